This is an optimization exercise on Yosys and OpenROAD, whose aim is small area and a short achievable clock period, not a production implementation.
RTL that was checked went through simulation tests only; none was proved equivalent to the original.
The runs stand in the order in which they began. Some may have run side by side, so a run need not build on the results above it, and the first need not be the original design.
Some runs may be left out. An edit can pass the tests and still lose a function that they never use.
For runs 2, 21 and 23, only the layout was checked, not whether the RTL still works.
In runs 9 to 14 and 17 to 38 the design's own scripts or RTL, not TritonCTS, make the clock network.
The flow treats the clock pin as an ideal source. Dropping or thinning the clock tree relies on that and would not hold on a real chip.

[design/flow/config.mk]
export PLATFORM = sky130hd
export DESIGN_NAME = mul32
export DESIGN_NICKNAME = mul32
export VERILOG_FILES = /design/flow/design.v
export SDC_FILE = /design/flow/constraint.sdc
export NUM_CORES = 4
export LEC_CHECK = 0
export CAP_MARGIN = 20
export CORE_MARGIN = 2
export CORE_UTILIZATION = 40
export SLEW_MARGIN = 20
[design/flow/design.v]
module BarCell(bn, am, si, ci, co, so);
    input bn, am, si, ci;
    output co, so;
    wire t;
    nand (t, am, bn);
    FACell fa(.bn(t), .am(si), .ci(ci), .co(co), .so(so));
endmodule
module Cell(bn, am, si, ci, co, so);
    input bn, am, si, ci;
    output co, so;
    wire t;
    and (t, bn, am);
    FACell fa(.bn(t), .am(si), .ci(ci), .co(co), .so(so));
endmodule
module FACell(bn, am, ci, co, so);
    input bn, am, ci;
    output co, so;
    wire t1, t2, t3;
    xor (t1, am, bn);
    and (t2, am, bn);
    xor (so, t1, ci);
    and (t3, t1, ci);
    or (co, t2, t3);
endmodule
module baughWooleyArrayMultiplier(product, a, b);
    parameter M = 32;
    parameter N = 32;
    output [M+N-1:0] product;
    input [M-1:0] a;
    input [N-1:0] b;
    wire [M-1:0] c_partial[N-1:0] ;
    wire [M-1:0] s_partial[N-1:0] ;
    genvar i, j;
    generate
        for(i=0; i<N; i=i+1)begin
            for(j=0; j<M; j=j+1)begin
                if(i == 0) begin
                    if(j<M-1)
                        Cell cell_first(.bn(b[i]), .am(a[j]), .si(1'b0), .ci(1'b0),
                                        .co(c_partial[i][j]), .so(s_partial[i][j]));
                    else
                        BarCell bcell_first(.bn(b[i]), .am(a[j]), .si(1'b0), .ci(1'b0),
                                            .co(c_partial[i][j]), .so(s_partial[i][j]));
                end
                else if(i<N-1) begin
                    if(j<M-1)
                        Cell cell_middle(b[i], a[j], s_partial[i-1][j+1], c_partial[i-1][j],
                                         c_partial[i][j], s_partial[i][j]);
                    else
                        BarCell bcell_middle(.bn(b[i]), .am(a[j]), .si(1'b0), .ci(c_partial[i-1][j]),
                                             .co(c_partial[i][j]), .so(s_partial[i][j]));
                end
                else begin
                    if(j<M-1)
                        BarCell bcell_last(.bn(b[i]), .am(a[j]), .si(s_partial[i-1][j+1]), .ci(c_partial[i-1][j]),
                                           .co(c_partial[i][j]), .so(s_partial[i][j]));
                    else
                        Cell cell_last(.bn(b[i]), .am(a[j]), .si(1'b0), .ci(c_partial[i-1][j]),
                                       .co(c_partial[i][j]), .so(s_partial[i][j]));
                end
            end
        end
    endgenerate
    wire [M:0] c_last;
    assign c_last[0] = 1'b1;
    generate
        for(i=0; i<N; i=i+1)begin
            assign product[i] = s_partial[i][0];
        end
    endgenerate
    generate
        for(j=0; j<M; j=j+1)begin
            if(j<M-1)
                FACell fa(s_partial[N-1][j+1], c_partial[N-1][j], c_last[j],
                          c_last[j+1], product[N+j]);
            else
                FACell fa(1'b1, c_partial[N-1][j], c_last[j],
                          c_last[j+1], product[N+j]);
        end
    endgenerate
endmodule
module mul32 (
    input             clk,
    input      [31:0] a,
    input      [31:0] b,
    output reg [63:0] product
);
    reg  [31:0] a_q, b_q;
    wire [63:0] p;
    baughWooleyArrayMultiplier #(.M(32), .N(32)) u_mul (
        .product(p), .a(a_q), .b(b_q)
    );
    always @(posedge clk) begin
        a_q     <= a;
        b_q     <= b;
        product <= p;
    end
endmodule
[design/flow/constraint.sdc]
create_clock -name core_clock -period 30.0 [get_ports {clk}]
set_input_delay 6.0000 -clock core_clock [delete_from_list [all_inputs] [get_ports {clk}]]
set_output_delay 6.0000 -clock core_clock [all_outputs]
set_load 0.01 [all_outputs]
[design/flow/run.sh]
#!/bin/bash
# synth_recipe.tcl (not shown) runs the flow's synth.tcl, then flattens the netlist and writes it again
# the make line also repeats each setting of config.mk as NAME=value (left out here)
make -C /OpenROAD-flow-scripts/flow DESIGN_CONFIG=/design/flow/config.mk WORK_HOME=/design/flow/orfs CLKGATE_MAP_FILE= SYNTH_SCRIPT=/design/flow/synth_recipe.tcl finish
==> results of run 1 <==
==> sequential cells by signal (all words and copies together), names as in the netlist <==
signal / cells
b_q: 32
a_q: 32
product: 64
==> per-layer routing <==
| metal | GRT usage | up-vias | wire, um |
|---|---|---|---|
| li1 | - | 7387 | - |
| met1 | 0.156 | 9479 | 19300 |
| met2 | 0.284 | 103 | 27600 |
| met3 | 0.0225 | 34 | 931 |
| met4 | 0.0267 | 0 | 442 |
| met5 | 0 | - | 0 |
==> layout make-up <==
class | instances | area share
sequential | 128 | 0.0787
tap | 978 | 0.0375
inverter | 296 | 0.0340
clock inverter | 14 | 0.00548
timing repair buffer | 132 | 0.0402
multi-input combinational | 2016 | 0.791
clock buffer | 18 | 0.0135
==> through the flow <==
step	std cells	worst slack, ns	area [um2]	util	hold slack, ns
after floorplan	2632	1.87	30400	-	0.624
after global placement	3550	0.766	32000	0.423	0.851
after detailed placement	3550	0.615	32000	0.423	0.842
after CTS	3582	0.601	32600	0.431	0.864
after global routing	3582	0.104	32600	0.431	0.894
final	3582	1.08	32600	0.431	0.851
==> worst paths after layout <==
path                            slack (ns)             endpoint
worst max-delay path                  1.08  product[62]$_DFF_P_
worst min-delay path                  0.85   product[0]$_DFF_P_
worst max register to register        1.08  product[62]$_DFF_P_
worst min register to register        0.85   product[0]$_DFF_P_
==> cell families (layout without fill, tap and decap cells) <==
kind of cell	Yosys count	in the layout	share of synthesized area
and+or+nand+nor	1024	1024	0.203
buffers and inverters	488	460	0.0681
DFF	128	128	0.0842
adders and majority gates	992	992	0.644
==> cells in the final DEF (no fill, tap or decap), drive strengths merged <==
master	n
buf	4
clkbuf	18
dfxtp	128
inv	300
bufinv	3
clkinvlp	5
ha	32
clkinv	2
and2	933
nand2	91
clkdlybuf4s50	128
fa	960
==> critical path, delay by kind of cell, from the launching register on <==
family	cells	cell delay (ns)
simple gates	1	0.23
fa+ha+maj	62	27.28
flops	1	0.85
buf+inv	8	0.47
==> results.ini, run 1 <==
[status]
outcome=finished clean

[clock_tree]
cts_tree=done
h-tree-depth=4
cts_setup_buffers=0
ctsResizeCount=0
clock-sinks=128
clockBufferDepth=2
insertion_delay_ns=0.49
clk_pin_slew_ns=0.07
root_buffer=clkbuf_16
ctsHoldBuffers=0
cts-buffers-inserted=17

[floorplan]
row_count=101
initial_utilization=0.402
dieArea_um2=78300
ioPinCount=129
die_w_um=280
core_um2=75700
die_height_um=280

[worst_setup_path]
critPathLaunch=a_q[28]$_DFF_P_
rr_startpoint=a_q[28]$_DFF_P_
cpMostUsedCell=fa_1
cp-start-kind=flip-flop
crit_type=reg2reg
crit_arrival_ns=29.36
worst_ep_required_time_ns=30.44
r2r_cells=71
cp_max_fo=32
max_stage_delay_ns=0.85
crit_path_end_kind=flip-flop
critPathSlowestCell=dfxtp_1

[synth]
synth_commonest_cells=fa_1, and2_1, inv_1
ys_types=9
yosys_warnings=2
synth_nets=3689
synth_seq_cells=128
synth-edff-count=0
ys.flop_type=dfxtp_1
ys_async_sr_fraction=0
synth_area_leaders=fa_1, and2_1, dfxtp_1
syn_area_um2=30400
synth_area_leader_cell=fa_1
syn_inst=2632
syn-mean-instance-area_um2=11.6
yosysSeqAreaShare=0.0842
post-synth-top-count-cell=fa_1
yosysTopAreaCellShare=0.631

[timing]
worst_slew_pin_slew_ns=1.03
max_freq_ghz=0.0346
fin_skew_ns=0.0176
hold_viol=0
fin_crit_sh=0.964
timing.final.crit_period_ns=28.92
slew_viol_final=0
rsz0062_at_grt=false
setup_viol=0
relSlewSlack=0.313
fin_setup_tns_ns=0

[global_routing]
antenna_found_initial=0
grt_pass1_vias=20853
grt_max_degree=33
grt_pass1_wl_um=92800
grt.overflow.total=0
track_usage=0.142

[hold_path]
hp-class=reg2reg
worstHoldStart=b_q[0]$_DFF_P_
min_delay_path_depth=2

[finish]
multi_input_area_um2=25800
antenna_cells=0
syn2layout_area_growth_pct=7.22
ff_latch_area_um2=2570
num-nets-final=3648
final_layout_size_suffix_gt1_frac=0.0188
nFillCells=7220

[placed_design]
port_buffers=128
place.gp.congestion=0.756
hpwl_um=43100

[flow_run]
maxCapViolCount=0

[drt]
wirelength_um=48200
routedWlPerCell_um=13.5
drc=0
drtAntennaViolNets=0
drt_iter0_drc=293
via_count=17003
viasPerCell=4.75
drt_first_pass_iters=4

Power of run 1 is not shown: default switching activity piles up to over one toggle a cycle in this logic, so the estimate is an artifact.
## Run 2: large edit since run 1, in outline
design/flow/design.v: 98 -> 2431 lines; modules unchanged: 1
  bw_fa: new, 4 lines
  bw_ha: new, 4 lines
  baughWooleyArrayMultiplier: edited, 57 -> 2406 lines, shown in part
  removed: BarCell, Cell, FACell
==> module bw_fa as of run 2 <==
module bw_fa(input a, input b, input ci, output s, output co);
    assign s = a ^ b ^ ci;
    assign co = (a & b) | (a & ci) | (b & ci);
endmodule
==> module bw_ha as of run 2 <==
module bw_ha(input a, input b, output s, output co);
    assign s = a ^ b;
    assign co = a & b;
endmodule
==> module baughWooleyArrayMultiplier as of run 2, first 122 of 2406 lines <==
module baughWooleyArrayMultiplier(product, a, b);
    parameter M = 32;
    parameter N = 32;
    output [63:0] product;
    input [31:0] a;
    input [31:0] b;
    wire s1;
    wire c2;
    wire s3;
    wire c4;
    wire s5;
    wire c6;
    wire s7;
    wire c8;
    wire s9;
    wire c10;
    wire s11;
    wire c12;
    wire s13;
    wire c14;
    wire s15;
    wire c16;
    wire s17;
    wire c18;
    wire s19;
    wire c20;
    wire s21;
    wire c22;
    wire s23;
    wire c24;
    wire s25;
    wire c26;
    wire s27;
    wire c28;
    wire s29;
    wire c30;
    wire s31;
    wire c32;
    wire s33;
    wire c34;
    wire s35;
    wire c36;
    wire s37;
    wire c38;
    wire s39;
    wire c40;
    wire s41;
    wire c42;
    wire s43;
    wire c44;
    wire s45;
    wire c46;
    wire s47;
    wire c48;
    wire s49;
    wire c50;
    wire s51;
    wire c52;
    wire s53;
    wire c54;
    wire s55;
    wire c56;
    wire s57;
    wire c58;
    wire s59;
    wire c60;
    wire s61;
    wire c62;
    wire s63;
    wire c64;
    wire s65;
    wire c66;
    wire s67;
    wire c68;
    wire s69;
    wire c70;
    wire s71;
    wire c72;
    wire s73;
    wire c74;
    wire s75;
    wire c76;
    wire s77;
    wire c78;
    wire s79;
    wire c80;
    wire s81;
    wire c82;
    wire s83;
    wire c84;
    wire s85;
    wire c86;
    wire s87;
    wire c88;
    wire s89;
    wire c90;
    wire s91;
    wire c92;
    wire s93;
    wire c94;
    wire s95;
    wire c96;
    wire s97;
    wire c98;
    wire s99;
    wire c100;
    wire s101;
    wire c102;
    wire s103;
    wire c104;
    wire s105;
    wire c106;
    wire s107;
    wire c108;
    wire s109;
    wire c110;
    wire s111;
    wire c112;
    wire s113;
    wire c114;
    wire s115;
    wire c116;
--- a/design/flow/config.mk
+++ b/design/flow/config.mk
@@ -5,7 +5,10 @@
 export SDC_FILE = /design/flow/constraint.sdc
 export NUM_CORES = 4
 export LEC_CHECK = 0
+export ABC_AREA = 1
 export CAP_MARGIN = 20
 export CORE_MARGIN = 2
 export CORE_UTILIZATION = 40
 export SLEW_MARGIN = 20
+export SYNTH_HIERARCHICAL = 1
+export SYNTH_MINIMUM_KEEP_SIZE = 0
==> run 2 against run 1 <==
Net effect:
- highest routed layer unchanged
- worst hold slack lost 0.24 ns
- via count grew 13%
- count of clock-buffer cells in the layout is the same
- final cell count shrank 11%
- worst setup slack gained 21 ns
- core utilization grew 1.3 points
==> results.ini, run 2 <==
[timing]
timing.final.crit_period_ns=7.63
fin_skew_ns=0.0213
rsz0062_at_grt=false
setup_viol=0
slew_viol_final=0
fin_crit_sh=0.254
worst_slew_pin_slew_ns=0.995
relSlewSlack=0.334
fin_setup_tns_ns=0
hold_viol=0
timing.final.ws_setup_ns=22.37
max_freq_ghz=0.131

[global_routing]
track_usage=0.260
antenna_found_initial=1
grt.overflow.total=0
grt_max_degree=47
grt_pass1_vias=20815
grt_pass1_wl_um=124000

[worst_setup_path]
crit_type=reg2reg
worst_ep_required_time_ns=30.39
cp-start-kind=flip-flop
max_stage_delay_ns=0.77
critPathSlowestCell=o21ai_2
crit_arrival_ns=8.02
crit_path_end_kind=flip-flop
cp_max_fo=37

[finish]
nFillCells=5740
multi_input_area_um2=20200
final_layout_size_suffix_gt1_frac=0.0722
syn2layout_area_growth_pct=10.2
ff_latch_area_um2=2580
final_cell_mix=xor2_1, o22ai_1, fa_1
num-nets-final=3037
largest_reg_flops=64
final_core_util=0.444
reg_top3=product x64, a_q x32, b_q x32
top_register=product
mostFrequentLayoutCell=xor2_1

[drt]
drtAntennaViolNets=0
routedWlPerCell_um=25.2
drt_first_pass_iters=6
drt_iter0_drc=2207
via_count=19283
viasPerCell=6.06
drc=0
wirelength_um=80100

[floorplan]
die_w_um=250
dieArea_um2=62500
initial_utilization=0.403
ioPinCount=129
row_count=90
core_um2=60100
die_height_um=250

[synth]
ys_types=34
synth_area_leaders=fa_1, xor2_1, o22ai_1
ys_async_sr_fraction=0
syn_area_um2=24200
ys.flop_type=dfxtp_1
synth_seq_cells=128
syn-mean-instance-area_um2=10.0
synth_nets=3071
synth_commonest_cells=xor2_1, o22ai_1, fa_1
post-synth-top-count-cell=xor2_1
yosysSeqAreaShare=0.106
synth-edff-count=0
yosys_warnings=7
synth_area_leader_cell=fa_1
syn_inst=2418
yosysTopAreaCellShare=0.384

[clock_tree]
ctsHoldBuffers=0
insertion_delay_ns=0.51
root_buffer=clkbuf_16
h-tree-depth=4
cts-buffers-inserted=17
ctsResizeCount=0
cts_setup_buffers=0
cts_tree=done
clk_pin_slew_ns=0.06
clock-sinks=128
clockBufferDepth=2

[flow_run]
maxCapViolCount=0

[placed_design]
place.gp.congestion=0.909
hpwl_um=54900
post-place-ws_ns=22.45
port_buffers=128

[hold_path]
hp-class=reg2reg

[status]
outcome=finished clean

[run 2: cell count changes after synthesis, moves of 34 or more]
cell	change
a21oi_1	+34
and2_1	-924
buf_1	+52
clkbuf_1	+112
clkbuf_2	-118
fa_1	-495
ha_1	+91
inv_1	-173
nor2_1	+45
o22ai_1	+495
xor2_1	+533
[run 2: cells by family after synthesis]
family	Yosys count	share of synthesized area
compound gates	590	0.153
fa+ha+maj	588	0.448
xor+xnor	542	0.196
buf+inv	382	0.0640
simple gates	188	0.0331
flops	128	0.106
[run 2: per-module statistics from Yosys (local to each module, per instance), excerpt]
module	cells inside	times used	cell area (um2)	flip-flops and latches
bw_fa	1	434	20.0	0
mul32	128	1	2560	128
bw_ha	1	61	12.5	0
[run 2: final cells by class]
cell class	count	share of cell area
Sequential cell	128	0.0968
Inverter	125	0.0176
Multi-Input combinational cell	1908	0.758
Timing Repair Buffer	204	0.0694
Tap cell	782	0.0367
Clock buffer	18	0.0165
Clock inverter	14	0.00492
Antenna cell	1	0.0000938
[run 2: stage by stage]
step                instances  hold WS, ns  instance area [um2]
CTS                      3179        0.613                26700
detailed placement       3147        0.609                26100
global placement         3147        0.597                26100
global route             3180        0.651                26700
floorplan                2418        0.544                24200
finish                   3180        0.609                26700
[run 2: critical path: cells and delay by family (launching register included)]
kind,cells,cell delay [ns]
buf+inv,4,1.30
compound gates,4,1.35
simple gates,11,0.82
fa+ha+maj,7,3.18
flops,1,0.31
xor+xnor,2,0.50
[run 2: path summary, 6_finish.rpt]
path	start	to	slack, ns	cells after the start
worst max-delay path	b_q[9]$_DFF_P_	product[63]$_DFF_P_	22.37	28
worst min-delay path	a_q[0]$_DFF_P_	product[0]$_DFF_P_	0.61	3
worst max register to register	b_q[9]$_DFF_P_	product[63]$_DFF_P_	22.37	28
worst min register to register	a_q[0]$_DFF_P_	product[0]$_DFF_P_	0.61	3
[run 2: metal layers]
metal / vias to the layer above / GRT usage / part of all wire
li1: 8126 / - / -
met1: 9780 / 0.320 / 0.39
met2: 1137 / 0.421 / 0.47
met3: 240 / 0.0615 / 0.086
met4: 0 / 0.139 / 0.053
met5: - / 0 / 0
Power of run 2 is left out for the same reason.
==> run 3: too many edits to list; what changed since run 2 <==
design/flow/design.v: 2431 -> 2399 lines; modules unchanged: 2
  bw_booth_enc: new, 11 lines
  baughWooleyArrayMultiplier: edited, 2406 -> 2358 lines, shown in part
  mul32: edited, 17 -> 22 lines
==> module bw_booth_enc as of run 3 <==
module bw_booth_enc(input [31:0] b, output [15:0] none, output [15:0] ntwo, output [15:0] neg);
    wire [32:0] bx = {b, 1'b0};
    genvar i;
    generate
        for (i = 0; i < 16; i = i + 1) begin : g
            assign none[i] = ~(bx[2*i+1] ^ bx[2*i]);
            assign ntwo[i] = ~((bx[2*i+2] & ~bx[2*i+1] & ~bx[2*i]) | (~bx[2*i+2] & bx[2*i+1] & bx[2*i]));
            assign neg[i] = bx[2*i+2];
        end
    endgenerate
endmodule
==> module baughWooleyArrayMultiplier, changes in run 3, first 43 of 1245 lines <==
@@ -1,9 +1,9 @@
-module baughWooleyArrayMultiplier(product, a, b);
-    parameter M = 32;
-    parameter N = 32;
+module baughWooleyArrayMultiplier(product, na, none, ntwo, neg);
     output [63:0] product;
-    input [31:0] a;
-    input [31:0] b;
+    input [31:0] na;
+    input [15:0] none;
+    input [15:0] ntwo;
+    input [15:0] neg;
     wire s1;
     wire c2;
     wire s3;
@@ -994,597 +994,549 @@
     wire c988;
     wire s989;
     wire c990;
-    wire neg0 = b[1];
-    wire one0 = b[0] ^ 1'b0;
-    wire two0 = (b[1] & ~b[0] & ~1'b0) | (~b[1] & b[0] & 1'b0);
-    wire p0_0 = (a[0] & one0) ^ neg0;
-    wire p0_1 = ((a[1] & one0) | (a[0] & two0)) ^ neg0;
-    wire p0_2 = ((a[2] & one0) | (a[1] & two0)) ^ neg0;
-    wire p0_3 = ((a[3] & one0) | (a[2] & two0)) ^ neg0;
-    wire p0_4 = ((a[4] & one0) | (a[3] & two0)) ^ neg0;
-    wire p0_5 = ((a[5] & one0) | (a[4] & two0)) ^ neg0;
-    wire p0_6 = ((a[6] & one0) | (a[5] & two0)) ^ neg0;
-    wire p0_7 = ((a[7] & one0) | (a[6] & two0)) ^ neg0;
-    wire p0_8 = ((a[8] & one0) | (a[7] & two0)) ^ neg0;
-    wire p0_9 = ((a[9] & one0) | (a[8] & two0)) ^ neg0;
-    wire p0_10 = ((a[10] & one0) | (a[9] & two0)) ^ neg0;
-    wire p0_11 = ((a[11] & one0) | (a[10] & two0)) ^ neg0;
-    wire p0_12 = ((a[12] & one0) | (a[11] & two0)) ^ neg0;
-    wire p0_13 = ((a[13] & one0) | (a[12] & two0)) ^ neg0;
-    wire p0_14 = ((a[14] & one0) | (a[13] & two0)) ^ neg0;
-    wire p0_15 = ((a[15] & one0) | (a[14] & two0)) ^ neg0;
-    wire p0_16 = ((a[16] & one0) | (a[15] & two0)) ^ neg0;
-    wire p0_17 = ((a[17] & one0) | (a[16] & two0)) ^ neg0;
-    wire p0_18 = ((a[18] & one0) | (a[17] & two0)) ^ neg0;
-    wire p0_19 = ((a[19] & one0) | (a[18] & two0)) ^ neg0;
-    wire p0_20 = ((a[20] & one0) | (a[19] & two0)) ^ neg0;
==> module mul32 as of run 3 <==
module mul32 (
    input             clk,
    input      [31:0] a,
    input      [31:0] b,
    output reg [63:0] product
);
    reg  [31:0] na_q;
    reg  [15:0] none_q, ntwo_q, neg_q;
    wire [15:0] none_d, ntwo_d, neg_d;
    wire [63:0] p;
    bw_booth_enc u_enc (.b(b), .none(none_d), .ntwo(ntwo_d), .neg(neg_d));
    baughWooleyArrayMultiplier u_mul (
        .product(p), .na(na_q), .none(none_q), .ntwo(ntwo_q), .neg(neg_q)
    );
    always @(posedge clk) begin
        na_q    <= ~a;
        none_q  <= none_d;
        ntwo_q  <= ntwo_d;
        neg_q   <= neg_d;
        product <= p;
    end
endmodule
==> run 3 against run 2 <==
Net effect:
- sequential cell count rose by 16
- first-iteration DRC count increased by 8.2%
- area after synthesis grew 2.1%
- register-to-register slack better by 0.79 ns
- still clean on timing, DRC and antenna
- non-clock buffer count fell by 11
- wire length increased by 7.8%
- clock skew down 0.0021 ns
- synthesized cell count is 1.9% higher
- count of clock-buffer cells in the layout stayed put
- core utilization decreased by 0.48 points
- critical path depth is 27 lower
- worst hold slack better by 0.30 ns
==> results.ini, run 3 <==
[clock_tree]
clockBufferDepth=2
cts_setup_buffers=0
clk_pin_slew_ns=0.07
root_buffer=clkbuf_16
insertion_delay_ns=0.49
clock-sinks=144
ctsHoldBuffers=0
cts-buffers-inserted=17
h-tree-depth=4
ctsResizeCount=0
cts_tree=done

[worst_setup_path]
path_cells=clkdlybuf4s50_1
crit_arrival_ns=1.36
crit_buf_inv=1
cp_top_family=buffers and inverters
critPathSlowestCell=clkdlybuf4s50_1
cp-start-kind=flip-flop
crit_path_end_kind=output port
worst_ep_required_time_ns=24.00
max_stage_delay_ns=0.55
path_depth=1
r2r_cells=24
cp_max_fo=1
crit_type=reg2out

[global_routing]
grt_pass1_vias=21854
antenna_found_initial=0
grtUsageMet1=0.325
track_usage=0.273
met3_usage=0.0807
grt.overflow.total=0
grt_max_degree=35
met2_usage=0.437
grt_busiest_layer=met2
grt_pass1_wl_um=131000

[timing]
setup_viol=0
slew_viol_final=0
worst_slew_pin_slew_ns=1.15
relSlewSlack=0.231
fin_skew_ns=0.0192
timing.final.crit_period_ns=7.36
fin_crit_sh=0.245
max_freq_ghz=0.136
rsz0062_at_grt=false
fin_setup_tns_ns=0
hold_viol=0

[finish]
num-nets-final=3042
largest_reg_flops=64
final_cell_mix=xor2_1, o22ai_1, fa_1
antenna_cells=0
final_layout_size_suffix_gt1_frac=0.0758
mostFrequentLayoutCell=xor2_1
top_register=product
reg_top3=product x64, na_q x32
nFillCells=5729
syn2layout_area_growth_pct=9.01

[hold_path]
min_delay_path_depth=2
hp-class=reg2reg

[synth]
ys_async_sr_fraction=0
yosysTopAreaCellShare=0.377
synth_area_leaders=fa_1, xor2_1, o22ai_1
yosysSeqAreaShare=0.117
yosys_warnings=7
synth_area_leader_cell=fa_1
synth-edff-count=0
synth_commonest_cells=xor2_1, o22ai_1, fa_1
ys_types=33
ys.flop_type=dfxtp_1
syn-mean-instance-area_um2=10.0
post-synth-top-count-cell=xor2_1
syn_inst=2465
syn_area_um2=24700
synth_nets=3118
synth_seq_cells=144

[drt]
drt_iter0_drc=2389
routedWlPerCell_um=27.0
viasPerCell=6.35
via_count=20283
drt_first_pass_iters=5
wirelength_um=86300
drtAntennaViolNets=0
drc=0

[floorplan]
row_count=91
dieArea_um2=63800
initial_utilization=0.403
die_height_um=253
die_w_um=253
ioPinCount=129
core_um2=61400

[placed_design]
port_buffers=128
hpwl_um=52900
place.gp.congestion=0.868

[status]
outcome=finished clean

[flow_run]
maxCapViolCount=0

## run 3: cell count changes in the layout (fill, tap and decap cells not counted), moves of 14 or more
cell	change
xnor2_1	+15
nor2_1	-14
dfxtp_2	+44
a211oi_1	-15
xor2_1	+17
dfxtp_1	-28
o21ai_0	+14
## run 3: kinds of logic after synthesis
group	synth area share
AOI/OAI and AO/OA	0.144
and+or+nand+nor	0.0300
adders and majority gates	0.439
DFF	0.117
buffers and inverters	0.0667
xor gates and xnor gates	0.203
## run 3: worst min-delay path: cells and delay by family (launching register included)
family	cells	cell delay, ns
flops	1	0.31
buf+inv	1	0.30
xor+xnor	1	0.24
## run 3: cell type report
type                            count  area (um2)  area share
Clock buffer                       18         439      0.0163
Clock inverter                     14         138     0.00511
Inverter                          124         465      0.0173
Multi-Input combinational cell   1909       20200       0.749
Sequential cell                   144        2960       0.110
Tap cell                          790         988      0.0367
Timing Repair Buffer              193        1770      0.0657
## run 3: metal layers
| layer | up-vias | routed length, um | part of all wire |
|---|---|---|---|
| met1 | 10175 | 31100 | 0.36 |
| met4 | 0 | 5030 | 0.058 |
| met3 | 394 | 10100 | 0.12 |
| met5 | - | 0 | 0 |
| met2 | 1597 | 40000 | 0.46 |
| li1 | 8117 | - | - |
## run 3: Yosys stat by module, one instance, submodules excluded
module                      area (um2)  times used  cells  flops+latches
baughWooleyArrayMultiplier       11700           1   1686              0
mul32                             3000           1    176            144
bw_booth_enc                       559           1    108              0
bw_fa                             20.0         434      1              0
bw_ha                             12.5          61      1              0
## run 3: metrics by stage
step / std cells / instance area [um2] / utilization / hold slack, ns / setup WS (ns)
after detailed placement: 3160 / 26400 / 0.430 / 0.909 / 23.01
after global routing: 3192 / 26900 / 0.439 / 0.933 / 22.59
after floorplan: 2465 / 24700 / - / 0.548 / 23.67
after global placement: 3160 / 26400 / 0.430 / 0.909 / 22.98
final: 3192 / 26900 / 0.439 / 0.909 / 22.64
after CTS: 3192 / 26900 / 0.439 / 0.920 / 22.60
## run 3: path summary, 6_finish.rpt
path                         endpoint  slack (ns)           startpoint
hold reg to reg    product[0]$_DFF_P_        0.91     neg_q[0]$_DFF_P_
hold / removal     product[0]$_DFF_P_        0.91     neg_q[0]$_DFF_P_
setup reg to reg  product[63]$_DFF_P_       23.16    ntwo_q[4]$_DFF_P_
setup / recovery          product[60]       22.64  product[60]$_DFF_P_
Power of run 3 is left out for the same reason.
==> run 4: changes to the inputs <==
==> design/flow/flow/run.sh (new file) <==
#!/bin/bash
export BUFFER_PORTS_ARGS="-buffer_cell sky130_fd_sc_hd__buf_2"
cp standard.sh standard_copy.sh.txt 2>/dev/null
bash standard.sh > standard.log 2>&1
==> design/flow/standard.sh (new file) <==
#!/bin/bash
# synth_recipe.tcl (not shown) runs the flow's synth.tcl, then flattens the netlist and writes it again
# the make line also repeats each setting of config.mk as NAME=value (left out here)
make -C /OpenROAD-flow-scripts/flow DESIGN_CONFIG=/design/flow/config.mk WORK_HOME=/design/flow/orfs CLKGATE_MAP_FILE= SYNTH_SCRIPT=/design/flow/synth_recipe.tcl "${@:-finish}"
removed: design/flow/run.sh
==> run 4 against run 3 <==
Net effect:
- still clean
- sequential share of layout area up 0.22 points
- global-route usage down 1.3 points
- area after synthesis unchanged
- count of clock-buffer cells in the layout down 1
- die area unchanged
- clock skew up 0.012 ns
- critical path type unchanged
- largest cell class unchanged
- highest routed layer is now met5
==> results.ini, run 4 <==
[flow_run]
maxCapViolCount=0

[global_routing]
grtUsageMet1=0.326
grt_pass1_wl_um=126000
met2_usage=0.418
grt.overflow.total=0
antenna_found_initial=1
grt_pass1_vias=21183
grt_max_degree=35
track_usage=0.260
met3_usage=0.0604
grt_busiest_layer=met2

[finish]
syn2layout_area_growth_pct=6.16
ff_latch_area_um2=2940
nFillCells=5806
multi_input_area_um2=20200
num-nets-final=3031
top_register=product
antenna_cells=0
final_cell_mix=xor2_1, o22ai_1, fa_1
largest_reg_flops=64
reg_top3=product x64, na_q x32
mostFrequentLayoutCell=xor2_1
final_layout_size_suffix_gt1_frac=0.119

[timing]
timing.final.crit_period_ns=7.02
slew_viol_final=0
fin_crit_sh=0.234
hold_viol=0
fin_skew_ns=0.0311
worst_slew_pin_slew_ns=1.07
setup_viol=0
fin_setup_tns_ns=0
max_freq_ghz=0.142
relSlewSlack=0.284
rsz0062_at_grt=false

[drt]
drtAntennaViolNets=0
viasPerCell=6.22
via_count=19772
drt_iter0_drc=2381
routedWlPerCell_um=25.7
drt_first_pass_iters=6
drc=0
wirelength_um=81600

[synth]
syn-mean-instance-area_um2=10.0
syn_area_um2=24700
synth_area_leader_cell=fa_1
synth_area_leaders=fa_1, xor2_1, o22ai_1
synth_nets=3118
synth_seq_cells=144
ys.flop_type=dfxtp_1
post-synth-top-count-cell=xor2_1
yosys_warnings=7
synth_compound_area_frac=0.144
yosysTopAreaCellShare=0.377
synth_commonest_cells=xor2_1, o22ai_1, fa_1
yosysSeqAreaShare=0.117
synthAdderAreaFrac=0.439
synth-edff-count=0
syn_inst=2465
synth_xor_area_frac=0.203
synthMuxAreaShare=0
synth_top_family_by_area=adder cells
ys_types=33
synth-simple-area-share=0.0300
ys_async_sr_fraction=0

[clock_tree]
clockBufferDepth=2
insertion_delay_ns=0.52
cts_tree=done
clock-sinks=144
clk_pin_slew_ns=0.10
ctsResizeCount=0
h-tree-depth=4
root_buffer=clkbuf_16
cts-buffers-inserted=17
cts_setup_buffers=0
ctsHoldBuffers=0

[worst_setup_path]
cp_max_fo=1
crit_arrival_ns=1.02
worst_ep_required_time_ns=24.00
critPathSlowestCell=dfxtp_1
crit_type=reg2out
cp_top_family=flip-flops
path_cells=buf_2
crit_path_end_kind=output port
max_stage_delay_ns=0.36
crit_buf_inv=1
cp-start-kind=flip-flop

[floorplan]
row_count=91
core_um2=61400
initial_utilization=0.403
die_w_um=253
dieArea_um2=63800
ioPinCount=129
die_height_um=253

[placed_design]
place.gp.congestion=0.857
port_buffers=128
hpwl_um=53100

[status]
outcome=finished clean

[hold_path]
hp-class=reg2reg

run 4: cell type report:
| cell class | instances | area share |
|---|---|---|
| flip-flops and latches | 144 | 0.112 |
| multi-input cells | 1909 | 0.769 |
| inverters | 124 | 0.0177 |
| repair buffers | 182 | 0.0399 |
| well taps | 790 | 0.0377 |
| clock buffers | 17 | 0.0162 |
| clock inverters | 15 | 0.00725 |
run 4: logic make-up (layout without fill, tap and decap cells):
group | Yosys count | after routing
AO/OA/AOI/OAI | 571 | 571
XOR/XNOR | 574 | 574
adder cells (fa/ha/maj) | 588 | 588
buffers and inverters | 412 | 338
flip-flops | 144 | 144
AND/OR/NAND/NOR | 176 | 176
run 4: modules after synthesis (local to each module, per instance):
module / cells inside / cell area, um2 / flip-flops and latches / copies in the design
baughWooleyArrayMultiplier: 1686 / 11700 / 0 / 1
mul32: 176 / 3000 / 144 / 1
bw_booth_enc: 108 / 559 / 0 / 1
bw_fa: 1 / 20.0 / 0 / 434
bw_ha: 1 / 12.5 / 0 / 61
run 4: metrics by stage:
| stage | area [um2] | util | std cells | hold slack (ns) | setup slack (ns) |
|---|---|---|---|---|---|
| floorplan | 24700 | - | 2465 | 0.548 | 23.67 |
| detailed placement | 25600 | 0.418 | 3149 | 0.867 | 23.44 |
| global route | 26200 | 0.428 | 3181 | 0.891 | 22.95 |
| global placement | 25600 | 0.418 | 3149 | 0.853 | 23.45 |
| finish | 26200 | 0.428 | 3181 | 0.881 | 22.98 |
| CTS | 26200 | 0.428 | 3181 | 0.878 | 22.93 |
run 4: final timing paths:
| check | start | endpoint | slack, ns | depth (start not counted) |
|---|---|---|---|---|
| setup / recovery | product[7]$_DFF_P_ | product[7] | 22.98 | 1 |
| setup reg to reg | none_q[5]$_DFF_P_ | product[55]$_DFF_P_ | 23.37 | 20 |
| hold reg to reg | neg_q[0]$_DFF_P_ | product[0]$_DFF_P_ | 0.88 | 2 |
| hold / removal | neg_q[0]$_DFF_P_ | product[0]$_DFF_P_ | 0.88 | 2 |
run 4: metal layers:
layer,wire (um),part of all wire
met5,16,0.00020
met3,8140,0.10
met2,38400,0.47
met1,31000,0.38
met4,4100,0.050
Power of run 4 is left out for the same reason.
==> run 5: changes to the inputs <==
==> design/flow/flow/run.sh (replaced) <==
#!/bin/bash
export BUFFER_PORTS_ARGS="-buffer_cell sky130_fd_sc_hd__buf_2"
bash standard.sh > standard.log 2>&1
==> run 5 against run 4 <==
Net effect:
- still clean
- clock skew is the same
- non-clock buffer count stayed put
- core utilization unchanged
- count of clock-buffer cells in the layout did not move
- area after synthesis unchanged
==> results.ini, run 5 <==
[finish]
antenna_cells=0
reg_top3=product x64, na_q x32
top_register=product
final_cell_mix=xor2_1, o22ai_1, fa_1
num-nets-final=3031
largest_reg_flops=64
final_layout_size_suffix_gt1_frac=0.119
nFillCells=5806
syn2layout_area_growth_pct=6.16
mostFrequentLayoutCell=xor2_1

[synth]
post-synth-top-count-cell=xor2_1
synth-edff-count=0
syn_area_um2=24700
synth_seq_cells=144
synth_area_leaders=fa_1, xor2_1, o22ai_1
yosysTopAreaCellShare=0.377
synth_top_family_by_area=adder cells
synth_nets=3118
yosys_warnings=7
ys.flop_type=dfxtp_1
syn_inst=2465
synth_commonest_cells=xor2_1, o22ai_1, fa_1
ys_async_sr_fraction=0
synth_xor_area_frac=0.203
synth_area_leader_cell=fa_1
syn-mean-instance-area_um2=10.0
synthAdderAreaFrac=0.439
synth_compound_area_frac=0.144
synth-simple-area-share=0.0300
synthMuxAreaShare=0
yosysSeqAreaShare=0.117
ys_types=33

[worst_setup_path]
critPathSlowestCell=dfxtp_1
cp-start-kind=flip-flop
cp_top_family=flip-flops
cp_max_fo=1
crit_arrival_ns=1.02
worst_ep_required_time_ns=24.00
crit_path_end_kind=output port
crit_buf_inv=1
crit_type=reg2out
max_stage_delay_ns=0.36
path_cells=buf_2

[clock_tree]
ctsHoldBuffers=0
clockBufferDepth=2
clk_pin_slew_ns=0.10
cts_setup_buffers=0
cts_tree=done
ctsResizeCount=0
root_buffer=clkbuf_16
insertion_delay_ns=0.52
clock-sinks=144
cts-buffers-inserted=17
h-tree-depth=4

[timing]
rsz0062_at_grt=false
fin_skew_ns=0.0311
slew_viol_final=0
timing.final.crit_period_ns=7.02
fin_crit_sh=0.234
setup_viol=0
timing.final.ws_setup_ns=22.98
relSlewSlack=0.284
hold_viol=0
worst_slew_pin_slew_ns=1.07
fin_setup_tns_ns=0
timing.hold.ws_ns=0.881
max_freq_ghz=0.142

[drt]
drt_first_pass_iters=6
drtAntennaViolNets=0
via_count=19772
viasPerCell=6.22
drc=0
routedWlPerCell_um=25.7
drt_iter0_drc=2381
wirelength_um=81600

[global_routing]
track_usage=0.260
antenna_found_initial=1
grt.overflow.total=0
grt_pass1_wl_um=126000
grt_max_degree=35
grt_pass1_vias=21183

[floorplan]
die_height_um=253
initial_utilization=0.403
row_count=91
die_w_um=253
ioPinCount=129
core_um2=61400
dieArea_um2=63800

[placed_design]
port_buffers=128
post-place-ws_ns=23.44
place.gp.congestion=0.857
hpwl_um=53100

[flow_run]
maxCapViolCount=0

[status]
outcome=finished clean

[hold_path]
hp-class=reg2reg

## run 5: cell counts in the layout (fill, tap and decap cells not counted)
Identical to the previous run, type by type.
## run 5: cell type report
class	instances	area (um2)	area share
clock inverters	15	190	0.00725
inverters	124	465	0.0177
clock buffers	17	425	0.0162
well taps	790	988	0.0377
flip-flops and latches	144	2940	0.112
repair buffers	182	1050	0.0399
multi-input cells	1909	20200	0.769
## run 5: final timing paths
check | start | endpoint | slack (ns) | cells past startpoint
max | product[7]$_DFF_P_ | product[7] | 22.98 | 1
max reg2reg | none_q[5]$_DFF_P_ | product[55]$_DFF_P_ | 23.37 | 20
min | neg_q[0]$_DFF_P_ | product[0]$_DFF_P_ | 0.88 | 2
min reg2reg | neg_q[0]$_DFF_P_ | product[0]$_DFF_P_ | 0.88 | 2
## run 5: per-layer routing
| metal | vias up | track usage | routed length [um] |
|---|---|---|---|
| met3 | 291 | 0.0604 | 8140 |
| li1 | 8099 | - | - |
| met2 | 1379 | 0.418 | 38400 |
| met4 | 2 | 0.135 | 4100 |
| met5 | - | 0 | 16 |
| met1 | 10001 | 0.326 | 31000 |
## run 5: through the flow
stage | utilization | cell area [um2] | std cells
finish | 0.428 | 26200 | 3181
detailed placement | 0.418 | 25600 | 3149
CTS | 0.428 | 26200 | 3181
global route | 0.428 | 26200 | 3181
floorplan | - | 24700 | 2465
global placement | 0.418 | 25600 | 3149
## run 5: per-module statistics from Yosys (local to each module, per instance)
module,area (um2),copies in the design
baughWooleyArrayMultiplier,11700,1
mul32,3000,1
bw_booth_enc,559,1
bw_fa,20.0,434
bw_ha,12.5,61
## run 5: cells by family after synthesis
| group | count (synthesis) |
|---|---|
| fa+ha+maj | 588 |
| xor+xnor | 574 |
| compound gates | 571 |
| buf+inv | 412 |
| simple gates | 176 |
| flops | 144 |
Power of run 5 is left out for the same reason.
==> run 6: changes to the inputs <==
==> design/flow/flow/run.sh (replaced) <==
#!/bin/bash
export BUFFER_PORTS_ARGS="-buffer_cell sky130_fd_sc_hd__buf_2"
export CTS_ARGS="-sink_clustering_enable -repair_clock_nets -dont_use_dummy_load -sink_clustering_size 24 -sink_clustering_max_diameter 100 -buf_list sky130_fd_sc_hd__clkbuf_16"
bash standard.sh > standard.log 2>&1
==> run 6 against run 5 <==
Net effect:
- final cell count fell by 0.47%
- synthesized cell count did not move
- critical endpoint unchanged
- sequential cell count did not move
- core utilization fell by 0.31 points
- first-iteration DRC count rose by 4.0%
- still clean on timing, DRC and antenna
- fmax rose by 0.21%
- worst setup slack improved by 0.015 ns
==> results.ini, run 6 <==
[drt]
drc=0
routedWlPerCell_um=25.8
drt_iter0_drc=2476
drtAntennaViolNets=0
drt_first_pass_iters=7
via_count=19691
wirelength_um=81600
viasPerCell=6.22

[placed_design]
place.gp.congestion=0.857
port_buffers=128
hpwl_um=53100

[clock_tree]
h-tree-depth=4
clock-sinks=144
clockBufferDepth=2
cts_setup_buffers=0
root_buffer=clkbuf_16
ctsResizeCount=0
insertion_delay_ns=0.50
clk_pin_slew_ns=0.07
cts-buffers-inserted=17
cts_tree=done
ctsHoldBuffers=0

[floorplan]
die_height_um=253
ioPinCount=129
row_count=91
die_w_um=253
dieArea_um2=63800
initial_utilization=0.403
core_um2=61400

[timing]
setup_viol=0
max_freq_ghz=0.143
timing.hold.ws_ns=0.879
relSlewSlack=0.301
fin_crit_sh=0.234
rsz0062_at_grt=false
worst_slew_pin_slew_ns=1.05
timing.final.crit_period_ns=7.01
slew_viol_final=0
hold_viol=0
fin_setup_tns_ns=0
fin_skew_ns=0.0401

[worst_setup_path]
cp-start-kind=flip-flop
crit_arrival_ns=1.01
crit_path_end_kind=output port
path_cells=buf_2
cp_top_family=flip-flops
crit_type=reg2out
worst_ep_required_time_ns=24.00
path_depth=1
critPathSlowestCell=dfxtp_1
max_stage_delay_ns=0.36
cp_max_fo=1
r2r_cells=22
crit_buf_inv=1

[synth]
synth_area_leader_cell=fa_1
syn-mean-instance-area_um2=10.0
synth_nets=3118
syn_inst=2465
ys_types=33
syn_area_um2=24700
post-synth-top-count-cell=xor2_1
synth_seq_cells=144
ys.flop_type=dfxtp_1
yosys_warnings=7
yosysSeqAreaShare=0.117
ys_async_sr_fraction=0
synth_area_leaders=fa_1, xor2_1, o22ai_1
synth-edff-count=0
synth_commonest_cells=xor2_1, o22ai_1, fa_1
yosysTopAreaCellShare=0.377

[finish]
nFillCells=5828
antenna_cells=0
largest_reg_flops=64
final_layout_size_suffix_gt1_frac=0.113
num-nets-final=3031
final_cell_mix=xor2_1, o22ai_1, fa_1
reg_top3=product x64, na_q x32
mostFrequentLayoutCell=xor2_1
top_register=product
syn2layout_area_growth_pct=5.39

[global_routing]
grt_pass1_vias=21112
antenna_found_initial=1
track_usage=0.260
grt_pass1_wl_um=126000
grt.overflow.total=0
grt_max_degree=35

[status]
outcome=finished clean

[flow_run]
maxCapViolCount=0

[hold_path]
hp-class=reg2reg
min_delay_path_depth=2

==> run 6: cell count changes in the layout (fill, tap and decap cells not counted), sizes merged <==
cell and delta:
inv -5, clkinv -9, clkinvlp -1
==> run 6: per-module statistics from Yosys (local to each module, per instance) <==
module                      cell area [um2]  cells
baughWooleyArrayMultiplier            11700   1686
bw_booth_enc                            559    108
bw_ha                                  12.5      1
mul32                                  3000    176
bw_fa                                  20.0      1
==> run 6: cells by family after synthesis <==
logic type / count (synthesis) / synth area share
adder cells (fa/ha/maj): 588 / 0.439
AND/OR/NAND/NOR: 176 / 0.0300
buffers and inverters: 412 / 0.0667
AO/OA/AOI/OAI: 571 / 0.144
XOR/XNOR: 574 / 0.203
flip-flops: 144 / 0.117
==> run 6: path summary, 6_finish.rpt <==
kind / start / endpoint / slack, ns
max: product[7]$_DFF_P_ / product[7] / 22.99
min: neg_q[0]$_DFF_P_ / product[0]$_DFF_P_ / 0.88
max reg2reg: none_q[5]$_DFF_P_ / product[55]$_DFF_P_ / 23.36
min reg2reg: neg_q[0]$_DFF_P_ / product[0]$_DFF_P_ / 0.88
==> run 6: final cells by class <==
type | instances | area, um2 | share of cell area
Clock buffer | 17 | 425 | 0.0163
Tap cell | 790 | 988 | 0.0379
Sequential cell | 144 | 2940 | 0.113
Inverter | 124 | 465 | 0.0179
Timing Repair Buffer | 182 | 1050 | 0.0402
Multi-Input combinational cell | 1909 | 20200 | 0.775
==> run 6: per-layer routing <==
| metal | vias to the layer above | routed length, um | share of wire | track usage |
|---|---|---|---|---|
| met5 | - | 16 | 0.00020 | 0 |
| met4 | 2 | 3850 | 0.047 | 0.135 |
| met3 | 259 | 8160 | 0.10 | 0.0577 |
| met2 | 1359 | 38500 | 0.47 | 0.417 |
| met1 | 9995 | 31000 | 0.38 | 0.328 |
| li1 | 8076 | - | - | - |
==> run 6: per-stage QoR <==
step	setup WS, ns	util	cells	instance area [um2]
floorplan	23.67	-	2465	24700
global placement	23.45	0.418	3149	25600
detailed placement	23.44	0.418	3149	25600
CTS	22.95	0.424	3166	26000
global route	22.97	0.424	3166	26000
finish	22.99	0.424	3166	26000
Power of run 6 is left out for the same reason.
==> run 7: changes to the inputs <==
--- a/design/flow/config.mk
+++ b/design/flow/config.mk
@@ -8,7 +8,7 @@
 export ABC_AREA = 1
 export CAP_MARGIN = 20
 export CORE_MARGIN = 2
-export CORE_UTILIZATION = 40
+export CORE_UTILIZATION = 65
 export SLEW_MARGIN = 20
 export SYNTH_HIERARCHICAL = 1
 export SYNTH_MINIMUM_KEEP_SIZE = 0
==> run 7 against run 6 <==
Net effect:
- worst hold slack improved by 0.048 ns
- worst setup slack better by 0.058 ns
- count of clock-buffer cells in the layout stayed put
- wire length grew 1.0%
- via count is 2.9% higher
- first-iteration DRC count grew 0.16%
- area after synthesis is the same
- critical path type unchanged
==> results.ini, run 7 <==
[worst_setup_path]
crit_path_end_kind=output port
worst_ep_required_time_ns=24.00
max_stage_delay_ns=0.33
path_cells=buf_2
crit_arrival_ns=0.95
cp_top_family=flip-flops
critPathSlowestCell=dfxtp_1
cp_max_fo=1
crit_type=reg2out
cp-start-kind=flip-flop
crit_buf_inv=1

[synth]
ys_types=33
post-synth-top-count-cell=xor2_1
synth_nets=3118
ys_async_sr_fraction=0
synth_area_leader_cell=fa_1
synth-edff-count=0
syn_area_um2=24700
synth_commonest_cells=xor2_1, o22ai_1, fa_1
yosysSeqAreaShare=0.117
syn_inst=2465
syn-mean-instance-area_um2=10.0
yosys_warnings=7
synth_area_leaders=fa_1, xor2_1, o22ai_1
ys.flop_type=dfxtp_1
synth_seq_cells=144
yosysTopAreaCellShare=0.377

[finish]
syn2layout_area_growth_pct=3.98
top_register=product
final_area_um2=25700
largest_reg_flops=64
multi_input_area_um2=20200
final_core_util=0.684
reg_top3=product x64, na_q x32
mostFrequentLayoutCell=xor2_1
ff_latch_area_um2=2950
final_layout_size_suffix_gt1_frac=0.117
nFillCells=2975
final_cell_mix=xor2_1, o22ai_1, fa_1
num-nets-final=3029

[floorplan]
row_count=71
ioPinCount=129
initial_utilization=0.658
die_w_um=199
die_height_um=199
core_um2=37600
dieArea_um2=39600

[timing]
timing.final.crit_period_ns=6.95
fin_setup_tns_ns=0
worst_slew_pin_slew_ns=1.10
fin_crit_sh=0.232
fin_skew_ns=0.0162
relSlewSlack=0.267
timing.hold.ws_ns=0.927
slew_viol_final=0
rsz0062_at_grt=false
hold_viol=0
setup_viol=0
max_freq_ghz=0.144

[global_routing]
track_usage=0.431
grt_max_degree=35
grt_pass1_wl_um=126000
antenna_found_initial=1
grt_pass1_vias=21634
grt.overflow.total=0

[drt]
drt_first_pass_iters=6
drt_iter0_drc=2480
wirelength_um=82400
drc=0
drtAntennaViolNets=0
via_count=20257
routedWlPerCell_um=28.5
viasPerCell=7.02

[clock_tree]
clockBufferDepth=2
root_buffer=clkbuf_16
ctsHoldBuffers=0
clock-sinks=144
cts-buffers-inserted=17
cts_tree=done
cts_setup_buffers=0
h-tree-depth=4
insertion_delay_ns=0.48
clk_pin_slew_ns=0.07
ctsResizeCount=0

[placed_design]
port_buffers=128
place.gp.congestion=0.871
hpwl_um=50700
place_area_um2=25300

[flow_run]
maxCapViolCount=0

[status]
outcome=finished clean

[hold_path]
hp-class=reg2reg

-- run 7: cell counts after synthesis --
No cell type changed its count.
-- run 7: kinds of logic after synthesis --
kind of cell	share of synthesized area
AO/OA/AOI/OAI	0.144
buffers and inverters	0.0667
AND/OR/NAND/NOR	0.0300
XOR/XNOR	0.203
adder cells (fa/ha/maj)	0.439
flip-flops	0.117
-- run 7: area by class of cell --
cell class,count,area share
repair buffers,180,0.0401
clock buffers,17,0.0166
multi-input cells,1909,0.785
flip-flops and latches,144,0.115
diodes,1,0.0000974
well taps,511,0.0249
inverters,124,0.0181
-- run 7: modules after synthesis (local to each module, per instance) --
module | times used | area, um2
mul32 | 1 | 3000
baughWooleyArrayMultiplier | 1 | 11700
bw_booth_enc | 1 | 559
bw_ha | 61 | 12.5
bw_fa | 434 | 20.0
-- run 7: worst paths after layout --
check / to / startpoint / slack, ns / cells past startpoint
worst min-delay path: product[0]$_DFF_P_ / neg_q[0]$_DFF_P_ / 0.93 / 2
worst max-delay path: product[58] / product[58]$_DFF_P_ / 23.05 / 1
worst max register to register: product[63]$_DFF_P_ / none_q[8]$_DFF_P_ / 23.11 / 24
worst min register to register: product[0]$_DFF_P_ / neg_q[0]$_DFF_P_ / 0.93 / 2
-- run 7: metrics by stage --
step           setup WS [ns]  instances
3_3_place_gp           23.42       2868
4_1_cts                23.03       2885
2_1_floorplan          23.67       2465
3_5_place_dp           23.34       2868
5_1_grt                22.98       2885
6_report               23.05       2886
-- run 7: metal layers --
layer / routed length (um) / vias to the layer above / global-route usage
met1: 30600 / 10081 / 0.561
met2: 36100 / 1725 / 0.638
met5: 13 / - / 0
met4: 3980 / 2 / 0.210
met3: 11700 / 368 / 0.157
li1: - / 8081 / -
Power of run 7 is left out for the same reason.
==> run 8: changes to the inputs <==
==> design/flow/flow/run.sh (replaced) <==
#!/bin/bash
export BUFFER_PORTS_ARGS="-buffer_cell sky130_fd_sc_hd__buf_2"
export CTS_ARGS="-sink_clustering_enable -repair_clock_nets -dont_use_dummy_load"
export POST_CTS_TCL="$PWD/flow/clock_roots.tcl"
bash standard.sh > standard.log 2>&1
==> design/flow/flow/clock_roots.tcl (new file) <==
set block [ord::get_db_block]
set port_net [[$block findBTerm clk] getNet]
set roots {}
foreach it [$port_net getITerms] { lappend roots [$it getInst] }
if {[llength $roots] != 1} { error "clock_roots: expected one root buffer, found [llength $roots]" }
set root [lindex $roots 0]
set root_master [[$root getMaster] getName]
set root_out ""
foreach it [$root getITerms] {
  if {[$it isOutputSignal]} { set root_out [$it getNet] }
}
set leaves {}
foreach it [$root_out getITerms] {
  if {[$it isInputSignal]} { lappend leaves $it }
}
puts "clock_roots: root [$root getName] ($root_master) drives [llength $leaves] pins"
# split the leaves at the median x, then each half at its median y
proc loc {it} {
  set b [[$it getInst] getBBox]
  return [list [expr {([$b xMin] + [$b xMax]) / 2}] [expr {([$b yMin] + [$b yMax]) / 2}]]
}
set pts {}
foreach it $leaves { lappend pts [concat [loc $it] [list $it]] }
set pts [lsort -integer -index 0 $pts]
set h [expr {[llength $pts] / 2}]
set groups {}
foreach half [list [lrange $pts 0 [expr {$h - 1}]] [lrange $pts $h end]] {
  set half [lsort -integer -index 1 $half]
  set q [expr {[llength $half] / 2}]
  lappend groups [lrange $half 0 [expr {$q - 1}]] [lrange $half $q end]
}
set n 0
foreach g $groups {
  if {[llength $g] == 0} continue
  set sx 0; set sy 0
  foreach p $g { incr sx [lindex $p 0]; incr sy [lindex $p 1] }
  set cx [expr {$sx / [llength $g]}]
  set cy [expr {$sy / [llength $g]}]
  set bname "clkroot_$n"
  set nname "clkroot_net_$n"
  set inst [odb::dbInst_create $block [[ord::get_db] findMaster $root_master] $bname]
  set net [odb::dbNet_create $block $nname]
  $inst setLocation $cx $cy
  $inst setPlacementStatus PLACED
  $net setSigType CLOCK
  foreach p $g {
    set it [lindex $p 2]
    $it disconnect
    $it connect $net
  }
  foreach it [$inst getITerms] {
    if {[$it isOutputSignal]} { $it connect $net }
    if {[$it isInputSignal]} { $it connect $port_net }
  }
  puts "clock_roots: $bname at $cx $cy drives [llength $g] pins"
  incr n
}
odb::dbInst_destroy $root
odb::dbNet_destroy $root_out
detailed_placement
check_placement
estimate_parasitics -placement
--- a/design/flow/config.mk
+++ b/design/flow/config.mk
@@ -8,7 +8,7 @@
 export ABC_AREA = 1
 export CAP_MARGIN = 20
 export CORE_MARGIN = 2
-export CORE_UTILIZATION = 65
+export CORE_UTILIZATION = 40
 export SLEW_MARGIN = 20
 export SYNTH_HIERARCHICAL = 1
 export SYNTH_MINIMUM_KEEP_SIZE = 0
==> run 8 against run 7 <==
Net effect:
- final cell count is 9.8% higher
- global-route usage is 17 points lower
- sequential share of layout area is 0.23 points lower
- wire length down 0.74%
- critical path depth stayed put
- first-iteration DRC count is 4.9% lower
- core utilization fell by 26 points
- worst setup slack improved by 0.14 ns
- critical endpoint is now product[7]
==> results.ini, run 8 <==
[status]
outcome=finished clean

[finish]
final_layout_size_suffix_gt1_frac=0.114
final_core_util=0.426
largest_reg_flops=64
antenna_cells=0
top_register=product
syn2layout_area_growth_pct=5.70
mostFrequentLayoutCell=xor2_1
num-nets-final=3034
final_cell_mix=xor2_1, o22ai_1, fa_1
nFillCells=5818
ff_latch_area_um2=2940
multi_input_area_um2=20200
reg_top3=product x64, na_q x32

[hold_path]
hp-class=reg2reg
min_delay_path_depth=2
worstHoldStart=neg_q[0]$_DFF_P_
hold_end=product[0]$_DFF_P_

[synth]
synth_area_leader_cell=fa_1
ys_types=33
synth_commonest_cells=xor2_1, o22ai_1, fa_1
synth_seq_cells=144
syn_inst=2465
synth_nets=3118
synth_area_leaders=fa_1, xor2_1, o22ai_1
syn-mean-instance-area_um2=10.0
yosys_warnings=7
ys.flop_type=dfxtp_1
synth-edff-count=0
yosysTopAreaCellShare=0.377
ys_async_sr_fraction=0
syn_area_um2=24700
post-synth-top-count-cell=xor2_1
yosysSeqAreaShare=0.117

[worst_setup_path]
cp_max_fo=1
crit_type=reg2out
cp_top_family=flip-flops
cp-start-kind=flip-flop
regToRegEndpoint=product[55]$_DFF_P_
worst_ep_required_time_ns=24.00
path_cells=buf_2
rr_startpoint=none_q[5]$_DFF_P_
critPathSlowestCell=dfxtp_1
max_stage_delay_ns=0.35
crit_arrival_ns=0.81
crit_buf_inv=1
crit_path_end_kind=output port
r2r_cells=22
reg2reg_slack_ns=23.37

[drt]
viasPerCell=6.26
via_count=19832
drc=0
drtAntennaViolNets=0
routedWlPerCell_um=25.8
drt_first_pass_iters=5
drt_iter0_drc=2358
wirelength_um=81800

[global_routing]
met2_usage=0.419
grt_pass1_vias=21145
met3_usage=0.0505
grt_max_degree=35
antenna_found_initial=0
grt_pass1_wl_um=126000
grt_busiest_layer=met2
grtUsageMet1=0.327
track_usage=0.257
grt.overflow.total=0

[floorplan]
ioPinCount=129
initial_utilization=0.403
die_w_um=253
dieArea_um2=63800
core_um2=61400
die_height_um=253
row_count=91

[placed_design]
port_buffers=128
hpwl_um=53100
place.gp.congestion=0.857

[timing]
slew_viol_final=0
setup_viol=0
fin_skew_ns=0.0443
hold_viol=0
timing.final.crit_period_ns=6.81
timing.hold.ws_ns=0.879
max_freq_ghz=0.147
fin_setup_tns_ns=0
fin_crit_sh=0.227
worst_slew_pin_slew_ns=1.10
relSlewSlack=0.270
rsz0062_at_grt=false

[clock_tree]
clk_pin_slew_ns=0.07
clock-sinks=144
insertion_delay_ns=0.33

[flow_run]
maxCapViolCount=0

-- run 8: worst max path at each step --
stage	from	endpoint	cells past startpoint
6_report	product[7]$_DFF_P_	product[7]	1
5_1_grt	none_q[5]$_DFF_P_	product[55]$_DFF_P_	22
3_5_place_dp	none_q[5]$_DFF_P_	product[55]$_DFF_P_	22
3_3_place_gp	b[13]	ntwo_q[7]$_DFF_P_	3
2_1_floorplan	product[0]$_DFF_P_	product[0]	0
-- run 8: per-module statistics from Yosys (local to each module, per instance) --
module                      cell area (um2)  copies in the design  cells inside
bw_ha                                  12.5                    61             1
bw_booth_enc                            559                     1           108
baughWooleyArrayMultiplier            11700                     1          1686
mul32                                  3000                     1           176
bw_fa                                  20.0                   434             1
-- run 8: cell families after synthesis --
logic type,Yosys count,share of synthesized area
AOI/OAI and AO/OA,571,0.144
xor gates and xnor gates,574,0.203
adders and majority gates,588,0.439
buffers and inverters,412,0.0667
DFF,144,0.117
and+or+nand+nor,176,0.0300
-- run 8: layout make-up, clock buffers not listed --
type / count / area share
multi-input cells: 1909 / 0.773
flip-flops and latches: 144 / 0.113
repair buffers: 182 / 0.0400
well taps: 790 / 0.0378
inverters: 124 / 0.0178
plain buffers: 4 / 0.00383
-- run 8: per-stage QoR --
step / cell area [um2] / setup WS, ns / cells
after floorplan: 24700 / 23.67 / 2465
after global placement: 25600 / 23.45 / 3149
after detailed placement: 25600 / 23.44 / 3149
after global routing: 26100 / 23.12 / 3169
final: 26100 / 23.19 / 3169
-- run 8: worst register-to-register path, cell delays in order (launching register included) --
cell	delay, ns
dfxtp_2	0.98
o22ai_1	0.24
xor2_1	0.21
fa_1	0.42
fa_1	0.59
fa_1	0.44
fa_1	0.40
fa_1	0.51
fa_1	0.47
ha_1	0.35
a21o_1	0.19
nor2_1	0.12
nand2_1	0.06
a21oi_1	0.22
nand2_4	0.15
nand2_4	0.11
nand2_4	0.08
inv_2	0.12
o21bai_4	0.07
nand3_1	0.07
nand2_1	0.06
fa_1	0.38
xor2_1	0.25
-- run 8: layer usage --
layer  wire (um)  share of wire  vias to the layer above
li1            -              -                     8089
met1       30600           0.37                    10016
met2       38400           0.47                     1432
met3        8470           0.10                      295
met4        4280          0.052                        0
met5           0              0                        -
Power of run 8 is left out for the same reason.
==> run 9: changes to the inputs <==
==> design/flow/flow/run.sh (replaced) <==
#!/bin/bash
export BUFFER_PORTS_ARGS="-buffer_cell sky130_fd_sc_hd__buf_2"
export CTS_ARGS="-sink_clustering_enable -repair_clock_nets -dont_use_dummy_load"
export POST_CTS_TCL="$PWD/flow/clock_inv.tcl"
bash standard.sh > standard.log 2>&1
==> design/flow/flow/clock_inv.tcl (new file) <==
# Clock tree rework, run after CTS. CTS builds one root buffer that drives
# every leaf buffer across the die. Here the clock port instead drives up to
# four root inverters, one per quadrant of the leaves, and each leaf buffer
# becomes an inverter: every register's clock still passes through the same
# two stages (now inverting twice), keeping the tree balanced, with about
# half the insertion delay. Leaf clusters and flip-flops are left as CTS
# made them.
set root_cell sky130_fd_sc_hd__clkinv_16
set leaf_cell sky130_fd_sc_hd__clkinv_8
set block [ord::get_db_block]
set port_net [[$block findBTerm clk] getNet]
set roots {}
foreach it [$port_net getITerms] { lappend roots [$it getInst] }
if {[llength $roots] != 1} { error "clock_roots: expected one root buffer, found [llength $roots]" }
set root [lindex $roots 0]
set root_master [[$root getMaster] getName]
set root_out ""
foreach it [$root getITerms] {
  if {[$it isOutputSignal]} { set root_out [$it getNet] }
}
set leaves {}
foreach it [$root_out getITerms] {
  if {[$it isInputSignal]} { lappend leaves $it }
}
# every leaf must be a buffer whose output drives only flip-flop clock pins
foreach it $leaves {
  set li [$it getInst]
  if {![string match "*clkbuf*" [[$li getMaster] getName]]} { error "clock_roots: unexpected leaf [$li getName]" }
  foreach o [$li getITerms] {
    if {[$o isOutputSignal]} {
      foreach s [[$o getNet] getITerms] {
        if {[$s isInputSignal] && ![string match "*dfxtp*" [[[$s getInst] getMaster] getName]]} {
          error "clock_roots: leaf [$li getName] drives [[$s getInst] getName]"
        }
      }
    }
  }
}
puts "clock_roots: root [$root getName] ($root_master) drives [llength $leaves] pins"
# split the leaves at the median x, then each half at its median y
proc loc {it} {
  set b [[$it getInst] getBBox]
  return [list [expr {([$b xMin] + [$b xMax]) / 2}] [expr {([$b yMin] + [$b yMax]) / 2}]]
}
set pts {}
foreach it $leaves { lappend pts [concat [loc $it] [list $it]] }
set pts [lsort -integer -index 0 $pts]
set h [expr {[llength $pts] / 2}]
set groups {}
foreach half [list [lrange $pts 0 [expr {$h - 1}]] [lrange $pts $h end]] {
  set half [lsort -integer -index 1 $half]
  set q [expr {[llength $half] / 2}]
  lappend groups [lrange $half 0 [expr {$q - 1}]] [lrange $half $q end]
}
set n 0
foreach g $groups {
  if {[llength $g] == 0} continue
  set sx 0; set sy 0
  foreach p $g { incr sx [lindex $p 0]; incr sy [lindex $p 1] }
  set cx [expr {$sx / [llength $g]}]
  set cy [expr {$sy / [llength $g]}]
  set bname "clkroot_$n"
  set nname "clkroot_net_$n"
  set inst [odb::dbInst_create $block [[ord::get_db] findMaster $root_cell] $bname]
  set net [odb::dbNet_create $block $nname]
  $inst setLocation $cx $cy
  $inst setPlacementStatus PLACED
  $net setSigType CLOCK
  foreach p $g {
    set it [lindex $p 2]
    $it disconnect
    $it connect $net
  }
  foreach it [$inst getITerms] {
    if {[$it isOutputSignal]} { $it connect $net }
    if {[$it isInputSignal]} { $it connect $port_net }
  }
  puts "clock_roots: $bname at $cx $cy drives [llength $g] pins"
  incr n
}
# replace each leaf buffer by an inverter at the same place
set k 0
foreach it $leaves {
  set li [$it getInst]
  set in_net ""
  set out_net ""
  foreach t [$li getITerms] {
    if {[$t isInputSignal]} { set in_net [$t getNet] }
    if {[$t isOutputSignal]} { set out_net [$t getNet] }
  }
  set loc [$li getLocation]
  set ni [odb::dbInst_create $block [[ord::get_db] findMaster $leaf_cell] "clkleaf_$k"]
  $ni setLocation [lindex $loc 0] [lindex $loc 1]
  $ni setPlacementStatus PLACED
  odb::dbInst_destroy $li
  foreach t [$ni getITerms] {
    if {[$t isInputSignal]} { $t connect $in_net }
    if {[$t isOutputSignal]} { $t connect $out_net }
  }
  incr k
}
odb::dbInst_destroy $root
odb::dbNet_destroy $root_out
detailed_placement
check_placement
estimate_parasitics -placement
removed: design/flow/flow/clock_roots.tcl
==> run 9 against run 8 <==
Net effect:
- clock skew fell by 0.0055 ns
- die area did not move
- wire length is 0.31% lower
- still clean
- area after synthesis did not move
- synthesized cell count is the same
- final area down 0.46%
- first-iteration DRC count is 1.5% higher
- critical path depth unchanged
- sequential share of layout area grew 0.052 points
- register-to-register slack got worse by 0.02 ns
- sequential cell count unchanged
- via count shrank 0.93%
==> results.ini, run 9 <==
[synth]
synth_nets=3118
yosysTopAreaCellShare=0.377
ys.flop_type=dfxtp_1
synth-edff-count=0
synth_area_leader_cell=fa_1
synth_area_leaders=fa_1, xor2_1, o22ai_1
yosysSeqAreaShare=0.117
syn_area_um2=24700
synth_seq_cells=144
synth_commonest_cells=xor2_1, o22ai_1, fa_1
post-synth-top-count-cell=xor2_1
ys_types=33
syn-mean-instance-area_um2=10.0
syn_inst=2465
ys_async_sr_fraction=0
yosys_warnings=7

[clock_tree]
clock-sinks=144
insertion_delay_ns=0.18
clk_pin_slew_ns=0.07

[floorplan]
row_count=91
ioPinCount=129
die_w_um=253
core_um2=61400
dieArea_um2=63800
initial_utilization=0.403
die_height_um=253

[worst_setup_path]
crit_type=reg2out
crit_buf_inv=1
r2r_cells=22
worst_ep_required_time_ns=24.00
critPathSlowestCell=dfxtp_1
max_stage_delay_ns=0.35
crit_path_end_kind=output port
rr_startpoint=none_q[5]$_DFF_P_
reg2reg_slack_ns=23.35
cp-start-kind=flip-flop
path_cells=buf_2
cp_max_fo=1
crit_arrival_ns=0.66
regToRegEndpoint=product[55]$_DFF_P_
cp_top_family=flip-flops

[timing]
slew_viol_final=0
rsz0062_at_grt=false
setup_viol=0
fin_crit_sh=0.222
max_freq_ghz=0.150
fin_setup_tns_ns=0
timing.final.crit_period_ns=6.66
relSlewSlack=0.270
hold_viol=0
worst_slew_pin_slew_ns=1.10
fin_skew_ns=0.0388

[finish]
final_cell_mix=xor2_1, o22ai_1, fa_1
syn2layout_area_growth_pct=5.21
num-nets-final=3034
top_register=product
antenna_cells=0
nFillCells=5837
reg_top3=product x64, na_q x32
largest_reg_flops=64
final_layout_size_suffix_gt1_frac=0.114
mostFrequentLayoutCell=xor2_1

[hold_path]
hp-class=reg2reg
min_delay_path_depth=2
worstHoldStart=neg_q[0]$_DFF_P_
hold_end=product[0]$_DFF_P_

[drt]
routedWlPerCell_um=25.7
drt_iter0_drc=2394
drtAntennaViolNets=0
drt_first_pass_iters=7
drc=0
viasPerCell=6.20
via_count=19647
wirelength_um=81500

[flow_run]
maxCapViolCount=0

[global_routing]
track_usage=0.257
grt_pass1_wl_um=126000
grt_max_degree=35
antenna_found_initial=1
grt.overflow.total=0
grt_pass1_vias=21161

[placed_design]
hpwl_um=53100
place.gp.congestion=0.857
port_buffers=128

[status]
outcome=finished clean

## run 9: worst max-delay path by stage
stage	depth (start not counted)	startpoint	slack, ns	end
after floorplan	0	product[0]$_DFF_P_	23.67	product[0]
after global placement	3	b[13]	23.45	ntwo_q[7]$_DFF_P_
after detailed placement	22	none_q[5]$_DFF_P_	23.44	product[55]$_DFF_P_
after global routing	22	none_q[5]$_DFF_P_	23.11	product[55]$_DFF_P_
final	1	product[7]$_DFF_P_	23.34	product[7]
## run 9: per-layer routing
layer  routed length (um)  vias up  GRT usage
li1                     -     8074          -
met1                30700     9946      0.325
met2                38300     1337      0.419
met3                 8300      290     0.0505
met4                 4190        0      0.130
met5                    0        -          0
## run 9: through the flow
step	instances	area [um2]	util	worst slack [ns]	hold WS, ns
2_1_floorplan	2465	24700	-	23.67	0.548
3_3_place_gp	3149	25600	0.418	23.45	0.853
3_5_place_dp	3149	25600	0.418	23.44	0.867
5_1_grt	3169	26000	0.424	23.11	0.888
6_report	3169	26000	0.424	23.34	0.875
## run 9: per-module statistics from Yosys, one instance, submodules excluded
module                      cell area (um2)  cells inside  times used
baughWooleyArrayMultiplier            11700          1686           1
bw_booth_enc                            559           108           1
bw_fa                                  20.0             1         434
bw_ha                                  12.5             1          61
mul32                                  3000           176           1
## run 9: cell type report
cell class / count / area, um2 / area share
multi-input combinational: 1909 / 20200 / 0.776
sequential: 144 / 2940 / 0.113
timing repair buffer: 182 / 1050 / 0.0402
tap: 790 / 988 / 0.0380
inverter: 144 / 846 / 0.0325
## run 9: cell families (layout without fill, tap and decap cells)
group,count (synthesis),in the layout,share of synthesized area
fa+ha+maj,588,588,0.439
xor+xnor,574,574,0.203
compound gates,571,571,0.144
buf+inv,412,326,0.0667
simple gates,176,176,0.0300
flops,144,144,0.117
Power of run 9 is left out for the same reason.
==> run 10: changes to the inputs <==
--- a/design/flow/config.mk
+++ b/design/flow/config.mk
@@ -8,7 +8,7 @@
 export ABC_AREA = 1
 export CAP_MARGIN = 20
 export CORE_MARGIN = 2
-export CORE_UTILIZATION = 40
+export CORE_UTILIZATION = 65
 export SLEW_MARGIN = 20
 export SYNTH_HIERARCHICAL = 1
 export SYNTH_MINIMUM_KEEP_SIZE = 0
==> run 10 against run 9 <==
Net effect:
- still clean on timing, DRC and antenna
- global-route usage up 17 points
- worst setup slack worse by 0.23 ns
- synthesized cell count unchanged
- die area down 38%
- worst hold slack better by 0.063 ns
- critical path type is now reg2reg
==> results.ini, run 10 <==
[synth]
synth_nets=3118
synthAdderAreaFrac=0.439
synth_commonest_cells=xor2_1, o22ai_1, fa_1
syn-mean-instance-area_um2=10.0
syn_inst=2465
yosysSeqAreaShare=0.117
synth_seq_cells=144
post-synth-top-count-cell=xor2_1
yosysTopAreaCellShare=0.377
yosys_warnings=7
synth_compound_area_frac=0.144
synth-edff-count=0
ys.flop_type=dfxtp_1
synth_area_leader_cell=fa_1
ys_async_sr_fraction=0
synth_xor_area_frac=0.203
synth-simple-area-share=0.0300
syn_area_um2=24700
synth_area_leaders=fa_1, xor2_1, o22ai_1
ys_types=33
synth_top_family_by_area=adder cells
synthMuxAreaShare=0

[worst_setup_path]
r2r_cells=24
path_cells=o22ai_1, xor2_1, ha_1, fa_1, fa_1, fa_1, fa_1, fa_1, ha_1, a21o_1, nor2_1, nand2_1, a21oi_1, nand2_4, nand2_4, nand2_4, nand2_2, nand2_2, nand2_2, nand2_2, nand2_1, nand2_1, fa_1, xnor2_1
reg2reg_slack_ns=23.11
crit_buf_inv=0
crit_arrival_ns=6.95
crit_path_end=product[63]$_DFF_P_
critPathSlowestCell=dfxtp_2
cp_top_family=adder cells
crit_path_end_kind=flip-flop
max_stage_delay_ns=1.03
rr_startpoint=none_q[8]$_DFF_P_
worst_ep_required_time_ns=30.06
cp-start-kind=flip-flop
regToRegEndpoint=product[63]$_DFF_P_
critPathLaunch=none_q[8]$_DFF_P_
crit_type=reg2reg
cp_max_fo=33
cpMostUsedCell=fa_1
path_depth=24

[global_routing]
antenna_found_initial=2
grt_pass1_wl_um=126000
grt_max_degree=35
track_usage=0.427
grt.overflow.total=0
grt_pass1_vias=21632

[placed_design]
hpwl_um=50700
post-place-ws_ns=23.34
place.gp.congestion=0.871
port_buffers=128

[drt]
drc=0
wirelength_um=82300
drt_first_pass_iters=8
routedWlPerCell_um=28.5
drtAntennaViolNets=0
drt_iter0_drc=2577
viasPerCell=7.01
via_count=20263

[finish]
reg_top3=product x64, na_q x32
ff_latch_area_um2=2950
final_layout_size_suffix_gt1_frac=0.118
final_cell_mix=xor2_1, o22ai_1, fa_1
top_register=product
mostFrequentLayoutCell=xor2_1
num-nets-final=3032
syn2layout_area_growth_pct=3.80
multi_input_area_um2=20200
nFillCells=2997
largest_reg_flops=64

[timing]
hold_viol=0
worst_slew_pin_slew_ns=1.09
rsz0062_at_grt=false
relSlewSlack=0.273
fin_setup_tns_ns=0
timing.final.crit_period_ns=6.89
setup_viol=0
timing.final.ws_setup_ns=23.11
max_freq_ghz=0.145
fin_skew_ns=0.0214
slew_viol_final=0
fin_crit_sh=0.230

[status]
outcome=finished clean

[clock_tree]
clock-sinks=144
clk_pin_slew_ns=0.06
insertion_delay_ns=0.16

[floorplan]
die_height_um=199
ioPinCount=129
initial_utilization=0.658
core_um2=37600
die_w_um=199
dieArea_um2=39600
row_count=71

[flow_run]
maxCapViolCount=0

[hold_path]
hp-class=reg2reg

[run 10: worst min-delay path by stage]
| stage | start | endpoint | slack [ns] | cells past startpoint |
|---|---|---|---|---|
| 3_5_place_dp | neg_q[0]$_DFF_P_ | product[0]$_DFF_P_ | 0.90 | 2 |
| 3_3_place_gp | neg_q[0]$_DFF_P_ | product[0]$_DFF_P_ | 0.90 | 2 |
| 2_1_floorplan | neg_q[0]$_DFF_P_ | product[0]$_DFF_P_ | 0.55 | 2 |
| 6_report | neg_q[0]$_DFF_P_ | product[0]$_DFF_P_ | 0.94 | 2 |
| 5_1_grt | neg_q[0]$_DFF_P_ | product[0]$_DFF_P_ | 0.95 | 2 |
[run 10: area by class of cell]
| cell class | count | area share |
|---|---|---|
| Sequential cell | 144 | 0.115 |
| Tap cell | 511 | 0.0249 |
| Inverter | 144 | 0.0330 |
| Antenna cell | 1 | 0.0000975 |
| Multi-Input combinational cell | 1909 | 0.787 |
| Timing Repair Buffer | 180 | 0.0402 |
[run 10: worst reg2reg max path, delay by kind of cell, from the launching register on]
kind,cells,cell delay (ns)
fa+ha+maj,8,3.46
simple gates,11,1.13
compound gates,3,0.68
xor+xnor,2,0.47
flops,1,1.03
[run 10: cell families (layout without fill, tap and decap cells)]
| kind of cell | count (synthesis) | count (layout) |
|---|---|---|
| AO/OA/AOI/OAI | 571 | 571 |
| XOR/XNOR | 574 | 574 |
| adder cells (fa/ha/maj) | 588 | 588 |
| buffers and inverters | 412 | 324 |
| flip-flops | 144 | 144 |
| other | 0 | 1 |
| AND/OR/NAND/NOR | 176 | 176 |
[run 10: stage by stage]
stage	instance area [um2]	hold WS, ns	util	cells
floorplan	24700	0.548	-	2465
global placement	25300	0.899	0.672	2868
detailed placement	25300	0.902	0.672	2868
global route	25700	0.955	0.683	2888
finish	25700	0.937	0.683	2889
[run 10: per-module statistics from Yosys (local to each module, per instance)]
module / flip-flops and latches / times used / area, um2
bw_booth_enc: 0 / 1 / 559
bw_ha: 0 / 61 / 12.5
mul32: 144 / 1 / 3000
bw_fa: 0 / 434 / 20.0
baughWooleyArrayMultiplier: 0 / 1 / 11700
[run 10: per-layer routing]
layer  vias up  track usage  routed length, um
met5         -            0                 27
met4         4        0.206               4190
met3       365        0.136              11500
met2      1702        0.639              35700
met1     10093        0.565              30900
li1       8099            -                  -
Power of run 10 is left out for the same reason.
==> run 11: too many edits to list; what changed since run 10 <==
design/flow/design.v: 2399 -> 2341 lines; modules unchanged: 3
  bw_booth_enc: edited, 11 -> 12 lines
  bw_xnor: new, 3 lines
  bw_or: new, 3 lines
  bw_fa1: new, 4 lines
  baughWooleyArrayMultiplier: edited, 2358 -> 2289 lines, shown in part
==> module bw_booth_enc as of run 11 <==
module bw_booth_enc(input [31:0] b, output [15:0] none, output [15:0] ntwo, output [15:0] neg);
    wire [32:0] bx = {b, 1'b0};
    genvar i;
    generate
        for (i = 0; i < 16; i = i + 1) begin : g
            wire x1 = bx[2*i+2] ^ bx[2*i+1];
            assign none[i] = ~(bx[2*i+1] ^ bx[2*i]);
            assign ntwo[i] = ~(x1 & none[i]);
            assign neg[i] = bx[2*i+2];
        end
    endgenerate
endmodule
==> module bw_xnor as of run 11 <==
module bw_xnor(input a, input b, output y);
    assign y = ~(a ^ b);
endmodule
==> module bw_or as of run 11 <==
module bw_or(input a, input b, output y);
    assign y = a | b;
endmodule
==> module bw_fa1 as of run 11 <==
module bw_fa1(input a, input b, output s, output co);
    bw_xnor u_s (.a(a), .b(b), .y(s));
    bw_or u_co (.a(a), .b(b), .y(co));
endmodule
==> module baughWooleyArrayMultiplier, changes in run 11, first 111 of 1686 lines <==
@@ -81,9 +81,9 @@
     wire s75;
     wire c76;
     wire s77;
-    wire c78;
-    wire s79;
-    wire c80;
+    wire s78;
+    wire c79;
+    wire s80;
     wire s81;
     wire c82;
     wire s83;
@@ -267,17 +267,17 @@
     wire s261;
     wire c262;
     wire s263;
-    wire c264;
-    wire s265;
-    wire c266;
-    wire s267;
-    wire c268;
-    wire s269;
-    wire c270;
-    wire s271;
-    wire c272;
-    wire s273;
-    wire c274;
+    wire s264;
+    wire c265;
+    wire s266;
+    wire c267;
+    wire s268;
+    wire c269;
+    wire s270;
+    wire c271;
+    wire s272;
+    wire c273;
+    wire s274;
     wire s275;
     wire c276;
     wire s277;
@@ -285,9 +285,9 @@
     wire s279;
     wire c280;
     wire s281;
-    wire c282;
-    wire s283;
-    wire c284;
+    wire s282;
+    wire c283;
+    wire s284;
     wire s285;
     wire c286;
     wire s287;
@@ -515,325 +515,325 @@
     wire s509;
     wire c510;
     wire s511;
-    wire c512;
-    wire s513;
-    wire c514;
-    wire s515;
-    wire c516;
-    wire s517;
-    wire c518;
+    wire s512;
+    wire c513;
+    wire s514;
+    wire c515;
+    wire s516;
+    wire c517;
+    wire s518;
     wire s519;
     wire c520;
     wire s521;
-    wire c522;
-    wire s523;
-    wire c524;
-    wire s525;
-    wire c526;
-    wire s527;
-    wire c528;
-    wire s529;
-    wire c530;
-    wire s531;
-    wire c532;
-    wire s533;
-    wire c534;
-    wire s535;
-    wire c536;
-    wire s537;
-    wire c538;
-    wire s539;
-    wire c540;
-    wire s541;
-    wire c542;
-    wire s543;
-    wire c544;
-    wire s545;
-    wire c546;
-    wire s547;
-    wire c548;
-    wire s549;
-    wire c550;
-    wire s551;
-    wire c552;
-    wire s553;
-    wire c554;
-    wire s555;
-    wire c556;
--- a/design/flow/config.mk
+++ b/design/flow/config.mk
@@ -8,7 +8,7 @@
 export ABC_AREA = 1
 export CAP_MARGIN = 20
 export CORE_MARGIN = 2
-export CORE_UTILIZATION = 65
+export CORE_UTILIZATION = 40
 export SLEW_MARGIN = 20
 export SYNTH_HIERARCHICAL = 1
 export SYNTH_MINIMUM_KEEP_SIZE = 0
==> run 11 against run 10 <==
Net effect:
- clock skew rose by 0.0039 ns
- final cell count rose by 9.2%
- synthesized cell count fell by 0.85%
==> results.ini, run 11 <==
[worst_setup_path]
crit_type=reg2reg
crit_arrival_ns=6.76
crit_path_end_kind=flip-flop
regToRegEndpoint=product[57]$_DFF_P_
rr_startpoint=ntwo_q[8]$_DFF_P_
r2r_cells=18
cpMostUsedCell=fa_1
cp-start-kind=flip-flop
max_stage_delay_ns=1.02
path_cells=o22ai_1, xor2_1, fa_1, fa_1, fa_1, fa_1, fa_1, fa_1, ha_1, nand4_1, nor4_1, nand2_2, nand2_2, nand2_1, nand2_1, inv_1, fa_1, xnor2_1
cp_max_fo=32
critPathSlowestCell=dfxtp_2
reg2reg_slack_ns=23.28
worst_ep_required_time_ns=30.04

[finish]
num-nets-final=2999
final_core_util=0.428
top_register=product
syn2layout_area_growth_pct=5.67
final_cell_mix=xor2_1, o22ai_1, fa_1
antenna_cells=0
final_layout_size_suffix_gt1_frac=0.127
mostFrequentLayoutCell=xor2_1
reg_top3=product x64, na_q x32
fin_cells=3154
largest_reg_flops=64

[synth]
syn-mean-instance-area_um2=9.99
synth-edff-count=0
synth_seq_cells=144
yosys_warnings=7
synth_area_leader_cell=fa_1
ys.flop_type=dfxtp_1
ys_types=36
post-synth-top-count-cell=xor2_1
synth_nets=3069
ys_async_sr_fraction=0
yosysTopAreaCellShare=0.381
syn_area_um2=24400
synth_commonest_cells=xor2_1, o22ai_1, fa_1
synth_area_leaders=fa_1, xor2_1, o22ai_1
syn_inst=2444
yosysSeqAreaShare=0.118

[hold_path]
hold_end=product[1]$_DFF_P_
min_delay_path_depth=3
hp-class=reg2reg
worstHoldStart=ntwo_q[0]$_DFF_P_

[timing]
timing.hold.ws_ns=0.759
setup_viol=0
fin_setup_tns_ns=0
fin_crit_sh=0.224
relSlewSlack=0.295
max_freq_ghz=0.149
slew_viol_final=0
worst_slew_pin_slew_ns=1.06
timing.final.crit_period_ns=6.72
rsz0062_at_grt=false
hold_viol=0
fin_skew_ns=0.0253

[drt]
drtAntennaViolNets=0
drt_iter0_drc=2082
via_count=19770
drt_first_pass_iters=6
wirelength_um=82200
drc=0
routedWlPerCell_um=26.1
viasPerCell=6.27

[floorplan]
die_height_um=251
die_w_um=251
row_count=90
core_um2=60400
initial_utilization=0.405
dieArea_um2=63000
ioPinCount=129

[global_routing]
antenna_found_initial=2
grt_max_degree=35
grt_pass1_wl_um=127000
track_usage=0.261
grt.overflow.total=0
grt_pass1_vias=21729

[placed_design]
hpwl_um=51800
dp.cells=3134
place.gp.congestion=0.870
port_buffers=128

[clock_tree]
clock-sinks=144
insertion_delay_ns=0.17
clk_pin_slew_ns=0.05

[status]
outcome=finished clean

[flow_run]
maxCapViolCount=0

==> run 11: changes by cell type in the layout (fill, tap and decap cells not counted), moves of 2 or more <==
cell,change
nand2_1,+6
a21oi_1,-3
inv_1,-2
nor2_1,-2
ha_1,-28
xnor2_1,+4
nand4_1,-2
buf_4,+16
a21oi_2,+3
xor2_1,-5
==> run 11: worst max path at each step <==
| stage | startpoint | slack [ns] | end |
|---|---|---|---|
| 2_1_floorplan | product[0]$_DFF_P_ | 23.67 | product[0] |
| 3_3_place_gp | b[17] | 23.43 | ntwo_q[9]$_DFF_P_ |
| 3_5_place_dp | none_q[8]$_DFF_P_ | 23.42 | product[62]$_DFF_P_ |
| 5_1_grt | ntwo_q[8]$_DFF_P_ | 23.11 | product[57]$_DFF_P_ |
| 6_report | ntwo_q[8]$_DFF_P_ | 23.28 | product[57]$_DFF_P_ |
==> run 11: cell type report <==
| cell class | count | area, um2 |
|---|---|---|
| multi-input cells | 1889 | 19900 |
| well taps | 782 | 978 |
| flip-flops and latches | 144 | 2950 |
| fillers | 5814 | 34600 |
| repair buffers | 196 | 1150 |
| inverters | 143 | 842 |
==> run 11: through the flow <==
step / worst slack [ns] / instance area [um2]
2_1_floorplan: 23.67 / 24400
3_3_place_gp: 23.43 / 25400
3_5_place_dp: 23.42 / 25400
5_1_grt: 23.11 / 25800
6_report: 23.28 / 25800
==> run 11: layer usage <==
| layer | global-route usage | vias to the layer above | share of wire |
|---|---|---|---|
| met2 | 0.426 | 1428 | 0.47 |
| met4 | 0.157 | 2 | 0.065 |
| li1 | - | 8026 | - |
| met3 | 0.0589 | 410 | 0.098 |
| met5 | 0 | - | 0.00016 |
| met1 | 0.317 | 9904 | 0.37 |
==> run 11: kinds of logic (layout without fill, tap and decap cells) <==
family,Yosys count,after routing,synth area share
xor+xnor,573,573,0.206
simple gates,184,184,0.0320
fa+ha+maj,560,560,0.430
flops,144,144,0.118
compound gates,572,572,0.147
buf+inv,411,339,0.0678
==> run 11: critical path: cells and delay by family, from the launching register on <==
kind / cells / cell delay [ns]
compound gates: 1 / 0.23
xor+xnor: 2 / 0.48
fa+ha+maj: 8 / 3.58
buf+inv: 1 / 0.11
flops: 1 / 1.02
simple gates: 6 / 1.17
==> run 11: per-module statistics from Yosys (local to each module, per instance), excerpt <==
module	copies in the design	cell area (um2)
bw_or	1	11.3
bw_ha	33	12.5
bw_fa	434	20.0
bw_booth_enc	1	559
bw_xnor	1	18.8
mul32	1	3000
baughWooleyArrayMultiplier	1	11700
Power of run 11 is left out for the same reason.
==> run 12: changes to the inputs <==
==> design/flow/flow/run.sh (replaced) <==
#!/bin/bash
export BUFFER_PORTS_ARGS="-buffer_cell sky130_fd_sc_hd__buf_2"
export CTS_ARGS="-sink_clustering_enable -repair_clock_nets -dont_use_dummy_load"
export POST_CTS_TCL="$PWD/flow/clock_inv.tcl"
export SETUP_SLACK_MARGIN=23.35
bash standard.sh > standard.log 2>&1
==> run 12 against run 11 <==
Net effect:
- sequential cell count did not move
- clock skew rose by 0.0024 ns
- via count rose by 0.17%
- synthesized cell count did not move
- global-route usage barely moved
- worst hold slack improved by 0.034 ns
- critical path depth fell by 17
- core utilization rose by 0.32 points
- die area did not move
- fmax rose by 1.9%
- first-iteration DRC count rose by 3.6%
- critical path type is now reg2out
==> results.ini, run 12 <==
[drt]
drtAntennaViolNets=0
drc=0
drt_iter0_drc=2157
viasPerCell=6.28
drt_first_pass_iters=5
via_count=19803
routedWlPerCell_um=26.2
wirelength_um=82600

[synth]
synth_nets=3069
syn_inst=2444
syn-mean-instance-area_um2=9.99
yosysSeqAreaShare=0.118
synth_area_leaders=fa_1, xor2_1, o22ai_1
synth-edff-count=0
ys_async_sr_fraction=0
syn_area_um2=24400
synth_area_leader_cell=fa_1
ys_types=36
ys.flop_type=dfxtp_1
yosys_warnings=7
yosysTopAreaCellShare=0.381
post-synth-top-count-cell=xor2_1
synth_seq_cells=144
synth_commonest_cells=xor2_1, o22ai_1, fa_1

[worst_setup_path]
crit_arrival_ns=0.60
worst_ep_required_time_ns=24.00
crit_path_end_kind=output port
critPathSlowestCell=dfxtp_1
r2r_cells=20
max_stage_delay_ns=0.31
reg2reg_slack_ns=23.53
rr_startpoint=na_q[9]$_DFF_P_
regToRegEndpoint=product[62]$_DFF_P_
crit_buf_inv=1
cp_max_fo=1
crit_type=reg2out
path_depth=1
cp-start-kind=flip-flop
path_cells=buf_2
cp_top_family=flip-flops

[flow_run]
maxCapViolCount=0

[finish]
num-nets-final=3000
multi_input_area_um2=19900
antenna_cells=0
final_cell_mix=xor2_1, o22ai_1, fa_1
top_register=product
ff_latch_area_um2=2990
final_layout_size_suffix_gt1_frac=0.134
nFillCells=5796
reg_top3=product x64, na_q x32
largest_reg_flops=64
syn2layout_area_growth_pct=6.47
mostFrequentLayoutCell=xor2_1

[clock_tree]
clock-sinks=144
insertion_delay_ns=0.17
clk_pin_slew_ns=0.06

[hold_path]
hp-class=reg2reg
hold_end=product[0]$_DFF_P_
min_delay_path_depth=2
worstHoldStart=neg_q[0]$_DFF_P_

[timing]
fin_skew_ns=0.0277
fin_setup_tns_ns=0
relSlewSlack=0.325
rsz0062_at_grt=false
hold_viol=0
worst_slew_pin_slew_ns=1.01
timing.final.crit_period_ns=6.60
max_freq_ghz=0.152
slew_viol_final=0
fin_crit_sh=0.220
setup_viol=0

[placed_design]
port_buffers=128
place.gp.congestion=0.870
hpwl_um=51800

[floorplan]
die_w_um=251
die_height_um=251
core_um2=60400
initial_utilization=0.405
ioPinCount=129
row_count=90
dieArea_um2=63000

[global_routing]
antenna_found_initial=2
grt_pass1_wl_um=127000
grt.overflow.total=0
track_usage=0.261
met3_usage=0.0592
grt_pass1_vias=21746
met2_usage=0.426
grt_busiest_layer=met2
grt_max_degree=35
grtUsageMet1=0.317

[status]
outcome=finished clean

==> run 12: cell types whose count changed in the layout (fill, tap and decap cells not counted), sizes merged <==
cell,before,now
buf,196,197
==> run 12: metal layers <==
layer,vias to the layer above,wire length (um)
li1,8029,-
met1,9981,30400
met2,1393,38600
met3,398,8210
met4,2,5380
met5,-,13
==> run 12: worst max-delay path by stage <==
stage	startpoint	end	slack (ns)
final	product[7]$_DFF_P_	product[7]	23.40
after global routing	ntwo_q[0]$_DFF_P_	product[59]$_DFF_P_	23.36
after detailed placement	none_q[8]$_DFF_P_	product[62]$_DFF_P_	23.42
after global placement	b[17]	ntwo_q[9]$_DFF_P_	23.43
after floorplan	product[0]$_DFF_P_	product[0]	23.67
==> run 12: cells by family after synthesis <==
logic type | Yosys count | synth area share
xor gates and xnor gates | 573 | 0.206
AOI/OAI and AO/OA | 572 | 0.147
adders and majority gates | 560 | 0.430
buffers and inverters | 411 | 0.0678
and+or+nand+nor | 184 | 0.0320
DFF | 144 | 0.118
==> run 12: per-stage QoR <==
stage	utilization	setup slack [ns]	area (um2)	hold slack [ns]	std cells
3_5_place_dp	0.421	23.42	25400	0.744	3134
6_report	0.431	23.40	26000	0.793	3155
5_1_grt	0.431	23.36	26000	0.817	3155
2_1_floorplan	-	23.67	24400	0.548	2444
3_3_place_gp	0.421	23.43	25400	0.743	3134
==> run 12: layout make-up <==
cell class | instances | share of cell area
timing repair buffer | 197 | 0.0500
tap | 782 | 0.0376
sequential | 144 | 0.115
multi-input combinational | 1889 | 0.765
inverter | 143 | 0.0324
==> run 12: per-module statistics from Yosys (local to each module, per instance), excerpt <==
module	flip-flops and latches	cell area, um2	cells inside	copies in the design
bw_xnor	0	18.8	5	1
bw_fa	0	20.0	1	434
mul32	144	3000	176	1
bw_booth_enc	0	559	108	1
bw_ha	0	12.5	1	33
bw_or	0	11.3	3	1
baughWooleyArrayMultiplier	0	11700	1685	1
Power of run 12 is left out for the same reason.
==> run 13: changes to the inputs <==
==> design/flow/flow/run.sh (replaced) <==
#!/bin/bash
export BUFFER_PORTS_ARGS="-buffer_cell sky130_fd_sc_hd__buf_2"
export CTS_ARGS="-sink_clustering_enable -repair_clock_nets -dont_use_dummy_load"
export POST_CTS_TCL="$PWD/flow/clock_inv.tcl"
export SETUP_SLACK_MARGIN=23.25
bash standard.sh > standard.log 2>&1
==> run 13 against run 12 <==
Net effect:
- still clean
- area after synthesis stayed put
- core utilization down 0.060 points
- via count did not move
- sequential cell count unchanged
- synthesized cell count stayed put
- global-route usage unchanged
- critical path depth unchanged
- worst setup slack got worse by 0.0018 ns
- die area is the same
==> results.ini, run 13 <==
[worst_setup_path]
path_cells=buf_2
worst_ep_required_time_ns=24.00
rr_startpoint=na_q[12]$_DFF_P_
crit_arrival_ns=0.60
crit_type=reg2out
cp-start-kind=flip-flop
r2r_cells=20
crit_path_end_kind=output port
crit_buf_inv=1
cp_max_fo=1
cp_top_family=flip-flops
regToRegEndpoint=product[62]$_DFF_P_
reg2reg_slack_ns=23.49
max_stage_delay_ns=0.31
critPathSlowestCell=dfxtp_1

[timing]
rsz0062_at_grt=false
slew_viol_final=0
fin_setup_tns_ns=0
timing.hold.ws_ns=0.787
fin_crit_sh=0.220
relSlewSlack=0.323
hold_viol=0
setup_viol=0
worst_slew_pin_slew_ns=1.02
max_freq_ghz=0.151
timing.final.crit_period_ns=6.60
fin_skew_ns=0.0270

[hold_path]
worstHoldStart=neg_q[0]$_DFF_P_
hp-class=reg2reg
hold_end=product[0]$_DFF_P_
min_delay_path_depth=2

[status]
outcome=finished clean

[floorplan]
die_height_um=251
ioPinCount=129
row_count=90
core_um2=60400
die_w_um=251
dieArea_um2=63000
initial_utilization=0.405

[finish]
final_layout_size_suffix_gt1_frac=0.134
nFillCells=5798
top_register=product
final_area_um2=26000
multi_input_area_um2=19900
syn2layout_area_growth_pct=6.32
reg_top3=product x64, na_q x32
num-nets-final=3000
final_cell_mix=xor2_1, o22ai_1, fa_1
largest_reg_flops=64
antenna_cells=0
mostFrequentLayoutCell=xor2_1
ff_latch_area_um2=2980

[placed_design]
place.gp.congestion=0.870
place_area_um2=25400
hpwl_um=51800
port_buffers=128

[drt]
drc=0
viasPerCell=6.28
via_count=19803
drt_first_pass_iters=6
drt_iter0_drc=2221
drtAntennaViolNets=0
wirelength_um=82400
routedWlPerCell_um=26.1

[synth]
synth_area_leaders=fa_1, xor2_1, o22ai_1
synth-edff-count=0
post-synth-top-count-cell=xor2_1
syn_inst=2444
syn-mean-instance-area_um2=9.99
ys_async_sr_fraction=0
synth_nets=3069
yosysSeqAreaShare=0.118
synth_commonest_cells=xor2_1, o22ai_1, fa_1
syn_area_um2=24400
ys_types=36
synth_seq_cells=144
synth_area_leader_cell=fa_1
yosysTopAreaCellShare=0.381
ys.flop_type=dfxtp_1
yosys_warnings=7

[global_routing]
grt_max_degree=35
grt_pass1_vias=21746
antenna_found_initial=2
grt.overflow.total=0
track_usage=0.261
grt_pass1_wl_um=127000

[flow_run]
maxCapViolCount=0

[clock_tree]
clock-sinks=144
clk_pin_slew_ns=0.06
insertion_delay_ns=0.17

-- run 13: cell counts after synthesis --
Identical to the previous run, type by type.
-- run 13: worst max path at each step --
stage	cells after the start	startpoint	endpoint	slack (ns)
2_1_floorplan	0	product[0]$_DFF_P_	product[0]	23.67
3_3_place_gp	3	b[17]	ntwo_q[9]$_DFF_P_	23.43
3_5_place_dp	20	none_q[8]$_DFF_P_	product[62]$_DFF_P_	23.42
5_1_grt	20	na_q[14]$_DFF_P_	product[59]$_DFF_P_	23.27
6_report	1	product[7]$_DFF_P_	product[7]	23.40
-- run 13: kinds of logic (layout without fill, tap and decap cells) --
kind of cell / Yosys count / in the layout / share of synthesized area
simple gates: 184 / 184 / 0.0320
compound gates: 572 / 572 / 0.147
flops: 144 / 144 / 0.118
fa+ha+maj: 560 / 560 / 0.430
buf+inv: 411 / 340 / 0.0678
xor+xnor: 573 / 573 / 0.206
-- run 13: cell type report --
cell class,instances,area share
timing repair buffer,197,0.0490
tap,782,0.0377
multi-input combinational,1889,0.766
sequential,144,0.115
inverter,143,0.0324
-- run 13: metrics by stage --
step                      cells  setup WS [ns]  utilization
final                      3155          23.40        0.430
after global routing       3155          23.27        0.430
after detailed placement   3134          23.42        0.421
after global placement     3134          23.43        0.421
after floorplan            2444          23.67            -
-- run 13: per-layer routing --
metal / global-route usage / part of all wire / up-vias
met4: 0.156 / 0.065 / 2
met2: 0.426 / 0.47 / 1455
met5: 0 / 0.00016 / -
li1: - / - / 8030
met1: 0.317 / 0.37 / 9908
met3: 0.0592 / 0.10 / 408
-- run 13: worst reg2reg max path: stages (launching register included) --
cell and delay (ns):
dfxtp_2 0.98, o22ai_1 0.23, xor2_1 0.20, ha_1 0.37, fa_1 0.53, fa_1 0.54
fa_1 0.44, fa_1 0.52, fa_1 0.43, ha_1 0.36, nand4_1 0.24, nor4_1 0.35
nand2_2 0.09, nand2_2 0.12, nand2_1 0.07, nand2_1 0.17, nand2_1 0.09, nand2_2 0.09
a21oi_2 0.06, fa_1 0.49, inv_1 0.04
-- run 13: modules after synthesis, one instance, submodules excluded, excerpt --
| module | times used | cell area (um2) | cells inside |
|---|---|---|---|
| bw_fa | 434 | 20.0 | 1 |
| bw_xnor | 1 | 18.8 | 5 |
| bw_booth_enc | 1 | 559 | 108 |
| bw_or | 1 | 11.3 | 3 |
| bw_ha | 33 | 12.5 | 1 |
| mul32 | 1 | 3000 | 176 |
| baughWooleyArrayMultiplier | 1 | 11700 | 1685 |
Power of run 13 is left out for the same reason.
==> run 14: changes to the inputs <==
==> design/flow/flow/run.sh (replaced) <==
#!/bin/bash
export BUFFER_PORTS_ARGS="-buffer_cell sky130_fd_sc_hd__buf_2"
export CTS_ARGS="-sink_clustering_enable -repair_clock_nets -dont_use_dummy_load"
export POST_CTS_TCL="$PWD/flow/clock_inv.tcl"
export SETUP_SLACK_MARGIN=23.30
bash standard.sh > standard.log 2>&1
==> run 14 against run 13 <==
Net effect:
- die area did not move
- highest routed layer unchanged
- synthesized cell count did not move
- sequential share of layout area barely moved
- via count barely moved
- still clean
- register-to-register slack improved by 0.07 ns
- clock skew barely moved
==> results.ini, run 14 <==
[status]
outcome=finished clean

[floorplan]
core_um2=60400
die_w_um=251
row_count=90
initial_utilization=0.405
die_height_um=251
ioPinCount=129
dieArea_um2=63000

[synth]
ys_types=36
ys.flop_type=dfxtp_1
post-synth-top-count-cell=xor2_1
syn_inst=2444
syn_area_um2=24400
yosysSeqAreaShare=0.118
syn-mean-instance-area_um2=9.99
ys_async_sr_fraction=0
yosysTopAreaCellShare=0.381
synth_nets=3069
synth_area_leader_cell=fa_1
yosys_warnings=7
synth-edff-count=0
synth_area_leaders=fa_1, xor2_1, o22ai_1
synth_seq_cells=144
synth_commonest_cells=xor2_1, o22ai_1, fa_1

[timing]
relSlewSlack=0.354
worst_slew_pin_slew_ns=0.969
timing.final.crit_period_ns=6.60
timing.final.ws_setup_ns=23.40
slew_viol_final=0
max_freq_ghz=0.152
fin_skew_ns=0.0265
fin_setup_tns_ns=0
hold_viol=0
rsz0062_at_grt=false
fin_crit_sh=0.220
setup_viol=0

[worst_setup_path]
cp_top_family=flip-flops
crit_buf_inv=1
crit_path_end_kind=output port
critPathSlowestCell=dfxtp_1
worst_ep_required_time_ns=24.00
cp-start-kind=flip-flop
path_cells=buf_2
cp_max_fo=1
max_stage_delay_ns=0.31
crit_arrival_ns=0.60
crit_type=reg2out

[finish]
final_cell_mix=xor2_1, o22ai_1, fa_1
syn2layout_area_growth_pct=6.35
fin_cells=3155
final_layout_size_suffix_gt1_frac=0.134
antenna_cells=0
top_register=product
num-nets-final=3000
mostFrequentLayoutCell=xor2_1
reg_top3=product x64, na_q x32
largest_reg_flops=64

[drt]
wirelength_um=82300
drt_first_pass_iters=6
viasPerCell=6.28
drt_iter0_drc=2188
via_count=19821
routedWlPerCell_um=26.1
drc=0
drtAntennaViolNets=0

[global_routing]
grt_pass1_vias=21746
track_usage=0.261
grt_pass1_wl_um=127000
grt_max_degree=35
grt.overflow.total=0
antenna_found_initial=2

[clock_tree]
clock-sinks=144
insertion_delay_ns=0.17
clk_pin_slew_ns=0.05

[placed_design]
port_buffers=128
place.gp.congestion=0.870
dp.cells=3134
post-place-ws_ns=23.42
hpwl_um=51800

[flow_run]
maxCapViolCount=0

[hold_path]
hp-class=reg2reg

-- run 14: modules after synthesis (local to each module, per instance), a selection --
| module | copies in the design | flip-flops and latches | area [um2] | cells |
|---|---|---|---|---|
| baughWooleyArrayMultiplier | 1 | 0 | 11700 | 1685 |
| bw_booth_enc | 1 | 0 | 559 | 108 |
| bw_fa | 434 | 0 | 20.0 | 1 |
| bw_ha | 33 | 0 | 12.5 | 1 |
| bw_or | 1 | 0 | 11.3 | 3 |
| bw_xnor | 1 | 0 | 18.8 | 5 |
| mul32 | 1 | 144 | 3000 | 176 |
-- run 14: logic make-up after synthesis --
family                     count (synthesis)  synth area share
buffers and inverters                    411            0.0678
adders and majority gates                560             0.430
xor gates and xnor gates                 573             0.206
AOI/OAI and AO/OA                        572             0.147
DFF                                      144             0.118
and+or+nand+nor                          184            0.0320
-- run 14: layer usage --
layer | up-vias | global-route usage | routed length [um]
met5 | - | 0 | 13
met4 | 2 | 0.156 | 5370
met3 | 399 | 0.0592 | 8270
met2 | 1491 | 0.426 | 38500
met1 | 9899 | 0.317 | 30100
li1 | 8030 | - | -
-- run 14: worst register-to-register path: stages, from the launching register on --
cell,delay (ns)
dfxtp_2,0.96
o22ai_1,0.17
xor2_1,0.20
ha_1,0.35
fa_1,0.53
fa_1,0.54
fa_1,0.44
fa_1,0.52
fa_1,0.43
ha_1,0.36
nand4_1,0.24
nor4_1,0.35
nand2_2,0.09
nand2_2,0.12
nand2_1,0.07
nand2_1,0.18
inv_1,0.11
fa_1,0.38
xnor2_1,0.27
-- run 14: through the flow --
stage                     hold slack (ns)  utilization  instance area, um2
after floorplan                     0.548            -               24400
after global placement              0.743        0.421               25400
after detailed placement            0.744        0.421               25400
after global routing                0.822        0.430               26000
final                               0.792        0.430               26000
-- run 14: area by class of cell --
class	count	area, um2
Fill cell	5797	34400
Inverter	143	842
Tap cell	782	978
Multi-Input combinational cell	1889	19900
Sequential cell	144	2990
Timing Repair Buffer	197	1270
-- run 14: path summary, 6_finish.rpt --
kind / start / endpoint / slack, ns / cells past startpoint
worst max register to register: na_q[9]$_DFF_P_ / product[57]$_DFF_P_ / 23.56 / 18
worst min register to register: neg_q[0]$_DFF_P_ / product[0]$_DFF_P_ / 0.79 / 2
worst min-delay path: neg_q[0]$_DFF_P_ / product[0]$_DFF_P_ / 0.79 / 2
worst max-delay path: product[62]$_DFF_P_ / product[62] / 23.40 / 1
Power of run 14 is left out for the same reason.
==> run 15: changes to the inputs <==
==> design/flow/flow/run.sh (replaced) <==
#!/bin/bash
export BUFFER_PORTS_ARGS="-buffer_cell sky130_fd_sc_hd__buf_2"
export CTS_ARGS="-sink_clustering_enable -repair_clock_nets -dont_use_dummy_load"
export POST_CTS_TCL="$PWD/flow/clock_inv.tcl"
export SETUP_SLACK_MARGIN=23.30
export POST_GLOBAL_PLACE_TCL="$PWD/flow/keep_outputs.tcl"
bash standard.sh > standard.log 2>&1
==> design/flow/flow/keep_outputs.tcl (new file) <==
set block [ord::get_db_block]
set n 0
foreach bt [$block getBTerms] {
  if {[$bt getIoType] != "OUTPUT"} continue
  set net [$bt getNet]
  foreach it [$net getITerms] {
    if {![$it isOutputSignal]} continue
    set buf [$it getInst]
    $buf setDoNotTouch 1
    incr n
    foreach bi [$buf getITerms] {
      if {![$bi isInputSignal]} continue
      foreach d [[$bi getNet] getITerms] {
        if {[$d isOutputSignal] && [[[$d getInst] getMaster] isSequential]} {
          [$d getInst] setDoNotTouch 1
          incr n
        }
      }
    }
  }
}
puts "keep_outputs: $n cells marked dont_touch"
==> run 15 against run 14 <==
Net effect:
- synthesized cell count unchanged
- the flow now stops in 4_1_cts
- area after synthesis unchanged
==> results.ini, run 15 <==
[status]
outcome=stopped before the end
lastStage=4_1_cts
firstError=[ERROR ODB-0370] Attempt to disconnect term CLK of dont_touch instance product\[9\]$_DFF_P_

[synth]
yosysTopAreaCellShare=0.381
synth-edff-count=0
synth_nets=3069
post-synth-top-count-cell=xor2_1
yosysSeqAreaShare=0.118
ys_types=36
yosys_warnings=7
ys_async_sr_fraction=0
syn_inst=2444
synth_area_leader_cell=fa_1
synth_area_leaders=fa_1, xor2_1, o22ai_1
syn-mean-instance-area_um2=9.99
synth_seq_cells=144
ys.flop_type=dfxtp_1
synth_commonest_cells=xor2_1, o22ai_1, fa_1
syn_area_um2=24400

[floorplan]
die_height_um=251
die_w_um=251
ioPinCount=129
initial_utilization=0.405
row_count=90

[placed_design]
hpwl_um=51800
port_buffers=128

[clock_tree]
clock-sinks=144

==> run 15: per-module statistics from Yosys (local to each module, per instance), excerpt <==
module,flops+latches,cells
baughWooleyArrayMultiplier,0,1685
bw_booth_enc,0,108
bw_fa,0,1
bw_ha,0,1
bw_or,0,3
bw_xnor,0,5
mul32,144,176
==> run 15: how the worst max path moves through the flow <==
stage | startpoint | to | slack [ns] | depth (start not counted)
floorplan | product[0]$_DFF_P_ | product[0] | 23.67 | 0
global placement | b[17] | ntwo_q[9]$_DFF_P_ | 23.43 | 3
detailed placement | none_q[8]$_DFF_P_ | product[62]$_DFF_P_ | 23.42 | 20
==> run 15: stage by stage <==
step / worst slack (ns) / hold WS [ns] / area (um2) / std cells
global placement: 23.43 / 0.743 / 25400 / 3134
detailed placement: 23.42 / 0.744 / 25400 / 3134
floorplan: 23.67 / 0.548 / 24400 / 2444
==> run 15: logic make-up after synthesis <==
group	Yosys count	share of synthesized area
AOI/OAI and AO/OA	572	0.147
adders and majority gates	560	0.430
and+or+nand+nor	184	0.0320
DFF	144	0.118
xor gates and xnor gates	573	0.206
buffers and inverters	411	0.0678
==> run 16: changes to the inputs <==
--- a/design/flow/flow/clock_inv.tcl
+++ b/design/flow/flow/clock_inv.tcl
@@ -6,7 +6,7 @@
 # half the insertion delay. Leaf clusters and flip-flops are left as CTS
 # made them.
 set root_cell sky130_fd_sc_hd__clkinv_16
-set leaf_cell sky130_fd_sc_hd__clkinv_8
+set leaf_cell sky130_fd_sc_hd__clkinv_4
 set block [ord::get_db_block]
 set port_net [[$block findBTerm clk] getNet]
 set roots {}
--- a/design/flow/config.mk
+++ b/design/flow/config.mk
@@ -5,7 +5,7 @@
 export SDC_FILE = /design/flow/constraint.sdc
 export NUM_CORES = 4
 export LEC_CHECK = 0
-export ABC_AREA = 1
+export ABC_AREA = 0
 export CAP_MARGIN = 20
 export CORE_MARGIN = 2
 export CORE_UTILIZATION = 40
==> run 16 against run 15 <==
Net effect:
- the run again fails in 4_1_cts
- synthesized cell count shrank 4.2%
- area after synthesis shrank 1.2%
==> results.ini, run 16 <==
[status]
outcome=stopped before the end
lastStage=4_1_cts
firstError=[ERROR ODB-0370] Attempt to disconnect term CLK of dont_touch instance product\[9\]$_DFF_P_

[synth]
synth_area_leaders=fa_1, xor2_1, o22ai_1
syn-mean-instance-area_um2=10.3
yosysTopAreaCellShare=0.386
ys_async_sr_fraction=0
synth_commonest_cells=xor2_1, o22ai_1, fa_1
syn_area_um2=24100
synth_nets=2966
yosysSeqAreaShare=0.119
synth-edff-count=0
post-synth-top-count-cell=xor2_1
synth_area_leader_cell=fa_1
yosys_warnings=7
ys_types=45
synth_seq_cells=144
ys.flop_type=dfxtp_1
syn_inst=2341

[floorplan]
die_height_um=250
initial_utilization=0.402
row_count=90
die_w_um=250
ioPinCount=129

[placed_design]
port_buffers=128
hpwl_um=52100

[clock_tree]
clock-sinks=144

## run 16: how the worst max path moves through the flow
| stage | start | endpoint | slack, ns |
|---|---|---|---|
| 2_1_floorplan | neg_q[4]$_DFF_P_ | product[55]$_DFF_P_ | 23.60 |
| 3_3_place_gp | ntwo_q[3]$_DFF_P_ | product[62]$_DFF_P_ | 22.69 |
| 3_5_place_dp | na_q[25]$_DFF_P_ | product[55]$_DFF_P_ | 22.87 |
## run 16: logic make-up after synthesis
kind of cell    count (synthesis)  share of synthesized area
flops                         144                      0.119
simple gates                   95                     0.0206
compound gates                611                      0.158
buf+inv                       357                     0.0580
fa+ha+maj                     560                      0.435
xor+xnor                      574                      0.208
## run 16: Yosys stat by module (local to each module, per instance), a selection
module                      flops+latches  cells inside
baughWooleyArrayMultiplier              0          1618
bw_booth_enc                            0            78
mul32                                 144           176
bw_xnor                                 0             1
bw_fa                                   0             1
bw_or                                   0             1
## run 16: stage by stage
stage / util / setup slack [ns] / instance area, um2 / hold WS [ns] / std cells
3_5_place_dp: 0.419 / 22.87 / 25100 / 0.857 / 3027
3_3_place_gp: 0.419 / 22.69 / 25100 / 0.868 / 3027
2_1_floorplan: - / 23.60 / 24100 / 0.548 / 2341
==> run 17: changes to the inputs <==
--- a/design/flow/flow/clock_inv.tcl
+++ b/design/flow/flow/clock_inv.tcl
@@ -6,7 +6,7 @@
 # half the insertion delay. Leaf clusters and flip-flops are left as CTS
 # made them.
 set root_cell sky130_fd_sc_hd__clkinv_16
-set leaf_cell sky130_fd_sc_hd__clkinv_4
+set leaf_cell sky130_fd_sc_hd__clkinv_8
 set block [ord::get_db_block]
 set port_net [[$block findBTerm clk] getNet]
 set roots {}
==> design/flow/flow/keep_outputs.tcl (replaced) <==
set block [ord::get_db_block]
set n 0
foreach bt [$block getBTerms] {
  if {[$bt getIoType] != "OUTPUT"} continue
  foreach it [[$bt getNet] getITerms] {
    if {[$it isOutputSignal]} {
      [$it getInst] setDoNotTouch 1
      incr n
    }
  }
}
puts "keep_outputs: $n output buffers marked dont_touch"
--- a/design/flow/config.mk
+++ b/design/flow/config.mk
@@ -5,7 +5,7 @@
 export SDC_FILE = /design/flow/constraint.sdc
 export NUM_CORES = 4
 export LEC_CHECK = 0
-export ABC_AREA = 0
+export ABC_AREA = 1
 export CAP_MARGIN = 20
 export CORE_MARGIN = 2
 export CORE_UTILIZATION = 40
==> run 17 against run 16 <==
Net effect:
- now clean on timing, DRC and antenna
- synthesized cell count increased by 4.4%
- area after synthesis increased by 1.2%
==> results.ini, run 17 <==
[status]
outcome=finished clean

[timing]
slew_viol_final=0
fin_setup_tns_ns=0
fin_skew_ns=0.0268
rsz0062_at_grt=false
timing.final.crit_period_ns=6.61
worst_slew_pin_slew_ns=0.982
fin_crit_sh=0.220
max_freq_ghz=0.151
timing.final.ws_setup_ns=23.39
relSlewSlack=0.345
hold_viol=0
setup_viol=0

[placed_design]
hpwl_um=51800
post-place-ws_ns=23.42
dp.cells=3134
port_buffers=128

[synth]
synth_area_leader_cell=fa_1
synth_seq_cells=144
synth_area_leaders=fa_1, xor2_1, o22ai_1
synth-edff-count=0
yosysSeqAreaShare=0.118
syn_area_um2=24400
ys_types=36
post-synth-top-count-cell=xor2_1
syn_inst=2444
yosys_warnings=7
ys.flop_type=dfxtp_1
syn-mean-instance-area_um2=9.99
ys_async_sr_fraction=0
synth_nets=3069
synth_commonest_cells=xor2_1, o22ai_1, fa_1
yosysTopAreaCellShare=0.381

[finish]
mostFrequentLayoutCell=xor2_1
antenna_cells=0
largest_reg_flops=64
final_cell_mix=xor2_1, o22ai_1, fa_1
num-nets-final=3000
final_layout_size_suffix_gt1_frac=0.132
top_register=product
syn2layout_area_growth_pct=5.97
multi_input_area_um2=19900
nFillCells=5803
reg_top3=product x64, na_q x32
ff_latch_area_um2=2980
fin_cells=3155

[worst_setup_path]
max_stage_delay_ns=0.31
crit_arrival_ns=0.61
cp-start-kind=flip-flop
crit_type=reg2out
crit_buf_inv=1
crit_path_end_kind=output port
cp_top_family=flip-flops
cp_max_fo=1
critPathSlowestCell=dfxtp_2
critPathLaunch=product[43]$_DFF_P_
rr_startpoint=na_q[10]$_DFF_P_
path_cells=buf_2
worst_ep_required_time_ns=24.00

[floorplan]
initial_utilization=0.405
core_um2=60400
row_count=90
dieArea_um2=63000
die_w_um=251
ioPinCount=129
die_height_um=251

[global_routing]
track_usage=0.261
grt_pass1_wl_um=127000
grt.overflow.total=0
antenna_found_initial=2
grt_max_degree=35
grt_pass1_vias=21729

[clock_tree]
clk_pin_slew_ns=0.06
clock-sinks=144
insertion_delay_ns=0.17

[drt]
drc=0
drtAntennaViolNets=0
viasPerCell=6.28
drt_first_pass_iters=6
routedWlPerCell_um=26.1
via_count=19820
wirelength_um=82400
drt_iter0_drc=2305

[hold_path]
hp-class=reg2reg
worstHoldStart=neg_q[0]$_DFF_P_

[flow_run]
maxCapViolCount=0

-- run 17: changes by cell type after synthesis, moves of 10 or more --
cell / previous run / this run
and3b_1: 14 / 0
a21oi_1: 55 / 30
a21o_1: 22 / 8
buf_1: 35 / 0
nor2_1: 39 / 29
inv_1: 69 / 121
nand2_1: 18 / 122
buf_2: 0 / 42
xnor2_1: 38 / 28
-- run 17: Yosys stat by module (local to each module, per instance), a selection --
module,flops+latches,cells
baughWooleyArrayMultiplier,0,1685
bw_booth_enc,0,108
bw_fa,0,1
bw_ha,0,1
bw_or,0,3
bw_xnor,0,5
mul32,144,176
-- run 17: stage by stage --
stage	hold WS [ns]	cell area, um2	util
after floorplan	0.548	24400	-
after global placement	0.743	25400	0.421
after detailed placement	0.744	25400	0.421
after global routing	0.822	25900	0.429
final	0.787	25900	0.429
-- run 17: cells by family after synthesis --
group / count (synthesis) / share of synthesized area
adders and majority gates: 560 / 0.430
AOI/OAI and AO/OA: 572 / 0.147
and+or+nand+nor: 184 / 0.0320
buffers and inverters: 411 / 0.0678
xor gates and xnor gates: 573 / 0.206
DFF: 144 / 0.118
-- run 17: routing by layer --
layer | wire (um) | GRT usage | share of wire | vias to the layer above
met5 | 13 | 0 | 0.00016 | -
met4 | 5380 | 0.157 | 0.065 | 2
met3 | 8580 | 0.0589 | 0.10 | 404
met2 | 38600 | 0.426 | 0.47 | 1437
met1 | 29900 | 0.317 | 0.36 | 9941
li1 | - | - | - | 8036
-- run 17: tightest hold or removal path, stage by stage (launching register included) --
cell     delay (ns)
dfxtp_2        0.31
buf_6          0.22
xnor2_1        0.19
-- run 17: area by class of cell --
class | instances | area share
inverter | 143 | 0.0325
multi-input combinational | 1889 | 0.769
sequential | 144 | 0.115
tap | 782 | 0.0378
timing repair buffer | 197 | 0.0458
-- run 17: path summary, 6_finish.rpt --
check	end	slack, ns	cells after the start
hold / removal	product[0]$_DFF_P_	0.79	2
setup reg to reg	product[62]$_DFF_P_	23.57	20
setup / recovery	product[43]	23.39	1
hold reg to reg	product[0]$_DFF_P_	0.79	2
Power of run 17 is left out for the same reason.
==> run 18: changes to the inputs <==
--- a/design/flow/flow/clock_inv.tcl
+++ b/design/flow/flow/clock_inv.tcl
@@ -6,7 +6,7 @@
 # half the insertion delay. Leaf clusters and flip-flops are left as CTS
 # made them.
 set root_cell sky130_fd_sc_hd__clkinv_16
-set leaf_cell sky130_fd_sc_hd__clkinv_8
+set leaf_cell sky130_fd_sc_hd__clkinv_4
 set block [ord::get_db_block]
 set port_net [[$block findBTerm clk] getNet]
 set roots {}
--- a/design/flow/config.mk
+++ b/design/flow/config.mk
@@ -5,7 +5,7 @@
 export SDC_FILE = /design/flow/constraint.sdc
 export NUM_CORES = 4
 export LEC_CHECK = 0
-export ABC_AREA = 1
+export ABC_AREA = 0
 export CAP_MARGIN = 20
 export CORE_MARGIN = 2
 export CORE_UTILIZATION = 40
==> run 18 against run 17 <==
Net effect:
- area after synthesis fell by 1.2%
- sequential cell count did not move
- critical path depth did not move
- global-route usage is 0.96 points higher
- fmax hardly changed
- core utilization is 1.2 points higher
- final cell count decreased by 2.4%
- die area is 1.2% lower
- clock skew rose by 0.018 ns
- wire length up 5.5%
- still clean
- critical path type unchanged
- register-to-register slack worse by 0.13 ns
- first-iteration DRC count grew 3.2%
==> results.ini, run 18 <==
[timing]
setup_viol=0
worst_slew_pin_slew_ns=0.801
fin_skew_ns=0.0451
timing.hold.ws_ns=0.826
relSlewSlack=0.466
fin_setup_tns_ns=0
hold_viol=0
max_freq_ghz=0.151
rsz0062_at_grt=false
fin_crit_sh=0.220
slew_viol_final=0
timing.final.crit_period_ns=6.61

[clock_tree]
clk_pin_slew_ns=0.09
clock-sinks=144
insertion_delay_ns=0.15

[drt]
drt_first_pass_iters=8
routedWlPerCell_um=28.3
viasPerCell=6.41
drc=0
drt_iter0_drc=2379
via_count=19730
wirelength_um=87000
drtAntennaViolNets=0

[worst_setup_path]
crit_buf_inv=1
cp_max_fo=1
crit_path_end_kind=output port
max_stage_delay_ns=0.33
crit_arrival_ns=0.61
worst_ep_required_time_ns=24.00
critPathSlowestCell=dfxtp_2
path_cells=buf_2
crit_type=reg2out
cp-start-kind=flip-flop
cp_top_family=flip-flops

[floorplan]
initial_utilization=0.402
row_count=90
dieArea_um2=62300
ioPinCount=129
core_um2=60000
die_w_um=250
die_height_um=250

[synth]
synth_nets=2966
synth_seq_cells=144
synth-edff-count=0
post-synth-top-count-cell=xor2_1
yosys_warnings=7
syn_inst=2341
synth_area_leader_cell=fa_1
synth_area_leaders=fa_1, xor2_1, o22ai_1
ys_async_sr_fraction=0
yosysSeqAreaShare=0.119
synth_commonest_cells=xor2_1, o22ai_1, fa_1
yosysTopAreaCellShare=0.386
ys.flop_type=dfxtp_1
syn-mean-instance-area_um2=10.3
syn_area_um2=24100
ys_types=45

[finish]
largest_reg_flops=64
nFillCells=5620
final_layout_size_suffix_gt1_frac=0.143
antenna_cells=0
syn2layout_area_growth_pct=9.56
final_cell_mix=xor2_1, o22ai_1, fa_1
reg_top3=product x64, na_q x32
multi_input_area_um2=19900
mostFrequentLayoutCell=xor2_1
num-nets-final=2924
top_register=product
ff_latch_area_um2=3000

[placed_design]
hpwl_um=52100
port_buffers=128

[global_routing]
track_usage=0.271
grt.overflow.total=0
grt_pass1_wl_um=129000
grt_max_degree=35
grt_pass1_vias=21120
antenna_found_initial=1

[hold_path]
hp-class=reg2reg

[flow_run]
maxCapViolCount=0

[status]
outcome=finished clean

==> run 18: changes by cell type after synthesis, sizes merged, moves of 9 or more <==
cell,change
nand2,-114
inv,-54
a21oi,+21
and3b,+15
a21o,+14
xnor2,+10
nand3,-9
xor2,-9
==> run 18: area by class of cell <==
| type | count | area share |
|---|---|---|
| multi-input cells | 1840 | 0.754 |
| well taps | 782 | 0.0370 |
| inverters | 89 | 0.0196 |
| repair buffers | 224 | 0.0754 |
| flip-flops and latches | 144 | 0.114 |
==> run 18: cell families after synthesis <==
family,share of synthesized area
compound gates,0.158
xor+xnor,0.208
fa+ha+maj,0.435
buf+inv,0.0580
flops,0.119
simple gates,0.0206
==> run 18: layer usage <==
layer	global-route usage	vias up	part of all wire
li1	-	7895	-
met1	0.341	9932	0.37
met2	0.432	1512	0.45
met3	0.0664	389	0.12
met4	0.143	2	0.063
met5	0	-	0.00023
==> run 18: final timing paths <==
check                           start                   to  slack [ns]  depth (start not counted)
setup reg to reg    ntwo_q[0]$_DFF_P_  product[62]$_DFF_P_       23.44                         21
setup / recovery  product[62]$_DFF_P_          product[62]       23.39                          1
hold / removal       neg_q[0]$_DFF_P_   product[0]$_DFF_P_        0.83                          2
hold reg to reg      neg_q[0]$_DFF_P_   product[0]$_DFF_P_        0.83                          2
==> run 18: metrics by stage <==
stage	std cells	cell area [um2]	setup slack (ns)	util
floorplan	2341	24100	23.60	-
global placement	3027	25100	22.69	0.419
detailed placement	3027	25100	22.87	0.419
global route	3079	26400	23.27	0.440
finish	3079	26400	23.39	0.440
==> run 18: worst register-to-register path, delay by kind of cell (launching register included) <==
kind            cells  cell delay (ns)
fa+ha+maj           8             3.71
compound gates      8             1.68
flops               1             0.33
xor+xnor            1             0.33
buf+inv             2             0.22
simple gates        2             0.21
==> run 18: modules after synthesis (local to each module, per instance), excerpt <==
module                      cells inside  flops+latches  area (um2)  copies in the design
bw_xnor                                1              0        8.76                     1
bw_or                                  1              0        6.26                     1
bw_fa                                  1              0        20.0                   434
bw_ha                                  1              0        12.5                    33
mul32                                176            144        3000                     1
bw_booth_enc                          78              0         523                     1
baughWooleyArrayMultiplier          1618              0       11500                     1
Power of run 18 is left out for the same reason.
==> run 19: changes to the inputs <==
--- a/design/flow/config.mk
+++ b/design/flow/config.mk
@@ -5,7 +5,7 @@
 export SDC_FILE = /design/flow/constraint.sdc
 export NUM_CORES = 4
 export LEC_CHECK = 0
-export ABC_AREA = 0
+export ABC_AREA = 1
 export CAP_MARGIN = 20
 export CORE_MARGIN = 2
 export CORE_UTILIZATION = 40
==> run 19 against run 18 <==
Net effect:
- still clean on timing, DRC and antenna
- worst hold slack worse by 0.026 ns
- sequential share of layout area is 0.22 points higher
- first-iteration DRC count is 6.7% lower
- die area is 1.2% higher
- wire length is 5.3% lower
- largest cell class unchanged
==> results.ini, run 19 <==
[worst_setup_path]
crit_buf_inv=1
cp-start-kind=flip-flop
path_cells=buf_2
cp_max_fo=1
crit_type=reg2out
worst_ep_required_time_ns=24.00
max_stage_delay_ns=0.32
rr_startpoint=na_q[10]$_DFF_P_
critPathSlowestCell=dfxtp_2
critPathLaunch=product[43]$_DFF_P_
crit_path_end_kind=output port
crit_arrival_ns=0.62
cp_top_family=flip-flops

[timing]
rsz0062_at_grt=false
hold_viol=0
relSlewSlack=0.352
worst_slew_pin_slew_ns=0.972
fin_setup_tns_ns=0
max_freq_ghz=0.151
fin_crit_sh=0.221
fin_skew_ns=0.0364
slew_viol_final=0
setup_viol=0
timing.final.crit_period_ns=6.62

[drt]
routedWlPerCell_um=26.1
drt_first_pass_iters=8
wirelength_um=82400
viasPerCell=6.26
drc=0
via_count=19753
drt_iter0_drc=2219
drtAntennaViolNets=0

[floorplan]
initial_utilization=0.405
ioPinCount=129
dieArea_um2=63000
die_height_um=251
row_count=90
core_um2=60400
die_w_um=251

[synth]
synth-edff-count=0
synthAdderAreaFrac=0.430
synth_top_family_by_area=adder cells
post-synth-top-count-cell=xor2_1
synth_area_leader_cell=fa_1
synth_commonest_cells=xor2_1, o22ai_1, fa_1
synthMuxAreaShare=0
yosysSeqAreaShare=0.118
syn_inst=2444
synth_area_leaders=fa_1, xor2_1, o22ai_1
synth-simple-area-share=0.0320
yosys_warnings=7
synth_seq_cells=144
synth_compound_area_frac=0.147
ys_types=36
syn-mean-instance-area_um2=9.99
synth_xor_area_frac=0.206
ys_async_sr_fraction=0
synth_nets=3069
ys.flop_type=dfxtp_1
yosysTopAreaCellShare=0.381
syn_area_um2=24400

[finish]
final_cell_mix=xor2_1, o22ai_1, fa_1
num-nets-final=3000
largest_reg_flops=64
reg_top3=product x64, na_q x32
top_register=product
nFillCells=5808
syn2layout_area_growth_pct=5.48
final_area_um2=25800
final_layout_size_suffix_gt1_frac=0.132
antenna_cells=0
mostFrequentLayoutCell=xor2_1

[global_routing]
grt_pass1_vias=21729
antenna_found_initial=2
grt_pass1_wl_um=127000
grt.overflow.total=0
grt_max_degree=35
track_usage=0.261

[flow_run]
maxCapViolCount=0

[clock_tree]
clock-sinks=144
insertion_delay_ns=0.16
clk_pin_slew_ns=0.09

[hold_path]
worstHoldStart=neg_q[0]$_DFF_P_
hp-class=reg2reg

[placed_design]
place_area_um2=25400
port_buffers=128
hpwl_um=51800

[status]
outcome=finished clean

==> run 19: cell count changes in the layout (fill, tap and decap cells not counted), sizes merged, moves of 14 or more <==
| cell | previous run | this run |
|---|---|---|
| a21oi | 56 | 35 |
| inv | 69 | 123 |
| a21o | 22 | 8 |
| and3b | 15 | 0 |
| nand2 | 18 | 132 |
| buf | 214 | 197 |
==> run 19: tightest hold or removal path, delay by kind of cell (launching register included) <==
family,cells,cell delay (ns)
XOR/XNOR,1,0.19
flip-flops,1,0.32
buffers and inverters,1,0.22
==> run 19: through the flow <==
stage                     hold WS [ns]   util  worst slack (ns)  std cells
after floorplan                  0.548      -             23.67       2444
after global placement           0.743  0.421             23.43       3134
after detailed placement         0.744  0.421             23.42       3134
after global routing             0.831  0.427             23.31       3155
final                            0.800  0.427             23.38       3155
==> run 19: modules after synthesis, one instance, submodules excluded, excerpt <==
module	cells inside	times used	flops+latches	cell area, um2
bw_booth_enc	108	1	0	559
bw_or	3	1	0	11.3
bw_ha	1	33	0	12.5
bw_xnor	5	1	0	18.8
baughWooleyArrayMultiplier	1685	1	0	11700
bw_fa	1	434	0	20.0
mul32	176	1	144	3000
==> run 19: layout make-up <==
| cell class | instances | area, um2 | area share |
|---|---|---|---|
| Multi-Input combinational cell | 1889 | 19900 | 0.772 |
| Sequential cell | 144 | 2980 | 0.116 |
| Inverter | 143 | 722 | 0.0280 |
| Tap cell | 782 | 978 | 0.0380 |
| Timing Repair Buffer | 197 | 1180 | 0.0460 |
==> run 19: kinds of logic (layout without fill, tap and decap cells) <==
logic type / count (synthesis) / in the layout
buf+inv: 411 / 340
flops: 144 / 144
xor+xnor: 573 / 573
simple gates: 184 / 184
compound gates: 572 / 572
fa+ha+maj: 560 / 560
==> run 19: path summary, 6_finish.rpt <==
path	endpoint	slack [ns]	cells past startpoint
hold / removal	product[0]$_DFF_P_	0.80	2
setup / recovery	product[43]	23.38	1
hold reg to reg	product[0]$_DFF_P_	0.80	2
setup reg to reg	product[57]$_DFF_P_	23.54	18
==> run 19: metal layers <==
metal  vias to the layer above  track usage  routed length (um)
met4                         2        0.157                5340
met2                      1454        0.426               38500
met5                         -            0                  13
li1                       8026            -                   -
met1                      9873        0.317               30100
met3                       398       0.0589                8440
Power of run 19 is left out for the same reason.
==> run 20: changes to the inputs <==
--- a/design/flow/flow/clock_inv.tcl
+++ b/design/flow/flow/clock_inv.tcl
@@ -6,7 +6,7 @@
 # half the insertion delay. Leaf clusters and flip-flops are left as CTS
 # made them.
 set root_cell sky130_fd_sc_hd__clkinv_16
-set leaf_cell sky130_fd_sc_hd__clkinv_4
+set leaf_cell sky130_fd_sc_hd__clkinv_8
 set block [ord::get_db_block]
 set port_net [[$block findBTerm clk] getNet]
 set roots {}
--- a/design/flow/config.mk
+++ b/design/flow/config.mk
@@ -6,9 +6,9 @@
 export NUM_CORES = 4
 export LEC_CHECK = 0
 export ABC_AREA = 1
-export CAP_MARGIN = 20
+export CAP_MARGIN = 5
 export CORE_MARGIN = 2
 export CORE_UTILIZATION = 40
-export SLEW_MARGIN = 20
+export SLEW_MARGIN = 5
 export SYNTH_HIERARCHICAL = 1
 export SYNTH_MINIMUM_KEEP_SIZE = 0
==> run 20 against run 19 <==
Net effect:
- via count up 0.34%
- final area up 0.47%
- global-route usage about the same
- worst setup slack better by 0.0085 ns
- critical path depth unchanged
==> results.ini, run 20 <==
[timing]
rsz0062_at_grt=false
fin_setup_tns_ns=0
timing.final.crit_period_ns=6.61
max_freq_ghz=0.151
setup_viol=0
hold_viol=0
timing.final.ws_setup_ns=23.39
slew_viol_final=0
fin_crit_sh=0.220
fin_skew_ns=0.0268
worst_slew_pin_slew_ns=0.982
relSlewSlack=0.345

[synth]
synth_seq_cells=144
syn_area_um2=24400
synth_area_leader_cell=fa_1
synth-edff-count=0
yosysTopAreaCellShare=0.381
synth_area_leaders=fa_1, xor2_1, o22ai_1
ys_async_sr_fraction=0
synth_nets=3069
post-synth-top-count-cell=xor2_1
yosysSeqAreaShare=0.118
syn-mean-instance-area_um2=9.99
yosys_warnings=7
ys.flop_type=dfxtp_1
syn_inst=2444
ys_types=36
synth_commonest_cells=xor2_1, o22ai_1, fa_1

[placed_design]
port_buffers=128
place_area_um2=25400
hpwl_um=51800
post-place-ws_ns=23.42

[worst_setup_path]
cp_top_family=flip-flops
critPathSlowestCell=dfxtp_2
crit_path_end_kind=output port
path_cells=buf_2
worst_ep_required_time_ns=24.00
crit_arrival_ns=0.61
crit_type=reg2out
cp_max_fo=1
max_stage_delay_ns=0.31
crit_buf_inv=1
cp-start-kind=flip-flop

[global_routing]
antenna_found_initial=2
grt_pass1_wl_um=127000
track_usage=0.261
grt.overflow.total=0
grt_pass1_vias=21729
grt_max_degree=35

[floorplan]
core_um2=60400
row_count=90
die_height_um=251
ioPinCount=129
die_w_um=251
initial_utilization=0.405
dieArea_um2=63000

[finish]
final_layout_size_suffix_gt1_frac=0.132
mostFrequentLayoutCell=xor2_1
num-nets-final=3000
final_cell_mix=xor2_1, o22ai_1, fa_1
antenna_cells=0
nFillCells=5803
top_register=product
syn2layout_area_growth_pct=5.97
final_area_um2=25900
largest_reg_flops=64
reg_top3=product x64, na_q x32

[drt]
via_count=19820
wirelength_um=82400
drt_first_pass_iters=6
drt_iter0_drc=2305
routedWlPerCell_um=26.1
drc=0
viasPerCell=6.28
drtAntennaViolNets=0

[flow_run]
maxCapViolCount=0

[hold_path]
hp-class=reg2reg

[clock_tree]
insertion_delay_ns=0.17
clk_pin_slew_ns=0.06
clock-sinks=144

[status]
outcome=finished clean

-- run 20: changes by cell type in the layout (fill, tap and decap cells not counted) --
cell / previous run / this run
clkinv_4: 16 / 0
clkinv_8: 0 / 16
-- run 20: stage by stage --
step,std cells,hold WS (ns),util
floorplan,2444,0.548,-
global placement,3134,0.743,0.421
detailed placement,3134,0.744,0.421
global route,3155,0.822,0.429
finish,3155,0.787,0.429
-- run 20: logic make-up (layout without fill, tap and decap cells) --
group                    count (synthesis)  count (layout)  share of synthesized area
AO/OA/AOI/OAI                          572             572                      0.147
XOR/XNOR                               573             573                      0.206
adder cells (fa/ha/maj)                560             560                      0.430
buffers and inverters                  411             340                     0.0678
flip-flops                             144             144                      0.118
AND/OR/NAND/NOR                        184             184                     0.0320
-- run 20: metal layers --
layer / track usage / wire length [um] / part of all wire / up-vias
met5: 0 / 13 / 0.00016 / -
met2: 0.426 / 38600 / 0.47 / 1437
met1: 0.317 / 29900 / 0.36 / 9941
li1: - / - / - / 8036
met4: 0.157 / 5380 / 0.065 / 2
met3: 0.0589 / 8580 / 0.10 / 404
-- run 20: worst register-to-register path, cell delays in order, from the launching register on --
cell and delay [ns]:
dfxtp_2 0.94, o22ai_1 0.21, xor2_1 0.20, ha_1 0.35, fa_1 0.53, fa_1 0.54
fa_1 0.44, fa_1 0.51, fa_1 0.43, ha_1 0.36, nand4_1 0.24, nor4_1 0.35
nand2_2 0.09, nand2_2 0.12, nand2_1 0.07, nand2_1 0.18, nand2_1 0.09, nand2_2 0.09
a21oi_2 0.06, fa_1 0.49, inv_1 0.04
-- run 20: worst paths after layout --
path | from | endpoint | slack, ns | cells past startpoint
hold reg to reg | neg_q[0]$_DFF_P_ | product[0]$_DFF_P_ | 0.79 | 2
setup reg to reg | na_q[10]$_DFF_P_ | product[62]$_DFF_P_ | 23.57 | 20
hold / removal | neg_q[0]$_DFF_P_ | product[0]$_DFF_P_ | 0.79 | 2
setup / recovery | product[43]$_DFF_P_ | product[43] | 23.39 | 1
-- run 20: final cells by class --
type                    instances  area [um2]  area share
inverters                     143         842      0.0325
multi-input cells            1889       19900       0.769
flip-flops and latches        144        2980       0.115
well taps                     782         978      0.0378
repair buffers                197        1180      0.0458
-- run 20: modules after synthesis, one instance, submodules excluded, excerpt --
module | times used | flip-flops and latches | cell area (um2) | cells inside
baughWooleyArrayMultiplier | 1 | 0 | 11700 | 1685
bw_booth_enc | 1 | 0 | 559 | 108
bw_fa | 434 | 0 | 20.0 | 1
bw_xnor | 1 | 0 | 18.8 | 5
bw_or | 1 | 0 | 11.3 | 3
bw_ha | 33 | 0 | 12.5 | 1
mul32 | 1 | 144 | 3000 | 176
Power of run 20 is left out for the same reason.
==> run 21: changes to the inputs <==
--- a/design/flow/design.v
+++ b/design/flow/design.v
@@ -2013,309 +2013,224 @@
     wire [63:0] g0 = opx & opy;
     wire [63:0] p0 = opx ^ opy;
     wire gg1 = g0[1] | (p0[1] & g0[0]);
-    wire pp1 = p0[1] & p0[0];
-    wire gg2 = g0[3] | (p0[3] & g0[2]);
-    wire pp2 = p0[3] & p0[2];
-    wire gg3 = g0[5] | (p0[5] & g0[4]);
-    wire pp3 = p0[5] & p0[4];
-    wire gg4 = g0[7] | (p0[7] & g0[6]);
-    wire pp4 = p0[7] & p0[6];
-    wire gg5 = g0[9] | (p0[9] & g0[8]);
-    wire pp5 = p0[9] & p0[8];
-    wire gg6 = g0[11] | (p0[11] & g0[10]);
-    wire pp6 = p0[11] & p0[10];
-    wire gg7 = g0[13] | (p0[13] & g0[12]);
-    wire pp7 = p0[13] & p0[12];
-    wire gg8 = g0[15] | (p0[15] & g0[14]);
-    wire pp8 = p0[15] & p0[14];
-    wire gg9 = g0[17] | (p0[17] & g0[16]);
-    wire pp9 = p0[17] & p0[16];
-    wire gg10 = g0[19] | (p0[19] & g0[18]);
-    wire pp10 = p0[19] & p0[18];
-    wire gg11 = g0[21] | (p0[21] & g0[20]);
-    wire pp11 = p0[21] & p0[20];
-    wire gg12 = g0[23] | (p0[23] & g0[22]);
-    wire pp12 = p0[23] & p0[22];
-    wire gg13 = g0[25] | (p0[25] & g0[24]);
-    wire pp13 = p0[25] & p0[24];
-    wire gg14 = g0[27] | (p0[27] & g0[26]);
-    wire pp14 = p0[27] & p0[26];
-    wire gg15 = g0[29] | (p0[29] & g0[28]);
-    wire pp15 = p0[29] & p0[28];
-    wire gg16 = g0[31] | (p0[31] & g0[30]);
-    wire pp16 = p0[31] & p0[30];
-    wire gg17 = g0[33] | (p0[33] & g0[32]);
-    wire pp17 = p0[33] & p0[32];
-    wire gg18 = g0[35] | (p0[35] & g0[34]);
-    wire pp18 = p0[35] & p0[34];
-    wire gg19 = g0[37] | (p0[37] & g0[36]);
-    wire pp19 = p0[37] & p0[36];
-    wire gg20 = g0[39] | (p0[39] & g0[38]);
-    wire pp20 = p0[39] & p0[38];
-    wire gg21 = g0[41] | (p0[41] & g0[40]);
-    wire pp21 = p0[41] & p0[40];
-    wire gg22 = g0[43] | (p0[43] & g0[42]);
-    wire pp22 = p0[43] & p0[42];
-    wire gg23 = g0[45] | (p0[45] & g0[44]);
-    wire pp23 = p0[45] & p0[44];
-    wire gg24 = g0[47] | (p0[47] & g0[46]);
-    wire pp24 = p0[47] & p0[46];
-    wire gg25 = g0[49] | (p0[49] & g0[48]);
-    wire pp25 = p0[49] & p0[48];
-    wire gg26 = g0[51] | (p0[51] & g0[50]);
-    wire pp26 = p0[51] & p0[50];
-    wire gg27 = g0[53] | (p0[53] & g0[52]);
-    wire pp27 = p0[53] & p0[52];
-    wire gg28 = g0[55] | (p0[55] & g0[54]);
-    wire pp28 = p0[55] & p0[54];
-    wire gg29 = g0[57] | (p0[57] & g0[56]);
-    wire pp29 = p0[57] & p0[56];
-    wire gg30 = g0[59] | (p0[59] & g0[58]);
-    wire pp30 = p0[59] & p0[58];
-    wire gg31 = g0[61] | (p0[61] & g0[60]);
-    wire pp31 = p0[61] & p0[60];
-    wire gg32 = g0[63] | (p0[63] & g0[62]);
-    wire pp32 = p0[63] & p0[62];
-    wire gg33 = gg2 | (pp2 & gg1);
-    wire pp33 = pp2 & pp1;
-    wire gg34 = gg4 | (pp4 & gg3);
-    wire pp34 = pp4 & pp3;
-    wire gg35 = gg6 | (pp6 & gg5);
-    wire pp35 = pp6 & pp5;
-    wire gg36 = gg8 | (pp8 & gg7);
-    wire pp36 = pp8 & pp7;
-    wire gg37 = gg10 | (pp10 & gg9);
-    wire pp37 = pp10 & pp9;
-    wire gg38 = gg12 | (pp12 & gg11);
-    wire pp38 = pp12 & pp11;
-    wire gg39 = gg14 | (pp14 & gg13);
-    wire pp39 = pp14 & pp13;
-    wire gg40 = gg16 | (pp16 & gg15);
-    wire pp40 = pp16 & pp15;
-    wire gg41 = gg18 | (pp18 & gg17);
-    wire pp41 = pp18 & pp17;
-    wire gg42 = gg20 | (pp20 & gg19);
-    wire pp42 = pp20 & pp19;
-    wire gg43 = gg22 | (pp22 & gg21);
-    wire pp43 = pp22 & pp21;
-    wire gg44 = gg24 | (pp24 & gg23);
-    wire pp44 = pp24 & pp23;
-    wire gg45 = gg26 | (pp26 & gg25);
-    wire pp45 = pp26 & pp25;
-    wire gg46 = gg28 | (pp28 & gg27);
-    wire pp46 = pp28 & pp27;
-    wire gg47 = gg30 | (pp30 & gg29);
-    wire pp47 = pp30 & pp29;
-    wire gg48 = gg32 | (pp32 & gg31);
-    wire pp48 = pp32 & pp31;
-    wire gg49 = gg34 | (pp34 & gg33);
-    wire pp49 = pp34 & pp33;
-    wire gg50 = gg36 | (pp36 & gg35);
-    wire pp50 = pp36 & pp35;
-    wire gg51 = gg38 | (pp38 & gg37);
-    wire pp51 = pp38 & pp37;
-    wire gg52 = gg40 | (pp40 & gg39);
-    wire pp52 = pp40 & pp39;
-    wire gg53 = gg42 | (pp42 & gg41);
-    wire pp53 = pp42 & pp41;
-    wire gg54 = gg44 | (pp44 & gg43);
-    wire pp54 = pp44 & pp43;
-    wire gg55 = gg46 | (pp46 & gg45);
-    wire pp55 = pp46 & pp45;
-    wire gg56 = gg48 | (pp48 & gg47);
-    wire pp56 = pp48 & pp47;
-    wire gg57 = gg50 | (pp50 & gg49);
-    wire pp57 = pp50 & pp49;
-    wire gg58 = gg52 | (pp52 & gg51);
-    wire pp58 = pp52 & pp51;
-    wire gg59 = gg54 | (pp54 & gg53);
-    wire pp59 = pp54 & pp53;
-    wire gg60 = gg56 | (pp56 & gg55);
-    wire pp60 = pp56 & pp55;
-    wire gg61 = gg58 | (pp58 & gg57);
-    wire pp61 = pp58 & pp57;
+    wire gg2 = g0[2] | (p0[2] & gg1);
+    wire gg3 = g0[3] | (p0[3] & gg2);
+    wire gg4 = g0[4] | (p0[4] & gg3);
+    wire gg5 = g0[5] | (p0[5] & gg4);
+    wire gg6 = g0[6] | (p0[6] & gg5);
+    wire gg7 = g0[7] | (p0[7] & gg6);
+    wire gg8 = g0[8] | (p0[8] & gg7);
+    wire gg9 = g0[9] | (p0[9] & gg8);
+    wire gg10 = g0[10] | (p0[10] & gg9);
+    wire gg11 = g0[11] | (p0[11] & gg10);
+    wire gg12 = g0[12] | (p0[12] & gg11);
+    wire gg13 = g0[13] | (p0[13] & gg12);
+    wire gg14 = g0[14] | (p0[14] & gg13);
+    wire gg15 = g0[15] | (p0[15] & gg14);
+    wire gg16 = g0[17] | (p0[17] & g0[16]);
+    wire pp16 = p0[17] & p0[16];
+    wire gg17 = g0[19] | (p0[19] & g0[18]);
+    wire pp17 = p0[19] & p0[18];
+    wire gg18 = g0[21] | (p0[21] & g0[20]);
+    wire pp18 = p0[21] & p0[20];
+    wire gg19 = g0[23] | (p0[23] & g0[22]);
+    wire pp19 = p0[23] & p0[22];
+    wire gg20 = g0[25] | (p0[25] & g0[24]);
+    wire pp20 = p0[25] & p0[24];
+    wire gg21 = g0[27] | (p0[27] & g0[26]);
+    wire pp21 = p0[27] & p0[26];
+    wire gg22 = g0[29] | (p0[29] & g0[28]);
+    wire pp22 = p0[29] & p0[28];
+    wire gg23 = g0[31] | (p0[31] & g0[30]);
+    wire pp23 = p0[31] & p0[30];
+    wire gg24 = g0[33] | (p0[33] & g0[32]);
+    wire pp24 = p0[33] & p0[32];
+    wire gg25 = g0[35] | (p0[35] & g0[34]);
+    wire pp25 = p0[35] & p0[34];
+    wire gg26 = g0[37] | (p0[37] & g0[36]);
+    wire pp26 = p0[37] & p0[36];
+    wire gg27 = g0[39] | (p0[39] & g0[38]);
+    wire pp27 = p0[39] & p0[38];
+    wire gg28 = g0[41] | (p0[41] & g0[40]);
+    wire pp28 = p0[41] & p0[40];
+    wire gg29 = g0[43] | (p0[43] & g0[42]);
+    wire pp29 = p0[43] & p0[42];
+    wire gg30 = g0[45] | (p0[45] & g0[44]);
+    wire pp30 = p0[45] & p0[44];
+    wire gg31 = g0[47] | (p0[47] & g0[46]);
+    wire pp31 = p0[47] & p0[46];
+    wire gg32 = g0[49] | (p0[49] & g0[48]);
+    wire pp32 = p0[49] & p0[48];
+    wire gg33 = g0[51] | (p0[51] & g0[50]);
+    wire pp33 = p0[51] & p0[50];
+    wire gg34 = g0[53] | (p0[53] & g0[52]);
+    wire pp34 = p0[53] & p0[52];
+    wire gg35 = g0[55] | (p0[55] & g0[54]);
+    wire pp35 = p0[55] & p0[54];
+    wire gg36 = g0[57] | (p0[57] & g0[56]);
+    wire pp36 = p0[57] & p0[56];
+    wire gg37 = g0[59] | (p0[59] & g0[58]);
+    wire pp37 = p0[59] & p0[58];
+    wire gg38 = g0[61] | (p0[61] & g0[60]);
+    wire pp38 = p0[61] & p0[60];
+    wire gg39 = g0[63] | (p0[63] & g0[62]);
+    wire pp39 = p0[63] & p0[62];
+    wire gg40 = gg17 | (pp17 & gg16);
+    wire pp40 = pp17 & pp16;
+    wire gg41 = gg19 | (pp19 & gg18);
+    wire pp41 = pp19 & pp18;
+    wire gg42 = gg21 | (pp21 & gg20);
+    wire pp42 = pp21 & pp20;
+    wire gg43 = gg23 | (pp23 & gg22);
+    wire pp43 = pp23 & pp22;
+    wire gg44 = gg25 | (pp25 & gg24);
+    wire pp44 = pp25 & pp24;
+    wire gg45 = gg27 | (pp27 & gg26);
+    wire pp45 = pp27 & pp26;
+    wire gg46 = gg29 | (pp29 & gg28);
+    wire pp46 = pp29 & pp28;
+    wire gg47 = gg31 | (pp31 & gg30);
+    wire pp47 = pp31 & pp30;
+    wire gg48 = gg33 | (pp33 & gg32);
+    wire pp48 = pp33 & pp32;
+    wire gg49 = gg35 | (pp35 & gg34);
+    wire pp49 = pp35 & pp34;
+    wire gg50 = gg37 | (pp37 & gg36);
+    wire pp50 = pp37 & pp36;
+    wire gg51 = gg39 | (pp39 & gg38);
+    wire pp51 = pp39 & pp38;
+    wire gg52 = gg41 | (pp41 & gg40);
+    wire pp52 = pp41 & pp40;
+    wire gg53 = gg43 | (pp43 & gg42);
+    wire pp53 = pp43 & pp42;
+    wire gg54 = gg45 | (pp45 & gg44);
+    wire pp54 = pp45 & pp44;
+    wire gg55 = gg47 | (pp47 & gg46);
+    wire pp55 = pp47 & pp46;
+    wire gg56 = gg49 | (pp49 & gg48);
+    wire pp56 = pp49 & pp48;
+    wire gg57 = gg51 | (pp51 & gg50);
+    wire pp57 = pp51 & pp50;
+    wire gg58 = gg53 | (pp53 & gg52);
+    wire pp58 = pp53 & pp52;
+    wire gg59 = gg55 | (pp55 & gg54);
+    wire pp59 = pp55 & pp54;
+    wire gg60 = gg57 | (pp57 & gg56);
+    wire pp60 = pp57 & pp56;
+    wire gg61 = gg58 | (pp58 & gg15);
     wire gg62 = gg60 | (pp60 & gg59);
     wire pp62 = pp60 & pp59;
     wire gg63 = gg62 | (pp62 & gg61);
-    wire pp63 = pp62 & pp61;
     wire gg64 = gg59 | (pp59 & gg61);
-    wire pp64 = pp59 & pp61;
-    wire gg65 = gg51 | (pp51 & gg57);
-    wire pp65 = pp51 & pp57;
-    wire gg66 = gg53 | (pp53 & gg61);
-    wire pp66 = pp53 & pp61;
-    wire gg67 = gg55 | (pp55 & gg64);
-    wire pp67 = pp55 & pp64;
-    wire gg68 = gg35 | (pp35 & gg49);
-    wire pp68 = pp35 & pp49;
-    wire gg69 = gg37 | (pp37 & gg57);
-    wire pp69 = pp37 & pp57;
-    wire gg70 = gg39 | (pp39 & gg65);
-    wire pp70 = pp39 & pp65;
-    wire gg71 = gg41 | (pp41 & gg61);
-    wire pp71 = pp41 & pp61;
-    wire gg72 = gg43 | (pp43 & gg66);
-    wire pp72 = pp43 & pp66;
-    wire gg73 = gg45 | (pp45 & gg64);
-    wire pp73 = pp45 & pp64;
-    wire gg74 = gg47 | (pp47 & gg67);
-    wire pp74 = pp47 & pp67;
-    wire gg75 = gg3 | (pp3 & gg33);
-    wire pp75 = pp3 & pp33;
-    wire gg76 = gg5 | (pp5 & gg49);
-    wire pp76 = pp5 & pp49;
-    wire gg77 = gg7 | (pp7 & gg68);
-    wire pp77 = pp7 & pp68;
-    wire gg78 = gg9 | (pp9 & gg57);
-    wire pp78 = pp9 & pp57;
-    wire gg79 = gg11 | (pp11 & gg69);
-    wire pp79 = pp11 & pp69;
-    wire gg80 = gg13 | (pp13 & gg65);
-    wire pp80 = pp13 & pp65;
-    wire gg81 = gg15 | (pp15 & gg70);
-    wire pp81 = pp15 & pp70;
-    wire gg82 = gg17 | (pp17 & gg61);
-    wire pp82 = pp17 & pp61;
-    wire gg83 = gg19 | (pp19 & gg71);
-    wire pp83 = pp19 & pp71;
-    wire gg84 = gg21 | (pp21 & gg66);
-    wire pp84 = pp21 & pp66;
-    wire gg85 = gg23 | (pp23 & gg72);
-    wire pp85 = pp23 & pp72;
-    wire gg86 = gg25 | (pp25 & gg64);
-    wire pp86 = pp25 & pp64;
-    wire gg87 = gg27 | (pp27 & gg73);
-    wire pp87 = pp27 & pp73;
-    wire gg88 = gg29 | (pp29 & gg67);
-    wire pp88 = pp29 & pp67;
-    wire gg89 = gg31 | (pp31 & gg74);
-    wire pp89 = pp31 & pp74;
-    wire gg90 = g0[2] | (p0[2] & gg1);
-    wire pp90 = p0[2] & pp1;
-    wire gg91 = g0[4] | (p0[4] & gg33);
-    wire pp91 = p0[4] & pp33;
-    wire gg92 = g0[6] | (p0[6] & gg75);
-    wire pp92 = p0[6] & pp75;
-    wire gg93 = g0[8] | (p0[8] & gg49);
-    wire pp93 = p0[8] & pp49;
-    wire gg94 = g0[10] | (p0[10] & gg76);
-    wire pp94 = p0[10] & pp76;
-    wire gg95 = g0[12] | (p0[12] & gg68);
-    wire pp95 = p0[12] & pp68;
-    wire gg96 = g0[14] | (p0[14] & gg77);
-    wire pp96 = p0[14] & pp77;
-    wire gg97 = g0[16] | (p0[16] & gg57);
-    wire pp97 = p0[16] & pp57;
-    wire gg98 = g0[18] | (p0[18] & gg78);
-    wire pp98 = p0[18] & pp78;
-    wire gg99 = g0[20] | (p0[20] & gg69);
-    wire pp99 = p0[20] & pp69;
-    wire gg100 = g0[22] | (p0[22] & gg79);
-    wire pp100 = p0[22] & pp79;
-    wire gg101 = g0[24] | (p0[24] & gg65);
-    wire pp101 = p0[24] & pp65;
-    wire gg102 = g0[26] | (p0[26] & gg80);
-    wire pp102 = p0[26] & pp80;
-    wire gg103 = g0[28] | (p0[28] & gg70);
-    wire pp103 = p0[28] & pp70;
-    wire gg104 = g0[30] | (p0[30] & gg81);
-    wire pp104 = p0[30] & pp81;
-    wire gg105 = g0[32] | (p0[32] & gg61);
-    wire pp105 = p0[32] & pp61;
-    wire gg106 = g0[34] | (p0[34] & gg82);
-    wire pp106 = p0[34] & pp82;
-    wire gg107 = g0[36] | (p0[36] & gg71);
-    wire pp107 = p0[36] & pp71;
-    wire gg108 = g0[38] | (p0[38] & gg83);
-    wire pp108 = p0[38] & pp83;
-    wire gg109 = g0[40] | (p0[40] & gg66);
-    wire pp109 = p0[40] & pp66;
-    wire gg110 = g0[42] | (p0[42] & gg84);
-    wire pp110 = p0[42] & pp84;
-    wire gg111 = g0[44] | (p0[44] & gg72);
-    wire pp111 = p0[44] & pp72;
-    wire gg112 = g0[46] | (p0[46] & gg85);
-    wire pp112 = p0[46] & pp85;
-    wire gg113 = g0[48] | (p0[48] & gg64);
-    wire pp113 = p0[48] & pp64;
-    wire gg114 = g0[50] | (p0[50] & gg86);
-    wire pp114 = p0[50] & pp86;
-    wire gg115 = g0[52] | (p0[52] & gg73);
-    wire pp115 = p0[52] & pp73;
-    wire gg116 = g0[54] | (p0[54] & gg87);
-    wire pp116 = p0[54] & pp87;
-    wire gg117 = g0[56] | (p0[56] & gg67);
-    wire pp117 = p0[56] & pp67;
-    wire gg118 = g0[58] | (p0[58] & gg88);
-    wire pp118 = p0[58] & pp88;
-    wire gg119 = g0[60] | (p0[60] & gg74);
-    wire pp119 = p0[60] & pp74;
-    wire gg120 = g0[62] | (p0[62] & gg89);
-    wire pp120 = p0[62] & pp89;
+    wire gg65 = gg52 | (pp52 & gg15);
+    wire gg66 = gg54 | (pp54 & gg61);
+    wire gg67 = gg56 | (pp56 & gg64);
+    wire gg68 = gg40 | (pp40 & gg15);
+    wire gg69 = gg42 | (pp42 & gg65);
+    wire gg70 = gg44 | (pp44 & gg61);
+    wire gg71 = gg46 | (pp46 & gg66);
+    wire gg72 = gg48 | (pp48 & gg64);
+    wire gg73 = gg50 | (pp50 & gg67);
+    wire gg74 = gg16 | (pp16 & gg15);
+    wire gg75 = gg18 | (pp18 & gg68);
+    wire gg76 = gg20 | (pp20 & gg65);
+    wire gg77 = gg22 | (pp22 & gg69);
+    wire gg78 = gg24 | (pp24 & gg61);
+    wire gg79 = gg26 | (pp26 & gg70);
+    wire gg80 = gg28 | (pp28 & gg66);
+    wire gg81 = gg30 | (pp30 & gg71);
+    wire gg82 = gg32 | (pp32 & gg64);
+    wire gg83 = gg34 | (pp34 & gg72);
+    wire gg84 = gg36 | (pp36 & gg67);
+    wire gg85 = gg38 | (pp38 & gg73);
+    wire gg86 = g0[16] | (p0[16] & gg15);
+    wire gg87 = g0[18] | (p0[18] & gg74);
+    wire gg88 = g0[20] | (p0[20] & gg68);
+    wire gg89 = g0[22] | (p0[22] & gg75);
+    wire gg90 = g0[24] | (p0[24] & gg65);
+    wire gg91 = g0[26] | (p0[26] & gg76);
+    wire gg92 = g0[28] | (p0[28] & gg69);
+    wire gg93 = g0[30] | (p0[30] & gg77);
+    wire gg94 = g0[32] | (p0[32] & gg61);
+    wire gg95 = g0[34] | (p0[34] & gg78);
+    wire gg96 = g0[36] | (p0[36] & gg70);
+    wire gg97 = g0[38] | (p0[38] & gg79);
+    wire gg98 = g0[40] | (p0[40] & gg66);
+    wire gg99 = g0[42] | (p0[42] & gg80);
+    wire gg100 = g0[44] | (p0[44] & gg71);
+    wire gg101 = g0[46] | (p0[46] & gg81);
+    wire gg102 = g0[48] | (p0[48] & gg64);
+    wire gg103 = g0[50] | (p0[50] & gg82);
+    wire gg104 = g0[52] | (p0[52] & gg72);
+    wire gg105 = g0[54] | (p0[54] & gg83);
+    wire gg106 = g0[56] | (p0[56] & gg67);
+    wire gg107 = g0[58] | (p0[58] & gg84);
+    wire gg108 = g0[60] | (p0[60] & gg73);
+    wire gg109 = g0[62] | (p0[62] & gg85);
     assign product[0] = p0[0];
     assign product[1] = p0[1] ^ g0[0];
     assign product[2] = p0[2] ^ gg1;
-    assign product[3] = p0[3] ^ gg90;
-    assign product[4] = p0[4] ^ gg33;
-    assign product[5] = p0[5] ^ gg91;
-    assign product[6] = p0[6] ^ gg75;
-    assign product[7] = p0[7] ^ gg92;
-    assign product[8] = p0[8] ^ gg49;
-    assign product[9] = p0[9] ^ gg93;
-    assign product[10] = p0[10] ^ gg76;
-    assign product[11] = p0[11] ^ gg94;
-    assign product[12] = p0[12] ^ gg68;
-    assign product[13] = p0[13] ^ gg95;
-    assign product[14] = p0[14] ^ gg77;
-    assign product[15] = p0[15] ^ gg96;
-    assign product[16] = p0[16] ^ gg57;
-    assign product[17] = p0[17] ^ gg97;
-    assign product[18] = p0[18] ^ gg78;
-    assign product[19] = p0[19] ^ gg98;
-    assign product[20] = p0[20] ^ gg69;
-    assign product[21] = p0[21] ^ gg99;
-    assign product[22] = p0[22] ^ gg79;
-    assign product[23] = p0[23] ^ gg100;
+    assign product[3] = p0[3] ^ gg2;
+    assign product[4] = p0[4] ^ gg3;
+    assign product[5] = p0[5] ^ gg4;
+    assign product[6] = p0[6] ^ gg5;
+    assign product[7] = p0[7] ^ gg6;
+    assign product[8] = p0[8] ^ gg7;
+    assign product[9] = p0[9] ^ gg8;
+    assign product[10] = p0[10] ^ gg9;
+    assign product[11] = p0[11] ^ gg10;
+    assign product[12] = p0[12] ^ gg11;
+    assign product[13] = p0[13] ^ gg12;
+    assign product[14] = p0[14] ^ gg13;
+    assign product[15] = p0[15] ^ gg14;
+    assign product[16] = p0[16] ^ gg15;
+    assign product[17] = p0[17] ^ gg86;
+    assign product[18] = p0[18] ^ gg74;
+    assign product[19] = p0[19] ^ gg87;
+    assign product[20] = p0[20] ^ gg68;
+    assign product[21] = p0[21] ^ gg88;
+    assign product[22] = p0[22] ^ gg75;
+    assign product[23] = p0[23] ^ gg89;
     assign product[24] = p0[24] ^ gg65;
-    assign product[25] = p0[25] ^ gg101;
-    assign product[26] = p0[26] ^ gg80;
-    assign product[27] = p0[27] ^ gg102;
-    assign product[28] = p0[28] ^ gg70;
-    assign product[29] = p0[29] ^ gg103;
-    assign product[30] = p0[30] ^ gg81;
-    assign product[31] = p0[31] ^ gg104;
+    assign product[25] = p0[25] ^ gg90;
+    assign product[26] = p0[26] ^ gg76;
+    assign product[27] = p0[27] ^ gg91;
+    assign product[28] = p0[28] ^ gg69;
+    assign product[29] = p0[29] ^ gg92;
+    assign product[30] = p0[30] ^ gg77;
+    assign product[31] = p0[31] ^ gg93;
     assign product[32] = p0[32] ^ gg61;
-    assign product[33] = p0[33] ^ gg105;
-    assign product[34] = p0[34] ^ gg82;
-    assign product[35] = p0[35] ^ gg106;
-    assign product[36] = p0[36] ^ gg71;
-    assign product[37] = p0[37] ^ gg107;
-    assign product[38] = p0[38] ^ gg83;
-    assign product[39] = p0[39] ^ gg108;
+    assign product[33] = p0[33] ^ gg94;
+    assign product[34] = p0[34] ^ gg78;
+    assign product[35] = p0[35] ^ gg95;
+    assign product[36] = p0[36] ^ gg70;
+    assign product[37] = p0[37] ^ gg96;
+    assign product[38] = p0[38] ^ gg79;
+    assign product[39] = p0[39] ^ gg97;
     assign product[40] = p0[40] ^ gg66;
-    assign product[41] = p0[41] ^ gg109;
-    assign product[42] = p0[42] ^ gg84;
-    assign product[43] = p0[43] ^ gg110;
-    assign product[44] = p0[44] ^ gg72;
-    assign product[45] = p0[45] ^ gg111;
-    assign product[46] = p0[46] ^ gg85;
-    assign product[47] = p0[47] ^ gg112;
+    assign product[41] = p0[41] ^ gg98;
+    assign product[42] = p0[42] ^ gg80;
+    assign product[43] = p0[43] ^ gg99;
+    assign product[44] = p0[44] ^ gg71;
+    assign product[45] = p0[45] ^ gg100;
+    assign product[46] = p0[46] ^ gg81;
+    assign product[47] = p0[47] ^ gg101;
     assign product[48] = p0[48] ^ gg64;
-    assign product[49] = p0[49] ^ gg113;
-    assign product[50] = p0[50] ^ gg86;
-    assign product[51] = p0[51] ^ gg114;
-    assign product[52] = p0[52] ^ gg73;
-    assign product[53] = p0[53] ^ gg115;
-    assign product[54] = p0[54] ^ gg87;
-    assign product[55] = p0[55] ^ gg116;
+    assign product[49] = p0[49] ^ gg102;
+    assign product[50] = p0[50] ^ gg82;
+    assign product[51] = p0[51] ^ gg103;
+    assign product[52] = p0[52] ^ gg72;
+    assign product[53] = p0[53] ^ gg104;
+    assign product[54] = p0[54] ^ gg83;
+    assign product[55] = p0[55] ^ gg105;
     assign product[56] = p0[56] ^ gg67;
-    assign product[57] = p0[57] ^ gg117;
-    assign product[58] = p0[58] ^ gg88;
-    assign product[59] = p0[59] ^ gg118;
-    assign product[60] = p0[60] ^ gg74;
-    assign product[61] = p0[61] ^ gg119;
-    assign product[62] = p0[62] ^ gg89;
-    assign product[63] = p0[63] ^ gg120;
+    assign product[57] = p0[57] ^ gg106;
+    assign product[58] = p0[58] ^ gg84;
+    assign product[59] = p0[59] ^ gg107;
+    assign product[60] = p0[60] ^ gg73;
+    assign product[61] = p0[61] ^ gg108;
+    assign product[62] = p0[62] ^ gg85;
+    assign product[63] = p0[63] ^ gg109;
 endmodule
 module mul32 (
     input             clk,
--- a/design/flow/flow/clock_inv.tcl
+++ b/design/flow/flow/clock_inv.tcl
@@ -6,7 +6,7 @@
 # half the insertion delay. Leaf clusters and flip-flops are left as CTS
 # made them.
 set root_cell sky130_fd_sc_hd__clkinv_16
-set leaf_cell sky130_fd_sc_hd__clkinv_8
+set leaf_cell sky130_fd_sc_hd__clkinv_4
 set block [ord::get_db_block]
 set port_net [[$block findBTerm clk] getNet]
 set roots {}
--- a/design/flow/config.mk
+++ b/design/flow/config.mk
@@ -6,9 +6,9 @@
 export NUM_CORES = 4
 export LEC_CHECK = 0
 export ABC_AREA = 1
-export CAP_MARGIN = 5
+export CAP_MARGIN = 20
 export CORE_MARGIN = 2
 export CORE_UTILIZATION = 40
-export SLEW_MARGIN = 5
+export SLEW_MARGIN = 20
 export SYNTH_HIERARCHICAL = 1
 export SYNTH_MINIMUM_KEEP_SIZE = 0
==> run 21 against run 20 <==
Net effect:
- sequential share of layout area hardly changed
- highest routed layer is now met4
- critical path depth rose by 34
- first-iteration DRC count fell by 10%
- area after synthesis decreased by 1.1%
- final cell count down 1.2%
- global-route usage about the same
- sequential cell count is the same
- clock skew rose by 0.0095 ns
- wire length decreased by 0.45%
==> results.ini, run 21 <==
[synth]
post-synth-top-count-cell=xor2_1
synth-edff-count=0
synth_commonest_cells=xor2_1, o22ai_1, fa_1
ys_async_sr_fraction=0
synth-simple-area-share=0.0271
syn_area_um2=24200
yosysTopAreaCellShare=0.391
synth_nets=3005
synth_top_family_by_area=adder cells
synth_xor_area_frac=0.205
synth_area_leaders=fa_1, xor2_1, o22ai_1
ys_types=36
syn-mean-instance-area_um2=10.1
yosys_warnings=7
ys.flop_type=dfxtp_1
synth_seq_cells=144
syn_inst=2387
yosysSeqAreaShare=0.119
synthAdderAreaFrac=0.433
synth_area_leader_cell=fa_1
synthMuxAreaShare=0
synth_compound_area_frac=0.147

[timing]
rsz0062_at_grt=true
fin_crit_sh=0.253
hold_viol=0
fin_skew_ns=0.0363
fin_setup_tns_ns=0
timing.final.crit_period_ns=7.58
worst_slew_pin_slew_ns=1.13
relSlewSlack=0.244
slew_viol_final=0
setup_viol=0
timing.final.ws_setup_ns=22.42
max_freq_ghz=0.132

[floorplan]
die_height_um=250
die_w_um=250
ioPinCount=129
initial_utilization=0.403
core_um2=60000
dieArea_um2=62400
row_count=90

[worst_setup_path]
max_stage_delay_ns=0.42
cpMostUsedCell=fa_2
crit_type=reg2reg
crit_path_end_kind=flip-flop
regToRegEndpoint=product[62]$_DFF_P_
worst_ep_required_time_ns=30.09
rr_startpoint=na_q[2]$_DFF_P_
cp_max_fo=3
reg2reg_slack_ns=22.42
r2r_cells=35
crit_arrival_ns=7.67
cp-start-kind=flip-flop
critPathSlowestCell=fa_1

[finish]
multi_input_area_um2=19800
top_register=product
reg_top3=product x64, na_q x32
num-nets-final=2955
largest_reg_flops=64
final_core_util=0.434
ff_latch_area_um2=3000
mostFrequentLayoutCell=xor2_1
nFillCells=5702
final_cell_mix=xor2_1, o22ai_1, fa_1
final_layout_size_suffix_gt1_frac=0.170
syn2layout_area_growth_pct=7.80

[placed_design]
hpwl_um=51600
port_buffers=128
post-place-ws_ns=21.64

[global_routing]
grt_pass1_vias=20575
antenna_found_initial=1
grt_pass1_wl_um=125000
track_usage=0.262
grt.overflow.total=0
grt_max_degree=35

[hold_path]
min_delay_path_depth=4
worstHoldStart=na_q[0]$_DFF_P_
hold_end=product[0]$_DFF_P_
hp-class=reg2reg

[drt]
wirelength_um=82100
drc=0
drt_iter0_drc=2069
routedWlPerCell_um=26.3
viasPerCell=6.29
drt_first_pass_iters=7
via_count=19614
drtAntennaViolNets=0

[clock_tree]
insertion_delay_ns=0.16
clock-sinks=144
clk_pin_slew_ns=0.08

[status]
outcome=finished clean

[flow_run]
maxCapViolCount=0

==> run 21: cell types whose count changed in the layout (fill, tap and decap cells not counted), sizes merged, moves of 4 or more <==
cell and delta:
buf +16, ha -14, fa +7, a21oi -4, xor2 -8, nand2 -26
==> run 21: final cells by class <==
class / instances / share of cell area
multi-input cells: 1834 / 0.762
flip-flops and latches: 144 / 0.115
diodes: 1 / 0.0000961
repair buffers: 216 / 0.0571
inverters: 141 / 0.0279
well taps: 782 / 0.0376
==> run 21: Yosys stat by module, one instance, submodules excluded, a selection <==
module	flops+latches	area, um2
mul32	144	3000
bw_or	0	11.3
bw_booth_enc	0	559
bw_xnor	0	18.8
bw_fa	0	20.0
bw_ha	0	12.5
baughWooleyArrayMultiplier	0	11500
==> run 21: worst max-delay path by stage <==
stage	depth (start not counted)	slack (ns)	startpoint	to
finish	35	22.42	na_q[2]$_DFF_P_	product[62]$_DFF_P_
detailed placement	34	21.64	none_q[0]$_DFF_P_	product[62]$_DFF_P_
global placement	34	21.73	none_q[0]$_DFF_P_	product[62]$_DFF_P_
global route	34	22.27	na_q[2]$_DFF_P_	product[55]$_DFF_P_
floorplan	35	22.83	none_q[0]$_DFF_P_	product[47]$_DFF_P_
==> run 21: per-layer routing <==
layer	wire length, um	up-vias	GRT usage	part of all wire
met1	30800	9949	0.334	0.38
met4	4440	0	0.139	0.054
li1	-	7874	-	-
met2	38200	1480	0.419	0.46
met5	0	-	0	0
met3	8650	311	0.0536	0.11
==> run 21: critical path, delay by kind of cell (launching register included) <==
kind                       cells  cell delay [ns]
xor gates and xnor gates       1             0.18
AOI/OAI and AO/OA              2             0.29
buffers and inverters          5             0.37
adders and majority gates     16             5.46
and+or+nand+nor               11             0.88
DFF                            1             0.35
==> run 21: through the flow <==
| stage | hold slack, ns | cells | area (um2) |
|---|---|---|---|
| after floorplan | 0.585 | 2387 | 24300 |
| after global placement | 0.967 | 3059 | 25100 |
| after detailed placement | 0.951 | 3059 | 25100 |
| after global routing | 0.846 | 3118 | 26000 |
| final | 0.821 | 3118 | 26000 |
==> run 21: cells by family (layout without fill, tap and decap cells) <==
kind of cell,Yosys count,in the layout
adders and majority gates,553,553
and+or+nand+nor,150,150
AOI/OAI and AO/OA,565,565
DFF,144,144
buffers and inverters,409,357
other,0,1
xor gates and xnor gates,566,566
Power of run 21 is left out for the same reason.
--- run 22: outline of the changes from run 21 ---
design/flow/design.v: 2256 -> 2251 lines; modules unchanged: 7
  baughWooleyArrayMultiplier: edited, 2204 -> 2199 lines, shown in part
==> module baughWooleyArrayMultiplier, changes in run 22, first 112 of 1768 lines <==
@@ -73,17 +73,17 @@
     wire s67;
     wire c68;
     wire s69;
-    wire c70;
-    wire s71;
-    wire c72;
+    wire s70;
+    wire c71;
+    wire s72;
     wire s73;
     wire c74;
     wire s75;
     wire c76;
     wire s77;
-    wire s78;
-    wire c79;
-    wire s80;
+    wire c78;
+    wire s79;
+    wire c80;
     wire s81;
     wire c82;
     wire s83;
@@ -251,33 +251,33 @@
     wire s245;
     wire c246;
     wire s247;
-    wire c248;
-    wire s249;
-    wire c250;
-    wire s251;
-    wire c252;
-    wire s253;
-    wire c254;
-    wire s255;
-    wire c256;
-    wire s257;
-    wire c258;
+    wire s248;
+    wire c249;
+    wire s250;
+    wire c251;
+    wire s252;
+    wire c253;
+    wire s254;
+    wire c255;
+    wire s256;
+    wire c257;
+    wire s258;
     wire s259;
     wire c260;
     wire s261;
     wire c262;
     wire s263;
-    wire s264;
-    wire c265;
+    wire c264;
+    wire s265;
     wire s266;
     wire c267;
     wire s268;
-    wire c269;
-    wire s270;
-    wire c271;
-    wire s272;
-    wire c273;
-    wire s274;
+    wire s269;
+    wire c270;
+    wire s271;
+    wire c272;
+    wire s273;
+    wire c274;
     wire s275;
     wire c276;
     wire s277;
@@ -285,9 +285,9 @@
     wire s279;
     wire c280;
     wire s281;
-    wire s282;
-    wire c283;
-    wire s284;
+    wire c282;
+    wire s283;
+    wire c284;
     wire s285;
     wire c286;
     wire s287;
@@ -493,28 +493,28 @@
     wire s487;
     wire c488;
     wire s489;
-    wire c490;
-    wire s491;
-    wire c492;
-    wire s493;
-    wire c494;
-    wire s495;
-    wire c496;
+    wire s490;
+    wire c491;
+    wire s492;
+    wire c493;
+    wire s494;
+    wire c495;
+    wire s496;
     wire s497;
     wire c498;
     wire s499;
-    wire c500;
--- a/design/flow/flow/run.sh
+++ b/design/flow/flow/run.sh
@@ -4,4 +4,5 @@
 export POST_CTS_TCL="$PWD/flow/clock_inv.tcl"
 export SETUP_SLACK_MARGIN=23.30
 export POST_GLOBAL_PLACE_TCL="$PWD/flow/keep_outputs.tcl"
+export PRE_FINAL_REPORT_TCL="$PWD/flow/release.tcl"
 bash standard.sh > standard.log 2>&1
==> design/flow/flow/release.tcl (new file) <==
# Run at the start of the final report step, before its global_connect: drop
# the dont_touch marks that flow/keep_outputs.tcl set on the output port
# buffers, so that global_connect ties their supply pins to VDD and VSS.
set n 0
foreach inst [[ord::get_db_block] getInsts] {
  if {[$inst isDoNotTouch]} {
    $inst setDoNotTouch 0
    incr n
  }
}
puts "release: cleared dont_touch on $n cells"
==> run 22 against run 21 <==
Net effect:
- first-iteration DRC count increased by 13%
- fmax up 14%
- final area fell by 2.7%
- critical path type is now reg2out
- critical endpoint is now product[58]
- highest routed layer unchanged
==> results.ini, run 22 <==
[floorplan]
initial_utilization=0.406
core_um2=59200
row_count=89
ioPinCount=129
die_w_um=249
die_height_um=249
dieArea_um2=62100

[synth]
yosysTopAreaCellShare=0.391
synthMuxAreaShare=0
synth_compound_area_frac=0.148
synthAdderAreaFrac=0.428
yosys_warnings=7
synth_area_leaders=fa_1, xor2_1, o22ai_1
ys.flop_type=dfxtp_1
synth-edff-count=0
yosysSeqAreaShare=0.120
ys_async_sr_fraction=0
synth_xor_area_frac=0.202
synth_seq_cells=144
synth_commonest_cells=xor2_1, o22ai_1, fa_1
synth-simple-area-share=0.0303
synth_nets=3024
ys_types=34
post-synth-top-count-cell=xor2_1
synth_area_leader_cell=fa_1
synth_top_family_by_area=adder cells
syn_area_um2=24000
syn_inst=2419
syn-mean-instance-area_um2=9.94

[timing]
slew_viol_final=0
setup_viol=0
timing.final.ws_setup_ns=23.37
timing.hold.ws_ns=0.833
timing.final.crit_period_ns=6.63
fin_skew_ns=0.0421
relSlewSlack=0.279
max_freq_ghz=0.151
worst_slew_pin_slew_ns=1.08
rsz0062_at_grt=false
fin_setup_tns_ns=0
hold_viol=0
fin_crit_sh=0.221

[worst_setup_path]
r2r_cells=20
crit_buf_inv=1
max_stage_delay_ns=0.36
worst_ep_required_time_ns=24.00
crit_path_end_kind=output port
cp_max_fo=1
critPathSlowestCell=dfxtp_2
crit_arrival_ns=0.63
path_cells=buf_2
crit_type=reg2out
cp-start-kind=flip-flop
cp_top_family=flip-flops
rr_startpoint=ntwo_q[9]$_DFF_P_
regToRegEndpoint=product[59]$_DFF_P_
reg2reg_slack_ns=23.47

[finish]
final_layout_size_suffix_gt1_frac=0.133
syn2layout_area_growth_pct=5.41
final_cell_mix=xor2_1, o22ai_1, fa_1
largest_reg_flops=64
top_register=product
nFillCells=5634
reg_top3=product x64, na_q x32
final_area_um2=25300
num-nets-final=2958
mostFrequentLayoutCell=xor2_1
antenna_cells=0

[hold_path]
min_delay_path_depth=2
hold_end=product[0]$_DFF_P_
worstHoldStart=none_q[0]$_DFF_P_
hp-class=reg2reg

[status]
outcome=finished clean

[placed_design]
hpwl_um=53400
place_area_um2=25000
port_buffers=128
post-place-ws_ns=23.48

[drt]
drtAntennaViolNets=0
drt_iter0_drc=2344
drc=0
routedWlPerCell_um=27.4
via_count=19746
wirelength_um=85700
drt_first_pass_iters=6
viasPerCell=6.32

[global_routing]
grt.overflow.total=0
antenna_found_initial=2
grt_pass1_vias=21511
grt_pass1_wl_um=130000
met2_usage=0.424
grtUsageMet1=0.333
grt_max_degree=34
track_usage=0.273
met3_usage=0.0814
grt_busiest_layer=met2

[clock_tree]
clock-sinks=144
insertion_delay_ns=0.17
clk_pin_slew_ns=0.08

[flow_run]
maxCapViolCount=0

## run 22: logic make-up (layout without fill, tap and decap cells)
logic type / Yosys count / after routing
xor gates and xnor gates: 553 / 553
buffers and inverters: 432 / 364
and+or+nand+nor: 182 / 182
AOI/OAI and AO/OA: 568 / 568
DFF: 144 / 144
adders and majority gates: 540 / 540
## run 22: modules after synthesis (local to each module, per instance), a selection
| module | cells inside | flops+latches | cell area [um2] |
|---|---|---|---|
| baughWooleyArrayMultiplier | 1675 | 0 | 11500 |
| bw_xnor | 5 | 0 | 18.8 |
| bw_booth_enc | 108 | 0 | 559 |
| bw_or | 3 | 0 | 11.3 |
| mul32 | 176 | 144 | 3000 |
| bw_fa | 1 | 0 | 20.0 |
| bw_ha | 1 | 0 | 12.5 |
## run 22: worst max path at each step
| stage | cells past startpoint | slack (ns) | endpoint | startpoint |
|---|---|---|---|---|
| 2_1_floorplan | 0 | 23.67 | product[0] | product[0]$_DFF_P_ |
| 3_3_place_gp | 1 | 23.49 | product[61] | product[61]$_DFF_P_ |
| 3_5_place_dp | 3 | 23.48 | ntwo_q[3]$_DFF_P_ | b[5] |
| 5_1_grt | 30 | 23.31 | product[59]$_DFF_P_ | na_q[0]$_DFF_P_ |
| 6_report | 1 | 23.37 | product[58] | product[58]$_DFF_P_ |
## run 22: metal layers
layer	part of all wire	vias to the layer above
met1	0.37	9867
met2	0.45	1575
li1	-	7907
met5	0	-
met3	0.12	397
met4	0.069	0
## run 22: layout make-up
cell class / instances / area, um2 / area share
Multi-Input combinational cell: 1843 / 19400 / 0.766
Sequential cell: 144 / 2980 / 0.117
Timing Repair Buffer: 198 / 1170 / 0.0463
Tap cell: 773 / 967 / 0.0382
Inverter: 166 / 808 / 0.0319
## run 22: per-stage QoR
stage,utilization,std cells
2_1_floorplan,-,2419
3_3_place_gp,0.423,3104
3_5_place_dp,0.423,3104
5_1_grt,0.428,3124
6_report,0.428,3124
Power of run 22 is left out for the same reason.
==> run 23: changes to the inputs <==
--- a/design/flow/design.v
+++ b/design/flow/design.v
@@ -2008,88 +2008,87 @@
     wire gg7 = g0[7] | (p0[7] & gg6);
     wire gg8 = g0[8] | (p0[8] & gg7);
     wire gg9 = g0[9] | (p0[9] & gg8);
-    wire gg10 = g0[11] | (p0[11] & g0[10]);
-    wire pp10 = p0[11] & p0[10];
-    wire gg11 = g0[13] | (p0[13] & g0[12]);
-    wire pp11 = p0[13] & p0[12];
-    wire gg12 = g0[15] | (p0[15] & g0[14]);
-    wire pp12 = p0[15] & p0[14];
-    wire gg13 = g0[17] | (p0[17] & g0[16]);
-    wire pp13 = p0[17] & p0[16];
-    wire gg14 = g0[19] | (p0[19] & g0[18]);
-    wire pp14 = p0[19] & p0[18];
-    wire gg15 = g0[21] | (p0[21] & g0[20]);
-    wire pp15 = p0[21] & p0[20];
-    wire gg16 = g0[23] | (p0[23] & g0[22]);
-    wire pp16 = p0[23] & p0[22];
-    wire gg17 = g0[25] | (p0[25] & g0[24]);
-    wire pp17 = p0[25] & p0[24];
-    wire gg18 = g0[27] | (p0[27] & g0[26]);
-    wire pp18 = p0[27] & p0[26];
-    wire gg19 = g0[29] | (p0[29] & g0[28]);
-    wire pp19 = p0[29] & p0[28];
-    wire gg20 = g0[31] | (p0[31] & g0[30]);
-    wire pp20 = p0[31] & p0[30];
-    wire gg21 = g0[33] | (p0[33] & g0[32]);
-    wire pp21 = p0[33] & p0[32];
-    wire gg22 = g0[35] | (p0[35] & g0[34]);
-    wire pp22 = p0[35] & p0[34];
-    wire gg23 = g0[37] | (p0[37] & g0[36]);
-    wire pp23 = p0[37] & p0[36];
-    wire gg24 = g0[39] | (p0[39] & g0[38]);
-    wire pp24 = p0[39] & p0[38];
-    wire gg25 = g0[41] | (p0[41] & g0[40]);
-    wire pp25 = p0[41] & p0[40];
-    wire gg26 = g0[43] | (p0[43] & g0[42]);
-    wire pp26 = p0[43] & p0[42];
-    wire gg27 = g0[45] | (p0[45] & g0[44]);
-    wire pp27 = p0[45] & p0[44];
-    wire gg28 = g0[47] | (p0[47] & g0[46]);
-    wire pp28 = p0[47] & p0[46];
-    wire gg29 = g0[49] | (p0[49] & g0[48]);
-    wire pp29 = p0[49] & p0[48];
-    wire gg30 = g0[51] | (p0[51] & g0[50]);
-    wire pp30 = p0[51] & p0[50];
-    wire gg31 = g0[53] | (p0[53] & g0[52]);
-    wire pp31 = p0[53] & p0[52];
-    wire gg32 = g0[55] | (p0[55] & g0[54]);
-    wire pp32 = p0[55] & p0[54];
-    wire gg33 = g0[57] | (p0[57] & g0[56]);
-    wire pp33 = p0[57] & p0[56];
-    wire gg34 = g0[59] | (p0[59] & g0[58]);
-    wire pp34 = p0[59] & p0[58];
-    wire gg35 = g0[61] | (p0[61] & g0[60]);
-    wire pp35 = p0[61] & p0[60];
-    wire gg36 = g0[63] | (p0[63] & g0[62]);
-    wire pp36 = p0[63] & p0[62];
-    wire gg37 = gg10 | (pp10 & gg9);
-    wire gg38 = gg12 | (pp12 & gg11);
-    wire pp38 = pp12 & pp11;
-    wire gg39 = gg14 | (pp14 & gg13);
-    wire pp39 = pp14 & pp13;
-    wire gg40 = gg16 | (pp16 & gg15);
-    wire pp40 = pp16 & pp15;
-    wire gg41 = gg18 | (pp18 & gg17);
-    wire pp41 = pp18 & pp17;
-    wire gg42 = gg20 | (pp20 & gg19);
-    wire pp42 = pp20 & pp19;
-    wire gg43 = gg22 | (pp22 & gg21);
-    wire pp43 = pp22 & pp21;
-    wire gg44 = gg24 | (pp24 & gg23);
-    wire pp44 = pp24 & pp23;
-    wire gg45 = gg26 | (pp26 & gg25);
-    wire pp45 = pp26 & pp25;
-    wire gg46 = gg28 | (pp28 & gg27);
-    wire pp46 = pp28 & pp27;
-    wire gg47 = gg30 | (pp30 & gg29);
-    wire pp47 = pp30 & pp29;
-    wire gg48 = gg32 | (pp32 & gg31);
-    wire pp48 = pp32 & pp31;
-    wire gg49 = gg34 | (pp34 & gg33);
-    wire pp49 = pp34 & pp33;
-    wire gg50 = gg36 | (pp36 & gg35);
-    wire pp50 = pp36 & pp35;
-    wire gg51 = gg38 | (pp38 & gg37);
+    wire gg10 = g0[10] | (p0[10] & gg9);
+    wire gg11 = g0[11] | (p0[11] & gg10);
+    wire gg12 = g0[13] | (p0[13] & g0[12]);
+    wire pp12 = p0[13] & p0[12];
+    wire gg13 = g0[15] | (p0[15] & g0[14]);
+    wire pp13 = p0[15] & p0[14];
+    wire gg14 = g0[17] | (p0[17] & g0[16]);
+    wire pp14 = p0[17] & p0[16];
+    wire gg15 = g0[19] | (p0[19] & g0[18]);
+    wire pp15 = p0[19] & p0[18];
+    wire gg16 = g0[21] | (p0[21] & g0[20]);
+    wire pp16 = p0[21] & p0[20];
+    wire gg17 = g0[23] | (p0[23] & g0[22]);
+    wire pp17 = p0[23] & p0[22];
+    wire gg18 = g0[25] | (p0[25] & g0[24]);
+    wire pp18 = p0[25] & p0[24];
+    wire gg19 = g0[27] | (p0[27] & g0[26]);
+    wire pp19 = p0[27] & p0[26];
+    wire gg20 = g0[29] | (p0[29] & g0[28]);
+    wire pp20 = p0[29] & p0[28];
+    wire gg21 = g0[31] | (p0[31] & g0[30]);
+    wire pp21 = p0[31] & p0[30];
+    wire gg22 = g0[33] | (p0[33] & g0[32]);
+    wire pp22 = p0[33] & p0[32];
+    wire gg23 = g0[35] | (p0[35] & g0[34]);
+    wire pp23 = p0[35] & p0[34];
+    wire gg24 = g0[37] | (p0[37] & g0[36]);
+    wire pp24 = p0[37] & p0[36];
+    wire gg25 = g0[39] | (p0[39] & g0[38]);
+    wire pp25 = p0[39] & p0[38];
+    wire gg26 = g0[41] | (p0[41] & g0[40]);
+    wire pp26 = p0[41] & p0[40];
+    wire gg27 = g0[43] | (p0[43] & g0[42]);
+    wire pp27 = p0[43] & p0[42];
+    wire gg28 = g0[45] | (p0[45] & g0[44]);
+    wire pp28 = p0[45] & p0[44];
+    wire gg29 = g0[47] | (p0[47] & g0[46]);
+    wire pp29 = p0[47] & p0[46];
+    wire gg30 = g0[49] | (p0[49] & g0[48]);
+    wire pp30 = p0[49] & p0[48];
+    wire gg31 = g0[51] | (p0[51] & g0[50]);
+    wire pp31 = p0[51] & p0[50];
+    wire gg32 = g0[53] | (p0[53] & g0[52]);
+    wire pp32 = p0[53] & p0[52];
+    wire gg33 = g0[55] | (p0[55] & g0[54]);
+    wire pp33 = p0[55] & p0[54];
+    wire gg34 = g0[57] | (p0[57] & g0[56]);
+    wire pp34 = p0[57] & p0[56];
+    wire gg35 = g0[59] | (p0[59] & g0[58]);
+    wire pp35 = p0[59] & p0[58];
+    wire gg36 = g0[61] | (p0[61] & g0[60]);
+    wire pp36 = p0[61] & p0[60];
+    wire gg37 = g0[63] | (p0[63] & g0[62]);
+    wire pp37 = p0[63] & p0[62];
+    wire gg38 = gg13 | (pp13 & gg12);
+    wire pp38 = pp13 & pp12;
+    wire gg39 = gg15 | (pp15 & gg14);
+    wire pp39 = pp15 & pp14;
+    wire gg40 = gg17 | (pp17 & gg16);
+    wire pp40 = pp17 & pp16;
+    wire gg41 = gg19 | (pp19 & gg18);
+    wire pp41 = pp19 & pp18;
+    wire gg42 = gg21 | (pp21 & gg20);
+    wire pp42 = pp21 & pp20;
+    wire gg43 = gg23 | (pp23 & gg22);
+    wire pp43 = pp23 & pp22;
+    wire gg44 = gg25 | (pp25 & gg24);
+    wire pp44 = pp25 & pp24;
+    wire gg45 = gg27 | (pp27 & gg26);
+    wire pp45 = pp27 & pp26;
+    wire gg46 = gg29 | (pp29 & gg28);
+    wire pp46 = pp29 & pp28;
+    wire gg47 = gg31 | (pp31 & gg30);
+    wire pp47 = pp31 & pp30;
+    wire gg48 = gg33 | (pp33 & gg32);
+    wire pp48 = pp33 & pp32;
+    wire gg49 = gg35 | (pp35 & gg34);
+    wire pp49 = pp35 & pp34;
+    wire gg50 = gg37 | (pp37 & gg36);
+    wire pp50 = pp37 & pp36;
+    wire gg51 = gg38 | (pp38 & gg11);
     wire gg52 = gg40 | (pp40 & gg39);
     wire pp52 = pp40 & pp39;
     wire gg53 = gg42 | (pp42 & gg41);
@@ -2122,46 +2121,45 @@
     wire gg71 = gg45 | (pp45 & gg66);
     wire gg72 = gg47 | (pp47 & gg64);
     wire gg73 = gg49 | (pp49 & gg67);
-    wire gg74 = gg11 | (pp11 & gg37);
-    wire gg75 = gg13 | (pp13 & gg51);
-    wire gg76 = gg15 | (pp15 & gg68);
-    wire gg77 = gg17 | (pp17 & gg65);
-    wire gg78 = gg19 | (pp19 & gg69);
-    wire gg79 = gg21 | (pp21 & gg61);
-    wire gg80 = gg23 | (pp23 & gg70);
-    wire gg81 = gg25 | (pp25 & gg66);
-    wire gg82 = gg27 | (pp27 & gg71);
-    wire gg83 = gg29 | (pp29 & gg64);
-    wire gg84 = gg31 | (pp31 & gg72);
-    wire gg85 = gg33 | (pp33 & gg67);
-    wire gg86 = gg35 | (pp35 & gg73);
-    wire gg87 = g0[10] | (p0[10] & gg9);
-    wire gg88 = g0[12] | (p0[12] & gg37);
-    wire gg89 = g0[14] | (p0[14] & gg74);
-    wire gg90 = g0[16] | (p0[16] & gg51);
-    wire gg91 = g0[18] | (p0[18] & gg75);
-    wire gg92 = g0[20] | (p0[20] & gg68);
-    wire gg93 = g0[22] | (p0[22] & gg76);
-    wire gg94 = g0[24] | (p0[24] & gg65);
-    wire gg95 = g0[26] | (p0[26] & gg77);
-    wire gg96 = g0[28] | (p0[28] & gg69);
-    wire gg97 = g0[30] | (p0[30] & gg78);
-    wire gg98 = g0[32] | (p0[32] & gg61);
-    wire gg99 = g0[34] | (p0[34] & gg79);
-    wire gg100 = g0[36] | (p0[36] & gg70);
-    wire gg101 = g0[38] | (p0[38] & gg80);
-    wire gg102 = g0[40] | (p0[40] & gg66);
-    wire gg103 = g0[42] | (p0[42] & gg81);
-    wire gg104 = g0[44] | (p0[44] & gg71);
-    wire gg105 = g0[46] | (p0[46] & gg82);
-    wire gg106 = g0[48] | (p0[48] & gg64);
-    wire gg107 = g0[50] | (p0[50] & gg83);
-    wire gg108 = g0[52] | (p0[52] & gg72);
-    wire gg109 = g0[54] | (p0[54] & gg84);
-    wire gg110 = g0[56] | (p0[56] & gg67);
-    wire gg111 = g0[58] | (p0[58] & gg85);
-    wire gg112 = g0[60] | (p0[60] & gg73);
-    wire gg113 = g0[62] | (p0[62] & gg86);
+    wire gg74 = gg12 | (pp12 & gg11);
+    wire gg75 = gg14 | (pp14 & gg51);
+    wire gg76 = gg16 | (pp16 & gg68);
+    wire gg77 = gg18 | (pp18 & gg65);
+    wire gg78 = gg20 | (pp20 & gg69);
+    wire gg79 = gg22 | (pp22 & gg61);
+    wire gg80 = gg24 | (pp24 & gg70);
+    wire gg81 = gg26 | (pp26 & gg66);
+    wire gg82 = gg28 | (pp28 & gg71);
+    wire gg83 = gg30 | (pp30 & gg64);
+    wire gg84 = gg32 | (pp32 & gg72);
+    wire gg85 = gg34 | (pp34 & gg67);
+    wire gg86 = gg36 | (pp36 & gg73);
+    wire gg87 = g0[12] | (p0[12] & gg11);
+    wire gg88 = g0[14] | (p0[14] & gg74);
+    wire gg89 = g0[16] | (p0[16] & gg51);
+    wire gg90 = g0[18] | (p0[18] & gg75);
+    wire gg91 = g0[20] | (p0[20] & gg68);
+    wire gg92 = g0[22] | (p0[22] & gg76);
+    wire gg93 = g0[24] | (p0[24] & gg65);
+    wire gg94 = g0[26] | (p0[26] & gg77);
+    wire gg95 = g0[28] | (p0[28] & gg69);
+    wire gg96 = g0[30] | (p0[30] & gg78);
+    wire gg97 = g0[32] | (p0[32] & gg61);
+    wire gg98 = g0[34] | (p0[34] & gg79);
+    wire gg99 = g0[36] | (p0[36] & gg70);
+    wire gg100 = g0[38] | (p0[38] & gg80);
+    wire gg101 = g0[40] | (p0[40] & gg66);
+    wire gg102 = g0[42] | (p0[42] & gg81);
+    wire gg103 = g0[44] | (p0[44] & gg71);
+    wire gg104 = g0[46] | (p0[46] & gg82);
+    wire gg105 = g0[48] | (p0[48] & gg64);
+    wire gg106 = g0[50] | (p0[50] & gg83);
+    wire gg107 = g0[52] | (p0[52] & gg72);
+    wire gg108 = g0[54] | (p0[54] & gg84);
+    wire gg109 = g0[56] | (p0[56] & gg67);
+    wire gg110 = g0[58] | (p0[58] & gg85);
+    wire gg111 = g0[60] | (p0[60] & gg73);
+    wire gg112 = g0[62] | (p0[62] & gg86);
     assign product[0] = p0[0];
     assign product[1] = p0[1] ^ g0[0];
     assign product[2] = p0[2] ^ gg1;
@@ -2173,59 +2171,59 @@
     assign product[8] = p0[8] ^ gg7;
     assign product[9] = p0[9] ^ gg8;
     assign product[10] = p0[10] ^ gg9;
-    assign product[11] = p0[11] ^ gg87;
-    assign product[12] = p0[12] ^ gg37;
-    assign product[13] = p0[13] ^ gg88;
+    assign product[11] = p0[11] ^ gg10;
+    assign product[12] = p0[12] ^ gg11;
+    assign product[13] = p0[13] ^ gg87;
     assign product[14] = p0[14] ^ gg74;
-    assign product[15] = p0[15] ^ gg89;
+    assign product[15] = p0[15] ^ gg88;
     assign product[16] = p0[16] ^ gg51;
-    assign product[17] = p0[17] ^ gg90;
+    assign product[17] = p0[17] ^ gg89;
     assign product[18] = p0[18] ^ gg75;
-    assign product[19] = p0[19] ^ gg91;
+    assign product[19] = p0[19] ^ gg90;
     assign product[20] = p0[20] ^ gg68;
-    assign product[21] = p0[21] ^ gg92;
+    assign product[21] = p0[21] ^ gg91;
     assign product[22] = p0[22] ^ gg76;
-    assign product[23] = p0[23] ^ gg93;
+    assign product[23] = p0[23] ^ gg92;
     assign product[24] = p0[24] ^ gg65;
-    assign product[25] = p0[25] ^ gg94;
+    assign product[25] = p0[25] ^ gg93;
     assign product[26] = p0[26] ^ gg77;
-    assign product[27] = p0[27] ^ gg95;
+    assign product[27] = p0[27] ^ gg94;
     assign product[28] = p0[28] ^ gg69;
-    assign product[29] = p0[29] ^ gg96;
+    assign product[29] = p0[29] ^ gg95;
     assign product[30] = p0[30] ^ gg78;
-    assign product[31] = p0[31] ^ gg97;
+    assign product[31] = p0[31] ^ gg96;
     assign product[32] = p0[32] ^ gg61;
-    assign product[33] = p0[33] ^ gg98;
+    assign product[33] = p0[33] ^ gg97;
     assign product[34] = p0[34] ^ gg79;
-    assign product[35] = p0[35] ^ gg99;
+    assign product[35] = p0[35] ^ gg98;
     assign product[36] = p0[36] ^ gg70;
-    assign product[37] = p0[37] ^ gg100;
+    assign product[37] = p0[37] ^ gg99;
     assign product[38] = p0[38] ^ gg80;
-    assign product[39] = p0[39] ^ gg101;
+    assign product[39] = p0[39] ^ gg100;
     assign product[40] = p0[40] ^ gg66;
-    assign product[41] = p0[41] ^ gg102;
+    assign product[41] = p0[41] ^ gg101;
     assign product[42] = p0[42] ^ gg81;
-    assign product[43] = p0[43] ^ gg103;
+    assign product[43] = p0[43] ^ gg102;
     assign product[44] = p0[44] ^ gg71;
-    assign product[45] = p0[45] ^ gg104;
+    assign product[45] = p0[45] ^ gg103;
     assign product[46] = p0[46] ^ gg82;
-    assign product[47] = p0[47] ^ gg105;
+    assign product[47] = p0[47] ^ gg104;
     assign product[48] = p0[48] ^ gg64;
-    assign product[49] = p0[49] ^ gg106;
+    assign product[49] = p0[49] ^ gg105;
     assign product[50] = p0[50] ^ gg83;
-    assign product[51] = p0[51] ^ gg107;
+    assign product[51] = p0[51] ^ gg106;
     assign product[52] = p0[52] ^ gg72;
-    assign product[53] = p0[53] ^ gg108;
+    assign product[53] = p0[53] ^ gg107;
     assign product[54] = p0[54] ^ gg84;
-    assign product[55] = p0[55] ^ gg109;
+    assign product[55] = p0[55] ^ gg108;
     assign product[56] = p0[56] ^ gg67;
-    assign product[57] = p0[57] ^ gg110;
+    assign product[57] = p0[57] ^ gg109;
     assign product[58] = p0[58] ^ gg85;
-    assign product[59] = p0[59] ^ gg111;
+    assign product[59] = p0[59] ^ gg110;
     assign product[60] = p0[60] ^ gg73;
-    assign product[61] = p0[61] ^ gg112;
+    assign product[61] = p0[61] ^ gg111;
     assign product[62] = p0[62] ^ gg86;
-    assign product[63] = p0[63] ^ gg113;
+    assign product[63] = p0[63] ^ gg112;
 endmodule
 module mul32 (
     input             clk,
==> run 23 against run 22 <==
Net effect:
- still clean
- die area is 0.20% lower
- sequential cell count stayed put
- core utilization is 0.34 points higher
- critical path depth stayed put
- worst hold slack worse by 0.19 ns
- register-to-register slack better by 0.02 ns
- global-route usage is 0.51 points higher
- sequential share of layout area hardly changed
- final area is 0.61% higher
- final cell count is 0.19% lower
- critical path type unchanged
- largest cell class unchanged
==> results.ini, run 23 <==
[timing]
fin_skew_ns=0.0443
worst_slew_pin_slew_ns=1.06
setup_viol=0
timing.final.crit_period_ns=6.69
fin_crit_sh=0.223
max_freq_ghz=0.149
rsz0062_at_grt=false
hold_viol=0
fin_setup_tns_ns=0
relSlewSlack=0.294
slew_viol_final=0

[synth]
synth_commonest_cells=xor2_1, o22ai_1, fa_1
synth_area_leader_cell=fa_1
synth-edff-count=0
yosysSeqAreaShare=0.120
syn_area_um2=24000
syn_inst=2406
ys_async_sr_fraction=0
synth_seq_cells=144
yosys_warnings=7
syn-mean-instance-area_um2=9.97
yosysTopAreaCellShare=0.392
synth_area_leaders=fa_1, xor2_1, o22ai_1
post-synth-top-count-cell=xor2_1
ys_types=33
synth_nets=3010
ys.flop_type=dfxtp_1

[finish]
final_cell_mix=xor2_1, o22ai_1, fa_1
top_register=product
mostFrequentLayoutCell=xor2_1
reg_top3=product x64, na_q x32
final_layout_size_suffix_gt1_frac=0.143
syn2layout_area_growth_pct=6.28
antenna_cells=0
num-nets-final=2951
largest_reg_flops=64
nFillCells=5640

[hold_path]
min_delay_path_depth=2
hp-class=reg2reg
worstHoldStart=na_q[0]$_DFF_P_
hold_end=product[0]$_DFF_P_

[floorplan]
initial_utilization=0.406
ioPinCount=129
core_um2=59100
die_w_um=249
die_height_um=249
dieArea_um2=61900
row_count=89

[worst_setup_path]
max_stage_delay_ns=0.38
crit_path_end_kind=output port
crit_type=reg2out
crit_arrival_ns=0.69
r2r_cells=25
cp-start-kind=flip-flop
crit_buf_inv=1
critPathSlowestCell=dfxtp_2
regToRegEndpoint=product[62]$_DFF_P_
reg2reg_slack_ns=23.49
worst_ep_required_time_ns=24.00
cp_top_family=flip-flops
cp_max_fo=1
rr_startpoint=neg_q[14]$_DFF_P_
path_cells=buf_2

[drt]
routedWlPerCell_um=27.9
drt_first_pass_iters=8
drc=0
via_count=19780
viasPerCell=6.34
drtAntennaViolNets=0
drt_iter0_drc=2777
wirelength_um=87000

[global_routing]
grt_pass1_vias=21132
grt_pass1_wl_um=132000
grt.overflow.total=0
track_usage=0.278
antenna_found_initial=0
grt_max_degree=34

[placed_design]
hpwl_um=54100
port_buffers=128

[clock_tree]
clock-sinks=144
clk_pin_slew_ns=0.11
insertion_delay_ns=0.17

[status]
outcome=finished clean

[flow_run]
maxCapViolCount=0

-- run 23: stage by stage --
| stage | worst slack [ns] | instance area [um2] | util | hold slack, ns | instances |
|---|---|---|---|---|---|
| floorplan | 23.67 | 24000 | - | 0.778 | 2406 |
| global placement | 22.69 | 25000 | 0.423 | 0.744 | 3091 |
| detailed placement | 22.52 | 25000 | 0.423 | 0.769 | 3091 |
| global route | 23.30 | 25500 | 0.431 | 0.668 | 3118 |
| finish | 23.31 | 25500 | 0.431 | 0.645 | 3118 |
-- run 23: how the worst max path moves through the flow --
stage                          endpoint  slack [ns]                from  cells after the start
global route                 product[0]       23.30  product[0]$_DFF_P_                      1
floorplan                    product[0]       23.67  product[0]$_DFF_P_                      0
detailed placement  product[47]$_DFF_P_       22.52   ntwo_q[0]$_DFF_P_                     27
finish                       product[1]       23.31  product[1]$_DFF_P_                      1
global placement    product[62]$_DFF_P_       22.69   none_q[0]$_DFF_P_                     30
-- run 23: layout make-up --
class                   instances  area (um2)  share of cell area
multi-input cells            1837       19400               0.763
flip-flops and latches        144        3000               0.118
repair buffers                205        1300              0.0510
well taps                     773         967              0.0379
inverters                     159         782              0.0307
-- run 23: kinds of logic after synthesis --
group / after synthesis / share of synthesized area
simple gates: 180 / 0.0304
buf+inv: 425 / 0.0715
flops: 144 / 0.120
compound gates: 566 / 0.148
fa+ha+maj: 539 / 0.428
xor+xnor: 552 / 0.202
-- run 23: per-module statistics from Yosys, one instance, submodules excluded, a selection --
module	area, um2	copies in the design	flops+latches
mul32	3000	1	144
bw_or	11.3	1	0
bw_ha	12.5	18	0
baughWooleyArrayMultiplier	11500	1	0
bw_xnor	18.8	1	0
bw_fa	20.0	434	0
bw_booth_enc	559	1	0
-- run 23: layer usage --
metal  track usage  wire length [um]  vias to the layer above
met2         0.434             38800                     1629
met1         0.345             31800                     9872
li1              -                 -                     7887
met3        0.0761             10600                      392
met5             0                 0                        -
met4         0.168              5800                        0
Power of run 23 is left out for the same reason.
==> run 24: too many edits to list; what changed since run 23 <==
design/flow/design.v: 2249 -> 2246 lines; modules unchanged: 7
  baughWooleyArrayMultiplier: edited, 2197 -> 2194 lines, shown in part
==> module baughWooleyArrayMultiplier, changes in run 24, first 113 of 1424 lines <==
@@ -51,17 +51,17 @@
     wire s45;
     wire c46;
     wire s47;
-    wire c48;
-    wire s49;
-    wire c50;
-    wire s51;
-    wire c52;
-    wire s53;
-    wire c54;
-    wire s55;
-    wire c56;
-    wire s57;
-    wire c58;
+    wire s48;
+    wire c49;
+    wire s50;
+    wire c51;
+    wire s52;
+    wire c53;
+    wire s54;
+    wire c55;
+    wire s56;
+    wire c57;
+    wire s58;
     wire s59;
     wire c60;
     wire s61;
@@ -69,13 +69,13 @@
     wire s63;
     wire c64;
     wire s65;
-    wire c66;
-    wire s67;
-    wire c68;
+    wire s66;
+    wire c67;
+    wire s68;
     wire s69;
-    wire s70;
-    wire c71;
-    wire s72;
+    wire c70;
+    wire s71;
+    wire c72;
     wire s73;
     wire c74;
     wire s75;
@@ -247,10 +247,10 @@
     wire s241;
     wire c242;
     wire s243;
-    wire c244;
-    wire s245;
-    wire c246;
-    wire s247;
+    wire s244;
+    wire c245;
+    wire s246;
+    wire c247;
     wire s248;
     wire c249;
     wire s250;
@@ -258,20 +258,20 @@
     wire s252;
     wire c253;
     wire s254;
-    wire c255;
-    wire s256;
-    wire c257;
-    wire s258;
+    wire s255;
+    wire c256;
+    wire s257;
+    wire c258;
     wire s259;
     wire c260;
     wire s261;
-    wire c262;
-    wire s263;
-    wire c264;
+    wire s262;
+    wire c263;
+    wire s264;
     wire s265;
-    wire s266;
-    wire c267;
-    wire s268;
+    wire c266;
+    wire s267;
+    wire c268;
     wire s269;
     wire c270;
     wire s271;
@@ -489,20 +489,20 @@
     wire s483;
     wire c484;
     wire s485;
-    wire c486;
-    wire s487;
-    wire c488;
-    wire s489;
+    wire s486;
+    wire c487;
+    wire s488;
+    wire c489;
     wire s490;
     wire c491;
     wire s492;
-    wire c493;
-    wire s494;
-    wire c495;
==> run 24 against run 23 <==
Net effect:
- synthesized cell count is 0.25% higher
- core utilization fell by 0.38 points
- final area shrank 0.89%
- global-route usage down 0.99 points
- critical endpoint is now product[60]
==> results.ini, run 24 <==
[status]
outcome=finished clean

[timing]
rsz0062_at_grt=false
setup_viol=0
slew_viol_final=0
fin_skew_ns=0.0280
hold_viol=0
timing.final.ws_setup_ns=23.37
fin_crit_sh=0.221
timing.final.crit_period_ns=6.63
worst_slew_pin_slew_ns=1.07
relSlewSlack=0.284
fin_setup_tns_ns=0
max_freq_ghz=0.151

[global_routing]
grt_max_degree=34
grt_pass1_vias=21071
track_usage=0.268
antenna_found_initial=0
grt_pass1_wl_um=128000
grt.overflow.total=0

[synth]
synth-edff-count=0
synth_commonest_cells=xor2_1, o22ai_1, fa_1
syn_area_um2=24000
ys_types=34
ys_async_sr_fraction=0
synth_seq_cells=144
ys.flop_type=dfxtp_1
yosysTopAreaCellShare=0.392
syn_inst=2412
synth_area_leaders=fa_1, xor2_1, o22ai_1
synth_nets=3014
synth_area_leader_cell=fa_1
syn-mean-instance-area_um2=9.94
yosysSeqAreaShare=0.120
yosys_warnings=7
post-synth-top-count-cell=xor2_1

[worst_setup_path]
critPathSlowestCell=dfxtp_2
max_stage_delay_ns=0.36
crit_path_end_kind=output port
worst_ep_required_time_ns=24.00
path_cells=buf_2
crit_type=reg2out
crit_buf_inv=1
cp_max_fo=1
crit_arrival_ns=0.63
cp-start-kind=flip-flop
cp_top_family=flip-flops

[clock_tree]
clock-sinks=144
clk_pin_slew_ns=0.08
insertion_delay_ns=0.15

[floorplan]
core_um2=59100
dieArea_um2=61900
initial_utilization=0.405
die_height_um=249
ioPinCount=129
row_count=89
die_w_um=249

[finish]
top_register=product
reg_top3=product x64, na_q x32
final_cell_mix=xor2_1, o22ai_1, fa_1
syn2layout_area_growth_pct=5.39
antenna_cells=0
final_layout_size_suffix_gt1_frac=0.129
largest_reg_flops=64
num-nets-final=2946
mostFrequentLayoutCell=xor2_1

[drt]
viasPerCell=6.28
drt_first_pass_iters=6
drc=0
drtAntennaViolNets=0
drt_iter0_drc=2615
via_count=19565
wirelength_um=83700
routedWlPerCell_um=26.9

[hold_path]
hp-class=reg2reg

[placed_design]
hpwl_um=53800
post-place-ws_ns=23.47
port_buffers=128

[flow_run]
maxCapViolCount=0

## run 24: changes by cell type after synthesis, sizes merged, moves of 2 or more
cell | before | now
nand3b | 0 | 2
clkbuf | 214 | 221
o21ai | 18 | 16
inv | 139 | 146
buf | 72 | 63
nand3 | 9 | 7
## run 24: final cells by class
type	count	area, um2
Tap cell	773	967
Multi-Input combinational cell	1838	19400
Sequential cell	144	2970
Timing Repair Buffer	194	1160
Inverter	166	808
Fill cell	5656	33900
## run 24: per-module statistics from Yosys (local to each module, per instance), a selection
| module | copies in the design | flops+latches | cell area [um2] |
|---|---|---|---|
| bw_booth_enc | 1 | 0 | 559 |
| bw_ha | 15 | 0 | 12.5 |
| bw_xnor | 1 | 0 | 18.8 |
| bw_or | 1 | 0 | 11.3 |
| bw_fa | 434 | 0 | 20.0 |
| mul32 | 1 | 144 | 3000 |
| baughWooleyArrayMultiplier | 1 | 0 | 11500 |
## run 24: path summary, 6_finish.rpt
kind | slack, ns | to | depth (start not counted) | from
worst min-delay path | 0.75 | product[0]$_DFF_P_ | 2 | none_q[0]$_DFF_P_
worst max register to register | 23.57 | product[62]$_DFF_P_ | 21 | ntwo_q[6]$_DFF_P_
worst min register to register | 0.75 | product[0]$_DFF_P_ | 2 | none_q[0]$_DFF_P_
worst max-delay path | 23.37 | product[60] | 1 | product[60]$_DFF_P_
## run 24: kinds of logic after synthesis
kind of cell               Yosys count  share of synthesized area
DFF                                144                      0.120
buffers and inverters              430                     0.0722
adders and majority gates          537                      0.427
AOI/OAI and AO/OA                  568                      0.148
xor gates and xnor gates           553                      0.202
and+or+nand+nor                    180                     0.0300
## run 24: through the flow
step	cells	hold slack [ns]	instance area [um2]	util
global route	3115	0.808	25300	0.427
finish	3115	0.755	25300	0.427
global placement	3095	0.825	24900	0.422
detailed placement	3095	0.815	24900	0.422
floorplan	2412	0.760	24000	-
## run 24: routing by layer
metal | GRT usage | part of all wire | vias to the layer above
met5 | 0 | 0 | -
met2 | 0.423 | 0.45 | 1565
met3 | 0.0722 | 0.12 | 312
met4 | 0.141 | 0.056 | 0
met1 | 0.338 | 0.37 | 9815
li1 | - | - | 7873
Power of run 24 is left out for the same reason.
==> run 25: changes to the inputs <==
--- a/design/flow/config.mk
+++ b/design/flow/config.mk
@@ -5,7 +5,7 @@
 export SDC_FILE = /design/flow/constraint.sdc
 export NUM_CORES = 4
 export LEC_CHECK = 0
-export ABC_AREA = 1
+export ABC_AREA = 0
 export CAP_MARGIN = 20
 export CORE_MARGIN = 2
 export CORE_UTILIZATION = 40
==> run 25 against run 24 <==
Net effect:
- die area shrank 0.81%
- sequential share of layout area is 0.29 points lower
- synthesized cell count shrank 4.0%
- critical endpoint is now product[0]
- global-route usage up 0.27 points
- via count grew 1.2%
- worst hold slack improved by 0.031 ns
- area after synthesis decreased by 0.82%
- worst setup slack worse by 0.0052 ns
- first-iteration DRC count shrank 11%
- still clean
- critical path depth unchanged
==> results.ini, run 25 <==
[status]
outcome=finished clean

[floorplan]
dieArea_um2=61400
die_w_um=248
ioPinCount=129
die_height_um=248
row_count=89
core_um2=58900
initial_utilization=0.404

[synth]
ys_types=45
ys.flop_type=dfxtp_1
synth-edff-count=0
syn_inst=2316
synth_commonest_cells=xor2_1, o22ai_1, fa_1
synth_seq_cells=144
ys_async_sr_fraction=0
synth_area_leaders=fa_1, xor2_1, o22ai_1
post-synth-top-count-cell=xor2_1
yosysSeqAreaShare=0.121
syn_area_um2=23800
yosys_warnings=7
yosysTopAreaCellShare=0.395
synth_area_leader_cell=fa_1
synth_nets=2918
syn-mean-instance-area_um2=10.3

[global_routing]
antenna_found_initial=1
grt_pass1_wl_um=127000
grt.overflow.total=0
grt_max_degree=34
track_usage=0.271
grt_pass1_vias=20978

[finish]
multi_input_area_um2=19700
reg_top3=product x64, na_q x32
num-nets-final=2881
syn2layout_area_growth_pct=11.8
final_area_um2=26600
final_core_util=0.451
top_register=product
final_layout_size_suffix_gt1_frac=0.169
antenna_cells=0
largest_reg_flops=64
mostFrequentLayoutCell=xor2_1
nFillCells=5404
ff_latch_area_um2=3050
final_cell_mix=xor2_1, o22ai_1, fa_1

[drt]
via_count=19799
drc=0
viasPerCell=6.49
drtAntennaViolNets=0
wirelength_um=87000
drt_first_pass_iters=6
drt_iter0_drc=2329
routedWlPerCell_um=28.5

[hold_path]
hold_end=product[0]$_DFF_P_
hp-class=reg2reg
min_delay_path_depth=2
worstHoldStart=na_q[0]$_DFF_P_

[worst_setup_path]
rr_startpoint=na_q[0]$_DFF_P_
crit_type=reg2out
crit_buf_inv=1
r2r_cells=27
path_cells=buf_2
max_stage_delay_ns=0.35
regToRegEndpoint=product[55]$_DFF_P_
critPathSlowestCell=dfxtp_2
reg2reg_slack_ns=23.40
cp_top_family=flip-flops
cp_max_fo=1
cp-start-kind=flip-flop
crit_path_end_kind=output port
crit_arrival_ns=0.64
worst_ep_required_time_ns=24.00

[timing]
fin_setup_tns_ns=0
timing.final.crit_period_ns=6.64
relSlewSlack=0.545
fin_skew_ns=0.0526
worst_slew_pin_slew_ns=0.683
hold_viol=0
slew_viol_final=0
fin_crit_sh=0.221
setup_viol=0
rsz0062_at_grt=true
max_freq_ghz=0.151

[clock_tree]
insertion_delay_ns=0.17
clk_pin_slew_ns=0.08
clock-sinks=144

[placed_design]
hpwl_um=51100
port_buffers=128
place_area_um2=24800

[flow_run]
maxCapViolCount=0

==> run 25: cell count changes after synthesis, sizes merged, moves of 13 or more <==
| cell | before | now |
|---|---|---|
| nand2 | 122 | 13 |
| and3b | 0 | 15 |
| nor2b | 0 | 18 |
| inv | 146 | 88 |
| xnor2 | 23 | 41 |
| xor2 | 530 | 513 |
| a21o | 5 | 18 |
| clkbuf | 221 | 238 |
==> run 25: final cells by class <==
cell class | count | share of cell area
inverters | 108 | 0.0222
well taps | 773 | 0.0364
multi-input cells | 1795 | 0.741
flip-flops and latches | 144 | 0.115
repair buffers | 230 | 0.0862
==> run 25: kinds of logic after synthesis <==
kind of cell | Yosys count | synth area share
AOI/OAI and AO/OA | 592 | 0.156
xor gates and xnor gates | 554 | 0.204
adders and majority gates | 537 | 0.431
buffers and inverters | 377 | 0.0622
DFF | 144 | 0.121
and+or+nand+nor | 112 | 0.0258
==> run 25: worst max-delay path by stage <==
stage                       startpoint                   to  slack [ns]  cells after the start
floorplan                        b[31]   ntwo_q[15]$_DFF_P_       23.66                      2
global placement     none_q[0]$_DFF_P_  product[59]$_DFF_P_       22.37                     24
detailed placement   none_q[0]$_DFF_P_  product[59]$_DFF_P_       22.21                     24
global route         ntwo_q[1]$_DFF_P_  product[55]$_DFF_P_       23.23                     22
finish              product[0]$_DFF_P_           product[0]       23.36                      1
==> run 25: metrics by stage <==
step / std cells / setup WS (ns) / hold slack [ns]
final: 3050 / 23.36 / 0.786
after global routing: 3050 / 23.23 / 0.782
after detailed placement: 2994 / 22.21 / 0.786
after global placement: 2994 / 22.37 / 0.755
after floorplan: 2316 / 23.66 / 0.676
==> run 25: modules after synthesis, one instance, submodules excluded, excerpt <==
module | flip-flops and latches | cells inside | area [um2]
mul32 | 144 | 176 | 3000
bw_fa | 0 | 1 | 20.0
baughWooleyArrayMultiplier | 0 | 1611 | 11400
bw_booth_enc | 0 | 78 | 523
bw_or | 0 | 1 | 6.26
bw_xnor | 0 | 1 | 8.76
bw_ha | 0 | 1 | 12.5
==> run 25: tightest hold or removal path, cell delays in order, from the launching register on <==
cell       delay, ns
dfxtp_4         0.38
bufbuf_16       0.31
nor2_2          0.06
==> run 25: layer usage <==
layer	part of all wire	global-route usage
met1	0.35	0.330
met3	0.12	0.0616
met5	0	0
met4	0.073	0.157
met2	0.46	0.441
Power of run 25 is left out for the same reason.
==> run 26: changes to the inputs <==
==> design/flow/flow/keep_outputs.tcl (replaced) <==
set block [ord::get_db_block]
set die [$block getDieArea]
set cx [expr {([$die xMin] + [$die xMax]) / 2}]
set cy [expr {([$die yMin] + [$die yMax]) / 2}]
set n 0
set moved 0
foreach bt [$block getBTerms] {
  if {[$bt getIoType] != "OUTPUT"} continue
  foreach it [[$bt getNet] getITerms] {
    if {![$it isOutputSignal]} continue
    set buf [$it getInst]
    $buf setDoNotTouch 1
    incr n
    set bb [$buf getBBox]
    set bx [expr {([$bb xMin] + [$bb xMax]) / 2}]
    set by [expr {([$bb yMin] + [$bb yMax]) / 2}]
    foreach bi [$buf getITerms] {
      if {![$bi isInputSignal]} continue
      foreach d [[$bi getNet] getITerms] {
        if {![$d isOutputSignal]} continue
        set ff [$d getInst]
        if {![[$ff getMaster] isSequential]} continue
        # 4 um from the buffer towards the die centre
        set dx [expr {$cx - $bx}]
        set dy [expr {$cy - $by}]
        set len [expr {sqrt(double($dx) * $dx + double($dy) * $dy)}]
        if {$len < 1} { set len 1 }
        set step [expr {4.0 * [$block getDbUnitsPerMicron]}]
        set x [expr {int($bx + $dx / $len * $step)}]
        set y [expr {int($by + $dy / $len * $step)}]
        $ff setLocation $x $y
        incr moved
      }
    }
  }
}
puts "keep_outputs: $n output buffers marked dont_touch, $moved flip-flops moved next to them"
--- a/design/flow/config.mk
+++ b/design/flow/config.mk
@@ -5,7 +5,7 @@
 export SDC_FILE = /design/flow/constraint.sdc
 export NUM_CORES = 4
 export LEC_CHECK = 0
-export ABC_AREA = 0
+export ABC_AREA = 1
 export CAP_MARGIN = 20
 export CORE_MARGIN = 2
 export CORE_UTILIZATION = 40
==> run 26 against run 25 <==
Net effect:
- still clean
- sequential cell count unchanged
- area after synthesis rose by 0.83%
- final area shrank 5.0%
- fmax increased by 0.62%
- register-to-register slack better by 0.09 ns
- first-iteration DRC count up 12%
- critical path type unchanged
- highest routed layer unchanged
==> results.ini, run 26 <==
[status]
outcome=finished clean

[worst_setup_path]
crit_arrival_ns=0.60
reg2reg_slack_ns=23.49
cp-start-kind=flip-flop
rr_startpoint=none_q[5]$_DFF_P_
crit_path_end=product[61]
crit_type=reg2out
r2r_cells=21
critPathSlowestCell=dfxtp_2
cp_max_fo=1
path_cells=buf_2
cp_top_family=flip-flops
critPathLaunch=product[61]$_DFF_P_
regToRegEndpoint=product[62]$_DFF_P_
path_depth=1
worst_ep_required_time_ns=24.00
crit_path_end_kind=output port
crit_buf_inv=1
max_stage_delay_ns=0.33

[timing]
fin_crit_sh=0.220
slew_viol_final=0
rsz0062_at_grt=false
max_freq_ghz=0.152
setup_viol=0
fin_skew_ns=0.0284
fin_setup_tns_ns=0
hold_viol=0
timing.final.crit_period_ns=6.60
worst_slew_pin_slew_ns=1.05
relSlewSlack=0.297

[global_routing]
track_usage=0.268
grt_max_degree=34
antenna_found_initial=0
grt.overflow.total=0
grt_pass1_vias=21015
grt_pass1_wl_um=127000

[floorplan]
initial_utilization=0.405
row_count=89
dieArea_um2=61900
ioPinCount=129
core_um2=59100
die_w_um=249
die_height_um=249

[synth]
yosysTopAreaCellShare=0.392
synth_area_leader_cell=fa_1
syn_area_um2=24000
ys.flop_type=dfxtp_1
synth_nets=3014
yosysSeqAreaShare=0.120
post-synth-top-count-cell=xor2_1
ys_async_sr_fraction=0
synth_seq_cells=144
syn_inst=2412
synth-edff-count=0
synth_area_leaders=fa_1, xor2_1, o22ai_1
ys_types=34
yosys_warnings=7
syn-mean-instance-area_um2=9.94
synth_commonest_cells=xor2_1, o22ai_1, fa_1

[finish]
syn2layout_area_growth_pct=5.34
mostFrequentLayoutCell=xor2_1
reg_top3=product x64, na_q x32
nFillCells=5665
antenna_cells=0
top_register=product
largest_reg_flops=64
final_area_um2=25300
final_layout_size_suffix_gt1_frac=0.125
final_cell_mix=xor2_1, o22ai_1, fa_1
num-nets-final=2949
fin_cells=3118

[drt]
drt_iter0_drc=2599
routedWlPerCell_um=26.9
drc=0
viasPerCell=6.29
wirelength_um=84000
drtAntennaViolNets=0
drt_first_pass_iters=5
via_count=19601

[flow_run]
maxCapViolCount=0

[hold_path]
hp-class=reg2reg

[clock_tree]
clock-sinks=144
clk_pin_slew_ns=0.08
insertion_delay_ns=0.15

[placed_design]
dp.cells=3095
place_area_um2=24900
port_buffers=128
hpwl_um=53800

## run 26: cell count changes after synthesis, sizes merged, moves of 7 or more
cell,previous run,this run
nand2,13,122
inv,88,146
nor2b,18,0
xnor2,41,23
clkbuf,238,221
xor2,513,530
and3b,15,0
a21o,18,5
a21oi,46,34
buf,51,63
o21bai,2,9
## run 26: cell families (layout without fill, tap and decap cells)
| family | Yosys count | count (layout) | share of synthesized area |
|---|---|---|---|
| fa+ha+maj | 537 | 537 | 0.427 |
| xor+xnor | 553 | 553 | 0.202 |
| flops | 144 | 144 | 0.120 |
| compound gates | 568 | 568 | 0.148 |
| buf+inv | 430 | 363 | 0.0722 |
| simple gates | 180 | 180 | 0.0300 |
## run 26: Yosys stat by module, one instance, submodules excluded, a selection
module / cell area, um2 / flip-flops and latches / cells inside / copies in the design
bw_booth_enc: 559 / 0 / 108 / 1
bw_ha: 12.5 / 0 / 1 / 15
bw_xnor: 18.8 / 0 / 5 / 1
baughWooleyArrayMultiplier: 11500 / 0 / 1671 / 1
bw_or: 11.3 / 0 / 3 / 1
mul32: 3000 / 144 / 176 / 1
bw_fa: 20.0 / 0 / 1 / 434
## run 26: how the worst min path moves through the flow
stage	start	to	slack (ns)	cells after the start
2_1_floorplan	neg_q[0]$_DFF_P_	product[1]$_DFF_P_	0.76	4
3_3_place_gp	none_q[0]$_DFF_P_	product[0]$_DFF_P_	0.82	2
3_5_place_dp	none_q[0]$_DFF_P_	product[0]$_DFF_P_	0.82	2
5_1_grt	none_q[0]$_DFF_P_	product[0]$_DFF_P_	0.87	2
6_report	none_q[0]$_DFF_P_	product[0]$_DFF_P_	0.84	2
## run 26: per-layer routing
metal,vias up,global-route usage,wire length (um)
met3,329,0.0714,10400
met1,9829,0.343,31100
met4,0,0.138,4790
li1,7880,-,-
met2,1563,0.418,37700
met5,-,0,0
## run 26: per-stage QoR
| stage | util | hold WS, ns | setup WS [ns] |
|---|---|---|---|
| floorplan | - | 0.760 | 23.67 |
| global placement | 0.422 | 0.825 | 23.48 |
| detailed placement | 0.422 | 0.817 | 23.48 |
| global route | 0.427 | 0.866 | 23.31 |
| finish | 0.427 | 0.838 | 23.40 |
## run 26: layout make-up
class	instances	area, um2	area share
well taps	773	967	0.0383
multi-input cells	1838	19400	0.767
flip-flops and latches	144	2950	0.117
repair buffers	197	1160	0.0460
inverters	166	812	0.0322
Power of run 26 is left out for the same reason.
==> run 27: changes to the inputs <==
==> design/flow/flow/run.sh (replaced) <==
#!/bin/bash
export BUFFER_PORTS_ARGS="-buffer_cell sky130_fd_sc_hd__buf_2"
export CTS_ARGS="-sink_clustering_enable -repair_clock_nets -dont_use_dummy_load"
export POST_CTS_TCL="$PWD/flow/clock_inv.tcl"
export SETUP_SLACK_MARGIN=23.40
export POST_GLOBAL_PLACE_TCL="$PWD/flow/keep_outputs.tcl"
export PRE_FINAL_REPORT_TCL="$PWD/flow/release.tcl"
bash standard.sh > standard.log 2>&1
==> run 27 against run 26 <==
Net effect:
- register-to-register slack better by 0.05 ns
- via count is 0.50% lower
- first-iteration DRC count is 4.1% higher
- global-route usage did not move
- sequential cell count is the same
- largest cell class unchanged
==> results.ini, run 27 <==
[finish]
final_layout_size_suffix_gt1_frac=0.130
num-nets-final=2949
largest_reg_flops=64
multi_input_area_um2=19400
nFillCells=5664
final_area_um2=25300
mostFrequentLayoutCell=xor2_1
antenna_cells=0
ff_latch_area_um2=2980
reg_top3=product x64, na_q x32
top_register=product
syn2layout_area_growth_pct=5.53
final_cell_mix=xor2_1, o22ai_1, fa_1

[timing]
timing.final.ws_setup_ns=23.40
fin_crit_sh=0.220
fin_skew_ns=0.0291
relSlewSlack=0.293
worst_slew_pin_slew_ns=1.06
slew_viol_final=0
max_freq_ghz=0.152
hold_viol=0
fin_setup_tns_ns=0
rsz0062_at_grt=true
timing.final.crit_period_ns=6.60
setup_viol=0

[synth]
post-synth-top-count-cell=xor2_1
yosys_warnings=7
syn_inst=2412
synth_area_leader_cell=fa_1
synth_seq_cells=144
ys_async_sr_fraction=0
yosysSeqAreaShare=0.120
ys.flop_type=dfxtp_1
synth_nets=3014
syn-mean-instance-area_um2=9.94
synth_area_leaders=fa_1, xor2_1, o22ai_1
synth-edff-count=0
syn_area_um2=24000
synth_commonest_cells=xor2_1, o22ai_1, fa_1
yosysTopAreaCellShare=0.392
ys_types=34

[worst_setup_path]
critPathSlowestCell=dfxtp_2
max_stage_delay_ns=0.33
crit_type=reg2out
cp_max_fo=1
crit_path_end_kind=output port
path_cells=buf_2
r2r_cells=24
crit_buf_inv=1
cp_top_family=flip-flops
cp-start-kind=flip-flop
path_depth=1
worst_ep_required_time_ns=24.00
crit_arrival_ns=0.60

[global_routing]
grt_pass1_vias=21015
antenna_found_initial=0
track_usage=0.268
grt_max_degree=34
grt_pass1_wl_um=127000
grt.overflow.total=0

[drt]
drc=0
wirelength_um=83800
drt_iter0_drc=2706
drt_first_pass_iters=8
via_count=19503
drtAntennaViolNets=0
routedWlPerCell_um=26.9
viasPerCell=6.25

[floorplan]
die_height_um=249
core_um2=59100
ioPinCount=129
initial_utilization=0.405
die_w_um=249
dieArea_um2=61900
row_count=89

[placed_design]
post-place-ws_ns=23.48
hpwl_um=53800
port_buffers=128
place_area_um2=24900

[flow_run]
maxCapViolCount=0

[status]
outcome=finished clean

[hold_path]
hp-class=reg2reg
min_delay_path_depth=2

[clock_tree]
clock-sinks=144
clk_pin_slew_ns=0.08
insertion_delay_ns=0.15

run 27: per-layer routing:
metal  part of all wire  up-vias  GRT usage
li1                   -     7865          -
met5                  0        -          0
met4              0.057        0      0.138
met2               0.45     1537      0.418
met3               0.12      311     0.0714
met1               0.37     9790      0.343
run 27: area by class of cell:
| class | instances | area share |
|---|---|---|
| well taps | 773 | 0.0382 |
| multi-input cells | 1838 | 0.765 |
| repair buffers | 197 | 0.0468 |
| flip-flops and latches | 144 | 0.118 |
| inverters | 166 | 0.0321 |
run 27: per-stage QoR:
step,std cells,util,hold WS (ns)
6_report,3118,0.428,0.761
5_1_grt,3118,0.428,0.798
3_5_place_dp,3095,0.422,0.817
3_3_place_gp,3095,0.422,0.825
2_1_floorplan,2412,-,0.760
run 27: cell families after synthesis:
logic type | synth area share
and+or+nand+nor | 0.0300
adders and majority gates | 0.427
DFF | 0.120
xor gates and xnor gates | 0.202
buffers and inverters | 0.0722
AOI/OAI and AO/OA | 0.148
run 27: path summary, 6_finish.rpt:
kind / from / end / slack [ns]
max reg2reg: na_q[13]$_DFF_P_ / product[62]$_DFF_P_ / 23.54
min reg2reg: none_q[0]$_DFF_P_ / product[0]$_DFF_P_ / 0.76
min: none_q[0]$_DFF_P_ / product[0]$_DFF_P_ / 0.76
max: product[61]$_DFF_P_ / product[61] / 23.40
run 27: modules after synthesis (local to each module, per instance), a selection:
module / cells / flops+latches / times used / cell area, um2
baughWooleyArrayMultiplier: 1671 / 0 / 1 / 11500
bw_booth_enc: 108 / 0 / 1 / 559
bw_fa: 1 / 0 / 434 / 20.0
bw_ha: 1 / 0 / 15 / 12.5
bw_or: 3 / 0 / 1 / 11.3
bw_xnor: 5 / 0 / 1 / 18.8
mul32: 176 / 144 / 1 / 3000
run 27: tightest hold or removal path, cell delays in order, from the launching register on:
cell	delay [ns]
dfxtp_1	0.31
buf_6	0.19
nor2_1	0.20
Power of run 27 is left out for the same reason.
==> run 28: changes to the inputs <==
--- a/design/flow/config.mk
+++ b/design/flow/config.mk
@@ -8,7 +8,7 @@
 export ABC_AREA = 1
 export CAP_MARGIN = 20
 export CORE_MARGIN = 2
-export CORE_UTILIZATION = 40
+export CORE_UTILIZATION = 55
 export SLEW_MARGIN = 20
 export SYNTH_HIERARCHICAL = 1
 export SYNTH_MINIMUM_KEEP_SIZE = 0
==> run 28 against run 27 <==
Net effect:
- still clean on timing, DRC and antenna
- synthesized cell count is the same
- core utilization rose by 15 points
- clock skew is 0.010 ns higher
- die area is 27% lower
- area after synthesis did not move
- critical path depth did not move
- largest cell class unchanged
==> results.ini, run 28 <==
[status]
outcome=finished clean

[clock_tree]
clk_pin_slew_ns=0.10
clock-sinks=144
insertion_delay_ns=0.16

[synth]
yosysSeqAreaShare=0.120
ys_async_sr_fraction=0
synth_nets=3014
yosysTopAreaCellShare=0.392
synth-edff-count=0
yosys_warnings=7
post-synth-top-count-cell=xor2_1
syn-mean-instance-area_um2=9.94
synth_area_leaders=fa_1, xor2_1, o22ai_1
ys_types=34
ys.flop_type=dfxtp_1
syn_area_um2=24000
synth_area_leader_cell=fa_1
syn_inst=2412
synth_commonest_cells=xor2_1, o22ai_1, fa_1
synth_seq_cells=144

[finish]
top_register=product
final_cell_mix=xor2_1, o22ai_1, fa_1
final_layout_size_suffix_gt1_frac=0.127
ff_latch_area_um2=2980
num-nets-final=2950
syn2layout_area_growth_pct=4.58
multi_input_area_um2=19400
reg_top3=product x64, na_q x32
nFillCells=3767
largest_reg_flops=64
mostFrequentLayoutCell=xor2_1

[drt]
drc=0
via_count=19389
drt_iter0_drc=2344
drt_first_pass_iters=5
viasPerCell=6.61
routedWlPerCell_um=27.6
drtAntennaViolNets=0
wirelength_um=80800

[global_routing]
grt_pass1_wl_um=125000
grt_max_degree=34
track_usage=0.368
antenna_found_initial=6
grt_pass1_vias=20434
grt.overflow.total=0

[floorplan]
ioPinCount=129
core_um2=43100
die_w_um=213
dieArea_um2=45300
row_count=76
die_height_um=213
initial_utilization=0.556

[worst_setup_path]
reg2reg_slack_ns=23.63
crit_buf_inv=1
path_cells=buf_2
cp-start-kind=flip-flop
crit_arrival_ns=0.61
max_stage_delay_ns=0.32
cp_max_fo=1
critPathSlowestCell=dfxtp_2
crit_path_end_kind=output port
cp_top_family=flip-flops
worst_ep_required_time_ns=24.00
crit_type=reg2out

[timing]
hold_viol=0
timing.final.crit_period_ns=6.61
worst_slew_pin_slew_ns=1.02
slew_viol_final=0
fin_skew_ns=0.0393
rsz0062_at_grt=true
relSlewSlack=0.319
setup_viol=0
fin_crit_sh=0.220
fin_setup_tns_ns=0
max_freq_ghz=0.151

[hold_path]
hp-class=reg2reg

[placed_design]
hpwl_um=52200
port_buffers=128

[flow_run]
maxCapViolCount=0

[run 28: worst paths after layout]
kind / depth (start not counted) / from / endpoint
worst min-delay path: 2 / none_q[0]$_DFF_P_ / product[0]$_DFF_P_
worst max register to register: 25 / neg_q[12]$_DFF_P_ / product[62]$_DFF_P_
worst max-delay path: 1 / product[30]$_DFF_P_ / product[30]
worst min register to register: 2 / none_q[0]$_DFF_P_ / product[0]$_DFF_P_
[run 28: cell type report]
class,instances,share of cell area
antenna,1,0.0000998
sequential,144,0.119
inverter,166,0.0322
tap,585,0.0292
timing repair buffer,198,0.0476
multi-input combinational,1838,0.772
[run 28: routing by layer]
layer / part of all wire / GRT usage / up-vias
met5: 0.00071 / 0 / -
met4: 0.043 / 0.151 / 8
met3: 0.14 / 0.128 / 265
met2: 0.43 / 0.536 / 1491
met1: 0.39 / 0.502 / 9739
li1: - / - / 7886
[run 28: worst register-to-register path: stages (launching register included)]
cell and delay (ns):
dfxtp_1 0.32, buf_4 0.54, inv_1 0.40, nor2_1 0.20, ha_1 0.24, fa_1 0.45, fa_1 0.51, fa_1 0.41
fa_1 0.54, fa_1 0.43, ha_1 0.34, nand2_1 0.08, nor2_1 0.21, nand2_1 0.10, nor2_1 0.11, nand2_1 0.07
nand3_2 0.17, nand2_2 0.07, nand2_2 0.16, nand2_1 0.08, nand2_1 0.10, nand2_1 0.07, nand2_2 0.09, a21oi_2 0.06
fa_1 0.47, inv_1 0.04
[run 28: through the flow]
| stage | hold WS, ns | utilization | setup slack [ns] | instance area (um2) | std cells |
|---|---|---|---|---|---|
| 2_1_floorplan | 0.760 | - | 23.67 | 24000 | 2412 |
| 3_3_place_gp | 0.879 | 0.574 | 23.48 | 24700 | 2911 |
| 3_5_place_dp | 0.842 | 0.574 | 23.48 | 24700 | 2911 |
| 5_1_grt | 0.925 | 0.582 | 23.36 | 25100 | 2931 |
| 6_report | 0.887 | 0.582 | 23.39 | 25100 | 2932 |
[run 28: logic make-up after synthesis]
| logic type | after synthesis | synth area share |
|---|---|---|
| AOI/OAI and AO/OA | 568 | 0.148 |
| xor gates and xnor gates | 553 | 0.202 |
| adders and majority gates | 537 | 0.427 |
| buffers and inverters | 430 | 0.0722 |
| DFF | 144 | 0.120 |
| and+or+nand+nor | 180 | 0.0300 |
[run 28: modules after synthesis (local to each module, per instance), a selection]
module                      flops+latches  times used
bw_booth_enc                            0           1
bw_fa                                   0         434
bw_or                                   0           1
bw_xnor                                 0           1
mul32                                 144           1
baughWooleyArrayMultiplier              0           1
Power of run 28 is left out for the same reason.
==> run 29: changes to the inputs <==
==> design/flow/flow/run.sh (replaced) <==
#!/bin/bash
export BUFFER_PORTS_ARGS="-buffer_cell sky130_fd_sc_hd__buf_2"
export CTS_ARGS="-sink_clustering_enable -repair_clock_nets -dont_use_dummy_load"
export POST_CTS_TCL="$PWD/flow/clock_inv.tcl"
export SETUP_SLACK_MARGIN=23.40
export PRE_GLOBAL_PLACE_TCL="$PWD/flow/size_flops.tcl"
export POST_GLOBAL_PLACE_TCL="$PWD/flow/keep_outputs.tcl"
export PRE_FINAL_REPORT_TCL="$PWD/flow/release.tcl"
bash standard.sh > standard.log 2>&1
==> design/flow/flow/size_flops.tcl (new file) <==
set block [ord::get_db_block]
# the buffers synthesis put on these nets go first (global placement would
# remove them anyway)
remove_buffers
set n 0
foreach inst [$block getInsts] {
  set m [$inst getMaster]
  if {![$m isSequential]} continue
  if {[$m getName] != "sky130_fd_sc_hd__dfxtp_1" && [$m getName] != "sky130_fd_sc_hd__dfxtp_2"} continue
  set fo 0
  foreach it [$inst getITerms] {
    if {[$it isOutputSignal] && [$it getNet] != "NULL"} {
      set fo [expr {[llength [[$it getNet] getITerms]] - 1}]
    }
  }
  if {$fo > 16} {
    replace_cell [$inst getName] sky130_fd_sc_hd__dfxtp_4
    incr n
  }
}
puts "size_flops: $n flip-flops set to dfxtp_4"
--- a/design/flow/config.mk
+++ b/design/flow/config.mk
@@ -8,7 +8,7 @@
 export ABC_AREA = 1
 export CAP_MARGIN = 20
 export CORE_MARGIN = 2
-export CORE_UTILIZATION = 55
+export CORE_UTILIZATION = 40
 export SLEW_MARGIN = 20
 export SYNTH_HIERARCHICAL = 1
 export SYNTH_MINIMUM_KEEP_SIZE = 0
==> run 29 against run 28 <==
Net effect:
- first-iteration DRC count rose by 14%
- final area is 1.1% higher
- die area is 37% higher
- sequential cell count stayed put
- global-route usage decreased by 9.2 points
- sequential share of layout area grew 0.81 points
- worst hold slack better by 0.014 ns
==> results.ini, run 29 <==
[worst_setup_path]
crit_type=reg2out
reg2reg_slack_ns=23.58
r2r_cells=22
crit_buf_inv=1
crit_arrival_ns=0.63
cp_top_family=flip-flops
cp-start-kind=flip-flop
worst_ep_required_time_ns=24.00
critPathSlowestCell=dfxtp_2
max_stage_delay_ns=0.33
cp_max_fo=1
path_cells=buf_2
crit_path_end_kind=output port
path_depth=1

[synth]
synth-edff-count=0
ys.flop_type=dfxtp_1
post-synth-top-count-cell=xor2_1
syn_inst=2412
synth_seq_cells=144
ys_types=34
yosys_warnings=7
ys_async_sr_fraction=0
synth_commonest_cells=xor2_1, o22ai_1, fa_1
syn_area_um2=24000
synth_area_leader_cell=fa_1
yosysTopAreaCellShare=0.392
yosysSeqAreaShare=0.120
synth_nets=3014
syn-mean-instance-area_um2=9.94
synth_area_leaders=fa_1, xor2_1, o22ai_1

[drt]
drtAntennaViolNets=0
drc=0
drt_iter0_drc=2674
viasPerCell=6.46
drt_first_pass_iters=8
via_count=19811
wirelength_um=89300
routedWlPerCell_um=29.1

[hold_path]
min_delay_path_depth=2
hp-class=reg2reg

[timing]
setup_viol=0
rsz0062_at_grt=true
fin_crit_sh=0.221
timing.final.crit_period_ns=6.63
relSlewSlack=0.492
worst_slew_pin_slew_ns=0.762
fin_skew_ns=0.0521
slew_viol_final=0
fin_setup_tns_ns=0
timing.final.ws_setup_ns=23.37
hold_viol=0
max_freq_ghz=0.151

[clock_tree]
clock-sinks=144
insertion_delay_ns=0.17
clk_pin_slew_ns=0.12

[floorplan]
row_count=89
die_w_um=249
dieArea_um2=61900
ioPinCount=129
core_um2=59100
initial_utilization=0.405
die_height_um=249

[placed_design]
post-place-ws_ns=23.49
hpwl_um=54200
port_buffers=128

[finish]
final_layout_size_suffix_gt1_frac=0.127
num-nets-final=2897
final_cell_mix=xor2_1, o22ai_1, fa_1
reg_top3=product x64, na_q x32
top_register=product
antenna_cells=0
syn2layout_area_growth_pct=5.77
largest_reg_flops=64
nFillCells=5579
mostFrequentLayoutCell=xor2_1

[global_routing]
grt_max_degree=34
grt.overflow.total=0
antenna_found_initial=0
track_usage=0.276
grt_pass1_wl_um=130000
grt_pass1_vias=20930

[flow_run]
maxCapViolCount=0

[status]
outcome=finished clean

## run 29: cell counts after synthesis
Identical to the previous run, type by type.
## run 29: kinds of logic (layout without fill, tap and decap cells)
group,Yosys count,in the layout,synth area share
AO/OA/AOI/OAI,568,568,0.148
XOR/XNOR,553,553,0.202
adder cells (fa/ha/maj),537,537,0.427
buffers and inverters,430,311,0.0722
AND/OR/NAND/NOR,180,180,0.0300
flip-flops,144,144,0.120
## run 29: worst paths after layout
kind,endpoint,start
worst max-delay path,product[33],product[33]$_DFF_P_
worst min-delay path,product[0]$_DFF_P_,none_q[0]$_DFF_P_
worst max register to register,product[59]$_DFF_P_,neg_q[4]$_DFF_P_
worst min register to register,product[0]$_DFF_P_,none_q[0]$_DFF_P_
## run 29: area by class of cell
cell class                      instances  area (um2)  share of cell area
Sequential cell                       144        3220               0.127
Multi-Input combinational cell       1838       19400               0.763
Tap cell                              773         967              0.0381
Timing Repair Buffer                  145        1000              0.0396
Inverter                              166         808              0.0319
## run 29: stage by stage
stage | std cells | util | cell area [um2] | hold slack [ns]
global route | 3066 | 0.429 | 25400 | 0.893
floorplan | 2412 | - | 24000 | 0.760
finish | 3066 | 0.429 | 25400 | 0.901
global placement | 3029 | 0.418 | 24700 | 0.674
detailed placement | 3029 | 0.418 | 24700 | 0.756
## run 29: modules after synthesis, one instance, submodules excluded, a selection
module,flops+latches,times used,cell area [um2]
baughWooleyArrayMultiplier,0,1,11500
bw_fa,0,434,20.0
bw_or,0,1,11.3
bw_xnor,0,1,18.8
bw_booth_enc,0,1,559
bw_ha,0,15,12.5
mul32,144,1,3000
## run 29: layer usage
layer	track usage	vias to the layer above	share of wire
met5	0	-	0
met4	0.149	0	0.063
met3	0.0887	373	0.14
met2	0.424	1735	0.44
met1	0.346	9920	0.36
li1	-	7783	-
Power of run 29 is left out for the same reason.
==> run 30: changes to the inputs <==
==> design/flow/flow/run.sh (replaced) <==
#!/bin/bash
export BUFFER_PORTS_ARGS="-buffer_cell sky130_fd_sc_hd__buf_2"
export CTS_ARGS="-sink_clustering_enable -repair_clock_nets -dont_use_dummy_load"
export POST_CTS_TCL="$PWD/flow/clock_inv.tcl"
export SETUP_SLACK_MARGIN=23.30
export PRE_GLOBAL_PLACE_TCL="$PWD/flow/size_flops.tcl"
export POST_GLOBAL_PLACE_TCL="$PWD/flow/keep_outputs.tcl"
export PRE_FINAL_REPORT_TCL="$PWD/flow/release.tcl"
bash standard.sh > standard.log 2>&1
==> run 30 against run 29 <==
Net effect:
- sequential cell count unchanged
- global-route usage did not move
- synthesized cell count stayed put
- critical path type unchanged
- critical endpoint unchanged
- largest cell class unchanged
==> results.ini, run 30 <==
[status]
outcome=finished clean

[drt]
wirelength_um=88200
drt_iter0_drc=2766
viasPerCell=6.46
routedWlPerCell_um=28.8
via_count=19764
drtAntennaViolNets=0
drc=0
drt_first_pass_iters=8

[floorplan]
dieArea_um2=61900
die_w_um=249
die_height_um=249
ioPinCount=129
core_um2=59100
initial_utilization=0.405
row_count=89

[worst_setup_path]
cp_max_fo=1
rr_startpoint=neg_q[4]$_DFF_P_
crit_arrival_ns=0.64
crit_path_end_kind=output port
r2r_cells=22
reg2reg_slack_ns=23.51
cp-start-kind=flip-flop
critPathSlowestCell=dfxtp_1
cp_top_family=flip-flops
crit_type=reg2out
crit_buf_inv=1
path_depth=1
path_cells=buf_2
worst_ep_required_time_ns=24.00
max_stage_delay_ns=0.34
regToRegEndpoint=product[59]$_DFF_P_

[synth]
synth_nets=3014
syn_inst=2412
synth-edff-count=0
yosysSeqAreaShare=0.120
synth_area_leader_cell=fa_1
syn_area_um2=24000
post-synth-top-count-cell=xor2_1
synth_seq_cells=144
ys_async_sr_fraction=0
ys.flop_type=dfxtp_1
ys_types=34
synth_area_leaders=fa_1, xor2_1, o22ai_1
synth_commonest_cells=xor2_1, o22ai_1, fa_1
yosysTopAreaCellShare=0.392
syn-mean-instance-area_um2=9.94
yosys_warnings=7

[finish]
final_cell_mix=xor2_1, o22ai_1, fa_1
reg_top3=product x64, na_q x32
final_layout_size_suffix_gt1_frac=0.117
final_area_um2=25200
antenna_cells=0
num-nets-final=2892
largest_reg_flops=64
mostFrequentLayoutCell=xor2_1
syn2layout_area_growth_pct=5.19
top_register=product

[hold_path]
worstHoldStart=none_q[0]$_DFF_P_
hp-class=reg2reg
min_delay_path_depth=2
hold_end=product[0]$_DFF_P_

[global_routing]
antenna_found_initial=0
grt.overflow.total=0
grt_pass1_vias=20930
grt_max_degree=34
track_usage=0.276
grt_pass1_wl_um=130000

[timing]
relSlewSlack=0.486
setup_viol=0
timing.final.crit_period_ns=6.64
hold_viol=0
max_freq_ghz=0.151
fin_setup_tns_ns=0
fin_crit_sh=0.221
worst_slew_pin_slew_ns=0.771
rsz0062_at_grt=false
fin_skew_ns=0.0530
slew_viol_final=0
timing.hold.ws_ns=0.895

[clock_tree]
clock-sinks=144
insertion_delay_ns=0.17
clk_pin_slew_ns=0.12

[placed_design]
place_area_um2=24700
port_buffers=128
hpwl_um=54200

[flow_run]
maxCapViolCount=0

run 30: cell counts after synthesis:
No cell type changed its count.
run 30: per-layer routing:
metal  part of all wire  GRT usage  wire [um]
met1               0.36      0.346      31500
met4              0.061      0.149       5390
met3               0.14     0.0887      12100
met5                  0          0          0
met2               0.44      0.424      39200
run 30: modules after synthesis (local to each module, per instance), excerpt:
module / copies in the design / area [um2] / cells
bw_booth_enc: 1 / 559 / 108
bw_xnor: 1 / 18.8 / 5
mul32: 1 / 3000 / 176
bw_or: 1 / 11.3 / 3
bw_ha: 15 / 12.5 / 1
baughWooleyArrayMultiplier: 1 / 11500 / 1671
run 30: worst max path at each step:
stage	startpoint	endpoint
after floorplan	product[0]$_DFF_P_	product[0]
after global placement	product[58]$_DFF_P_	product[58]
after detailed placement	b[1]	ntwo_q[1]$_DFF_P_
after global routing	none_q[5]$_DFF_P_	product[59]$_DFF_P_
final	product[33]$_DFF_P_	product[33]
run 30: cell type report:
class | count | area (um2)
inverters | 166 | 808
fillers | 5598 | 33900
flip-flops and latches | 144 | 3190
multi-input cells | 1838 | 19400
repair buffers | 140 | 892
well taps | 773 | 967
run 30: cell families (layout without fill, tap and decap cells):
kind of cell             after synthesis  in the layout  synth area share
flip-flops                           144            144             0.120
buffers and inverters                430            306            0.0722
XOR/XNOR                             553            553             0.202
adder cells (fa/ha/maj)              537            537             0.427
AND/OR/NAND/NOR                      180            180            0.0300
AO/OA/AOI/OAI                        568            568             0.148
run 30: per-stage QoR:
step                 util  std cells  setup slack (ns)
global route        0.426       3061             23.32
finish              0.426       3061             23.36
detailed placement  0.418       3029             23.49
floorplan               -       2412             23.67
global placement    0.418       3029             23.51
Power of run 30 is left out for the same reason.
==> run 31: changes to the inputs <==
==> design/flow/flow/run.sh (replaced) <==
#!/bin/bash
export BUFFER_PORTS_ARGS="-buffer_cell sky130_fd_sc_hd__buf_2"
export CTS_ARGS="-sink_clustering_enable -repair_clock_nets -dont_use_dummy_load"
export POST_CTS_TCL="$PWD/flow/clock_inv.tcl"
export SETUP_SLACK_MARGIN=23.35
export POST_GLOBAL_PLACE_TCL="$PWD/flow/keep_outputs.tcl"
export PRE_FINAL_REPORT_TCL="$PWD/flow/release.tcl"
bash standard.sh > standard.log 2>&1
removed: design/flow/flow/size_flops.tcl
==> run 31 against run 30 <==
Net effect:
- worst setup slack improved by 0.040 ns
- area after synthesis did not move
- core utilization increased by 0.089 points
- sequential cell count unchanged
- clock skew is 0.024 ns lower
- wire length shrank 5.0%
- register-to-register slack improved by 0.02 ns
- critical path depth stayed put
- fmax is 0.61% higher
- final area up 0.21%
==> results.ini, run 31 <==
[hold_path]
hp-class=reg2reg
worstHoldStart=none_q[0]$_DFF_P_

[synth]
synth_area_leader_cell=fa_1
ys_async_sr_fraction=0
ys.flop_type=dfxtp_1
synth_commonest_cells=xor2_1, o22ai_1, fa_1
syn_inst=2412
yosysSeqAreaShare=0.120
synth_seq_cells=144
yosysTopAreaCellShare=0.392
synth_nets=3014
ys_types=34
synth_area_leaders=fa_1, xor2_1, o22ai_1
syn-mean-instance-area_um2=9.94
syn_area_um2=24000
post-synth-top-count-cell=xor2_1
yosys_warnings=7
synth-edff-count=0

[finish]
largest_reg_flops=64
fin_cells=3118
final_layout_size_suffix_gt1_frac=0.125
mostFrequentLayoutCell=xor2_1
final_area_um2=25300
num-nets-final=2949
final_cell_mix=xor2_1, o22ai_1, fa_1
syn2layout_area_growth_pct=5.41
top_register=product
reg_top3=product x64, na_q x32
antenna_cells=0

[drt]
drtAntennaViolNets=0
wirelength_um=83800
via_count=19502
viasPerCell=6.25
drt_first_pass_iters=6
drc=0
drt_iter0_drc=2653
routedWlPerCell_um=26.9

[timing]
rsz0062_at_grt=false
slew_viol_final=0
worst_slew_pin_slew_ns=1.04
timing.final.crit_period_ns=6.60
fin_skew_ns=0.0290
setup_viol=0
hold_viol=0
relSlewSlack=0.309
fin_setup_tns_ns=0
max_freq_ghz=0.152
fin_crit_sh=0.220

[floorplan]
row_count=89
core_um2=59100
ioPinCount=129
die_w_um=249
dieArea_um2=61900
die_height_um=249
initial_utilization=0.405

[placed_design]
place_area_um2=24900
dp.cells=3095
port_buffers=128
hpwl_um=53800

[worst_setup_path]
critPathSlowestCell=dfxtp_2
rr_startpoint=ntwo_q[6]$_DFF_P_
cp_top_family=flip-flops
crit_type=reg2out
reg2reg_slack_ns=23.53
crit_path_end_kind=output port
cp_max_fo=1
cp-start-kind=flip-flop
critPathLaunch=product[61]$_DFF_P_
crit_buf_inv=1
path_cells=buf_2
worst_ep_required_time_ns=24.00
crit_arrival_ns=0.60
max_stage_delay_ns=0.33

[clock_tree]
clk_pin_slew_ns=0.08
insertion_delay_ns=0.15
clock-sinks=144

[status]
outcome=finished clean

[global_routing]
antenna_found_initial=0
grt.overflow.total=0
track_usage=0.268
grt_pass1_vias=21015
grt_max_degree=34
grt_pass1_wl_um=127000

[flow_run]
maxCapViolCount=0

[run 31: cell counts after synthesis]
Identical to the previous run, type by type.
[run 31: area by class of cell]
| type | count | area, um2 |
|---|---|---|
| repair buffers | 197 | 1180 |
| well taps | 773 | 967 |
| multi-input cells | 1838 | 19400 |
| inverters | 166 | 812 |
| flip-flops and latches | 144 | 2960 |
| fillers | 5667 | 33900 |
[run 31: cells by family (layout without fill, tap and decap cells)]
family                     Yosys count  in the layout  synth area share
and+or+nand+nor                    180            180            0.0300
AOI/OAI and AO/OA                  568            568             0.148
xor gates and xnor gates           553            553             0.202
adders and majority gates          537            537             0.427
buffers and inverters              430            363            0.0722
DFF                                144            144             0.120
[run 31: routing by layer]
layer  up-vias  routed length, um  track usage
met5         -                  0            0
met4         0               4630        0.138
met3       298              10300       0.0714
met2      1500              37900        0.418
met1      9832              31100        0.343
li1       7872                  -            -
[run 31: per-module statistics from Yosys (local to each module, per instance), excerpt]
module	times used	cells inside	flops+latches
bw_booth_enc	1	108	0
bw_xnor	1	5	0
baughWooleyArrayMultiplier	1	1671	0
bw_or	1	3	0
bw_ha	15	1	0
bw_fa	434	1	0
[run 31: path summary, 6_finish.rpt]
check                                      endpoint  cells past startpoint
worst min-delay path             product[0]$_DFF_P_                      2
worst max register to register  product[62]$_DFF_P_                     21
worst min register to register   product[0]$_DFF_P_                      2
worst max-delay path                    product[61]                      1
[run 31: tightest hold or removal path: stages, from the launching register on]
cell and delay, ns:
dfxtp_1 0.31, buf_6 0.19, nor2_1 0.20
[run 31: metrics by stage]
stage               hold WS (ns)   util  setup slack (ns)
finish                     0.766  0.427             23.40
floorplan                  0.760      -             23.67
detailed placement         0.817  0.422             23.48
global placement           0.825  0.422             23.48
global route               0.798  0.427             23.35
Power of run 31 is left out for the same reason.
==> run 32: changes to the inputs <==
--- a/design/flow/flow/keep_outputs.tcl
+++ b/design/flow/flow/keep_outputs.tcl
@@ -34,4 +34,18 @@
     }
   }
 }
+# input port buffers: the input paths have slack to spare, so the smallest
+# buffer does
+set nin 0
+foreach bt [$block getBTerms] {
+  if {[$bt getIoType] != "INPUT" || [$bt getSigType] == "CLOCK"} continue
+  foreach it [[$bt getNet] getITerms] {
+    set inst [$it getInst]
+    if {[$it isInputSignal] && [[$inst getMaster] getName] == "sky130_fd_sc_hd__buf_2"} {
+      replace_cell [$inst getName] sky130_fd_sc_hd__buf_1
+      incr nin
+    }
+  }
+}
+puts "keep_outputs: $nin input port buffers set to buf_1"
 puts "keep_outputs: $n output buffers marked dont_touch, $moved flip-flops moved next to them"
==> run 32 against run 31 <==
Net effect:
- final cell count did not move
- highest routed layer is now met5
- fmax fell by 0.55%
- area after synthesis did not move
- global-route usage rose by 0.055 points
- critical path depth did not move
- die area did not move
- still clean
- register-to-register slack barely moved
- wire length rose by 0.44%
==> results.ini, run 32 <==
[status]
outcome=finished clean

[synth]
synth_seq_cells=144
syn_area_um2=24000
yosys_warnings=7
ys.flop_type=dfxtp_1
ys_async_sr_fraction=0
yosysTopAreaCellShare=0.392
synth_xor_area_frac=0.202
synth-edff-count=0
synth_commonest_cells=xor2_1, o22ai_1, fa_1
yosysSeqAreaShare=0.120
post-synth-top-count-cell=xor2_1
synth_compound_area_frac=0.148
ys_types=34
synth_top_family_by_area=adder cells
synthAdderAreaFrac=0.427
synth_area_leader_cell=fa_1
synth_area_leaders=fa_1, xor2_1, o22ai_1
syn_inst=2412
synth-simple-area-share=0.0300
syn-mean-instance-area_um2=9.94
synthMuxAreaShare=0
synth_nets=3014

[floorplan]
die_w_um=249
row_count=89
die_height_um=249
core_um2=59100
ioPinCount=129
dieArea_um2=61900
initial_utilization=0.405

[clock_tree]
insertion_delay_ns=0.17
clk_pin_slew_ns=0.12
clock-sinks=144

[worst_setup_path]
cp_top_family=flip-flops
reg2reg_slack_ns=23.53
critPathSlowestCell=dfxtp_2
regToRegEndpoint=product[59]$_DFF_P_
crit_path_end_kind=output port
crit_arrival_ns=0.63
rr_startpoint=none_q[5]$_DFF_P_
max_stage_delay_ns=0.33
cp_max_fo=1
crit_buf_inv=1
cp-start-kind=flip-flop
worst_ep_required_time_ns=24.00
r2r_cells=20
path_cells=buf_2
crit_type=reg2out

[drt]
drtAntennaViolNets=0
viasPerCell=6.30
drt_iter0_drc=2769
via_count=19647
drc=0
drt_first_pass_iters=6
wirelength_um=84200
routedWlPerCell_um=27.0

[finish]
nFillCells=5609
mostFrequentLayoutCell=xor2_1
num-nets-final=2949
top_register=product
antenna_cells=0
final_cell_mix=xor2_1, o22ai_1, fa_1
final_layout_size_suffix_gt1_frac=0.0998
reg_top3=product x64, na_q x32
final_area_um2=25200
largest_reg_flops=64
syn2layout_area_growth_pct=5.14
final_core_util=0.426

[timing]
slew_viol_final=0
fin_skew_ns=0.0469
setup_viol=0
fin_setup_tns_ns=0
fin_crit_sh=0.221
timing.hold.ws_ns=0.748
worst_slew_pin_slew_ns=1.06
hold_viol=0
timing.final.crit_period_ns=6.63
max_freq_ghz=0.151
relSlewSlack=0.296
rsz0062_at_grt=true

[global_routing]
grt.overflow.total=0
grt_max_degree=34
track_usage=0.269
grt_pass1_vias=21031
antenna_found_initial=2
grt_pass1_wl_um=127000

[flow_run]
maxCapViolCount=0

[hold_path]
worstHoldStart=none_q[0]$_DFF_P_
hp-class=reg2reg
min_delay_path_depth=2
hold_end=product[0]$_DFF_P_

[placed_design]
hpwl_um=53900
place_area_um2=24900
port_buffers=128

-- run 32: cell counts after synthesis --
Identical to the previous run, type by type.
-- run 32: logic make-up after synthesis --
| family | Yosys count |
|---|---|
| compound gates | 568 |
| xor+xnor | 553 |
| fa+ha+maj | 537 |
| buf+inv | 430 |
| flops | 144 |
| simple gates | 180 |
-- run 32: through the flow --
step / std cells / setup WS [ns]
2_1_floorplan: 2412 / 23.67
3_3_place_gp: 3095 / 23.48
3_5_place_dp: 3095 / 23.43
5_1_grt: 3118 / 23.35
6_report: 3118 / 23.37
-- run 32: worst max-delay path by stage --
stage | end | depth (start not counted) | start | slack (ns)
2_1_floorplan | product[0] | 0 | product[0]$_DFF_P_ | 23.67
3_3_place_gp | ntwo_q[4]$_DFF_P_ | 3 | b[7] | 23.48
3_5_place_dp | ntwo_q[1]$_DFF_P_ | 4 | b[1] | 23.43
5_1_grt | product[54] | 1 | product[54]$_DFF_P_ | 23.35
6_report | product[54] | 1 | product[54]$_DFF_P_ | 23.37
-- run 32: Yosys stat by module (local to each module, per instance), a selection --
module                      copies in the design  cell area, um2  cells inside
baughWooleyArrayMultiplier                     1           11500          1671
mul32                                          1            3000           176
bw_booth_enc                                   1             559           108
bw_fa                                        434            20.0             1
bw_xnor                                        1            18.8             5
bw_ha                                         15            12.5             1
bw_or                                          1            11.3             3
-- run 32: area by class of cell --
class                           count  area, um2  share of cell area
Multi-Input combinational cell   1838      19400               0.768
Sequential cell                   144       2960               0.117
Timing Repair Buffer              197       1100              0.0437
Tap cell                          773        967              0.0384
Inverter                          166        812              0.0322
-- run 32: routing by layer --
layer	share of wire	track usage	wire, um	up-vias
met5	0.00034	0	29	-
met4	0.055	0.141	4670	4
met3	0.12	0.0850	10400	337
met2	0.45	0.414	37900	1503
met1	0.37	0.338	31300	9930
li1	-	-	-	7873
Power of run 32 is left out for the same reason.
==> run 33: changes to the inputs <==
==> design/flow/flow/run.sh (replaced) <==
#!/bin/bash
export BUFFER_PORTS_ARGS="-buffer_cell sky130_fd_sc_hd__buf_2"
export CTS_ARGS="-sink_clustering_enable -repair_clock_nets -dont_use_dummy_load"
export POST_CTS_TCL="$PWD/flow/clock_inv.tcl"
export SETUP_SLACK_MARGIN=23.35
export SETUP_MOVE_SEQUENCE="unbuffer,sizeup,swap"
export POST_GLOBAL_PLACE_TCL="$PWD/flow/keep_outputs.tcl"
export PRE_FINAL_REPORT_TCL="$PWD/flow/release.tcl"
bash standard.sh > standard.log 2>&1
--- a/design/flow/flow/clock_inv.tcl
+++ b/design/flow/flow/clock_inv.tcl
@@ -7,6 +7,8 @@
 # made them.
 set root_cell sky130_fd_sc_hd__clkinv_16
 set leaf_cell sky130_fd_sc_hd__clkinv_4
+set big_leaf_cell sky130_fd_sc_hd__clkinv_8
+set big_leaf_load 0.04
 set block [ord::get_db_block]
 set port_net [[$block findBTerm clk] getNet]
 set roots {}
@@ -89,7 +91,25 @@
     if {[$t isOutputSignal]} { set out_net [$t getNet] }
   }
   set loc [$li getLocation]
-  set ni [odb::dbInst_create $block [[ord::get_db] findMaster $leaf_cell] "clkleaf_$k"]
+  # a leaf with a large load (many sinks or long wires) gets the stronger
+  # inverter: estimated load = pins + wire over the half perimeter of the
+  # sinks' bounding box
+  set xs [list [lindex $loc 0]]
+  set ys [list [lindex $loc 1]]
+  set nsink 0
+  foreach t [$out_net getITerms] {
+    if {![$t isInputSignal]} continue
+    set b [[$t getInst] getBBox]
+    lappend xs [$b xMin]
+    lappend ys [$b yMin]
+    incr nsink
+  }
+  set um [$block getDbUnitsPerMicron]
+  set hpwl [expr {double([tcl::mathfunc::max {*}$xs] - [tcl::mathfunc::min {*}$xs] + [tcl::mathfunc::max {*}$ys] - [tcl::mathfunc::min {*}$ys]) / $um}]
+  set load [expr {$nsink * 0.0018 + $hpwl * 0.00019}]
+  set cell $leaf_cell
+  if {$load > $big_leaf_load} { set cell $big_leaf_cell }
+  set ni [odb::dbInst_create $block [[ord::get_db] findMaster $cell] "clkleaf_$k"]
   $ni setLocation [lindex $loc 0] [lindex $loc 1]
   $ni setPlacementStatus PLACED
   odb::dbInst_destroy $li
@@ -97,6 +117,7 @@
     if {[$t isInputSignal]} { $t connect $in_net }
     if {[$t isOutputSignal]} { $t connect $out_net }
   }
+  puts "clock_roots: clkleaf_$k [[$ni getMaster] getName] for $nsink sinks, [format %.0f $hpwl] um"
   incr k
 }
 odb::dbInst_destroy $root
==> run 33 against run 32 <==
Net effect:
- still clean
- wire length shrank 0.19%
- final area is essentially flat
- sequential share of layout area is essentially flat
- fmax grew 0.38%
- clock skew shrank 0.018 ns
- register-to-register slack is essentially flat
- critical path type unchanged
==> results.ini, run 33 <==
[floorplan]
die_height_um=249
row_count=89
initial_utilization=0.405
die_w_um=249
dieArea_um2=61900
core_um2=59100
ioPinCount=129

[finish]
mostFrequentLayoutCell=xor2_1
reg_top3=product x64, na_q x32
final_cell_mix=xor2_1, o22ai_1, fa_1
final_layout_size_suffix_gt1_frac=0.0982
antenna_cells=0
nFillCells=5611
top_register=product
largest_reg_flops=64
final_core_util=0.426
num-nets-final=2946
syn2layout_area_growth_pct=5.12

[clock_tree]
clk_pin_slew_ns=0.10
insertion_delay_ns=0.15
clock-sinks=144

[worst_setup_path]
crit_buf_inv=1
path_cells=buf_2
max_stage_delay_ns=0.32
cp_max_fo=1
critPathSlowestCell=dfxtp_1
cp_top_family=flip-flops
cp-start-kind=flip-flop
crit_arrival_ns=0.61
crit_path_end_kind=output port
worst_ep_required_time_ns=24.00
crit_type=reg2out

[drt]
viasPerCell=6.30
drt_iter0_drc=2619
routedWlPerCell_um=27.0
wirelength_um=84100
drt_first_pass_iters=6
drtAntennaViolNets=0
drc=0
via_count=19634

[synth]
synth-edff-count=0
yosysSeqAreaShare=0.120
synth_seq_cells=144
yosysTopAreaCellShare=0.392
syn-mean-instance-area_um2=9.94
ys_async_sr_fraction=0
post-synth-top-count-cell=xor2_1
syn_area_um2=24000
synth_area_leader_cell=fa_1
synth_commonest_cells=xor2_1, o22ai_1, fa_1
synth_area_leaders=fa_1, xor2_1, o22ai_1
ys_types=34
yosys_warnings=7
ys.flop_type=dfxtp_1
synth_nets=3014
syn_inst=2412

[timing]
setup_viol=0
slew_viol_final=0
timing.final.ws_setup_ns=23.39
fin_crit_sh=0.220
worst_slew_pin_slew_ns=1.04
timing.hold.ws_ns=0.749
relSlewSlack=0.309
timing.final.crit_period_ns=6.61
rsz0062_at_grt=false
fin_skew_ns=0.0288
max_freq_ghz=0.151
hold_viol=0
fin_setup_tns_ns=0

[global_routing]
grt_pass1_vias=21031
track_usage=0.269
grt.overflow.total=0
grt_max_degree=34
antenna_found_initial=2
grt_pass1_wl_um=127000

[status]
outcome=finished clean

[flow_run]
maxCapViolCount=0

[placed_design]
hpwl_um=53900
port_buffers=128
post-place-ws_ns=23.43

[hold_path]
hp-class=reg2reg

[run 33: final cells by class]
| type | count | area, um2 | area share |
|---|---|---|---|
| tap | 773 | 967 | 0.0384 |
| multi-input combinational | 1838 | 19400 | 0.768 |
| inverter | 166 | 827 | 0.0328 |
| timing repair buffer | 194 | 1080 | 0.0429 |
| sequential | 144 | 2960 | 0.117 |
[run 33: final timing paths]
check        cells past startpoint                   to  slack, ns                 from
max reg2reg                     21  product[62]$_DFF_P_      23.53    none_q[5]$_DFF_P_
max                              1          product[62]      23.39  product[62]$_DFF_P_
min                              2   product[0]$_DFF_P_       0.75    none_q[0]$_DFF_P_
min reg2reg                      2   product[0]$_DFF_P_       0.75    none_q[0]$_DFF_P_
[run 33: per-module statistics from Yosys (local to each module, per instance), a selection]
module,cell area [um2],cells,times used
bw_xnor,18.8,5,1
bw_booth_enc,559,108,1
bw_fa,20.0,1,434
bw_or,11.3,3,1
baughWooleyArrayMultiplier,11500,1671,1
mul32,3000,176,1
bw_ha,12.5,1,15
[run 33: kinds of logic after synthesis]
kind of cell / share of synthesized area
AOI/OAI and AO/OA: 0.148
xor gates and xnor gates: 0.202
adders and majority gates: 0.427
buffers and inverters: 0.0722
and+or+nand+nor: 0.0300
DFF: 0.120
[run 33: per-stage QoR]
step | std cells | cell area, um2
finish | 3115 | 25200
global route | 3115 | 25200
detailed placement | 3095 | 24900
global placement | 3095 | 24900
floorplan | 2412 | 24000
[run 33: routing by layer]
| metal | GRT usage | part of all wire |
|---|---|---|
| met1 | 0.338 | 0.37 |
| met2 | 0.414 | 0.45 |
| met3 | 0.0850 | 0.13 |
| met4 | 0.141 | 0.060 |
| met5 | 0 | 0.00035 |
Power of run 33 is left out for the same reason.
==> run 34: changes to the inputs <==
--- a/design/flow/flow/clock_inv.tcl
+++ b/design/flow/flow/clock_inv.tcl
@@ -7,8 +7,6 @@
 # made them.
 set root_cell sky130_fd_sc_hd__clkinv_16
 set leaf_cell sky130_fd_sc_hd__clkinv_4
-set big_leaf_cell sky130_fd_sc_hd__clkinv_8
-set big_leaf_load 0.04
 set block [ord::get_db_block]
 set port_net [[$block findBTerm clk] getNet]
 set roots {}
@@ -91,25 +89,7 @@
     if {[$t isOutputSignal]} { set out_net [$t getNet] }
   }
   set loc [$li getLocation]
-  # a leaf with a large load (many sinks or long wires) gets the stronger
-  # inverter: estimated load = pins + wire over the half perimeter of the
-  # sinks' bounding box
-  set xs [list [lindex $loc 0]]
-  set ys [list [lindex $loc 1]]
-  set nsink 0
-  foreach t [$out_net getITerms] {
-    if {![$t isInputSignal]} continue
-    set b [[$t getInst] getBBox]
-    lappend xs [$b xMin]
-    lappend ys [$b yMin]
-    incr nsink
-  }
-  set um [$block getDbUnitsPerMicron]
-  set hpwl [expr {double([tcl::mathfunc::max {*}$xs] - [tcl::mathfunc::min {*}$xs] + [tcl::mathfunc::max {*}$ys] - [tcl::mathfunc::min {*}$ys]) / $um}]
-  set load [expr {$nsink * 0.0018 + $hpwl * 0.00019}]
-  set cell $leaf_cell
-  if {$load > $big_leaf_load} { set cell $big_leaf_cell }
-  set ni [odb::dbInst_create $block [[ord::get_db] findMaster $cell] "clkleaf_$k"]
+  set ni [odb::dbInst_create $block [[ord::get_db] findMaster $leaf_cell] "clkleaf_$k"]
   $ni setLocation [lindex $loc 0] [lindex $loc 1]
   $ni setPlacementStatus PLACED
   odb::dbInst_destroy $li
@@ -117,7 +97,6 @@
     if {[$t isInputSignal]} { $t connect $in_net }
     if {[$t isOutputSignal]} { $t connect $out_net }
   }
-  puts "clock_roots: clkleaf_$k [[$ni getMaster] getName] for $nsink sinks, [format %.0f $hpwl] um"
   incr k
 }
 odb::dbInst_destroy $root
--- a/design/flow/flow/keep_outputs.tcl
+++ b/design/flow/flow/keep_outputs.tcl
@@ -34,18 +34,4 @@
     }
   }
 }
-# input port buffers: the input paths have slack to spare, so the smallest
-# buffer does
-set nin 0
-foreach bt [$block getBTerms] {
-  if {[$bt getIoType] != "INPUT" || [$bt getSigType] == "CLOCK"} continue
-  foreach it [[$bt getNet] getITerms] {
-    set inst [$it getInst]
-    if {[$it isInputSignal] && [[$inst getMaster] getName] == "sky130_fd_sc_hd__buf_2"} {
-      replace_cell [$inst getName] sky130_fd_sc_hd__buf_1
-      incr nin
-    }
-  }
-}
-puts "keep_outputs: $nin input port buffers set to buf_1"
 puts "keep_outputs: $n output buffers marked dont_touch, $moved flip-flops moved next to them"
==> run 34 against run 33 <==
Net effect:
- global-route usage is 0.055 points lower
- critical path type unchanged
- sequential share of layout area is essentially flat
- fmax up 0.17%
- highest routed layer is now met4
==> results.ini, run 34 <==
[global_routing]
grt_max_degree=34
antenna_found_initial=0
grt_pass1_vias=21015
grt.overflow.total=0
track_usage=0.268
grt_pass1_wl_um=127000

[timing]
setup_viol=0
fin_skew_ns=0.0291
fin_setup_tns_ns=0
timing.final.crit_period_ns=6.60
hold_viol=0
worst_slew_pin_slew_ns=1.05
timing.hold.ws_ns=0.773
fin_crit_sh=0.220
rsz0062_at_grt=false
max_freq_ghz=0.152
relSlewSlack=0.300
slew_viol_final=0

[drt]
routedWlPerCell_um=26.9
drt_iter0_drc=2586
drtAntennaViolNets=0
viasPerCell=6.28
via_count=19563
drt_first_pass_iters=7
wirelength_um=83700
drc=0

[worst_setup_path]
crit_buf_inv=1
worst_ep_required_time_ns=24.00
cp_max_fo=1
cp-start-kind=flip-flop
crit_type=reg2out
cp_top_family=flip-flops
path_cells=buf_2
crit_path_end_kind=output port
crit_arrival_ns=0.60
critPathSlowestCell=dfxtp_2
max_stage_delay_ns=0.33

[finish]
num-nets-final=2946
reg_top3=product x64, na_q x32
top_register=product
nFillCells=5664
final_area_um2=25300
final_cell_mix=xor2_1, o22ai_1, fa_1
final_core_util=0.427
antenna_cells=0
mostFrequentLayoutCell=xor2_1
syn2layout_area_growth_pct=5.36
final_layout_size_suffix_gt1_frac=0.125
largest_reg_flops=64

[floorplan]
dieArea_um2=61900
row_count=89
initial_utilization=0.405
ioPinCount=129
die_w_um=249
die_height_um=249
core_um2=59100

[clock_tree]
insertion_delay_ns=0.15
clk_pin_slew_ns=0.08
clock-sinks=144

[placed_design]
hpwl_um=53800
place_area_um2=24900
port_buffers=128

[synth]
ys_async_sr_fraction=0
synth-edff-count=0
synth_commonest_cells=xor2_1, o22ai_1, fa_1
synth_area_leaders=fa_1, xor2_1, o22ai_1
syn_area_um2=24000
yosysTopAreaCellShare=0.392
ys_types=34
synth_nets=3014
synth_seq_cells=144
syn_inst=2412
syn-mean-instance-area_um2=9.94
synth_area_leader_cell=fa_1
post-synth-top-count-cell=xor2_1
ys.flop_type=dfxtp_1
yosysSeqAreaShare=0.120
yosys_warnings=7

[hold_path]
hp-class=reg2reg

[flow_run]
maxCapViolCount=0

[status]
outcome=finished clean

-- run 34: cell types whose count changed in the layout (fill, tap and decap cells not counted) --
cell,delta
buf_4,+2
buf_2,+64
buf_6,-3
clkbuf_8,+1
clkinv_4,+2
clkinv_8,-2
dfxtp_2,-2
dfxtp_1,+2
buf_1,-64
-- run 34: cells by family (layout without fill, tap and decap cells) --
group	after synthesis	after routing	synth area share
XOR/XNOR	553	553	0.202
AND/OR/NAND/NOR	180	180	0.0300
AO/OA/AOI/OAI	568	568	0.148
adder cells (fa/ha/maj)	537	537	0.427
flip-flops	144	144	0.120
buffers and inverters	430	360	0.0722
-- run 34: path summary, 6_finish.rpt --
kind                  startpoint                  end  slack, ns  cells past startpoint
max          product[61]$_DFF_P_          product[61]      23.40                      1
min            none_q[0]$_DFF_P_   product[0]$_DFF_P_       0.77                      2
min reg2reg    none_q[0]$_DFF_P_   product[0]$_DFF_P_       0.77                      2
max reg2reg    ntwo_q[6]$_DFF_P_  product[62]$_DFF_P_      23.52                     21
-- run 34: Yosys stat by module (local to each module, per instance), excerpt --
module                      area [um2]  times used  cells inside
baughWooleyArrayMultiplier       11500           1          1671
bw_booth_enc                       559           1           108
bw_fa                             20.0         434             1
bw_ha                             12.5          15             1
bw_or                             11.3           1             3
bw_xnor                           18.8           1             5
mul32                             3000           1           176
-- run 34: routing by layer --
metal / track usage / up-vias / share of wire
met5: 0 / - / 0
met4: 0.138 / 0 / 0.059
met3: 0.0714 / 326 / 0.12
met2: 0.418 / 1536 / 0.45
met1: 0.343 / 9840 / 0.37
li1: - / 7861 / -
-- run 34: through the flow --
stage,setup slack (ns),std cells
finish,23.40,3115
floorplan,23.67,2412
global route,23.35,3115
detailed placement,23.48,3095
global placement,23.48,3095
-- run 34: area by class of cell --
class,instances,area [um2],share of cell area
sequential,144,2960,0.117
inverter,166,812,0.0322
tap,773,967,0.0383
multi-input combinational,1838,19400,0.767
timing repair buffer,194,1160,0.0458
Power of run 34 is left out for the same reason.
==> run 35: changes to the inputs <==
--- a/design/flow/flow/clock_inv.tcl
+++ b/design/flow/flow/clock_inv.tcl
@@ -7,6 +7,8 @@
 # made them.
 set root_cell sky130_fd_sc_hd__clkinv_16
 set leaf_cell sky130_fd_sc_hd__clkinv_4
+set big_leaf_cell sky130_fd_sc_hd__clkinv_8
+set big_leaf_load 0.03
 set block [ord::get_db_block]
 set port_net [[$block findBTerm clk] getNet]
 set roots {}
@@ -89,7 +91,25 @@
     if {[$t isOutputSignal]} { set out_net [$t getNet] }
   }
   set loc [$li getLocation]
-  set ni [odb::dbInst_create $block [[ord::get_db] findMaster $leaf_cell] "clkleaf_$k"]
+  # a leaf with a large load (many sinks or long wires) gets the stronger
+  # inverter: estimated load = pins + wire over the half perimeter of the
+  # sinks' bounding box
+  set xs [list [lindex $loc 0]]
+  set ys [list [lindex $loc 1]]
+  set nsink 0
+  foreach t [$out_net getITerms] {
+    if {![$t isInputSignal]} continue
+    set b [[$t getInst] getBBox]
+    lappend xs [$b xMin]
+    lappend ys [$b yMin]
+    incr nsink
+  }
+  set um [$block getDbUnitsPerMicron]
+  set hpwl [expr {double([tcl::mathfunc::max {*}$xs] - [tcl::mathfunc::min {*}$xs] + [tcl::mathfunc::max {*}$ys] - [tcl::mathfunc::min {*}$ys]) / $um}]
+  set load [expr {$nsink * 0.0018 + $hpwl * 0.00019}]
+  set cell $leaf_cell
+  if {$load > $big_leaf_load} { set cell $big_leaf_cell }
+  set ni [odb::dbInst_create $block [[ord::get_db] findMaster $cell] "clkleaf_$k"]
   $ni setLocation [lindex $loc 0] [lindex $loc 1]
   $ni setPlacementStatus PLACED
   odb::dbInst_destroy $li
@@ -97,6 +117,7 @@
     if {[$t isInputSignal]} { $t connect $in_net }
     if {[$t isOutputSignal]} { $t connect $out_net }
   }
+  puts "clock_roots: clkleaf_$k [[$ni getMaster] getName] for $nsink sinks, [format %.0f $hpwl] um"
   incr k
 }
 odb::dbInst_destroy $root
--- a/design/flow/flow/keep_outputs.tcl
+++ b/design/flow/flow/keep_outputs.tcl
@@ -34,4 +34,18 @@
     }
   }
 }
+# input port buffers: the input paths have slack to spare, so the smallest
+# buffer does
+set nin 0
+foreach bt [$block getBTerms] {
+  if {[$bt getIoType] != "INPUT" || [$bt getSigType] == "CLOCK"} continue
+  foreach it [[$bt getNet] getITerms] {
+    set inst [$it getInst]
+    if {[$it isInputSignal] && [[$inst getMaster] getName] == "sky130_fd_sc_hd__buf_2"} {
+      replace_cell [$inst getName] sky130_fd_sc_hd__buf_1
+      incr nin
+    }
+  }
+}
+puts "keep_outputs: $nin input port buffers set to buf_1"
 puts "keep_outputs: $n output buffers marked dont_touch, $moved flip-flops moved next to them"
==> run 35 against run 34 <==
Net effect:
- highest routed layer is now met5
- final area barely moved
- area after synthesis unchanged
- clock skew is 0.0030 ns lower
- final cell count did not move
- global-route usage up 0.055 points
- still clean on timing, DRC and antenna
- sequential share of layout area about the same
==> results.ini, run 35 <==
[status]
outcome=finished clean

[floorplan]
ioPinCount=129
die_height_um=249
die_w_um=249
dieArea_um2=61900
core_um2=59100
row_count=89
initial_utilization=0.405

[finish]
nFillCells=5605
num-nets-final=2946
final_core_util=0.427
final_layout_size_suffix_gt1_frac=0.0978
syn2layout_area_growth_pct=5.43
reg_top3=product x64, na_q x32
final_cell_mix=xor2_1, o22ai_1, fa_1
largest_reg_flops=64
antenna_cells=0
top_register=product
mostFrequentLayoutCell=xor2_1

[global_routing]
grt_pass1_wl_um=127000
grt_pass1_vias=21031
track_usage=0.269
grt_max_degree=34
antenna_found_initial=2
grt.overflow.total=0

[synth]
synth_commonest_cells=xor2_1, o22ai_1, fa_1
synth_area_leader_cell=fa_1
yosys_warnings=7
syn_inst=2412
ys_async_sr_fraction=0
syn_area_um2=24000
synth-edff-count=0
synth_nets=3014
ys_types=34
ys.flop_type=dfxtp_1
syn-mean-instance-area_um2=9.94
synth_area_leaders=fa_1, xor2_1, o22ai_1
post-synth-top-count-cell=xor2_1
synth_seq_cells=144
yosysSeqAreaShare=0.120
yosysTopAreaCellShare=0.392

[timing]
rsz0062_at_grt=false
worst_slew_pin_slew_ns=1.05
relSlewSlack=0.303
fin_crit_sh=0.220
hold_viol=0
fin_skew_ns=0.0261
setup_viol=0
max_freq_ghz=0.152
fin_setup_tns_ns=0
slew_viol_final=0
timing.final.crit_period_ns=6.60

[drt]
drc=0
drtAntennaViolNets=0
via_count=19679
routedWlPerCell_um=27.0
wirelength_um=84100
drt_iter0_drc=2616
drt_first_pass_iters=6
viasPerCell=6.32

[clock_tree]
clock-sinks=144
clk_pin_slew_ns=0.07
insertion_delay_ns=0.16

[placed_design]
port_buffers=128
hpwl_um=53900

[worst_setup_path]
critPathSlowestCell=dfxtp_1
crit_buf_inv=1
max_stage_delay_ns=0.31
path_depth=1
reg2reg_slack_ns=23.59
cp_max_fo=1
crit_type=reg2out
crit_arrival_ns=0.60
worst_ep_required_time_ns=24.00
crit_path_end_kind=output port
path_cells=buf_2
r2r_cells=21
cp_top_family=flip-flops
cp-start-kind=flip-flop

[flow_run]
maxCapViolCount=0

[hold_path]
min_delay_path_depth=2
hp-class=reg2reg

==> run 35: cell counts after synthesis <==
No cell type changed its count.
==> run 35: final cells by class <==
cell class / instances / area, um2 / area share
Timing Repair Buffer: 194 / 1090 / 0.0431
Tap cell: 773 / 967 / 0.0383
Inverter: 166 / 895 / 0.0354
Sequential cell: 144 / 2960 / 0.117
Multi-Input combinational cell: 1838 / 19400 / 0.766
==> run 35: kinds of logic (layout without fill, tap and decap cells) <==
kind of cell,Yosys count,in the layout,synth area share
DFF,144,144,0.120
buffers and inverters,430,360,0.0722
AOI/OAI and AO/OA,568,568,0.148
adders and majority gates,537,537,0.427
and+or+nand+nor,180,180,0.0300
xor gates and xnor gates,553,553,0.202
==> run 35: worst paths after layout <==
check	endpoint	startpoint
hold reg to reg	product[0]$_DFF_P_	none_q[0]$_DFF_P_
hold / removal	product[0]$_DFF_P_	none_q[0]$_DFF_P_
setup reg to reg	product[62]$_DFF_P_	none_q[5]$_DFF_P_
setup / recovery	product[54]	product[54]$_DFF_P_
==> run 35: metal layers <==
layer	routed length, um	up-vias	track usage
li1	-	7877	-
met1	30700	9869	0.338
met2	37700	1605	0.414
met3	11000	324	0.0850
met4	4700	4	0.141
met5	34	-	0
==> run 35: stage by stage <==
step	hold slack [ns]	setup WS [ns]	instances	cell area [um2]
5_1_grt	0.829	23.35	3115	25300
6_report	0.783	23.40	3115	25300
2_1_floorplan	0.760	23.67	2412	24000
3_3_place_gp	0.825	23.48	3095	24900
3_5_place_dp	0.826	23.43	3095	24900
==> run 35: modules after synthesis (local to each module, per instance), excerpt <==
module,cells inside,flops+latches,times used
baughWooleyArrayMultiplier,1671,0,1
bw_fa,1,0,434
bw_or,3,0,1
mul32,176,144,1
bw_ha,1,0,15
bw_booth_enc,108,0,1
bw_xnor,5,0,1
Power of run 35 is left out for the same reason.
==> run 36: changes to the inputs <==
--- a/design/flow/flow/clock_inv.tcl
+++ b/design/flow/flow/clock_inv.tcl
@@ -8,7 +8,7 @@
 set root_cell sky130_fd_sc_hd__clkinv_16
 set leaf_cell sky130_fd_sc_hd__clkinv_4
 set big_leaf_cell sky130_fd_sc_hd__clkinv_8
-set big_leaf_load 0.03
+set big_leaf_load 0.04
 set block [ord::get_db_block]
 set port_net [[$block findBTerm clk] getNet]
 set roots {}
--- a/design/flow/config.mk
+++ b/design/flow/config.mk
@@ -5,7 +5,7 @@
 export SDC_FILE = /design/flow/constraint.sdc
 export NUM_CORES = 4
 export LEC_CHECK = 0
-export ABC_AREA = 1
+export ABC_AREA = 0
 export CAP_MARGIN = 20
 export CORE_MARGIN = 2
 export CORE_UTILIZATION = 40
==> run 36 against run 35 <==
Net effect:
- still clean on timing, DRC and antenna
- first-iteration DRC count shrank 18%
- die area shrank 0.81%
- final area grew 1.4%
- sequential share of layout area shrank 0.051 points
- global-route usage grew 0.23 points
- critical path type is now reg2reg
==> results.ini, run 36 <==
[synth]
synth_area_leader_cell=fa_1
syn-mean-instance-area_um2=10.3
ys_types=45
yosys_warnings=7
synth_commonest_cells=xor2_1, o22ai_1, fa_1
yosysTopAreaCellShare=0.395
post-synth-top-count-cell=xor2_1
syn_area_um2=23800
synth_seq_cells=144
synth_area_leaders=fa_1, xor2_1, o22ai_1
synth_nets=2918
yosysSeqAreaShare=0.121
syn_inst=2316
synth-edff-count=0
ys.flop_type=dfxtp_1
ys_async_sr_fraction=0

[drt]
routedWlPerCell_um=27.3
drtAntennaViolNets=0
drc=0
viasPerCell=6.42
wirelength_um=82300
drt_iter0_drc=2151
drt_first_pass_iters=6
via_count=19367

[global_routing]
grt_max_degree=34
grt_pass1_wl_um=127000
track_usage=0.271
grt_pass1_vias=21019
antenna_found_initial=2
grt.overflow.total=0

[finish]
num-nets-final=2845
largest_reg_flops=64
final_layout_size_suffix_gt1_frac=0.115
top_register=product
syn2layout_area_growth_pct=7.80
final_cell_mix=xor2_1, o22ai_1, fa_1
mostFrequentLayoutCell=xor2_1
nFillCells=5518
reg_top3=product x64, na_q x32

[floorplan]
die_w_um=248
ioPinCount=129
core_um2=58900
die_height_um=248
dieArea_um2=61400
row_count=89
initial_utilization=0.404

[worst_setup_path]
r2r_cells=24
cpMostUsedCell=fa_2
crit_path_end_kind=flip-flop
cp_max_fo=33
crit_arrival_ns=6.63
critPathSlowestCell=a2111o_2
max_stage_delay_ns=0.63
cp-start-kind=flip-flop
worst_ep_required_time_ns=30.01
regToRegEndpoint=product[55]$_DFF_P_
rr_startpoint=none_q[0]$_DFF_P_
path_cells=o22ai_2, xor2_1, ha_2, fa_2, inv_2, fa_1, inv_2, fa_2, fa_2, fa_2, fa_2, fa_2, inv_2, fa_2, nor2b_4, o2111ai_4, a31oi_4, a2111o_2, a31oi_4, nor3_2, a21o_1, a31o_1, fa_2, xor2_1
crit_type=reg2reg
reg2reg_slack_ns=23.38

[timing]
max_freq_ghz=0.151
fin_skew_ns=0.0345
worst_slew_pin_slew_ns=0.734
relSlewSlack=0.510
slew_viol_final=0
timing.final.crit_period_ns=6.62
fin_setup_tns_ns=0
hold_viol=0
setup_viol=0
rsz0062_at_grt=true
fin_crit_sh=0.221

[clock_tree]
insertion_delay_ns=0.16
clk_pin_slew_ns=0.08
clock-sinks=144

[hold_path]
worstHoldStart=na_q[0]$_DFF_P_
hp-class=reg2reg
hold_end=product[0]$_DFF_P_
min_delay_path_depth=2

[status]
outcome=finished clean

[placed_design]
hpwl_um=51100
port_buffers=128

[flow_run]
maxCapViolCount=0

[run 36: layer usage]
layer  wire [um]  vias up  GRT usage
met5           0        -          0
met4        5340        0      0.167
met3        8280      378     0.0604
met2       39300     1444      0.440
met1       29400     9834      0.328
li1            -     7711          -
[run 36: cells by family after synthesis]
kind of cell             synth area share
buffers and inverters              0.0622
AO/OA/AOI/OAI                       0.156
adder cells (fa/ha/maj)             0.431
AND/OR/NAND/NOR                    0.0258
XOR/XNOR                            0.204
flip-flops                          0.121
[run 36: worst max-delay path by stage]
stage / startpoint / to / cells past startpoint
6_report: none_q[0]$_DFF_P_ / product[55]$_DFF_P_ / 24
5_1_grt: none_q[0]$_DFF_P_ / product[55]$_DFF_P_ / 24
2_1_floorplan: b[31] / ntwo_q[15]$_DFF_P_ / 2
3_5_place_dp: none_q[0]$_DFF_P_ / product[59]$_DFF_P_ / 24
3_3_place_gp: none_q[0]$_DFF_P_ / product[59]$_DFF_P_ / 24
[run 36: metrics by stage]
| step | area (um2) | hold WS, ns | std cells | setup WS, ns | util |
|---|---|---|---|---|---|
| after floorplan | 23800 | 0.676 | 2316 | 23.66 | - |
| after global placement | 24800 | 0.755 | 2994 | 22.37 | 0.421 |
| after detailed placement | 24700 | 0.963 | 2994 | 22.24 | 0.419 |
| after global routing | 25600 | 0.753 | 3014 | 23.18 | 0.435 |
| final | 25600 | 0.731 | 3015 | 23.38 | 0.435 |
[run 36: layout make-up]
cell class | instances | area [um2] | share of cell area
Sequential cell | 144 | 2990 | 0.116
Tap cell | 773 | 967 | 0.0377
Timing Repair Buffer | 194 | 1400 | 0.0547
Antenna cell | 1 | 2.50 | 0.0000976
Multi-Input combinational cell | 1795 | 19600 | 0.766
Inverter | 108 | 628 | 0.0245
[run 36: worst max-delay path, delay by kind of cell (launching register included)]
| family | cells | cell delay (ns) |
|---|---|---|
| fa+ha+maj | 10 | 3.17 |
| compound gates | 7 | 2.03 |
| flops | 1 | 0.57 |
| xor+xnor | 2 | 0.32 |
| buf+inv | 3 | 0.18 |
| simple gates | 2 | 0.16 |
[run 36: per-module statistics from Yosys, one instance, submodules excluded, excerpt]
| module | cells | area (um2) | copies in the design |
|---|---|---|---|
| bw_or | 1 | 6.26 | 1 |
| bw_ha | 1 | 12.5 | 15 |
| bw_xnor | 1 | 8.76 | 1 |
| mul32 | 176 | 3000 | 1 |
| baughWooleyArrayMultiplier | 1611 | 11400 | 1 |
| bw_fa | 1 | 20.0 | 434 |
| bw_booth_enc | 78 | 523 | 1 |
Power of run 36 is left out for the same reason.
==> run 37: changes to the inputs <==
--- a/design/flow/flow/run.sh
+++ b/design/flow/flow/run.sh
@@ -6,4 +6,6 @@
 export SETUP_MOVE_SEQUENCE="unbuffer,sizeup,swap"
 export POST_GLOBAL_PLACE_TCL="$PWD/flow/keep_outputs.tcl"
 export PRE_FINAL_REPORT_TCL="$PWD/flow/release.tcl"
+# ORFS writes each step's full log under orfs/logs/; the make and DEF export
+# output goes to standard.log.
 bash standard.sh > standard.log 2>&1
--- a/design/flow/flow/clock_inv.tcl
+++ b/design/flow/flow/clock_inv.tcl
@@ -7,8 +7,6 @@
 # made them.
 set root_cell sky130_fd_sc_hd__clkinv_16
 set leaf_cell sky130_fd_sc_hd__clkinv_4
-set big_leaf_cell sky130_fd_sc_hd__clkinv_8
-set big_leaf_load 0.04
 set block [ord::get_db_block]
 set port_net [[$block findBTerm clk] getNet]
 set roots {}
@@ -91,25 +89,7 @@
     if {[$t isOutputSignal]} { set out_net [$t getNet] }
   }
   set loc [$li getLocation]
-  # a leaf with a large load (many sinks or long wires) gets the stronger
-  # inverter: estimated load = pins + wire over the half perimeter of the
-  # sinks' bounding box
-  set xs [list [lindex $loc 0]]
-  set ys [list [lindex $loc 1]]
-  set nsink 0
-  foreach t [$out_net getITerms] {
-    if {![$t isInputSignal]} continue
-    set b [[$t getInst] getBBox]
-    lappend xs [$b xMin]
-    lappend ys [$b yMin]
-    incr nsink
-  }
-  set um [$block getDbUnitsPerMicron]
-  set hpwl [expr {double([tcl::mathfunc::max {*}$xs] - [tcl::mathfunc::min {*}$xs] + [tcl::mathfunc::max {*}$ys] - [tcl::mathfunc::min {*}$ys]) / $um}]
-  set load [expr {$nsink * 0.0018 + $hpwl * 0.00019}]
-  set cell $leaf_cell
-  if {$load > $big_leaf_load} { set cell $big_leaf_cell }
-  set ni [odb::dbInst_create $block [[ord::get_db] findMaster $cell] "clkleaf_$k"]
+  set ni [odb::dbInst_create $block [[ord::get_db] findMaster $leaf_cell] "clkleaf_$k"]
   $ni setLocation [lindex $loc 0] [lindex $loc 1]
   $ni setPlacementStatus PLACED
   odb::dbInst_destroy $li
@@ -117,7 +97,6 @@
     if {[$t isInputSignal]} { $t connect $in_net }
     if {[$t isOutputSignal]} { $t connect $out_net }
   }
-  puts "clock_roots: clkleaf_$k [[$ni getMaster] getName] for $nsink sinks, [format %.0f $hpwl] um"
   incr k
 }
 odb::dbInst_destroy $root
--- a/design/flow/flow/keep_outputs.tcl
+++ b/design/flow/flow/keep_outputs.tcl
@@ -34,18 +34,4 @@
     }
   }
 }
-# input port buffers: the input paths have slack to spare, so the smallest
-# buffer does
-set nin 0
-foreach bt [$block getBTerms] {
-  if {[$bt getIoType] != "INPUT" || [$bt getSigType] == "CLOCK"} continue
-  foreach it [[$bt getNet] getITerms] {
-    set inst [$it getInst]
-    if {[$it isInputSignal] && [[$inst getMaster] getName] == "sky130_fd_sc_hd__buf_2"} {
-      replace_cell [$inst getName] sky130_fd_sc_hd__buf_1
-      incr nin
-    }
-  }
-}
-puts "keep_outputs: $nin input port buffers set to buf_1"
 puts "keep_outputs: $n output buffers marked dont_touch, $moved flip-flops moved next to them"
--- a/design/flow/config.mk
+++ b/design/flow/config.mk
@@ -5,7 +5,7 @@
 export SDC_FILE = /design/flow/constraint.sdc
 export NUM_CORES = 4
 export LEC_CHECK = 0
-export ABC_AREA = 0
+export ABC_AREA = 1
 export CAP_MARGIN = 20
 export CORE_MARGIN = 2
 export CORE_UTILIZATION = 40
==> run 37 against run 36 <==
Net effect:
- wire length grew 1.7%
- highest routed layer unchanged
- global-route usage shrank 0.29 points
- worst hold slack gained 0.042 ns
- clock skew shrank 0.0054 ns
- critical endpoint is now product[61]
- area after synthesis grew 0.83%
- critical path type is now reg2out
- final area shrank 1.5%
- synthesized cell count grew 4.1%
- worst setup slack gained 0.021 ns
- still clean on timing, DRC and antenna
- register-to-register slack gained 0.14 ns
- critical path depth shrank 23
- sequential share of layout area grew 0.053 points
- final cell count grew 3.3%
==> results.ini, run 37 <==
[global_routing]
met3_usage=0.0714
grt_max_degree=34
grt_pass1_vias=21015
track_usage=0.268
grt.overflow.total=0
grt_busiest_layer=met2
met2_usage=0.418
grtUsageMet1=0.343
antenna_found_initial=0
grt_pass1_wl_um=127000

[worst_setup_path]
cp-start-kind=flip-flop
crit_buf_inv=1
crit_type=reg2out
crit_arrival_ns=0.60
critPathSlowestCell=dfxtp_2
cp_top_family=flip-flops
crit_path_end_kind=output port
cp_max_fo=1
path_cells=buf_2
worst_ep_required_time_ns=24.00
max_stage_delay_ns=0.33

[synth]
yosysSeqAreaShare=0.120
synth_seq_cells=144
post-synth-top-count-cell=xor2_1
synth_nets=3014
ys.flop_type=dfxtp_1
syn_area_um2=24000
synth_area_leaders=fa_1, xor2_1, o22ai_1
synth-edff-count=0
syn_inst=2412
yosysTopAreaCellShare=0.392
ys_types=34
synth_area_leader_cell=fa_1
yosys_warnings=7
ys_async_sr_fraction=0
syn-mean-instance-area_um2=9.94
synth_commonest_cells=xor2_1, o22ai_1, fa_1

[floorplan]
initial_utilization=0.405
ioPinCount=129
core_um2=59100
die_height_um=249
die_w_um=249
dieArea_um2=61900
row_count=89

[finish]
num-nets-final=2946
final_core_util=0.427
fin_cells=3115
final_layout_size_suffix_gt1_frac=0.125
mostFrequentLayoutCell=xor2_1
largest_reg_flops=64
syn2layout_area_growth_pct=5.36
reg_top3=product x64, na_q x32
antenna_cells=0
final_cell_mix=xor2_1, o22ai_1, fa_1
top_register=product

[status]
outcome=finished clean

[drt]
drt_iter0_drc=2586
drt_first_pass_iters=7
drc=0
viasPerCell=6.28
drtAntennaViolNets=0
routedWlPerCell_um=26.9
wirelength_um=83700
via_count=19563

[timing]
timing.final.crit_period_ns=6.60
setup_viol=0
fin_skew_ns=0.0291
worst_slew_pin_slew_ns=1.05
relSlewSlack=0.300
slew_viol_final=0
hold_viol=0
fin_crit_sh=0.220
fin_setup_tns_ns=0
max_freq_ghz=0.152
timing.final.ws_setup_ns=23.40
rsz0062_at_grt=false

[placed_design]
post-place-ws_ns=23.48
dp.cells=3095
hpwl_um=53800
port_buffers=128

[flow_run]
maxCapViolCount=0

[clock_tree]
insertion_delay_ns=0.15
clk_pin_slew_ns=0.08
clock-sinks=144

[hold_path]
hp-class=reg2reg

-- run 37: cell types whose count changed after synthesis, moves of 5 or more --
cell and delta:
nor2b_1 -17, clkbuf_1 -17, buf_1 -31, xor2_1 +17, inv_1 +56, nand2_2 +5
nand4_1 -6, xnor2_1 -18, and3b_1 -14, o21ai_0 +7, buf_2 +43, a21oi_1 -15
a21o_1 -13, nand2_1 +104
-- run 37: worst reg2reg max path: cells and delay by family, from the launching register on --
family,cells,cell delay [ns]
buf+inv,1,0.08
flops,1,0.88
xor+xnor,1,0.21
compound gates,5,0.96
fa+ha+maj,8,3.64
simple gates,6,0.63
-- run 37: logic make-up after synthesis --
| logic type | share of synthesized area |
|---|---|
| adders and majority gates | 0.427 |
| xor gates and xnor gates | 0.202 |
| AOI/OAI and AO/OA | 0.148 |
| buffers and inverters | 0.0722 |
| and+or+nand+nor | 0.0300 |
| DFF | 0.120 |
-- run 37: modules after synthesis, one instance, submodules excluded, a selection --
module                      cells  flip-flops and latches  copies in the design  cell area, um2
bw_xnor                         5                       0                     1            18.8
bw_ha                           1                       0                    15            12.5
baughWooleyArrayMultiplier   1671                       0                     1           11500
bw_booth_enc                  108                       0                     1             559
bw_or                           3                       0                     1            11.3
mul32                         176                     144                     1            3000
bw_fa                           1                       0                   434            20.0
-- run 37: path summary, 6_finish.rpt --
| path | startpoint | endpoint | slack [ns] | cells past startpoint |
|---|---|---|---|---|
| hold / removal | none_q[0]$_DFF_P_ | product[0]$_DFF_P_ | 0.77 | 2 |
| setup / recovery | product[61]$_DFF_P_ | product[61] | 23.40 | 1 |
| setup reg to reg | ntwo_q[6]$_DFF_P_ | product[62]$_DFF_P_ | 23.52 | 21 |
| hold reg to reg | none_q[0]$_DFF_P_ | product[0]$_DFF_P_ | 0.77 | 2 |
-- run 37: final cells by class --
class                      count  area (um2)
timing repair buffer         194        1160
tap                          773         967
sequential                   144        2960
multi-input combinational   1838       19400
fill                        5664       33900
inverter                     166         812
-- run 37: metrics by stage --
step	hold WS [ns]	area [um2]
2_1_floorplan	0.760	24000
3_3_place_gp	0.825	24900
3_5_place_dp	0.817	24900
5_1_grt	0.797	25300
6_report	0.773	25300
-- run 37: layer usage --
| metal | vias up | wire [um] | part of all wire |
|---|---|---|---|
| li1 | 7861 | - | - |
| met1 | 9840 | 30700 | 0.37 |
| met2 | 1536 | 37700 | 0.45 |
| met3 | 326 | 10300 | 0.12 |
| met4 | 0 | 4950 | 0.059 |
| met5 | - | 0 | 0 |
Power of run 37 is left out for the same reason.
==> run 38: changes to the inputs <==
--- a/design/flow/flow/run.sh
+++ b/design/flow/flow/run.sh
@@ -2,7 +2,7 @@
 export BUFFER_PORTS_ARGS="-buffer_cell sky130_fd_sc_hd__buf_2"
 export CTS_ARGS="-sink_clustering_enable -repair_clock_nets -dont_use_dummy_load"
 export POST_CTS_TCL="$PWD/flow/clock_inv.tcl"
-export SETUP_SLACK_MARGIN=23.35
+export SETUP_SLACK_MARGIN=23.30
 export SETUP_MOVE_SEQUENCE="unbuffer,sizeup,swap"
 export POST_GLOBAL_PLACE_TCL="$PWD/flow/keep_outputs.tcl"
 export PRE_FINAL_REPORT_TCL="$PWD/flow/release.tcl"
--- a/design/flow/flow/clock_inv.tcl
+++ b/design/flow/flow/clock_inv.tcl
@@ -7,6 +7,8 @@
 # made them.
 set root_cell sky130_fd_sc_hd__clkinv_16
 set leaf_cell sky130_fd_sc_hd__clkinv_4
+set big_leaf_cell sky130_fd_sc_hd__clkinv_8
+set big_leaf_load 0.03
 set block [ord::get_db_block]
 set port_net [[$block findBTerm clk] getNet]
 set roots {}
@@ -89,7 +91,25 @@
     if {[$t isOutputSignal]} { set out_net [$t getNet] }
   }
   set loc [$li getLocation]
-  set ni [odb::dbInst_create $block [[ord::get_db] findMaster $leaf_cell] "clkleaf_$k"]
+  # a leaf with a large load (many sinks or long wires) gets the stronger
+  # inverter: estimated load = pins + wire over the half perimeter of the
+  # sinks' bounding box
+  set xs [list [lindex $loc 0]]
+  set ys [list [lindex $loc 1]]
+  set nsink 0
+  foreach t [$out_net getITerms] {
+    if {![$t isInputSignal]} continue
+    set b [[$t getInst] getBBox]
+    lappend xs [$b xMin]
+    lappend ys [$b yMin]
+    incr nsink
+  }
+  set um [$block getDbUnitsPerMicron]
+  set hpwl [expr {double([tcl::mathfunc::max {*}$xs] - [tcl::mathfunc::min {*}$xs] + [tcl::mathfunc::max {*}$ys] - [tcl::mathfunc::min {*}$ys]) / $um}]
+  set load [expr {$nsink * 0.0018 + $hpwl * 0.00019}]
+  set cell $leaf_cell
+  if {$load > $big_leaf_load} { set cell $big_leaf_cell }
+  set ni [odb::dbInst_create $block [[ord::get_db] findMaster $cell] "clkleaf_$k"]
   $ni setLocation [lindex $loc 0] [lindex $loc 1]
   $ni setPlacementStatus PLACED
   odb::dbInst_destroy $li
@@ -97,6 +117,7 @@
     if {[$t isInputSignal]} { $t connect $in_net }
     if {[$t isOutputSignal]} { $t connect $out_net }
   }
+  puts "clock_roots: clkleaf_$k [[$ni getMaster] getName] for $nsink sinks, [format %.0f $hpwl] um"
   incr k
 }
 odb::dbInst_destroy $root
--- a/design/flow/flow/keep_outputs.tcl
+++ b/design/flow/flow/keep_outputs.tcl
@@ -34,4 +34,18 @@
     }
   }
 }
+# input port buffers: the input paths have slack to spare, so the smallest
+# buffer does
+set nin 0
+foreach bt [$block getBTerms] {
+  if {[$bt getIoType] != "INPUT" || [$bt getSigType] == "CLOCK"} continue
+  foreach it [[$bt getNet] getITerms] {
+    set inst [$it getInst]
+    if {[$it isInputSignal] && [[$inst getMaster] getName] == "sky130_fd_sc_hd__buf_2"} {
+      replace_cell [$inst getName] sky130_fd_sc_hd__buf_1
+      incr nin
+    }
+  }
+}
+puts "keep_outputs: $nin input port buffers set to buf_1"
 puts "keep_outputs: $n output buffers marked dont_touch, $moved flip-flops moved next to them"
==> run 38 against run 37 <==
Net effect:
- still clean on timing, DRC and antenna
- sequential cell count unchanged
- worst setup slack got worse by 0.0035 ns
- area after synthesis unchanged
- register-to-register slack better by 0.05 ns
- critical path depth did not move
- synthesized cell count stayed put
- final cell count unchanged
- sequential share of layout area is essentially flat
- first-iteration DRC count fell by 0.70%
- wire length rose by 0.67%
- worst hold slack worse by 0.0042 ns
- largest cell class unchanged
==> results.ini, run 38 <==
[floorplan]
ioPinCount=129
initial_utilization=0.405
die_height_um=249
row_count=89
core_um2=59100
dieArea_um2=61900
die_w_um=249

[timing]
timing.final.crit_period_ns=6.60
relSlewSlack=0.305
setup_viol=0
fin_setup_tns_ns=0
worst_slew_pin_slew_ns=1.04
timing.hold.ws_ns=0.769
fin_skew_ns=0.0258
hold_viol=0
slew_viol_final=0
timing.final.ws_setup_ns=23.40
rsz0062_at_grt=false
fin_crit_sh=0.220
max_freq_ghz=0.152

[drt]
wirelength_um=84200
drt_iter0_drc=2568
drtAntennaViolNets=0
viasPerCell=6.34
routedWlPerCell_um=27.0
drc=0
via_count=19749
drt_first_pass_iters=8

[worst_setup_path]
crit_path_end_kind=output port
crit_type=reg2out
crit_buf_inv=1
max_stage_delay_ns=0.31
r2r_cells=21
cp-start-kind=flip-flop
path_cells=buf_2
cp_top_family=flip-flops
critPathSlowestCell=dfxtp_1
cp_max_fo=1
crit_arrival_ns=0.60
path_depth=1
worst_ep_required_time_ns=24.00

[finish]
nFillCells=5605
multi_input_area_um2=19400
final_core_util=0.427
top_register=product
largest_reg_flops=64
final_layout_size_suffix_gt1_frac=0.0974
antenna_cells=0
syn2layout_area_growth_pct=5.32
final_cell_mix=xor2_1, o22ai_1, fa_1
reg_top3=product x64, na_q x32
ff_latch_area_um2=2950
num-nets-final=2946
mostFrequentLayoutCell=xor2_1

[synth]
yosysTopAreaCellShare=0.392
synth_commonest_cells=xor2_1, o22ai_1, fa_1
synth_area_leaders=fa_1, xor2_1, o22ai_1
syn_inst=2412
ys_types=34
post-synth-top-count-cell=xor2_1
ys.flop_type=dfxtp_1
synth_nets=3014
syn_area_um2=24000
syn-mean-instance-area_um2=9.94
synth_area_leader_cell=fa_1
synth-edff-count=0
ys_async_sr_fraction=0
yosys_warnings=7
yosysSeqAreaShare=0.120
synth_seq_cells=144

[clock_tree]
insertion_delay_ns=0.16
clock-sinks=144
clk_pin_slew_ns=0.07

[placed_design]
post-place-ws_ns=23.43
port_buffers=128
hpwl_um=53900

[hold_path]
min_delay_path_depth=2
hp-class=reg2reg

[flow_run]
maxCapViolCount=0

[global_routing]
antenna_found_initial=2
track_usage=0.269
grt_pass1_vias=21031
grt.overflow.total=0
grt_pass1_wl_um=127000
grt_max_degree=34

[status]
outcome=finished clean

run 38: worst paths after layout:
kind | from | to | slack [ns]
hold reg to reg | none_q[0]$_DFF_P_ | product[0]$_DFF_P_ | 0.77
setup reg to reg | none_q[5]$_DFF_P_ | product[62]$_DFF_P_ | 23.57
hold / removal | none_q[0]$_DFF_P_ | product[0]$_DFF_P_ | 0.77
setup / recovery | product[54]$_DFF_P_ | product[54] | 23.40
run 38: kinds of logic after synthesis:
| group | share of synthesized area |
|---|---|
| buffers and inverters | 0.0722 |
| adder cells (fa/ha/maj) | 0.427 |
| AND/OR/NAND/NOR | 0.0300 |
| XOR/XNOR | 0.202 |
| AO/OA/AOI/OAI | 0.148 |
| flip-flops | 0.120 |
run 38: routing by layer:
metal / track usage / share of wire / routed length [um] / vias up
li1: - / - / - / 7880
met1: 0.338 / 0.37 / 31100 / 9977
met2: 0.414 / 0.45 / 37600 / 1555
met3: 0.0850 / 0.13 / 10800 / 333
met4: 0.141 / 0.056 / 4750 / 4
met5: 0 / 0.00034 / 29 / -
run 38: modules after synthesis, one instance, submodules excluded, excerpt:
module / area [um2] / flops+latches / cells / copies in the design
bw_booth_enc: 559 / 0 / 108 / 1
baughWooleyArrayMultiplier: 11500 / 0 / 1671 / 1
bw_fa: 20.0 / 0 / 1 / 434
bw_or: 11.3 / 0 / 3 / 1
mul32: 3000 / 144 / 176 / 1
bw_xnor: 18.8 / 0 / 5 / 1
run 38: stage by stage:
step,area [um2],std cells
global placement,24900,3095
finish,25200,3115
detailed placement,24900,3095
global route,25200,3115
floorplan,24000,2412
run 38: worst min-delay path: stages (launching register included):
cell	delay (ns)
dfxtp_1	0.31
buf_6	0.19
nor2_1	0.21
run 38: area by class of cell:
cell class | instances | share of cell area
Multi-Input combinational cell | 1838 | 0.767
Inverter | 166 | 0.0354
Sequential cell | 144 | 0.117
Tap cell | 773 | 0.0383
Timing Repair Buffer | 194 | 0.0426
Power of run 38 is left out for the same reason.

==> re-timing with driven ports <==
Ports are ideal in the flow. The routed layouts listed here were re-timed in OpenROAD. Step 1: set_driving_cell puts a clkbuf_16 on clk and a buf_2 on each other input, an assumption about the parent block. Step 2 adds t to the input delays and takes it off the output delays; t is the mean of the earliest and latest rising clock arrival at the registers after step 1. Input paths then give back, and output paths get back, about the clock's delay inside the block. Slacks: ideal / step 1 / step 2; pairs: ideal / step 1.
| run | t, ns | setup slack, ns | hold slack, ns | worst register clock-pin slew, ns | worst data-port slew with drivers (ns) |
|---|---|---|---|---|---|
| run 1 | 0.545 | 1.075 / 1.075 / 1.075 | 0.851 / 0.851 / 0.851 | 0.08 / 0.08 | 0.11 |
| run 2 | 0.560 | 22.367 / 22.367 / 22.367 | 0.609 / 0.609 / 0.609 | 0.07 / 0.07 | 0.08 |
| run 3 | 0.544 | 22.644 / 22.580 / 23.010 | 0.909 / 0.909 / 0.909 | 0.08 / 0.08 | 0.07 |
| run 4 | 0.561 | 22.978 / 22.914 / 23.369 | 0.881 / 0.881 / 0.881 | 0.10 / 0.10 | 0.05 |
| run 5 | 0.561 | 22.978 / 22.914 / 23.369 | 0.881 / 0.881 / 0.881 | 0.10 / 0.10 | 0.05 |
| run 6 | 0.540 | 22.992 / 22.931 / 23.356 | 0.879 / 0.879 / 0.879 | 0.08 / 0.08 | 0.05 |
| run 7 | 0.530 | 23.050 / 22.995 / 23.105 | 0.927 / 0.927 / 0.927 | 0.07 / 0.07 | 0.07 |
| run 8 | 0.429 | 23.195 / 23.068 / 23.375 | 0.879 / 0.879 / 0.879 | 0.07 / 0.07 | 0.05 |
| run 9 | 0.409 | 23.340 / 23.093 / 23.347 | 0.875 / 0.875 / 0.875 | 0.07 / 0.07 | 0.05 |
| run 10 | 0.403 | 23.111 / 23.109 / 23.109 | 0.937 / 0.938 / 0.938 | 0.06 / 0.07 | 0.07 |
| run 11 | 0.405 | 23.276 / 23.135 / 23.275 | 0.759 / 0.761 / 0.761 | 0.06 / 0.07 | 0.09 |
| run 12 | 0.405 | 23.401 / 23.145 / 23.474 | 0.793 / 0.794 / 0.794 | 0.06 / 0.07 | 0.10 |
| run 13 | 0.406 | 23.399 / 23.144 / 23.475 | 0.787 / 0.788 / 0.788 | 0.06 / 0.07 | 0.10 |
| run 14 | 0.404 | 23.400 / 23.147 / 23.478 | 0.792 / 0.793 / 0.793 | 0.06 / 0.07 | 0.10 |
| run 17 | 0.404 | 23.389 / 23.134 / 23.478 | 0.787 / 0.787 / 0.787 | 0.06 / 0.07 | 0.09 |
| run 18 | 0.373 | 23.389 / 23.145 / 23.421 | 0.826 / 0.827 / 0.827 | 0.10 / 0.10 | 0.06 |
| run 19 | 0.386 | 23.380 / 23.136 / 23.480 | 0.800 / 0.801 / 0.801 | 0.10 / 0.10 | 0.09 |
| run 20 | 0.404 | 23.389 / 23.134 / 23.478 | 0.787 / 0.787 / 0.787 | 0.06 / 0.07 | 0.09 |
| run 21 | 0.392 | 22.419 / 22.417 / 22.417 | 0.821 / 0.821 / 0.821 | 0.10 / 0.10 | 0.05 |
| run 22 | 0.384 | 23.367 / 23.130 / 23.470 | 0.833 / 0.833 / 0.833 | 0.10 / 0.10 | 0.06 |
| run 23 | 0.400 | 23.307 / 23.056 / 23.456 | 0.645 / 0.647 / 0.647 | 0.11 / 0.12 | 0.06 |
| run 24 | 0.383 | 23.368 / 23.128 / 23.468 | 0.755 / 0.752 / 0.752 | 0.08 / 0.08 | 0.07 |
| run 25 | 0.389 | 23.363 / 23.116 / 23.397 | 0.786 / 0.786 / 0.786 | 0.11 / 0.11 | 0.04 |
| run 26 | 0.366 | 23.404 / 23.169 / 23.488 | 0.838 / 0.839 / 0.839 | 0.09 / 0.09 | 0.07 |
| run 27 | 0.367 | 23.405 / 23.170 / 23.495 | 0.761 / 0.762 / 0.762 | 0.09 / 0.09 | 0.07 |
| run 28 | 0.374 | 23.389 / 23.155 / 23.463 | 0.887 / 0.887 / 0.887 | 0.10 / 0.10 | 0.08 |
| run 29 | 0.388 | 23.366 / 23.123 / 23.484 | 0.901 / 0.901 / 0.901 | 0.12 / 0.12 | 0.08 |
| run 30 | 0.390 | 23.363 / 23.120 / 23.481 | 0.895 / 0.895 / 0.895 | 0.12 / 0.12 | 0.07 |
| run 31 | 0.366 | 23.404 / 23.170 / 23.491 | 0.766 / 0.767 / 0.767 | 0.09 / 0.09 | 0.07 |
| run 32 | 0.383 | 23.367 / 23.131 / 23.402 | 0.748 / 0.748 / 0.748 | 0.12 / 0.12 | 0.07 |
| run 33 | 0.377 | 23.392 / 23.155 / 23.404 | 0.749 / 0.749 / 0.749 | 0.10 / 0.10 | 0.07 |
| run 34 | 0.366 | 23.404 / 23.169 / 23.499 | 0.773 / 0.773 / 0.773 | 0.09 / 0.09 | 0.07 |
| run 35 | 0.385 | 23.399 / 23.158 / 23.409 | 0.783 / 0.784 / 0.784 | 0.07 / 0.08 | 0.07 |
| run 36 | 0.392 | 23.383 / 23.148 / 23.314 | 0.731 / 0.732 / 0.732 | 0.09 / 0.09 | 0.05 |
| run 37 | 0.366 | 23.404 / 23.169 / 23.499 | 0.773 / 0.773 / 0.773 | 0.09 / 0.09 | 0.07 |
| run 38 | 0.385 | 23.400 / 23.158 / 23.410 | 0.769 / 0.770 / 0.770 | 0.07 / 0.07 | 0.07 |
After both steps setup and hold are still met in every run listed. For run 36, which loses most, drivers alone change the setup slack by -0.235 ns; drivers and shift together by -0.069 ns.
